This is an optimization exercise on Yosys and OpenROAD, whose aim is small area, a short achievable clock period and few clock cycles per item, not a production implementation.
At most, simulation tests tie the RTL to the original design; equivalence was not proved.
The runs stand in the order in which they began. Some may have run side by side, so a run need not build on the results above it, and the first need not be the original design.
Some runs may be left out. An edit can pass the tests and still lose a function that they never use.
The RTL of runs 2, 3, 6 to 14, 19, 21, 23, 24, 26, 27, 29, 35 and 38 was laid out without a check of its function.

==> design.v <==
module melendez_mult (rst, clk, multiplier, multiplicand, product, done);
	input rst, clk;
	input [31:0] multiplier, multiplicand;
	wire [31:0] multiplier, multiplicand;
	output [63:0] product;
	output done;							 
	reg [63:0] product;
	reg [63:0] internal_multiplicand;
	reg [31:0] internal_multiplier;
	reg [5:0] count;
	reg [3:0] state;
	parameter [3:0] init = 2'b00, add = 2'b01, shift = 2'b10, done_st = 2'b11;
	assign done = (state == done_st);
	always @(posedge clk)
      if (rst == 1) begin					 
			state <= init;				 
        end else begin
			case (state)				 
				init: begin
					count <= 0; product <= 0; 
					internal_multiplier <= multiplier; 
					internal_multiplicand <= multiplicand;			 
					if (multiplier[0] == 1) begin
						state <= add;				 
					end else if (multiplier[0] == 0)
						state <= shift;				 
				end
				add: begin
					product = product + internal_multiplicand;			 
					state <= shift;										 
				end
				shift: begin
					internal_multiplier = internal_multiplier >> 1;		 
					internal_multiplicand = internal_multiplicand << 1;	 
					count = count + 1;										 
                  if (((internal_multiplier [0] == 1) && (count < 32)))	 
						state <= add;
                  else if(((internal_multiplier [0] == 0) && (count < 32)))
						state <= shift;
					else if (count >= 32) begin									 
						state <= done_st;
					end
				end
				done_st: begin														 
                  if(rst == 1) begin
					state <= init;
					end else if(rst == 0) begin
					state <= done_st;
                  end
                end
				default: begin
					state <= init;
				end
			endcase
		end
endmodule
==> run.sh <==
#!/bin/bash
# synth_recipe.tcl (not shown) runs the flow's synth.tcl, then flattens the netlist and writes it again
# the make line also repeats each setting of config.mk as NAME=value (left out here)
make -C /OpenROAD-flow-scripts/flow DESIGN_CONFIG=/design/flow/config.mk WORK_HOME=/design/flow/orfs CLKGATE_MAP_FILE= SYNTH_SCRIPT=/design/flow/synth_recipe.tcl finish
==> config.mk <==
export PLATFORM = sky130hd
export DESIGN_NAME = melendez_mult
export DESIGN_NICKNAME = melendez_mult
export VERILOG_FILES = /design/flow/design.v
export SDC_FILE = /design/flow/constraint.sdc
export NUM_CORES = 4
export LEC_CHECK = 0
export CAP_MARGIN = 20
export CORE_MARGIN = 2
export CORE_UTILIZATION = 40
export SLEW_MARGIN = 20
==> constraint.sdc <==
create_clock -name core_clock -period 5.0 [get_ports {clk}]
set_input_delay 1.0000 -clock core_clock [delete_from_list [all_inputs] [get_ports {clk}]]
set_output_delay 1.0000 -clock core_clock [all_outputs]
set_load 0.01 [all_outputs]
==> impl_metrics.ini, run 1 <==
[clock_tree]
clkLatencyLatePin_ns = 0.44
path_clk_slew_ns = 0.08
ctsResizeCount = 0
cts_root_buffer = clkbuf_16
cts_htree_levels = 4
cts_buffer_depth = 2
cts_hold_buf = 0
cts_tree = yes
post_cts_buffers = 0
clkSinkCount = 167
cts_buffers = 17

[die]
core_area_um2 = 25910
placementRows = 59
initial_utilization = 0.4043
die_h_um = 165.8
dieArea_um2 = 27500
io_pins = 131
die_x_um = 165.8

[critical_path]
crit_type = flip-flop to flip-flop
cp-end-kind = flip-flop
crit_required_ns = 5.17
crit_path_start_kind = flip-flop
cp.arrival_ns = 3.44
worst-path-max-fanout = 4

[grt]
busiest_layer = met2
grt_max_degree = 65
overflow = 0
grt_pass1_vias = 8260
grt_pass1_wl_mm = 42.86
grt_util_met1 = 0.2622
grtUsageMet3 = 0.05029
antenna_found_initial = 1
use_met2 = 0.3042
grt_usage = 0.1912

[run_status]
status = complete, no violations

[detailed_routing]
first_pass_iters = 5
drt-initial-drc-count = 608
vias = 8302
wl_per_cell_um = 16.91
drc = 0
ant_nets = 0
vias_per_cell = 5.391
routed_wl_mm = 26.04

[synth]
ys_warn_count = 1
ys_seq_area_frac = 0.4768
ys_ff_latch = 167
avgSynthCellArea_um2 = 9.672
netlist_instances = 1083
mappedNetlistArea_um2 = 10480
synth_cell_type_count = 79
ys.flop_type = edfxtp_1
async_flop_share = 0
synth_edf_count = 165

[sta]
finalSetupTns_ns = 0
rsz0062_at_grt = false
clock_skew_ns = 0.01332
finalHoldViolations = 0
period_minus_slack_ns = 3.272
whs_ns = 0.5117
tightest_slew_ns = 0.9441
setup_viol = 0
fmax_ghz = 0.3057
finalMaxSlewViolations = 0
layout_worst_path_cycle_share = 0.6543
relSlewSlack = 0.3706

[place]
hpwl_mm = 19.13
gp_congestion = 0.8843
port_buffers = 130
dpl_cell_area_um2 = 12050

[final_layout]
antenna_cells = 0
drive_gt1_frac = 0.06224
final_design_area_no_fill_um2 = 12650
syn2layout_area_growth_pct = 20.81
final_cell_mix = nand2_1 (250), edfxtp_1 (165), clkdlybuf4s50_1 (130), nor2_1 (86), a21oi_1 (75)
fill_cells = 2470
layout.nets = 1323
final_core_util = 0.4884
mostFrequentLayoutCell = nand2_1

[run]
maxCapViolCount = 0

[hold_path]
hold_class = flip-flop to flip-flop
final cells by class:
class / instances / area, um^2 / share of cell area
Sequential cell: 167 / 4995 / 0.3947
Clock buffer: 17 / 425.4 / 0.03362
Multi-Input combinational cell: 844 / 5172 / 0.4087
Clock inverter: 15 / 178.9 / 0.01414
Tap cell: 335 / 419.2 / 0.03312
Inverter: 24 / 90.09 / 0.007119
Timing Repair Buffer: 138 / 1374 / 0.1086
registers in the layout (all words and copies together), names as in the netlist:
signal,flops
internal_multiplicand,64
state,2
count,6
product,64
internal_multiplier,31
worst max-delay path: stages (launching register included):
cell and delay, ns:
edfxtp_1 0.41, ha_1 0.27, fa_1 0.43, a211oi_1 0.31
o21bai_1 0.14, a21oi_1 0.33, a2111o_1 0.22, a21oi_1 0.10
or2_2 0.37, a21boi_0 0.23, xor2_1 0.16, nor2_1 0.05
Yosys cell counts, types with 8 or more instances:
master,count,area (um^2)
nand3_1,15,75.07
xnor2_1,27,236.5
nand2_1,251,942.2
nor2_1,88,330.3
a21oi_1,75,375.4
o21bai_1,17,127.6
and2_1,45,281.5
and3_1,12,75.07
a211oi_1,10,75.07
a31oi_1,8,50.05
inv_1,24,90.09
nor3_1,13,65.06
o21ai_0,35,175.2
xor2_1,19,166.4
or2_2,8,50.05
edfxtp_1,165,4955
o21a_1,12,90.09
nand4_1,22,137.6
a21o_1,31,232.7
ha_1,64,800.8
clkbuf_1,35,131.4
cell families (layout without fill, tap and decap cells):
| logic type | after synthesis | after routing | share of synthesized area |
|---|---|---|---|
| flops | 167 | 167 | 0.4768 |
| buf+inv | 72 | 194 | 0.03201 |
| simple gates | 484 | 484 | 0.2075 |
| compound gates | 242 | 242 | 0.1602 |
| xor+xnor | 46 | 46 | 0.03846 |
| fa+ha+maj | 65 | 65 | 0.07836 |
| mux | 7 | 7 | 0.006689 |
metrics by stage:
step	cells	worst slack, ns
after global routing	1540	1.412
after global placement	1508	1.793
after detailed placement	1508	1.735
final	1540	1.728
after CTS	1540	1.723
after floorplan	1083	0.8301
routing by layer:
metal,part of all wire,up-vias
met3,0.062,25
li1,-,4111
met4,0.011,2
met1,0.47,3955
met5,0.00050,-
met2,0.45,209
worst paths after layout:
kind | cells past startpoint | end | startpoint | slack [ns]
worst max register to register | 11 | product[32] | product[0] | 1.73
worst min-delay path | 2 | internal_multiplier[12] | internal_multiplier[13] | 0.51
worst max-delay path | 11 | product[32] | product[0] | 1.73
worst min register to register | 2 | internal_multiplier[12] | internal_multiplier[13] | 0.51
Testbench counts, summed over its fixed seeds: cycles 19,563, products 384.
Power of run 1 is not shown: the default activity estimate is doubtful for this run.
==> inputs of run 2 (changes only) <==
==> design.v (replaced) <==
module melendez_mult (rst, clk, multiplier, multiplicand, product, done);
  input rst, clk;
  input [31:0] multiplier, multiplicand;
  output [63:0] product;
  output done;
  reg [2:0] cnt;           
  reg done_q;                   
  reg [31:0] s_q, c_q;         
  reg ci_q;                     
  reg [31:0] lo_q;          
  assign done = done_q;
  wire [31:0] mpad = multiplier;
  wire [3:0] dig = mpad[cnt*4 +: 4];
  wire [31:0] pp0 = multiplicand & {32{dig[0]}};
  wire [31:0] pp1 = multiplicand & {32{dig[1]}};
  wire [31:0] pp2 = multiplicand & {32{dig[2]}};
  wire [31:0] pp3 = multiplicand & {32{dig[3]}};
  wire hs1;
  wire hc2;
  wire fs3;
  wire fc4;
  wire hs5;
  wire hc6;
  wire fs7;
  wire fc8;
  wire fs9;
  wire fc10;
  wire fs11;
  wire fc12;
  wire fs13;
  wire fc14;
  wire fs15;
  wire fc16;
  wire fs17;
  wire fc18;
  wire fs19;
  wire fc20;
  wire fs21;
  wire fc22;
  wire fs23;
  wire fc24;
  wire fs25;
  wire fc26;
  wire fs27;
  wire fc28;
  wire fs29;
  wire fc30;
  wire fs31;
  wire fc32;
  wire fs33;
  wire fc34;
  wire fs35;
  wire fc36;
  wire fs37;
  wire fc38;
  wire fs39;
  wire fc40;
  wire fs41;
  wire fc42;
  wire fs43;
  wire fc44;
  wire fs45;
  wire fc46;
  wire fs47;
  wire fc48;
  wire fs49;
  wire fc50;
  wire fs51;
  wire fc52;
  wire fs53;
  wire fc54;
  wire fs55;
  wire fc56;
  wire fs57;
  wire fc58;
  wire fs59;
  wire fc60;
  wire fs61;
  wire fc62;
  wire fs63;
  wire fc64;
  wire fs65;
  wire fc66;
  wire fs67;
  wire fc68;
  wire fs69;
  wire fc70;
  wire fs71;
  wire fc72;
  wire fs73;
  wire fc74;
  wire fs75;
  wire fc76;
  wire fs77;
  wire fc78;
  wire fs79;
  wire fc80;
  wire fs81;
  wire fc82;
  wire fs83;
  wire fc84;
  wire fs85;
  wire fc86;
  wire fs87;
  wire fc88;
  wire fs89;
  wire fc90;
  wire fs91;
  wire fc92;
  wire fs93;
  wire fc94;
  wire fs95;
  wire fc96;
  wire fs97;
  wire fc98;
  wire fs99;
  wire fc100;
  wire fs101;
  wire fc102;
  wire fs103;
  wire fc104;
  wire fs105;
  wire fc106;
  wire fs107;
  wire fc108;
  wire fs109;
  wire fc110;
  wire fs111;
  wire fc112;
  wire fs113;
  wire fc114;
  wire fs115;
  wire fc116;
  wire fs117;
  wire fc118;
  wire hs119;
  wire hc120;
  wire hs121;
  wire hc122;
  wire fs123;
  wire fc124;
  wire fs125;
  wire fc126;
  wire fs127;
  wire fc128;
  wire fs129;
  wire fc130;
  wire fs131;
  wire fc132;
  wire fs133;
  wire fc134;
  wire fs135;
  wire fc136;
  wire fs137;
  wire fc138;
  wire fs139;
  wire fc140;
  wire fs141;
  wire fc142;
  wire fs143;
  wire fc144;
  wire fs145;
  wire fc146;
  wire fs147;
  wire fc148;
  wire fs149;
  wire fc150;
  wire fs151;
  wire fc152;
  wire fs153;
  wire fc154;
  wire fs155;
  wire fc156;
  wire fs157;
  wire fc158;
  wire fs159;
  wire fc160;
  wire fs161;
  wire fc162;
  wire fs163;
  wire fc164;
  wire fs165;
  wire fc166;
  wire fs167;
  wire fc168;
  wire fs169;
  wire fc170;
  wire fs171;
  wire fc172;
  wire fs173;
  wire fc174;
  wire fs175;
  wire fc176;
  wire fs177;
  wire fc178;
  wire fs179;
  wire fc180;
  wire fs181;
  wire fc182;
  wire fs183;
  wire fc184;
  wire fs185;
  wire fc186;
  wire hs187;
  wire hc188;
  wire hs189;
  wire hc190;
  wire fs191;
  wire fc192;
  wire fs193;
  wire fc194;
  wire fs195;
  wire fc196;
  wire fs197;
  wire fc198;
  wire fs199;
  wire fc200;
  wire fs201;
  wire fc202;
  wire fs203;
  wire fc204;
  wire fs205;
  wire fc206;
  wire fs207;
  wire fc208;
  wire fs209;
  wire fc210;
  wire fs211;
  wire fc212;
  wire fs213;
  wire fc214;
  wire fs215;
  wire fc216;
  wire fs217;
  wire fc218;
  wire fs219;
  wire fc220;
  wire fs221;
  wire fc222;
  wire fs223;
  wire fc224;
  wire fs225;
  wire fc226;
  wire fs227;
  wire fc228;
  wire fs229;
  wire fc230;
  wire fs231;
  wire fc232;
  wire fs233;
  wire fc234;
  wire fs235;
  wire fc236;
  wire fs237;
  wire fc238;
  wire fs239;
  wire fc240;
  wire fs241;
  wire fc242;
  wire fs243;
  wire fc244;
  wire fs245;
  wire fc246;
  wire fs247;
  wire fc248;
  wire fs249;
  wire fc250;
  wire fs251;
  wire fc252;
  wire fs253;
  wire fc254;
  wire fs255;
  wire fc256;
  wire hs257;
  wire hc258;
  wire hs259;
  wire hc260;
  wire fs261;
  wire fc262;
  wire fs263;
  wire fc264;
  wire fs265;
  wire fc266;
  assign hs1 = s_q[2] ^ c_q[2];
  assign hc2 = s_q[2] & c_q[2];
  assign fs3 = s_q[3] ^ c_q[3] ^ pp0[3];
  assign fc4 = (s_q[3] & c_q[3]) | (s_q[3] & pp0[3]) | (c_q[3] & pp0[3]);
  assign hs5 = pp1[2] ^ pp2[1];
  assign hc6 = pp1[2] & pp2[1];
  assign fs7 = s_q[4] ^ c_q[4] ^ pp0[4];
  assign fc8 = (s_q[4] & c_q[4]) | (s_q[4] & pp0[4]) | (c_q[4] & pp0[4]);
  assign fs9 = pp1[3] ^ pp2[2] ^ pp3[1];
  assign fc10 = (pp1[3] & pp2[2]) | (pp1[3] & pp3[1]) | (pp2[2] & pp3[1]);
  assign fs11 = s_q[5] ^ c_q[5] ^ pp0[5];
  assign fc12 = (s_q[5] & c_q[5]) | (s_q[5] & pp0[5]) | (c_q[5] & pp0[5]);
  assign fs13 = pp1[4] ^ pp2[3] ^ pp3[2];
  assign fc14 = (pp1[4] & pp2[3]) | (pp1[4] & pp3[2]) | (pp2[3] & pp3[2]);
  assign fs15 = s_q[6] ^ c_q[6] ^ pp0[6];
  assign fc16 = (s_q[6] & c_q[6]) | (s_q[6] & pp0[6]) | (c_q[6] & pp0[6]);
  assign fs17 = pp1[5] ^ pp2[4] ^ pp3[3];
  assign fc18 = (pp1[5] & pp2[4]) | (pp1[5] & pp3[3]) | (pp2[4] & pp3[3]);
  assign fs19 = s_q[7] ^ c_q[7] ^ pp0[7];
  assign fc20 = (s_q[7] & c_q[7]) | (s_q[7] & pp0[7]) | (c_q[7] & pp0[7]);
  assign fs21 = pp1[6] ^ pp2[5] ^ pp3[4];
  assign fc22 = (pp1[6] & pp2[5]) | (pp1[6] & pp3[4]) | (pp2[5] & pp3[4]);
  assign fs23 = s_q[8] ^ c_q[8] ^ pp0[8];
  assign fc24 = (s_q[8] & c_q[8]) | (s_q[8] & pp0[8]) | (c_q[8] & pp0[8]);
  assign fs25 = pp1[7] ^ pp2[6] ^ pp3[5];
  assign fc26 = (pp1[7] & pp2[6]) | (pp1[7] & pp3[5]) | (pp2[6] & pp3[5]);
  assign fs27 = s_q[9] ^ c_q[9] ^ pp0[9];
  assign fc28 = (s_q[9] & c_q[9]) | (s_q[9] & pp0[9]) | (c_q[9] & pp0[9]);
  assign fs29 = pp1[8] ^ pp2[7] ^ pp3[6];
  assign fc30 = (pp1[8] & pp2[7]) | (pp1[8] & pp3[6]) | (pp2[7] & pp3[6]);
  assign fs31 = s_q[10] ^ c_q[10] ^ pp0[10];
  assign fc32 = (s_q[10] & c_q[10]) | (s_q[10] & pp0[10]) | (c_q[10] & pp0[10]);
  assign fs33 = pp1[9] ^ pp2[8] ^ pp3[7];
  assign fc34 = (pp1[9] & pp2[8]) | (pp1[9] & pp3[7]) | (pp2[8] & pp3[7]);
  assign fs35 = s_q[11] ^ c_q[11] ^ pp0[11];
  assign fc36 = (s_q[11] & c_q[11]) | (s_q[11] & pp0[11]) | (c_q[11] & pp0[11]);
  assign fs37 = pp1[10] ^ pp2[9] ^ pp3[8];
  assign fc38 = (pp1[10] & pp2[9]) | (pp1[10] & pp3[8]) | (pp2[9] & pp3[8]);
  assign fs39 = s_q[12] ^ c_q[12] ^ pp0[12];
  assign fc40 = (s_q[12] & c_q[12]) | (s_q[12] & pp0[12]) | (c_q[12] & pp0[12]);
  assign fs41 = pp1[11] ^ pp2[10] ^ pp3[9];
  assign fc42 = (pp1[11] & pp2[10]) | (pp1[11] & pp3[9]) | (pp2[10] & pp3[9]);
  assign fs43 = s_q[13] ^ c_q[13] ^ pp0[13];
  assign fc44 = (s_q[13] & c_q[13]) | (s_q[13] & pp0[13]) | (c_q[13] & pp0[13]);
  assign fs45 = pp1[12] ^ pp2[11] ^ pp3[10];
  assign fc46 = (pp1[12] & pp2[11]) | (pp1[12] & pp3[10]) | (pp2[11] & pp3[10]);
  assign fs47 = s_q[14] ^ c_q[14] ^ pp0[14];
  assign fc48 = (s_q[14] & c_q[14]) | (s_q[14] & pp0[14]) | (c_q[14] & pp0[14]);
  assign fs49 = pp1[13] ^ pp2[12] ^ pp3[11];
  assign fc50 = (pp1[13] & pp2[12]) | (pp1[13] & pp3[11]) | (pp2[12] & pp3[11]);
  assign fs51 = s_q[15] ^ c_q[15] ^ pp0[15];
  assign fc52 = (s_q[15] & c_q[15]) | (s_q[15] & pp0[15]) | (c_q[15] & pp0[15]);
  assign fs53 = pp1[14] ^ pp2[13] ^ pp3[12];
  assign fc54 = (pp1[14] & pp2[13]) | (pp1[14] & pp3[12]) | (pp2[13] & pp3[12]);
  assign fs55 = s_q[16] ^ c_q[16] ^ pp0[16];
  assign fc56 = (s_q[16] & c_q[16]) | (s_q[16] & pp0[16]) | (c_q[16] & pp0[16]);
  assign fs57 = pp1[15] ^ pp2[14] ^ pp3[13];
  assign fc58 = (pp1[15] & pp2[14]) | (pp1[15] & pp3[13]) | (pp2[14] & pp3[13]);
  assign fs59 = s_q[17] ^ c_q[17] ^ pp0[17];
  assign fc60 = (s_q[17] & c_q[17]) | (s_q[17] & pp0[17]) | (c_q[17] & pp0[17]);
  assign fs61 = pp1[16] ^ pp2[15] ^ pp3[14];
  assign fc62 = (pp1[16] & pp2[15]) | (pp1[16] & pp3[14]) | (pp2[15] & pp3[14]);
  assign fs63 = s_q[18] ^ c_q[18] ^ pp0[18];
  assign fc64 = (s_q[18] & c_q[18]) | (s_q[18] & pp0[18]) | (c_q[18] & pp0[18]);
  assign fs65 = pp1[17] ^ pp2[16] ^ pp3[15];
  assign fc66 = (pp1[17] & pp2[16]) | (pp1[17] & pp3[15]) | (pp2[16] & pp3[15]);
  assign fs67 = s_q[19] ^ c_q[19] ^ pp0[19];
  assign fc68 = (s_q[19] & c_q[19]) | (s_q[19] & pp0[19]) | (c_q[19] & pp0[19]);
  assign fs69 = pp1[18] ^ pp2[17] ^ pp3[16];
  assign fc70 = (pp1[18] & pp2[17]) | (pp1[18] & pp3[16]) | (pp2[17] & pp3[16]);
  assign fs71 = s_q[20] ^ c_q[20] ^ pp0[20];
  assign fc72 = (s_q[20] & c_q[20]) | (s_q[20] & pp0[20]) | (c_q[20] & pp0[20]);
  assign fs73 = pp1[19] ^ pp2[18] ^ pp3[17];
  assign fc74 = (pp1[19] & pp2[18]) | (pp1[19] & pp3[17]) | (pp2[18] & pp3[17]);
  assign fs75 = s_q[21] ^ c_q[21] ^ pp0[21];
  assign fc76 = (s_q[21] & c_q[21]) | (s_q[21] & pp0[21]) | (c_q[21] & pp0[21]);
  assign fs77 = pp1[20] ^ pp2[19] ^ pp3[18];
  assign fc78 = (pp1[20] & pp2[19]) | (pp1[20] & pp3[18]) | (pp2[19] & pp3[18]);
  assign fs79 = s_q[22] ^ c_q[22] ^ pp0[22];
  assign fc80 = (s_q[22] & c_q[22]) | (s_q[22] & pp0[22]) | (c_q[22] & pp0[22]);
  assign fs81 = pp1[21] ^ pp2[20] ^ pp3[19];
  assign fc82 = (pp1[21] & pp2[20]) | (pp1[21] & pp3[19]) | (pp2[20] & pp3[19]);
  assign fs83 = s_q[23] ^ c_q[23] ^ pp0[23];
  assign fc84 = (s_q[23] & c_q[23]) | (s_q[23] & pp0[23]) | (c_q[23] & pp0[23]);
  assign fs85 = pp1[22] ^ pp2[21] ^ pp3[20];
  assign fc86 = (pp1[22] & pp2[21]) | (pp1[22] & pp3[20]) | (pp2[21] & pp3[20]);
  assign fs87 = s_q[24] ^ c_q[24] ^ pp0[24];
  assign fc88 = (s_q[24] & c_q[24]) | (s_q[24] & pp0[24]) | (c_q[24] & pp0[24]);
  assign fs89 = pp1[23] ^ pp2[22] ^ pp3[21];
  assign fc90 = (pp1[23] & pp2[22]) | (pp1[23] & pp3[21]) | (pp2[22] & pp3[21]);
  assign fs91 = s_q[25] ^ c_q[25] ^ pp0[25];
  assign fc92 = (s_q[25] & c_q[25]) | (s_q[25] & pp0[25]) | (c_q[25] & pp0[25]);
  assign fs93 = pp1[24] ^ pp2[23] ^ pp3[22];
  assign fc94 = (pp1[24] & pp2[23]) | (pp1[24] & pp3[22]) | (pp2[23] & pp3[22]);
  assign fs95 = s_q[26] ^ c_q[26] ^ pp0[26];
  assign fc96 = (s_q[26] & c_q[26]) | (s_q[26] & pp0[26]) | (c_q[26] & pp0[26]);
  assign fs97 = pp1[25] ^ pp2[24] ^ pp3[23];
  assign fc98 = (pp1[25] & pp2[24]) | (pp1[25] & pp3[23]) | (pp2[24] & pp3[23]);
  assign fs99 = s_q[27] ^ c_q[27] ^ pp0[27];
  assign fc100 = (s_q[27] & c_q[27]) | (s_q[27] & pp0[27]) | (c_q[27] & pp0[27]);
  assign fs101 = pp1[26] ^ pp2[25] ^ pp3[24];
  assign fc102 = (pp1[26] & pp2[25]) | (pp1[26] & pp3[24]) | (pp2[25] & pp3[24]);
  assign fs103 = s_q[28] ^ c_q[28] ^ pp0[28];
  assign fc104 = (s_q[28] & c_q[28]) | (s_q[28] & pp0[28]) | (c_q[28] & pp0[28]);
  assign fs105 = pp1[27] ^ pp2[26] ^ pp3[25];
  assign fc106 = (pp1[27] & pp2[26]) | (pp1[27] & pp3[25]) | (pp2[26] & pp3[25]);
  assign fs107 = s_q[29] ^ c_q[29] ^ pp0[29];
  assign fc108 = (s_q[29] & c_q[29]) | (s_q[29] & pp0[29]) | (c_q[29] & pp0[29]);
  assign fs109 = pp1[28] ^ pp2[27] ^ pp3[26];
  assign fc110 = (pp1[28] & pp2[27]) | (pp1[28] & pp3[26]) | (pp2[27] & pp3[26]);
  assign fs111 = s_q[30] ^ c_q[30] ^ pp0[30];
  assign fc112 = (s_q[30] & c_q[30]) | (s_q[30] & pp0[30]) | (c_q[30] & pp0[30]);
  assign fs113 = pp1[29] ^ pp2[28] ^ pp3[27];
  assign fc114 = (pp1[29] & pp2[28]) | (pp1[29] & pp3[27]) | (pp2[28] & pp3[27]);
  assign fs115 = s_q[31] ^ c_q[31] ^ pp0[31];
  assign fc116 = (s_q[31] & c_q[31]) | (s_q[31] & pp0[31]) | (c_q[31] & pp0[31]);
  assign fs117 = pp1[30] ^ pp2[29] ^ pp3[28];
  assign fc118 = (pp1[30] & pp2[29]) | (pp1[30] & pp3[28]) | (pp2[29] & pp3[28]);
  assign hs119 = pp1[31] ^ pp2[30];
  assign hc120 = pp1[31] & pp2[30];
  assign hs121 = s_q[0] ^ c_q[0];
  assign hc122 = s_q[0] & c_q[0];
  assign fs123 = s_q[1] ^ c_q[1] ^ pp0[1];
  assign fc124 = (s_q[1] & c_q[1]) | (s_q[1] & pp0[1]) | (c_q[1] & pp0[1]);
  assign fs125 = pp0[2] ^ pp1[1] ^ pp2[0];
  assign fc126 = (pp0[2] & pp1[1]) | (pp0[2] & pp2[0]) | (pp1[1] & pp2[0]);
  assign fs127 = pp3[0] ^ fs3 ^ hs5;
  assign fc128 = (pp3[0] & fs3) | (pp3[0] & hs5) | (fs3 & hs5);
  assign fs129 = fs7 ^ fs9 ^ fc4;
  assign fc130 = (fs7 & fs9) | (fs7 & fc4) | (fs9 & fc4);
  assign fs131 = fs11 ^ fs13 ^ fc8;
  assign fc132 = (fs11 & fs13) | (fs11 & fc8) | (fs13 & fc8);
  assign fs133 = fs15 ^ fs17 ^ fc12;
  assign fc134 = (fs15 & fs17) | (fs15 & fc12) | (fs17 & fc12);
  assign fs135 = fs19 ^ fs21 ^ fc16;
  assign fc136 = (fs19 & fs21) | (fs19 & fc16) | (fs21 & fc16);
  assign fs137 = fs23 ^ fs25 ^ fc20;
  assign fc138 = (fs23 & fs25) | (fs23 & fc20) | (fs25 & fc20);
  assign fs139 = fs27 ^ fs29 ^ fc24;
  assign fc140 = (fs27 & fs29) | (fs27 & fc24) | (fs29 & fc24);
  assign fs141 = fs31 ^ fs33 ^ fc28;
  assign fc142 = (fs31 & fs33) | (fs31 & fc28) | (fs33 & fc28);
  assign fs143 = fs35 ^ fs37 ^ fc32;
  assign fc144 = (fs35 & fs37) | (fs35 & fc32) | (fs37 & fc32);
  assign fs145 = fs39 ^ fs41 ^ fc36;
  assign fc146 = (fs39 & fs41) | (fs39 & fc36) | (fs41 & fc36);
  assign fs147 = fs43 ^ fs45 ^ fc40;
  assign fc148 = (fs43 & fs45) | (fs43 & fc40) | (fs45 & fc40);
  assign fs149 = fs47 ^ fs49 ^ fc44;
  assign fc150 = (fs47 & fs49) | (fs47 & fc44) | (fs49 & fc44);
  assign fs151 = fs51 ^ fs53 ^ fc48;
  assign fc152 = (fs51 & fs53) | (fs51 & fc48) | (fs53 & fc48);
  assign fs153 = fs55 ^ fs57 ^ fc52;
  assign fc154 = (fs55 & fs57) | (fs55 & fc52) | (fs57 & fc52);
  assign fs155 = fs59 ^ fs61 ^ fc56;
  assign fc156 = (fs59 & fs61) | (fs59 & fc56) | (fs61 & fc56);
  assign fs157 = fs63 ^ fs65 ^ fc60;
  assign fc158 = (fs63 & fs65) | (fs63 & fc60) | (fs65 & fc60);
  assign fs159 = fs67 ^ fs69 ^ fc64;
  assign fc160 = (fs67 & fs69) | (fs67 & fc64) | (fs69 & fc64);
  assign fs161 = fs71 ^ fs73 ^ fc68;
  assign fc162 = (fs71 & fs73) | (fs71 & fc68) | (fs73 & fc68);
  assign fs163 = fs75 ^ fs77 ^ fc72;
  assign fc164 = (fs75 & fs77) | (fs75 & fc72) | (fs77 & fc72);
  assign fs165 = fs79 ^ fs81 ^ fc76;
  assign fc166 = (fs79 & fs81) | (fs79 & fc76) | (fs81 & fc76);
  assign fs167 = fs83 ^ fs85 ^ fc80;
  assign fc168 = (fs83 & fs85) | (fs83 & fc80) | (fs85 & fc80);
  assign fs169 = fs87 ^ fs89 ^ fc84;
  assign fc170 = (fs87 & fs89) | (fs87 & fc84) | (fs89 & fc84);
  assign fs171 = fs91 ^ fs93 ^ fc88;
  assign fc172 = (fs91 & fs93) | (fs91 & fc88) | (fs93 & fc88);
  assign fs173 = fs95 ^ fs97 ^ fc92;
  assign fc174 = (fs95 & fs97) | (fs95 & fc92) | (fs97 & fc92);
  assign fs175 = fs99 ^ fs101 ^ fc96;
  assign fc176 = (fs99 & fs101) | (fs99 & fc96) | (fs101 & fc96);
  assign fs177 = fs103 ^ fs105 ^ fc100;
  assign fc178 = (fs103 & fs105) | (fs103 & fc100) | (fs105 & fc100);
  assign fs179 = fs107 ^ fs109 ^ fc104;
  assign fc180 = (fs107 & fs109) | (fs107 & fc104) | (fs109 & fc104);
  assign fs181 = fs111 ^ fs113 ^ fc108;
  assign fc182 = (fs111 & fs113) | (fs111 & fc108) | (fs113 & fc108);
  assign fs183 = fs115 ^ fs117 ^ fc112;
  assign fc184 = (fs115 & fs117) | (fs115 & fc112) | (fs117 & fc112);
  assign fs185 = pp3[29] ^ hs119 ^ fc116;
  assign fc186 = (pp3[29] & hs119) | (pp3[29] & fc116) | (hs119 & fc116);
  assign hs187 = pp2[31] ^ pp3[30];
  assign hc188 = pp2[31] & pp3[30];
  assign hs189 = pp0[0] ^ ci_q;
  assign hc190 = pp0[0] & ci_q;
  assign fs191 = pp1[0] ^ fs123 ^ hc122;
  assign fc192 = (pp1[0] & fs123) | (pp1[0] & hc122) | (fs123 & hc122);
  assign fs193 = hs1 ^ fs125 ^ fc124;
  assign fc194 = (hs1 & fs125) | (hs1 & fc124) | (fs125 & fc124);
  assign fs195 = hc2 ^ fs127 ^ fc126;
  assign fc196 = (hc2 & fs127) | (hc2 & fc126) | (fs127 & fc126);
  assign fs197 = hc6 ^ fs129 ^ fc128;
  assign fc198 = (hc6 & fs129) | (hc6 & fc128) | (fs129 & fc128);
  assign fs199 = fc10 ^ fs131 ^ fc130;
  assign fc200 = (fc10 & fs131) | (fc10 & fc130) | (fs131 & fc130);
  assign fs201 = fc14 ^ fs133 ^ fc132;
  assign fc202 = (fc14 & fs133) | (fc14 & fc132) | (fs133 & fc132);
  assign fs203 = fc18 ^ fs135 ^ fc134;
  assign fc204 = (fc18 & fs135) | (fc18 & fc134) | (fs135 & fc134);
  assign fs205 = fc22 ^ fs137 ^ fc136;
  assign fc206 = (fc22 & fs137) | (fc22 & fc136) | (fs137 & fc136);
  assign fs207 = fc26 ^ fs139 ^ fc138;
  assign fc208 = (fc26 & fs139) | (fc26 & fc138) | (fs139 & fc138);
  assign fs209 = fc30 ^ fs141 ^ fc140;
  assign fc210 = (fc30 & fs141) | (fc30 & fc140) | (fs141 & fc140);
  assign fs211 = fc34 ^ fs143 ^ fc142;
  assign fc212 = (fc34 & fs143) | (fc34 & fc142) | (fs143 & fc142);
  assign fs213 = fc38 ^ fs145 ^ fc144;
  assign fc214 = (fc38 & fs145) | (fc38 & fc144) | (fs145 & fc144);
  assign fs215 = fc42 ^ fs147 ^ fc146;
  assign fc216 = (fc42 & fs147) | (fc42 & fc146) | (fs147 & fc146);
  assign fs217 = fc46 ^ fs149 ^ fc148;
  assign fc218 = (fc46 & fs149) | (fc46 & fc148) | (fs149 & fc148);
  assign fs219 = fc50 ^ fs151 ^ fc150;
  assign fc220 = (fc50 & fs151) | (fc50 & fc150) | (fs151 & fc150);
  assign fs221 = fc54 ^ fs153 ^ fc152;
  assign fc222 = (fc54 & fs153) | (fc54 & fc152) | (fs153 & fc152);
  assign fs223 = fc58 ^ fs155 ^ fc154;
  assign fc224 = (fc58 & fs155) | (fc58 & fc154) | (fs155 & fc154);
  assign fs225 = fc62 ^ fs157 ^ fc156;
  assign fc226 = (fc62 & fs157) | (fc62 & fc156) | (fs157 & fc156);
  assign fs227 = fc66 ^ fs159 ^ fc158;
  assign fc228 = (fc66 & fs159) | (fc66 & fc158) | (fs159 & fc158);
  assign fs229 = fc70 ^ fs161 ^ fc160;
  assign fc230 = (fc70 & fs161) | (fc70 & fc160) | (fs161 & fc160);
  assign fs231 = fc74 ^ fs163 ^ fc162;
  assign fc232 = (fc74 & fs163) | (fc74 & fc162) | (fs163 & fc162);
  assign fs233 = fc78 ^ fs165 ^ fc164;
  assign fc234 = (fc78 & fs165) | (fc78 & fc164) | (fs165 & fc164);
  assign fs235 = fc82 ^ fs167 ^ fc166;
  assign fc236 = (fc82 & fs167) | (fc82 & fc166) | (fs167 & fc166);
  assign fs237 = fc86 ^ fs169 ^ fc168;
  assign fc238 = (fc86 & fs169) | (fc86 & fc168) | (fs169 & fc168);
  assign fs239 = fc90 ^ fs171 ^ fc170;
  assign fc240 = (fc90 & fs171) | (fc90 & fc170) | (fs171 & fc170);
  assign fs241 = fc94 ^ fs173 ^ fc172;
  assign fc242 = (fc94 & fs173) | (fc94 & fc172) | (fs173 & fc172);
  assign fs243 = fc98 ^ fs175 ^ fc174;
  assign fc244 = (fc98 & fs175) | (fc98 & fc174) | (fs175 & fc174);
  assign fs245 = fc102 ^ fs177 ^ fc176;
  assign fc246 = (fc102 & fs177) | (fc102 & fc176) | (fs177 & fc176);
  assign fs247 = fc106 ^ fs179 ^ fc178;
  assign fc248 = (fc106 & fs179) | (fc106 & fc178) | (fs179 & fc178);
  assign fs249 = fc110 ^ fs181 ^ fc180;
  assign fc250 = (fc110 & fs181) | (fc110 & fc180) | (fs181 & fc180);
  assign fs251 = fc114 ^ fs183 ^ fc182;
  assign fc252 = (fc114 & fs183) | (fc114 & fc182) | (fs183 & fc182);
  assign fs253 = fc118 ^ fs185 ^ fc184;
  assign fc254 = (fc118 & fs185) | (fc118 & fc184) | (fs185 & fc184);
  assign fs255 = hc120 ^ hs187 ^ fc186;
  assign fc256 = (hc120 & hs187) | (hc120 & fc186) | (hs187 & fc186);
  assign hs257 = pp3[31] ^ hc188;
  assign hc258 = pp3[31] & hc188;
  assign hs259 = hs121 ^ hs189;
  assign hc260 = hs121 & hs189;
  assign fs261 = fs191 ^ hc190 ^ hc260;
  assign fc262 = (fs191 & hc190) | (fs191 & hc260) | (hc190 & hc260);
  assign fs263 = fs193 ^ fc192 ^ fc262;
  assign fc264 = (fs193 & fc192) | (fs193 & fc262) | (fc192 & fc262);
  assign fs265 = fs195 ^ fc194 ^ fc264;
  assign fc266 = (fs195 & fc194) | (fs195 & fc264) | (fc194 & fc264);
  wire [3:0] p_new = {fs265, fs263, fs261, hs259};
  wire [31:0] s_new = {hc258, hs257, fs255, fs253, fs251, fs249, fs247, fs245, fs243, fs241, fs239, fs237, fs235, fs233, fs231, fs229, fs227, fs225, fs223, fs221, fs219, fs217, fs215, fs213, fs211, fs209, fs207, fs205, fs203, fs201, fs199, fs197};
  wire [31:0] c_new = {1'b0, fc256, fc254, fc252, fc250, fc248, fc246, fc244, fc242, fc240, fc238, fc236, fc234, fc232, fc230, fc228, fc226, fc224, fc222, fc220, fc218, fc216, fc214, fc212, fc210, fc208, fc206, fc204, fc202, fc200, fc198, fc196};
  wire ci_new = fc266;
  wire [31:0] hi = s_q + c_q + {31'b0, ci_q};
  assign product = {hi[31:0], lo_q[31:0]};
  always @(posedge clk) begin
    if (rst) begin
      cnt <= 0;
      done_q <= 1'b0;
      s_q <= 32'd0;
      c_q <= 32'd0;
      ci_q <= 1'b0;
    end else if (!done_q) begin
      cnt <= cnt + 1'b1;
      done_q <= (cnt == 7);
      s_q <= s_new;
      c_q <= c_new;
      ci_q <= ci_new;
    end
  end
  always @(posedge clk)
    if (!done_q)
      case (cnt)
        0: lo_q[3:0] <= p_new;
        1: lo_q[7:4] <= p_new;
        2: lo_q[11:8] <= p_new;
        3: lo_q[15:12] <= p_new;
        4: lo_q[19:16] <= p_new;
        5: lo_q[23:20] <= p_new;
        6: lo_q[27:24] <= p_new;
        7: lo_q[31:28] <= p_new;
        default: ;
      endcase
endmodule
==> impl_metrics.ini, run 2 <==
[die]
die_x_um = 158.0
io_pins = 131
initial_utilization = 0.4053
die_h_um = 158.0
dieArea_um2 = 24960
placementRows = 56
core_area_um2 = 23400

[synth]
synth_fa_ha_area_frac = 0.3240
synth_cell_type_count = 71
synth_xor_area_frac = 0.02585
ys_ff_latch = 100
synthMostInstantiatedCell = inv_1
netlist_instances = 966
ys_warn_count = 1
synth.area.top_cells = fa_1 (27%), dfxtp_1 (14%), edfxtp_1 (10%)
ys_seq_area_frac = 0.2448
yosys.area_share.simple = 0.1541
async_flop_share = 0
muxShareOfSynthArea = 0.09300
avgSynthCellArea_um2 = 9.819
synth_common_cells = inv_1 (176), fa_1 (126), nor2b_1 (96)
synth_compound_area_frac = 0.06859
mappedNetlistArea_um2 = 9485
ys.flop_type = dfxtp_1
netlist.top_cell.by_area = fa_1
synth_edf_count = 32
synth_top_family_by_area = adder cells
yosysTopAreaCellShare = 0.2659

[final_layout]
mostFrequentLayoutCell = inv_1
fill_cells = 2276
ff_latch_area_um2 = 2326
layout.nets = 1321
syn2layout_area_growth_pct = 20.79
multi_input_area_um2 = 6361
drive_gt1_frac = 0.05963
antenna_cells = 0
final_cell_count_no_fill = 1409
reg_top3 = lo_q x32, s_q x32, c_q x31
final_cell_mix = inv_1 (176), clkdlybuf4s50_1 (129), fa_1 (126), nor2b_1 (96), nor2_1 (89)

[critical_path]
r2r_setup_slack_ns = 0.89
regToRegStartpoint = cnt[0]
crit_type = flip-flop to output pin
crit_slowest_cell = clkdlybuf4s50_1
crit_required_ns = 4.00
slowest_delay_ns = 0.57
cp.arrival_ns = 3.68
cp_cell_sequence = inv_1 > fa_1 > inv_1 > fa_1 > a21oi_1 > nor2_1 > o31ai_2 > buf_4 > o21ba_2 > o21ai_0 > a31oi_1 > xnor2_1 > clkdlybuf4s50_1
cp-end-kind = output pin
worstSetupStartpoint = s_q[0]
worst-path-max-fanout = 3
crit_path_start_kind = flip-flop

[run_status]
status = complete, no violations

[clock_tree]
cts_htree_levels = 3
cts_buffer_depth = 2
clkSinkCount = 100
clkLatencyLatePin_ns = 0.36
cts_root_buffer = clkbuf_16
path_clk_slew_ns = 0.08
cts_tree = yes
cts_buffers = 9

[grt]
grt_pass1_wl_mm = 36.36
antenna_found_initial = 0
grt_max_degree = 69
grt_pass1_vias = 6923
overflow = 0
grt_usage = 0.1868

[run]
maxCapViolCount = 0

[detailed_routing]
vias = 6731
top_layer = met4
dr_wl_met2_mm = 10.18
wl_per_cell_um = 15.61
first_pass_iters = 5
vias_per_cell = 4.777
wl_met1_mm = 10.77
routed_wl_mm = 21.99
drc = 0
route.met3.wl_um = 780
ant_nets = 0
drt-initial-drc-count = 248

[sta]
whs_ns = 0.5101
rsz0062_at_grt = false
layout_worst_path_cycle_share = 0.9364
finalSetupTns_ns = 0
relSlewSlack = 0.3070
finalMaxSlewViolations = 0
setup_viol = 0
period_minus_slack_ns = 4.682
tightest_slew_ns = 1.040
fmax_ghz = 0.2136
finalHoldViolations = 0
clock_skew_ns = 0.01052

[hold_path]
hp-start = c_q[2]
hold_class = flip-flop to flip-flop

[place]
dp.cells = 1393
hpwl_mm = 17.78
gp_congestion = 0.8288
port_buffers = 130
## run 2: changes by cell type after synthesis, sizes merged, moves of 46 or more
cell / delta
a21oi: -46
edfxtp: -133
inv: +152
nand2: -202
mux2i: +62
dfxtp: +66
nor2b: +90
fa: +125
## run 2: worst paths after layout
check / cells after the start / endpoint
setup / recovery: 13 / product[50]
hold / removal: 2 / c_q[2]
setup reg to reg: 9 / lo_q[31]
hold reg to reg: 2 / c_q[2]
## run 2: final cells by class
type                            instances  area share
Sequential cell                       100      0.2030
Clock inverter                          7    0.006552
Inverter                              177     0.05799
Timing Repair Buffer                  143      0.1227
Clock buffer                            9     0.01966
Tap cell                              319     0.03484
Multi-Input combinational cell        654      0.5552
## run 2: critical path: cells and delay by family (launching register included)
| kind | cells | cell delay (ns) |
|---|---|---|
| flip-flops | 1 | 0.34 |
| buffers and inverters | 4 | 0.91 |
| AO/OA/AOI/OAI | 5 | 1.22 |
| XOR/XNOR | 1 | 0.15 |
| AND/OR/NAND/NOR | 1 | 0.09 |
| adder cells (fa/ha/maj) | 2 | 0.60 |
## run 2: cells by family (layout without fill, tap and decap cells)
kind of cell,count (synthesis),after routing
flops,100,100
compound gates,92,92
fa+ha+maj,170,170
buf+inv,212,336
xor+xnor,28,28
mux,78,78
simple gates,286,286
## run 2: through the flow
stage | setup slack (ns) | instance area [um^2] | util
after floorplan | 0.7008 | 9485 | -
after global placement | 0.1955 | 11150 | 0.4763
after detailed placement | 0.1095 | 11150 | 0.4763
after CTS | 0.06855 | 11450 | 0.4891
after global routing | 0.04404 | 11460 | 0.4896
final | 0.3180 | 11460 | 0.4896
## run 2: metal layers
layer | vias to the layer above | global-route usage
met5 | - | 0
met2 | 119 | 0.2973
met4 | 0 | 0.04333
li1 | 3302 | -
met1 | 3292 | 0.2737
met3 | 18 | 0.02135
## run 2: repair_timing
item                       in CTS  in global routing
setup endpoints to repair       0                  5
buffers inserted                0                  0
resized for setup               0                  2
hold buffers                    0                  0
Power of run 2 is not shown: the default activity estimate is doubtful for this run.
## Run 3: large edit since run 2, in outline
design.v: 584 -> 654 lines; modules unchanged: 0
  melendez_mult: edited, 584 -> 654 lines, shown in part
==> module melendez_mult, changes in run 3, first 29 of 673 lines <==
@@ -5,12 +5,31 @@
   output done;
   reg [2:0] cnt;           
   reg done_q;                   
-  reg [31:0] s_q, c_q;         
-  reg ci_q;                     
-  reg [31:0] lo_q;          
+  reg first_q;                  
+  reg [3:0] dig_q;           
+  reg [31:0] s_q;           
+  reg [30:0] c_q;           
+  reg [3:0] pa_q;           
+  reg [3:0] pb_q;           
+  reg lc_q;                     
+  reg [27:0] lo_q;          
   assign done = done_q;
   wire [31:0] mpad = multiplier;
-  wire [3:0] dig = mpad[cnt*4 +: 4];
+  wire [3:0] dig = first_q ? multiplier[3:0] : dig_q;
+  reg [3:0] dig_next;
+  always @(*)
+    case (cnt)
+      0: dig_next = mpad[7:4];
+      1: dig_next = mpad[11:8];
+      2: dig_next = mpad[15:12];
+      3: dig_next = mpad[19:16];
+      4: dig_next = mpad[23:20];
+      5: dig_next = mpad[27:24];
+      6: dig_next = mpad[31:28];
==> impl_metrics.ini, run 3 <==
[final_layout]
reg_top3 = s_q x32, c_q x31, lo_q x28
final_design_area_no_fill_um2 = 11850
layout.nets = 1323
antenna_cells = 0
final_cell_mix = inv_1 (160), clkdlybuf4s50_1 (130), fa_1 (122), nand2_1 (110), edfxtp_1 (100)
syn2layout_area_growth_pct = 18.97
drive_gt1_frac = 0.03208
top_register = s_q
largest_reg_flops = 32
fill_cells = 2315
mostFrequentLayoutCell = inv_1

[synth]
ys.flop_type = edfxtp_1
ys_ff_latch = 109
synthMostInstantiatedCell = inv_1
synth_cell_type_count = 61
yosysTopAreaCellShare = 0.3016
synth_fa_ha_area_frac = 0.3069
synth_common_cells = inv_1 (161), fa_1 (122), nand2_1 (110)
async_flop_share = 0
mappedNetlistArea_um2 = 9957
ys_seq_area_frac = 0.3197
synth_edf_count = 100
synth.area.top_cells = edfxtp_1 (30%), fa_1 (25%), ha_1 (6.2%)
netlist_instances = 980
netlist.top_cell.by_area = edfxtp_1
synth_xor_area_frac = 0.02639
synth_compound_area_frac = 0.09764
avgSynthCellArea_um2 = 10.16
ys_warn_count = 1
muxShareOfSynthArea = 0.005403
yosys.area_share.simple = 0.1655
synth_top_family_by_area = adder cells

[grt]
grt_pass1_wl_mm = 38.18
overflow = 0
grt_max_degree = 43
grt_pass1_vias = 7447
antenna_found_initial = 0
grt_usage = 0.1860

[hold_path]
hold_class = flip-flop to flip-flop

[die]
die_h_um = 161.8
dieArea_um2 = 26170
initial_utilization = 0.4082
core_area_um2 = 24390
die_x_um = 161.8
placementRows = 57
io_pins = 131

[place]
hpwl_mm = 18.05
dp_worst_setup_slack_ns = 0.6317
port_buffers = 130
dpl_cell_area_um2 = 11540
gp_congestion = 0.8651

[clock_tree]
cts_buffer_depth = 2
cts_hold_buf = 0
cts_root_buffer = clkbuf_16
clkSinkCount = 109
post_cts_buffers = 0
cts_htree_levels = 3
cts_buffers = 9
ctsResizeCount = 0
cts_tree = yes
path_clk_slew_ns = 0.08
clkLatencyLatePin_ns = 0.37

[detailed_routing]
ant_nets = 0
vias = 7045
routed_wl_mm = 23.35
wl_per_cell_um = 16.50
first_pass_iters = 5
drt-initial-drc-count = 331
vias_per_cell = 4.979
drc = 0

[critical_path]
r2r_setup_slack_ns = 1.27
crit_path_start_kind = flip-flop
crit_slowest_cell = clkdlybuf4s50_1
cp-end-kind = output pin
slowest_delay_ns = 0.63
worst-path-max-fanout = 10
crit_required_ns = 4.00
cp.arrival_ns = 3.71
crit_type = flip-flop to output pin
cp_cell_sequence = ha_1 > a21o_1 > and3_1 > a2111oi_0 > o21bai_1 > o21ai_0 > a21oi_1 > nor4b_1 > clkdlybuf4s50_1

[sta]
layout_worst_path_cycle_share = 0.9424
fmax_ghz = 0.2122
finalMaxSlewViolations = 0
tightest_slew_ns = 0.8911
whs_ns = 0.5830
period_minus_slack_ns = 4.712
setup_viol = 0
clock_skew_ns = 0.009977
finalHoldViolations = 0
rsz0062_at_grt = false
relSlewSlack = 0.4059
setup_ws_ns = 0.2880
finalSetupTns_ns = 0

[run]
maxCapViolCount = 0

[run_status]
status = complete, no violations
==> run 3: cell count changes after synthesis, moves of 15 or more <==
cell,before,now
dfxtp_1,68,9
nor2_1,89,42
inv_1,176,161
nand2_1,49,110
edfxtp_1,32,100
a21o_1,7,23
mux2i_1,69,2
==> run 3: final timing paths <==
check	from	end	depth (start not counted)
worst max-delay path	c_q[6]	product[61]	9
worst min-delay path	cnt[1]	cnt[1]	2
worst max register to register	first_q	s_q[19]	6
worst min register to register	cnt[1]	cnt[1]	2
==> run 3: worst max-delay path: cells and delay by family, from the launching register on <==
| kind | cells | cell delay (ns) |
|---|---|---|
| buffers and inverters | 1 | 0.63 |
| adder cells (fa/ha/maj) | 1 | 0.44 |
| AND/OR/NAND/NOR | 2 | 0.69 |
| AO/OA/AOI/OAI | 5 | 1.21 |
| flip-flops | 1 | 0.38 |
==> run 3: logic make-up after synthesis <==
logic type	count (synthesis)
flip-flops	109
buffers and inverters	202
XOR/XNOR	30
AO/OA/AOI/OAI	141
multiplexers	5
AND/OR/NAND/NOR	322
adder cells (fa/ha/maj)	171
==> run 3: stage by stage <==
| step | util | cells |
|---|---|---|
| after floorplan | - | 980 |
| after global placement | 0.4733 | 1399 |
| after detailed placement | 0.4733 | 1399 |
| after CTS | 0.4857 | 1415 |
| after global routing | 0.4857 | 1415 |
| final | 0.4857 | 1415 |
==> run 3: final cells by class <==
type	count	area (um^2)	share of cell area
clock buffers	10	239.0	0.02017
clock inverters	6	62.56	0.005281
inverters	161	604.3	0.05101
multi-input cells	669	6005	0.5069
flip-flops and latches	109	3184	0.2688
well taps	324	405.4	0.03422
repair buffers	136	1346	0.1136
==> run 3: routing by layer <==
metal  share of wire  GRT usage  vias to the layer above
li1                -          -                     3403
met1            0.45     0.2454                     3462
met2            0.49     0.3267                      165
met3           0.049    0.02783                       15
met4          0.0098    0.03821                        0
met5               0          0                        -
Power of run 3 is not shown: the default activity estimate is doubtful for this run.
==> inputs of run 4 (changes only) <==
==> design.v (replaced) <==
module melendez_mult (rst, clk, multiplier, multiplicand, product, done);
  input rst, clk;
  input [31:0] multiplier, multiplicand;
  output [63:0] product;
  output done;
  reg [2:0] cnt;           
  reg done_q;                   
  reg first_q;                  
  reg [3:0] dig_q;           
  reg [31:0] s_q;           
  reg [30:0] c_q;           
  reg [3:0] pa_q;           
  reg [3:0] pb_q;           
  reg lc_q;                     
  reg [27:0] lo_q;          
  assign done = done_q;
  wire [31:0] mpad = multiplier;
  wire [3:0] dig = first_q ? multiplier[3:0] : dig_q;
  reg [3:0] dig_next;
  always @(*)
    case (cnt)
      0: dig_next = mpad[7:4];
      1: dig_next = mpad[11:8];
      2: dig_next = mpad[15:12];
      3: dig_next = mpad[19:16];
      4: dig_next = mpad[23:20];
      5: dig_next = mpad[27:24];
      6: dig_next = mpad[31:28];
      default: dig_next = 4'd0;
    endcase
  wire [31:0] s_in = s_q & {32{~first_q}};
  wire [30:0] c_in = c_q & {31{~first_q}};
  wire [31:0] pp0 = multiplicand & {32{dig[0]}};
  wire [31:0] pp1 = multiplicand & {32{dig[1]}};
  wire [31:0] pp2 = multiplicand & {32{dig[2]}};
  wire [31:0] pp3 = multiplicand & {32{dig[3]}};
  wire hs1;
  wire hc2;
  wire fs3;
  wire fc4;
  wire hs5;
  wire hc6;
  wire fs7;
  wire fc8;
  wire fs9;
  wire fc10;
  wire fs11;
  wire fc12;
  wire fs13;
  wire fc14;
  wire fs15;
  wire fc16;
  wire fs17;
  wire fc18;
  wire fs19;
  wire fc20;
  wire fs21;
  wire fc22;
  wire fs23;
  wire fc24;
  wire fs25;
  wire fc26;
  wire fs27;
  wire fc28;
  wire fs29;
  wire fc30;
  wire fs31;
  wire fc32;
  wire fs33;
  wire fc34;
  wire fs35;
  wire fc36;
  wire fs37;
  wire fc38;
  wire fs39;
  wire fc40;
  wire fs41;
  wire fc42;
  wire fs43;
  wire fc44;
  wire fs45;
  wire fc46;
  wire fs47;
  wire fc48;
  wire fs49;
  wire fc50;
  wire fs51;
  wire fc52;
  wire fs53;
  wire fc54;
  wire fs55;
  wire fc56;
  wire fs57;
  wire fc58;
  wire fs59;
  wire fc60;
  wire fs61;
  wire fc62;
  wire fs63;
  wire fc64;
  wire fs65;
  wire fc66;
  wire fs67;
  wire fc68;
  wire fs69;
  wire fc70;
  wire fs71;
  wire fc72;
  wire fs73;
  wire fc74;
  wire fs75;
  wire fc76;
  wire fs77;
  wire fc78;
  wire fs79;
  wire fc80;
  wire fs81;
  wire fc82;
  wire fs83;
  wire fc84;
  wire fs85;
  wire fc86;
  wire fs87;
  wire fc88;
  wire fs89;
  wire fc90;
  wire fs91;
  wire fc92;
  wire fs93;
  wire fc94;
  wire fs95;
  wire fc96;
  wire fs97;
  wire fc98;
  wire fs99;
  wire fc100;
  wire fs101;
  wire fc102;
  wire fs103;
  wire fc104;
  wire fs105;
  wire fc106;
  wire fs107;
  wire fc108;
  wire fs109;
  wire fc110;
  wire fs111;
  wire fc112;
  wire fs113;
  wire fc114;
  wire fs115;
  wire fc116;
  wire hs117;
  wire hc118;
  wire hs119;
  wire hc120;
  wire hs121;
  wire hc122;
  wire fs123;
  wire fc124;
  wire fs125;
  wire fc126;
  wire fs127;
  wire fc128;
  wire fs129;
  wire fc130;
  wire fs131;
  wire fc132;
  wire fs133;
  wire fc134;
  wire fs135;
  wire fc136;
  wire fs137;
  wire fc138;
  wire fs139;
  wire fc140;
  wire fs141;
  wire fc142;
  wire fs143;
  wire fc144;
  wire fs145;
  wire fc146;
  wire fs147;
  wire fc148;
  wire fs149;
  wire fc150;
  wire fs151;
  wire fc152;
  wire fs153;
  wire fc154;
  wire fs155;
  wire fc156;
  wire fs157;
  wire fc158;
  wire fs159;
  wire fc160;
  wire fs161;
  wire fc162;
  wire fs163;
  wire fc164;
  wire fs165;
  wire fc166;
  wire fs167;
  wire fc168;
  wire fs169;
  wire fc170;
  wire fs171;
  wire fc172;
  wire fs173;
  wire fc174;
  wire fs175;
  wire fc176;
  wire fs177;
  wire fc178;
  wire fs179;
  wire fc180;
  wire fs181;
  wire fc182;
  wire fs183;
  wire fc184;
  wire hs185;
  wire hc186;
  wire hs187;
  wire hc188;
  wire fs189;
  wire fc190;
  wire fs191;
  wire fc192;
  wire fs193;
  wire fc194;
  wire fs195;
  wire fc196;
  wire fs197;
  wire fc198;
  wire fs199;
  wire fc200;
  wire fs201;
  wire fc202;
  wire fs203;
  wire fc204;
  wire fs205;
  wire fc206;
  wire fs207;
  wire fc208;
  wire fs209;
  wire fc210;
  wire fs211;
  wire fc212;
  wire fs213;
  wire fc214;
  wire fs215;
  wire fc216;
  wire fs217;
  wire fc218;
  wire fs219;
  wire fc220;
  wire fs221;
  wire fc222;
  wire fs223;
  wire fc224;
  wire fs225;
  wire fc226;
  wire fs227;
  wire fc228;
  wire fs229;
  wire fc230;
  wire fs231;
  wire fc232;
  wire fs233;
  wire fc234;
  wire fs235;
  wire fc236;
  wire fs237;
  wire fc238;
  wire fs239;
  wire fc240;
  wire fs241;
  wire fc242;
  wire fs243;
  wire fc244;
  wire fs245;
  wire fc246;
  wire fs247;
  wire fc248;
  wire fs249;
  wire fc250;
  wire fs251;
  wire fc252;
  wire fs253;
  wire fc254;
  wire hs255;
  wire hc256;
  mm_ha u_hs1 (.a(s_in[2]), .b(c_in[2]), .s(hs1), .co(hc2));
  mm_fa u_fs3 (.a(s_in[3]), .b(c_in[3]), .c(pp0[3]), .s(fs3), .co(fc4));
  mm_ha u_hs5 (.a(pp1[2]), .b(pp2[1]), .s(hs5), .co(hc6));
  mm_fa u_fs7 (.a(s_in[4]), .b(c_in[4]), .c(pp0[4]), .s(fs7), .co(fc8));
  mm_fa u_fs9 (.a(pp1[3]), .b(pp2[2]), .c(pp3[1]), .s(fs9), .co(fc10));
  mm_fa u_fs11 (.a(s_in[5]), .b(c_in[5]), .c(pp0[5]), .s(fs11), .co(fc12));
  mm_fa u_fs13 (.a(pp1[4]), .b(pp2[3]), .c(pp3[2]), .s(fs13), .co(fc14));
  mm_fa u_fs15 (.a(s_in[6]), .b(c_in[6]), .c(pp0[6]), .s(fs15), .co(fc16));
  mm_fa u_fs17 (.a(pp1[5]), .b(pp2[4]), .c(pp3[3]), .s(fs17), .co(fc18));
  mm_fa u_fs19 (.a(s_in[7]), .b(c_in[7]), .c(pp0[7]), .s(fs19), .co(fc20));
  mm_fa u_fs21 (.a(pp1[6]), .b(pp2[5]), .c(pp3[4]), .s(fs21), .co(fc22));
  mm_fa u_fs23 (.a(s_in[8]), .b(c_in[8]), .c(pp0[8]), .s(fs23), .co(fc24));
  mm_fa u_fs25 (.a(pp1[7]), .b(pp2[6]), .c(pp3[5]), .s(fs25), .co(fc26));
  mm_fa u_fs27 (.a(s_in[9]), .b(c_in[9]), .c(pp0[9]), .s(fs27), .co(fc28));
  mm_fa u_fs29 (.a(pp1[8]), .b(pp2[7]), .c(pp3[6]), .s(fs29), .co(fc30));
  mm_fa u_fs31 (.a(s_in[10]), .b(c_in[10]), .c(pp0[10]), .s(fs31), .co(fc32));
  mm_fa u_fs33 (.a(pp1[9]), .b(pp2[8]), .c(pp3[7]), .s(fs33), .co(fc34));
  mm_fa u_fs35 (.a(s_in[11]), .b(c_in[11]), .c(pp0[11]), .s(fs35), .co(fc36));
  mm_fa u_fs37 (.a(pp1[10]), .b(pp2[9]), .c(pp3[8]), .s(fs37), .co(fc38));
  mm_fa u_fs39 (.a(s_in[12]), .b(c_in[12]), .c(pp0[12]), .s(fs39), .co(fc40));
  mm_fa u_fs41 (.a(pp1[11]), .b(pp2[10]), .c(pp3[9]), .s(fs41), .co(fc42));
  mm_fa u_fs43 (.a(s_in[13]), .b(c_in[13]), .c(pp0[13]), .s(fs43), .co(fc44));
  mm_fa u_fs45 (.a(pp1[12]), .b(pp2[11]), .c(pp3[10]), .s(fs45), .co(fc46));
  mm_fa u_fs47 (.a(s_in[14]), .b(c_in[14]), .c(pp0[14]), .s(fs47), .co(fc48));
  mm_fa u_fs49 (.a(pp1[13]), .b(pp2[12]), .c(pp3[11]), .s(fs49), .co(fc50));
  mm_fa u_fs51 (.a(s_in[15]), .b(c_in[15]), .c(pp0[15]), .s(fs51), .co(fc52));
  mm_fa u_fs53 (.a(pp1[14]), .b(pp2[13]), .c(pp3[12]), .s(fs53), .co(fc54));
  mm_fa u_fs55 (.a(s_in[16]), .b(c_in[16]), .c(pp0[16]), .s(fs55), .co(fc56));
  mm_fa u_fs57 (.a(pp1[15]), .b(pp2[14]), .c(pp3[13]), .s(fs57), .co(fc58));
  mm_fa u_fs59 (.a(s_in[17]), .b(c_in[17]), .c(pp0[17]), .s(fs59), .co(fc60));
  mm_fa u_fs61 (.a(pp1[16]), .b(pp2[15]), .c(pp3[14]), .s(fs61), .co(fc62));
  mm_fa u_fs63 (.a(s_in[18]), .b(c_in[18]), .c(pp0[18]), .s(fs63), .co(fc64));
  mm_fa u_fs65 (.a(pp1[17]), .b(pp2[16]), .c(pp3[15]), .s(fs65), .co(fc66));
  mm_fa u_fs67 (.a(s_in[19]), .b(c_in[19]), .c(pp0[19]), .s(fs67), .co(fc68));
  mm_fa u_fs69 (.a(pp1[18]), .b(pp2[17]), .c(pp3[16]), .s(fs69), .co(fc70));
  mm_fa u_fs71 (.a(s_in[20]), .b(c_in[20]), .c(pp0[20]), .s(fs71), .co(fc72));
  mm_fa u_fs73 (.a(pp1[19]), .b(pp2[18]), .c(pp3[17]), .s(fs73), .co(fc74));
  mm_fa u_fs75 (.a(s_in[21]), .b(c_in[21]), .c(pp0[21]), .s(fs75), .co(fc76));
  mm_fa u_fs77 (.a(pp1[20]), .b(pp2[19]), .c(pp3[18]), .s(fs77), .co(fc78));
  mm_fa u_fs79 (.a(s_in[22]), .b(c_in[22]), .c(pp0[22]), .s(fs79), .co(fc80));
  mm_fa u_fs81 (.a(pp1[21]), .b(pp2[20]), .c(pp3[19]), .s(fs81), .co(fc82));
  mm_fa u_fs83 (.a(s_in[23]), .b(c_in[23]), .c(pp0[23]), .s(fs83), .co(fc84));
  mm_fa u_fs85 (.a(pp1[22]), .b(pp2[21]), .c(pp3[20]), .s(fs85), .co(fc86));
  mm_fa u_fs87 (.a(s_in[24]), .b(c_in[24]), .c(pp0[24]), .s(fs87), .co(fc88));
  mm_fa u_fs89 (.a(pp1[23]), .b(pp2[22]), .c(pp3[21]), .s(fs89), .co(fc90));
  mm_fa u_fs91 (.a(s_in[25]), .b(c_in[25]), .c(pp0[25]), .s(fs91), .co(fc92));
  mm_fa u_fs93 (.a(pp1[24]), .b(pp2[23]), .c(pp3[22]), .s(fs93), .co(fc94));
  mm_fa u_fs95 (.a(s_in[26]), .b(c_in[26]), .c(pp0[26]), .s(fs95), .co(fc96));
  mm_fa u_fs97 (.a(pp1[25]), .b(pp2[24]), .c(pp3[23]), .s(fs97), .co(fc98));
  mm_fa u_fs99 (.a(s_in[27]), .b(c_in[27]), .c(pp0[27]), .s(fs99), .co(fc100));
  mm_fa u_fs101 (.a(pp1[26]), .b(pp2[25]), .c(pp3[24]), .s(fs101), .co(fc102));
  mm_fa u_fs103 (.a(s_in[28]), .b(c_in[28]), .c(pp0[28]), .s(fs103), .co(fc104));
  mm_fa u_fs105 (.a(pp1[27]), .b(pp2[26]), .c(pp3[25]), .s(fs105), .co(fc106));
  mm_fa u_fs107 (.a(s_in[29]), .b(c_in[29]), .c(pp0[29]), .s(fs107), .co(fc108));
  mm_fa u_fs109 (.a(pp1[28]), .b(pp2[27]), .c(pp3[26]), .s(fs109), .co(fc110));
  mm_fa u_fs111 (.a(s_in[30]), .b(c_in[30]), .c(pp0[30]), .s(fs111), .co(fc112));
  mm_fa u_fs113 (.a(pp1[29]), .b(pp2[28]), .c(pp3[27]), .s(fs113), .co(fc114));
  mm_fa u_fs115 (.a(s_in[31]), .b(pp0[31]), .c(pp1[30]), .s(fs115), .co(fc116));
  mm_ha u_hs117 (.a(pp2[29]), .b(pp3[28]), .s(hs117), .co(hc118));
  mm_ha u_hs119 (.a(pp1[31]), .b(pp2[30]), .s(hs119), .co(hc120));
  mm_ha u_hs121 (.a(s_in[1]), .b(c_in[1]), .s(hs121), .co(hc122));
  mm_fa u_fs123 (.a(pp0[2]), .b(pp1[1]), .c(pp2[0]), .s(fs123), .co(fc124));
  mm_fa u_fs125 (.a(pp3[0]), .b(fs3), .c(hs5), .s(fs125), .co(fc126));
  mm_fa u_fs127 (.a(fs7), .b(fs9), .c(fc4), .s(fs127), .co(fc128));
  mm_fa u_fs129 (.a(fs11), .b(fs13), .c(fc8), .s(fs129), .co(fc130));
  mm_fa u_fs131 (.a(fs15), .b(fs17), .c(fc12), .s(fs131), .co(fc132));
  mm_fa u_fs133 (.a(fs19), .b(fs21), .c(fc16), .s(fs133), .co(fc134));
  mm_fa u_fs135 (.a(fs23), .b(fs25), .c(fc20), .s(fs135), .co(fc136));
  mm_fa u_fs137 (.a(fs27), .b(fs29), .c(fc24), .s(fs137), .co(fc138));
  mm_fa u_fs139 (.a(fs31), .b(fs33), .c(fc28), .s(fs139), .co(fc140));
  mm_fa u_fs141 (.a(fs35), .b(fs37), .c(fc32), .s(fs141), .co(fc142));
  mm_fa u_fs143 (.a(fs39), .b(fs41), .c(fc36), .s(fs143), .co(fc144));
  mm_fa u_fs145 (.a(fs43), .b(fs45), .c(fc40), .s(fs145), .co(fc146));
  mm_fa u_fs147 (.a(fs47), .b(fs49), .c(fc44), .s(fs147), .co(fc148));
  mm_fa u_fs149 (.a(fs51), .b(fs53), .c(fc48), .s(fs149), .co(fc150));
  mm_fa u_fs151 (.a(fs55), .b(fs57), .c(fc52), .s(fs151), .co(fc152));
  mm_fa u_fs153 (.a(fs59), .b(fs61), .c(fc56), .s(fs153), .co(fc154));
  mm_fa u_fs155 (.a(fs63), .b(fs65), .c(fc60), .s(fs155), .co(fc156));
  mm_fa u_fs157 (.a(fs67), .b(fs69), .c(fc64), .s(fs157), .co(fc158));
  mm_fa u_fs159 (.a(fs71), .b(fs73), .c(fc68), .s(fs159), .co(fc160));
  mm_fa u_fs161 (.a(fs75), .b(fs77), .c(fc72), .s(fs161), .co(fc162));
  mm_fa u_fs163 (.a(fs79), .b(fs81), .c(fc76), .s(fs163), .co(fc164));
  mm_fa u_fs165 (.a(fs83), .b(fs85), .c(fc80), .s(fs165), .co(fc166));
  mm_fa u_fs167 (.a(fs87), .b(fs89), .c(fc84), .s(fs167), .co(fc168));
  mm_fa u_fs169 (.a(fs91), .b(fs93), .c(fc88), .s(fs169), .co(fc170));
  mm_fa u_fs171 (.a(fs95), .b(fs97), .c(fc92), .s(fs171), .co(fc172));
  mm_fa u_fs173 (.a(fs99), .b(fs101), .c(fc96), .s(fs173), .co(fc174));
  mm_fa u_fs175 (.a(fs103), .b(fs105), .c(fc100), .s(fs175), .co(fc176));
  mm_fa u_fs177 (.a(fs107), .b(fs109), .c(fc104), .s(fs177), .co(fc178));
  mm_fa u_fs179 (.a(fs111), .b(fs113), .c(fc108), .s(fs179), .co(fc180));
  mm_fa u_fs181 (.a(fs115), .b(hs117), .c(fc112), .s(fs181), .co(fc182));
  mm_fa u_fs183 (.a(pp3[29]), .b(hs119), .c(fc116), .s(fs183), .co(fc184));
  mm_ha u_hs185 (.a(pp2[31]), .b(pp3[30]), .s(hs185), .co(hc186));
  mm_ha u_hs187 (.a(s_in[0]), .b(c_in[0]), .s(hs187), .co(hc188));
  mm_fa u_fs189 (.a(pp0[1]), .b(pp1[0]), .c(hs121), .s(fs189), .co(fc190));
  mm_fa u_fs191 (.a(hs1), .b(fs123), .c(hc122), .s(fs191), .co(fc192));
  mm_fa u_fs193 (.a(hc2), .b(fs125), .c(fc124), .s(fs193), .co(fc194));
  mm_fa u_fs195 (.a(hc6), .b(fs127), .c(fc126), .s(fs195), .co(fc196));
  mm_fa u_fs197 (.a(fc10), .b(fs129), .c(fc128), .s(fs197), .co(fc198));
  mm_fa u_fs199 (.a(fc14), .b(fs131), .c(fc130), .s(fs199), .co(fc200));
  mm_fa u_fs201 (.a(fc18), .b(fs133), .c(fc132), .s(fs201), .co(fc202));
  mm_fa u_fs203 (.a(fc22), .b(fs135), .c(fc134), .s(fs203), .co(fc204));
  mm_fa u_fs205 (.a(fc26), .b(fs137), .c(fc136), .s(fs205), .co(fc206));
  mm_fa u_fs207 (.a(fc30), .b(fs139), .c(fc138), .s(fs207), .co(fc208));
  mm_fa u_fs209 (.a(fc34), .b(fs141), .c(fc140), .s(fs209), .co(fc210));
  mm_fa u_fs211 (.a(fc38), .b(fs143), .c(fc142), .s(fs211), .co(fc212));
  mm_fa u_fs213 (.a(fc42), .b(fs145), .c(fc144), .s(fs213), .co(fc214));
  mm_fa u_fs215 (.a(fc46), .b(fs147), .c(fc146), .s(fs215), .co(fc216));
  mm_fa u_fs217 (.a(fc50), .b(fs149), .c(fc148), .s(fs217), .co(fc218));
  mm_fa u_fs219 (.a(fc54), .b(fs151), .c(fc150), .s(fs219), .co(fc220));
  mm_fa u_fs221 (.a(fc58), .b(fs153), .c(fc152), .s(fs221), .co(fc222));
  mm_fa u_fs223 (.a(fc62), .b(fs155), .c(fc154), .s(fs223), .co(fc224));
  mm_fa u_fs225 (.a(fc66), .b(fs157), .c(fc156), .s(fs225), .co(fc226));
  mm_fa u_fs227 (.a(fc70), .b(fs159), .c(fc158), .s(fs227), .co(fc228));
  mm_fa u_fs229 (.a(fc74), .b(fs161), .c(fc160), .s(fs229), .co(fc230));
  mm_fa u_fs231 (.a(fc78), .b(fs163), .c(fc162), .s(fs231), .co(fc232));
  mm_fa u_fs233 (.a(fc82), .b(fs165), .c(fc164), .s(fs233), .co(fc234));
  mm_fa u_fs235 (.a(fc86), .b(fs167), .c(fc166), .s(fs235), .co(fc236));
  mm_fa u_fs237 (.a(fc90), .b(fs169), .c(fc168), .s(fs237), .co(fc238));
  mm_fa u_fs239 (.a(fc94), .b(fs171), .c(fc170), .s(fs239), .co(fc240));
  mm_fa u_fs241 (.a(fc98), .b(fs173), .c(fc172), .s(fs241), .co(fc242));
  mm_fa u_fs243 (.a(fc102), .b(fs175), .c(fc174), .s(fs243), .co(fc244));
  mm_fa u_fs245 (.a(fc106), .b(fs177), .c(fc176), .s(fs245), .co(fc246));
  mm_fa u_fs247 (.a(fc110), .b(fs179), .c(fc178), .s(fs247), .co(fc248));
  mm_fa u_fs249 (.a(fc114), .b(fs181), .c(fc180), .s(fs249), .co(fc250));
  mm_fa u_fs251 (.a(hc118), .b(fs183), .c(fc182), .s(fs251), .co(fc252));
  mm_fa u_fs253 (.a(hc120), .b(hs185), .c(fc184), .s(fs253), .co(fc254));
  mm_ha u_hs255 (.a(pp3[31]), .b(hc186), .s(hs255), .co(hc256));
  wire [3:0] pa_new = {fs193, fs191, fs189, pp0[0]};
  wire [3:0] pb_new = {fc192, fc190, hc188, hs187};
  wire [31:0] s_new = {hc256, hs255, fs253, fs251, fs249, fs247, fs245, fs243, fs241, fs239, fs237, fs235, fs233, fs231, fs229, fs227, fs225, fs223, fs221, fs219, fs217, fs215, fs213, fs211, fs209, fs207, fs205, fs203, fs201, fs199, fs197, fs195};
  wire [31:0] c_new = {1'b0, fc254, fc252, fc250, fc248, fc246, fc244, fc242, fc240, fc238, fc236, fc234, fc232, fc230, fc228, fc226, fc224, fc222, fc220, fc218, fc216, fc214, fc212, fc210, fc208, fc206, fc204, fc202, fc200, fc198, fc196, fc194};
  wire [4:0] lo_sum = {pa_q[3], pa_q[2], pa_q[1], pa_q[0]} + {pb_q[3], pb_q[2], pb_q[1], pb_q[0]} + lc_q;
  wire [36:0] hi_a = {{s_q[31], s_q[30], s_q[29], s_q[28], s_q[27], s_q[26], s_q[25], s_q[24], s_q[23], s_q[22], s_q[21], s_q[20], s_q[19], s_q[18], s_q[17], s_q[16], s_q[15], s_q[14], s_q[13], s_q[12], s_q[11], s_q[10], s_q[9], s_q[8], s_q[7], s_q[6], s_q[5], s_q[4], s_q[3], s_q[2], s_q[1], s_q[0]}, {pa_q[3], pa_q[2], pa_q[1], pa_q[0]}, lc_q};
  wire [36:0] hi_b = {{1'b0, c_q[30], c_q[29], c_q[28], c_q[27], c_q[26], c_q[25], c_q[24], c_q[23], c_q[22], c_q[21], c_q[20], c_q[19], c_q[18], c_q[17], c_q[16], c_q[15], c_q[14], c_q[13], c_q[12], c_q[11], c_q[10], c_q[9], c_q[8], c_q[7], c_q[6], c_q[5], c_q[4], c_q[3], c_q[2], c_q[1], c_q[0]}, {pb_q[3], pb_q[2], pb_q[1], pb_q[0]}, lc_q};
  wire [36:0] hi_sum = hi_a + hi_b;
  assign product = {hi_sum[36:1], lo_q};
  always @(posedge clk) begin
    first_q <= rst;
    dig_q <= dig_next;
    if (rst) begin
      cnt <= 0;
      done_q <= 1'b0;
    end else if (!done_q) begin
      cnt <= cnt + 1'b1;
      done_q <= (cnt == 7);
    end
  end
  always @(posedge clk)
    if (!done_q) begin
      s_q[0] <= s_new[0];
      c_q[0] <= c_new[0];
      s_q[1] <= s_new[1];
      c_q[1] <= c_new[1];
      s_q[2] <= s_new[2];
      c_q[2] <= c_new[2];
      s_q[3] <= s_new[3];
      c_q[3] <= c_new[3];
      s_q[4] <= s_new[4];
      c_q[4] <= c_new[4];
      s_q[5] <= s_new[5];
      c_q[5] <= c_new[5];
      s_q[6] <= s_new[6];
      c_q[6] <= c_new[6];
      s_q[7] <= s_new[7];
      c_q[7] <= c_new[7];
      s_q[8] <= s_new[8];
      c_q[8] <= c_new[8];
      s_q[9] <= s_new[9];
      c_q[9] <= c_new[9];
      s_q[10] <= s_new[10];
      c_q[10] <= c_new[10];
      s_q[11] <= s_new[11];
      c_q[11] <= c_new[11];
      s_q[12] <= s_new[12];
      c_q[12] <= c_new[12];
      s_q[13] <= s_new[13];
      c_q[13] <= c_new[13];
      s_q[14] <= s_new[14];
      c_q[14] <= c_new[14];
      s_q[15] <= s_new[15];
      c_q[15] <= c_new[15];
      s_q[16] <= s_new[16];
      c_q[16] <= c_new[16];
      s_q[17] <= s_new[17];
      c_q[17] <= c_new[17];
      s_q[18] <= s_new[18];
      c_q[18] <= c_new[18];
      s_q[19] <= s_new[19];
      c_q[19] <= c_new[19];
      s_q[20] <= s_new[20];
      c_q[20] <= c_new[20];
      s_q[21] <= s_new[21];
      c_q[21] <= c_new[21];
      s_q[22] <= s_new[22];
      c_q[22] <= c_new[22];
      s_q[23] <= s_new[23];
      c_q[23] <= c_new[23];
      s_q[24] <= s_new[24];
      c_q[24] <= c_new[24];
      s_q[25] <= s_new[25];
      c_q[25] <= c_new[25];
      s_q[26] <= s_new[26];
      c_q[26] <= c_new[26];
      s_q[27] <= s_new[27];
      c_q[27] <= c_new[27];
      s_q[28] <= s_new[28];
      c_q[28] <= c_new[28];
      s_q[29] <= s_new[29];
      c_q[29] <= c_new[29];
      s_q[30] <= s_new[30];
      c_q[30] <= c_new[30];
      s_q[31] <= s_new[31];
      pa_q[0] <= pa_new[0];
      pb_q[0] <= pb_new[0];
      pa_q[1] <= pa_new[1];
      pb_q[1] <= pb_new[1];
      pa_q[2] <= pa_new[2];
      pb_q[2] <= pb_new[2];
      pa_q[3] <= pa_new[3];
      pb_q[3] <= pb_new[3];
      lc_q <= first_q ? 1'b0 : lo_sum[4];
      case (cnt)
        1: lo_q[3:0] <= lo_sum[3:0];
        2: lo_q[7:4] <= lo_sum[3:0];
        3: lo_q[11:8] <= lo_sum[3:0];
        4: lo_q[15:12] <= lo_sum[3:0];
        5: lo_q[19:16] <= lo_sum[3:0];
        6: lo_q[23:20] <= lo_sum[3:0];
        7: lo_q[27:24] <= lo_sum[3:0];
        default: ;
      endcase
    end
endmodule
module mm_fa (a, b, c, s, co);
  input a, b, c;
  output s, co;
  assign s = a ^ b ^ c;
  assign co = (a & b) | (a & c) | (b & c);
endmodule
module mm_ha (a, b, s, co);
  input a, b;
  output s, co;
  assign s = a ^ b;
  assign co = a & b;
endmodule
--- a/config.mk
+++ b/config.mk
@@ -8,4 +8,7 @@
 export CAP_MARGIN = 20
 export CORE_MARGIN = 2
 export CORE_UTILIZATION = 40
+export SETUP_SLACK_MARGIN = 1.5
 export SLEW_MARGIN = 20
+export SYNTH_HIERARCHICAL = 1
+export SYNTH_MINIMUM_KEEP_SIZE = 0
==> impl_metrics.ini, run 4 <==
[run_status]
status = complete, no violations

[die]
placementRows = 56
die_x_um = 158.0
core_area_um2 = 23400
dieArea_um2 = 24980
die_h_um = 158.0
initial_utilization = 0.4056
io_pins = 131

[synth]
avgSynthCellArea_um2 = 11.58
synth_fa_ha_area_frac = 0.3219
synth_edf_count = 100
synth.area.top_cells = edfxtp_1 (32%), fa_1 (26%), nor2b_1 (13%)
synthMostInstantiatedCell = nor2b_1
synth_top_family_by_area = adder cells
synth_xor_area_frac = 0.02491
yosysTopAreaCellShare = 0.3164
netlist.top_cell.by_area = edfxtp_1
netlist_instances = 820
ys.flop_type = edfxtp_1
yosys.area_share.simple = 0.1872
async_flop_share = 0
synth_common_cells = nor2b_1 (198), fa_1 (122), edfxtp_1 (100)
synth_compound_area_frac = 0.09570
synth_cell_type_count = 61
muxShareOfSynthArea = 0.007646
ys_seq_area_frac = 0.3354
mappedNetlistArea_um2 = 9492
ys_warn_count = 7
ys_ff_latch = 109

[final_layout]
largest_reg_flops = 32
layout.nets = 1214
top_register = s_q
drive_gt1_frac = 0.2189
mostFrequentLayoutCell = nor2b_1
syn2layout_area_growth_pct = 32.03
reg_top3 = s_q x32, c_q x31, lo_q x28
final_cell_mix = nor2b_1 (188), fa_1 (120), edfxtp_1 (100), clkdlybuf4s50_1 (100), buf_4 (37)
antenna_cells = 0
final_cell_count_no_fill = 1301

[grt]
grt_usage = 0.1909
grt_pass1_vias = 6946
grt_util_met1 = 0.2609
grtUsageMet3 = 0.02573
overflow = 0
grt_pass1_wl_mm = 36.87
busiest_layer = met2
grt_max_degree = 63
use_met2 = 0.3263
antenna_found_initial = 0

[sta]
finalHoldViolations = 0
setup_viol = 0
clock_skew_ns = 0.01030
tightest_slew_ns = 0.8248
layout_worst_path_cycle_share = 0.8042
finalMaxSlewViolations = 0
rsz0062_at_grt = true
fmax_ghz = 0.2487
finalSetupTns_ns = 0
relSlewSlack = 0.4493
period_minus_slack_ns = 4.021

[clock_tree]
cts_tree = yes
cts_buffer_depth = 2
path_clk_slew_ns = 0.09
cts_htree_levels = 3
clkLatencyLatePin_ns = 0.37
cts_hold_buf = 0
cts_buffers = 9
clkSinkCount = 109
cts_root_buffer = clkbuf_16

[critical_path]
crit_path_start_kind = flip-flop
cp-end-kind = output pin
crit_required_ns = 4.00
worst-path-max-fanout = 6
cp.arrival_ns = 3.02
crit_type = flip-flop to output pin
r2r_cells = 5

[hold_path]
hold_depth = 2
hold_class = flip-flop to flip-flop

[detailed_routing]
wl_per_cell_um = 17.84
vias = 6663
drc = 0
vias_per_cell = 5.121
ant_nets = 0
routed_wl_mm = 23.20
drt-initial-drc-count = 326
first_pass_iters = 4

[place]
gp_congestion = 0.8481
dp.cells = 1238
hpwl_mm = 17.24
port_buffers = 130

[run]
maxCapViolCount = 0
## run 4: cell count changes after synthesis, sizes merged, moves of 5 or more
cell / before / now
nor3: 5 / 11
a21o: 23 / 12
nor2b: 97 / 198
and3: 13 / 6
nand2b: 7 / 2
and2: 18 / 2
o21bai: 9 / 2
nand2: 110 / 28
inv: 161 / 23
## run 4: cell type report
class                      instances  area (um^2)
timing repair buffer             187         1735
inverter                          23        86.33
fill                            2087        10870
sequential                       109         3184
clock inverter                     7        106.4
multi-input combinational        647         6795
tap                              319        399.1
clock buffer                       9        225.2
## run 4: final timing paths
check / start / slack (ns) / to
setup / recovery: pb_q[3] / 0.98 / product[50]
hold / removal: cnt[1] / 0.57 / cnt[1]
setup reg to reg: first_q / 1.80 / s_q[0]
hold reg to reg: cnt[1] / 0.57 / cnt[1]
## run 4: per-layer routing
layer | wire length (um) | vias to the layer above
met5 | 0 | -
met4 | 310 | 0
met3 | 927 | 18
met2 | 11630 | 134
met1 | 10330 | 3364
li1 | - | 3147
## run 4: cells by family after synthesis
logic type / count (synthesis)
adder cells (fa/ha/maj): 171
multiplexers: 7
buffers and inverters: 64
XOR/XNOR: 27
AO/OA/AOI/OAI: 130
flip-flops: 109
AND/OR/NAND/NOR: 312
## run 4: worst max-delay path, cell delays in order (launching register included)
cell and delay (ns):
edfxtp_1 0.43, ha_4 0.33, a21o_1 0.17, a31oi_4 0.05, a211o_1 0.36, a2111oi_4 0.43
buf_4 0.19, nor2_1 0.05, o311ai_2 0.25, xnor2_1 0.20, buf_2 0.18
## run 4: what timing repair did
item                                    4_1_cts  5_1_grt
gates resized for setup                     194       79
buffers inserted                             32       14
pin swaps                                    45       34
cloned                                        0        1
endpoints found under the setup margin       64       55
## run 4: per-stage QoR
step / worst slack (ns) / hold WS, ns / utilization / area, um^2
finish: 0.9791 / 0.5668 / 0.5355 / 12530
CTS: 0.9746 / 0.5725 / 0.5157 / 12070
global route: 0.8696 / 0.6208 / 0.5355 / 12530
floorplan: 1.630 / 0.5175 / - / 9492
detailed placement: 0.8148 / 0.5597 / 0.4773 / 11170
global placement: 0.8648 / 0.5567 / 0.4773 / 11170
## run 4: Yosys stat by module, one instance, submodules excluded
module	cell area (um^2)	copies in the design	flops+latches	cells inside
melendez_mult	6989	1	109	692
mm_fa	20.02	120	0	1
mm_ha	12.51	8	0	1
Testbench counts for the RTL of run 4, summed over its fixed seeds: cycles 3,832, products 384.
Power of run 4 is not shown: the default activity estimate is doubtful for this run.
==> inputs of run 5 (changes only) <==
==> flow/run.sh (new file) <==
#!/bin/bash
set -euo pipefail
export BUFFER_PORTS_ARGS="-buffer_cell sky130_fd_sc_hd__buf_2"
bash standard.sh > standard_flow.log 2>&1
==> standard.sh (new file) <==
#!/bin/bash
# synth_recipe.tcl (not shown) runs the flow's synth.tcl, then flattens the netlist and writes it again
# the make line also repeats each setting of config.mk as NAME=value (left out here)
make -C /OpenROAD-flow-scripts/flow DESIGN_CONFIG=/design/flow/config.mk WORK_HOME=/design/flow/orfs CLKGATE_MAP_FILE= SYNTH_SCRIPT=/design/flow/synth_recipe.tcl "${@:-finish}"
removed: run.sh
==> impl_metrics.ini, run 5 <==
[synth]
ys_warn_count = 7
netlist_instances = 820
mappedNetlistArea_um2 = 9492
synthMostInstantiatedCell = nor2b_1
synth.area.top_cells = edfxtp_1 (32%), fa_1 (26%), nor2b_1 (13%)
yosysTopAreaCellShare = 0.3164
ys.flop_type = edfxtp_1
ys_ff_latch = 109
netlist.top_cell.by_area = edfxtp_1
synth_cell_type_count = 61
synth_edf_count = 100
ys_seq_area_frac = 0.3354
async_flop_share = 0
synth_common_cells = nor2b_1 (198), fa_1 (122), edfxtp_1 (100)
avgSynthCellArea_um2 = 11.58

[clock_tree]
cts_htree_levels = 3
path_clk_slew_ns = 0.09
cts_tree = yes
cts_root_buffer = clkbuf_16
cts_buffer_depth = 2
cts_buffers = 9
clkSinkCount = 109
cts_hold_buf = 0
clkLatencyLatePin_ns = 0.37

[die]
initial_utilization = 0.4056
die_x_um = 158.0
io_pins = 131
placementRows = 56
core_area_um2 = 23400
die_h_um = 158.0
dieArea_um2 = 24980

[sta]
rsz0062_at_grt = true
relSlewSlack = 0.4950
layout_worst_path_cycle_share = 0.7949
setup_viol = 0
fmax_ghz = 0.2516
period_minus_slack_ns = 3.975
finalMaxSlewViolations = 0
finalSetupTns_ns = 0
finalHoldViolations = 0
tightest_slew_ns = 0.7563
clock_skew_ns = 0.01670

[critical_path]
crit_required_ns = 4.00
cp.arrival_ns = 2.97
r2r_cells = 5
crit_path_start_kind = flip-flop
cp-end-kind = output pin
crit_type = flip-flop to output pin
worst-path-max-fanout = 8

[final_layout]
mostFrequentLayoutCell = nor2b_1
syn2layout_area_growth_pct = 19.10
largest_reg_flops = 32
reg_top3 = s_q x32, c_q x31, lo_q x28
top_register = s_q
final_cell_mix = nor2b_1 (197), buf_2 (128), fa_1 (121), edfxtp_1 (100), ha_1 (38)
drive_gt1_frac = 0.2553
layout.nets = 1184
antenna_cells = 0

[grt]
antenna_found_initial = 0
grt_usage = 0.1868
overflow = 0
grt_pass1_vias = 6895
grt_pass1_wl_mm = 35.75
grt_max_degree = 65

[detailed_routing]
routed_wl_mm = 22.36
first_pass_iters = 6
vias = 6602
vias_per_cell = 5.194
drt-initial-drc-count = 364
wl_per_cell_um = 17.59
drc = 0
ant_nets = 0

[place]
gp_congestion = 0.9103
hpwl_mm = 17.28
port_buffers = 130

[run]
maxCapViolCount = 0

[run_status]
status = complete, no violations

[hold_path]
hold_class = flip-flop to flip-flop
hold_depth = 2
run 5: cell count changes in the layout (fill, tap and decap cells not counted), sizes merged:
cell | before | now
buf | 83 | 157
clkbuf | 12 | 9
clkdlybuf4s50 | 100 | 0
clkinv | 4 | 3
dlygate4sd2 | 1 | 0
inv | 26 | 27
run 5: final cells by class:
type	count	area, um^2
clock buffer	9	225.2
inverter	23	86.33
timing repair buffer	157	877.1
multi-input combinational	647	6431
fill	2181	12100
clock inverter	7	101.3
tap	319	399.1
sequential	109	3184
run 5: worst paths after layout:
kind	slack, ns	from	to
max	1.03	pb_q[3]	product[60]
min	0.57	cnt[1]	cnt[1]
max reg2reg	1.84	first_q	s_q[1]
min reg2reg	0.57	cnt[1]	cnt[1]
run 5: metrics by stage:
stage | area [um^2] | utilization | hold slack, ns | cells | worst slack, ns
final | 11300 | 0.4831 | 0.5703 | 1271 | 1.025
after global routing | 11300 | 0.4831 | 0.6152 | 1271 | 0.8578
after CTS | 11120 | 0.4752 | 0.5806 | 1263 | 1.002
after detailed placement | 10470 | 0.4472 | 0.5661 | 1234 | 1.114
after global placement | 10470 | 0.4472 | 0.5499 | 1234 | 1.187
after floorplan | 9492 | - | 0.5175 | 820 | 1.630
run 5: kinds of logic after synthesis:
family | Yosys count | share of synthesized area
buffers and inverters | 64 | 0.02729
muxes | 7 | 0.007646
and+or+nand+nor | 312 | 0.1872
DFF | 109 | 0.3354
xor gates and xnor gates | 27 | 0.02491
adders and majority gates | 171 | 0.3219
AOI/OAI and AO/OA | 130 | 0.09570
run 5: what timing repair did:
action                                  4_1_cts  5_1_grt
endpoints found under the setup margin       28       43
setup buffers                                13        8
endpoints found under the hold margin         0        0
resized for setup                            52       24
pin swaps                                    31        8
run 5: metal layers:
layer | vias up | routed length [um] | GRT usage
li1 | 3083 | - | -
met1 | 3319 | 10140 | 0.2574
met2 | 183 | 10690 | 0.3048
met3 | 17 | 1265 | 0.03805
met4 | 0 | 269 | 0.04462
met5 | - | 0 | 0
run 5: per-module statistics from Yosys, one instance, submodules excluded:
module	cell area, um^2	cells
melendez_mult	6989	692
mm_fa	20.02	1
mm_ha	12.51	1
run 5: critical path, stage by stage (launching register included):
cell       delay (ns)
edfxtp_1         0.42
ha_4             0.33
a21o_1           0.16
a31oi_2          0.06
a211o_1          0.39
a2111oi_4        0.40
o21ai_4          0.16
a2111o_1         0.40
o311ai_2         0.10
buf_2            0.19
Power of run 5 is not shown: the default activity estimate is doubtful for this run.
==> inputs of run 6 (changes only) <==
--- a/design.v
+++ b/design.v
@@ -425,7 +425,8 @@
   wire [4:0] lo_sum = {pa_q[3], pa_q[2], pa_q[1], pa_q[0]} + {pb_q[3], pb_q[2], pb_q[1], pb_q[0]} + lc_q;
   wire [36:0] hi_a = {{s_q[31], s_q[30], s_q[29], s_q[28], s_q[27], s_q[26], s_q[25], s_q[24], s_q[23], s_q[22], s_q[21], s_q[20], s_q[19], s_q[18], s_q[17], s_q[16], s_q[15], s_q[14], s_q[13], s_q[12], s_q[11], s_q[10], s_q[9], s_q[8], s_q[7], s_q[6], s_q[5], s_q[4], s_q[3], s_q[2], s_q[1], s_q[0]}, {pa_q[3], pa_q[2], pa_q[1], pa_q[0]}, lc_q};
   wire [36:0] hi_b = {{1'b0, c_q[30], c_q[29], c_q[28], c_q[27], c_q[26], c_q[25], c_q[24], c_q[23], c_q[22], c_q[21], c_q[20], c_q[19], c_q[18], c_q[17], c_q[16], c_q[15], c_q[14], c_q[13], c_q[12], c_q[11], c_q[10], c_q[9], c_q[8], c_q[7], c_q[6], c_q[5], c_q[4], c_q[3], c_q[2], c_q[1], c_q[0]}, {pb_q[3], pb_q[2], pb_q[1], pb_q[0]}, lc_q};
-  wire [36:0] hi_sum = hi_a + hi_b;
+  wire [37:0] hi_sum;
+  mm_add u_add (.a(hi_a), .b(hi_b), .s(hi_sum));
   assign product = {hi_sum[36:1], lo_q};
   always @(posedge clk) begin
     first_q <= rst;
@@ -536,3 +537,389 @@
   assign s = a ^ b;
   assign co = a & b;
 endmodule
+module mm_add (a, b, s);
+  input [36:0] a, b;
+  output [37:0] s;
+  wire [36:0] p0, g0;
+  mm_pg u_pg0 (.a(a[0]), .b(b[0]), .g(g0[0]), .p(p0[0]));
+  mm_pg u_pg1 (.a(a[1]), .b(b[1]), .g(g0[1]), .p(p0[1]));
+  mm_pg u_pg2 (.a(a[2]), .b(b[2]), .g(g0[2]), .p(p0[2]));
+  mm_pg u_pg3 (.a(a[3]), .b(b[3]), .g(g0[3]), .p(p0[3]));
+  mm_pg u_pg4 (.a(a[4]), .b(b[4]), .g(g0[4]), .p(p0[4]));
+  mm_pg u_pg5 (.a(a[5]), .b(b[5]), .g(g0[5]), .p(p0[5]));
+  mm_pg u_pg6 (.a(a[6]), .b(b[6]), .g(g0[6]), .p(p0[6]));
+  mm_pg u_pg7 (.a(a[7]), .b(b[7]), .g(g0[7]), .p(p0[7]));
+  mm_pg u_pg8 (.a(a[8]), .b(b[8]), .g(g0[8]), .p(p0[8]));
+  mm_pg u_pg9 (.a(a[9]), .b(b[9]), .g(g0[9]), .p(p0[9]));
+  mm_pg u_pg10 (.a(a[10]), .b(b[10]), .g(g0[10]), .p(p0[10]));
+  mm_pg u_pg11 (.a(a[11]), .b(b[11]), .g(g0[11]), .p(p0[11]));
+  mm_pg u_pg12 (.a(a[12]), .b(b[12]), .g(g0[12]), .p(p0[12]));
+  mm_pg u_pg13 (.a(a[13]), .b(b[13]), .g(g0[13]), .p(p0[13]));
+  mm_pg u_pg14 (.a(a[14]), .b(b[14]), .g(g0[14]), .p(p0[14]));
+  mm_pg u_pg15 (.a(a[15]), .b(b[15]), .g(g0[15]), .p(p0[15]));
+  mm_pg u_pg16 (.a(a[16]), .b(b[16]), .g(g0[16]), .p(p0[16]));
+  mm_pg u_pg17 (.a(a[17]), .b(b[17]), .g(g0[17]), .p(p0[17]));
+  mm_pg u_pg18 (.a(a[18]), .b(b[18]), .g(g0[18]), .p(p0[18]));
+  mm_pg u_pg19 (.a(a[19]), .b(b[19]), .g(g0[19]), .p(p0[19]));
+  mm_pg u_pg20 (.a(a[20]), .b(b[20]), .g(g0[20]), .p(p0[20]));
+  mm_pg u_pg21 (.a(a[21]), .b(b[21]), .g(g0[21]), .p(p0[21]));
+  mm_pg u_pg22 (.a(a[22]), .b(b[22]), .g(g0[22]), .p(p0[22]));
+  mm_pg u_pg23 (.a(a[23]), .b(b[23]), .g(g0[23]), .p(p0[23]));
+  mm_pg u_pg24 (.a(a[24]), .b(b[24]), .g(g0[24]), .p(p0[24]));
+  mm_pg u_pg25 (.a(a[25]), .b(b[25]), .g(g0[25]), .p(p0[25]));
+  mm_pg u_pg26 (.a(a[26]), .b(b[26]), .g(g0[26]), .p(p0[26]));
+  mm_pg u_pg27 (.a(a[27]), .b(b[27]), .g(g0[27]), .p(p0[27]));
+  mm_pg u_pg28 (.a(a[28]), .b(b[28]), .g(g0[28]), .p(p0[28]));
+  mm_pg u_pg29 (.a(a[29]), .b(b[29]), .g(g0[29]), .p(p0[29]));
+  mm_pg u_pg30 (.a(a[30]), .b(b[30]), .g(g0[30]), .p(p0[30]));
+  mm_pg u_pg31 (.a(a[31]), .b(b[31]), .g(g0[31]), .p(p0[31]));
+  mm_pg u_pg32 (.a(a[32]), .b(b[32]), .g(g0[32]), .p(p0[32]));
+  mm_pg u_pg33 (.a(a[33]), .b(b[33]), .g(g0[33]), .p(p0[33]));
+  mm_pg u_pg34 (.a(a[34]), .b(b[34]), .g(g0[34]), .p(p0[34]));
+  mm_pg u_pg35 (.a(a[35]), .b(b[35]), .g(g0[35]), .p(p0[35]));
+  mm_pg u_pg36 (.a(a[36]), .b(b[36]), .g(g0[36]), .p(p0[36]));
+  wire gx1;
+  mm_grayp u_g1 (.gh(g0[1]), .ph(p0[1]), .gl(g0[0]), .g(gx1));
+  wire gx2;
+  wire px2;
+  mm_blackp u_b2 (.gh(g0[3]), .ph(p0[3]), .gl(g0[2]), .pl(p0[2]), .g(gx2), .p(px2));
+  wire gx3;
+  wire px3;
+  mm_blackp u_b3 (.gh(g0[5]), .ph(p0[5]), .gl(g0[4]), .pl(p0[4]), .g(gx3), .p(px3));
+  wire gx4;
+  wire px4;
+  mm_blackp u_b4 (.gh(g0[7]), .ph(p0[7]), .gl(g0[6]), .pl(p0[6]), .g(gx4), .p(px4));
+  wire gx5;
+  wire px5;
+  mm_blackp u_b5 (.gh(g0[9]), .ph(p0[9]), .gl(g0[8]), .pl(p0[8]), .g(gx5), .p(px5));
+  wire gx6;
+  wire px6;
+  mm_blackp u_b6 (.gh(g0[11]), .ph(p0[11]), .gl(g0[10]), .pl(p0[10]), .g(gx6), .p(px6));
+  wire gx7;
+  wire px7;
+  mm_blackp u_b7 (.gh(g0[13]), .ph(p0[13]), .gl(g0[12]), .pl(p0[12]), .g(gx7), .p(px7));
+  wire gx8;
+  wire px8;
+  mm_blackp u_b8 (.gh(g0[15]), .ph(p0[15]), .gl(g0[14]), .pl(p0[14]), .g(gx8), .p(px8));
+  wire gx9;
+  wire px9;
+  mm_blackp u_b9 (.gh(g0[17]), .ph(p0[17]), .gl(g0[16]), .pl(p0[16]), .g(gx9), .p(px9));
+  wire gx10;
+  wire px10;
+  mm_blackp u_b10 (.gh(g0[19]), .ph(p0[19]), .gl(g0[18]), .pl(p0[18]), .g(gx10), .p(px10));
+  wire gx11;
+  wire px11;
+  mm_blackp u_b11 (.gh(g0[21]), .ph(p0[21]), .gl(g0[20]), .pl(p0[20]), .g(gx11), .p(px11));
+  wire gx12;
+  wire px12;
+  mm_blackp u_b12 (.gh(g0[23]), .ph(p0[23]), .gl(g0[22]), .pl(p0[22]), .g(gx12), .p(px12));
+  wire gx13;
+  wire px13;
+  mm_blackp u_b13 (.gh(g0[25]), .ph(p0[25]), .gl(g0[24]), .pl(p0[24]), .g(gx13), .p(px13));
+  wire gx14;
+  wire px14;
+  mm_blackp u_b14 (.gh(g0[27]), .ph(p0[27]), .gl(g0[26]), .pl(p0[26]), .g(gx14), .p(px14));
+  wire gx15;
+  wire px15;
+  mm_blackp u_b15 (.gh(g0[29]), .ph(p0[29]), .gl(g0[28]), .pl(p0[28]), .g(gx15), .p(px15));
+  wire gx16;
+  wire px16;
+  mm_blackp u_b16 (.gh(g0[31]), .ph(p0[31]), .gl(g0[30]), .pl(p0[30]), .g(gx16), .p(px16));
+  wire gx17;
+  wire px17;
+  mm_blackp u_b17 (.gh(g0[33]), .ph(p0[33]), .gl(g0[32]), .pl(p0[32]), .g(gx17), .p(px17));
+  wire gx18;
+  wire px18;
+  mm_blackp u_b18 (.gh(g0[35]), .ph(p0[35]), .gl(g0[34]), .pl(p0[34]), .g(gx18), .p(px18));
+  wire gx19;
+  mm_grayn u_g19 (.gh(gx2), .ph(px2), .gl(gx1), .g(gx19));
+  wire gx20;
+  wire px20;
+  mm_blackn u_b20 (.gh(gx3), .ph(px3), .gl(gx2), .pl(px2), .g(gx20), .p(px20));
+  wire gx21;
+  wire px21;
+  mm_blackn u_b21 (.gh(gx4), .ph(px4), .gl(gx3), .pl(px3), .g(gx21), .p(px21));
+  wire gx22;
+  wire px22;
+  mm_blackn u_b22 (.gh(gx5), .ph(px5), .gl(gx4), .pl(px4), .g(gx22), .p(px22));
+  wire gx23;
+  wire px23;
+  mm_blackn u_b23 (.gh(gx6), .ph(px6), .gl(gx5), .pl(px5), .g(gx23), .p(px23));
+  wire gx24;
+  wire px24;
+  mm_blackn u_b24 (.gh(gx7), .ph(px7), .gl(gx6), .pl(px6), .g(gx24), .p(px24));
+  wire gx25;
+  wire px25;
+  mm_blackn u_b25 (.gh(gx8), .ph(px8), .gl(gx7), .pl(px7), .g(gx25), .p(px25));
+  wire gx26;
+  wire px26;
+  mm_blackn u_b26 (.gh(gx9), .ph(px9), .gl(gx8), .pl(px8), .g(gx26), .p(px26));
+  wire gx27;
+  wire px27;
+  mm_blackn u_b27 (.gh(gx10), .ph(px10), .gl(gx9), .pl(px9), .g(gx27), .p(px27));
+  wire gx28;
+  wire px28;
+  mm_blackn u_b28 (.gh(gx11), .ph(px11), .gl(gx10), .pl(px10), .g(gx28), .p(px28));
+  wire gx29;
+  wire px29;
+  mm_blackn u_b29 (.gh(gx12), .ph(px12), .gl(gx11), .pl(px11), .g(gx29), .p(px29));
+  wire gx30;
+  wire px30;
+  mm_blackn u_b30 (.gh(gx13), .ph(px13), .gl(gx12), .pl(px12), .g(gx30), .p(px30));
+  wire gx31;
+  wire px31;
+  mm_blackn u_b31 (.gh(gx14), .ph(px14), .gl(gx13), .pl(px13), .g(gx31), .p(px31));
+  wire gx32;
+  wire px32;
+  mm_blackn u_b32 (.gh(gx15), .ph(px15), .gl(gx14), .pl(px14), .g(gx32), .p(px32));
+  wire gx33;
+  wire px33;
+  mm_blackn u_b33 (.gh(gx16), .ph(px16), .gl(gx15), .pl(px15), .g(gx33), .p(px33));
+  wire gx34;
+  wire px34;
+  mm_blackn u_b34 (.gh(gx17), .ph(px17), .gl(gx16), .pl(px16), .g(gx34), .p(px34));
+  wire gx35;
+  wire px35;
+  mm_blackn u_b35 (.gh(gx18), .ph(px18), .gl(gx17), .pl(px17), .g(gx35), .p(px35));
+  wire iv36;
+  mm_inv u_i36 (.a(gx1), .y(iv36));
+  wire gx37;
+  mm_grayp u_g37 (.gh(gx20), .ph(px20), .gl(iv36), .g(gx37));
+  wire gx38;
+  mm_grayp u_g38 (.gh(gx21), .ph(px21), .gl(gx19), .g(gx38));
+  wire gx39;
+  wire px39;
+  mm_blackp u_b39 (.gh(gx22), .ph(px22), .gl(gx20), .pl(px20), .g(gx39), .p(px39));
+  wire gx40;
+  wire px40;
+  mm_blackp u_b40 (.gh(gx23), .ph(px23), .gl(gx21), .pl(px21), .g(gx40), .p(px40));
+  wire gx41;
+  wire px41;
+  mm_blackp u_b41 (.gh(gx24), .ph(px24), .gl(gx22), .pl(px22), .g(gx41), .p(px41));
+  wire gx42;
+  wire px42;
+  mm_blackp u_b42 (.gh(gx25), .ph(px25), .gl(gx23), .pl(px23), .g(gx42), .p(px42));
+  wire gx43;
+  wire px43;
+  mm_blackp u_b43 (.gh(gx26), .ph(px26), .gl(gx24), .pl(px24), .g(gx43), .p(px43));
+  wire gx44;
+  wire px44;
+  mm_blackp u_b44 (.gh(gx27), .ph(px27), .gl(gx25), .pl(px25), .g(gx44), .p(px44));
+  wire gx45;
+  wire px45;
+  mm_blackp u_b45 (.gh(gx28), .ph(px28), .gl(gx26), .pl(px26), .g(gx45), .p(px45));
+  wire gx46;
+  wire px46;
+  mm_blackp u_b46 (.gh(gx29), .ph(px29), .gl(gx27), .pl(px27), .g(gx46), .p(px46));
+  wire gx47;
+  wire px47;
+  mm_blackp u_b47 (.gh(gx30), .ph(px30), .gl(gx28), .pl(px28), .g(gx47), .p(px47));
+  wire gx48;
+  wire px48;
+  mm_blackp u_b48 (.gh(gx31), .ph(px31), .gl(gx29), .pl(px29), .g(gx48), .p(px48));
+  wire gx49;
+  wire px49;
+  mm_blackp u_b49 (.gh(gx32), .ph(px32), .gl(gx30), .pl(px30), .g(gx49), .p(px49));
+  wire gx50;
+  wire px50;
+  mm_blackp u_b50 (.gh(gx33), .ph(px33), .gl(gx31), .pl(px31), .g(gx50), .p(px50));
+  wire gx51;
+  wire px51;
+  mm_blackp u_b51 (.gh(gx34), .ph(px34), .gl(gx32), .pl(px32), .g(gx51), .p(px51));
+  wire gx52;
+  wire px52;
+  mm_blackp u_b52 (.gh(gx35), .ph(px35), .gl(gx33), .pl(px33), .g(gx52), .p(px52));
+  wire gx53;
+  mm_grayn u_g53 (.gh(gx39), .ph(px39), .gl(gx1), .g(gx53));
+  wire iv54;
+  mm_inv u_i54 (.a(gx19), .y(iv54));
+  wire gx55;
+  mm_grayn u_g55 (.gh(gx40), .ph(px40), .gl(iv54), .g(gx55));
+  wire gx56;
+  mm_grayn u_g56 (.gh(gx41), .ph(px41), .gl(gx37), .g(gx56));
+  wire gx57;
+  mm_grayn u_g57 (.gh(gx42), .ph(px42), .gl(gx38), .g(gx57));
+  wire gx58;
+  wire px58;
+  mm_blackn u_b58 (.gh(gx43), .ph(px43), .gl(gx39), .pl(px39), .g(gx58), .p(px58));
+  wire gx59;
+  wire px59;
+  mm_blackn u_b59 (.gh(gx44), .ph(px44), .gl(gx40), .pl(px40), .g(gx59), .p(px59));
+  wire gx60;
+  wire px60;
+  mm_blackn u_b60 (.gh(gx45), .ph(px45), .gl(gx41), .pl(px41), .g(gx60), .p(px60));
+  wire gx61;
+  wire px61;
+  mm_blackn u_b61 (.gh(gx46), .ph(px46), .gl(gx42), .pl(px42), .g(gx61), .p(px61));
+  wire gx62;
+  wire px62;
+  mm_blackn u_b62 (.gh(gx47), .ph(px47), .gl(gx43), .pl(px43), .g(gx62), .p(px62));
+  wire gx63;
+  wire px63;
+  mm_blackn u_b63 (.gh(gx48), .ph(px48), .gl(gx44), .pl(px44), .g(gx63), .p(px63));
+  wire gx64;
+  wire px64;
+  mm_blackn u_b64 (.gh(gx49), .ph(px49), .gl(gx45), .pl(px45), .g(gx64), .p(px64));
+  wire gx65;
+  wire px65;
+  mm_blackn u_b65 (.gh(gx50), .ph(px50), .gl(gx46), .pl(px46), .g(gx65), .p(px65));
+  wire gx66;
+  wire px66;
+  mm_blackn u_b66 (.gh(gx51), .ph(px51), .gl(gx47), .pl(px47), .g(gx66), .p(px66));
+  wire gx67;
+  wire px67;
+  mm_blackn u_b67 (.gh(gx52), .ph(px52), .gl(gx48), .pl(px48), .g(gx67), .p(px67));
+  wire gx68;
+  mm_grayp u_g68 (.gh(gx58), .ph(px58), .gl(iv36), .g(gx68));
+  wire gx69;
+  mm_grayp u_g69 (.gh(gx59), .ph(px59), .gl(gx19), .g(gx69));
+  wire iv70;
+  mm_inv u_i70 (.a(gx37), .y(iv70));
+  wire gx71;
+  mm_grayp u_g71 (.gh(gx60), .ph(px60), .gl(iv70), .g(gx71));
+  wire iv72;
+  mm_inv u_i72 (.a(gx38), .y(iv72));
+  wire gx73;
+  mm_grayp u_g73 (.gh(gx61), .ph(px61), .gl(iv72), .g(gx73));
+  wire gx74;
+  mm_grayp u_g74 (.gh(gx62), .ph(px62), .gl(gx53), .g(gx74));
+  wire gx75;
+  mm_grayp u_g75 (.gh(gx63), .ph(px63), .gl(gx55), .g(gx75));
+  wire gx76;
+  mm_grayp u_g76 (.gh(gx64), .ph(px64), .gl(gx56), .g(gx76));
+  wire gx77;
+  mm_grayp u_g77 (.gh(gx65), .ph(px65), .gl(gx57), .g(gx77));
+  wire gx78;
+  wire px78;
+  mm_blackp u_b78 (.gh(gx66), .ph(px66), .gl(gx58), .pl(px58), .g(gx78), .p(px78));
+  wire gx79;
+  wire px79;
+  mm_blackp u_b79 (.gh(gx67), .ph(px67), .gl(gx59), .pl(px59), .g(gx79), .p(px79));
+  wire gx80;
+  mm_grayn u_g80 (.gh(gx78), .ph(px78), .gl(gx1), .g(gx80));
+  wire gx81;
+  mm_grayn u_g81 (.gh(gx79), .ph(px79), .gl(iv54), .g(gx81));
+  wire gx82;
+  mm_grayp u_g82 (.gh(g0[2]), .ph(p0[2]), .gl(iv36), .g(gx82));
+  wire gx83;
+  mm_grayp u_g83 (.gh(g0[4]), .ph(p0[4]), .gl(gx19), .g(gx83));
+  wire gx84;
+  mm_grayp u_g84 (.gh(g0[6]), .ph(p0[6]), .gl(iv70), .g(gx84));
+  wire gx85;
+  mm_grayp u_g85 (.gh(g0[8]), .ph(p0[8]), .gl(iv72), .g(gx85));
+  wire gx86;
+  mm_grayp u_g86 (.gh(g0[10]), .ph(p0[10]), .gl(gx53), .g(gx86));
+  wire gx87;
+  mm_grayp u_g87 (.gh(g0[12]), .ph(p0[12]), .gl(gx55), .g(gx87));
+  wire gx88;
+  mm_grayp u_g88 (.gh(g0[14]), .ph(p0[14]), .gl(gx56), .g(gx88));
+  wire gx89;
+  mm_grayp u_g89 (.gh(g0[16]), .ph(p0[16]), .gl(gx57), .g(gx89));
+  wire iv90;
+  mm_inv u_i90 (.a(gx68), .y(iv90));
+  wire gx91;
+  mm_grayp u_g91 (.gh(g0[18]), .ph(p0[18]), .gl(iv90), .g(gx91));
+  wire iv92;
+  mm_inv u_i92 (.a(gx69), .y(iv92));
+  wire gx93;
+  mm_grayp u_g93 (.gh(g0[20]), .ph(p0[20]), .gl(iv92), .g(gx93));
+  wire iv94;
+  mm_inv u_i94 (.a(gx71), .y(iv94));
+  wire gx95;
+  mm_grayp u_g95 (.gh(g0[22]), .ph(p0[22]), .gl(iv94), .g(gx95));
+  wire iv96;
+  mm_inv u_i96 (.a(gx73), .y(iv96));
+  wire gx97;
+  mm_grayp u_g97 (.gh(g0[24]), .ph(p0[24]), .gl(iv96), .g(gx97));
+  wire iv98;
+  mm_inv u_i98 (.a(gx74), .y(iv98));
+  wire gx99;
+  mm_grayp u_g99 (.gh(g0[26]), .ph(p0[26]), .gl(iv98), .g(gx99));
+  wire iv100;
+  mm_inv u_i100 (.a(gx75), .y(iv100));
+  wire gx101;
+  mm_grayp u_g101 (.gh(g0[28]), .ph(p0[28]), .gl(iv100), .g(gx101));
+  wire iv102;
+  mm_inv u_i102 (.a(gx76), .y(iv102));
+  wire gx103;
+  mm_grayp u_g103 (.gh(g0[30]), .ph(p0[30]), .gl(iv102), .g(gx103));
+  wire iv104;
+  mm_inv u_i104 (.a(gx77), .y(iv104));
+  wire gx105;
+  mm_grayp u_g105 (.gh(g0[32]), .ph(p0[32]), .gl(iv104), .g(gx105));
+  wire gx106;
+  mm_grayp u_g106 (.gh(g0[34]), .ph(p0[34]), .gl(gx80), .g(gx106));
+  wire gx107;
+  mm_grayp u_g107 (.gh(g0[36]), .ph(p0[36]), .gl(gx81), .g(gx107));
+  assign s[0] = p0[0];
+  assign s[1] = p0[1] ^ g0[0];
+  assign s[2] = ~(p0[2] ^ gx1);
+  assign s[3] = ~(p0[3] ^ gx82);
+  assign s[4] = p0[4] ^ gx19;
+  assign s[5] = ~(p0[5] ^ gx83);
+  assign s[6] = ~(p0[6] ^ gx37);
+  assign s[7] = ~(p0[7] ^ gx84);
+  assign s[8] = ~(p0[8] ^ gx38);
+  assign s[9] = ~(p0[9] ^ gx85);
+  assign s[10] = p0[10] ^ gx53;
+  assign s[11] = ~(p0[11] ^ gx86);
+  assign s[12] = p0[12] ^ gx55;
+  assign s[13] = ~(p0[13] ^ gx87);
+  assign s[14] = p0[14] ^ gx56;
+  assign s[15] = ~(p0[15] ^ gx88);
+  assign s[16] = p0[16] ^ gx57;
+  assign s[17] = ~(p0[17] ^ gx89);
+  assign s[18] = ~(p0[18] ^ gx68);
+  assign s[19] = ~(p0[19] ^ gx91);
+  assign s[20] = ~(p0[20] ^ gx69);
+  assign s[21] = ~(p0[21] ^ gx93);
+  assign s[22] = ~(p0[22] ^ gx71);
+  assign s[23] = ~(p0[23] ^ gx95);
+  assign s[24] = ~(p0[24] ^ gx73);
+  assign s[25] = ~(p0[25] ^ gx97);
+  assign s[26] = ~(p0[26] ^ gx74);
+  assign s[27] = ~(p0[27] ^ gx99);
+  assign s[28] = ~(p0[28] ^ gx75);
+  assign s[29] = ~(p0[29] ^ gx101);
+  assign s[30] = ~(p0[30] ^ gx76);
+  assign s[31] = ~(p0[31] ^ gx103);
+  assign s[32] = ~(p0[32] ^ gx77);
+  assign s[33] = ~(p0[33] ^ gx105);
+  assign s[34] = p0[34] ^ gx80;
+  assign s[35] = ~(p0[35] ^ gx106);
+  assign s[36] = p0[36] ^ gx81;
+  assign s[37] = ~gx107;
+endmodule
+module mm_pg (a, b, g, p);
+  input a, b;
+  output g, p;
+  assign g = a & b;
+  assign p = a ^ b;
+endmodule
+module mm_inv (a, y);
+  input a;
+  output y;
+  assign y = ~a;
+endmodule
+module mm_blackp (gh, ph, gl, pl, g, p);
+  input gh, ph, gl, pl;
+  output g, p;
+  assign g = ~(gh | (ph & gl));
+  assign p = ~(ph & pl);
+endmodule
+module mm_grayp (gh, ph, gl, g);
+  input gh, ph, gl;
+  output g;
+  assign g = ~(gh | (ph & gl));
+endmodule
+module mm_blackn (gh, ph, gl, pl, g, p);
+  input gh, ph, gl, pl;
+  output g, p;
+  assign g = ~(gh & (ph | gl));
+  assign p = ~(ph | pl);
+endmodule
+module mm_grayn (gh, ph, gl, g);
+  input gh, ph, gl;
+  output g;
+  assign g = ~(gh & (ph | gl));
+endmodule
==> impl_metrics.ini, run 6 <==
[sta]
period_minus_slack_ns = 3.483
finalMaxSlewViolations = 0
clock_skew_ns = 0.01328
layout_worst_path_cycle_share = 0.6965
rsz0062_at_grt = true
finalSetupTns_ns = 0
setup_ws_ns = 1.517
setup_viol = 0
tightest_slew_ns = 0.8565
finalHoldViolations = 0
fmax_ghz = 0.2871
relSlewSlack = 0.4282

[place]
hpwl_mm = 16.87
dpl_cell_area_um2 = 10720
dp_worst_setup_slack_ns = 1.331
port_buffers = 130
gp_congestion = 0.8007

[detailed_routing]
vias = 6061
wl_per_cell_um = 17.46
first_pass_iters = 4
routed_wl_mm = 21.77
drt-initial-drc-count = 286
vias_per_cell = 4.860
ant_nets = 0
drc = 0

[synth]
netlist_instances = 759
ys_warn_count = 7
avgSynthCellArea_um2 = 12.91
mappedNetlistArea_um2 = 9799

[die]
core_area_um2 = 24180
die_x_um = 160.5
initial_utilization = 0.4053
io_pins = 131
dieArea_um2 = 25770
die_h_um = 160.5
placementRows = 57

[hold_path]
hold_depth = 2
hold_class = flip-flop to flip-flop

[critical_path]
crit_slowest_cell = edfxtp_1
crit_type = flip-flop to output pin
cp.arrival_ns = 2.48
crit_family = compound AO/OA/AOI/OAI gates
r2r_cells = 7
slowest_delay_ns = 0.45
cp-end-kind = output pin
critPathBufInv = 4
crit_required_ns = 4.00
path_depth = 10
worst-path-max-fanout = 4
crit_path_start_kind = flip-flop
critPathMostFrequentCell = a21oi_4
cp_cell_sequence = ha_4 > a21oi_4 > inv_2 > a21oi_4 > inv_2 > a21oi_4 > inv_2 > a21oi_4 > xnor2_2 > buf_2

[grt]
grt_pass1_vias = 6629
antenna_found_initial = 0
grt_max_degree = 40
grt_pass1_wl_mm = 35.12
overflow = 0
grt_usage = 0.1747

[clock_tree]
cts_tree = yes
clkLatencyLatePin_ns = 0.37
cts_root_buffer = clkbuf_16
clkSinkCount = 109
cts_buffer_depth = 2
cts_buffers = 9
cts_htree_levels = 3
path_clk_slew_ns = 0.09

[run_status]
status = complete, no violations

[final_layout]
final_cell_mix = buf_2 (130), fa_1 (122), nor2b_2 (110), edfxtp_1 (100), nor2b_1 (79)
syn2layout_area_growth_pct = 24.00
largest_reg_flops = 32
final_design_area_no_fill_um2 = 12150
drive_gt1_frac = 0.5244
reg_top3 = s_q x32, c_q x31, lo_q x28
antenna_cells = 0
top_register = s_q
final_core_util = 0.5026
mostFrequentLayoutCell = buf_2
layout.nets = 1160

[run]
maxCapViolCount = 0
-- run 6: cell count changes in the layout (fill, tap and decap cells not counted), sizes merged, moves of 8 or more --
| cell | previous run | this run |
|---|---|---|
| o21ai | 25 | 35 |
| nor2 | 41 | 32 |
| nor3 | 11 | 0 |
| buf | 157 | 171 |
| nand4 | 8 | 0 |
| nor2b | 198 | 189 |
| a21oi | 37 | 66 |
| xnor2 | 15 | 30 |
| a21o | 12 | 1 |
-- run 6: timing repair --
action / in CTS / in global routing
resized for setup: 73 / 69
setup endpoints to repair: 28 / 56
buffers inserted: 22 / 10
pin swaps: 28 / 39
hold buffers: 0 / 0
-- run 6: layout make-up --
class,count,area [um^2]
tap,324,405.4
inverter,21,78.83
multi-input combinational,606,7178
sequential,109,3184
clock buffer,9,225.2
clock inverter,7,101.3
timing repair buffer,171,978.4
fill,2135,12030
-- run 6: final timing paths --
| check | slack (ns) | start | end |
|---|---|---|---|
| setup reg to reg | 1.71 | first_q | s_q[27] |
| setup / recovery | 1.52 | pa_q[0] | product[50] |
| hold / removal | 0.57 | cnt[1] | cnt[1] |
| hold reg to reg | 0.57 | cnt[1] | cnt[1] |
-- run 6: metal layers --
layer | track usage | part of all wire
met4 | 0.03481 | 0.0088
met1 | 0.2437 | 0.46
met5 | 0 | 0
met2 | 0.2921 | 0.50
met3 | 0.02660 | 0.033
-- run 6: tightest hold or removal path: cells and delay by family (launching register included) --
kind | cells | cell delay, ns
mux | 1 | 0.13
simple gates | 1 | 0.05
flops | 1 | 0.34
-- run 6: metrics by stage --
stage                     cells  hold WS, ns
after floorplan             759       0.5175
after global placement     1199       0.5541
after detailed placement   1199       0.5644
after CTS                  1237       0.5772
after global routing       1247       0.6130
final                      1247       0.5677
Power of run 6 is not shown: the default activity estimate is doubtful for this run.
==> inputs of run 7 (changes only) <==
--- a/design.v
+++ b/design.v
@@ -5,6 +5,7 @@
   output done;
   reg [2:0] cnt;           
   reg done_q;                   
+  reg last_q;                   
   reg first_q;                  
   reg [3:0] dig_q;           
   reg [31:0] s_q;           
@@ -425,22 +426,27 @@
   wire [4:0] lo_sum = {pa_q[3], pa_q[2], pa_q[1], pa_q[0]} + {pb_q[3], pb_q[2], pb_q[1], pb_q[0]} + lc_q;
   wire [36:0] hi_a = {{s_q[31], s_q[30], s_q[29], s_q[28], s_q[27], s_q[26], s_q[25], s_q[24], s_q[23], s_q[22], s_q[21], s_q[20], s_q[19], s_q[18], s_q[17], s_q[16], s_q[15], s_q[14], s_q[13], s_q[12], s_q[11], s_q[10], s_q[9], s_q[8], s_q[7], s_q[6], s_q[5], s_q[4], s_q[3], s_q[2], s_q[1], s_q[0]}, {pa_q[3], pa_q[2], pa_q[1], pa_q[0]}, lc_q};
   wire [36:0] hi_b = {{1'b0, c_q[30], c_q[29], c_q[28], c_q[27], c_q[26], c_q[25], c_q[24], c_q[23], c_q[22], c_q[21], c_q[20], c_q[19], c_q[18], c_q[17], c_q[16], c_q[15], c_q[14], c_q[13], c_q[12], c_q[11], c_q[10], c_q[9], c_q[8], c_q[7], c_q[6], c_q[5], c_q[4], c_q[3], c_q[2], c_q[1], c_q[0]}, {pb_q[3], pb_q[2], pb_q[1], pb_q[0]}, lc_q};
-  wire [37:0] hi_sum;
-  mm_add u_add (.a(hi_a), .b(hi_b), .s(hi_sum));
-  assign product = {hi_sum[36:1], lo_q};
+  wire [36:0] hi_sum = hi_a + hi_b;
+  reg [35:0] hi_q;          
+  always @(posedge clk) hi_q <= hi_sum[36:1];
+  assign product = {hi_q, lo_q};
   always @(posedge clk) begin
     first_q <= rst;
     dig_q <= dig_next;
     if (rst) begin
       cnt <= 0;
       done_q <= 1'b0;
-    end else if (!done_q) begin
-      cnt <= cnt + 1'b1;
-      done_q <= (cnt == 7);
+      last_q <= 1'b0;
+    end else begin
+      done_q <= last_q;
+      if (!last_q) begin
+        cnt <= cnt + 1'b1;
+        last_q <= (cnt == 7);
+      end
     end
   end
   always @(posedge clk)
-    if (!done_q) begin
+    if (!last_q) begin
       s_q[0] <= s_new[0];
       c_q[0] <= c_new[0];
       s_q[1] <= s_new[1];
@@ -537,389 +543,3 @@
   assign s = a ^ b;
   assign co = a & b;
 endmodule
-module mm_add (a, b, s);
-  input [36:0] a, b;
-  output [37:0] s;
-  wire [36:0] p0, g0;
-  mm_pg u_pg0 (.a(a[0]), .b(b[0]), .g(g0[0]), .p(p0[0]));
-  mm_pg u_pg1 (.a(a[1]), .b(b[1]), .g(g0[1]), .p(p0[1]));
-  mm_pg u_pg2 (.a(a[2]), .b(b[2]), .g(g0[2]), .p(p0[2]));
-  mm_pg u_pg3 (.a(a[3]), .b(b[3]), .g(g0[3]), .p(p0[3]));
-  mm_pg u_pg4 (.a(a[4]), .b(b[4]), .g(g0[4]), .p(p0[4]));
-  mm_pg u_pg5 (.a(a[5]), .b(b[5]), .g(g0[5]), .p(p0[5]));
-  mm_pg u_pg6 (.a(a[6]), .b(b[6]), .g(g0[6]), .p(p0[6]));
-  mm_pg u_pg7 (.a(a[7]), .b(b[7]), .g(g0[7]), .p(p0[7]));
-  mm_pg u_pg8 (.a(a[8]), .b(b[8]), .g(g0[8]), .p(p0[8]));
-  mm_pg u_pg9 (.a(a[9]), .b(b[9]), .g(g0[9]), .p(p0[9]));
-  mm_pg u_pg10 (.a(a[10]), .b(b[10]), .g(g0[10]), .p(p0[10]));
-  mm_pg u_pg11 (.a(a[11]), .b(b[11]), .g(g0[11]), .p(p0[11]));
-  mm_pg u_pg12 (.a(a[12]), .b(b[12]), .g(g0[12]), .p(p0[12]));
-  mm_pg u_pg13 (.a(a[13]), .b(b[13]), .g(g0[13]), .p(p0[13]));
-  mm_pg u_pg14 (.a(a[14]), .b(b[14]), .g(g0[14]), .p(p0[14]));
-  mm_pg u_pg15 (.a(a[15]), .b(b[15]), .g(g0[15]), .p(p0[15]));
-  mm_pg u_pg16 (.a(a[16]), .b(b[16]), .g(g0[16]), .p(p0[16]));
-  mm_pg u_pg17 (.a(a[17]), .b(b[17]), .g(g0[17]), .p(p0[17]));
-  mm_pg u_pg18 (.a(a[18]), .b(b[18]), .g(g0[18]), .p(p0[18]));
-  mm_pg u_pg19 (.a(a[19]), .b(b[19]), .g(g0[19]), .p(p0[19]));
-  mm_pg u_pg20 (.a(a[20]), .b(b[20]), .g(g0[20]), .p(p0[20]));
-  mm_pg u_pg21 (.a(a[21]), .b(b[21]), .g(g0[21]), .p(p0[21]));
-  mm_pg u_pg22 (.a(a[22]), .b(b[22]), .g(g0[22]), .p(p0[22]));
-  mm_pg u_pg23 (.a(a[23]), .b(b[23]), .g(g0[23]), .p(p0[23]));
-  mm_pg u_pg24 (.a(a[24]), .b(b[24]), .g(g0[24]), .p(p0[24]));
-  mm_pg u_pg25 (.a(a[25]), .b(b[25]), .g(g0[25]), .p(p0[25]));
-  mm_pg u_pg26 (.a(a[26]), .b(b[26]), .g(g0[26]), .p(p0[26]));
-  mm_pg u_pg27 (.a(a[27]), .b(b[27]), .g(g0[27]), .p(p0[27]));
-  mm_pg u_pg28 (.a(a[28]), .b(b[28]), .g(g0[28]), .p(p0[28]));
-  mm_pg u_pg29 (.a(a[29]), .b(b[29]), .g(g0[29]), .p(p0[29]));
-  mm_pg u_pg30 (.a(a[30]), .b(b[30]), .g(g0[30]), .p(p0[30]));
-  mm_pg u_pg31 (.a(a[31]), .b(b[31]), .g(g0[31]), .p(p0[31]));
-  mm_pg u_pg32 (.a(a[32]), .b(b[32]), .g(g0[32]), .p(p0[32]));
-  mm_pg u_pg33 (.a(a[33]), .b(b[33]), .g(g0[33]), .p(p0[33]));
-  mm_pg u_pg34 (.a(a[34]), .b(b[34]), .g(g0[34]), .p(p0[34]));
-  mm_pg u_pg35 (.a(a[35]), .b(b[35]), .g(g0[35]), .p(p0[35]));
-  mm_pg u_pg36 (.a(a[36]), .b(b[36]), .g(g0[36]), .p(p0[36]));
-  wire gx1;
-  mm_grayp u_g1 (.gh(g0[1]), .ph(p0[1]), .gl(g0[0]), .g(gx1));
-  wire gx2;
-  wire px2;
-  mm_blackp u_b2 (.gh(g0[3]), .ph(p0[3]), .gl(g0[2]), .pl(p0[2]), .g(gx2), .p(px2));
-  wire gx3;
-  wire px3;
-  mm_blackp u_b3 (.gh(g0[5]), .ph(p0[5]), .gl(g0[4]), .pl(p0[4]), .g(gx3), .p(px3));
-  wire gx4;
-  wire px4;
-  mm_blackp u_b4 (.gh(g0[7]), .ph(p0[7]), .gl(g0[6]), .pl(p0[6]), .g(gx4), .p(px4));
-  wire gx5;
-  wire px5;
-  mm_blackp u_b5 (.gh(g0[9]), .ph(p0[9]), .gl(g0[8]), .pl(p0[8]), .g(gx5), .p(px5));
-  wire gx6;
-  wire px6;
-  mm_blackp u_b6 (.gh(g0[11]), .ph(p0[11]), .gl(g0[10]), .pl(p0[10]), .g(gx6), .p(px6));
-  wire gx7;
-  wire px7;
-  mm_blackp u_b7 (.gh(g0[13]), .ph(p0[13]), .gl(g0[12]), .pl(p0[12]), .g(gx7), .p(px7));
-  wire gx8;
-  wire px8;
-  mm_blackp u_b8 (.gh(g0[15]), .ph(p0[15]), .gl(g0[14]), .pl(p0[14]), .g(gx8), .p(px8));
-  wire gx9;
-  wire px9;
-  mm_blackp u_b9 (.gh(g0[17]), .ph(p0[17]), .gl(g0[16]), .pl(p0[16]), .g(gx9), .p(px9));
-  wire gx10;
-  wire px10;
-  mm_blackp u_b10 (.gh(g0[19]), .ph(p0[19]), .gl(g0[18]), .pl(p0[18]), .g(gx10), .p(px10));
-  wire gx11;
-  wire px11;
-  mm_blackp u_b11 (.gh(g0[21]), .ph(p0[21]), .gl(g0[20]), .pl(p0[20]), .g(gx11), .p(px11));
-  wire gx12;
-  wire px12;
-  mm_blackp u_b12 (.gh(g0[23]), .ph(p0[23]), .gl(g0[22]), .pl(p0[22]), .g(gx12), .p(px12));
-  wire gx13;
-  wire px13;
-  mm_blackp u_b13 (.gh(g0[25]), .ph(p0[25]), .gl(g0[24]), .pl(p0[24]), .g(gx13), .p(px13));
-  wire gx14;
-  wire px14;
-  mm_blackp u_b14 (.gh(g0[27]), .ph(p0[27]), .gl(g0[26]), .pl(p0[26]), .g(gx14), .p(px14));
-  wire gx15;
-  wire px15;
-  mm_blackp u_b15 (.gh(g0[29]), .ph(p0[29]), .gl(g0[28]), .pl(p0[28]), .g(gx15), .p(px15));
-  wire gx16;
-  wire px16;
-  mm_blackp u_b16 (.gh(g0[31]), .ph(p0[31]), .gl(g0[30]), .pl(p0[30]), .g(gx16), .p(px16));
-  wire gx17;
-  wire px17;
-  mm_blackp u_b17 (.gh(g0[33]), .ph(p0[33]), .gl(g0[32]), .pl(p0[32]), .g(gx17), .p(px17));
-  wire gx18;
-  wire px18;
-  mm_blackp u_b18 (.gh(g0[35]), .ph(p0[35]), .gl(g0[34]), .pl(p0[34]), .g(gx18), .p(px18));
-  wire gx19;
-  mm_grayn u_g19 (.gh(gx2), .ph(px2), .gl(gx1), .g(gx19));
-  wire gx20;
-  wire px20;
-  mm_blackn u_b20 (.gh(gx3), .ph(px3), .gl(gx2), .pl(px2), .g(gx20), .p(px20));
-  wire gx21;
-  wire px21;
-  mm_blackn u_b21 (.gh(gx4), .ph(px4), .gl(gx3), .pl(px3), .g(gx21), .p(px21));
-  wire gx22;
-  wire px22;
-  mm_blackn u_b22 (.gh(gx5), .ph(px5), .gl(gx4), .pl(px4), .g(gx22), .p(px22));
-  wire gx23;
-  wire px23;
-  mm_blackn u_b23 (.gh(gx6), .ph(px6), .gl(gx5), .pl(px5), .g(gx23), .p(px23));
-  wire gx24;
-  wire px24;
-  mm_blackn u_b24 (.gh(gx7), .ph(px7), .gl(gx6), .pl(px6), .g(gx24), .p(px24));
-  wire gx25;
-  wire px25;
-  mm_blackn u_b25 (.gh(gx8), .ph(px8), .gl(gx7), .pl(px7), .g(gx25), .p(px25));
-  wire gx26;
-  wire px26;
-  mm_blackn u_b26 (.gh(gx9), .ph(px9), .gl(gx8), .pl(px8), .g(gx26), .p(px26));
-  wire gx27;
-  wire px27;
-  mm_blackn u_b27 (.gh(gx10), .ph(px10), .gl(gx9), .pl(px9), .g(gx27), .p(px27));
-  wire gx28;
-  wire px28;
-  mm_blackn u_b28 (.gh(gx11), .ph(px11), .gl(gx10), .pl(px10), .g(gx28), .p(px28));
-  wire gx29;
-  wire px29;
-  mm_blackn u_b29 (.gh(gx12), .ph(px12), .gl(gx11), .pl(px11), .g(gx29), .p(px29));
-  wire gx30;
-  wire px30;
-  mm_blackn u_b30 (.gh(gx13), .ph(px13), .gl(gx12), .pl(px12), .g(gx30), .p(px30));
-  wire gx31;
-  wire px31;
-  mm_blackn u_b31 (.gh(gx14), .ph(px14), .gl(gx13), .pl(px13), .g(gx31), .p(px31));
-  wire gx32;
-  wire px32;
-  mm_blackn u_b32 (.gh(gx15), .ph(px15), .gl(gx14), .pl(px14), .g(gx32), .p(px32));
-  wire gx33;
-  wire px33;
-  mm_blackn u_b33 (.gh(gx16), .ph(px16), .gl(gx15), .pl(px15), .g(gx33), .p(px33));
-  wire gx34;
-  wire px34;
-  mm_blackn u_b34 (.gh(gx17), .ph(px17), .gl(gx16), .pl(px16), .g(gx34), .p(px34));
-  wire gx35;
-  wire px35;
-  mm_blackn u_b35 (.gh(gx18), .ph(px18), .gl(gx17), .pl(px17), .g(gx35), .p(px35));
-  wire iv36;
-  mm_inv u_i36 (.a(gx1), .y(iv36));
-  wire gx37;
-  mm_grayp u_g37 (.gh(gx20), .ph(px20), .gl(iv36), .g(gx37));
-  wire gx38;
-  mm_grayp u_g38 (.gh(gx21), .ph(px21), .gl(gx19), .g(gx38));
-  wire gx39;
-  wire px39;
-  mm_blackp u_b39 (.gh(gx22), .ph(px22), .gl(gx20), .pl(px20), .g(gx39), .p(px39));
-  wire gx40;
-  wire px40;
-  mm_blackp u_b40 (.gh(gx23), .ph(px23), .gl(gx21), .pl(px21), .g(gx40), .p(px40));
-  wire gx41;
-  wire px41;
-  mm_blackp u_b41 (.gh(gx24), .ph(px24), .gl(gx22), .pl(px22), .g(gx41), .p(px41));
-  wire gx42;
-  wire px42;
-  mm_blackp u_b42 (.gh(gx25), .ph(px25), .gl(gx23), .pl(px23), .g(gx42), .p(px42));
-  wire gx43;
-  wire px43;
-  mm_blackp u_b43 (.gh(gx26), .ph(px26), .gl(gx24), .pl(px24), .g(gx43), .p(px43));
-  wire gx44;
-  wire px44;
-  mm_blackp u_b44 (.gh(gx27), .ph(px27), .gl(gx25), .pl(px25), .g(gx44), .p(px44));
-  wire gx45;
-  wire px45;
-  mm_blackp u_b45 (.gh(gx28), .ph(px28), .gl(gx26), .pl(px26), .g(gx45), .p(px45));
-  wire gx46;
-  wire px46;
-  mm_blackp u_b46 (.gh(gx29), .ph(px29), .gl(gx27), .pl(px27), .g(gx46), .p(px46));
-  wire gx47;
-  wire px47;
-  mm_blackp u_b47 (.gh(gx30), .ph(px30), .gl(gx28), .pl(px28), .g(gx47), .p(px47));
-  wire gx48;
-  wire px48;
-  mm_blackp u_b48 (.gh(gx31), .ph(px31), .gl(gx29), .pl(px29), .g(gx48), .p(px48));
-  wire gx49;
-  wire px49;
-  mm_blackp u_b49 (.gh(gx32), .ph(px32), .gl(gx30), .pl(px30), .g(gx49), .p(px49));
-  wire gx50;
-  wire px50;
-  mm_blackp u_b50 (.gh(gx33), .ph(px33), .gl(gx31), .pl(px31), .g(gx50), .p(px50));
-  wire gx51;
-  wire px51;
-  mm_blackp u_b51 (.gh(gx34), .ph(px34), .gl(gx32), .pl(px32), .g(gx51), .p(px51));
-  wire gx52;
-  wire px52;
-  mm_blackp u_b52 (.gh(gx35), .ph(px35), .gl(gx33), .pl(px33), .g(gx52), .p(px52));
-  wire gx53;
-  mm_grayn u_g53 (.gh(gx39), .ph(px39), .gl(gx1), .g(gx53));
-  wire iv54;
-  mm_inv u_i54 (.a(gx19), .y(iv54));
-  wire gx55;
-  mm_grayn u_g55 (.gh(gx40), .ph(px40), .gl(iv54), .g(gx55));
-  wire gx56;
-  mm_grayn u_g56 (.gh(gx41), .ph(px41), .gl(gx37), .g(gx56));
-  wire gx57;
-  mm_grayn u_g57 (.gh(gx42), .ph(px42), .gl(gx38), .g(gx57));
-  wire gx58;
-  wire px58;
-  mm_blackn u_b58 (.gh(gx43), .ph(px43), .gl(gx39), .pl(px39), .g(gx58), .p(px58));
-  wire gx59;
-  wire px59;
-  mm_blackn u_b59 (.gh(gx44), .ph(px44), .gl(gx40), .pl(px40), .g(gx59), .p(px59));
-  wire gx60;
-  wire px60;
-  mm_blackn u_b60 (.gh(gx45), .ph(px45), .gl(gx41), .pl(px41), .g(gx60), .p(px60));
-  wire gx61;
-  wire px61;
-  mm_blackn u_b61 (.gh(gx46), .ph(px46), .gl(gx42), .pl(px42), .g(gx61), .p(px61));
-  wire gx62;
-  wire px62;
-  mm_blackn u_b62 (.gh(gx47), .ph(px47), .gl(gx43), .pl(px43), .g(gx62), .p(px62));
-  wire gx63;
-  wire px63;
-  mm_blackn u_b63 (.gh(gx48), .ph(px48), .gl(gx44), .pl(px44), .g(gx63), .p(px63));
-  wire gx64;
-  wire px64;
-  mm_blackn u_b64 (.gh(gx49), .ph(px49), .gl(gx45), .pl(px45), .g(gx64), .p(px64));
-  wire gx65;
-  wire px65;
-  mm_blackn u_b65 (.gh(gx50), .ph(px50), .gl(gx46), .pl(px46), .g(gx65), .p(px65));
-  wire gx66;
-  wire px66;
-  mm_blackn u_b66 (.gh(gx51), .ph(px51), .gl(gx47), .pl(px47), .g(gx66), .p(px66));
-  wire gx67;
-  wire px67;
-  mm_blackn u_b67 (.gh(gx52), .ph(px52), .gl(gx48), .pl(px48), .g(gx67), .p(px67));
-  wire gx68;
-  mm_grayp u_g68 (.gh(gx58), .ph(px58), .gl(iv36), .g(gx68));
-  wire gx69;
-  mm_grayp u_g69 (.gh(gx59), .ph(px59), .gl(gx19), .g(gx69));
-  wire iv70;
-  mm_inv u_i70 (.a(gx37), .y(iv70));
-  wire gx71;
-  mm_grayp u_g71 (.gh(gx60), .ph(px60), .gl(iv70), .g(gx71));
-  wire iv72;
-  mm_inv u_i72 (.a(gx38), .y(iv72));
-  wire gx73;
-  mm_grayp u_g73 (.gh(gx61), .ph(px61), .gl(iv72), .g(gx73));
-  wire gx74;
-  mm_grayp u_g74 (.gh(gx62), .ph(px62), .gl(gx53), .g(gx74));
-  wire gx75;
-  mm_grayp u_g75 (.gh(gx63), .ph(px63), .gl(gx55), .g(gx75));
-  wire gx76;
-  mm_grayp u_g76 (.gh(gx64), .ph(px64), .gl(gx56), .g(gx76));
-  wire gx77;
-  mm_grayp u_g77 (.gh(gx65), .ph(px65), .gl(gx57), .g(gx77));
-  wire gx78;
-  wire px78;
-  mm_blackp u_b78 (.gh(gx66), .ph(px66), .gl(gx58), .pl(px58), .g(gx78), .p(px78));
-  wire gx79;
-  wire px79;
-  mm_blackp u_b79 (.gh(gx67), .ph(px67), .gl(gx59), .pl(px59), .g(gx79), .p(px79));
-  wire gx80;
-  mm_grayn u_g80 (.gh(gx78), .ph(px78), .gl(gx1), .g(gx80));
-  wire gx81;
-  mm_grayn u_g81 (.gh(gx79), .ph(px79), .gl(iv54), .g(gx81));
-  wire gx82;
-  mm_grayp u_g82 (.gh(g0[2]), .ph(p0[2]), .gl(iv36), .g(gx82));
-  wire gx83;
-  mm_grayp u_g83 (.gh(g0[4]), .ph(p0[4]), .gl(gx19), .g(gx83));
-  wire gx84;
-  mm_grayp u_g84 (.gh(g0[6]), .ph(p0[6]), .gl(iv70), .g(gx84));
-  wire gx85;
-  mm_grayp u_g85 (.gh(g0[8]), .ph(p0[8]), .gl(iv72), .g(gx85));
-  wire gx86;
-  mm_grayp u_g86 (.gh(g0[10]), .ph(p0[10]), .gl(gx53), .g(gx86));
-  wire gx87;
-  mm_grayp u_g87 (.gh(g0[12]), .ph(p0[12]), .gl(gx55), .g(gx87));
-  wire gx88;
-  mm_grayp u_g88 (.gh(g0[14]), .ph(p0[14]), .gl(gx56), .g(gx88));
-  wire gx89;
-  mm_grayp u_g89 (.gh(g0[16]), .ph(p0[16]), .gl(gx57), .g(gx89));
-  wire iv90;
-  mm_inv u_i90 (.a(gx68), .y(iv90));
-  wire gx91;
-  mm_grayp u_g91 (.gh(g0[18]), .ph(p0[18]), .gl(iv90), .g(gx91));
-  wire iv92;
-  mm_inv u_i92 (.a(gx69), .y(iv92));
-  wire gx93;
-  mm_grayp u_g93 (.gh(g0[20]), .ph(p0[20]), .gl(iv92), .g(gx93));
-  wire iv94;
-  mm_inv u_i94 (.a(gx71), .y(iv94));
-  wire gx95;
-  mm_grayp u_g95 (.gh(g0[22]), .ph(p0[22]), .gl(iv94), .g(gx95));
-  wire iv96;
-  mm_inv u_i96 (.a(gx73), .y(iv96));
-  wire gx97;
-  mm_grayp u_g97 (.gh(g0[24]), .ph(p0[24]), .gl(iv96), .g(gx97));
-  wire iv98;
-  mm_inv u_i98 (.a(gx74), .y(iv98));
-  wire gx99;
-  mm_grayp u_g99 (.gh(g0[26]), .ph(p0[26]), .gl(iv98), .g(gx99));
-  wire iv100;
-  mm_inv u_i100 (.a(gx75), .y(iv100));
-  wire gx101;
-  mm_grayp u_g101 (.gh(g0[28]), .ph(p0[28]), .gl(iv100), .g(gx101));
-  wire iv102;
-  mm_inv u_i102 (.a(gx76), .y(iv102));
-  wire gx103;
-  mm_grayp u_g103 (.gh(g0[30]), .ph(p0[30]), .gl(iv102), .g(gx103));
-  wire iv104;
-  mm_inv u_i104 (.a(gx77), .y(iv104));
-  wire gx105;
-  mm_grayp u_g105 (.gh(g0[32]), .ph(p0[32]), .gl(iv104), .g(gx105));
-  wire gx106;
-  mm_grayp u_g106 (.gh(g0[34]), .ph(p0[34]), .gl(gx80), .g(gx106));
-  wire gx107;
-  mm_grayp u_g107 (.gh(g0[36]), .ph(p0[36]), .gl(gx81), .g(gx107));
-  assign s[0] = p0[0];
-  assign s[1] = p0[1] ^ g0[0];
-  assign s[2] = ~(p0[2] ^ gx1);
-  assign s[3] = ~(p0[3] ^ gx82);
-  assign s[4] = p0[4] ^ gx19;
-  assign s[5] = ~(p0[5] ^ gx83);
-  assign s[6] = ~(p0[6] ^ gx37);
-  assign s[7] = ~(p0[7] ^ gx84);
-  assign s[8] = ~(p0[8] ^ gx38);
-  assign s[9] = ~(p0[9] ^ gx85);
-  assign s[10] = p0[10] ^ gx53;
-  assign s[11] = ~(p0[11] ^ gx86);
-  assign s[12] = p0[12] ^ gx55;
-  assign s[13] = ~(p0[13] ^ gx87);
-  assign s[14] = p0[14] ^ gx56;
-  assign s[15] = ~(p0[15] ^ gx88);
-  assign s[16] = p0[16] ^ gx57;
-  assign s[17] = ~(p0[17] ^ gx89);
-  assign s[18] = ~(p0[18] ^ gx68);
-  assign s[19] = ~(p0[19] ^ gx91);
-  assign s[20] = ~(p0[20] ^ gx69);
-  assign s[21] = ~(p0[21] ^ gx93);
-  assign s[22] = ~(p0[22] ^ gx71);
-  assign s[23] = ~(p0[23] ^ gx95);
-  assign s[24] = ~(p0[24] ^ gx73);
-  assign s[25] = ~(p0[25] ^ gx97);
-  assign s[26] = ~(p0[26] ^ gx74);
-  assign s[27] = ~(p0[27] ^ gx99);
-  assign s[28] = ~(p0[28] ^ gx75);
-  assign s[29] = ~(p0[29] ^ gx101);
-  assign s[30] = ~(p0[30] ^ gx76);
-  assign s[31] = ~(p0[31] ^ gx103);
-  assign s[32] = ~(p0[32] ^ gx77);
-  assign s[33] = ~(p0[33] ^ gx105);
-  assign s[34] = p0[34] ^ gx80;
-  assign s[35] = ~(p0[35] ^ gx106);
-  assign s[36] = p0[36] ^ gx81;
-  assign s[37] = ~gx107;
-endmodule
-module mm_pg (a, b, g, p);
-  input a, b;
-  output g, p;
-  assign g = a & b;
-  assign p = a ^ b;
-endmodule
-module mm_inv (a, y);
-  input a;
-  output y;
-  assign y = ~a;
-endmodule
-module mm_blackp (gh, ph, gl, pl, g, p);
-  input gh, ph, gl, pl;
-  output g, p;
-  assign g = ~(gh | (ph & gl));
-  assign p = ~(ph & pl);
-endmodule
-module mm_grayp (gh, ph, gl, g);
-  input gh, ph, gl;
-  output g;
-  assign g = ~(gh | (ph & gl));
-endmodule
-module mm_blackn (gh, ph, gl, pl, g, p);
-  input gh, ph, gl, pl;
-  output g, p;
-  assign g = ~(gh & (ph | gl));
-  assign p = ~(ph | pl);
-endmodule
-module mm_grayn (gh, ph, gl, g);
-  input gh, ph, gl;
-  output g;
-  assign g = ~(gh & (ph | gl));
-endmodule
==> impl_metrics.ini, run 7 <==
[synth]
yosysTopAreaCellShare = 0.2888
netlist.top_cell.by_area = edfxtp_1
synth_cell_type_count = 61
avgSynthCellArea_um2 = 11.91
ys.flop_type = edfxtp_1
ys_seq_area_frac = 0.3773
mappedNetlistArea_um2 = 10400
synth_edf_count = 100
synth_common_cells = nor2b_1 (198), fa_1 (122), edfxtp_1 (100)
ys_warn_count = 7
ys_ff_latch = 146
netlist_instances = 873
synthMostInstantiatedCell = nor2b_1
async_flop_share = 0
synth.area.top_cells = edfxtp_1 (29%), fa_1 (23%), nor2b_1 (12%)

[die]
dieArea_um2 = 27300
placementRows = 59
core_area_um2 = 25760
die_h_um = 165.2
io_pins = 131
initial_utilization = 0.4036
die_x_um = 165.2

[detailed_routing]
ant_nets = 0
wl_per_cell_um = 17.57
vias_per_cell = 5.123
vias = 6839
first_pass_iters = 7
drt-initial-drc-count = 414
routed_wl_mm = 23.46
drc = 0

[critical_path]
crit_required_ns = 5.16
worst-path-max-fanout = 32
critPathMostFrequentCell = fa_1
crit_type = primary input to flip-flop
crit_family = adder cells
cp-end-kind = flip-flop
slowest_delay_ns = 0.57
critPathBufInv = 2
cp_cell_sequence = buf_2 > mux2i_4 > buf_4 > nor2b_1 > fa_1 > fa_1 > fa_1
worstSetupStartpoint = multiplier[1]
crit_slowest_cell = fa_1
crit_path_start_kind = primary input
cp.arrival_ns = 3.34
regToRegStartpoint = first_q

[final_layout]
layout.nets = 1224
antenna_cells = 0
top_register = hi_q
syn2layout_area_growth_pct = 15.50
fill_cells = 2314
mostFrequentLayoutCell = nor2b_1
largest_reg_flops = 36
ff_latch_area_um2 = 3925
reg_top3 = hi_q x36, s_q x32, c_q x31
final_cell_mix = nor2b_1 (198), buf_2 (130), fa_1 (122), edfxtp_1 (100), ha_1 (49)
drive_gt1_frac = 0.1910
multi_input_area_um2 = 6295

[sta]
setup_viol = 0
finalHoldViolations = 0
finalSetupTns_ns = 0
fmax_ghz = 0.3144
whs_ns = 0.5560
period_minus_slack_ns = 3.181
layout_worst_path_cycle_share = 0.6362
rsz0062_at_grt = false
finalMaxSlewViolations = 0
clock_skew_ns = 0.009558
tightest_slew_ns = 0.8551
relSlewSlack = 0.4299

[clock_tree]
cts_hold_buf = 0
cts_tree = yes
ctsResizeCount = 0
cts_root_buffer = clkbuf_16
cts_buffer_depth = 2
cts_buffers = 17
clkSinkCount = 146
clkLatencyLatePin_ns = 0.43
post_cts_buffers = 0
cts_htree_levels = 4
path_clk_slew_ns = 0.07

[hold_path]
hold_class = flip-flop to flip-flop
hp-start = s_q[31]

[grt]
grt_pass1_vias = 7151
grt_pass1_wl_mm = 37.90
overflow = 0
grt_max_degree = 65
grt_usage = 0.1811
antenna_found_initial = 0

[place]
port_buffers = 130
hpwl_mm = 17.66
gp_congestion = 0.8232

[run]
maxCapViolCount = 0

[run_status]
status = complete, no violations
-- run 7: cells by family (layout without fill, tap and decap cells) --
logic type | after synthesis | after routing | synth area share
xor+xnor | 32 | 32 | 0.02695
compound gates | 147 | 147 | 0.1017
simple gates | 312 | 312 | 0.1711
fa+ha+maj | 171 | 171 | 0.2938
mux | 7 | 7 | 0.006979
flops | 146 | 146 | 0.3773
buf+inv | 58 | 185 | 0.02214
-- run 7: per-module statistics from Yosys, one instance, submodules excluded --
module	flops+latches	cell area (um^2)	copies in the design	cells inside
mm_fa	0	20.02	120	1
melendez_mult	146	7896	1	745
mm_ha	0	12.51	8	1
-- run 7: per-layer routing --
layer	GRT usage	share of wire	vias up	routed length [um]
li1	-	-	3259	-
met2	0.2968	0.48	140	11350
met3	0.03047	0.038	16	897
met5	0	0	-	0
met1	0.2508	0.47	3424	10940
met4	0.04704	0.011	0	259
-- run 7: stage by stage --
step                      setup WS (ns)  utilization  instance area (um^2)  std cells
after floorplan                   1.630            -                 10400        873
after global placement            1.389       0.4424                 11400       1303
after detailed placement          1.389       0.4424                 11400       1303
after CTS                         1.834       0.4662                 12010       1335
after global routing              1.712       0.4662                 12010       1335
final                             1.819       0.4662                 12010       1335
-- run 7: worst paths after layout --
| path | to | slack, ns | cells past startpoint |
|---|---|---|---|
| worst max register to register | s_q[19] | 1.84 | 5 |
| worst min-delay path | hi_q[35] | 0.56 | 1 |
| worst max-delay path | s_q[19] | 1.82 | 7 |
| worst min register to register | hi_q[35] | 0.56 | 1 |
-- run 7: cell type report --
cell class | count | area share
repair buffers | 136 | 0.05792
clock buffers | 17 | 0.03542
multi-input cells | 669 | 0.5241
clock inverters | 15 | 0.01552
well taps | 335 | 0.03490
inverters | 17 | 0.005313
flip-flops and latches | 146 | 0.3268
-- run 7: worst reg2reg max path, cell delays in order (launching register included) --
cell	delay [ns]
dfxtp_2	0.49
buf_4	0.60
nor2b_1	0.19
fa_1	0.54
fa_1	0.61
fa_1	0.47
Power of run 7 is not shown: the default activity estimate is doubtful for this run.
==> inputs of run 8 (changes only) <==
==> design.v: back to that of run 6 <==
--- a/config.mk
+++ b/config.mk
@@ -8,7 +8,7 @@
 export CAP_MARGIN = 20
 export CORE_MARGIN = 2
 export CORE_UTILIZATION = 40
-export SETUP_SLACK_MARGIN = 1.5
+export SETUP_SLACK_MARGIN = 2.0
 export SLEW_MARGIN = 20
 export SYNTH_HIERARCHICAL = 1
 export SYNTH_MINIMUM_KEEP_SIZE = 0
==> impl_metrics.ini, run 8 <==
[final_layout]
mostFrequentLayoutCell = buf_2
fill_cells = 1961
layout.nets = 1217
reg_top3 = s_q x32, c_q x31, lo_q x28
syn2layout_area_growth_pct = 36.67
final_cell_mix = buf_2 (124), nor2b_2 (102), fa_1 (102), edfxtp_1 (100), nor2b_1 (76)
top_register = s_q
final_cell_count_no_fill = 1304
largest_reg_flops = 32
antenna_cells = 0
final_design_area_no_fill_um2 = 13390
drive_gt1_frac = 0.5959

[place]
port_buffers = 130
dpl_cell_area_um2 = 10760
gp_congestion = 0.7993
dp.cells = 1197
hpwl_mm = 17.10

[clock_tree]
cts_buffer_depth = 2
cts_tree = yes
path_clk_slew_ns = 0.09
cts_buffers = 9
clkLatencyLatePin_ns = 0.37
cts_htree_levels = 3
clkSinkCount = 109
cts_root_buffer = clkbuf_16

[sta]
clock_skew_ns = 0.01083
period_minus_slack_ns = 3.557
finalMaxSlewViolations = 0
whs_ns = 0.5705
finalHoldViolations = 0
tightest_slew_ns = 0.9151
layout_worst_path_cycle_share = 0.7113
finalSetupTns_ns = 0
setup_viol = 0
fmax_ghz = 0.2812
rsz0062_at_grt = true
relSlewSlack = 0.3900

[grt]
grt_pass1_vias = 7182
antenna_found_initial = 0
overflow = 0
grt_pass1_wl_mm = 41.39
grt_usage = 0.2119
grt_max_degree = 42

[critical_path]
crit_path_start_kind = flip-flop
cp-end-kind = output pin
crit_required_ns = 4.00
worst-path-max-fanout = 3
crit_type = flip-flop to output pin
cp.arrival_ns = 2.56
r2r_setup_slack_ns = 1.98

[die]
io_pins = 131
die_h_um = 160.5
die_x_um = 160.5
initial_utilization = 0.4053
placementRows = 57
core_area_um2 = 24180
dieArea_um2 = 25770

[detailed_routing]
routed_wl_mm = 26.46
vias_per_cell = 5.004
wl_per_cell_um = 20.29
ant_nets = 0
drc = 0
drt-initial-drc-count = 219
first_pass_iters = 6
vias = 6525

[synth]
mappedNetlistArea_um2 = 9799
netlist_instances = 759
avgSynthCellArea_um2 = 12.91
ys_warn_count = 7

[hold_path]
hold_class = flip-flop to flip-flop

[run]
maxCapViolCount = 0

[run_status]
status = complete, no violations
run 8: repair_timing:
item	CTS	global route
pin swaps	93	59
hold buffers	0	0
resized for setup	176	62
endpoints found under the setup margin	98	69
setup buffers	68	15
gates cloned	8	0
run 8: worst paths after layout:
kind / end / cells past startpoint / from
setup reg to reg: s_q[24] / 8 / first_q
setup / recovery: product[50] / 11 / s_q[2]
hold / removal: cnt[1] / 2 / cnt[1]
hold reg to reg: cnt[1] / 2 / cnt[1]
run 8: stage by stage:
stage / utilization / worst slack [ns]
finish: 0.5540 / 1.443
global route: 0.5540 / 1.344
CTS: 0.5347 / 1.487
detailed placement: 0.4449 / 1.113
global placement: 0.4449 / 1.169
floorplan: - / 1.869
run 8: area by class of cell:
class                   count  area, um^2  area share
flip-flops and latches    109        3187      0.2379
inverters                  21       81.33    0.006073
multi-input cells         606        7517      0.5613
well taps                 324       405.4     0.03027
clock buffers               9       225.2     0.01682
repair buffers            228        1876      0.1400
clock inverters             7       101.3    0.007567
run 8: worst max-delay path, cell delays in order (launching register included):
cell,delay (ns)
edfxtp_1,0.47
ha_4,0.28
a21oi_4,0.19
o21ai_2,0.12
a21oi_2,0.21
buf_4,0.15
o21ai_2,0.06
a21oi_2,0.16
inv_1,0.08
a21oi_2,0.17
xnor2_2,0.15
buf_2,0.17
run 8: per-layer routing:
metal	GRT usage	part of all wire	vias up
met5	0	0	-
met4	0.04996	0.019	0
met3	0.02712	0.043	27
met2	0.3648	0.51	156
met1	0.2869	0.43	3356
li1	-	-	2986
Power of run 8 is not shown: the default activity estimate is doubtful for this run.
==> inputs of run 9 (changes only) <==
--- a/config.mk
+++ b/config.mk
@@ -8,7 +8,7 @@
 export CAP_MARGIN = 20
 export CORE_MARGIN = 2
 export CORE_UTILIZATION = 40
-export SETUP_SLACK_MARGIN = 2.0
+export SETUP_SLACK_MARGIN = 2.5
 export SLEW_MARGIN = 20
 export SYNTH_HIERARCHICAL = 1
 export SYNTH_MINIMUM_KEEP_SIZE = 0
==> impl_metrics.ini, run 9 <==
[sta]
finalMaxSlewViolations = 0
relSlewSlack = 0.5176
setup_viol = 0
tightest_slew_ns = 0.7185
fmax_ghz = 0.2791
finalHoldViolations = 0
layout_worst_path_cycle_share = 0.7165
period_minus_slack_ns = 3.582
rsz0062_at_grt = true
finalSetupTns_ns = 0
clock_skew_ns = 0.009865

[critical_path]
crit_family = compound AO/OA/AOI/OAI gates
crit_slowest_cell = edfxtp_1
critPathBufInv = 3
cp-end-kind = output pin
crit_path_start_kind = flip-flop
worstSetupStartpoint = s_q[4]
crit_required_ns = 4.00
slowest_delay_ns = 0.47
crit_type = flip-flop to output pin
cp.arrival_ns = 2.58
r2r_cells = 10
r2r_setup_slack_ns = 1.98
worst_r2r_endpoint = s_q[22]
regToRegStartpoint = first_q
cp_cell_sequence = ha_4 > buf_4 > nand2_4 > o21ai_4 > a21oi_4 > o21ai_4 > a21oi_2 > inv_1 > a21oi_2 > xnor2_2 > buf_2
crit_path_end = product[54]
path_depth = 11
worst-path-max-fanout = 3

[die]
die_h_um = 160.5
io_pins = 131
die_x_um = 160.5
initial_utilization = 0.4053
core_area_um2 = 24180
placementRows = 57
dieArea_um2 = 25770

[detailed_routing]
ant_nets = 0
first_pass_iters = 4
routed_wl_mm = 25.21
drt-initial-drc-count = 224
vias_per_cell = 4.899
vias = 6408
wl_per_cell_um = 19.27
drc = 0

[final_layout]
drive_gt1_frac = 0.6474
antenna_cells = 0
layout.nets = 1221
reg_top3 = s_q x32, c_q x31, lo_q x28
final_cell_mix = buf_2 (123), edfxtp_1 (100), fa_1 (75), nor2b_1 (74), nor2b_2 (58)
syn2layout_area_growth_pct = 44.33
top_register = s_q
mostFrequentLayoutCell = buf_2
largest_reg_flops = 32

[clock_tree]
cts_root_buffer = clkbuf_16
path_clk_slew_ns = 0.09
clkLatencyLatePin_ns = 0.37
cts_htree_levels = 3
cts_buffer_depth = 2
cts_tree = yes
cts_buffers = 9
clkSinkCount = 109
cts_hold_buf = 0

[grt]
overflow = 0
grt_pass1_wl_mm = 39.31
antenna_found_initial = 0
grt_max_degree = 33
grt_usage = 0.2006
grt_pass1_vias = 6989

[place]
gp_congestion = 0.7532
hpwl_mm = 17.09
port_buffers = 130

[synth]
avgSynthCellArea_um2 = 12.91
netlist_instances = 759
ys_warn_count = 7
mappedNetlistArea_um2 = 9799

[run]
maxCapViolCount = 0

[run_status]
status = complete, no violations

[hold_path]
hold_class = flip-flop to flip-flop
[run 9: layout make-up]
class	instances	area [um^2]
Fill cell	1905	10030
Inverter	21	85.08
Clock inverter	7	101.3
Sequential cell	109	3187
Multi-Input combinational cell	606	8125
Timing Repair inverter	1	7.507
Timing Repair Buffer	231	2007
Clock buffer	9	225.2
Tap cell	324	405.4
[run 9: per-stage QoR]
stage | hold slack (ns) | area (um^2) | worst slack, ns | util | std cells
finish | 0.5879 | 14140 | 1.418 | 0.5850 | 1308
global route | 0.6442 | 14140 | 1.354 | 0.5850 | 1308
CTS | 0.5952 | 13580 | 1.484 | 0.5617 | 1285
detailed placement | 0.5760 | 11600 | 1.038 | 0.4800 | 1200
global placement | 0.5527 | 11600 | 1.113 | 0.4800 | 1200
floorplan | 0.5175 | 10670 | 1.869 | - | 759
[run 9: worst min-delay path by stage]
stage | start | endpoint | slack, ns | cells past startpoint
2_1_floorplan | cnt[1] | cnt[1] | 0.52 | 2
3_3_place_gp | cnt[1] | cnt[1] | 0.55 | 2
3_5_place_dp | cnt[1] | cnt[1] | 0.58 | 2
4_1_cts | cnt[1] | cnt[1] | 0.60 | 2
5_1_grt | cnt[1] | cnt[1] | 0.64 | 2
6_report | cnt[1] | cnt[1] | 0.59 | 2
[run 9: layer usage]
layer,vias to the layer above,wire length [um],GRT usage
li1,3000,-,-
met1,3276,11120,0.2732
met2,115,12970,0.3493
met3,17,819,0.02376
met4,0,299,0.03808
met5,-,0,0
[run 9: repair_timing]
action,4_1_cts,5_1_grt
cloned,9,0
pin swaps,93,78
gates resized for setup,191,72
setup endpoints to repair,146,100
buffers inserted,60,23
[run 9: worst reg2reg max path, cell delays in order (launching register included)]
cell	delay, ns
dfxtp_4	0.42
buf_12	0.14
mux2i_4	0.24
buf_12	0.13
buf_12	0.13
buf_8	0.12
buf_6	0.09
nor2b_4	0.03
fa_1	0.50
fa_2	0.56
fa_2	0.42
Power of run 9 is not shown: the default activity estimate is doubtful for this run.
==> inputs of run 10 (changes only) <==
--- a/config.mk
+++ b/config.mk
@@ -7,8 +7,8 @@
 export LEC_CHECK = 0
 export CAP_MARGIN = 20
 export CORE_MARGIN = 2
-export CORE_UTILIZATION = 40
-export SETUP_SLACK_MARGIN = 2.5
+export CORE_UTILIZATION = 65
+export SETUP_SLACK_MARGIN = 1.5
 export SLEW_MARGIN = 20
 export SYNTH_HIERARCHICAL = 1
 export SYNTH_MINIMUM_KEEP_SIZE = 0
==> impl_metrics.ini, run 10 <==
[final_layout]
layout.nets = 1167
top_register = s_q
mostFrequentLayoutCell = buf_2
syn2layout_area_growth_pct = 21.64
antenna_cells = 0
largest_reg_flops = 32
fill_cells = 839
reg_top3 = s_q x32, c_q x31, lo_q x28
drive_gt1_frac = 0.5151
final_cell_mix = buf_2 (130), fa_1 (122), nor2b_2 (110), edfxtp_1 (100), nor2b_1 (79)

[critical_path]
slowest_delay_ns = 0.45
crit_type = flip-flop to output pin
crit_family = compound AO/OA/AOI/OAI gates
crit_slowest_cell = edfxtp_1
crit_required_ns = 4.00
cp.arrival_ns = 2.55
cp_cell_sequence = ha_4 > nand2_2 > o21ai_2 > a21oi_2 > buf_4 > o21ai_2 > a21oi_4 > buf_4 > xnor2_1 > buf_2
worst-path-max-fanout = 3
cp-end-kind = output pin
crit_path_start_kind = flip-flop
critPathBufInv = 3

[grt]
grt_max_degree = 43
antenna_found_initial = 0
grt_pass1_wl_mm = 35.63
overflow = 0
grt_pass1_vias = 6838
grt_usage = 0.2891

[sta]
finalSetupTns_ns = 0
layout_worst_path_cycle_share = 0.7103
finalMaxSlewViolations = 0
setup_viol = 0
tightest_slew_ns = 0.7887
fmax_ghz = 0.2816
clock_skew_ns = 0.008471
period_minus_slack_ns = 3.551
relSlewSlack = 0.4735
rsz0062_at_grt = true
finalHoldViolations = 0

[clock_tree]
path_clk_slew_ns = 0.09
clkSinkCount = 109
clkLatencyLatePin_ns = 0.37
cts_buffer_depth = 2
cts_tree = yes
cts_htree_levels = 3
cts_root_buffer = clkbuf_16
cts_buffers = 9

[die]
die_x_um = 126.8
placementRows = 44
die_h_um = 126.8
dieArea_um2 = 16070
core_area_um2 = 14640
initial_utilization = 0.6692
io_pins = 131

[detailed_routing]
vias = 6441
first_pass_iters = 4
drt-initial-drc-count = 402
routed_wl_mm = 22.84
ant_nets = 0
wl_per_cell_um = 20.50
drc = 0
vias_per_cell = 5.782

[place]
port_buffers = 130
hpwl_mm = 16.56
gp_congestion = 0.8168

[synth]
avgSynthCellArea_um2 = 12.91
ys_warn_count = 7
mappedNetlistArea_um2 = 9799
netlist_instances = 759

[run_status]
status = complete, no violations

[hold_path]
hold_class = flip-flop to flip-flop

[run]
maxCapViolCount = 0
## run 10: routing by layer
layer	vias up	share of wire	global-route usage
li1	2898	-	-
met1	3317	0.42	0.3895
met2	194	0.51	0.4989
met3	32	0.046	0.04724
met4	0	0.021	0.07046
met5	-	0	0
## run 10: path summary, 6_finish.rpt
path | start | to | slack (ns) | cells past startpoint
worst max-delay path | s_q[5] | product[51] | 1.45 | 10
worst min-delay path | cnt[1] | cnt[1] | 0.58 | 2
worst max register to register | first_q | s_q[3] | 1.69 | 7
worst min register to register | cnt[1] | cnt[1] | 0.58 | 2
## run 10: repair_timing
action | 4_1_cts | 5_1_grt
pin swaps | 29 | 23
buffers inserted | 19 | 20
hold buffers | 0 | 0
endpoints found under the setup margin | 23 | 56
resized for setup | 63 | 59
## run 10: final cells by class
type	count	area, um^2	area share
multi-input cells	606	7059	0.5922
clock buffers	9	225.2	0.01889
repair buffers	178	1044	0.08754
flip-flops and latches	109	3184	0.2671
clock inverters	7	96.34	0.008082
well taps	184	230.2	0.01931
inverters	21	81.33	0.006823
## run 10: tightest hold or removal path, delay by kind of cell (launching register included)
family,cells,cell delay [ns]
flip-flops,1,0.35
multiplexers,1,0.14
AND/OR/NAND/NOR,1,0.05
## run 10: stage by stage
step | setup slack, ns | utilization | std cells | hold WS [ns] | area (um^2)
5_1_grt | 1.372 | 0.8140 | 1114 | 0.6345 | 11920
6_report | 1.449 | 0.8140 | 1114 | 0.5761 | 11920
4_1_cts | 1.495 | 0.7800 | 1094 | 0.5794 | 11420
3_5_place_dp | 1.222 | 0.7206 | 1059 | 0.5619 | 10550
3_3_place_gp | 1.304 | 0.7206 | 1059 | 0.5333 | 10550
2_1_floorplan | 1.858 | - | 759 | 0.5175 | 9799
Power of run 10 is not shown: the default activity estimate is doubtful for this run.
==> inputs of run 11 (changes only) <==
--- a/config.mk
+++ b/config.mk
@@ -7,8 +7,8 @@
 export LEC_CHECK = 0
 export CAP_MARGIN = 20
 export CORE_MARGIN = 2
-export CORE_UTILIZATION = 65
-export SETUP_SLACK_MARGIN = 1.5
+export CORE_UTILIZATION = 40
+export SETUP_SLACK_MARGIN = 1.25
 export SLEW_MARGIN = 20
 export SYNTH_HIERARCHICAL = 1
 export SYNTH_MINIMUM_KEEP_SIZE = 0
==> impl_metrics.ini, run 11 <==
[run_status]
status = complete, no violations

[clock_tree]
cts_buffers = 9
cts_tree = yes
path_clk_slew_ns = 0.09
cts_root_buffer = clkbuf_16
clkSinkCount = 109
cts_htree_levels = 3
cts_buffer_depth = 2
clkLatencyLatePin_ns = 0.36

[critical_path]
cp-end-kind = output pin
crit_path_start_kind = flip-flop
crit_required_ns = 4.00
worst-path-max-fanout = 3
cp.arrival_ns = 2.60
crit_type = flip-flop to output pin

[hold_path]
hold_class = flip-flop to flip-flop

[final_layout]
largest_reg_flops = 32
syn2layout_area_growth_pct = 15.16
top_register = s_q
drive_gt1_frac = 0.4369
antenna_cells = 0
reg_top3 = s_q x32, c_q x31, lo_q x28
fill_cells = 2224
final_core_util = 0.4667
mostFrequentLayoutCell = buf_2
ff_latch_area_um2 = 3184
layout.nets = 1132
multi_input_area_um2 = 6541
final_cell_mix = buf_2 (130), fa_1 (122), nor2b_2 (110), edfxtp_1 (100), nor2b_1 (79)
final_design_area_no_fill_um2 = 11280

[synth]
netlist_instances = 759
avgSynthCellArea_um2 = 12.91
ys_warn_count = 7
mappedNetlistArea_um2 = 9799

[detailed_routing]
wl_met1_mm = 9.805
wl_per_cell_um = 17.24
ant_nets = 0
drc = 0
drt-initial-drc-count = 292
route.met3.wl_um = 841
first_pass_iters = 5
dr_wl_met2_mm = 10.20
routed_wl_mm = 21.02
vias = 5884
top_layer = met4
vias_per_cell = 4.827

[place]
dpl_cell_area_um2 = 10720
hpwl_mm = 16.87
gp_congestion = 0.8007
port_buffers = 130

[die]
io_pins = 131
die_x_um = 160.5
initial_utilization = 0.4053
core_area_um2 = 24180
placementRows = 57
dieArea_um2 = 25770
die_h_um = 160.5

[sta]
whs_ns = 0.5669
clock_skew_ns = 0.01764
setup_viol = 0
rsz0062_at_grt = true
period_minus_slack_ns = 3.600
finalHoldViolations = 0
fmax_ghz = 0.2778
relSlewSlack = 0.4295
tightest_slew_ns = 0.8557
layout_worst_path_cycle_share = 0.7200
finalSetupTns_ns = 0
finalMaxSlewViolations = 0

[grt]
grt_max_degree = 40
grt_pass1_vias = 6423
grt_pass1_wl_mm = 34.27
grt_usage = 0.1709
antenna_found_initial = 0
overflow = 0

[run]
maxCapViolCount = 0
==> run 11: path summary, 6_finish.rpt <==
path,from,cells past startpoint,end,slack [ns]
worst min-delay path,cnt[1],2,cnt[1],0.57
worst max register to register,first_q,7,s_q[27],1.57
worst max-delay path,pa_q[1],10,product[62],1.40
worst min register to register,cnt[1],2,cnt[1],0.57
==> run 11: routing by layer <==
metal | track usage | vias to the layer above
met5 | 0 | -
met4 | 0.03645 | 0
met3 | 0.02350 | 8
met2 | 0.2804 | 133
met1 | 0.2438 | 2924
li1 | - | 2819
==> run 11: timing repair <==
item / 4_1_cts / 5_1_grt
hold endpoints to repair: 0 / 0
setup buffers: 1 / 3
endpoints found under the setup margin: 15 / 13
pin swaps: 2 / 8
hold buffers: 0 / 0
resized for setup: 9 / 31
==> run 11: area by class of cell <==
type                       count  area share
timing repair buffer         143     0.06630
inverter                      21    0.006985
tap                          324     0.03592
sequential                   109      0.2822
clock buffer                   9     0.01996
multi-input combinational    606      0.5797
clock inverter                 7    0.008981
==> run 11: per-stage QoR <==
step | std cells | setup slack (ns)
global route | 1219 | 1.234
global placement | 1199 | 1.332
floorplan | 759 | 1.858
detailed placement | 1199 | 1.331
finish | 1219 | 1.400
CTS | 1216 | 1.241
==> run 11: critical path, cell delays in order (launching register included) <==
cell and delay, ns:
edfxtp_1 0.45, ha_1 0.38, nand2_1 0.15, nor2_2 0.18, nand2_1 0.13, nor2_1 0.20
nand2_1 0.09, o21ai_2 0.19, a21oi_2 0.08, xnor2_1 0.21, buf_2 0.17
Power of run 11 is not shown: the default activity estimate is doubtful for this run.
## Run 12: large edit since run 11, in outline
design.v: 925 -> 999 lines; modules unchanged: 8
  melendez_mult: edited, 527 -> 592 lines, not shown
  mm_or: new, 5 lines
  mm_han: new, 6 lines
  mm_add: edited, 353 -> 351 lines, not shown
==> module mm_or as of run 12 <==
module mm_or (a, b, y);
  input a, b;
  output y;
  assign y = a | b;
endmodule
==> module mm_han as of run 12 <==
module mm_han (a, b, s, co);
  input a, b;
  output s, co;
  assign s = ~(a ^ b);
  assign co = a | b;
endmodule
--- a/config.mk
+++ b/config.mk
@@ -8,7 +8,7 @@
 export CAP_MARGIN = 20
 export CORE_MARGIN = 2
 export CORE_UTILIZATION = 40
-export SETUP_SLACK_MARGIN = 1.25
+export SETUP_SLACK_MARGIN = 1.5
 export SLEW_MARGIN = 20
 export SYNTH_HIERARCHICAL = 1
 export SYNTH_MINIMUM_KEEP_SIZE = 0
==> impl_metrics.ini, run 12 <==
[critical_path]
cp-end-kind = output pin
crit_path_start_kind = flip-flop
crit_required_ns = 4.00
worst-path-max-fanout = 3
crit_type = flip-flop to output pin
cp.arrival_ns = 2.59

[final_layout]
multi_input_area_um2 = 6337
layout.nets = 1182
top_register = s_q
final_cell_mix = nand2_1 (155), buf_2 (130), fa_1 (122), edfxtp_1 (100), or2_1 (63)
final_design_area_no_fill_um2 = 11260
drive_gt1_frac = 0.3605
syn2layout_area_growth_pct = 21.25
final_cell_count_no_fill = 1231
largest_reg_flops = 32
reg_top3 = s_q x32, c_q x31, lo_q x28
antenna_cells = 0
fill_cells = 2110
ff_latch_area_um2 = 3184
mostFrequentLayoutCell = nand2_1

[hold_path]
hold_class = flip-flop to flip-flop

[grt]
grt_usage = 0.1899
antenna_found_initial = 0
grt_pass1_vias = 6669
grt_pass1_wl_mm = 35.39
grt_max_degree = 41
overflow = 0

[detailed_routing]
ant_nets = 0
wl_per_cell_um = 17.84
first_pass_iters = 5
vias_per_cell = 5.061
routed_wl_mm = 21.96
drt-initial-drc-count = 284
vias = 6230
drc = 0

[clock_tree]
path_clk_slew_ns = 0.09
cts_root_buffer = clkbuf_16
clkLatencyLatePin_ns = 0.37
cts_buffers = 9
cts_buffer_depth = 2
cts_htree_levels = 3
cts_tree = yes
clkSinkCount = 109
cts_hold_buf = 0

[place]
dp.cells = 1193
dpl_cell_area_um2 = 10190
gp_congestion = 0.8239
port_buffers = 130
hpwl_mm = 16.69

[sta]
period_minus_slack_ns = 3.589
tightest_slew_ns = 0.8889
finalMaxSlewViolations = 0
relSlewSlack = 0.4074
finalHoldViolations = 0
layout_worst_path_cycle_share = 0.7178
clock_skew_ns = 0.007423
finalSetupTns_ns = 0
fmax_ghz = 0.2786
rsz0062_at_grt = true
setup_viol = 0

[synth]
synth_edf_count = 100
synth.area.top_cells = edfxtp_1 (32%), fa_1 (26%), ha_1 (7.1%)
ys_warn_count = 7
synth_common_cells = nand2_1 (165), fa_1 (122), edfxtp_1 (100)
synth_cell_type_count = 29
ys_seq_area_frac = 0.3426
netlist_instances = 791
avgSynthCellArea_um2 = 11.74
yosysTopAreaCellShare = 0.3232
async_flop_share = 0
ys_ff_latch = 109
ys.flop_type = edfxtp_1
synthMostInstantiatedCell = nand2_1
netlist.top_cell.by_area = edfxtp_1
mappedNetlistArea_um2 = 9290

[die]
io_pins = 131
core_area_um2 = 22710
die_x_um = 156.4
placementRows = 55
dieArea_um2 = 24460
die_h_um = 156.4
initial_utilization = 0.4091

[run]
maxCapViolCount = 0

[run_status]
status = complete, no violations
run 12: logic make-up after synthesis:
group,synth area share
compound gates,0.09629
xor+xnor,0.03677
fa+ha+maj,0.3343
buf+inv,0.03771
flops,0.3426
mux,0.02411
other cells,0.0004037
simple gates,0.1278
run 12: worst paths after layout:
path	end	slack [ns]	cells after the start	start
setup / recovery	product[48]	1.41	10	s_q[2]
setup reg to reg	s_q[15]	1.75	5	first_q
hold reg to reg	cnt[1]	0.57	2	cnt[1]
hold / removal	cnt[1]	0.57	2	cnt[1]
run 12: per-layer routing:
| metal | vias to the layer above | part of all wire | GRT usage | routed length (um) |
|---|---|---|---|---|
| met5 | - | 0 | 0 | 0 |
| met4 | 0 | 0.014 | 0.05374 | 301 |
| met3 | 22 | 0.038 | 0.02991 | 831 |
| met2 | 132 | 0.50 | 0.3302 | 11080 |
| met1 | 3176 | 0.44 | 0.2464 | 9754 |
| li1 | 2900 | - | - | - |
run 12: what timing repair did:
action,in CTS,in global routing
endpoints found under the setup margin,27,18
setup buffers,21,1
hold endpoints to repair,0,0
cloned,0,0
resized for setup,63,29
pin swaps,30,12
run 12: modules after synthesis, one instance, submodules excluded, excerpt:
| module | flops+latches | cells inside |
|---|---|---|
| mm_or | 0 | 1 |
| mm_blackn | 0 | 2 |
| mm_blackp | 0 | 2 |
| mm_fa | 0 | 1 |
| mm_pg | 0 | 1 |
| mm_add | 0 | 36 |
run 12: critical path: stages, from the launching register on:
cell	delay, ns
edfxtp_1	0.47
ha_4	0.30
a21oi_4	0.20
o21ai_2	0.11
a21oi_2	0.23
o21ai_2	0.11
a21oi_2	0.19
inv_1	0.08
a21oi_2	0.13
xor2_1	0.22
buf_2	0.18
run 12: final cells by class:
type / instances / share of cell area
Sequential cell: 109 / 0.2827
Clock inverter: 7 / 0.008997
Inverter: 60 / 0.01999
Clock buffer: 9 / 0.01999
Multi-Input combinational cell: 607 / 0.5626
Timing Repair Buffer: 154 / 0.07409
Tap cell: 285 / 0.03166
run 12: per-stage QoR:
step                utilization  setup slack [ns]  hold WS, ns
floorplan                     -             1.669       0.5175
detailed placement       0.4487             1.452       0.5596
global route             0.4960             1.318       0.6354
CTS                      0.4885             1.456       0.5748
global placement         0.4487             1.518       0.5525
finish                   0.4960             1.411       0.5728
Power of run 12 is not shown: the default activity estimate is doubtful for this run.
--- run 13: outline of the changes from run 12 ---
design.v: 999 -> 1183 lines; modules unchanged: 11
  mm_add: edited, 351 -> 535 lines, not shown
==> impl_metrics.ini, run 13 <==
[synth]
synth_edf_count = 100
netlist.top_cell.by_area = edfxtp_1
synth_common_cells = nand2_1 (198), fa_1 (122), edfxtp_1 (100)
synthMostInstantiatedCell = nand2_1
ys.flop_type = edfxtp_1
ys_ff_latch = 109
netlist_instances = 905
ys_warn_count = 7
async_flop_share = 0
synth.area.top_cells = edfxtp_1 (30%), fa_1 (24%), a21oi_2 (7.6%)
ys_seq_area_frac = 0.3187
yosysTopAreaCellShare = 0.3007
synth_cell_type_count = 29
avgSynthCellArea_um2 = 11.04
mappedNetlistArea_um2 = 9987

[clock_tree]
cts_htree_levels = 3
clkSinkCount = 109
path_clk_slew_ns = 0.09
cts_buffer_depth = 2
cts_root_buffer = clkbuf_16
cts_hold_buf = 0
clkLatencyLatePin_ns = 0.37
cts_buffers = 9
cts_tree = yes

[grt]
grt_max_degree = 54
grt_usage = 0.2009
antenna_found_initial = 0
grt_pass1_wl_mm = 40.79
overflow = 0
grt_pass1_vias = 7546

[place]
dp.cells = 1346
hpwl_mm = 20.41
gp_congestion = 0.9413
port_buffers = 130

[critical_path]
critPathBufInv = 1
cp-end-kind = output pin
r2r_setup_slack_ns = 1.77
cp.arrival_ns = 2.45
critPathMostFrequentCell = a21oi_2
worst-path-max-fanout = 4
slowest_delay_ns = 0.46
crit_type = flip-flop to output pin
cp_cell_sequence = ha_4 > a21oi_2 > o21ai_2 > a21oi_2 > o21ai_2 > a21oi_2 > o21ai_4 > xnor2_2 > buf_2
crit_family = compound AO/OA/AOI/OAI gates
path_depth = 9
worstSetupStartpoint = s_q[9]
crit_path_start_kind = flip-flop
crit_path_end = product[60]
regToRegStartpoint = first_q
r2r_cells = 5
crit_required_ns = 4.00
crit_slowest_cell = edfxtp_1
worst_r2r_endpoint = s_q[12]

[final_layout]
reg_top3 = s_q x32, c_q x31, lo_q x28
largest_reg_flops = 32
top_register = s_q
antenna_cells = 0
layout.nets = 1285
drive_gt1_frac = 0.4109
mostFrequentLayoutCell = nand2_1
syn2layout_area_growth_pct = 21.80
final_cell_mix = nand2_1 (178), buf_2 (130), fa_1 (122), edfxtp_1 (100), a21oi_2 (77)
final_cell_count_no_fill = 1373

[run_status]
status = complete, no violations

[sta]
fmax_ghz = 0.2897
period_minus_slack_ns = 3.451
clock_skew_ns = 0.01439
finalSetupTns_ns = 0
finalMaxSlewViolations = 0
tightest_slew_ns = 0.7672
layout_worst_path_cycle_share = 0.6903
relSlewSlack = 0.4879
rsz0062_at_grt = true
setup_viol = 0
finalHoldViolations = 0

[detailed_routing]
top_layer = met4
dr_wl_met2_mm = 11.82
wl_met1_mm = 12.26
wl_per_cell_um = 18.67
vias = 7045
route.met3.wl_mm = 1.340
routed_wl_mm = 25.64
first_pass_iters = 5
ant_nets = 0
vias_per_cell = 5.131
drc = 0
drt-initial-drc-count = 405

[die]
placementRows = 57
io_pins = 131
die_x_um = 162.0
dieArea_um2 = 26250
initial_utilization = 0.4095
die_h_um = 162.0
core_area_um2 = 24390

[run]
maxCapViolCount = 0

[hold_path]
hold_class = flip-flop to flip-flop
[run 13: changes by cell type in the layout (fill, tap and decap cells not counted), sizes merged]
cell	delta
inv	-5
buf	-11
nor2	+26
a21oi	+26
xor2	-7
o21ai	+33
xnor2	+7
clkinv	+1
nand2	+33
[run 13: layout make-up]
cell class	instances	area (um^2)
repair buffers	143	748.2
well taps	324	405.4
inverters	56	210.2
multi-input cells	725	7307
clock inverters	7	83.83
fillers	2270	12230
clock buffers	9	225.2
flip-flops and latches	109	3184
[run 13: worst min path at each step]
stage / startpoint / endpoint / slack, ns / cells past startpoint
3_5_place_dp: cnt[1] / cnt[1] / 0.56 / 2
5_1_grt: cnt[1] / cnt[1] / 0.63 / 2
3_3_place_gp: cnt[1] / cnt[1] / 0.54 / 2
6_report: cnt[1] / cnt[1] / 0.56 / 2
2_1_floorplan: cnt[1] / cnt[1] / 0.52 / 2
4_1_cts: cnt[1] / cnt[1] / 0.58 / 2
[run 13: through the flow]
| stage | util | setup slack [ns] | cell area [um^2] | hold slack (ns) |
|---|---|---|---|---|
| after global placement | 0.4483 | 1.418 | 10930 | 0.5427 |
| after CTS | 0.4784 | 1.494 | 11670 | 0.5764 |
| final | 0.4987 | 1.549 | 12160 | 0.5638 |
| after detailed placement | 0.4483 | 1.421 | 10930 | 0.5634 |
| after floorplan | - | 1.669 | 9987 | 0.5175 |
| after global routing | 0.4987 | 1.454 | 12160 | 0.6310 |
[run 13: modules after synthesis, one instance, submodules excluded]
module,cells,copies in the design
melendez_mult,331,1
mm_inv,1,8
mm_fa,1,120
mm_blackn,2,52
mm_grayn,1,14
mm_blackp,2,66
mm_grayp,1,21
mm_pg,1,36
mm_or,1,63
mm_add,36,1
mm_han,5,8
[run 13: logic make-up (layout without fill, tap and decap cells)]
family                   count (synthesis)  count (layout)  share of synthesized area
AND/OR/NAND/NOR                        327             327                     0.1411
adder cells (fa/ha/maj)                175             175                     0.3109
AO/OA/AOI/OAI                          166             166                     0.1387
flip-flops                             109             109                     0.3187
buffers and inverters                   71             215                    0.03358
XOR/XNOR                                39              39                    0.03420
multiplexers                            17              17                    0.02243
other                                    1               1                  0.0003755
[run 13: metal layers]
layer	global-route usage	up-vias
met5	0	-
met4	0.02896	0
met3	0.04035	15
met2	0.3159	174
met1	0.2955	3557
li1	-	3299
[run 13: repair_timing]
| item | CTS | global route |
|---|---|---|
| endpoints found under the setup margin | 15 | 16 |
| endpoints found under the hold margin | 0 | 0 |
| resized for setup | 83 | 89 |
| pin swaps | 8 | 12 |
| setup buffers | 4 | 7 |
[run 13: worst min-delay path, delay by kind of cell, from the launching register on]
family / cells / cell delay (ns)
flip-flops: 1 / 0.34
multiplexers: 1 / 0.13
AND/OR/NAND/NOR: 1 / 0.05
Power of run 13 is not shown: the default activity estimate is doubtful for this run.
## Run 14: large edit since run 13, in outline
design.v: 1183 -> 1774 lines; modules unchanged: 10
  melendez_mult: edited, 592 -> 1275 lines, shown in part
  mm_add: edited, 535 -> 443 lines, not shown
==> module melendez_mult, changes in run 14, first 19 of 1148 lines <==
@@ -3,30 +3,25 @@
   input [31:0] multiplier, multiplicand;
   output [63:0] product;
   output done;
-  reg [2:0] cnt;           
+  reg [1:0] cnt;           
   reg done_q;                   
   reg first_q;                  
-  reg [3:0] dig_q;           
+  reg [10:0] dig_q;           
   reg [31:0] s_q;           
   reg [30:0] c_q;           
-  reg [3:0] pa_q;           
-  reg [3:0] pb_q;           
+  reg [10:0] pa_q;           
+  reg [10:0] pb_q;           
   reg lc_q;                     
-  reg [27:0] lo_q;          
+  reg [21:0] lo_q;          
--- a/config.mk
+++ b/config.mk
@@ -8,7 +8,7 @@
 export CAP_MARGIN = 20
 export CORE_MARGIN = 2
 export CORE_UTILIZATION = 40
-export SETUP_SLACK_MARGIN = 1.5
+export SETUP_SLACK_MARGIN = 1.25
 export SLEW_MARGIN = 20
 export SYNTH_HIERARCHICAL = 1
 export SYNTH_MINIMUM_KEEP_SIZE = 0
==> impl_metrics.ini, run 14 <==
[critical_path]
crit_type = primary input to flip-flop
crit_path_start_kind = primary input
worst-path-max-fanout = 8
r2r_setup_slack_ns = 1.05
cp-end-kind = flip-flop
worstSetupStartpoint = multiplier[5]
regToRegStartpoint = first_q
cp.arrival_ns = 4.15
crit_required_ns = 5.19

[final_layout]
mostFrequentLayoutCell = nand2_1
antenna_cells = 0
layout.nets = 2121
multi_input_area_um2 = 13270
syn2layout_area_growth_pct = 26.23
fill_cells = 3494
drive_gt1_frac = 0.3562
reg_top3 = s_q x32, c_q x31, lo_q x22
largest_reg_flops = 32
top_register = s_q
final_cell_mix = nand2_1 (331), fa_1 (285), buf_2 (125), inv_1 (122), edfxtp_1 (108)
ff_latch_area_um2 = 3547

[grt]
grt_usage = 0.2731
grt_pass1_wl_mm = 81.79
antenna_found_initial = 0
overflow = 0
grt_pass1_vias = 13240
grt_max_degree = 50

[place]
port_buffers = 130
gp_congestion = 0.8522
hpwl_mm = 34.42

[sta]
period_minus_slack_ns = 3.964
finalHoldViolations = 0
relSlewSlack = 0.3292
clock_skew_ns = 0.009246
finalSetupTns_ns = 0
tightest_slew_ns = 1.004
rsz0062_at_grt = true
finalMaxSlewViolations = 0
setup_viol = 0
layout_worst_path_cycle_share = 0.7927
fmax_ghz = 0.2523

[synth]
netlist_instances = 1457
ys_warn_count = 7
avgSynthCellArea_um2 = 10.92
mappedNetlistArea_um2 = 15920

[clock_tree]
path_clk_slew_ns = 0.06
cts_buffers = 17
clkLatencyLatePin_ns = 0.45
clkSinkCount = 123
cts_root_buffer = clkbuf_16
cts_tree = yes
cts_htree_levels = 4
cts_hold_buf = 0
cts_buffer_depth = 2

[detailed_routing]
vias_per_cell = 5.513
drc = 0
ant_nets = 0
vias = 12040
first_pass_iters = 6
routed_wl_mm = 55.32
drt-initial-drc-count = 875
wl_per_cell_um = 25.33

[die]
initial_utilization = 0.4033
die_h_um = 203.5
io_pins = 131
die_x_um = 203.5
placementRows = 73
core_area_um2 = 39460
dieArea_um2 = 41400

[run_status]
status = complete, no violations

[hold_path]
hp-start = cnt[1]
hold_class = flip-flop to flip-flop

[run]
maxCapViolCount = 0
==> run 14: worst paths after layout <==
| check | cells after the start | endpoint |
|---|---|---|
| max reg2reg | 9 | s_q[15] |
| max | 8 | s_q[14] |
| min | 2 | cnt[1] |
| min reg2reg | 2 | cnt[1] |
==> run 14: through the flow <==
| stage | cell area (um^2) | hold WS (ns) | instances | setup slack (ns) | utilization |
|---|---|---|---|---|---|
| 3_5_place_dp | 17180 | 0.5208 | 2055 | 0.2323 | 0.4353 |
| 3_3_place_gp | 17180 | 0.5077 | 2055 | 0.3051 | 0.4353 |
| 5_1_grt | 20090 | 0.5580 | 2184 | 0.9723 | 0.5092 |
| 2_1_floorplan | 16210 | 0.4905 | 1457 | 0.8952 | - |
| 6_report | 20090 | 0.5287 | 2184 | 1.036 | 0.5092 |
| 4_1_cts | 19270 | 0.5359 | 2155 | 1.066 | 0.4883 |
==> run 14: layer usage <==
layer / global-route usage / wire (um) / part of all wire / vias to the layer above
met2: 0.4517 / 26570 / 0.48 / 623
met3: 0.05960 / 4807 / 0.087 / 167
li1: - / - / - / 4995
met4: 0.1298 / 3118 / 0.056 / 0
met5: 0 / 0 / 0 / -
met1: 0.3421 / 20830 / 0.38 / 6255
==> run 14: critical path: stages <==
cell     delay, ns
buf_2         0.17
mux2_8        0.40
nand2_1       0.12
fa_1          0.46
fa_1          0.52
fa_1          0.53
fa_1          0.52
fa_2          0.42
==> run 14: layout make-up <==
cell class | instances | area share
inverter | 128 | 0.02435
timing repair buffer | 219 | 0.07691
clock buffer | 18 | 0.02186
multi-input combinational | 1157 | 0.6603
tap | 525 | 0.03270
sequential | 123 | 0.1766
clock inverter | 14 | 0.007349
==> run 14: what timing repair did <==
item,CTS,global route
gates cloned,19,3
resized for setup,148,119
buffers inserted,49,26
endpoints found under the setup margin,95,80
pin swaps,52,62
Power of run 14 is not shown: the default activity estimate is doubtful for this run.
==> run 15: too many edits to list; what changed since run 14 <==
design.v: 1774 -> 1332 lines; modules unchanged: 10
  melendez_mult: edited, 1275 -> 883 lines, shown in part
  mm_add: edited, 443 -> 393 lines, not shown
==> module melendez_mult, changes in run 15, first 27 of 1099 lines <==
@@ -3,25 +3,27 @@
   input [31:0] multiplier, multiplicand;
   output [63:0] product;
   output done;
-  reg [1:0] cnt;           
+  reg [2:0] cnt;           
   reg done_q;                   
   reg first_q;                  
-  reg [10:0] dig_q;           
+  reg [6:0] dig_q;           
   reg [31:0] s_q;           
   reg [30:0] c_q;           
-  reg [10:0] pa_q;           
-  reg [10:0] pb_q;           
+  reg [6:0] pa_q;           
+  reg [6:0] pb_q;           
   reg lc_q;                     
-  reg [21:0] lo_q;          
+  reg [27:0] lo_q;          
   assign done = done_q;
-  wire [32:0] mpad = {{1{1'b0}}, multiplier};
-  wire [10:0] dig = first_q ? multiplier[10:0] : dig_q;
-  reg [10:0] dig_next;
+  wire [34:0] mpad = {{3{1'b0}}, multiplier};
+  wire [6:0] dig = first_q ? multiplier[6:0] : dig_q;
+  reg [6:0] dig_next;
   always @(*)
==> impl_metrics.ini, run 15 <==
[run_status]
status = complete, no violations

[place]
gp_congestion = 0.8179
port_buffers = 130
dpl_cell_area_um2 = 13000
hpwl_mm = 23.18
dp.cells = 1549

[sta]
layout_worst_path_cycle_share = 0.7330
clock_skew_ns = 0.01802
relSlewSlack = 0.5323
finalHoldViolations = 0
setup_viol = 0
fmax_ghz = 0.2728
finalSetupTns_ns = 0
rsz0062_at_grt = true
period_minus_slack_ns = 3.665
tightest_slew_ns = 0.6989
finalMaxSlewViolations = 0

[critical_path]
cp.arrival_ns = 2.67
crit_path_end = product[52]
worst-path-max-fanout = 4
crit_type = flip-flop to output pin
r2r_cells = 6
worst_r2r_endpoint = s_q[0]
r2r_setup_slack_ns = 1.45
crit_required_ns = 4.00
worstSetupStartpoint = pb_q[0]
regToRegStartpoint = first_q
crit_path_start_kind = flip-flop
cp-end-kind = output pin

[die]
initial_utilization = 0.4066
die_x_um = 177.8
die_h_um = 177.8
dieArea_um2 = 31620
placementRows = 63
core_area_um2 = 29720
io_pins = 131

[clock_tree]
cts_root_buffer = clkbuf_16
clkSinkCount = 118
cts_hold_buf = 0
cts_buffers = 17
cts_tree = yes
cts_buffer_depth = 2
path_clk_slew_ns = 0.06
cts_htree_levels = 4
clkLatencyLatePin_ns = 0.43

[final_layout]
reg_top3 = s_q x32, c_q x31, lo_q x28
final_cell_mix = nand2_1 (263), fa_1 (212), buf_2 (130), edfxtp_1 (106), inv_1 (84)
top_register = s_q
layout.nets = 1539
final_cell_count_no_fill = 1603
drive_gt1_frac = 0.2778
final_design_area_no_fill_um2 = 14260
fill_cells = 2675
largest_reg_flops = 32
antenna_cells = 0
syn2layout_area_growth_pct = 18.02
mostFrequentLayoutCell = nand2_1

[detailed_routing]
drc = 0
routed_wl_mm = 31.30
vias = 8193
drt-initial-drc-count = 515
ant_nets = 0
wl_per_cell_um = 19.53
first_pass_iters = 5
vias_per_cell = 5.111

[grt]
grt_pass1_wl_mm = 49.16
grt_usage = 0.2063
grt_pass1_vias = 9063
grt_max_degree = 42
antenna_found_initial = 0
overflow = 0

[synth]
mappedNetlistArea_um2 = 12080
avgSynthCellArea_um2 = 11.51
ys_warn_count = 7
netlist_instances = 1050

[run]
maxCapViolCount = 0

[hold_path]
hold_class = flip-flop to flip-flop
run 15: layer usage:
| layer | GRT usage | share of wire |
|---|---|---|
| met3 | 0.03449 | 0.037 |
| met4 | 0.05533 | 0.015 |
| met1 | 0.2772 | 0.45 |
| met2 | 0.3466 | 0.50 |
| met5 | 0 | 0 |
run 15: timing repair:
item,CTS,global route
setup buffers,6,16
pin swaps,4,38
endpoints found under the setup margin,74,45
gates resized for setup,22,57
run 15: through the flow:
stage	utilization	worst slack, ns	hold slack, ns
final	0.4799	1.335	0.5703
after global routing	0.4799	1.228	0.5847
after CTS	0.4634	1.165	0.5718
after detailed placement	0.4373	0.9097	0.5603
after global placement	0.4373	0.9233	0.5469
after floorplan	-	1.332	0.5175
run 15: worst min-delay path by stage:
stage                       from      to  cells past startpoint
after floorplan           cnt[1]  cnt[1]                      2
after global placement    cnt[1]  cnt[1]                      2
after detailed placement  cnt[1]  cnt[1]                      2
after CTS                 cnt[1]  cnt[1]                      2
after global routing      cnt[1]  cnt[1]                      2
final                     cnt[1]  cnt[1]                      2
run 15: critical path, stage by stage (launching register included):
cell and delay, ns:
edfxtp_1 0.43, ha_4 0.28, a21oi_4 0.22, o21ai_2 0.07
buf_4 0.16, a21oi_4 0.19, inv_2 0.07, a21oi_4 0.16
inv_2 0.05, a21oi_2 0.16, xor2_1 0.26, buf_2 0.19
run 15: area by class of cell:
type / count / area [um^2] / area share
Sequential cell: 118 / 3427 / 0.2403
Clock inverter: 15 / 151.4 / 0.01062
Timing Repair Buffer: 155 / 842.1 / 0.05905
Clock buffer: 17 / 425.4 / 0.02983
Inverter: 90 / 339.1 / 0.02378
Tap cell: 390 / 488.0 / 0.03422
Multi-Input combinational cell: 818 / 8588 / 0.6022
Testbench counts for the RTL of run 15, summed over its fixed seeds: cycles 2,680, products 384.
Power of run 15 is not shown: the default activity estimate is doubtful for this run.
==> inputs of run 16 (changes only) <==
--- a/config.mk
+++ b/config.mk
@@ -8,6 +8,7 @@
 export CAP_MARGIN = 20
 export CORE_MARGIN = 2
 export CORE_UTILIZATION = 40
+export CTS_BUF_LIST = sky130_fd_sc_hd__clkbuf_8
 export SETUP_SLACK_MARGIN = 1.25
 export SLEW_MARGIN = 20
 export SYNTH_HIERARCHICAL = 1
==> impl_metrics.ini, run 16 <==
[grt]
antenna_found_initial = 0
grt_usage = 0.2073
grt_pass1_wl_mm = 49.37
overflow = 0
grt_max_degree = 42
grt_pass1_vias = 9108

[clock_tree]
cts_hold_buf = 0
path_clk_slew_ns = 0.11
cts_htree_levels = 4
cts_buffers = 17
clkSinkCount = 118
cts_tree = yes
clkLatencyLatePin_ns = 0.47
cts_buffer_depth = 2
cts_root_buffer = clkbuf_8

[die]
io_pins = 131
die_h_um = 177.8
initial_utilization = 0.4066
core_area_um2 = 29720
placementRows = 63
dieArea_um2 = 31620
die_x_um = 177.8

[hold_path]
hold_class = flip-flop to flip-flop
hold_depth = 2

[detailed_routing]
drc = 0
vias_per_cell = 5.108
routed_wl_mm = 31.23
first_pass_iters = 5
drt-initial-drc-count = 534
wl_per_cell_um = 19.41
vias = 8219
ant_nets = 0

[final_layout]
mostFrequentLayoutCell = nand2_1
largest_reg_flops = 32
syn2layout_area_growth_pct = 17.44
fill_cells = 2683
antenna_cells = 0
drive_gt1_frac = 0.2879
layout.nets = 1545
final_cell_mix = nand2_1 (263), fa_1 (212), buf_2 (130), edfxtp_1 (106), inv_1 (83)
reg_top3 = s_q x32, c_q x31, lo_q x28
top_register = s_q

[run]
maxCapViolCount = 0

[place]
hpwl_mm = 23.18
dp_worst_setup_slack_ns = 0.9097
gp_congestion = 0.8179
port_buffers = 130

[critical_path]
r2r_cells = 6
cp.arrival_ns = 2.71
cp-end-kind = output pin
crit_type = flip-flop to output pin
crit_required_ns = 4.00
crit_path_start_kind = flip-flop
worst-path-max-fanout = 3

[sta]
rsz0062_at_grt = true
tightest_slew_ns = 0.7207
fmax_ghz = 0.2697
finalSetupTns_ns = 0
finalHoldViolations = 0
period_minus_slack_ns = 3.708
setup_viol = 0
finalMaxSlewViolations = 0
clock_skew_ns = 0.02785
layout_worst_path_cycle_share = 0.7416
setup_ws_ns = 1.292
relSlewSlack = 0.5196

[synth]
ys_warn_count = 7
avgSynthCellArea_um2 = 11.51
mappedNetlistArea_um2 = 12080
netlist_instances = 1050

[run_status]
status = complete, no violations
==> run 16: worst max-delay path: stages (launching register included) <==
cell and delay, ns:
edfxtp_1 0.46, ha_4 0.29, a21oi_4 0.24, o21ai_4 0.12, a21oi_2 0.22, buf_4 0.15, o21ai_2 0.08, a21oi_4 0.19
inv_1 0.08, a21oi_2 0.13, xor2_1 0.14, buf_2 0.14
==> run 16: through the flow <==
step                cells  hold slack, ns  utilization  instance area (um^2)
floorplan            1050          0.5175            -                 12090
global placement     1549          0.5469       0.4373                 13000
detailed placement   1549          0.5603       0.4373                 13000
CTS                  1594          0.5747       0.4619                 13730
global route         1609          0.5882       0.4775                 14190
finish               1609          0.5737       0.4775                 14190
==> run 16: layer usage <==
layer / track usage / routed length, um / part of all wire / vias up
li1: - / - / - / 3676
met1: 0.2760 / 13670 / 0.44 / 4305
met2: 0.3498 / 15730 / 0.50 / 216
met3: 0.03792 / 1441 / 0.046 / 22
met4: 0.05328 / 385 / 0.012 / 0
met5: 0 / 0 / 0 / -
==> run 16: final timing paths <==
kind                            startpoint          end  slack (ns)
worst max-delay path               pb_q[4]  product[46]        1.29
worst min-delay path                cnt[1]       cnt[1]        0.57
worst max register to register     first_q       s_q[0]        1.46
worst min register to register      cnt[1]       cnt[1]        0.57
==> run 16: layout make-up <==
type | count | area, um^2 | share of cell area
inverter | 90 | 339.1 | 0.02389
timing repair buffer | 161 | 890.9 | 0.06278
clock buffer | 17 | 234.0 | 0.01649
sequential | 118 | 3427 | 0.2415
clock inverter | 15 | 151.4 | 0.01067
tap | 390 | 488.0 | 0.03439
multi-input combinational | 818 | 8661 | 0.6103
==> run 16: timing repair <==
item,CTS,global route
pin swaps,15,38
resized for setup,40,54
setup endpoints to repair,76,48
buffers inserted,13,15
Power of run 16 is not shown: the default activity estimate is doubtful for this run.
==> inputs of run 17 (changes only) <==
--- a/config.mk
+++ b/config.mk
@@ -8,8 +8,7 @@
 export CAP_MARGIN = 20
 export CORE_MARGIN = 2
 export CORE_UTILIZATION = 40
-export CTS_BUF_LIST = sky130_fd_sc_hd__clkbuf_8
-export SETUP_SLACK_MARGIN = 1.25
+export SETUP_SLACK_MARGIN = 1.0
 export SLEW_MARGIN = 20
 export SYNTH_HIERARCHICAL = 1
 export SYNTH_MINIMUM_KEEP_SIZE = 0
==> impl_metrics.ini, run 17 <==
[final_layout]
mostFrequentLayoutCell = nand2_1
syn2layout_area_growth_pct = 13.19
fill_cells = 2756
layout.nets = 1520
antenna_cells = 0
final_cell_count_no_fill = 1584
top_register = s_q
drive_gt1_frac = 0.2286
final_design_area_no_fill_um2 = 13680
largest_reg_flops = 32
final_cell_mix = nand2_1 (269), fa_1 (212), buf_2 (130), edfxtp_1 (106), inv_1 (89)
reg_top3 = s_q x32, c_q x31, lo_q x28

[detailed_routing]
wl_per_cell_um = 18.95
drc = 0
first_pass_iters = 5
vias_per_cell = 5.081
drt-initial-drc-count = 502
routed_wl_mm = 30.02
vias = 8049
ant_nets = 0

[die]
io_pins = 131
placementRows = 63
dieArea_um2 = 31620
die_h_um = 177.8
core_area_um2 = 29720
initial_utilization = 0.4066
die_x_um = 177.8

[clock_tree]
cts_htree_levels = 4
path_clk_slew_ns = 0.07
cts_hold_buf = 0
clkSinkCount = 118
cts_tree = yes
cts_root_buffer = clkbuf_16
clkLatencyLatePin_ns = 0.43
cts_buffer_depth = 2
cts_buffers = 17

[critical_path]
crit_type = flip-flop to output pin
crit_required_ns = 4.00
cp.arrival_ns = 2.88
regToRegStartpoint = first_q
crit_path_start_kind = flip-flop
worst_r2r_endpoint = s_q[15]
worst-path-max-fanout = 3
r2r_cells = 6
cp-end-kind = output pin
r2r_setup_slack_ns = 1.44

[synth]
avgSynthCellArea_um2 = 11.51
ys_warn_count = 7
mappedNetlistArea_um2 = 12080
netlist_instances = 1050

[sta]
setup_viol = 0
layout_worst_path_cycle_share = 0.7767
finalHoldViolations = 0
period_minus_slack_ns = 3.884
relSlewSlack = 0.5200
setup_ws_ns = 1.116
finalMaxSlewViolations = 0
fmax_ghz = 0.2575
rsz0062_at_grt = true
tightest_slew_ns = 0.7174
finalSetupTns_ns = 0
clock_skew_ns = 0.01554

[place]
port_buffers = 130
dpl_cell_area_um2 = 13000
hpwl_mm = 23.07
dp_worst_setup_slack_ns = 0.9327
dp.cells = 1549
gp_congestion = 0.8104

[grt]
overflow = 0
antenna_found_initial = 0
grt_pass1_wl_mm = 48.31
grt_max_degree = 66
grt_pass1_vias = 8830
grt_usage = 0.2027

[hold_path]
hold_class = flip-flop to flip-flop
hp-start = cnt[1]
holdPathEnd = cnt[1]
hold_depth = 2

[run]
maxCapViolCount = 0

[run_status]
status = complete, no violations
run 17: final cells by class:
| cell class | count | area, um^2 | share of cell area |
|---|---|---|---|
| Multi-Input combinational cell | 818 | 8127 | 0.5941 |
| Sequential cell | 118 | 3425 | 0.2504 |
| Timing Repair Buffer | 136 | 695.7 | 0.05086 |
| Tap cell | 390 | 488.0 | 0.03568 |
| Clock buffer | 17 | 425.4 | 0.03110 |
| Inverter | 90 | 339.1 | 0.02479 |
| Clock inverter | 15 | 178.9 | 0.01308 |
run 17: worst max-delay path by stage:
| stage | to | slack, ns | startpoint |
|---|---|---|---|
| detailed placement | s_q[16] | 0.93 | multiplier[1] |
| CTS | product[58] | 1.0 | pa_q[0] |
| global route | product[54] | 0.90 | pb_q[3] |
| floorplan | s_q[0] | 1.03 | first_q |
| finish | product[54] | 1.12 | pa_q[3] |
| global placement | s_q[0] | 0.94 | multiplier[1] |
run 17: through the flow:
step	utilization	hold slack (ns)
2_1_floorplan	-	0.5175
5_1_grt	0.4603	0.6298
4_1_cts	0.4580	0.5785
6_report	0.4603	0.5719
3_5_place_dp	0.4373	0.5698
3_3_place_gp	0.4373	0.5517
run 17: critical path, stage by stage (launching register included):
cell and delay, ns:
edfxtp_1 0.41, ha_1 0.38, nand2_1 0.16, nor2_1 0.26, nand2_1 0.13, o21ai_2 0.33
a21oi_2 0.15, inv_1 0.10, a21oi_2 0.05, xor2_1 0.28, buf_2 0.19
run 17: routing by layer:
metal | GRT usage | up-vias | part of all wire
li1 | - | 3634 | -
met1 | 0.2730 | 4144 | 0.44
met2 | 0.3387 | 239 | 0.49
met3 | 0.03256 | 32 | 0.053
met4 | 0.05840 | 0 | 0.018
met5 | 0 | - | 0
run 17: timing repair:
action                     4_1_cts  5_1_grt
resized for setup                2        7
pin swaps                        0        2
buffers inserted                 0        3
setup endpoints to repair        2        7
Power of run 17 is not shown: the default activity estimate is doubtful for this run.
==> inputs of run 18 (changes only) <==
--- a/config.mk
+++ b/config.mk
@@ -8,7 +8,7 @@
 export CAP_MARGIN = 20
 export CORE_MARGIN = 2
 export CORE_UTILIZATION = 40
-export SETUP_SLACK_MARGIN = 1.0
+export SETUP_SLACK_MARGIN = 1.5
 export SLEW_MARGIN = 20
 export SYNTH_HIERARCHICAL = 1
 export SYNTH_MINIMUM_KEEP_SIZE = 0
==> impl_metrics.ini, run 18 <==
[run_status]
status = complete, no violations

[sta]
finalSetupTns_ns = 0
clock_skew_ns = 0.01310
layout_worst_path_cycle_share = 0.7437
finalHoldViolations = 0
whs_ns = 0.5653
period_minus_slack_ns = 3.718
tightest_slew_ns = 0.7762
finalMaxSlewViolations = 0
fmax_ghz = 0.2689
setup_viol = 0
relSlewSlack = 0.4819
rsz0062_at_grt = true

[critical_path]
cp-end-kind = output pin
crit_family = compound AO/OA/AOI/OAI gates
worst-path-max-fanout = 3
crit_required_ns = 4.00
slowest_delay_ns = 0.45
cp.arrival_ns = 2.72
r2r_setup_slack_ns = 1.54
crit_path_start_kind = flip-flop
path_depth = 10
r2r_cells = 8
critPathBufInv = 2
crit_type = flip-flop to output pin
crit_slowest_cell = edfxtp_1
cp_cell_sequence = ha_4 > a21oi_4 > o21ai_2 > a21oi_4 > o21ai_4 > a21oi_2 > inv_1 > a21oi_2 > xor2_2 > buf_2

[final_layout]
mostFrequentLayoutCell = nand2_1
fill_cells = 2543
top_register = s_q
antenna_cells = 0
largest_reg_flops = 32
layout.nets = 1585
reg_top3 = s_q x32, c_q x31, lo_q x28
syn2layout_area_growth_pct = 27.81
final_cell_count_no_fill = 1649
final_core_util = 0.5197
multi_input_area_um2 = 9470
final_cell_mix = nand2_1 (222), fa_1 (192), buf_2 (125), edfxtp_1 (106), inv_1 (83)
ff_latch_area_um2 = 3427
drive_gt1_frac = 0.3797

[place]
gp_congestion = 0.8136
port_buffers = 130
dp.cells = 1548
hpwl_mm = 23.38

[synth]
avgSynthCellArea_um2 = 11.51
ys_warn_count = 7
netlist_instances = 1050
mappedNetlistArea_um2 = 12080

[die]
io_pins = 131
initial_utilization = 0.4066
die_x_um = 177.8
dieArea_um2 = 31620
die_h_um = 177.8
placementRows = 63
core_area_um2 = 29720

[grt]
antenna_found_initial = 1
grt_pass1_vias = 9222
grt_usage = 0.2197
grt_pass1_wl_mm = 51.58
overflow = 0
grt_max_degree = 66

[detailed_routing]
ant_nets = 0
wl_per_cell_um = 23.35
first_pass_iters = 5
drc = 0
drt-initial-drc-count = 789
vias = 8910
routed_wl_mm = 38.50
vias_per_cell = 5.403

[clock_tree]
clkSinkCount = 118
path_clk_slew_ns = 0.07
cts_hold_buf = 0
cts_buffers = 17
cts_buffer_depth = 2
cts_tree = yes
cts_htree_levels = 4
cts_root_buffer = clkbuf_16
clkLatencyLatePin_ns = 0.43

[run]
maxCapViolCount = 0

[hold_path]
hold_depth = 2
hold_class = flip-flop to flip-flop
run 18: cell type report:
cell class,count,area share
multi-input cells,837,0.6132
flip-flops and latches,118,0.2219
repair buffers,182,0.07388
well taps,390,0.03159
clock buffers,17,0.02754
inverters,90,0.02195
clock inverters,15,0.009964
run 18: tightest hold or removal path: cells and delay by family, from the launching register on:
family	cells	cell delay, ns
DFF	1	0.34
muxes	1	0.13
and+or+nand+nor	1	0.05
run 18: what timing repair did:
item | 4_1_cts | 5_1_grt
endpoints found under the setup margin | 65 | 56
cloned | 2 | 17
buffers inserted | 29 | 21
gates resized for setup | 104 | 80
pin swaps | 40 | 62
run 18: through the flow:
step	setup WS [ns]	instance area (um^2)
detailed placement	0.9111	13090
global placement	0.9731	13090
CTS	1.335	14620
floorplan	1.332	12190
finish	1.282	15440
global route	1.202	15440
run 18: worst paths after layout:
kind,to,start
min,cnt[1],cnt[1]
min reg2reg,cnt[1],cnt[1]
max,product[56],s_q[3]
max reg2reg,s_q[23],first_q
run 18: routing by layer:
layer	up-vias	global-route usage	wire length, um
met1	4628	0.2842	15270
met3	84	0.04734	3072
met4	2	0.06421	1151
li1	3794	-	-
met5	-	0	6
met2	402	0.3716	19000
Power of run 18 is not shown: the default activity estimate is doubtful for this run.
==> run 19: too many edits to list; what changed since run 18 <==
design.v: 1332 -> 1029 lines; modules unchanged: 8
  melendez_mult: edited, 883 -> 581 lines, shown in part
  mm_fa1: new, 6 lines
  mm_add: edited, 393 -> 397 lines, not shown
  removed: mm_or, mm_han
==> module melendez_mult, changes in run 19, first 14 of 962 lines <==
@@ -3,114 +3,66 @@
   input [31:0] multiplier, multiplicand;
   output [63:0] product;
   output done;
-  reg [2:0] cnt;           
+  reg [1:0] cnt;                
   reg done_q;                   
   reg first_q;                  
-  reg [6:0] dig_q;           
-  reg [31:0] s_q;           
-  reg [30:0] c_q;           
-  reg [6:0] pa_q;           
-  reg [6:0] pb_q;           
-  reg lc_q;                     
==> module mm_fa1 as of run 19 <==
module mm_fa1 (a, b, s, co);
  input a, b;
  output s, co;
  assign s = ~(a ^ b);
  assign co = a | b;
endmodule
--- a/config.mk
+++ b/config.mk
@@ -8,7 +8,7 @@
 export CAP_MARGIN = 20
 export CORE_MARGIN = 2
 export CORE_UTILIZATION = 40
-export SETUP_SLACK_MARGIN = 1.5
+export SETUP_SLACK_MARGIN = 1.25
 export SLEW_MARGIN = 20
 export SYNTH_HIERARCHICAL = 1
 export SYNTH_MINIMUM_KEEP_SIZE = 0
==> impl_metrics.ini, run 19 <==
[critical_path]
crit_required_ns = 5.16
cp-end-kind = flip-flop
critPathMostFrequentCell = fa_1
path_depth = 9
cp.arrival_ns = 3.96
crit_slowest_cell = a222oi_1
worst-path-max-fanout = 7
crit_type = primary input to flip-flop
slowest_delay_ns = 0.56
cp_cell_sequence = buf_6 > mux2i_4 > xnor2_2 > nor2_4 > buf_4 > a222oi_1 > fa_1 > fa_1 > fa_1
critPathBufInv = 2
crit_path_start_kind = primary input
crit_family = adder cells
r2r_cells = 9

[hold_path]
hold_depth = 2
hold_class = flip-flop to flip-flop

[sta]
clock_skew_ns = 0.01715
relSlewSlack = 0.3634
tightest_slew_ns = 0.9530
whs_ns = 0.5680
fmax_ghz = 0.2628
finalHoldViolations = 0
setup_viol = 0
period_minus_slack_ns = 3.806
rsz0062_at_grt = true
finalMaxSlewViolations = 0
finalSetupTns_ns = 0
layout_worst_path_cycle_share = 0.7612

[detailed_routing]
drc = 0
vias = 11690
ant_nets = 0
wl_per_cell_um = 26.00
routed_wl_mm = 46.98
drt-initial-drc-count = 1830
first_pass_iters = 14
vias_per_cell = 6.469

[final_layout]
final_cell_count_no_fill = 1807
final_cell_mix = fa_1 (133), buf_2 (129), edfxtp_1 (107), a222oi_1 (101)
drive_gt1_frac = 0.3528
mostFrequentLayoutCell = fa_1
fill_cells = 2997
layout.nets = 1607
syn2layout_area_growth_pct = 23.01
reg_top3 = c_q x33, s_q x33, lo_q x24

[clock_tree]
cts_tree = yes
cts_root_buffer = clkbuf_16
path_clk_slew_ns = 0.07
cts_buffers = 17
cts_hold_buf = 0
cts_buffer_depth = 2
clkLatencyLatePin_ns = 0.43
clkSinkCount = 120
cts_htree_levels = 4

[grt]
grt_max_degree = 57
antenna_found_initial = 6
grt_pass1_vias = 11210
grt_usage = 0.2515
overflow = 0
grt_pass1_wl_mm = 68.23

[synth]
synth_common_cells = fa_1 (133), edfxtp_1 (107), a222oi_1 (101)
mappedNetlistArea_um2 = 13430
yosysTopAreaCellShare = 0.2392
synth_cell_type_count = 55
synthMostInstantiatedCell = fa_1
synth.area.top_cells = edfxtp_1 (24%), fa_1 (20%), a222oi_1 (7.5%)
synth_edf_count = 107
ys_ff_latch = 120
async_flop_share = 0
netlist_instances = 1217
avgSynthCellArea_um2 = 11.04
ys.flop_type = edfxtp_1
netlist.top_cell.by_area = edfxtp_1
ys_warn_count = 7
ys_seq_area_frac = 0.2586

[die]
placementRows = 67
core_area_um2 = 33280
die_h_um = 187.3
initial_utilization = 0.4036
io_pins = 131
dieArea_um2 = 35060
die_x_um = 187.3

[place]
dp.cells = 1699
gp_congestion = 0.8820
port_buffers = 130
hpwl_mm = 31.56

[run]
maxCapViolCount = 0

[run_status]
status = complete, no violations
==> run 19: timing repair <==
action | in CTS | in global routing
pin swaps | 10 | 69
cloned | 0 | 7
setup endpoints to repair | 83 | 72
buffers inserted | 8 | 56
gates resized for setup | 82 | 116
==> run 19: worst register-to-register path, stage by stage, from the launching register on <==
cell and delay, ns:
dfxtp_4 0.42, buf_8 0.15, mux2i_4 0.44, xnor2_2 0.20, nor2_4 0.12, buf_4 0.16, a222oi_1 0.57, fa_1 0.53
fa_1 0.52, fa_1 0.42
==> run 19: stage by stage <==
step                      area (um^2)  setup WS, ns  utilization
after CTS                       15210         1.176       0.4571
after global placement          14190        0.1405       0.4265
after floorplan                 13450         1.233            -
after detailed placement        14230        0.4581       0.4275
after global routing            16520         1.141       0.4963
final                           16520         1.194       0.4965
==> run 19: cell type report <==
type | count | area [um^2] | share of cell area
inverter | 30 | 116.4 | 0.007042
timing repair buffer | 233 | 1841 | 0.1114
sequential | 120 | 3477 | 0.2104
antenna | 4 | 10.01 | 0.0006058
multi-input combinational | 940 | 9975 | 0.6037
clock inverter | 14 | 115.1 | 0.006967
clock buffer | 18 | 429.2 | 0.02597
tap | 448 | 560.5 | 0.03392
==> run 19: per-module statistics from Yosys (local to each module, per instance), a selection <==
module	cells	flops+latches	area [um^2]	times used
melendez_mult	805	120	8628	1
mm_blackp	2	0	12.51	39
mm_ha	1	0	12.51	7
mm_fa	1	0	20.02	131
mm_grayp	1	0	8.758	30
mm_blackn	2	0	12.51	30
mm_inv	1	0	3.754	12
mm_pg	1	0	12.51	40
mm_grayn	1	0	5.005	9
==> run 19: routing by layer <==
layer	vias up	GRT usage	share of wire
met1	5805	0.3418	0.39
met5	-	0	0.00049
met4	4	0.06410	0.027
met2	809	0.3982	0.47
li1	4959	-	-
met3	112	0.06792	0.12
==> run 19: cell families after synthesis <==
family | share of synthesized area
AO/OA/AOI/OAI | 0.2498
AND/OR/NAND/NOR | 0.09967
adder cells (fa/ha/maj) | 0.2597
buffers and inverters | 0.06688
flip-flops | 0.2586
XOR/XNOR | 0.05412
multiplexers | 0.01099
other | 0.0002792
==> run 19: path summary, 6_finish.rpt <==
path | start | to | slack [ns]
min | cnt[1] | cnt[1] | 0.57
max reg2reg | first_q | s_q[8] | 1.21
min reg2reg | cnt[1] | cnt[1] | 0.57
max | multiplier[7] | s_q[8] | 1.19
Power of run 19 is not shown: the default activity estimate is doubtful for this run.
==> inputs of run 20 (changes only) <==
--- a/design.v
+++ b/design.v
@@ -7,7 +7,8 @@
   reg done_q;                   
   reg first_q;                  
   reg [8:0] dig_q;              
-  reg [34:0] s_q, c_q;       
+  reg [32:0] s_q;           
+  reg [32:0] c_q;           
   reg [7:0] pa_q, pb_q;         
   reg neg3_q;                   
   reg [23:0] lo_q;              
@@ -40,14 +41,146 @@
   assign two[3] = (dig[8] & ~dig[7] & ~dig[6]) | (~dig[8] & dig[7] & dig[6]);
   assign neg[3] = dig[8];
   assign negn[3] = ~dig[8];
-  wire [32:0] pp0 = ((a_ext & {33{one[0]}}) | (a_sh & {33{two[0]}})) ^ {33{neg[0]}};
-  wire [32:0] pp1 = ((a_ext & {33{one[1]}}) | (a_sh & {33{two[1]}})) ^ {33{neg[1]}};
-  wire [32:0] pp2 = ((a_ext & {33{one[2]}}) | (a_sh & {33{two[2]}})) ^ {33{neg[2]}};
-  wire [32:0] pp3 = ((a_ext & {33{one[3]}}) | (a_sh & {33{two[3]}})) ^ {33{neg[3]}};
+  wire [32:0] pp0;
+  mm_bsel u_bs0_0 (.one(one[0]), .two(two[0]), .neg(neg[0]), .a(a_ext[0]), .a1(a_sh[0]), .p(pp0[0]));
+  mm_bsel u_bs0_1 (.one(one[0]), .two(two[0]), .neg(neg[0]), .a(a_ext[1]), .a1(a_sh[1]), .p(pp0[1]));
+  mm_bsel u_bs0_2 (.one(one[0]), .two(two[0]), .neg(neg[0]), .a(a_ext[2]), .a1(a_sh[2]), .p(pp0[2]));
+  mm_bsel u_bs0_3 (.one(one[0]), .two(two[0]), .neg(neg[0]), .a(a_ext[3]), .a1(a_sh[3]), .p(pp0[3]));
+  mm_bsel u_bs0_4 (.one(one[0]), .two(two[0]), .neg(neg[0]), .a(a_ext[4]), .a1(a_sh[4]), .p(pp0[4]));
+  mm_bsel u_bs0_5 (.one(one[0]), .two(two[0]), .neg(neg[0]), .a(a_ext[5]), .a1(a_sh[5]), .p(pp0[5]));
+  mm_bsel u_bs0_6 (.one(one[0]), .two(two[0]), .neg(neg[0]), .a(a_ext[6]), .a1(a_sh[6]), .p(pp0[6]));
+  mm_bsel u_bs0_7 (.one(one[0]), .two(two[0]), .neg(neg[0]), .a(a_ext[7]), .a1(a_sh[7]), .p(pp0[7]));
+  mm_bsel u_bs0_8 (.one(one[0]), .two(two[0]), .neg(neg[0]), .a(a_ext[8]), .a1(a_sh[8]), .p(pp0[8]));
+  mm_bsel u_bs0_9 (.one(one[0]), .two(two[0]), .neg(neg[0]), .a(a_ext[9]), .a1(a_sh[9]), .p(pp0[9]));
+  mm_bsel u_bs0_10 (.one(one[0]), .two(two[0]), .neg(neg[0]), .a(a_ext[10]), .a1(a_sh[10]), .p(pp0[10]));
+  mm_bsel u_bs0_11 (.one(one[0]), .two(two[0]), .neg(neg[0]), .a(a_ext[11]), .a1(a_sh[11]), .p(pp0[11]));
+  mm_bsel u_bs0_12 (.one(one[0]), .two(two[0]), .neg(neg[0]), .a(a_ext[12]), .a1(a_sh[12]), .p(pp0[12]));
+  mm_bsel u_bs0_13 (.one(one[0]), .two(two[0]), .neg(neg[0]), .a(a_ext[13]), .a1(a_sh[13]), .p(pp0[13]));
+  mm_bsel u_bs0_14 (.one(one[0]), .two(two[0]), .neg(neg[0]), .a(a_ext[14]), .a1(a_sh[14]), .p(pp0[14]));
+  mm_bsel u_bs0_15 (.one(one[0]), .two(two[0]), .neg(neg[0]), .a(a_ext[15]), .a1(a_sh[15]), .p(pp0[15]));
+  mm_bsel u_bs0_16 (.one(one[0]), .two(two[0]), .neg(neg[0]), .a(a_ext[16]), .a1(a_sh[16]), .p(pp0[16]));
+  mm_bsel u_bs0_17 (.one(one[0]), .two(two[0]), .neg(neg[0]), .a(a_ext[17]), .a1(a_sh[17]), .p(pp0[17]));
+  mm_bsel u_bs0_18 (.one(one[0]), .two(two[0]), .neg(neg[0]), .a(a_ext[18]), .a1(a_sh[18]), .p(pp0[18]));
+  mm_bsel u_bs0_19 (.one(one[0]), .two(two[0]), .neg(neg[0]), .a(a_ext[19]), .a1(a_sh[19]), .p(pp0[19]));
+  mm_bsel u_bs0_20 (.one(one[0]), .two(two[0]), .neg(neg[0]), .a(a_ext[20]), .a1(a_sh[20]), .p(pp0[20]));
+  mm_bsel u_bs0_21 (.one(one[0]), .two(two[0]), .neg(neg[0]), .a(a_ext[21]), .a1(a_sh[21]), .p(pp0[21]));
+  mm_bsel u_bs0_22 (.one(one[0]), .two(two[0]), .neg(neg[0]), .a(a_ext[22]), .a1(a_sh[22]), .p(pp0[22]));
+  mm_bsel u_bs0_23 (.one(one[0]), .two(two[0]), .neg(neg[0]), .a(a_ext[23]), .a1(a_sh[23]), .p(pp0[23]));
+  mm_bsel u_bs0_24 (.one(one[0]), .two(two[0]), .neg(neg[0]), .a(a_ext[24]), .a1(a_sh[24]), .p(pp0[24]));
+  mm_bsel u_bs0_25 (.one(one[0]), .two(two[0]), .neg(neg[0]), .a(a_ext[25]), .a1(a_sh[25]), .p(pp0[25]));
+  mm_bsel u_bs0_26 (.one(one[0]), .two(two[0]), .neg(neg[0]), .a(a_ext[26]), .a1(a_sh[26]), .p(pp0[26]));
+  mm_bsel u_bs0_27 (.one(one[0]), .two(two[0]), .neg(neg[0]), .a(a_ext[27]), .a1(a_sh[27]), .p(pp0[27]));
+  mm_bsel u_bs0_28 (.one(one[0]), .two(two[0]), .neg(neg[0]), .a(a_ext[28]), .a1(a_sh[28]), .p(pp0[28]));
+  mm_bsel u_bs0_29 (.one(one[0]), .two(two[0]), .neg(neg[0]), .a(a_ext[29]), .a1(a_sh[29]), .p(pp0[29]));
+  mm_bsel u_bs0_30 (.one(one[0]), .two(two[0]), .neg(neg[0]), .a(a_ext[30]), .a1(a_sh[30]), .p(pp0[30]));
+  mm_bsel u_bs0_31 (.one(one[0]), .two(two[0]), .neg(neg[0]), .a(a_ext[31]), .a1(a_sh[31]), .p(pp0[31]));
+  mm_bsel u_bs0_32 (.one(one[0]), .two(two[0]), .neg(neg[0]), .a(a_ext[32]), .a1(a_sh[32]), .p(pp0[32]));
+  wire [32:0] pp1;
+  mm_bsel u_bs1_0 (.one(one[1]), .two(two[1]), .neg(neg[1]), .a(a_ext[0]), .a1(a_sh[0]), .p(pp1[0]));
+  mm_bsel u_bs1_1 (.one(one[1]), .two(two[1]), .neg(neg[1]), .a(a_ext[1]), .a1(a_sh[1]), .p(pp1[1]));
+  mm_bsel u_bs1_2 (.one(one[1]), .two(two[1]), .neg(neg[1]), .a(a_ext[2]), .a1(a_sh[2]), .p(pp1[2]));
+  mm_bsel u_bs1_3 (.one(one[1]), .two(two[1]), .neg(neg[1]), .a(a_ext[3]), .a1(a_sh[3]), .p(pp1[3]));
+  mm_bsel u_bs1_4 (.one(one[1]), .two(two[1]), .neg(neg[1]), .a(a_ext[4]), .a1(a_sh[4]), .p(pp1[4]));
+  mm_bsel u_bs1_5 (.one(one[1]), .two(two[1]), .neg(neg[1]), .a(a_ext[5]), .a1(a_sh[5]), .p(pp1[5]));
+  mm_bsel u_bs1_6 (.one(one[1]), .two(two[1]), .neg(neg[1]), .a(a_ext[6]), .a1(a_sh[6]), .p(pp1[6]));
+  mm_bsel u_bs1_7 (.one(one[1]), .two(two[1]), .neg(neg[1]), .a(a_ext[7]), .a1(a_sh[7]), .p(pp1[7]));
+  mm_bsel u_bs1_8 (.one(one[1]), .two(two[1]), .neg(neg[1]), .a(a_ext[8]), .a1(a_sh[8]), .p(pp1[8]));
+  mm_bsel u_bs1_9 (.one(one[1]), .two(two[1]), .neg(neg[1]), .a(a_ext[9]), .a1(a_sh[9]), .p(pp1[9]));
+  mm_bsel u_bs1_10 (.one(one[1]), .two(two[1]), .neg(neg[1]), .a(a_ext[10]), .a1(a_sh[10]), .p(pp1[10]));
+  mm_bsel u_bs1_11 (.one(one[1]), .two(two[1]), .neg(neg[1]), .a(a_ext[11]), .a1(a_sh[11]), .p(pp1[11]));
+  mm_bsel u_bs1_12 (.one(one[1]), .two(two[1]), .neg(neg[1]), .a(a_ext[12]), .a1(a_sh[12]), .p(pp1[12]));
+  mm_bsel u_bs1_13 (.one(one[1]), .two(two[1]), .neg(neg[1]), .a(a_ext[13]), .a1(a_sh[13]), .p(pp1[13]));
+  mm_bsel u_bs1_14 (.one(one[1]), .two(two[1]), .neg(neg[1]), .a(a_ext[14]), .a1(a_sh[14]), .p(pp1[14]));
+  mm_bsel u_bs1_15 (.one(one[1]), .two(two[1]), .neg(neg[1]), .a(a_ext[15]), .a1(a_sh[15]), .p(pp1[15]));
+  mm_bsel u_bs1_16 (.one(one[1]), .two(two[1]), .neg(neg[1]), .a(a_ext[16]), .a1(a_sh[16]), .p(pp1[16]));
+  mm_bsel u_bs1_17 (.one(one[1]), .two(two[1]), .neg(neg[1]), .a(a_ext[17]), .a1(a_sh[17]), .p(pp1[17]));
+  mm_bsel u_bs1_18 (.one(one[1]), .two(two[1]), .neg(neg[1]), .a(a_ext[18]), .a1(a_sh[18]), .p(pp1[18]));
+  mm_bsel u_bs1_19 (.one(one[1]), .two(two[1]), .neg(neg[1]), .a(a_ext[19]), .a1(a_sh[19]), .p(pp1[19]));
+  mm_bsel u_bs1_20 (.one(one[1]), .two(two[1]), .neg(neg[1]), .a(a_ext[20]), .a1(a_sh[20]), .p(pp1[20]));
+  mm_bsel u_bs1_21 (.one(one[1]), .two(two[1]), .neg(neg[1]), .a(a_ext[21]), .a1(a_sh[21]), .p(pp1[21]));
+  mm_bsel u_bs1_22 (.one(one[1]), .two(two[1]), .neg(neg[1]), .a(a_ext[22]), .a1(a_sh[22]), .p(pp1[22]));
+  mm_bsel u_bs1_23 (.one(one[1]), .two(two[1]), .neg(neg[1]), .a(a_ext[23]), .a1(a_sh[23]), .p(pp1[23]));
+  mm_bsel u_bs1_24 (.one(one[1]), .two(two[1]), .neg(neg[1]), .a(a_ext[24]), .a1(a_sh[24]), .p(pp1[24]));
+  mm_bsel u_bs1_25 (.one(one[1]), .two(two[1]), .neg(neg[1]), .a(a_ext[25]), .a1(a_sh[25]), .p(pp1[25]));
+  mm_bsel u_bs1_26 (.one(one[1]), .two(two[1]), .neg(neg[1]), .a(a_ext[26]), .a1(a_sh[26]), .p(pp1[26]));
+  mm_bsel u_bs1_27 (.one(one[1]), .two(two[1]), .neg(neg[1]), .a(a_ext[27]), .a1(a_sh[27]), .p(pp1[27]));
+  mm_bsel u_bs1_28 (.one(one[1]), .two(two[1]), .neg(neg[1]), .a(a_ext[28]), .a1(a_sh[28]), .p(pp1[28]));
+  mm_bsel u_bs1_29 (.one(one[1]), .two(two[1]), .neg(neg[1]), .a(a_ext[29]), .a1(a_sh[29]), .p(pp1[29]));
+  mm_bsel u_bs1_30 (.one(one[1]), .two(two[1]), .neg(neg[1]), .a(a_ext[30]), .a1(a_sh[30]), .p(pp1[30]));
+  mm_bsel u_bs1_31 (.one(one[1]), .two(two[1]), .neg(neg[1]), .a(a_ext[31]), .a1(a_sh[31]), .p(pp1[31]));
+  mm_bsel u_bs1_32 (.one(one[1]), .two(two[1]), .neg(neg[1]), .a(a_ext[32]), .a1(a_sh[32]), .p(pp1[32]));
+  wire [32:0] pp2;
+  mm_bsel u_bs2_0 (.one(one[2]), .two(two[2]), .neg(neg[2]), .a(a_ext[0]), .a1(a_sh[0]), .p(pp2[0]));
+  mm_bsel u_bs2_1 (.one(one[2]), .two(two[2]), .neg(neg[2]), .a(a_ext[1]), .a1(a_sh[1]), .p(pp2[1]));
+  mm_bsel u_bs2_2 (.one(one[2]), .two(two[2]), .neg(neg[2]), .a(a_ext[2]), .a1(a_sh[2]), .p(pp2[2]));
+  mm_bsel u_bs2_3 (.one(one[2]), .two(two[2]), .neg(neg[2]), .a(a_ext[3]), .a1(a_sh[3]), .p(pp2[3]));
+  mm_bsel u_bs2_4 (.one(one[2]), .two(two[2]), .neg(neg[2]), .a(a_ext[4]), .a1(a_sh[4]), .p(pp2[4]));
+  mm_bsel u_bs2_5 (.one(one[2]), .two(two[2]), .neg(neg[2]), .a(a_ext[5]), .a1(a_sh[5]), .p(pp2[5]));
+  mm_bsel u_bs2_6 (.one(one[2]), .two(two[2]), .neg(neg[2]), .a(a_ext[6]), .a1(a_sh[6]), .p(pp2[6]));
+  mm_bsel u_bs2_7 (.one(one[2]), .two(two[2]), .neg(neg[2]), .a(a_ext[7]), .a1(a_sh[7]), .p(pp2[7]));
+  mm_bsel u_bs2_8 (.one(one[2]), .two(two[2]), .neg(neg[2]), .a(a_ext[8]), .a1(a_sh[8]), .p(pp2[8]));
+  mm_bsel u_bs2_9 (.one(one[2]), .two(two[2]), .neg(neg[2]), .a(a_ext[9]), .a1(a_sh[9]), .p(pp2[9]));
+  mm_bsel u_bs2_10 (.one(one[2]), .two(two[2]), .neg(neg[2]), .a(a_ext[10]), .a1(a_sh[10]), .p(pp2[10]));
+  mm_bsel u_bs2_11 (.one(one[2]), .two(two[2]), .neg(neg[2]), .a(a_ext[11]), .a1(a_sh[11]), .p(pp2[11]));
+  mm_bsel u_bs2_12 (.one(one[2]), .two(two[2]), .neg(neg[2]), .a(a_ext[12]), .a1(a_sh[12]), .p(pp2[12]));
+  mm_bsel u_bs2_13 (.one(one[2]), .two(two[2]), .neg(neg[2]), .a(a_ext[13]), .a1(a_sh[13]), .p(pp2[13]));
+  mm_bsel u_bs2_14 (.one(one[2]), .two(two[2]), .neg(neg[2]), .a(a_ext[14]), .a1(a_sh[14]), .p(pp2[14]));
+  mm_bsel u_bs2_15 (.one(one[2]), .two(two[2]), .neg(neg[2]), .a(a_ext[15]), .a1(a_sh[15]), .p(pp2[15]));
+  mm_bsel u_bs2_16 (.one(one[2]), .two(two[2]), .neg(neg[2]), .a(a_ext[16]), .a1(a_sh[16]), .p(pp2[16]));
+  mm_bsel u_bs2_17 (.one(one[2]), .two(two[2]), .neg(neg[2]), .a(a_ext[17]), .a1(a_sh[17]), .p(pp2[17]));
+  mm_bsel u_bs2_18 (.one(one[2]), .two(two[2]), .neg(neg[2]), .a(a_ext[18]), .a1(a_sh[18]), .p(pp2[18]));
+  mm_bsel u_bs2_19 (.one(one[2]), .two(two[2]), .neg(neg[2]), .a(a_ext[19]), .a1(a_sh[19]), .p(pp2[19]));
+  mm_bsel u_bs2_20 (.one(one[2]), .two(two[2]), .neg(neg[2]), .a(a_ext[20]), .a1(a_sh[20]), .p(pp2[20]));
+  mm_bsel u_bs2_21 (.one(one[2]), .two(two[2]), .neg(neg[2]), .a(a_ext[21]), .a1(a_sh[21]), .p(pp2[21]));
+  mm_bsel u_bs2_22 (.one(one[2]), .two(two[2]), .neg(neg[2]), .a(a_ext[22]), .a1(a_sh[22]), .p(pp2[22]));
+  mm_bsel u_bs2_23 (.one(one[2]), .two(two[2]), .neg(neg[2]), .a(a_ext[23]), .a1(a_sh[23]), .p(pp2[23]));
+  mm_bsel u_bs2_24 (.one(one[2]), .two(two[2]), .neg(neg[2]), .a(a_ext[24]), .a1(a_sh[24]), .p(pp2[24]));
+  mm_bsel u_bs2_25 (.one(one[2]), .two(two[2]), .neg(neg[2]), .a(a_ext[25]), .a1(a_sh[25]), .p(pp2[25]));
+  mm_bsel u_bs2_26 (.one(one[2]), .two(two[2]), .neg(neg[2]), .a(a_ext[26]), .a1(a_sh[26]), .p(pp2[26]));
+  mm_bsel u_bs2_27 (.one(one[2]), .two(two[2]), .neg(neg[2]), .a(a_ext[27]), .a1(a_sh[27]), .p(pp2[27]));
+  mm_bsel u_bs2_28 (.one(one[2]), .two(two[2]), .neg(neg[2]), .a(a_ext[28]), .a1(a_sh[28]), .p(pp2[28]));
+  mm_bsel u_bs2_29 (.one(one[2]), .two(two[2]), .neg(neg[2]), .a(a_ext[29]), .a1(a_sh[29]), .p(pp2[29]));
+  mm_bsel u_bs2_30 (.one(one[2]), .two(two[2]), .neg(neg[2]), .a(a_ext[30]), .a1(a_sh[30]), .p(pp2[30]));
+  mm_bsel u_bs2_31 (.one(one[2]), .two(two[2]), .neg(neg[2]), .a(a_ext[31]), .a1(a_sh[31]), .p(pp2[31]));
+  mm_bsel u_bs2_32 (.one(one[2]), .two(two[2]), .neg(neg[2]), .a(a_ext[32]), .a1(a_sh[32]), .p(pp2[32]));
+  wire [32:0] pp3;
+  mm_bsel u_bs3_0 (.one(one[3]), .two(two[3]), .neg(neg[3]), .a(a_ext[0]), .a1(a_sh[0]), .p(pp3[0]));
+  mm_bsel u_bs3_1 (.one(one[3]), .two(two[3]), .neg(neg[3]), .a(a_ext[1]), .a1(a_sh[1]), .p(pp3[1]));
+  mm_bsel u_bs3_2 (.one(one[3]), .two(two[3]), .neg(neg[3]), .a(a_ext[2]), .a1(a_sh[2]), .p(pp3[2]));
+  mm_bsel u_bs3_3 (.one(one[3]), .two(two[3]), .neg(neg[3]), .a(a_ext[3]), .a1(a_sh[3]), .p(pp3[3]));
+  mm_bsel u_bs3_4 (.one(one[3]), .two(two[3]), .neg(neg[3]), .a(a_ext[4]), .a1(a_sh[4]), .p(pp3[4]));
+  mm_bsel u_bs3_5 (.one(one[3]), .two(two[3]), .neg(neg[3]), .a(a_ext[5]), .a1(a_sh[5]), .p(pp3[5]));
+  mm_bsel u_bs3_6 (.one(one[3]), .two(two[3]), .neg(neg[3]), .a(a_ext[6]), .a1(a_sh[6]), .p(pp3[6]));
+  mm_bsel u_bs3_7 (.one(one[3]), .two(two[3]), .neg(neg[3]), .a(a_ext[7]), .a1(a_sh[7]), .p(pp3[7]));
+  mm_bsel u_bs3_8 (.one(one[3]), .two(two[3]), .neg(neg[3]), .a(a_ext[8]), .a1(a_sh[8]), .p(pp3[8]));
+  mm_bsel u_bs3_9 (.one(one[3]), .two(two[3]), .neg(neg[3]), .a(a_ext[9]), .a1(a_sh[9]), .p(pp3[9]));
+  mm_bsel u_bs3_10 (.one(one[3]), .two(two[3]), .neg(neg[3]), .a(a_ext[10]), .a1(a_sh[10]), .p(pp3[10]));
+  mm_bsel u_bs3_11 (.one(one[3]), .two(two[3]), .neg(neg[3]), .a(a_ext[11]), .a1(a_sh[11]), .p(pp3[11]));
+  mm_bsel u_bs3_12 (.one(one[3]), .two(two[3]), .neg(neg[3]), .a(a_ext[12]), .a1(a_sh[12]), .p(pp3[12]));
+  mm_bsel u_bs3_13 (.one(one[3]), .two(two[3]), .neg(neg[3]), .a(a_ext[13]), .a1(a_sh[13]), .p(pp3[13]));
+  mm_bsel u_bs3_14 (.one(one[3]), .two(two[3]), .neg(neg[3]), .a(a_ext[14]), .a1(a_sh[14]), .p(pp3[14]));
+  mm_bsel u_bs3_15 (.one(one[3]), .two(two[3]), .neg(neg[3]), .a(a_ext[15]), .a1(a_sh[15]), .p(pp3[15]));
+  mm_bsel u_bs3_16 (.one(one[3]), .two(two[3]), .neg(neg[3]), .a(a_ext[16]), .a1(a_sh[16]), .p(pp3[16]));
+  mm_bsel u_bs3_17 (.one(one[3]), .two(two[3]), .neg(neg[3]), .a(a_ext[17]), .a1(a_sh[17]), .p(pp3[17]));
+  mm_bsel u_bs3_18 (.one(one[3]), .two(two[3]), .neg(neg[3]), .a(a_ext[18]), .a1(a_sh[18]), .p(pp3[18]));
+  mm_bsel u_bs3_19 (.one(one[3]), .two(two[3]), .neg(neg[3]), .a(a_ext[19]), .a1(a_sh[19]), .p(pp3[19]));
+  mm_bsel u_bs3_20 (.one(one[3]), .two(two[3]), .neg(neg[3]), .a(a_ext[20]), .a1(a_sh[20]), .p(pp3[20]));
+  mm_bsel u_bs3_21 (.one(one[3]), .two(two[3]), .neg(neg[3]), .a(a_ext[21]), .a1(a_sh[21]), .p(pp3[21]));
+  mm_bsel u_bs3_22 (.one(one[3]), .two(two[3]), .neg(neg[3]), .a(a_ext[22]), .a1(a_sh[22]), .p(pp3[22]));
+  mm_bsel u_bs3_23 (.one(one[3]), .two(two[3]), .neg(neg[3]), .a(a_ext[23]), .a1(a_sh[23]), .p(pp3[23]));
+  mm_bsel u_bs3_24 (.one(one[3]), .two(two[3]), .neg(neg[3]), .a(a_ext[24]), .a1(a_sh[24]), .p(pp3[24]));
+  mm_bsel u_bs3_25 (.one(one[3]), .two(two[3]), .neg(neg[3]), .a(a_ext[25]), .a1(a_sh[25]), .p(pp3[25]));
+  mm_bsel u_bs3_26 (.one(one[3]), .two(two[3]), .neg(neg[3]), .a(a_ext[26]), .a1(a_sh[26]), .p(pp3[26]));
+  mm_bsel u_bs3_27 (.one(one[3]), .two(two[3]), .neg(neg[3]), .a(a_ext[27]), .a1(a_sh[27]), .p(pp3[27]));
+  mm_bsel u_bs3_28 (.one(one[3]), .two(two[3]), .neg(neg[3]), .a(a_ext[28]), .a1(a_sh[28]), .p(pp3[28]));
+  mm_bsel u_bs3_29 (.one(one[3]), .two(two[3]), .neg(neg[3]), .a(a_ext[29]), .a1(a_sh[29]), .p(pp3[29]));
+  mm_bsel u_bs3_30 (.one(one[3]), .two(two[3]), .neg(neg[3]), .a(a_ext[30]), .a1(a_sh[30]), .p(pp3[30]));
+  mm_bsel u_bs3_31 (.one(one[3]), .two(two[3]), .neg(neg[3]), .a(a_ext[31]), .a1(a_sh[31]), .p(pp3[31]));
+  mm_bsel u_bs3_32 (.one(one[3]), .two(two[3]), .neg(neg[3]), .a(a_ext[32]), .a1(a_sh[32]), .p(pp3[32]));
   wire [34:0] s_init = {1'b1, 2'b00, multiplicand & {32{multiplier[0]}}};
   wire [34:0] s_in = first_q ? s_init : {1'b0, 1'b1, s_q[32], s_q[31], s_q[30], s_q[29], s_q[28], s_q[27], s_q[26], s_q[25], s_q[24], s_q[23], s_q[22], s_q[21], s_q[20], s_q[19], s_q[18], s_q[17], s_q[16], s_q[15], s_q[14], s_q[13], s_q[12], s_q[11], s_q[10], s_q[9], s_q[8], s_q[7], s_q[6], s_q[5], s_q[4], s_q[3], s_q[2], s_q[1], s_q[0]};
   wire [34:0] c_in = {1'b0, 1'b0, c_q[32], c_q[31], c_q[30], c_q[29], c_q[28], c_q[27], c_q[26], c_q[25], c_q[24], c_q[23], c_q[22], c_q[21], c_q[20], c_q[19], c_q[18], c_q[17], c_q[16], c_q[15], c_q[14], c_q[13], c_q[12], c_q[11], c_q[10], c_q[9], c_q[8], c_q[7], c_q[6], c_q[5], c_q[4], c_q[3], c_q[2], c_q[1], c_q[0]} & {35{~first_q}};
-  wire [9:0] lo_sum = {pa_q[7], pa_q[6], pa_q[5], pa_q[4], pa_q[3], pa_q[2], pa_q[1], pa_q[0]} + {pb_q[7], pb_q[6], pb_q[5], pb_q[4], pb_q[3], pb_q[2], pb_q[1], pb_q[0]} + {neg3_q, 7'd0};
+  wire [9:0] lo_sum = {2'b00, {pa_q[7], pa_q[6], pa_q[5], pa_q[4], pa_q[3], pa_q[2], pa_q[1], pa_q[0]}} + {2'b00, {pb_q[7], pb_q[6], pb_q[5], pb_q[4], pb_q[3], pb_q[2], pb_q[1], pb_q[0]}} + {2'b00, neg3_q, 7'd0};
   wire [1:0] lcin = lo_sum[9:8] & {2{~first_q}};
   wire hs1;
   wire hc2;
@@ -591,6 +724,11 @@
   assign s = ~(a ^ b);
   assign co = a | b;
 endmodule
+module mm_bsel (one, two, neg, a, a1, p);
+  input one, two, neg, a, a1;
+  output p;
+  assign p = ((one & a) | (two & a1)) ^ neg;
+endmodule
 module mm_ha (a, b, s, co);
   input a, b;
   output s, co;
@@ -951,8 +1089,6 @@
   mm_grayp u_g119 (.gh(g0[35]), .ph(p0[35]), .gl(gx91), .g(gx119));
   wire gx120;
   mm_grayp u_g120 (.gh(g0[37]), .ph(p0[37]), .gl(gx92), .g(gx120));
-  wire gx121;
-  mm_grayp u_g121 (.gh(g0[39]), .ph(p0[39]), .gl(gx93), .g(gx121));
   assign s[0] = p0[0] ^ ci;
   assign s[1] = ~(p0[1] ^ gx1);
   assign s[2] = ~(p0[2] ^ gx94);
==> impl_metrics.ini, run 20 <==
[run_status]
status = complete, no violations

[synth]
avgSynthCellArea_um2 = 12.54
yosysTopAreaCellShare = 0.2553
synthMostInstantiatedCell = xnor2_1
mappedNetlistArea_um2 = 12590
netlist_instances = 1004
synth_edf_count = 107
ys_ff_latch = 120
ys.flop_type = edfxtp_1
ys_warn_count = 7
ys_seq_area_frac = 0.2759
netlist.top_cell.by_area = edfxtp_1
synth_common_cells = xnor2_1 (171), fa_1 (133), a22oi_2 (132)
synth.area.top_cells = edfxtp_1 (26%), fa_1 (21%), a22oi_2 (13%)
async_flop_share = 0
synth_cell_type_count = 39

[grt]
grt_pass1_vias = 9476
grt_pass1_wl_mm = 56.88
overflow = 0
grt_usage = 0.2294
grt_max_degree = 45
antenna_found_initial = 0

[detailed_routing]
drt-initial-drc-count = 721
drc = 0
first_pass_iters = 5
vias = 9217
routed_wl_mm = 38.86
ant_nets = 0
wl_per_cell_um = 23.88
vias_per_cell = 5.665

[sta]
finalHoldViolations = 0
clock_skew_ns = 0.01106
whs_ns = 0.5573
setup_viol = 0
layout_worst_path_cycle_share = 0.7456
tightest_slew_ns = 0.8597
period_minus_slack_ns = 3.728
fmax_ghz = 0.2682
relSlewSlack = 0.4257
rsz0062_at_grt = true
finalMaxSlewViolations = 0

[critical_path]
worst_r2r_endpoint = s_q[22]
crit_family = simple AND/OR/NAND/NOR gates
cp.arrival_ns = 2.73
worstSetupStartpoint = pa_q[7]
crit_required_ns = 4.00
cp-end-kind = output pin
crit_path_start_kind = flip-flop
slowest_delay_ns = 0.42
r2r_cells = 11
crit_slowest_cell = edfxtp_1
crit_type = flip-flop to output pin
r2r_setup_slack_ns = 1.32
critPathBufInv = 1
crit_path_end = product[58]
cp_cell_sequence = ha_1 > nand2_2 > nor2_2 > nand2_1 > nor2_2 > nand2_1 > o21ai_4 > a21oi_2 > xnor2_2 > buf_2
worst-path-max-fanout = 3
regToRegStartpoint = first_q
path_depth = 10

[place]
dp.cells = 1546
port_buffers = 130
hpwl_mm = 27.05
gp_congestion = 0.8450

[final_layout]
layout.nets = 1483
drive_gt1_frac = 0.4842
final_cell_count_no_fill = 1627
reg_top3 = c_q x33, s_q x33, lo_q x24
antenna_cells = 0
mostFrequentLayoutCell = xnor2_1
syn2layout_area_growth_pct = 29.40
fill_cells = 2664
final_cell_mix = xnor2_1 (148), a22oi_2 (132), buf_2 (129), fa_1 (128), edfxtp_1 (107)

[die]
io_pins = 131
core_area_um2 = 30750
die_h_um = 181.4
placementRows = 64
dieArea_um2 = 32900
die_x_um = 181.4
initial_utilization = 0.4093

[hold_path]
hold_class = flip-flop to flip-flop

[clock_tree]
cts_buffers = 17
cts_tree = yes
cts_htree_levels = 4
cts_root_buffer = clkbuf_16
path_clk_slew_ns = 0.06
cts_buffer_depth = 2
clkLatencyLatePin_ns = 0.43
clkSinkCount = 120
cts_hold_buf = 0

[run]
maxCapViolCount = 0
-- run 20: cell types whose count changed in the layout (fill, tap and decap cells not counted), sizes merged, moves of 31 or more --
cell    change
a222oi     -93
a22oi     +132
a32oi      -31
buf        -37
o211ai     -92
or3        -93
xnor2      +99
-- run 20: how the worst min path moves through the flow --
stage           start      to  slack (ns)  depth (start not counted)
2_1_floorplan  cnt[1]  cnt[1]        0.52                          2
3_3_place_gp   cnt[1]  cnt[1]        0.54                          2
3_5_place_dp   cnt[1]  cnt[1]        0.55                          2
4_1_cts        cnt[1]  cnt[1]        0.56                          2
5_1_grt        cnt[1]  cnt[1]        0.63                          2
6_report       cnt[1]  cnt[1]        0.56                          2
-- run 20: kinds of logic (layout without fill, tap and decap cells) --
kind of cell,after synthesis,in the layout,synth area share
compound gates,305,305,0.2445
fa+ha+maj,199,199,0.2771
xor+xnor,182,182,0.1266
simple gates,140,140,0.05179
flops,120,120,0.2759
buf+inv,50,266,0.01610
mux,7,7,0.007555
other cells,1,12,0.0002979
-- run 20: through the flow --
stage	setup slack, ns	util	TNS, ns	area, um^2
final	1.272	0.5297	0	16290
after global routing	1.194	0.5297	0	16290
after CTS	1.206	0.4966	0	15270
after detailed placement	0.5400	0.4595	0	14130
after global placement	0.5897	0.4595	0	14130
after floorplan	-0.04727	-	-1.323	12810
-- run 20: tightest hold or removal path, stage by stage, from the launching register on --
cell	delay [ns]
dfxtp_1	0.33
mux2i_1	0.13
nor2_1	0.05
-- run 20: cell type report --
cell class	instances	area, um^2	share of cell area
multi-input cells	845	10000	0.6140
well taps	396	495.5	0.03042
clock buffers	17	425.4	0.02612
repair inverters	2	20.02	0.001229
clock inverters	15	182.7	0.01122
repair buffers	199	1501	0.09218
flip-flops and latches	120	3477	0.2135
inverters	33	185.2	0.01137
-- run 20: modules after synthesis (local to each module, per instance) --
module         flops+latches  cell area [um^2]
mm_inv                     0             3.754
mm_grayn                   0             5.005
mm_blackp                  0             12.51
mm_grayp                   0             8.758
melendez_mult            120              4975
mm_bsel                    0             21.27
mm_fa1                     0             27.53
mm_fa                      0             20.02
mm_ha                      0             12.51
mm_blackn                  0             12.51
mm_add                     0             350.3
mm_pg                      0             12.51
-- run 20: what timing repair did --
action	CTS	global route
resized for setup	67	103
setup buffers	16	22
gates cloned	1	10
pin swaps	12	36
setup endpoints to repair	76	49
-- run 20: layer usage --
layer | vias to the layer above | track usage | part of all wire
met3 | 38 | 0.03028 | 0.046
met2 | 272 | 0.3913 | 0.51
met5 | - | 0 | 0
li1 | 4096 | - | -
met1 | 4811 | 0.3145 | 0.44
met4 | 0 | 0.04650 | 0.013
Testbench counts for the RTL of run 20, summed over its fixed seeds: cycles 2,296, products 384.
Power of run 20 is not shown: the default activity estimate is doubtful for this run.
## Run 21: large edit since run 20, in outline
design.v: 1165 -> 1315 lines; modules unchanged: 8
  melendez_mult: edited, 714 -> 883 lines, shown in part
  mm_or: new, 5 lines
  mm_han: new, 6 lines
  mm_add: edited, 395 -> 376 lines, not shown
  removed: mm_fa1, mm_bsel
==> module melendez_mult, changes in run 21, first 12 of 1095 lines <==
@@ -3,199 +3,114 @@
   input [31:0] multiplier, multiplicand;
   output [63:0] product;
   output done;
-  reg [1:0] cnt;                
+  reg [2:0] cnt;           
   reg done_q;                   
   reg first_q;                  
-  reg [8:0] dig_q;              
-  reg [32:0] s_q;           
-  reg [32:0] c_q;           
-  reg [7:0] pa_q, pb_q;         
==> module mm_or as of run 21 <==
module mm_or (a, b, y);
  input a, b;
  output y;
  assign y = a | b;
endmodule
==> module mm_han as of run 21 <==
module mm_han (a, b, s, co);
  input a, b;
  output s, co;
  assign s = ~(a ^ b);
  assign co = a | b;
endmodule
--- a/config.mk
+++ b/config.mk
@@ -5,6 +5,7 @@
 export SDC_FILE = /design/flow/constraint.sdc
 export NUM_CORES = 4
 export LEC_CHECK = 0
+export ABC_AREA = 1
 export CAP_MARGIN = 20
 export CORE_MARGIN = 2
 export CORE_UTILIZATION = 40
==> impl_metrics.ini, run 21 <==
[die]
core_area_um2 = 31720
die_x_um = 183.9
placementRows = 65
initial_utilization = 0.4082
dieArea_um2 = 33820
die_h_um = 183.9
io_pins = 131

[grt]
overflow = 0
grt_usage = 0.2016
grt_pass1_wl_mm = 51.78
busiest_layer = met2
grt_max_degree = 45
grt_util_met1 = 0.2671
use_met2 = 0.3378
grt_pass1_vias = 9793
grtUsageMet3 = 0.04160
antenna_found_initial = 0

[critical_path]
regToRegStartpoint = first_q
crit_slowest_cell = edfxtp_1
crit_path_start_kind = flip-flop
worstSetupStartpoint = s_q[3]
cp.arrival_ns = 2.64
r2r_setup_slack_ns = 1.44
r2r_cells = 7
slowest_delay_ns = 0.41
cp_cell_sequence = ha_2 > a21oi_4 > o21ai_2 > a21oi_2 > buf_4 > o21ai_2 > a21oi_2 > inv_1 > a21oi_2 > inv_1 > nand2_1 > nand2_1 > buf_2
critPathMostFrequentCell = a21oi_2
critPathBufInv = 4
crit_path_end = product[50]
cp-end-kind = output pin
crit_required_ns = 4.00
crit_type = flip-flop to output pin
worst_r2r_endpoint = s_q[1]
path_depth = 13
crit_family = compound AO/OA/AOI/OAI gates
worst-path-max-fanout = 4

[final_layout]
drive_gt1_frac = 0.2187
top_register = s_q
multi_input_area_um2 = 8408
antenna_cells = 0
final_cell_mix = nand2_1 (477), inv_1 (299), fa_1 (212), buf_2 (130), edfxtp_1 (106)
reg_top3 = s_q x32, c_q x31, lo_q x28
layout.nets = 1858
ff_latch_area_um2 = 3425
largest_reg_flops = 32
syn2layout_area_growth_pct = 14.77
mostFrequentLayoutCell = nand2_1
fill_cells = 3015

[clock_tree]
clkLatencyLatePin_ns = 0.43
clkSinkCount = 118
path_clk_slew_ns = 0.07
cts_buffers = 17
cts_tree = yes
cts_buffer_depth = 2
cts_root_buffer = clkbuf_16
cts_hold_buf = 0
cts_htree_levels = 4

[synth]
mappedNetlistArea_um2 = 12950
avgSynthCellArea_um2 = 9.436
netlist_instances = 1372
ys_warn_count = 7

[sta]
clock_skew_ns = 0.01349
relSlewSlack = 0.4536
fmax_ghz = 0.2744
period_minus_slack_ns = 3.645
tightest_slew_ns = 0.8196
finalMaxSlewViolations = 0
finalHoldViolations = 0
setup_viol = 0
layout_worst_path_cycle_share = 0.7290
finalSetupTns_ns = 0
rsz0062_at_grt = true

[detailed_routing]
wl_per_cell_um = 16.69
vias = 9295
ant_nets = 0
routed_wl_mm = 32.28
vias_per_cell = 4.806
drt-initial-drc-count = 637
first_pass_iters = 5
drc = 0

[place]
port_buffers = 130
gp_congestion = 0.8363
hpwl_mm = 24.77

[hold_path]
hold_class = flip-flop to flip-flop

[run]
maxCapViolCount = 0

[run_status]
status = complete, no violations
-- run 21: how the worst min path moves through the flow --
stage,from,endpoint,slack (ns),depth (start not counted)
floorplan,cnt[0],cnt[0],0.46,2
global placement,cnt[0],cnt[0],0.49,2
detailed placement,cnt[0],cnt[0],0.51,2
CTS,cnt[0],cnt[0],0.52,2
global route,cnt[0],cnt[0],0.55,2
finish,cnt[0],cnt[0],0.53,2
-- run 21: metrics by stage --
stage | worst slack (ns) | instances | hold slack [ns] | cell area, um^2 | utilization
after floorplan | 1.323 | 1372 | 0.4643 | 12950 | -
after global placement | 0.9488 | 1883 | 0.4938 | 13780 | 0.4345
after detailed placement | 0.9205 | 1883 | 0.5117 | 13790 | 0.4347
after CTS | 1.206 | 1919 | 0.5199 | 14500 | 0.4571
after global routing | 1.192 | 1934 | 0.5500 | 14860 | 0.4684
final | 1.355 | 1934 | 0.5251 | 14860 | 0.4684
-- run 21: repair_timing --
action | 4_1_cts | 5_1_grt
setup endpoints to repair | 22 | 16
hold endpoints to repair | 0 | 0
pin swaps | 3 | 18
gates resized for setup | 23 | 50
setup buffers | 4 | 15
-- run 21: routing by layer --
metal,routed length (um),vias up
li1,-,4403
met1,13930,4580
met2,15720,276
met3,2039,36
met4,582,0
met5,0,-
-- run 21: layout make-up --
type	count	area share
clock buffer	17	0.02863
clock inverter	15	0.009095
inverter	303	0.07714
multi-input combinational	927	0.5659
sequential	118	0.2305
tap	402	0.03385
timing repair buffer	152	0.05491
-- run 21: worst reg2reg max path, cell delays in order (launching register included) --
cell and delay (ns):
dfxtp_2 0.50, nand2_1 0.15, nand2_4 0.42, nand2_1 0.16, fa_1 0.51, fa_1 0.54
fa_1 0.59, fa_1 0.43
Power of run 21 is not shown: the default activity estimate is doubtful for this run.
==> inputs of run 22 (changes only) <==
==> design.v: back to that of run 20 <==
==> impl_metrics.ini, run 22 <==
[detailed_routing]
ant_nets = 0
wl_per_cell_um = 17.58
drt-initial-drc-count = 1211
routed_wl_mm = 46.42
vias_per_cell = 5.182
first_pass_iters = 6
vias = 13680
drc = 0

[critical_path]
crit_path_end = s_q[17]
crit_slowest_cell = fa_1
cp-end-kind = flip-flop
r2r_setup_slack_ns = 1.37
crit_type = primary input to flip-flop
worstSetupStartpoint = multiplier[2]
worst_r2r_endpoint = s_q[17]
path_depth = 13
crit_required_ns = 5.18
critPathMostFrequentCell = nand2_1
regToRegStartpoint = first_q
critPathBufInv = 2
worst-path-max-fanout = 6
slowest_delay_ns = 0.57
crit_path_start_kind = primary input
crit_family = adder cells
cp.arrival_ns = 3.89
r2r_cells = 13
cp_cell_sequence = buf_2 > or2_4 > o21ai_4 > clkinvlp_4 > nand2_8 > nand2_4 > nand2_1 > nand2_1 > nand2_1 > nand2_1 > fa_1 > fa_1 > fa_1

[run]
maxCapViolCount = 0

[die]
die_h_um = 191.4
initial_utilization = 0.4065
placementRows = 68
dieArea_um2 = 36620
io_pins = 131
core_area_um2 = 34540
die_x_um = 191.4

[sta]
finalMaxSlewViolations = 0
relSlewSlack = 0.4201
setup_ws_ns = 1.295
layout_worst_path_cycle_share = 0.7410
finalHoldViolations = 0
clock_skew_ns = 0.01450
period_minus_slack_ns = 3.705
finalSetupTns_ns = 0
tightest_slew_ns = 0.8698
fmax_ghz = 0.2699
setup_viol = 0
rsz0062_at_grt = true

[synth]
synth.area.top_cells = nand2_1 (25%), edfxtp_1 (23%), fa_1 (19%)
ys_ff_latch = 120
ys_seq_area_frac = 0.2473
synthMostInstantiatedCell = nand2_1
mappedNetlistArea_um2 = 14040
netlist_instances = 1979
synth_cell_type_count = 28
synth_edf_count = 107
yosysTopAreaCellShare = 0.2550
ys_warn_count = 7
async_flop_share = 0
synth_common_cells = nand2_1 (954), inv_1 (294), nand3_1 (179)
avgSynthCellArea_um2 = 7.096
netlist.top_cell.by_area = nand2_1
ys.flop_type = edfxtp_1

[place]
dp_worst_setup_slack_ns = 0.7741
port_buffers = 130
hpwl_mm = 31.97
gp_congestion = 0.8841

[final_layout]
layout.nets = 2437
syn2layout_area_growth_pct = 23.12
drive_gt1_frac = 0.1963
mostFrequentLayoutCell = nand2_1
reg_top3 = c_q x33, s_q x33, lo_q x24
final_cell_mix = nand2_1 (921), inv_1 (291), nand3_1 (178), buf_2 (130), fa_1 (129)
final_core_util = 0.5005
fill_cells = 3401
antenna_cells = 0

[clock_tree]
clkLatencyLatePin_ns = 0.44
cts_tree = yes
cts_root_buffer = clkbuf_16
cts_htree_levels = 4
clkSinkCount = 120
cts_buffers = 17
path_clk_slew_ns = 0.07
cts_buffer_depth = 2

[grt]
grt_usage = 0.2474
grt_max_degree = 47
grt_pass1_wl_mm = 69.62
grt_pass1_vias = 12960
overflow = 0
antenna_found_initial = 0

[run_status]
status = complete, no violations

[hold_path]
hold_class = flip-flop to flip-flop
-- run 22: repair_timing --
action,4_1_cts,5_1_grt
hold buffers,0,0
pin swaps,5,42
gates cloned,1,6
buffers inserted,4,19
endpoints found under the setup margin,86,74
endpoints found under the hold margin,0,0
gates resized for setup,53,115
-- run 22: worst min path at each step --
stage / startpoint / to / slack, ns / cells after the start
floorplan: cnt[0] / cnt[0] / 0.46 / 2
global placement: cnt[0] / cnt[0] / 0.49 / 2
detailed placement: cnt[0] / cnt[0] / 0.50 / 2
CTS: cnt[0] / cnt[0] / 0.50 / 2
global route: cnt[0] / cnt[0] / 0.54 / 2
finish: cnt[0] / cnt[0] / 0.50 / 2
-- run 22: cell type report --
cell class | count | area [um^2] | share of cell area
clock buffers | 17 | 425.4 | 0.02460
clock inverters | 15 | 152.6 | 0.008828
inverters | 297 | 1130 | 0.06534
multi-input cells | 1562 | 10470 | 0.6058
flip-flops and latches | 120 | 3477 | 0.2011
well taps | 455 | 569.3 | 0.03293
repair buffers | 174 | 1062 | 0.06144
-- run 22: metrics by stage --
stage	hold WS [ns]	instance area [um^2]	std cells
floorplan	0.4643	14210	1991
global placement	0.4902	15510	2578
detailed placement	0.4953	15510	2578
CTS	0.5035	16400	2615
global route	0.5413	17290	2640
finish	0.4997	17290	2640
-- run 22: layer usage --
| metal | up-vias | global-route usage | wire length (um) |
|---|---|---|---|
| li1 | 6534 | - | - |
| met1 | 6569 | 0.3349 | 20060 |
| met3 | 69 | 0.03121 | 3158 |
| met5 | - | 0 | 0 |
| met4 | 0 | 0.07367 | 1299 |
| met2 | 509 | 0.4138 | 21890 |
-- run 22: modules after synthesis, one instance, submodules excluded --
module / flops+latches / cells inside
mm_grayp: 0 / 1
mm_fa: 0 / 1
mm_pg: 0 / 1
mm_grayn: 0 / 1
mm_blackn: 0 / 2
mm_blackp: 0 / 2
melendez_mult: 120 / 483
mm_bsel: 0 / 7
mm_fa1: 0 / 5
mm_add: 0 / 200
mm_inv: 0 / 1
mm_ha: 0 / 1
-- run 22: cell families (layout without fill, tap and decap cells) --
logic type / count (synthesis) / count (layout) / synth area share
buffers and inverters: 315 / 503 / 0.08544
muxes: 3 / 3 / 0.002138
and+or+nand+nor: 1210 / 1216 / 0.3401
DFF: 120 / 120 / 0.2473
xor gates and xnor gates: 8 / 8 / 0.004990
AOI/OAI and AO/OA: 123 / 123 / 0.07136
adders and majority gates: 199 / 199 / 0.2484
other: 1 / 13 / 0.0002670
-- run 22: worst reg2reg max path: cells and delay by family, from the launching register on --
family	cells	cell delay (ns)
fa+ha+maj	3	1.48
simple gates	7	0.97
flops	1	0.45
buf+inv	2	0.38
compound gates	1	0.12
Testbench counts for the RTL of run 22, summed over its fixed seeds: cycles 2,296, products 384.
Power of run 22 is not shown: the default activity estimate is doubtful for this run.
==> run 23: too many edits to list; what changed since run 22 <==
design.v: 1165 -> 1320 lines; modules unchanged: 8
  melendez_mult: edited, 714 -> 883 lines, shown in part
  mm_or: new, 5 lines
  mm_han: new, 6 lines, not shown
  mm_xnor: new, 5 lines
  mm_add: edited, 395 -> 376 lines, not shown
  removed: mm_fa1, mm_bsel
==> module melendez_mult, changes in run 23, first 11 of 1095 lines <==
@@ -3,199 +3,114 @@
   input [31:0] multiplier, multiplicand;
   output [63:0] product;
   output done;
-  reg [1:0] cnt;                
+  reg [2:0] cnt;           
   reg done_q;                   
   reg first_q;                  
-  reg [8:0] dig_q;              
-  reg [32:0] s_q;           
-  reg [32:0] c_q;           
==> module mm_or as of run 23 <==
module mm_or (a, b, y);
  input a, b;
  output y;
  assign y = a | b;
endmodule
==> module mm_xnor as of run 23 <==
module mm_xnor (a, b, y);
  input a, b;
  output y;
  assign y = ~(a ^ b);
endmodule
--- a/config.mk
+++ b/config.mk
@@ -5,7 +5,6 @@
 export SDC_FILE = /design/flow/constraint.sdc
 export NUM_CORES = 4
 export LEC_CHECK = 0
-export ABC_AREA = 1
 export CAP_MARGIN = 20
 export CORE_MARGIN = 2
 export CORE_UTILIZATION = 40
==> impl_metrics.ini, run 23 <==
[die]
io_pins = 131
core_area_um2 = 28860
initial_utilization = 0.4079
die_x_um = 175.5
placementRows = 62
dieArea_um2 = 30810
die_h_um = 175.5

[clock_tree]
cts_htree_levels = 4
cts_root_buffer = clkbuf_16
cts_buffers = 17
cts_buffer_depth = 2
path_clk_slew_ns = 0.06
clkLatencyLatePin_ns = 0.43
clkSinkCount = 118
cts_tree = yes
cts_hold_buf = 0

[synth]
netlist_instances = 1008
mappedNetlistArea_um2 = 11770
ys_warn_count = 7
avgSynthCellArea_um2 = 11.68

[sta]
relSlewSlack = 0.4846
setup_viol = 0
clock_skew_ns = 0.01395
layout_worst_path_cycle_share = 0.7502
finalSetupTns_ns = 0
whs_ns = 0.5638
tightest_slew_ns = 0.7702
period_minus_slack_ns = 3.751
rsz0062_at_grt = true
fmax_ghz = 0.2666
finalMaxSlewViolations = 0
finalHoldViolations = 0

[critical_path]
crit_type = flip-flop to output pin
critPathBufInv = 1
cp.arrival_ns = 2.75
crit_family = simple AND/OR/NAND/NOR gates
cp_cell_sequence = ha_4 > nand2_4 > nor2_4 > nand2_1 > nor2_2 > nand2_1 > o21ai_4 > a21oi_2 > xor2_1 > buf_2
worst-path-max-fanout = 3
crit_required_ns = 4.00
crit_path_start_kind = flip-flop
critPathMostFrequentCell = nand2_1
slowest_delay_ns = 0.51
crit_slowest_cell = edfxtp_1
cp-end-kind = output pin

[final_layout]
largest_reg_flops = 32
antenna_cells = 0
drive_gt1_frac = 0.3043
mostFrequentLayoutCell = nand2_1
layout.nets = 1485
top_register = s_q
reg_top3 = s_q x32, c_q x31, lo_q x28
syn2layout_area_growth_pct = 21.91
final_cell_mix = nand2_1 (254), fa_1 (212), buf_2 (130), edfxtp_1 (106), or2_1 (77)

[place]
gp_congestion = 0.8274
port_buffers = 130
hpwl_mm = 23.29

[detailed_routing]
drc = 0
vias_per_cell = 5.133
first_pass_iters = 5
vias = 7992
ant_nets = 0
routed_wl_mm = 30.33
wl_per_cell_um = 19.48
drt-initial-drc-count = 542

[grt]
grt_max_degree = 44
grt_pass1_vias = 8616
grt_usage = 0.2032
overflow = 0
antenna_found_initial = 1
grt_pass1_wl_mm = 47.47

[run]
maxCapViolCount = 0

[hold_path]
hold_class = flip-flop to flip-flop

[run_status]
status = complete, no violations
==> run 23: worst min-delay path, cell delays in order (launching register included) <==
cell and delay, ns:
dfxtp_1 0.34, mux2i_1 0.13, nor2_1 0.05
==> run 23: cell type report <==
cell class / instances / area [um^2]
Fill cell: 2587 / 14510
Multi-Input combinational cell: 832 / 8885
Sequential cell: 118 / 3427
Timing Repair Buffer: 157 / 853.3
Tap cell: 384 / 480.5
Clock buffer: 17 / 425.4
Clock inverter: 15 / 148.9
Inverter: 34 / 128.9
==> run 23: path summary, 6_finish.rpt <==
kind | slack, ns | endpoint | startpoint | cells past startpoint
min reg2reg | 0.56 | cnt[1] | cnt[1] | 2
min | 0.56 | cnt[1] | cnt[1] | 2
max | 1.25 | product[62] | s_q[23] | 10
max reg2reg | 1.38 | s_q[6] | first_q | 6
==> run 23: what timing repair did <==
action	4_1_cts	5_1_grt
setup buffers	6	19
pin swaps	10	36
resized for setup	39	76
setup endpoints to repair	58	19
==> run 23: layer usage <==
metal / GRT usage / vias to the layer above / share of wire
met3: 0.04935 / 32 / 0.066
li1: - / 3580 / -
met4: 0.06302 / 2 / 0.017
met2: 0.3243 / 238 / 0.48
met1: 0.2757 / 4140 / 0.43
met5: 0 / - / 0.00023
==> run 23: stage by stage <==
| step | util | cells | instance area [um^2] | setup slack, ns |
|---|---|---|---|---|
| 2_1_floorplan | - | 1008 | 11770 | 1.314 |
| 3_3_place_gp | 0.4435 | 1500 | 12800 | 0.9958 |
| 3_5_place_dp | 0.4435 | 1500 | 12800 | 0.9669 |
| 4_1_cts | 0.4734 | 1538 | 13660 | 1.184 |
| 5_1_grt | 0.4972 | 1557 | 14350 | 1.189 |
| 6_report | 0.4972 | 1557 | 14350 | 1.249 |
Power of run 23 is not shown: the default activity estimate is doubtful for this run.
==> inputs of run 24 (changes only) <==
--- a/config.mk
+++ b/config.mk
@@ -8,6 +8,8 @@
 export CAP_MARGIN = 20
 export CORE_MARGIN = 2
 export CORE_UTILIZATION = 40
+export CTS_CLUSTER_DIAMETER = 60
+export CTS_CLUSTER_SIZE = 30
 export SETUP_SLACK_MARGIN = 1.25
 export SLEW_MARGIN = 20
 export SYNTH_HIERARCHICAL = 1
==> impl_metrics.ini, run 24 <==
[run_status]
status = complete, no violations

[critical_path]
cp-end-kind = output pin
regToRegStartpoint = first_q
critPathBufInv = 1
crit_slowest_cell = edfxtp_1
cp.arrival_ns = 2.75
crit_type = flip-flop to output pin
critPathMostFrequentCell = nand2_1
worst-path-max-fanout = 3
crit_family = simple AND/OR/NAND/NOR gates
cp_cell_sequence = ha_4 > nand2_4 > nor2_4 > nand2_1 > nor2_2 > nand2_1 > o21ai_4 > a21oi_2 > xor2_1 > buf_2
r2r_setup_slack_ns = 1.38
worst_r2r_endpoint = s_q[6]
r2r_cells = 6
slowest_delay_ns = 0.51
crit_path_start_kind = flip-flop
crit_required_ns = 4.00

[synth]
netlist_instances = 1008
ys_warn_count = 7
mappedNetlistArea_um2 = 11770
avgSynthCellArea_um2 = 11.68

[grt]
overflow = 0
grt_usage = 0.2032
grt_pass1_vias = 8616
grt_max_degree = 44
antenna_found_initial = 1
grt_pass1_wl_mm = 47.47

[final_layout]
antenna_cells = 0
largest_reg_flops = 32
top_register = s_q
final_cell_mix = nand2_1 (254), fa_1 (212), buf_2 (130), edfxtp_1 (106), or2_1 (77)
reg_top3 = s_q x32, c_q x31, lo_q x28
syn2layout_area_growth_pct = 21.91
layout.nets = 1485
mostFrequentLayoutCell = nand2_1
drive_gt1_frac = 0.3043

[hold_path]
hp-start = cnt[1]
hold_class = flip-flop to flip-flop
hold_depth = 2
holdPathEnd = cnt[1]

[sta]
setup_viol = 0
tightest_slew_ns = 0.7702
clock_skew_ns = 0.01395
relSlewSlack = 0.4846
fmax_ghz = 0.2666
finalMaxSlewViolations = 0
rsz0062_at_grt = true
period_minus_slack_ns = 3.751
finalSetupTns_ns = 0
layout_worst_path_cycle_share = 0.7502
finalHoldViolations = 0

[die]
placementRows = 62
core_area_um2 = 28860
die_x_um = 175.5
die_h_um = 175.5
initial_utilization = 0.4079
dieArea_um2 = 30810
io_pins = 131

[place]
hpwl_mm = 23.29
port_buffers = 130
gp_congestion = 0.8274

[clock_tree]
cts_tree = yes
cts_buffer_depth = 2
cts_htree_levels = 4
cts_buffers = 17
clkLatencyLatePin_ns = 0.43
cts_root_buffer = clkbuf_16
path_clk_slew_ns = 0.06
clkSinkCount = 118

[detailed_routing]
drc = 0
first_pass_iters = 5
wl_per_cell_um = 19.48
vias = 7992
drt-initial-drc-count = 542
ant_nets = 0
vias_per_cell = 5.133
routed_wl_mm = 30.33

[run]
maxCapViolCount = 0
## run 24: worst max path at each step
| stage | endpoint | cells past startpoint | slack, ns | from |
|---|---|---|---|---|
| floorplan | s_q[0] | 7 | 1.31 | multiplier[0] |
| global placement | s_q[6] | 7 | 1.0 | multiplier[0] |
| detailed placement | s_q[7] | 7 | 0.97 | multiplier[1] |
| CTS | product[60] | 10 | 1.18 | pa_q[1] |
| global route | product[62] | 10 | 1.19 | pa_q[4] |
| finish | product[62] | 10 | 1.25 | s_q[23] |
## run 24: stage by stage
step	util	hold WS, ns	std cells	cell area (um^2)	setup slack [ns]
floorplan	-	0.5175	1008	11770	1.314
global placement	0.4435	0.5459	1500	12800	0.9958
detailed placement	0.4435	0.5668	1500	12800	0.9669
CTS	0.4734	0.5751	1538	13660	1.184
global route	0.4972	0.6048	1557	14350	1.189
finish	0.4972	0.5638	1557	14350	1.249
## run 24: layout make-up
type | instances | area [um^2]
fill | 2587 | 14510
multi-input combinational | 832 | 8885
sequential | 118 | 3427
timing repair buffer | 157 | 853.3
tap | 384 | 480.5
clock buffer | 17 | 425.4
clock inverter | 15 | 148.9
inverter | 34 | 128.9
## run 24: worst min-delay path, delay by kind of cell, from the launching register on
family | cells | cell delay [ns]
muxes | 1 | 0.13
and+or+nand+nor | 1 | 0.05
DFF | 1 | 0.34
## run 24: repair_timing
| item | 4_1_cts | 5_1_grt |
|---|---|---|
| pin swaps | 10 | 36 |
| hold buffers | 0 | 0 |
| hold endpoints to repair | 0 | 0 |
| setup endpoints to repair | 58 | 19 |
| resized for setup | 39 | 76 |
| buffers inserted | 6 | 19 |
## run 24: per-layer routing
layer	share of wire	global-route usage	vias up
met4	0.017	0.06302	2
met5	0.00023	0	-
met1	0.43	0.2757	4140
li1	-	-	3580
met2	0.48	0.3243	238
met3	0.066	0.04935	32
Power of run 24 is not shown: the default activity estimate is doubtful for this run.
==> inputs of run 25 (changes only) <==
==> design.v: back to that of run 20 <==
--- a/config.mk
+++ b/config.mk
@@ -8,9 +8,7 @@
 export CAP_MARGIN = 20
 export CORE_MARGIN = 2
 export CORE_UTILIZATION = 40
-export CTS_CLUSTER_DIAMETER = 60
-export CTS_CLUSTER_SIZE = 30
-export SETUP_SLACK_MARGIN = 1.25
+export SETUP_SLACK_MARGIN = 0.75
 export SLEW_MARGIN = 20
 export SYNTH_HIERARCHICAL = 1
 export SYNTH_MINIMUM_KEEP_SIZE = 0
==> impl_metrics.ini, run 25 <==
[clock_tree]
path_clk_slew_ns = 0.06
cts_root_buffer = clkbuf_16
cts_htree_levels = 4
cts_buffers = 17
clkLatencyLatePin_ns = 0.43
cts_tree = yes
clkSinkCount = 120
cts_buffer_depth = 2

[final_layout]
layout.nets = 1437
mostFrequentLayoutCell = xnor2_1
final_cell_mix = xnor2_1 (168), a22oi_2 (132), buf_2 (130), fa_1 (129), edfxtp_1 (107)
drive_gt1_frac = 0.3781
reg_top3 = c_q x33, s_q x33, lo_q x24
syn2layout_area_growth_pct = 17.16

[synth]
ys_ff_latch = 120
async_flop_share = 0
mappedNetlistArea_um2 = 12590
netlist_instances = 1004
synth_edf_count = 107
avgSynthCellArea_um2 = 12.54
synth_common_cells = xnor2_1 (171), fa_1 (133), a22oi_2 (132)
netlist.top_cell.by_area = edfxtp_1
yosysTopAreaCellShare = 0.2553
synth_cell_type_count = 39
ys_seq_area_frac = 0.2759
synth.area.top_cells = edfxtp_1 (26%), fa_1 (21%), a22oi_2 (13%)
ys_warn_count = 7
synthMostInstantiatedCell = xnor2_1
ys.flop_type = edfxtp_1

[sta]
finalSetupTns_ns = 0
relSlewSlack = 0.3915
fmax_ghz = 0.2421
finalHoldViolations = 0
rsz0062_at_grt = false
setup_viol = 0
clock_skew_ns = 0.01230
layout_worst_path_cycle_share = 0.8262
whs_ns = 0.5594
period_minus_slack_ns = 4.131
finalMaxSlewViolations = 0
tightest_slew_ns = 0.9093

[critical_path]
slowest_delay_ns = 0.46
regToRegStartpoint = first_q
worst-path-max-fanout = 3
crit_required_ns = 4.00
cp.arrival_ns = 3.13
critPathMostFrequentCell = nand2_1
crit_slowest_cell = edfxtp_1
cp_cell_sequence = ha_1 > nand2_1 > nor2_2 > nand2_1 > nor2_1 > nand2_1 > o21ai_4 > a21oi_2 > xnor2_1 > buf_2
crit_path_start_kind = flip-flop
worstSetupStartpoint = s_q[23]
crit_type = flip-flop to output pin
cp-end-kind = output pin

[run]
maxCapViolCount = 0

[detailed_routing]
vias_per_cell = 5.603
first_pass_iters = 5
routed_wl_mm = 35.75
drc = 0
drt-initial-drc-count = 584
wl_per_cell_um = 22.58
vias = 8870
ant_nets = 0

[grt]
grt_max_degree = 50
overflow = 0
grt_usage = 0.2215
antenna_found_initial = 2
grt_pass1_wl_mm = 55.39
grt_pass1_vias = 9291

[die]
initial_utilization = 0.4093
die_h_um = 181.4
core_area_um2 = 30750
dieArea_um2 = 32900
placementRows = 64
io_pins = 131
die_x_um = 181.4

[hold_path]
hp-start = cnt[1]
hold_class = flip-flop to flip-flop

[place]
port_buffers = 130
hpwl_mm = 26.79
gp_congestion = 0.8963

[run_status]
status = complete, no violations
run 25: cell types whose count changed in the layout (fill, tap and decap cells not counted), sizes merged, moves of 12 or more:
cell,change
a22o,+31
a22oi,+129
and2b,+12
conb,+12
fa,-79
ha,+19
nand2,-223
nor2,+12
nor2b,+19
or2,-77
xnor2,+146
xor2,-18
run 25: per-layer routing:
layer / GRT usage / part of all wire / wire length (um)
met1: 0.2960 / 0.44 / 15740
met2: 0.3796 / 0.49 / 17650
met3: 0.03791 / 0.054 / 1925
met4: 0.04553 / 0.012 / 438
met5: 0 / 0 / 0
run 25: worst paths after layout:
path / endpoint / slack [ns] / cells past startpoint
worst max-delay path: product[62] / 0.87 / 10
worst min-delay path: cnt[1] / 0.56 / 2
worst max register to register: s_q[12] / 0.91 / 10
worst min register to register: cnt[1] / 0.56 / 2
run 25: cells by family after synthesis:
| family | count (synthesis) | synth area share |
|---|---|---|
| AO/OA/AOI/OAI | 305 | 0.2445 |
| adder cells (fa/ha/maj) | 199 | 0.2771 |
| XOR/XNOR | 182 | 0.1266 |
| AND/OR/NAND/NOR | 140 | 0.05179 |
| flip-flops | 120 | 0.2759 |
| buffers and inverters | 50 | 0.01610 |
| multiplexers | 7 | 0.007555 |
| other | 1 | 0.0002979 |
run 25: metrics by stage:
step | worst slack (ns) | cell area (um^2) | instances | utilization
2_1_floorplan | -0.04796 | 12740 | 1015 | -
3_3_place_gp | 0.4195 | 14060 | 1546 | 0.4573
3_5_place_dp | 0.3558 | 14060 | 1546 | 0.4573
4_1_cts | 0.7723 | 14700 | 1580 | 0.4780
5_1_grt | 0.7309 | 14750 | 1583 | 0.4796
6_report | 0.8691 | 14750 | 1583 | 0.4796
run 25: final cells by class:
type | count | area [um^2]
fill | 2879 | 16000
inverter | 33 | 131.4
antenna | 2 | 5.005
clock inverter | 14 | 161.4
sequential | 120 | 3475
clock buffer | 18 | 429.2
multi-input combinational | 846 | 9136
timing repair buffer | 154 | 913.4
tap | 396 | 495.5
run 25: modules after synthesis, one instance, submodules excluded, excerpt:
module / flip-flops and latches / cells
melendez_mult: 120 / 328
mm_add: 0 / 40
mm_blackn: 0 / 2
mm_grayn: 0 / 1
mm_ha: 0 / 1
mm_inv: 0 / 1
mm_pg: 0 / 1
run 25: timing repair:
| action | CTS | global route |
|---|---|---|
| setup endpoints to repair | 12 | 47 |
| setup buffers | 2 | 0 |
| cloned | 0 | 1 |
| hold buffers | 0 | 0 |
| pin swaps | 1 | 1 |
| gates resized for setup | 2 | 9 |
run 25: critical path, delay by kind of cell, from the launching register on:
family | cells | cell delay, ns
AND/OR/NAND/NOR | 5 | 1.02
flip-flops | 1 | 0.46
adder cells (fa/ha/maj) | 1 | 0.39
XOR/XNOR | 1 | 0.33
AO/OA/AOI/OAI | 2 | 0.31
buffers and inverters | 1 | 0.20
Testbench counts for the RTL of run 25, summed over its fixed seeds: cycles 2,296, products 384.
Power of run 25 is not shown: the default activity estimate is doubtful for this run.
==> inputs of run 26 (changes only) <==
--- a/design.v
+++ b/design.v
@@ -6,14 +6,13 @@
   reg [1:0] cnt;                
   reg done_q;                   
   reg first_q;                  
-  reg [8:0] dig_q;              
+  reg zero_q;                   
   reg [32:0] s_q;           
   reg [32:0] c_q;           
   reg [7:0] pa_q, pb_q;         
   reg neg3_q;                   
   reg [23:0] lo_q;              
   assign done = done_q;
-  wire [8:0] dig = first_q ? {multiplier[8:1], 1'b0} : dig_q;
   reg [8:0] dig_next;
   always @(*)
     case (cnt)
@@ -25,22 +24,43 @@
   wire [3:0] one, two, neg, negn;
   wire [32:0] a_ext = {1'b0, multiplicand};
   wire [32:0] a_sh = {multiplicand, 1'b0};
-  assign one[0] = dig[1] ^ dig[0];
-  assign two[0] = (dig[2] & ~dig[1] & ~dig[0]) | (~dig[2] & dig[1] & dig[0]);
-  assign neg[0] = dig[2];
-  assign negn[0] = ~dig[2];
-  assign one[1] = dig[3] ^ dig[2];
-  assign two[1] = (dig[4] & ~dig[3] & ~dig[2]) | (~dig[4] & dig[3] & dig[2]);
-  assign neg[1] = dig[4];
-  assign negn[1] = ~dig[4];
-  assign one[2] = dig[5] ^ dig[4];
-  assign two[2] = (dig[6] & ~dig[5] & ~dig[4]) | (~dig[6] & dig[5] & dig[4]);
-  assign neg[2] = dig[6];
-  assign negn[2] = ~dig[6];
-  assign one[3] = dig[7] ^ dig[6];
-  assign two[3] = (dig[8] & ~dig[7] & ~dig[6]) | (~dig[8] & dig[7] & dig[6]);
-  assign neg[3] = dig[8];
-  assign negn[3] = ~dig[8];
+  wire [8:0] dig0 = {multiplier[8:1], 1'b0};
+  wire [3:0] one0, two0, neg0;
+  assign one0[0] = dig0[1] ^ dig0[0];
+  assign two0[0] = (dig0[2] & ~dig0[1] & ~dig0[0]) | (~dig0[2] & dig0[1] & dig0[0]);
+  assign neg0[0] = dig0[2];
+  assign one0[1] = dig0[3] ^ dig0[2];
+  assign two0[1] = (dig0[4] & ~dig0[3] & ~dig0[2]) | (~dig0[4] & dig0[3] & dig0[2]);
+  assign neg0[1] = dig0[4];
+  assign one0[2] = dig0[5] ^ dig0[4];
+  assign two0[2] = (dig0[6] & ~dig0[5] & ~dig0[4]) | (~dig0[6] & dig0[5] & dig0[4]);
+  assign neg0[2] = dig0[6];
+  assign one0[3] = dig0[7] ^ dig0[6];
+  assign two0[3] = (dig0[8] & ~dig0[7] & ~dig0[6]) | (~dig0[8] & dig0[7] & dig0[6]);
+  assign neg0[3] = dig0[8];
+  wire [3:0] one_n, two_n, neg_n;
+  assign one_n[0] = dig_next[1] ^ dig_next[0];
+  assign two_n[0] = (dig_next[2] & ~dig_next[1] & ~dig_next[0]) | (~dig_next[2] & dig_next[1] & dig_next[0]);
+  assign neg_n[0] = dig_next[2];
+  assign one_n[1] = dig_next[3] ^ dig_next[2];
+  assign two_n[1] = (dig_next[4] & ~dig_next[3] & ~dig_next[2]) | (~dig_next[4] & dig_next[3] & dig_next[2]);
+  assign neg_n[1] = dig_next[4];
+  assign one_n[2] = dig_next[5] ^ dig_next[4];
+  assign two_n[2] = (dig_next[6] & ~dig_next[5] & ~dig_next[4]) | (~dig_next[6] & dig_next[5] & dig_next[4]);
+  assign neg_n[2] = dig_next[6];
+  assign one_n[3] = dig_next[7] ^ dig_next[6];
+  assign two_n[3] = (dig_next[8] & ~dig_next[7] & ~dig_next[6]) | (~dig_next[8] & dig_next[7] & dig_next[6]);
+  assign neg_n[3] = dig_next[8];
+  reg [3:0] one_q, two_q, neg_q;
+  always @(posedge clk) begin
+    one_q <= one_n;
+    two_q <= two_n;
+    neg_q <= neg_n;
+  end
+  assign one = first_q ? one0 : one_q;
+  assign two = first_q ? two0 : two_q;
+  assign neg = first_q ? neg0 : neg_q;
+  assign negn = ~neg;
   wire [32:0] pp0;
   mm_bsel u_bs0_0 (.one(one[0]), .two(two[0]), .neg(neg[0]), .a(a_ext[0]), .a1(a_sh[0]), .p(pp0[0]));
   mm_bsel u_bs0_1 (.one(one[0]), .two(two[0]), .neg(neg[0]), .a(a_ext[1]), .a1(a_sh[1]), .p(pp0[1]));
@@ -178,10 +198,10 @@
   mm_bsel u_bs3_31 (.one(one[3]), .two(two[3]), .neg(neg[3]), .a(a_ext[31]), .a1(a_sh[31]), .p(pp3[31]));
   mm_bsel u_bs3_32 (.one(one[3]), .two(two[3]), .neg(neg[3]), .a(a_ext[32]), .a1(a_sh[32]), .p(pp3[32]));
   wire [34:0] s_init = {1'b1, 2'b00, multiplicand & {32{multiplier[0]}}};
-  wire [34:0] s_in = first_q ? s_init : {1'b0, 1'b1, s_q[32], s_q[31], s_q[30], s_q[29], s_q[28], s_q[27], s_q[26], s_q[25], s_q[24], s_q[23], s_q[22], s_q[21], s_q[20], s_q[19], s_q[18], s_q[17], s_q[16], s_q[15], s_q[14], s_q[13], s_q[12], s_q[11], s_q[10], s_q[9], s_q[8], s_q[7], s_q[6], s_q[5], s_q[4], s_q[3], s_q[2], s_q[1], s_q[0]};
-  wire [34:0] c_in = {1'b0, 1'b0, c_q[32], c_q[31], c_q[30], c_q[29], c_q[28], c_q[27], c_q[26], c_q[25], c_q[24], c_q[23], c_q[22], c_q[21], c_q[20], c_q[19], c_q[18], c_q[17], c_q[16], c_q[15], c_q[14], c_q[13], c_q[12], c_q[11], c_q[10], c_q[9], c_q[8], c_q[7], c_q[6], c_q[5], c_q[4], c_q[3], c_q[2], c_q[1], c_q[0]} & {35{~first_q}};
+  wire [34:0] s_in = zero_q ? s_init : {1'b0, 1'b1, s_q[32], s_q[31], s_q[30], s_q[29], s_q[28], s_q[27], s_q[26], s_q[25], s_q[24], s_q[23], s_q[22], s_q[21], s_q[20], s_q[19], s_q[18], s_q[17], s_q[16], s_q[15], s_q[14], s_q[13], s_q[12], s_q[11], s_q[10], s_q[9], s_q[8], s_q[7], s_q[6], s_q[5], s_q[4], s_q[3], s_q[2], s_q[1], s_q[0]};
+  wire [34:0] c_in = {1'b0, 1'b0, c_q[32], c_q[31], c_q[30], c_q[29], c_q[28], c_q[27], c_q[26], c_q[25], c_q[24], c_q[23], c_q[22], c_q[21], c_q[20], c_q[19], c_q[18], c_q[17], c_q[16], c_q[15], c_q[14], c_q[13], c_q[12], c_q[11], c_q[10], c_q[9], c_q[8], c_q[7], c_q[6], c_q[5], c_q[4], c_q[3], c_q[2], c_q[1], c_q[0]} & {35{~zero_q}};
   wire [9:0] lo_sum = {2'b00, {pa_q[7], pa_q[6], pa_q[5], pa_q[4], pa_q[3], pa_q[2], pa_q[1], pa_q[0]}} + {2'b00, {pb_q[7], pb_q[6], pb_q[5], pb_q[4], pb_q[3], pb_q[2], pb_q[1], pb_q[0]}} + {2'b00, neg3_q, 7'd0};
-  wire [1:0] lcin = lo_sum[9:8] & {2{~first_q}};
+  wire [1:0] lcin = lo_sum[9:8] & {2{~zero_q}};
   wire hs1;
   wire hc2;
   wire hs3;
@@ -610,7 +630,7 @@
   assign product = {hi_s, lo_q};
   always @(posedge clk) begin
     first_q <= rst;
-    dig_q <= dig_next;
+    zero_q <= rst | done_q;
     if (rst) begin
       cnt <= 2'd0;
       done_q <= 1'b0;
--- a/config.mk
+++ b/config.mk
@@ -8,7 +8,7 @@
 export CAP_MARGIN = 20
 export CORE_MARGIN = 2
 export CORE_UTILIZATION = 40
-export SETUP_SLACK_MARGIN = 0.75
+export SETUP_SLACK_MARGIN = 1.0
 export SLEW_MARGIN = 20
 export SYNTH_HIERARCHICAL = 1
 export SYNTH_MINIMUM_KEEP_SIZE = 0
==> impl_metrics.ini, run 26 <==
[critical_path]
crit_required_ns = 4.00
worstSetupStartpoint = s_q[16]
regToRegStartpoint = first_q
crit_path_start_kind = flip-flop
cp-end-kind = output pin
crit_type = flip-flop to output pin
cp.arrival_ns = 2.92
worst-path-max-fanout = 3

[synth]
async_flop_share = 0
avgSynthCellArea_um2 = 12.41
yosysTopAreaCellShare = 0.2519
synth_edf_count = 107
synth.area.top_cells = edfxtp_1 (25%), fa_1 (21%), a22oi_2 (13%)
synth_fa_ha_area_frac = 0.2735
ys_seq_area_frac = 0.2786
ys_warn_count = 7
netlist_instances = 1028
muxShareOfSynthArea = 0.004807
ys_ff_latch = 124
synth_top_family_by_area = adder cells
netlist.top_cell.by_area = edfxtp_1
synth_cell_type_count = 40
synth_common_cells = xnor2_1 (172), fa_1 (133), a22oi_2 (132)
synthMostInstantiatedCell = xnor2_1
synth_compound_area_frac = 0.2446
ys.flop_type = edfxtp_1
mappedNetlistArea_um2 = 12750
yosys.area_share.simple = 0.05631
synth_xor_area_frac = 0.1257

[detailed_routing]
drt-initial-drc-count = 670
routed_wl_mm = 36.22
vias = 8998
drc = 0
wl_per_cell_um = 22.22
ant_nets = 0
vias_per_cell = 5.520
first_pass_iters = 5

[clock_tree]
cts_buffers = 17
clkSinkCount = 124
path_clk_slew_ns = 0.07
cts_htree_levels = 4
clkLatencyLatePin_ns = 0.43
cts_buffer_depth = 2
cts_tree = yes
cts_root_buffer = clkbuf_16
cts_hold_buf = 0

[die]
core_area_um2 = 31470
initial_utilization = 0.4052
die_h_um = 182.6
die_x_um = 182.6
placementRows = 65
dieArea_um2 = 33330
io_pins = 131

[grt]
antenna_found_initial = 2
grt_pass1_vias = 9634
grt_usage = 0.2236
overflow = 0
grt_max_degree = 49
grt_pass1_wl_mm = 56.37

[sta]
finalHoldViolations = 0
tightest_slew_ns = 0.8735
finalSetupTns_ns = 0
clock_skew_ns = 0.01104
whs_ns = 0.5749
setup_viol = 0
finalMaxSlewViolations = 0
relSlewSlack = 0.4177
fmax_ghz = 0.2550
rsz0062_at_grt = true
layout_worst_path_cycle_share = 0.7842
period_minus_slack_ns = 3.921

[final_layout]
final_cell_count_no_fill = 1630
final_design_area_no_fill_um2 = 15200
reg_top3 = c_q x33, s_q x33, lo_q x24
fill_cells = 2834
layout.nets = 1478
syn2layout_area_growth_pct = 19.21
final_cell_mix = xnor2_1 (171), fa_1 (133), a22oi_2 (132), buf_2 (130), edfxtp_1 (107)
drive_gt1_frac = 0.3858
mostFrequentLayoutCell = xnor2_1

[place]
dp.cells = 1576
hpwl_mm = 27.48
gp_congestion = 0.9058
port_buffers = 130
dpl_cell_area_um2 = 14260

[run]
maxCapViolCount = 0

[hold_path]
hp-start = cnt[1]
hold_class = flip-flop to flip-flop

[run_status]
status = complete, no violations
==> run 26: cell count changes in the layout (fill, tap and decap cells not counted), sizes merged, moves of 5 or more <==
cell | previous run | this run
nand3b | 0 | 5
a21oi | 77 | 85
and2b | 12 | 0
nor2b | 26 | 38
nor2 | 46 | 55
buf | 154 | 173
o21ai | 49 | 43
==> run 26: worst paths after layout <==
kind,endpoint,cells after the start,slack (ns)
hold reg to reg,cnt[1],2,0.57
setup / recovery,product[52],10,1.08
hold / removal,cnt[1],2,0.57
setup reg to reg,s_q[1],8,1.16
==> run 26: kinds of logic after synthesis <==
kind of cell / Yosys count
DFF: 124
other: 1
AOI/OAI and AO/OA: 312
adders and majority gates: 199
and+or+nand+nor: 152
muxes: 6
buffers and inverters: 51
xor gates and xnor gates: 183
==> run 26: layer usage <==
layer / GRT usage / part of all wire
met1: 0.2965 / 0.43
met2: 0.3717 / 0.49
met3: 0.05189 / 0.063
met4: 0.05323 / 0.014
met5: 0 / 0
==> run 26: worst max-delay path: stages, from the launching register on <==
cell	delay, ns
edfxtp_1	0.42
ha_1	0.38
a21oi_2	0.35
o21ai_2	0.18
a21oi_2	0.20
o21ai_2	0.08
a21oi_2	0.26
inv_1	0.09
a21oi_2	0.14
xnor2_1	0.19
buf_2	0.19
==> run 26: repair_timing <==
action                     4_1_cts  5_1_grt
setup buffers                    0       20
pin swaps                        0        3
setup endpoints to repair       13       28
resized for setup               12       22
==> run 26: per-module statistics from Yosys (local to each module, per instance) <==
module	cell area (um^2)	cells	copies in the design
mm_inv	3.754	1	12
melendez_mult	5141	352	1
mm_blackp	12.51	2	39
mm_add	350.3	40	1
mm_grayn	5.005	1	9
mm_blackn	12.51	2	30
mm_grayp	8.758	1	30
mm_fa	20.02	1	131
mm_pg	12.51	1	40
mm_fa1	27.53	5	1
mm_bsel	21.27	2	132
mm_ha	12.51	1	7
==> run 26: cell type report <==
| class | instances | area (um^2) | area share |
|---|---|---|---|
| Multi-Input combinational cell | 864 | 9284 | 0.6107 |
| Sequential cell | 124 | 3553 | 0.2337 |
| Timing Repair Buffer | 173 | 1111 | 0.07308 |
| Tap cell | 402 | 503.0 | 0.03308 |
| Clock buffer | 17 | 425.4 | 0.02798 |
| Clock inverter | 15 | 192.7 | 0.01267 |
| Inverter | 33 | 128.9 | 0.008477 |
| Antenna cell | 2 | 5.005 | 0.0003292 |
==> run 26: through the flow <==
stage / setup slack [ns] / util
2_1_floorplan: 0.8076 / -
3_3_place_gp: 0.6516 / 0.4530
3_5_place_dp: 0.5991 / 0.4530
4_1_cts: 0.9812 / 0.4744
5_1_grt: 0.9345 / 0.4830
6_report: 1.079 / 0.4830
Power of run 26 is not shown: the default activity estimate is doubtful for this run.
==> inputs of run 27 (changes only) <==
--- a/config.mk
+++ b/config.mk
@@ -8,7 +8,7 @@
 export CAP_MARGIN = 20
 export CORE_MARGIN = 2
 export CORE_UTILIZATION = 40
-export SETUP_SLACK_MARGIN = 1.0
+export SETUP_SLACK_MARGIN = 1.25
 export SLEW_MARGIN = 20
 export SYNTH_HIERARCHICAL = 1
 export SYNTH_MINIMUM_KEEP_SIZE = 0
==> impl_metrics.ini, run 27 <==
[detailed_routing]
drc = 0
wl_per_cell_um = 22.63
drt-initial-drc-count = 696
vias = 9287
routed_wl_mm = 37.37
first_pass_iters = 5
vias_per_cell = 5.625
ant_nets = 0

[clock_tree]
cts_htree_levels = 4
clkSinkCount = 124
clkLatencyLatePin_ns = 0.43
cts_hold_buf = 0
cts_tree = yes
cts_buffers = 17
cts_buffer_depth = 2
path_clk_slew_ns = 0.07
cts_root_buffer = clkbuf_16

[grt]
overflow = 0
antenna_found_initial = 1
grt_max_degree = 53
grt_pass1_vias = 9742
grt_usage = 0.2285
grt_pass1_wl_mm = 57.53

[sta]
period_minus_slack_ns = 3.722
finalMaxSlewViolations = 0
finalSetupTns_ns = 0
layout_worst_path_cycle_share = 0.7444
rsz0062_at_grt = true
setup_viol = 0
clock_skew_ns = 0.01436
tightest_slew_ns = 0.8868
finalHoldViolations = 0
fmax_ghz = 0.2687
relSlewSlack = 0.4076

[critical_path]
crit_slowest_cell = edfxtp_1
crit_family = compound AO/OA/AOI/OAI gates
crit_path_start_kind = flip-flop
cp-end-kind = output pin
cp.arrival_ns = 2.72
crit_type = flip-flop to output pin
worst-path-max-fanout = 3
crit_required_ns = 4.00
cp_cell_sequence = ha_4 > a21oi_4 > o21ai_2 > a21oi_4 > o21ai_2 > a21oi_4 > inv_1 > a21oi_2 > xnor2_2 > buf_2
critPathMostFrequentCell = a21oi_4
slowest_delay_ns = 0.45
critPathBufInv = 2

[synth]
yosysTopAreaCellShare = 0.2519
synth.area.top_cells = edfxtp_1 (25%), fa_1 (21%), a22oi_2 (13%)
synth_common_cells = xnor2_1 (172), fa_1 (133), a22oi_2 (132)
avgSynthCellArea_um2 = 12.41
ys.flop_type = edfxtp_1
async_flop_share = 0
ys_warn_count = 7
ys_seq_area_frac = 0.2786
netlist_instances = 1028
mappedNetlistArea_um2 = 12750
ys_ff_latch = 124
synthMostInstantiatedCell = xnor2_1
netlist.top_cell.by_area = edfxtp_1
synth_edf_count = 107
synth_cell_type_count = 40

[die]
dieArea_um2 = 33330
die_x_um = 182.6
placementRows = 65
io_pins = 131
core_area_um2 = 31470
initial_utilization = 0.4052
die_h_um = 182.6

[place]
gp_congestion = 0.8797
hpwl_mm = 28.08
port_buffers = 130

[final_layout]
final_cell_mix = xnor2_1 (167), a22oi_2 (132), buf_2 (130), fa_1 (129), edfxtp_1 (107)
layout.nets = 1500
reg_top3 = c_q x33, s_q x33, lo_q x24
drive_gt1_frac = 0.4559
mostFrequentLayoutCell = xnor2_1
final_core_util = 0.5093
syn2layout_area_growth_pct = 25.68
fill_cells = 2759

[run_status]
status = complete, no violations

[hold_path]
hold_class = flip-flop to flip-flop

[run]
maxCapViolCount = 0
==> run 27: cell counts after synthesis <==
No cell type changed its count.
==> run 27: layout make-up <==
| class | count | area (um^2) | area share |
|---|---|---|---|
| clock inverter | 15 | 167.7 | 0.01046 |
| multi-input combinational | 864 | 9956 | 0.6211 |
| sequential | 124 | 3557 | 0.2219 |
| tap | 402 | 503.0 | 0.03138 |
| antenna | 1 | 2.502 | 0.0001561 |
| timing repair buffer | 195 | 1289 | 0.08040 |
| clock buffer | 17 | 425.4 | 0.02654 |
| inverter | 33 | 128.9 | 0.008040 |
==> run 27: cell families after synthesis <==
logic type | Yosys count | share of synthesized area
adders and majority gates | 199 | 0.2735
AOI/OAI and AO/OA | 312 | 0.2446
DFF | 124 | 0.2786
other | 1 | 0.0002940
xor gates and xnor gates | 183 | 0.1257
muxes | 6 | 0.004807
buffers and inverters | 51 | 0.01619
and+or+nand+nor | 152 | 0.05631
==> run 27: tightest hold or removal path, cell delays in order, from the launching register on <==
cell	delay, ns
dfxtp_1	0.38
mux2i_1	0.10
nor2_1	0.08
==> run 27: stage by stage <==
| stage | cell area (um^2) | setup slack, ns | std cells | hold slack (ns) |
|---|---|---|---|---|
| CTS | 15500 | 1.227 | 1632 | 0.5900 |
| global placement | 14280 | 0.5831 | 1579 | 0.5390 |
| floorplan | 12900 | 0.8076 | 1039 | 0.5175 |
| global route | 16030 | 1.231 | 1651 | 0.6038 |
| detailed placement | 14280 | 0.5613 | 1579 | 0.5794 |
| finish | 16030 | 1.278 | 1651 | 0.5873 |
==> run 27: final timing paths <==
check             startpoint           to  slack, ns  depth (start not counted)
hold reg to reg       cnt[1]       cnt[1]       0.59                          2
hold / removal        cnt[1]       cnt[1]       0.59                          2
setup / recovery     s_q[16]  product[56]       1.28                         10
setup reg to reg     first_q      s_q[14]       1.49                          8
==> run 27: metal layers <==
metal	vias up	share of wire	wire, um	track usage
met2	278	0.49	18370	0.3799
met4	0	0.020	761	0.07097
li1	4170	-	-	-
met5	-	0	0	0
met3	38	0.059	2212	0.04330
met1	4801	0.43	16020	0.3027
==> run 27: Yosys stat by module (local to each module, per instance) <==
module         flops+latches  area [um^2]
mm_fa                      0        20.02
mm_pg                      0        12.51
mm_bsel                    0        21.27
mm_grayp                   0        8.758
mm_add                     0        350.3
mm_blackp                  0        12.51
melendez_mult            124         5141
mm_ha                      0        12.51
mm_grayn                   0        5.005
mm_inv                     0        3.754
mm_blackn                  0        12.51
mm_fa1                     0        27.53
==> run 27: repair_timing <==
action | CTS | global route
gates resized for setup | 74 | 62
endpoints found under the setup margin | 80 | 22
setup buffers | 21 | 18
pin swaps | 19 | 20
Power of run 27 is not shown: the default activity estimate is doubtful for this run.
==> inputs of run 28 (changes only) <==
==> design.v: back to that of run 20 <==
--- a/config.mk
+++ b/config.mk
@@ -8,7 +8,7 @@
 export CAP_MARGIN = 20
 export CORE_MARGIN = 2
 export CORE_UTILIZATION = 40
-export SETUP_SLACK_MARGIN = 1.25
+export SETUP_SLACK_MARGIN = 1.0
 export SLEW_MARGIN = 20
 export SYNTH_HIERARCHICAL = 1
 export SYNTH_MINIMUM_KEEP_SIZE = 0
==> impl_metrics.ini, run 28 <==
[critical_path]
crit_required_ns = 4.00
cp-end-kind = output pin
r2r_setup_slack_ns = 1.12
regToRegStartpoint = first_q
worst-path-max-fanout = 3
r2r_cells = 8
crit_path_start_kind = flip-flop
worst_r2r_endpoint = s_q[5]
crit_type = flip-flop to output pin
cp.arrival_ns = 2.94

[sta]
rsz0062_at_grt = true
setup_viol = 0
clock_skew_ns = 0.01328
fmax_ghz = 0.2541
finalMaxSlewViolations = 0
layout_worst_path_cycle_share = 0.7871
relSlewSlack = 0.4017
tightest_slew_ns = 0.8941
finalHoldViolations = 0
period_minus_slack_ns = 3.936

[detailed_routing]
drt-initial-drc-count = 613
wl_per_cell_um = 22.90
ant_nets = 0
drc = 0
vias = 8897
first_pass_iters = 5
vias_per_cell = 5.575
routed_wl_mm = 36.55

[clock_tree]
cts_root_buffer = clkbuf_16
clkSinkCount = 120
cts_tree = yes
cts_hold_buf = 0
cts_buffer_depth = 2
cts_htree_levels = 4
cts_buffers = 17
clkLatencyLatePin_ns = 0.43
path_clk_slew_ns = 0.06

[hold_path]
hold_depth = 2
hold_class = flip-flop to flip-flop
hp-start = cnt[1]
holdPathEnd = cnt[1]

[final_layout]
final_design_area_no_fill_um2 = 15120
mostFrequentLayoutCell = xnor2_1
reg_top3 = c_q x33, s_q x33, lo_q x24
ff_latch_area_um2 = 3477
final_cell_mix = xnor2_1 (160), a22oi_2 (132), buf_2 (130), fa_1 (129), edfxtp_1 (107)
layout.nets = 1450
fill_cells = 2832
drive_gt1_frac = 0.4040
multi_input_area_um2 = 9339
final_core_util = 0.4917
syn2layout_area_growth_pct = 20.11
final_cell_count_no_fill = 1596

[grt]
antenna_found_initial = 3
grt_pass1_wl_mm = 55.85
grt_pass1_vias = 9302
grt_usage = 0.2239
overflow = 0
grt_max_degree = 50

[place]
dp.cells = 1546
gp_congestion = 0.8963
hpwl_mm = 26.79
dpl_cell_area_um2 = 14060
port_buffers = 130

[synth]
ys_ff_latch = 120
ys.flop_type = edfxtp_1
yosysTopAreaCellShare = 0.2553
ys_seq_area_frac = 0.2759
avgSynthCellArea_um2 = 12.54
synth_common_cells = xnor2_1 (171), fa_1 (133), a22oi_2 (132)
synthMostInstantiatedCell = xnor2_1
synth.area.top_cells = edfxtp_1 (26%), fa_1 (21%), a22oi_2 (13%)
mappedNetlistArea_um2 = 12590
synth_cell_type_count = 39
netlist.top_cell.by_area = edfxtp_1
ys_warn_count = 7
netlist_instances = 1004
synth_edf_count = 107
async_flop_share = 0

[die]
dieArea_um2 = 32900
initial_utilization = 0.4093
die_x_um = 181.4
io_pins = 131
placementRows = 64
core_area_um2 = 30750
die_h_um = 181.4

[run]
maxCapViolCount = 0

[run_status]
status = complete, no violations
==> run 28: through the flow <==
stage          hold WS, ns  setup WS (ns)  setup TNS [ns]
2_1_floorplan       0.5175       -0.04796          -1.343
3_3_place_gp        0.5408         0.4195               0
3_5_place_dp        0.5546         0.3558               0
4_1_cts             0.5629         0.9463               0
5_1_grt             0.6140         0.9513               0
6_report            0.5588          1.064               0
==> run 28: cells by family (layout without fill, tap and decap cells) <==
| group | count (synthesis) | count (layout) | synth area share |
|---|---|---|---|
| AO/OA/AOI/OAI | 305 | 306 | 0.2445 |
| XOR/XNOR | 182 | 182 | 0.1266 |
| adder cells (fa/ha/maj) | 199 | 199 | 0.2771 |
| buffers and inverters | 50 | 232 | 0.01610 |
| flip-flops | 120 | 120 | 0.2759 |
| multiplexers | 7 | 7 | 0.007555 |
| other | 1 | 14 | 0.0002979 |
| AND/OR/NAND/NOR | 140 | 140 | 0.05179 |
==> run 28: layout make-up <==
class,count,area share
Inverter,33,0.008690
Antenna cell,2,0.0003310
Tap cell,396,0.03277
Clock inverter,14,0.01068
Multi-Input combinational cell,846,0.6177
Timing Repair Buffer,167,0.07142
Sequential cell,120,0.2300
Clock buffer,18,0.02839
==> run 28: what timing repair did <==
item	CTS	global route
cloned	1	3
pin swaps	3	4
hold endpoints to repair	0	0
gates resized for setup	13	41
setup buffers	5	7
setup endpoints to repair	70	66
==> run 28: worst max-delay path by stage <==
| stage | endpoint | start | cells past startpoint | slack [ns] |
|---|---|---|---|---|
| after global routing | product[61] | s_q[23] | 9 | 0.95 |
| after floorplan | s_q[0] | multiplier[2] | 9 | -0.05 |
| after global placement | s_q[16] | multiplier[2] | 12 | 0.42 |
| after detailed placement | s_q[23] | multiplier[2] | 12 | 0.36 |
| after CTS | product[62] | s_q[23] | 10 | 0.95 |
| final | product[62] | s_q[23] | 10 | 1.06 |
==> run 28: critical path, stage by stage (launching register included) <==
cell,delay [ns]
edfxtp_1,0.46
ha_1,0.39
nand2_1,0.17
nor2_4,0.23
nand2_1,0.18
nor2_1,0.22
nand2_1,0.12
o21ai_4,0.22
a21oi_2,0.11
xnor2_2,0.24
buf_2,0.18
==> run 28: metal layers <==
layer  global-route usage  part of all wire  up-vias
li1                     -                 -     4038
met1               0.2995              0.44     4555
met2               0.3856              0.49      275
met3              0.03590             0.057       29
met4              0.04520             0.012        0
met5                    0                 0        -
==> run 28: modules after synthesis, one instance, submodules excluded <==
module / area, um^2 / cells inside / flip-flops and latches
mm_fa1: 27.53 / 5 / 0
mm_blackp: 12.51 / 2 / 0
melendez_mult: 4975 / 328 / 120
mm_fa: 20.02 / 1 / 0
mm_pg: 12.51 / 1 / 0
mm_add: 350.3 / 40 / 0
mm_blackn: 12.51 / 2 / 0
mm_bsel: 21.27 / 2 / 0
mm_grayp: 8.758 / 1 / 0
mm_grayn: 5.005 / 1 / 0
mm_ha: 12.51 / 1 / 0
mm_inv: 3.754 / 1 / 0
Testbench counts for the RTL of run 28, summed over its fixed seeds: cycles 2,296, products 384.
Power of run 28 is not shown: the default activity estimate is doubtful for this run.
## Run 29: large edit since run 28, in outline
design.v: 1165 -> 1144 lines; modules unchanged: 10
  melendez_mult: edited, 714 -> 711 lines, not shown
  mm_add: edited, 395 -> 377 lines, not shown
--- a/config.mk
+++ b/config.mk
@@ -8,6 +8,7 @@
 export CAP_MARGIN = 20
 export CORE_MARGIN = 2
 export CORE_UTILIZATION = 40
+export PLACE_DENSITY = 0.8
 export SETUP_SLACK_MARGIN = 1.0
 export SLEW_MARGIN = 20
 export SYNTH_HIERARCHICAL = 1
==> impl_metrics.ini, run 29 <==
[sta]
tightest_slew_ns = 1.094
fmax_ghz = 0.2506
relSlewSlack = 0.2677
setup_viol = 0
finalSetupTns_ns = 0
rsz0062_at_grt = true
period_minus_slack_ns = 3.990
finalMaxSlewViolations = 0
finalHoldViolations = 0
layout_worst_path_cycle_share = 0.7980
clock_skew_ns = 0.008452

[synth]
async_flop_share = 0
yosysTopAreaCellShare = 0.2575
synth_fa_ha_area_frac = 0.2795
synth_compound_area_frac = 0.2431
mappedNetlistArea_um2 = 12480
netlist.top_cell.by_area = edfxtp_1
synthMostInstantiatedCell = xnor2_1
yosys.area_share.simple = 0.04973
ys_seq_area_frac = 0.2783
muxShareOfSynthArea = 0.007018
synth_top_family_by_area = adder cells
ys.flop_type = edfxtp_1
synth.area.top_cells = edfxtp_1 (26%), fa_1 (21%), a22oi_2 (13%)
synth_cell_type_count = 42
synth_common_cells = xnor2_1 (169), fa_1 (133), a22oi_2 (132)
netlist_instances = 989
ys_warn_count = 7
ys_ff_latch = 120
synth_edf_count = 107
avgSynthCellArea_um2 = 12.62
synth_xor_area_frac = 0.1256

[detailed_routing]
vias_per_cell = 5.742
drc = 0
vias = 9032
wl_per_cell_um = 22.06
first_pass_iters = 9
ant_nets = 0
routed_wl_mm = 34.71
drt-initial-drc-count = 806

[final_layout]
fill_cells = 2642
layout.nets = 1428
multi_input_area_um2 = 9208
drive_gt1_frac = 0.4039
final_design_area_no_fill_um2 = 14910
final_cell_mix = xnor2_1 (162), a22oi_2 (132), buf_2 (130), fa_1 (129), edfxtp_1 (107)
ff_latch_area_um2 = 3477
reg_top3 = c_q x33, s_q x33, lo_q x24
syn2layout_area_growth_pct = 19.45
mostFrequentLayoutCell = xnor2_1

[critical_path]
crit_slowest_cell = edfxtp_1
crit_family = simple AND/OR/NAND/NOR gates
crit_path_start_kind = flip-flop
critPathMostFrequentCell = nand2_1
cp.arrival_ns = 2.99
worst-path-max-fanout = 3
critPathBufInv = 1
crit_type = flip-flop to output pin
crit_required_ns = 4.00
slowest_delay_ns = 0.41
cp_cell_sequence = ha_1 > nand2_1 > nor2_2 > nand2_1 > nor2_1 > nand2_1 > o21ai_4 > a21oi_2 > xnor2_2 > buf_2
cp-end-kind = output pin

[place]
dpl_cell_area_um2 = 13970
gp_congestion = 0.9114
hpwl_mm = 25.60
port_buffers = 130

[clock_tree]
clkSinkCount = 120
clkLatencyLatePin_ns = 0.43
cts_htree_levels = 4
cts_buffers = 17
cts_root_buffer = clkbuf_16
path_clk_slew_ns = 0.06
cts_buffer_depth = 2
cts_tree = yes

[die]
initial_utilization = 0.4069
die_h_um = 180.6
io_pins = 131
dieArea_um2 = 32630
placementRows = 64
die_x_um = 180.6
core_area_um2 = 30670

[grt]
grt_usage = 0.2143
grt_max_degree = 69
grt_pass1_vias = 9780
overflow = 0
antenna_found_initial = 1
grt_pass1_wl_mm = 54.42

[run]
maxCapViolCount = 0

[hold_path]
hold_class = flip-flop to flip-flop

[run_status]
status = complete, no violations
run 29: changes by cell type after synthesis, moves of 2 or more:
| cell | previous run | this run |
|---|---|---|
| a21oi_1 | 8 | 6 |
| o21ai_2 | 32 | 28 |
| a21oi_2 | 69 | 66 |
| nor2_1 | 46 | 43 |
| xnor2_1 | 171 | 169 |
| nand2b_1 | 2 | 0 |
| mux2i_2 | 0 | 2 |
| o21a_1 | 0 | 2 |
| or3_1 | 0 | 2 |
| and2b_1 | 12 | 0 |
| o31a_1 | 0 | 2 |
| nor2b_1 | 26 | 38 |
| mux2i_4 | 2 | 0 |
| nand2_1 | 46 | 42 |
run 29: what timing repair did:
action                                  in CTS  in global routing
cloned                                       0                  1
hold buffers                                 0                  0
pin swaps                                    3                  6
setup buffers                                3                  6
resized for setup                           19                 34
endpoints found under the setup margin      73                 63
hold endpoints to repair                     0                  0
run 29: cell type report:
type / instances / share of cell area
Sequential cell: 120 / 0.2333
Timing Repair Buffer: 164 / 0.06757
Clock buffer: 17 / 0.02854
Tap cell: 396 / 0.03324
Inverter: 32 / 0.008981
Antenna cell: 1 / 0.0001679
Clock inverter: 15 / 0.01058
Multi-Input combinational cell: 828 / 0.6177
run 29: worst min-delay path: cells and delay by family, from the launching register on:
family        cells  cell delay [ns]
simple gates      1             0.05
flops             1             0.34
mux               1             0.13
run 29: modules after synthesis (local to each module, per instance), excerpt:
module,cell area [um^2],cells,times used,flops+latches
mm_pg,12.51,1,40,0
mm_ha,12.51,1,7,0
mm_blackp,12.51,2,36,0
mm_fa,20.02,1,131,0
mm_grayp,8.758,1,30,0
mm_fa1,27.53,5,1,0
mm_grayn,5.005,1,8,0
mm_blackn,12.51,2,28,0
mm_add,349.1,40,1,0
mm_bsel,21.27,2,132,0
melendez_mult,4936,324,1,120
run 29: cells by family after synthesis:
logic type | count (synthesis)
other | 1
xor gates and xnor gates | 179
AOI/OAI and AO/OA | 299
muxes | 8
DFF | 120
adders and majority gates | 199
and+or+nand+nor | 133
buffers and inverters | 50
run 29: path summary, 6_finish.rpt:
path	startpoint	to	slack, ns	cells past startpoint
min	cnt[1]	cnt[1]	0.56	2
min reg2reg	cnt[1]	cnt[1]	0.56	2
max	c_q[19]	product[59]	1.01	10
max reg2reg	dig_q[0]	s_q[18]	1.09	8
run 29: metrics by stage:
step / cells / util / setup slack, ns / hold slack (ns)
final: 1573 / 0.4860 / 1.010 / 0.5633
after global routing: 1573 / 0.4860 / 0.9538 / 0.5831
after CTS: 1565 / 0.4783 / 0.9904 / 0.5650
after detailed placement: 1530 / 0.4557 / 0.4098 / 0.5561
after global placement: 1530 / 0.4557 / 0.4700 / 0.5342
after floorplan: 998 / - / -0.04794 / 0.5175
run 29: metal layers:
layer  vias up  share of wire  global-route usage
li1       3966              -                   -
met1      4669           0.41              0.2690
met2       316           0.50              0.3633
met3        81          0.057             0.04305
met4         0          0.033             0.08323
met5         -              0                   0
Power of run 29 is not shown: the default activity estimate is doubtful for this run.
==> inputs of run 30 (changes only) <==
==> design.v: back to that of run 20 <==
==> flow/run.sh (replaced) <==
#!/bin/bash
set -euo pipefail
export BUFFER_PORTS_ARGS="-buffer_cell sky130_fd_sc_hd__buf_2"
bash standard.sh synth > flow_synth.log 2>&1
odb=orfs/results/sky130hd/melendez_mult/base/1_synth.odb
openroad -no_init -exit flow/downsize.tcl > flow_downsize.log 2>&1
bash standard.sh > flow_layout.log 2>&1
==> flow/downsize.tcl (new file) <==
# Set every logic gate of the synthesized netlist to the smallest drive strength of
# its family (flip-flops, adders, buffers, inverters and tie cells are left alone).
set odb orfs/results/sky130hd/melendez_mult/base/1_synth.odb
read_db $odb
set db [ord::get_db]
set block [ord::get_db_block]
set n 0
set before 0.0
set after 0.0
foreach inst [$block getInsts] {
  set m [$inst getMaster]
  set name [$m getName]
  if {![regexp {^(sky130_fd_sc_hd__([a-z0-9]+))_([0-9]+)$} $name -> base fam drive]} { continue }
  if {[regexp {^(buf|inv|clkbuf|clkinv|clkinvlp|dfxtp|edfxtp|dfxbp|dfrtp|dfstp|fa|ha|conb|dlygate|clkdlybuf|dlymetal|bufbuf|lpflow|tap|fill|decap|mux2i|mux2)} $fam]} { continue }
  set best ""
  foreach d {1 0} {
    set cand [$db findMaster ${base}_$d]
    if {$cand != "NULL"} { set best $cand; break }
  }
  if {$best == "" || [$best getName] == $name} { continue }
  set before [expr {$before + [$m getWidth] * [$m getHeight] / 1e6}]
  set after [expr {$after + [$best getWidth] * [$best getHeight] / 1e6}]
  if {[$inst swapMaster $best]} { incr n }
}
puts "downsized $n instances: area $before -> $after um2"
write_db $odb
--- a/config.mk
+++ b/config.mk
@@ -8,7 +8,6 @@
 export CAP_MARGIN = 20
 export CORE_MARGIN = 2
 export CORE_UTILIZATION = 40
-export PLACE_DENSITY = 0.8
 export SETUP_SLACK_MARGIN = 1.0
 export SLEW_MARGIN = 20
 export SYNTH_HIERARCHICAL = 1
==> impl_metrics.ini, run 30 <==
[run_status]
status = complete, no violations

[die]
io_pins = 131
die_x_um = 173.9
core_area_um2 = 28550
dieArea_um2 = 30230
placementRows = 62
die_h_um = 173.9
initial_utilization = 0.4044

[hold_path]
hold_class = flip-flop to flip-flop

[sta]
finalMaxSlewViolations = 0
fmax_ghz = 0.2533
finalHoldViolations = 0
period_minus_slack_ns = 3.948
setup_viol = 0
rsz0062_at_grt = true
relSlewSlack = 0.4760
layout_worst_path_cycle_share = 0.7896
finalSetupTns_ns = 0
clock_skew_ns = 0.01318
tightest_slew_ns = 0.7844

[detailed_routing]
first_pass_iters = 6
drt-initial-drc-count = 948
ant_nets = 0
wl_per_cell_um = 22.31
drc = 0
vias = 9091
routed_wl_mm = 35.25
vias_per_cell = 5.754

[clock_tree]
cts_buffer_depth = 2
cts_hold_buf = 0
clkLatencyLatePin_ns = 0.43
clkSinkCount = 120
cts_root_buffer = clkbuf_16
cts_tree = yes
cts_buffers = 17
path_clk_slew_ns = 0.06
cts_htree_levels = 4

[final_layout]
antenna_cells = 0
reg_top3 = c_q x33, s_q x33, lo_q x24
syn2layout_area_growth_pct = 20.36
final_core_util = 0.4867
layout.nets = 1448
mostFrequentLayoutCell = xnor2_1
final_cell_mix = xnor2_1 (167), a22oi_1 (131), fa_1 (131), buf_2 (130), edfxtp_1 (107)
drive_gt1_frac = 0.2099

[critical_path]
worst-path-max-fanout = 5
crit_path_start_kind = flip-flop
cp-end-kind = output pin
crit_type = flip-flop to output pin
cp.arrival_ns = 2.95
crit_required_ns = 4.00
r2r_setup_slack_ns = 1.20

[grt]
grt_usage = 0.2383
grt_max_degree = 48
grt_pass1_vias = 9469
overflow = 0
grt_pass1_wl_mm = 54.96
antenna_found_initial = 1

[synth]
ys_warn_count = 7
mappedNetlistArea_um2 = 11540
avgSynthCellArea_um2 = 11.50
netlist_instances = 1004

[run]
maxCapViolCount = 0

[place]
hpwl_mm = 24.90
gp_congestion = 0.8692
port_buffers = 130
## run 30: metal layers
| layer | vias to the layer above | share of wire | global-route usage |
|---|---|---|---|
| met1 | 4587 | 0.41 | 0.3275 |
| met5 | - | 0.00020 | 0 |
| met4 | 2 | 0.022 | 0.07353 |
| met3 | 54 | 0.090 | 0.04145 |
| li1 | 4031 | - | - |
| met2 | 417 | 0.48 | 0.3860 |
## run 30: timing repair
| item | in CTS | in global routing |
|---|---|---|
| endpoints found under the setup margin | 72 | 63 |
| setup buffers | 5 | 9 |
| pin swaps | 2 | 5 |
| resized for setup | 24 | 31 |
| cloned | 1 | 0 |
| hold endpoints to repair | 0 | 0 |
## run 30: final timing paths
kind,from,to,cells after the start
hold / removal,cnt[1],cnt[1],2
setup reg to reg,first_q,s_q[6],12
setup / recovery,pa_q[2],product[56],10
hold reg to reg,cnt[1],cnt[1],2
## run 30: critical path, cell delays in order (launching register included)
cell and delay, ns:
edfxtp_1 0.44, ha_1 0.38, nand2_1 0.10, o21ai_2 0.35, a21oi_4 0.13, o21ai_2 0.37, a21oi_2 0.13, inv_1 0.07
a21oi_1 0.07, xnor2_1 0.28, buf_2 0.19
## run 30: final cells by class
class | count | area, um^2
clock buffer | 17 | 425.4
clock inverter | 15 | 117.6
fill | 2666 | 14650
inverter | 33 | 135.1
multi-input combinational | 846 | 8183
sequential | 120 | 3477
tap | 384 | 480.5
timing repair buffer | 165 | 1075
## run 30: stage by stage
step / setup WS (ns) / hold slack [ns] / std cells / cell area, um^2
3_5_place_dp: 0.1732 / 0.5721 / 1533 / 12940
4_1_cts: 0.9961 / 0.5836 / 1571 / 13670
6_report: 1.052 / 0.5788 / 1580 / 13890
3_3_place_gp: 0.2281 / 0.5498 / 1533 / 12940
5_1_grt: 0.9566 / 0.6008 / 1580 / 13890
2_1_floorplan: 0.1678 / 0.5175 / 1015 / 11680
Testbench counts for the RTL of run 30, summed over its fixed seeds: cycles 2,296, products 384.
Power of run 30 is not shown: the default activity estimate is doubtful for this run.
==> inputs of run 31 (changes only) <==
==> design.v: back to that of run 15 <==
--- a/config.mk
+++ b/config.mk
@@ -8,7 +8,7 @@
 export CAP_MARGIN = 20
 export CORE_MARGIN = 2
 export CORE_UTILIZATION = 40
-export SETUP_SLACK_MARGIN = 1.0
+export SETUP_SLACK_MARGIN = 1.25
 export SLEW_MARGIN = 20
 export SYNTH_HIERARCHICAL = 1
 export SYNTH_MINIMUM_KEEP_SIZE = 0
==> impl_metrics.ini, run 31 <==
[synth]
mappedNetlistArea_um2 = 11730
netlist_instances = 1050
ys_warn_count = 7
avgSynthCellArea_um2 = 11.18

[die]
initial_utilization = 0.4077
dieArea_um2 = 30720
placementRows = 62
die_h_um = 175.3
core_area_um2 = 28780
die_x_um = 175.3
io_pins = 131

[detailed_routing]
drc = 0
ant_nets = 0
vias_per_cell = 5.099
vias = 8118
drt-initial-drc-count = 576
first_pass_iters = 5
wl_per_cell_um = 18.92
routed_wl_mm = 30.12

[final_layout]
final_cell_count_no_fill = 1592
reg_top3 = s_q x32, c_q x31, lo_q x28
layout.nets = 1534
largest_reg_flops = 32
mostFrequentLayoutCell = nand2_1
antenna_cells = 0
drive_gt1_frac = 0.2111
fill_cells = 2645
final_core_util = 0.4772
syn2layout_area_growth_pct = 17.04
final_cell_mix = nand2_1 (264), fa_1 (212), buf_2 (130), edfxtp_1 (106), inv_1 (87)
top_register = s_q

[critical_path]
cp.arrival_ns = 2.74
worst_r2r_endpoint = s_q[19]
r2r_setup_slack_ns = 1.47
cp_cell_sequence = ha_4 > a21oi_2 > o21ai_1 > a21oi_2 > o21ai_1 > a21oi_2 > inv_1 > a21oi_1 > xor2_1 > buf_2
critPathMostFrequentCell = a21oi_2
worst-path-max-fanout = 3
cp-end-kind = output pin
crit_family = compound AO/OA/AOI/OAI gates
regToRegStartpoint = first_q
crit_type = flip-flop to output pin
crit_required_ns = 4.00
worstSetupStartpoint = s_q[5]
crit_slowest_cell = edfxtp_1
r2r_cells = 6
critPathBufInv = 2
path_depth = 10
crit_path_end = product[56]
slowest_delay_ns = 0.46
crit_path_start_kind = flip-flop

[clock_tree]
cts_buffers = 17
clkSinkCount = 118
path_clk_slew_ns = 0.07
clkLatencyLatePin_ns = 0.42
cts_htree_levels = 4
cts_root_buffer = clkbuf_16
cts_buffer_depth = 2
cts_tree = yes
cts_hold_buf = 0

[sta]
period_minus_slack_ns = 3.737
rsz0062_at_grt = true
clock_skew_ns = 0.01675
relSlewSlack = 0.4894
fmax_ghz = 0.2676
layout_worst_path_cycle_share = 0.7474
setup_viol = 0
tightest_slew_ns = 0.7658
finalMaxSlewViolations = 0
finalSetupTns_ns = 0
finalHoldViolations = 0

[run]
maxCapViolCount = 0

[grt]
grt_max_degree = 66
overflow = 0
grt_pass1_vias = 8924
antenna_found_initial = 0
grt_usage = 0.2058
grt_pass1_wl_mm = 48.02

[place]
dp.cells = 1542
hpwl_mm = 22.49
gp_congestion = 0.8587
port_buffers = 130

[run_status]
status = complete, no violations

[hold_path]
hold_class = flip-flop to flip-flop
[run 31: worst min-delay path, stage by stage, from the launching register on]
cell and delay, ns:
dfxtp_1 0.34, mux2i_1 0.14, nor2_1 0.05
[run 31: metrics by stage]
| step | hold WS [ns] | setup slack, ns | area [um^2] |
|---|---|---|---|
| 3_3_place_gp | 0.5493 | 0.9481 | 12630 |
| 2_1_floorplan | 0.5175 | 1.332 | 11740 |
| 4_1_cts | 0.5730 | 1.245 | 13520 |
| 3_5_place_dp | 0.5638 | 0.9389 | 12630 |
| 5_1_grt | 0.6038 | 1.143 | 13730 |
| 6_report | 0.5681 | 1.263 | 13730 |
[run 31: area by class of cell]
type / count / area (um^2) / share of cell area
multi-input cells: 818 / 8110 / 0.5906
flip-flops and latches: 118 / 3425 / 0.2494
repair buffers: 150 / 800.8 / 0.05831
well taps: 384 / 480.5 / 0.03499
clock buffers: 17 / 425.4 / 0.03098
inverters: 90 / 339.1 / 0.02469
clock inverters: 15 / 152.6 / 0.01112
[run 31: worst min path at each step]
stage	start	endpoint	slack, ns	cells after the start
5_1_grt	cnt[1]	cnt[1]	0.60	2
6_report	cnt[1]	cnt[1]	0.57	2
2_1_floorplan	cnt[1]	cnt[1]	0.52	2
3_3_place_gp	cnt[1]	cnt[1]	0.55	2
3_5_place_dp	cnt[1]	cnt[1]	0.56	2
4_1_cts	cnt[1]	cnt[1]	0.57	2
[run 31: routing by layer]
layer  track usage  wire, um  vias up  share of wire
li1              -         -     3663              -
met3       0.04848      1939       28          0.064
met1        0.2644     12560     4139           0.42
met4       0.05764       507        0          0.017
met2        0.3494     15110      288           0.50
met5             0         0        -              0
[run 31: repair_timing]
action / CTS / global route
setup endpoints to repair: 23 / 17
pin swaps: 18 / 15
buffers inserted: 9 / 9
gates resized for setup: 43 / 34
Testbench counts for the RTL of run 31, summed over its fixed seeds: cycles 2,680, products 384.
Power of run 31 is not shown: the default activity estimate is doubtful for this run.
==> inputs of run 32 (changes only) <==
==> design.v: back to that of run 20 <==
==> impl_metrics.ini, run 32 <==
[detailed_routing]
wl_per_cell_um = 22.19
first_pass_iters = 5
routed_wl_mm = 35.45
drc = 0
vias = 9203
vias_per_cell = 5.763
drt-initial-drc-count = 761
ant_nets = 0

[final_layout]
final_cell_mix = xnor2_1 (150), fa_1 (130), buf_2 (130), a22oi_1 (108), edfxtp_1 (107)
syn2layout_area_growth_pct = 29.10
antenna_cells = 0
reg_top3 = c_q x33, s_q x33, lo_q x24
drive_gt1_frac = 0.3298
layout.nets = 1465
mostFrequentLayoutCell = xnor2_1

[clock_tree]
cts_htree_levels = 4
clkLatencyLatePin_ns = 0.43
path_clk_slew_ns = 0.06
cts_buffers = 17
clkSinkCount = 120
cts_tree = yes
cts_buffer_depth = 2
cts_root_buffer = clkbuf_16

[critical_path]
cp.arrival_ns = 2.76
crit_type = flip-flop to output pin
crit_required_ns = 4.00
worst-path-max-fanout = 3
crit_family = simple AND/OR/NAND/NOR gates
cp-end-kind = output pin
crit_slowest_cell = edfxtp_1
regToRegStartpoint = first_q
worstSetupStartpoint = s_q[3]
r2r_setup_slack_ns = 1.39
crit_path_start_kind = flip-flop
slowest_delay_ns = 0.43
critPathBufInv = 1
cp_cell_sequence = ha_1 > nand2_2 > nor2_2 > nand2_1 > nor2_2 > nand2_1 > o21ai_2 > a21oi_1 > xnor2_1 > buf_2
r2r_cells = 9
worst_r2r_endpoint = pa_q[7]

[grt]
grt_pass1_wl_mm = 53.90
overflow = 0
grt_usage = 0.2323
antenna_found_initial = 0
grt_pass1_vias = 9624
grt_max_degree = 58

[hold_path]
hold_class = flip-flop to flip-flop
hp-start = cnt[1]
hold_depth = 2
holdPathEnd = cnt[1]

[place]
hpwl_mm = 25.15
gp_congestion = 0.8580
port_buffers = 130

[sta]
finalHoldViolations = 0
rsz0062_at_grt = true
setup_viol = 0
relSlewSlack = 0.4657
finalMaxSlewViolations = 0
clock_skew_ns = 0.01427
period_minus_slack_ns = 3.761
finalSetupTns_ns = 0
tightest_slew_ns = 0.8014
layout_worst_path_cycle_share = 0.7523
fmax_ghz = 0.2659

[synth]
avgSynthCellArea_um2 = 11.50
netlist_instances = 1004
ys_warn_count = 7
mappedNetlistArea_um2 = 11540

[die]
placementRows = 62
die_x_um = 173.9
die_h_um = 173.9
io_pins = 131
core_area_um2 = 28550
dieArea_um2 = 30230
initial_utilization = 0.4044

[run_status]
status = complete, no violations

[run]
maxCapViolCount = 0
-- run 32: metrics by stage --
stage / hold WS (ns) / instance area [um^2] / instances / setup slack, ns / utilization
2_1_floorplan: 0.5175 / 11710 / 1015 / 0.1678 / -
3_3_place_gp: 0.5457 / 12950 / 1535 / 0.5934 / 0.4535
6_report: 0.5579 / 14900 / 1597 / 1.239 / 0.5220
4_1_cts: 0.5629 / 13980 / 1580 / 1.226 / 0.4896
3_5_place_dp: 0.5529 / 12950 / 1535 / 0.5214 / 0.4535
5_1_grt: 0.5965 / 14900 / 1597 / 1.192 / 0.5220
-- run 32: timing repair --
| action | in CTS | in global routing |
|---|---|---|
| pin swaps | 15 | 76 |
| endpoints found under the setup margin | 83 | 75 |
| hold buffers | 0 | 0 |
| gates resized for setup | 66 | 150 |
| setup buffers | 12 | 17 |
| gates cloned | 1 | 0 |
-- run 32: worst max path at each step --
| stage | end | slack (ns) | cells after the start |
|---|---|---|---|
| 4_1_cts | product[54] | 1.23 | 10 |
| 2_1_floorplan | s_q[10] | 0.17 | 9 |
| 5_1_grt | product[54] | 1.19 | 10 |
| 6_report | product[58] | 1.24 | 10 |
| 3_3_place_gp | s_q[5] | 0.59 | 11 |
| 3_5_place_dp | s_q[7] | 0.52 | 11 |
-- run 32: area by class of cell --
type	instances	area (um^2)
clock buffers	17	425.4
clock inverters	15	177.7
fillers	2564	13640
inverters	33	141.4
multi-input cells	845	9044
flip-flops and latches	120	3477
well taps	384	480.5
repair buffers	183	1157
-- run 32: per-layer routing --
layer | vias to the layer above | track usage | routed length (um)
li1 | 4056 | - | -
met4 | 0 | 0.07353 | 616
met1 | 4728 | 0.3077 | 15050
met3 | 42 | 0.04978 | 2388
met2 | 377 | 0.3818 | 17390
met5 | - | 0 | 0
-- run 32: worst register-to-register path, stage by stage, from the launching register on --
cell and delay, ns:
dfxtp_4 0.49, mux2i_4 0.38, inv_8 0.14, xnor2_2 0.24, buf_12 0.24, a22oi_1 0.14, xnor2_1 0.17, fa_1 0.53
fa_1 0.60, fa_2 0.44
Testbench counts for the RTL of run 32, summed over its fixed seeds: cycles 2,296, products 384.
Power of run 32 is not shown: the default activity estimate is doubtful for this run.
==> inputs of run 33 (changes only) <==
--- a/config.mk
+++ b/config.mk
@@ -8,7 +8,7 @@
 export CAP_MARGIN = 20
 export CORE_MARGIN = 2
 export CORE_UTILIZATION = 40
-export SETUP_SLACK_MARGIN = 1.25
+export SETUP_SLACK_MARGIN = 0.75
 export SLEW_MARGIN = 20
 export SYNTH_HIERARCHICAL = 1
 export SYNTH_MINIMUM_KEEP_SIZE = 0
==> impl_metrics.ini, run 33 <==
[sta]
finalMaxSlewViolations = 0
period_minus_slack_ns = 4.078
whs_ns = 0.5595
finalHoldViolations = 0
clock_skew_ns = 0.01292
rsz0062_at_grt = true
tightest_slew_ns = 0.8240
relSlewSlack = 0.4507
layout_worst_path_cycle_share = 0.8157
finalSetupTns_ns = 0
setup_viol = 0
fmax_ghz = 0.2452

[synth]
avgSynthCellArea_um2 = 11.50
netlist_instances = 1004
ys_warn_count = 7
mappedNetlistArea_um2 = 11540

[die]
placementRows = 62
dieArea_um2 = 30230
core_area_um2 = 28550
die_h_um = 173.9
die_x_um = 173.9
io_pins = 131
initial_utilization = 0.4044

[final_layout]
final_cell_mix = xnor2_1 (168), a22oi_1 (131), fa_1 (131), buf_2 (130), edfxtp_1 (107)
mostFrequentLayoutCell = xnor2_1
drive_gt1_frac = 0.1834
syn2layout_area_growth_pct = 18.57
antenna_cells = 0
layout.nets = 1435
reg_top3 = c_q x33, s_q x33, lo_q x24

[detailed_routing]
ant_nets = 0
drc = 0
wl_per_cell_um = 22.41
routed_wl_mm = 35.12
drt-initial-drc-count = 905
vias = 9055
first_pass_iters = 5
vias_per_cell = 5.779

[grt]
grt_pass1_wl_mm = 53.48
overflow = 0
grt_usage = 0.2336
grt_max_degree = 46
antenna_found_initial = 0
grt_pass1_vias = 9371

[run_status]
status = complete, no violations

[clock_tree]
clkSinkCount = 120
cts_htree_levels = 4
cts_buffer_depth = 2
cts_tree = yes
cts_hold_buf = 0
path_clk_slew_ns = 0.06
cts_root_buffer = clkbuf_16
clkLatencyLatePin_ns = 0.43
cts_buffers = 17

[critical_path]
slowest_delay_ns = 0.46
crit_family = compound AO/OA/AOI/OAI gates
crit_slowest_cell = edfxtp_1
worst-path-max-fanout = 5
crit_path_start_kind = flip-flop
cp_cell_sequence = ha_1 > a21oi_1 > o21ai_2 > a21oi_2 > inv_1 > a21oi_1 > inv_1 > a21oi_1 > xnor2_1 > buf_2
worstSetupStartpoint = pa_q[2]
critPathBufInv = 3
critPathMostFrequentCell = a21oi_1
regToRegStartpoint = first_q
cp.arrival_ns = 3.08
cp-end-kind = output pin
crit_required_ns = 4.00
crit_type = flip-flop to output pin

[place]
gp_congestion = 0.8674
hpwl_mm = 24.57
port_buffers = 130

[hold_path]
hold_class = flip-flop to flip-flop
hp-start = cnt[1]

[run]
maxCapViolCount = 0
-- run 33: cell count changes in the layout (fill, tap and decap cells not counted), sizes merged --
cell      previous run  this run
clkinv               3         6
clkbuf              17        18
inv                 40        36
clkinvlp             3         4
buf                183       151
o21ai               48        49
-- run 33: worst reg2reg max path, cell delays in order (launching register included) --
cell and delay (ns):
dfxtp_4 0.46, buf_8 0.28, inv_2 0.09, a21boi_4 0.25, clkinvlp_4 0.15, buf_4 0.23, xnor2_4 0.18, buf_12 0.23
a22oi_1 0.16, xnor2_1 0.28, fa_1 0.47, fa_1 0.55, fa_1 0.42
-- run 33: layer usage --
metal	GRT usage	vias up	routed length (um)
met5	0	-	0
met4	0.07948	0	854
met3	0.05219	57	2831
met2	0.3803	394	16670
met1	0.3089	4597	14760
li1	-	4007	-
-- run 33: area by class of cell --
cell class                      count  area (um^2)
Clock buffer                       17        425.4
Clock inverter                     15        166.4
Fill cell                        2720        14860
Inverter                           33        135.1
Multi-Input combinational cell    846         8085
Sequential cell                   120         3477
Tap cell                          384        480.5
Timing Repair Buffer              152        917.1
-- run 33: what timing repair did --
action,CTS,global route
setup endpoints to repair,18,59
pin swaps,0,1
resized for setup,5,13
gates cloned,0,1
buffers inserted,0,3
-- run 33: worst paths after layout --
path,to,slack [ns],depth (start not counted)
setup reg to reg,s_q[6],0.98,12
hold reg to reg,cnt[1],0.56,2
setup / recovery,product[48],0.92,10
hold / removal,cnt[1],0.56,2
-- run 33: per-stage QoR --
step | setup WS (ns) | instances | utilization | instance area [um^2]
after global placement | 0.2929 | 1531 | 0.4532 | 12940
after global routing | 0.7345 | 1567 | 0.4794 | 13690
after floorplan | 0.1678 | 1015 | - | 11680
final | 0.9217 | 1567 | 0.4794 | 13690
after CTS | 0.7120 | 1563 | 0.4749 | 13560
after detailed placement | 0.2512 | 1531 | 0.4532 | 12940
Power of run 33 is not shown: the default activity estimate is doubtful for this run.
==> inputs of run 34 (changes only) <==
--- a/config.mk
+++ b/config.mk
@@ -8,7 +8,8 @@
 export CAP_MARGIN = 20
 export CORE_MARGIN = 2
 export CORE_UTILIZATION = 40
-export SETUP_SLACK_MARGIN = 0.75
+export CTS_BUF_LIST = sky130_fd_sc_hd__clkbuf_4 sky130_fd_sc_hd__clkbuf_8
+export SETUP_SLACK_MARGIN = 1.0
 export SLEW_MARGIN = 20
 export SYNTH_HIERARCHICAL = 1
 export SYNTH_MINIMUM_KEEP_SIZE = 0
==> impl_metrics.ini, run 34 <==
[clock_tree]
cts_buffer_depth = 2
cts_tree = yes
cts_buffers = 17
path_clk_slew_ns = 0.09
cts_root_buffer = clkbuf_8
clkLatencyLatePin_ns = 0.46
cts_hold_buf = 0
clkSinkCount = 120
cts_htree_levels = 4

[grt]
grt_usage = 0.2372
antenna_found_initial = 0
busiest_layer = met2
use_met2 = 0.3845
grt_pass1_wl_mm = 54.88
grtUsageMet3 = 0.03596
grt_pass1_vias = 9386
grt_max_degree = 48
overflow = 0
grt_util_met1 = 0.3300

[critical_path]
cp-end-kind = output pin
worst-path-max-fanout = 5
worstSetupStartpoint = pa_q[2]
regToRegStartpoint = first_q
crit_path_start_kind = flip-flop
crit_required_ns = 4.00
cp.arrival_ns = 2.91
crit_type = flip-flop to output pin

[place]
dpl_cell_area_um2 = 12940
hpwl_mm = 24.90
dp_worst_setup_slack_ns = 0.1732
gp_congestion = 0.8692
port_buffers = 130

[sta]
tightest_slew_ns = 0.7847
setup_viol = 0
layout_worst_path_cycle_share = 0.7815
clock_skew_ns = 0.01528
finalMaxSlewViolations = 0
rsz0062_at_grt = false
period_minus_slack_ns = 3.907
finalSetupTns_ns = 0
relSlewSlack = 0.4758
finalHoldViolations = 0
setup_ws_ns = 1.093
fmax_ghz = 0.2559

[detailed_routing]
vias = 9069
routed_wl_mm = 35.37
drc = 0
drt-initial-drc-count = 846
first_pass_iters = 6
vias_per_cell = 5.725
ant_nets = 0
wl_per_cell_um = 22.33

[die]
initial_utilization = 0.4044
dieArea_um2 = 30230
die_h_um = 173.9
core_area_um2 = 28550
placementRows = 62
die_x_um = 173.9
io_pins = 131

[final_layout]
final_core_util = 0.4842
layout.nets = 1452
multi_input_area_um2 = 8287
fill_cells = 2696
drive_gt1_frac = 0.2250
mostFrequentLayoutCell = xnor2_1
final_design_area_no_fill_um2 = 13820
final_cell_mix = xnor2_1 (167), a22oi_1 (131), fa_1 (131), buf_2 (130), edfxtp_1 (107)
antenna_cells = 0
reg_top3 = c_q x33, s_q x33, lo_q x24
ff_latch_area_um2 = 3477
syn2layout_area_growth_pct = 19.74

[run_status]
status = complete, no violations

[synth]
mappedNetlistArea_um2 = 11540
avgSynthCellArea_um2 = 11.50
ys_warn_count = 7
netlist_instances = 1004

[run]
maxCapViolCount = 0

[hold_path]
hp-start = cnt[1]
hold_class = flip-flop to flip-flop
==> run 34: worst paths after layout <==
path | end | slack [ns] | cells after the start
setup reg to reg | s_q[6] | 1.20 | 11
setup / recovery | product[51] | 1.09 | 9
hold / removal | cnt[1] | 0.58 | 2
hold reg to reg | cnt[1] | 0.58 | 2
==> run 34: timing repair <==
item | CTS | global route
buffers inserted | 5 | 13
hold endpoints to repair | 0 | 0
resized for setup | 23 | 55
gates cloned | 1 | 0
pin swaps | 1 | 8
endpoints found under the setup margin | 71 | 64
==> run 34: critical path: stages (launching register included) <==
cell	delay, ns
edfxtp_1	0.45
ha_1	0.42
nand2_1	0.14
o21ai_4	0.28
inv_1	0.14
o21ai_2	0.38
a21oi_2	0.17
buf_4	0.16
xnor2_1	0.14
buf_2	0.15
==> run 34: stage by stage <==
step / hold WS [ns] / std cells
after floorplan: 0.5175 / 1015
after global placement: 0.5498 / 1533
after detailed placement: 0.5721 / 1533
after CTS: 0.5871 / 1571
after global routing: 0.6052 / 1584
final: 0.5826 / 1584
==> run 34: area by class of cell <==
cell class	count	area share
flip-flops and latches	120	0.2516
clock inverters	15	0.008509
well taps	384	0.03476
inverters	33	0.009776
multi-input cells	846	0.5995
repair buffers	169	0.07894
clock buffers	17	0.01693
==> run 34: per-layer routing <==
layer,routed length (um),vias up,share of wire
met2,17100,393,0.48
met1,14980,4602,0.42
met4,707,0,0.020
met5,0,-,0
li1,-,4032,-
met3,2581,42,0.073
Power of run 34 is not shown: the default activity estimate is doubtful for this run.
## Run 35: large edit since run 34, in outline
design.v: 1165 -> 1167 lines; modules unchanged: 10
  melendez_mult: edited, 714 -> 734 lines, not shown
  mm_add: edited, 395 -> 377 lines, not shown
==> impl_metrics.ini, run 35 <==
[run_status]
status = complete, no violations

[final_layout]
layout.nets = 1451
syn2layout_area_growth_pct = 16.92
final_cell_mix = xnor2_1 (171), fa_1 (133), a22oi_1 (132), buf_2 (130), edfxtp_1 (107)
final_design_area_no_fill_um2 = 13640
antenna_cells = 0
fill_cells = 2739
reg_top3 = c_q x33, s_q x33, lo_q x24
mostFrequentLayoutCell = xnor2_1
drive_gt1_frac = 0.2018

[synth]
netlist_instances = 1017
mappedNetlistArea_um2 = 11670
ys_warn_count = 7
avgSynthCellArea_um2 = 11.47

[sta]
finalSetupTns_ns = 0
whs_ns = 0.5631
tightest_slew_ns = 1.087
finalHoldViolations = 0
rsz0062_at_grt = true
finalMaxSlewViolations = 0
clock_skew_ns = 0.01677
period_minus_slack_ns = 3.958
fmax_ghz = 0.2526
layout_worst_path_cycle_share = 0.7916
relSlewSlack = 0.2746
setup_viol = 0

[detailed_routing]
vias = 9167
first_pass_iters = 6
drc = 0
routed_wl_mm = 34.84
drt-initial-drc-count = 844
wl_per_cell_um = 22.01
vias_per_cell = 5.791
ant_nets = 0

[grt]
overflow = 0
grt_pass1_vias = 9339
antenna_found_initial = 0
grt_pass1_wl_mm = 53.40
grt_max_degree = 45
grt_usage = 0.2295

[critical_path]
crit_slowest_cell = edfxtp_1
crit_required_ns = 4.00
r2r_setup_slack_ns = 1.09
r2r_cells = 7
crit_path_start_kind = flip-flop
regToRegStartpoint = first_q
crit_type = flip-flop to output pin
slowest_delay_ns = 0.42
critPathMostFrequentCell = a21oi_1
worst_r2r_endpoint = s_q[23]
cp_cell_sequence = ha_1 > a21oi_1 > o21ai_1 > a21oi_1 > o21ai_2 > a21oi_2 > inv_1 > a21oi_1 > xnor2_1 > buf_2
cp-end-kind = output pin
worst-path-max-fanout = 3
cp.arrival_ns = 2.96

[die]
dieArea_um2 = 30550
io_pins = 131
core_area_um2 = 28700
die_x_um = 174.8
placementRows = 62
die_h_um = 174.8
initial_utilization = 0.4065

[clock_tree]
cts_tree = yes
path_clk_slew_ns = 0.09
clkSinkCount = 124
cts_buffers = 17
clkLatencyLatePin_ns = 0.46
cts_hold_buf = 0
cts_buffer_depth = 2
cts_htree_levels = 4
cts_root_buffer = clkbuf_8

[place]
gp_congestion = 0.9045
hpwl_mm = 24.85
port_buffers = 130
dpl_cell_area_um2 = 13030

[hold_path]
hp-start = cnt[1]
hold_depth = 2
holdPathEnd = cnt[1]
hold_class = flip-flop to flip-flop

[run]
maxCapViolCount = 0
==> run 35: worst max path at each step <==
stage                   to          start  cells past startpoint  slack, ns
6_report       product[55]         s_q[5]                     10       1.04
5_1_grt        product[55]         s_q[5]                     10       0.94
4_1_cts        product[55]        pa_q[3]                     10       0.93
3_5_place_dp       s_q[15]  multiplier[2]                      9       0.60
3_3_place_gp       s_q[18]  multiplier[2]                      9       0.67
2_1_floorplan      pa_q[7]  multiplier[2]                      7       0.96
==> run 35: critical path, delay by kind of cell (launching register included) <==
kind | cells | cell delay [ns]
compound gates | 6 | 1.24
flops | 1 | 0.42
fa+ha+maj | 1 | 0.38
buf+inv | 2 | 0.26
xor+xnor | 1 | 0.21
==> run 35: layer usage <==
| metal | vias up | wire, um | global-route usage |
|---|---|---|---|
| li1 | 4041 | - | - |
| met1 | 4638 | 14450 | 0.3115 |
| met5 | - | 0 | 0 |
| met3 | 64 | 2487 | 0.03851 |
| met4 | 0 | 1001 | 0.07188 |
| met2 | 424 | 16910 | 0.3768 |
==> run 35: final cells by class <==
type	count	area [um^2]	area share
flip-flops and latches	124	3555	0.2606
multi-input cells	850	8198	0.6009
well taps	384	480.5	0.03522
clock inverters	14	108.9	0.007979
inverters	33	132.6	0.009722
repair buffers	160	925.9	0.06787
clock buffers	18	241.5	0.01770
==> run 35: repair_timing <==
item / 4_1_cts / 5_1_grt
hold endpoints to repair: 0 / 0
pin swaps: 1 / 6
gates resized for setup: 15 / 27
endpoints found under the setup margin: 31 / 14
buffers inserted: 0 / 9
==> run 35: stage by stage <==
stage | setup WS, ns | instances | utilization
3_5_place_dp | 0.6044 | 1542 | 0.4538
2_1_floorplan | 0.9629 | 1026 | -
3_3_place_gp | 0.6697 | 1542 | 0.4538
4_1_cts | 0.9271 | 1574 | 0.4680
6_report | 1.042 | 1583 | 0.4753
5_1_grt | 0.9423 | 1583 | 0.4753
Power of run 35 is not shown: the default activity estimate is doubtful for this run.
==> inputs of run 36 (changes only) <==
==> design.v: back to that of run 20 <==
--- a/config.mk
+++ b/config.mk
@@ -9,7 +9,7 @@
 export CORE_MARGIN = 2
 export CORE_UTILIZATION = 40
 export CTS_BUF_LIST = sky130_fd_sc_hd__clkbuf_4 sky130_fd_sc_hd__clkbuf_8
-export SETUP_SLACK_MARGIN = 1.0
+export SETUP_SLACK_MARGIN = 0.9
 export SLEW_MARGIN = 20
 export SYNTH_HIERARCHICAL = 1
 export SYNTH_MINIMUM_KEEP_SIZE = 0
==> impl_metrics.ini, run 36 <==
[sta]
finalSetupTns_ns = 0
finalHoldViolations = 0
layout_worst_path_cycle_share = 0.8034
finalMaxSlewViolations = 0
period_minus_slack_ns = 4.017
setup_viol = 0
clock_skew_ns = 0.01365
fmax_ghz = 0.2489
tightest_slew_ns = 0.7910
rsz0062_at_grt = true
relSlewSlack = 0.4716

[final_layout]
mostFrequentLayoutCell = xnor2_1
final_cell_mix = xnor2_1 (167), a22oi_1 (131), fa_1 (131), buf_2 (130), edfxtp_1 (107)
syn2layout_area_growth_pct = 17.36
layout.nets = 1441
antenna_cells = 0
drive_gt1_frac = 0.1993
reg_top3 = c_q x33, s_q x33, lo_q x24

[die]
io_pins = 131
die_h_um = 173.9
die_x_um = 173.9
core_area_um2 = 28550
placementRows = 62
dieArea_um2 = 30230
initial_utilization = 0.4044

[grt]
antenna_found_initial = 0
grt_pass1_vias = 9392
grt_pass1_wl_mm = 54.55
overflow = 0
grt_max_degree = 48
grt_usage = 0.2370

[hold_path]
hp-start = cnt[1]
hold_class = flip-flop to flip-flop

[clock_tree]
clkLatencyLatePin_ns = 0.46
cts_tree = yes
clkSinkCount = 120
path_clk_slew_ns = 0.09
cts_buffers = 17
cts_htree_levels = 4
cts_root_buffer = clkbuf_8
cts_buffer_depth = 2
cts_hold_buf = 0

[synth]
mappedNetlistArea_um2 = 11540
avgSynthCellArea_um2 = 11.50
ys_warn_count = 7
netlist_instances = 1004

[detailed_routing]
vias_per_cell = 5.719
drc = 0
routed_wl_mm = 35.31
drt-initial-drc-count = 882
ant_nets = 0
wl_per_cell_um = 22.45
vias = 8996
first_pass_iters = 7

[place]
port_buffers = 130
gp_congestion = 0.8692
hpwl_mm = 24.90

[critical_path]
crit_type = primary input to flip-flop
cp_cell_sequence = buf_2 > mux2i_4 > inv_2 > xnor2_4 > buf_12 > a22oi_1 > xnor2_1 > fa_1 > fa_1 > fa_1
cp-end-kind = flip-flop
cp.arrival_ns = 4.22
worstSetupStartpoint = multiplier[6]
crit_path_start_kind = primary input
crit_required_ns = 5.20
crit_family = adder cells
crit_slowest_cell = xnor2_4
critPathBufInv = 3
critPathMostFrequentCell = fa_1
slowest_delay_ns = 0.63
worst-path-max-fanout = 17
regToRegStartpoint = first_q

[run]
maxCapViolCount = 0

[run_status]
status = complete, no violations
## run 36: changes by cell type in the layout (fill, tap and decap cells not counted), moves of 7 or more
cell,delta
nor2b_1,-12
a21oi_4,-7
buf_4,-8
and2b_1,+12
## run 36: per-layer routing
metal,GRT usage,up-vias,share of wire
li1,-,4011,-
met1,0.3185,4536,0.42
met2,0.3835,403,0.48
met3,0.04934,46,0.076
met4,0.07843,0,0.022
met5,0,-,0
## run 36: what timing repair did
action | 4_1_cts | 5_1_grt
setup endpoints to repair | 61 | 62
gates cloned | 1 | 0
pin swaps | 1 | 2
endpoints found under the hold margin | 0 | 0
resized for setup | 14 | 28
buffers inserted | 2 | 5
## run 36: through the flow
step	utilization	worst slack, ns	hold slack, ns	std cells	instance area (um^2)
after floorplan	-	0.1678	0.5175	1015	11680
after global placement	0.4533	0.2281	0.5498	1533	12940
after detailed placement	0.4533	0.1732	0.5721	1533	12940
after CTS	0.4694	0.9133	0.5871	1568	13400
after global routing	0.4746	0.8698	0.6052	1573	13550
final	0.4746	0.9831	0.5826	1573	13550
## run 36: path summary, 6_finish.rpt
kind,slack (ns),endpoint,cells after the start
setup / recovery,0.98,s_q[24],10
hold / removal,0.58,cnt[1],2
setup reg to reg,1.05,s_q[24],9
hold reg to reg,0.58,cnt[1],2
## run 36: worst register-to-register path: stages, from the launching register on
cell and delay (ns):
dfxtp_4 0.47, mux2i_4 0.36, inv_2 0.14, xnor2_4 0.63, buf_12 0.26, a22oi_1 0.12
xnor2_1 0.28, fa_1 0.49, fa_1 0.55, fa_1 0.41
## run 36: final cells by class
type                            instances  area [um^2]
Clock inverter                         15        117.6
Timing Repair Buffer                  158        947.2
Clock buffer                           17        234.0
Tap cell                              384        480.5
Sequential cell                       120         3477
Inverter                               33        135.1
Fill cell                            2716        15000
Multi-Input combinational cell        846         8157
Testbench counts for the RTL of run 36, summed over its fixed seeds: cycles 2,296, products 384.
Power of run 36 is not shown: the default activity estimate is doubtful for this run.
==> inputs of run 37 (changes only) <==
--- a/config.mk
+++ b/config.mk
@@ -9,7 +9,7 @@
 export CORE_MARGIN = 2
 export CORE_UTILIZATION = 40
 export CTS_BUF_LIST = sky130_fd_sc_hd__clkbuf_4 sky130_fd_sc_hd__clkbuf_8
-export SETUP_SLACK_MARGIN = 0.9
+export SETUP_SLACK_MARGIN = 1.1
 export SLEW_MARGIN = 20
 export SYNTH_HIERARCHICAL = 1
 export SYNTH_MINIMUM_KEEP_SIZE = 0
==> impl_metrics.ini, run 37 <==
[run_status]
status = complete, no violations

[critical_path]
r2r_setup_slack_ns = 1.23
critPathBufInv = 2
crit_path_start_kind = flip-flop
cp.arrival_ns = 2.88
crit_type = flip-flop to output pin
crit_slowest_cell = edfxtp_1
critPathMostFrequentCell = o21ai_2
worst-path-max-fanout = 4
worst_r2r_endpoint = s_q[4]
crit_family = compound AO/OA/AOI/OAI gates
cp-end-kind = output pin
slowest_delay_ns = 0.44
regToRegStartpoint = first_q
r2r_cells = 11
crit_required_ns = 4.00
cp_cell_sequence = ha_1 > nand2_1 > o21ai_2 > a21oi_4 > o21ai_2 > a21oi_2 > buf_4 > xnor2_1 > buf_2

[place]
gp_congestion = 0.8904
dpl_cell_area_um2 = 12940
port_buffers = 130
hpwl_mm = 24.67
dp.cells = 1532

[hold_path]
hp-start = cnt[1]
holdPathEnd = cnt[1]
hold_depth = 2
hold_class = flip-flop to flip-flop

[final_layout]
ff_latch_area_um2 = 3477
mostFrequentLayoutCell = xnor2_1
layout.nets = 1450
final_design_area_no_fill_um2 = 14080
reg_top3 = c_q x33, s_q x33, lo_q x24
fill_cells = 2667
multi_input_area_um2 = 8498
antenna_cells = 0
drive_gt1_frac = 0.2504
final_cell_mix = xnor2_1 (167), a22oi_1 (131), fa_1 (131), buf_2 (130), edfxtp_1 (107)
final_cell_count_no_fill = 1582
syn2layout_area_growth_pct = 21.98

[clock_tree]
cts_buffers = 17
cts_tree = yes
cts_htree_levels = 4
clkSinkCount = 120
cts_root_buffer = clkbuf_8
path_clk_slew_ns = 0.09
clkLatencyLatePin_ns = 0.48
cts_buffer_depth = 2

[grt]
antenna_found_initial = 0
overflow = 0
grt_pass1_vias = 9358
grt_usage = 0.2385
grt_max_degree = 45
grt_pass1_wl_mm = 54.54

[detailed_routing]
drc = 0
ant_nets = 0
drt-initial-drc-count = 777
wl_per_cell_um = 22.68
vias_per_cell = 5.771
first_pass_iters = 5
routed_wl_mm = 35.88
vias = 9129

[die]
die_h_um = 173.9
die_x_um = 173.9
dieArea_um2 = 30230
core_area_um2 = 28550
io_pins = 131
initial_utilization = 0.4044
placementRows = 62

[sta]
finalHoldViolations = 0
finalMaxSlewViolations = 0
finalSetupTns_ns = 0
tightest_slew_ns = 0.8588
setup_viol = 0
relSlewSlack = 0.4275
fmax_ghz = 0.2577
rsz0062_at_grt = true
clock_skew_ns = 0.02553
period_minus_slack_ns = 3.881
layout_worst_path_cycle_share = 0.7761
whs_ns = 0.5693

[synth]
mappedNetlistArea_um2 = 11540
avgSynthCellArea_um2 = 11.50
netlist_instances = 1004
ys_warn_count = 7

[run]
maxCapViolCount = 0
==> run 37: worst max-delay path by stage <==
stage | slack [ns] | depth (start not counted) | to | start
2_1_floorplan | 0.17 | 9 | s_q[10] | multiplier[2]
3_3_place_gp | 0.25 | 11 | s_q[19] | multiplier[4]
3_5_place_dp | 0.17 | 11 | s_q[23] | multiplier[4]
4_1_cts | 1.05 | 10 | product[46] | pa_q[4]
5_1_grt | 1.06 | 10 | product[58] | pb_q[3]
6_report | 1.12 | 9 | product[53] | pb_q[3]
==> run 37: worst register-to-register path, stage by stage (launching register included) <==
cell and delay (ns):
dfxtp_4 0.49, buf_6 0.25, mux2i_1 0.22, buf_4 0.22, nand3_2 0.19, o21ai_4 0.13
buf_12 0.20, a22oi_1 0.10, xnor2_1 0.27, fa_1 0.49, fa_1 0.57, fa_1 0.43
==> run 37: repair_timing <==
action / CTS / global route
resized for setup: 38 / 70
pin swaps: 7 / 12
hold buffers: 0 / 0
buffers inserted: 8 / 9
gates cloned: 1 / 0
endpoints found under the setup margin: 84 / 73
==> run 37: through the flow <==
step | utilization | setup slack [ns]
3_3_place_gp | 0.4535 | 0.2523
3_5_place_dp | 0.4535 | 0.1721
4_1_cts | 0.4778 | 1.049
2_1_floorplan | - | 0.1678
6_report | 0.4933 | 1.119
5_1_grt | 0.4933 | 1.057
==> run 37: area by class of cell <==
type,instances,area share
Clock buffer,18,0.01715
Tap cell,384,0.03412
Inverter,33,0.009597
Clock inverter,14,0.01395
Sequential cell,120,0.2469
Multi-Input combinational cell,846,0.6035
Timing Repair Buffer,167,0.07473
==> run 37: per-layer routing <==
metal,up-vias,track usage,share of wire,wire [um]
met1,4666,0.3136,0.41,14860
met4,0,0.08018,0.020,715
met2,392,0.3936,0.49,17670
met3,48,0.04956,0.073,2632
li1,4023,-,-,-
met5,-,0,0,0
Power of run 37 is not shown: the default activity estimate is doubtful for this run.
## Run 38: large edit since run 37, in outline
design.v: 1165 -> 1158 lines; modules unchanged: 9
  melendez_mult: edited, 714 -> 708 lines, not shown
  mm_benc: new, 7 lines, not shown
  mm_add: edited, 395 -> 377 lines, not shown
  mm_pg: edited, 6 -> 6 lines, not shown
  mm_and2: new, 5 lines
  mm_xor2: new, 5 lines
==> module mm_and2 as of run 38 <==
module mm_and2 (a, b, y);
  input a, b;
  output y;
  assign y = a & b;
endmodule
==> module mm_xor2 as of run 38 <==
module mm_xor2 (a, b, y);
  input a, b;
  output y;
  assign y = a ^ b;
endmodule
--- a/config.mk
+++ b/config.mk
@@ -9,7 +9,7 @@
 export CORE_MARGIN = 2
 export CORE_UTILIZATION = 40
 export CTS_BUF_LIST = sky130_fd_sc_hd__clkbuf_4 sky130_fd_sc_hd__clkbuf_8
-export SETUP_SLACK_MARGIN = 1.1
+export SETUP_SLACK_MARGIN = 1.0
 export SLEW_MARGIN = 20
 export SYNTH_HIERARCHICAL = 1
 export SYNTH_MINIMUM_KEEP_SIZE = 0
==> impl_metrics.ini, run 38 <==
[synth]
mappedNetlistArea_um2 = 11760
ys_warn_count = 7
netlist_instances = 1053
avgSynthCellArea_um2 = 11.17

[clock_tree]
cts_htree_levels = 4
cts_buffers = 17
path_clk_slew_ns = 0.09
cts_buffer_depth = 2
cts_hold_buf = 0
cts_root_buffer = clkbuf_8
clkLatencyLatePin_ns = 0.46
cts_tree = yes
clkSinkCount = 120

[grt]
antenna_found_initial = 2
grt_util_met1 = 0.3111
grtUsageMet3 = 0.04632
use_met2 = 0.3799
grt_pass1_wl_mm = 53.94
busiest_layer = met2
grt_max_degree = 43
overflow = 0
grt_usage = 0.2302
grt_pass1_vias = 9313

[final_layout]
layout.nets = 1457
reg_top3 = c_q x33, s_q x33, lo_q x24
fill_cells = 2705
final_cell_mix = xnor2_1 (166), a22oi_1 (133), fa_1 (133), buf_2 (130), edfxtp_1 (107)
mostFrequentLayoutCell = xnor2_1
syn2layout_area_growth_pct = 18.14
drive_gt1_frac = 0.2126

[die]
die_x_um = 175.5
placementRows = 62
die_h_um = 175.5
core_area_um2 = 28860
io_pins = 131
initial_utilization = 0.4075
dieArea_um2 = 30780

[detailed_routing]
drc = 0
vias_per_cell = 5.600
ant_nets = 0
wl_per_cell_um = 21.52
drt-initial-drc-count = 786
first_pass_iters = 7
routed_wl_mm = 34.91
vias = 9084

[sta]
layout_worst_path_cycle_share = 0.8003
finalHoldViolations = 0
rsz0062_at_grt = true
finalSetupTns_ns = 0
setup_viol = 0
finalMaxSlewViolations = 0
relSlewSlack = 0.4446
fmax_ghz = 0.2499
period_minus_slack_ns = 4.002
clock_skew_ns = 0.02600
tightest_slew_ns = 0.8330

[place]
hpwl_mm = 26.48
port_buffers = 130
gp_congestion = 0.8639

[run]
maxCapViolCount = 0

[critical_path]
crit_required_ns = 4.00
cp.arrival_ns = 3.00
crit_path_start_kind = flip-flop
crit_type = flip-flop to output pin
worst-path-max-fanout = 3
cp-end-kind = output pin

[hold_path]
hold_class = flip-flop to flip-flop

[run_status]
status = complete, no violations
-- run 38: worst paths after layout --
check                from     endpoint  slack [ns]  cells after the start
setup / recovery  c_q[25]  product[59]         1.0                     10
setup reg to reg  first_q      s_q[14]        1.17                      7
hold / removal     cnt[1]       cnt[1]        0.57                      2
hold reg to reg    cnt[1]       cnt[1]        0.57                      2
-- run 38: area by class of cell --
type	instances	area, um^2	area share
Multi-Input combinational cell	892	8502	0.6120
Sequential cell	120	3475	0.2501
Timing Repair Buffer	161	908.4	0.06539
Tap cell	384	480.5	0.03459
Clock buffer	17	234.0	0.01684
Clock inverter	15	168.9	0.01216
Inverter	32	121.4	0.008736
Antenna cell	1	2.502	0.0001801
-- run 38: per-stage QoR --
stage	util	worst slack [ns]	area, um^2	hold WS, ns	instances
after floorplan	-	1.046	11900	0.5175	1062
final	0.4814	0.9984	13890	0.5705	1622
after CTS	0.4702	0.9307	13570	0.5787	1613
after global routing	0.4814	0.8730	13890	0.6351	1622
after detailed placement	0.4541	0.4633	13110	0.5660	1581
after global placement	0.4541	0.5202	13110	0.5370	1581
-- run 38: routing by layer --
metal  vias to the layer above  wire, um
met5                         -        16
met4                         2       705
met3                        55      2283
met2                       358     17020
met1                      4556     14890
li1                       4113         -
-- run 38: repair_timing --
item,CTS,global route
gates cloned,0,0
gates resized for setup,14,40
buffers inserted,0,8
setup endpoints to repair,21,44
pin swaps,0,2
-- run 38: worst max-delay path, stage by stage (launching register included) --
cell	delay (ns)
edfxtp_1	0.49
xor2_2	0.29
nand2_1	0.21
nor2_1	0.24
nand2_1	0.12
nor2_1	0.17
nand2_1	0.10
o21ai_2	0.27
a21oi_1	0.13
xnor2_1	0.31
buf_2	0.20
Power of run 38 is not shown: the default activity estimate is doubtful for this run.
## Run 39: large edit since run 38, in outline
design.v: 1158 -> 1154 lines; modules unchanged: 13
  melendez_mult: edited, 708 -> 711 lines, not shown
  removed: mm_benc
==> impl_metrics.ini, run 39 <==
[run]
maxCapViolCount = 0

[clock_tree]
clkSinkCount = 120
path_clk_slew_ns = 0.08
clkLatencyLatePin_ns = 0.45
cts_root_buffer = clkbuf_8
cts_hold_buf = 0
cts_buffer_depth = 2
cts_htree_levels = 4
cts_tree = yes
cts_buffers = 17

[critical_path]
r2r_setup_slack_ns = 1.17
worst-path-max-fanout = 17
regToRegStartpoint = first_q
critPathBufInv = 2
crit_slowest_cell = o21ai_4
critPathMostFrequentCell = fa_1
cp.arrival_ns = 4.12
cp_cell_sequence = buf_2 > mux2i_2 > nand2_1 > o21ai_4 > buf_12 > a22oi_1 > xnor2_1 > fa_1 > fa_1 > fa_1
crit_family = adder cells
crit_type = primary input to flip-flop
worst_r2r_endpoint = s_q[22]
crit_path_start_kind = primary input
crit_required_ns = 5.19
r2r_cells = 10
cp-end-kind = flip-flop
path_depth = 10
slowest_delay_ns = 0.59

[final_layout]
final_cell_count_no_fill = 1592
layout.nets = 1419
mostFrequentLayoutCell = xnor2_1
syn2layout_area_growth_pct = 17.70
reg_top3 = c_q x33, s_q x33, lo_q x24
drive_gt1_frac = 0.2038
final_cell_mix = xnor2_1 (165), a22oi_1 (131), fa_1 (131), buf_2 (130), edfxtp_1 (107)
fill_cells = 2757
final_design_area_no_fill_um2 = 13590

[die]
placementRows = 62
io_pins = 131
die_x_um = 173.9
initial_utilization = 0.4045
die_h_um = 173.9
dieArea_um2 = 30250
core_area_um2 = 28550

[synth]
avgSynthCellArea_um2 = 11.23
mappedNetlistArea_um2 = 11550
ys_warn_count = 7
netlist_instances = 1028

[sta]
setup_viol = 0
layout_worst_path_cycle_share = 0.7852
setup_ws_ns = 1.074
rsz0062_at_grt = true
period_minus_slack_ns = 3.926
tightest_slew_ns = 0.8570
finalSetupTns_ns = 0
finalMaxSlewViolations = 0
fmax_ghz = 0.2547
finalHoldViolations = 0
clock_skew_ns = 0.01750
relSlewSlack = 0.4286

[detailed_routing]
routed_wl_mm = 34.21
first_pass_iters = 6
drc = 0
vias_per_cell = 5.672
wl_per_cell_um = 21.49
drt-initial-drc-count = 879
ant_nets = 0
vias = 9030

[hold_path]
holdPathEnd = done_q
hp-start = done_q
hold_class = flip-flop to flip-flop
hold_depth = 2

[grt]
antenna_found_initial = 1
grt_max_degree = 47
grt_pass1_vias = 9201
grt_pass1_wl_mm = 53.06
overflow = 0
grt_usage = 0.2274

[place]
dp.cells = 1555
dp_worst_setup_slack_ns = 0.2293
dpl_cell_area_um2 = 12910
port_buffers = 130
hpwl_mm = 24.66
gp_congestion = 0.8918

[run_status]
status = complete, no violations
run 39: worst max-delay path by stage:
| stage | slack, ns | to | startpoint |
|---|---|---|---|
| 6_report | 1.07 | s_q[22] | multiplier[6] |
| 5_1_grt | 0.92 | product[55] | s_q[5] |
| 4_1_cts | 1.02 | product[57] | pb_q[1] |
| 3_5_place_dp | 0.23 | s_q[14] | multiplier[4] |
| 3_3_place_gp | 0.28 | s_q[1] | multiplier[4] |
| 2_1_floorplan | 0.16 | s_q[10] | multiplier[2] |
run 39: what timing repair did:
item / in CTS / in global routing
gates resized for setup: 18 / 36
setup endpoints to repair: 65 / 65
setup buffers: 0 / 4
pin swaps: 0 / 4
run 39: worst reg2reg max path, cell delays in order, from the launching register on:
cell	delay, ns
dfxtp_4	0.43
buf_12	0.21
mux2i_2	0.41
nand2_1	0.12
o21ai_2	0.14
buf_6	0.32
a22oi_1	0.15
xnor2_1	0.32
fa_1	0.50
fa_1	0.54
fa_1	0.42
run 39: final cells by class:
class                   instances  area [um^2]  share of cell area
well taps                     384        480.5             0.03535
flip-flops and latches        120         3477              0.2558
diodes                          1        2.502           0.0001841
repair buffers                156        907.1             0.06673
clock inverters                15        157.7             0.01160
inverters                      32        128.9            0.009481
multi-input cells             867         8205              0.6036
clock buffers                  17        234.0             0.01721
run 39: per-layer routing:
| metal | track usage | wire length, um | vias up |
|---|---|---|---|
| met1 | 0.3091 | 14320 | 4544 |
| met4 | 0.06338 | 631 | 0 |
| met2 | 0.3755 | 16500 | 422 |
| met5 | 0 | 0 | - |
| met3 | 0.04003 | 2761 | 49 |
| li1 | - | - | 4015 |
run 39: through the flow:
| stage | hold slack [ns] | utilization |
|---|---|---|
| 2_1_floorplan | 0.5175 | - |
| 3_3_place_gp | 0.5399 | 0.4524 |
| 3_5_place_dp | 0.5780 | 0.4524 |
| 4_1_cts | 0.5986 | 0.4684 |
| 5_1_grt | 0.6356 | 0.4762 |
| 6_report | 0.6011 | 0.4762 |
Testbench counts for the RTL of run 39, summed over its fixed seeds: cycles 2,296, products 384.
Power of run 39 is not shown: the default activity estimate is doubtful for this run.
==> inputs of run 40 (changes only) <==
--- a/config.mk
+++ b/config.mk
@@ -7,7 +7,7 @@
 export LEC_CHECK = 0
 export CAP_MARGIN = 20
 export CORE_MARGIN = 2
-export CORE_UTILIZATION = 40
+export CORE_UTILIZATION = 50
 export CTS_BUF_LIST = sky130_fd_sc_hd__clkbuf_4 sky130_fd_sc_hd__clkbuf_8
 export SETUP_SLACK_MARGIN = 1.0
 export SLEW_MARGIN = 20
==> impl_metrics.ini, run 40 <==
[critical_path]
crit_required_ns = 5.22
crit_path_start_kind = primary input
regToRegStartpoint = first_q
worst_r2r_endpoint = s_q[2]
cp-end-kind = flip-flop
worst-path-max-fanout = 19
r2r_setup_slack_ns = 1.09
cp.arrival_ns = 4.18
crit_type = primary input to flip-flop
r2r_cells = 13

[clock_tree]
cts_buffers = 17
cts_root_buffer = clkbuf_8
cts_buffer_depth = 2
clkLatencyLatePin_ns = 0.47
clkSinkCount = 120
cts_tree = yes
path_clk_slew_ns = 0.09
cts_htree_levels = 4

[detailed_routing]
vias_per_cell = 6.023
first_pass_iters = 8
drt-initial-drc-count = 856
ant_nets = 0
vias = 9064
drc = 0
routed_wl_mm = 34.72
wl_per_cell_um = 23.07

[grt]
grt_pass1_wl_mm = 52.83
overflow = 0
grt_pass1_vias = 9210
grt_usage = 0.2896
antenna_found_initial = 0
grt_max_degree = 48

[synth]
netlist_instances = 1028
mappedNetlistArea_um2 = 11550
ys_warn_count = 7
avgSynthCellArea_um2 = 11.23

[sta]
layout_worst_path_cycle_share = 0.7928
tightest_slew_ns = 0.8129
finalMaxSlewViolations = 0
rsz0062_at_grt = true
whs_ns = 0.5642
relSlewSlack = 0.4569
fmax_ghz = 0.2523
setup_ws_ns = 1.036
setup_viol = 0
clock_skew_ns = 0.01705
finalSetupTns_ns = 0
period_minus_slack_ns = 3.964
finalHoldViolations = 0

[die]
dieArea_um2 = 24330
placementRows = 55
die_x_um = 156.0
initial_utilization = 0.5101
io_pins = 131
die_h_um = 156.0
core_area_um2 = 22640

[hold_path]
hold_class = flip-flop to flip-flop
holdPathEnd = cnt[1]
hp-start = cnt[1]
hold_depth = 2

[final_layout]
syn2layout_area_growth_pct = 17.68
multi_input_area_um2 = 8194
final_cell_count_no_fill = 1505
antenna_cells = 0
reg_top3 = c_q x33, s_q x33, lo_q x24
layout.nets = 1432
drive_gt1_frac = 0.2066
mostFrequentLayoutCell = xnor2_1
final_cell_mix = xnor2_1 (166), fa_1 (131), a22oi_1 (130), buf_2 (130), edfxtp_1 (107)
fill_cells = 1894
ff_latch_area_um2 = 3477

[run]
maxCapViolCount = 0

[place]
hpwl_mm = 24.02
port_buffers = 130
dp.cells = 1456
dp_worst_setup_slack_ns = 0.3039
gp_congestion = 0.8661

[run_status]
status = complete, no violations
## run 40: cell types whose count changed in the layout (fill, tap and decap cells not counted), moves of 3 or more
cell and change:
nor2_1 +3, o21ai_2 -5, buf_6 -3, buf_4 +11, buf_8 +3, inv_8 -4
o21ai_1 +3, o21ai_4 +3, nor2_2 -3
## run 40: metal layers
| metal | part of all wire | up-vias | global-route usage |
|---|---|---|---|
| met5 | 0 | - | 0 |
| met4 | 0.017 | 0 | 0.07471 |
| met3 | 0.077 | 49 | 0.04833 |
| met2 | 0.48 | 406 | 0.4735 |
| met1 | 0.43 | 4561 | 0.4047 |
| li1 | - | 4048 | - |
## run 40: how the worst max path moves through the flow
stage | startpoint | to | slack (ns) | cells past startpoint
after floorplan | multiplier[2] | s_q[10] | 0.16 | 9
after global placement | multiplier[4] | s_q[1] | 0.35 | 9
after detailed placement | multiplier[4] | s_q[18] | 0.30 | 9
after CTS | pb_q[1] | product[55] | 1.00 | 10
after global routing | pb_q[1] | product[55] | 0.90 | 10
final | multiplier[2] | s_q[2] | 1.04 | 13
## run 40: worst max-delay path, stage by stage
cell	delay (ns)
buf_2	0.12
nand2_4	0.06
a21boi_4	0.23
clkinvlp_4	0.17
buf_8	0.22
xnor2_4	0.17
buf_12	0.14
clkbuf_16	0.19
a22oi_1	0.24
xnor2_1	0.13
fa_1	0.58
fa_1	0.46
fa_1	0.46
## run 40: metrics by stage
| stage | area [um^2] | utilization |
|---|---|---|
| after floorplan | 11680 | - |
| after global placement | 12780 | 0.5644 |
| after detailed placement | 12780 | 0.5644 |
| after CTS | 13310 | 0.5877 |
| after global routing | 13590 | 0.6003 |
| final | 13590 | 0.6003 |
## run 40: layout make-up
class                      instances  share of cell area
multi-input combinational        868              0.6029
clock buffer                      18             0.01777
inverter                          32            0.009483
tap                              285             0.02624
timing repair buffer             168             0.07586
clock inverter                    14             0.01188
sequential                       120              0.2558
## run 40: repair_timing
action | in CTS | in global routing
setup buffers | 4 | 10
pin swaps | 2 | 5
setup endpoints to repair | 75 | 64
cloned | 1 | 2
gates resized for setup | 17 | 29
hold buffers | 0 | 0
Power of run 40 is not shown: the default activity estimate is doubtful for this run.

## re-timing with driven ports
In the flow no input, the clock included, has a driving cell. The finished layouts below were timed again as built, in two steps.
Step 1, drivers: a clkbuf_16 drives clk and a buf_2 each remaining input, both assumed.
Step 2 adds t to the input delays and takes it off the output delays; t is the mean of the earliest and latest rising clock arrival at the registers after step 1. Input paths then give back, and output paths get back, about the clock's delay inside the block.
Three values: ideal, step 1, step 2; two values: the first two.
| run | shift t [ns] | setup slack, ns | worst hold slack (ns) | slew at the worst register clock pin (ns) | pins driven straight from the clock port |
|---|---|---|---|---|---|
| run 1 | 0.481 | 1.728 / 1.728 / 1.728 | 0.512 / 0.512 / 0.512 | 0.08 / 0.08 | 1 |
| run 2 | 0.396 | 0.318 / 0.274 / 0.158 | 0.510 / 0.510 / 0.510 | 0.08 / 0.08 | 1 |
| run 3 | 0.409 | 0.288 / 0.240 / 0.649 | 0.583 / 0.583 / 0.583 | 0.08 / 0.08 | 1 |
| run 4 | 0.415 | 0.979 / 0.930 / 1.099 | 0.567 / 0.567 / 0.567 | 0.09 / 0.09 | 1 |
| run 5 | 0.409 | 1.025 / 0.979 / 1.389 | 0.570 / 0.570 / 0.570 | 0.09 / 0.09 | 1 |
| run 6 | 0.407 | 1.517 / 1.469 / 1.348 | 0.568 / 0.568 / 0.568 | 0.09 / 0.09 | 1 |
| run 7 | 0.476 | 1.819 / 1.836 / 1.369 | 0.556 / 0.556 / 0.556 | 0.07 / 0.07 | 1 |
| run 8 | 0.411 | 1.443 / 1.396 / 1.504 | 0.570 / 0.570 / 0.570 | 0.09 / 0.09 | 1 |
| run 9 | 0.412 | 1.418 / 1.369 / 1.495 | 0.588 / 0.588 / 0.588 | 0.09 / 0.09 | 1 |
| run 10 | 0.410 | 1.449 / 1.404 / 1.408 | 0.576 / 0.576 / 0.576 | 0.09 / 0.09 | 1 |
| run 11 | 0.405 | 1.400 / 1.351 / 1.324 | 0.567 / 0.567 / 0.567 | 0.09 / 0.09 | 1 |
| run 12 | 0.415 | 1.411 / 1.365 / 1.474 | 0.573 / 0.573 / 0.573 | 0.09 / 0.09 | 1 |
| run 13 | 0.404 | 1.549 / 1.505 / 1.348 | 0.564 / 0.564 / 0.564 | 0.09 / 0.09 | 1 |
| run 14 | 0.494 | 1.036 / 1.047 / 0.562 | 0.529 / 0.529 / 0.529 | 0.07 / 0.07 | 1 |
| run 15 | 0.474 | 1.335 / 1.284 / 0.990 | 0.570 / 0.570 / 0.570 | 0.08 / 0.08 | 1 |
| run 16 | 0.503 | 1.292 / 1.246 / 0.999 | 0.574 / 0.574 / 0.574 | 0.11 / 0.11 | 1 |
| run 17 | 0.473 | 1.116 / 1.067 / 0.894 | 0.572 / 0.572 / 0.572 | 0.07 / 0.07 | 1 |
| run 18 | 0.475 | 1.282 / 1.234 / 1.045 | 0.565 / 0.565 / 0.565 | 0.07 / 0.07 | 1 |
| run 19 | 0.477 | 1.194 / 1.208 / 0.737 | 0.568 / 0.568 / 0.568 | 0.07 / 0.07 | 1 |
| run 20 | 0.480 | 1.272 / 1.221 / 0.815 | 0.557 / 0.557 / 0.557 | 0.07 / 0.07 | 1 |
| run 21 | 0.480 | 1.355 / 1.301 / 0.902 | 0.525 / 0.525 / 0.525 | 0.07 / 0.07 | 1 |
| run 22 | 0.476 | 1.295 / 1.252 / 0.826 | 0.500 / 0.500 / 0.500 | 0.07 / 0.07 | 1 |
| run 23 | 0.472 | 1.249 / 1.203 / 0.996 | 0.564 / 0.564 / 0.564 | 0.07 / 0.07 | 1 |
| run 24 | 0.472 | 1.249 / 1.203 / 0.996 | 0.564 / 0.564 / 0.564 | 0.07 / 0.07 | 1 |
| run 25 | 0.467 | 0.869 / 0.822 / 0.533 | 0.559 / 0.559 / 0.559 | 0.07 / 0.07 | 1 |
| run 26 | 0.466 | 1.079 / 1.037 / 0.730 | 0.575 / 0.575 / 0.575 | 0.07 / 0.07 | 1 |
| run 27 | 0.469 | 1.278 / 1.232 / 0.901 | 0.587 / 0.587 / 0.587 | 0.07 / 0.07 | 1 |
| run 28 | 0.469 | 1.064 / 1.019 / 0.638 | 0.559 / 0.559 / 0.559 | 0.07 / 0.07 | 1 |
| run 29 | 0.475 | 1.010 / 0.961 / 0.688 | 0.563 / 0.563 / 0.563 | 0.07 / 0.07 | 1 |
| run 30 | 0.474 | 1.052 / 1.003 / 0.673 | 0.579 / 0.579 / 0.579 | 0.07 / 0.07 | 1 |
| run 31 | 0.464 | 1.263 / 1.215 / 0.947 | 0.568 / 0.568 / 0.568 | 0.07 / 0.07 | 1 |
| run 32 | 0.471 | 1.239 / 1.191 / 0.829 | 0.558 / 0.558 / 0.558 | 0.07 / 0.07 | 1 |
| run 33 | 0.475 | 0.922 / 0.872 / 0.473 | 0.560 / 0.560 / 0.560 | 0.07 / 0.07 | 1 |
| run 34 | 0.501 | 1.093 / 1.046 / 0.622 | 0.583 / 0.583 / 0.583 | 0.09 / 0.09 | 1 |
| run 35 | 0.489 | 1.042 / 1.002 / 0.608 | 0.563 / 0.563 / 0.563 | 0.09 / 0.09 | 1 |
| run 36 | 0.498 | 0.983 / 0.958 / 0.500 | 0.583 / 0.583 / 0.583 | 0.09 / 0.09 | 1 |
| run 37 | 0.510 | 1.119 / 1.078 / 0.693 | 0.569 / 0.569 / 0.569 | 0.10 / 0.10 | 1 |
| run 38 | 0.499 | 0.998 / 0.951 / 0.669 | 0.570 / 0.570 / 0.570 | 0.10 / 0.10 | 1 |
| run 39 | 0.493 | 1.074 / 1.056 / 0.597 | 0.601 / 0.601 / 0.601 | 0.10 / 0.10 | 1 |
| run 40 | 0.506 | 1.036 / 0.995 / 0.547 | 0.564 / 0.564 / 0.564 | 0.09 / 0.09 | 1 |
After both steps setup and hold are still met in every run listed. For run 40, which loses most, drivers alone change the setup slack by -0.041 ns; drivers and shift together by -0.489 ns.
